What follows belongs to an exercise in optimizing a design on an open flow for small area, a short achievable clock period and few clock cycles per item; a production flow would make more cautious choices.
Only simulation tests tie the RTL to the original design; equivalence was not proved.
Runs are listed by start time; runs that overlapped did not see each other's results, and the first one shown may already differ from the original design.
Not every run is shown, and edits may drop behaviour that the tests do not exercise.
No driver is modelled on the clock port, so clock power and skew are understated where the tree is cut down; a real chip needs a root buffer or a tree.
Power figures rest on the tool's default switching activity, not on a simulated workload.

==> flow/design.v <==
`timescale 1ns / 1ps
module mult;
endmodule
`timescale 1ns / 1ps
module cbrt (
	input [7 : 0] a_bi,
	output [2 : 0] y_bo
);
    assign y_bo = (a_bi >= 8'd217) ? 3'd7 :
                  (a_bi >= 8'd216) ? 3'd6 :
                  (a_bi >= 8'd125) ? 3'd5 :
                  (a_bi >= 8'd64)  ? 3'd4 :
                  (a_bi >= 8'd27)  ? 3'd3 :
                  (a_bi >= 8'd8)   ? 3'd2 :
                  (a_bi != 8'd0)   ? 3'd1 : 3'd0;
endmodule
`timescale 1ns / 1ps
module main(
	input rst_i,
	input clk_i,
	input [7 : 0] a_in,
	input [7 : 0] b_in,
	output busy_out,
	output [15 : 0] y_out
);
    wire [2:0] g;
    wire [9:0] y_next;
    reg  [9:0] y;
    cbrt cbrt1(.a_bi(b_in), .y_bo(g));
    assign y_next = {2'b00, a_in} + {1'b0, a_in, 1'b0} + {6'd0, g, 1'b0};
    always @(posedge clk_i)
        if (rst_i)
            y <= y_next;
    assign busy_out = 1'b0;
    assign y_out = {6'd0, y};
endmodule
==> flow/flow/run.sh <==
#!/bin/bash
# Own flow: the standard layout, but the port buffers are the smallest
# buffer (buf_1) instead of the resizer's default pick.
set -euo pipefail
bash standard.sh "BUFFER_PORTS_ARGS=-buffer_cell sky130_fd_sc_hd__buf_1" finish > standard.log 2>&1
==> flow/standard.sh <==
#!/bin/bash
# synth_recipe.tcl (not shown) runs the flow's synth.tcl, then flattens the netlist and writes it again
# the make line also repeats each setting of config.mk as NAME=value (left out here)
make -C /OpenROAD-flow-scripts/flow DESIGN_CONFIG=/design/flow/config.mk WORK_HOME=/design/flow/orfs CLKGATE_MAP_FILE= SYNTH_SCRIPT=/design/flow/synth_recipe.tcl "${@:-finish}"
==> flow/config.mk <==
export PLATFORM = sky130hd
export DESIGN_NAME = main
export DESIGN_NICKNAME = main
export VERILOG_FILES = /design/flow/design.v
export SDC_FILE = /design/flow/constraint.sdc
export NUM_CORES = 4
export LEC_CHECK = 0
export CAP_MARGIN = 20
export CORE_AREA = 2.5 2.5 59.5 59.5
export DIE_AREA = 0 0 62 62
export SLEW_MARGIN = 20
==> flow/constraint.sdc <==
create_clock -name core_clock -period 5.0 [get_ports {clk_i}]
set_input_delay 1.0000 -clock core_clock [delete_from_list [all_inputs] [get_ports {clk_i}]]
set_output_delay 1.0000 -clock core_clock [all_outputs]
set_load 0.01 [all_outputs]
==> metrics list, run 1 <==
- Prevailing post-synth register cell: sky130_fd_sc_hd__edfxtp_1
- The clock drives 10 sinks.
* ANT cells: 0
* Flip-flop and latch count after synthesis: 10
* RSZ-0062 raised after global routing: false
* Clock tree from TritonCTS: done
- The synthesized netlist occupies a cell area of approximately 900 µm².
- Mean instance size in the synthesized netlist: approximately 10 µm²
* Most flop-heavy register: y
* Number of antenna violations at the first check in global routing: 0
- Post-DP HPWL: roughly 1200 µm
* Largest register FFs: 10
- With fillers left out, the area of the finished cells amounts to roughly 1000 µm².
* Status: no timing/DRC/antenna violations
* Part of the cycle the worst path needs: between 60% and 70%
* Crit path DAT: around 3.3 ns
* Per-cell routed wire length: about 8.7 µm
* I/O pin cnt: 35
- Commonest non-fill, non-tap cell in the layout: sky130_fd_sc_hd__buf_1
- After clock tree synthesis, the clock-pin slew on the worst setup and hold paths is about 0.05 ns.
- In this run, distinct cell masters in the synthesized netlist total 29.
- Min setup slack post-route: 1.659 ns
- The initialized floorplan defines 20 standard-cell rows.
- Summed over all layers, the global routing overflow is 0.
- Summing over every cut layer, the via total after detailed routing is a little under 700.
- In this run the biggest area consumer among cell types represents 33.85% of the synthesized area.
- Along the worst path, the maximum fanout reaches 4.
- After floorplanning, the core was sized to cover 3078 µm².
* Final worst path period need: 3.341 ns
* TritonCTS Buffers: 3
- Die height: between 60 and 70 µm
- Of the cells placed in the final design, the portion with a size suffix greater than 1 is approximately 4.3%.
* Peak VDD IR: 61.86 µV
* Count of synthesis-stage warnings from yosys: 1
* CP endpoint kind: flip-flop
- Pwr Density: roughly 260 nW/µm²
- After clock tree synthesis, the flow added hold-fix buffers numbering 0.
* Static leakage: about 0.42 nW
- Total number of H-tree levels: 1
* Required time at the endpoint of the critical path: 5.00 ns
- The final layout contains around 150 nets.
- Start point of the worst min-delay path: a_in[0]
* First-pass GRT wire length: 2187 µm
* Number of endpoints with negative hold slack in the final report: 0
- Measured along the x axis, the die boundary spans around 62 µm.
- Critical path launch point: b_in[3]
- Entering global routing, the biggest net connects 11 pins.
- Router iterations before antenna repair: 4
- Detail-routed via count per cell: 4.344
- DRC Markers: 0
- Final-layout fill cell count: approximately 330
- Starting Density: between 20% and 30%
- Total Negative Setup Slacks: 0 ns
* Post-synth EDFFs: 10
* Top cells by area, synth: sky130_fd_sc_hd__edfxtp_1, sky130_fd_sc_hd__ha_1, sky130_fd_sc_hd__fa_1
- In this run, post-CTS repair resized a total of 0 instances.
- Top library cells by usage in the layout, fill and taps aside: sky130_fd_sc_hd__buf_1, sky130_fd_sc_hd__ha_1, sky130_fd_sc_hd__inv_1, sky130_fd_sc_hd__edfxtp_1
- Maximum clock rate: 0.2993 GHz
- The via count of the first global-routing pass came to around 600.
- Critical Path Source Type: input port
* Max Transition Viols Final: 0
- Global routing used ~7.6% of the available tracks.
- Summed over all instances, the cell type with the most area after synthesis is sky130_fd_sc_hd__edfxtp_1.
- Setup violations remaining at the end of the flow were counted as 0.
- Drt first-iter violations: 5
- Die Outline Area: 3844 µm²
- After detailed placement, the total cell area comes to 1013 µm².
- Counting along the longest clock path gives a buffer depth of 2.
* Detailed Route WL: between 1000 and 1500 µm
- Instance count of the mapped netlist: 87
- Worst hold path class: in -> reg
- GP Congestion: approximately 0.80
- Timing analysis after detailed placement gives a worst setup slack of ~1.4 ns.
- Relative to the synthesized area, the layout overhead comes to 16.78%.
- The critical path is of the in -> reg type.
* Synth async-reset ratio: 0%
- Antenna Nets Post-Route: 0
- Once the clock tree was built, the setup fixing pass inserted 0 buffers.
* Root Buffer: sky130_fd_sc_hd__clkbuf_4
- The share of the Yosys chip area taken by registers is 33.85%.
- Count of max-cap constraint violations: 0
- Largest registers in the final layout: y: 10 flops
- The count of buffers added on input and output ports is 27.
[area by class of cell]
type | count | area [µm²] | area share (%)
clock buffers | 3 | 22.52 | 2.174
inverters | 10 | 37.54 | 3.623
multi-input cells | 66 | 519.2 | 50.12
flip-flops and latches | 10 | 300.3 | 28.99
well taps | 44 | 55.05 | 5.314
repair buffers | 27 | 101.3 | 9.783
[path summary, 6_finish.rpt]
path	slack, ns	cells after the start	endpoint
hold / removal	0.95	1	y[0]
setup / recovery	1.66	11	y[8]
[cells in the mapped netlist, drive strengths merged (3+ instances only)]
cell type,n
a21oi,3
buf,7
edfxtp,10
fa,4
ha,11
inv,10
nand2,7
nor2,3
nor3,5
o21ai,3
xor2,4
[worst max-delay path, cell delays in order]
cell and delay (ns):
sky130_fd_sc_hd__buf_1 0.17, sky130_fd_sc_hd__nand2_1 0.12, sky130_fd_sc_hd__o31a_1 0.25, sky130_fd_sc_hd__o32ai_1 0.40, sky130_fd_sc_hd__fa_1 0.24, sky130_fd_sc_hd__inv_1 0.04
sky130_fd_sc_hd__ha_1 0.19, sky130_fd_sc_hd__fa_1 0.42, sky130_fd_sc_hd__a211oi_1 0.26, sky130_fd_sc_hd__or4b_1 0.16, sky130_fd_sc_hd__nand4_1 0.08
[metrics by stage]
step | total power, mW | utilization, % | instances | hold slack, ns
final | 0.2658 | 33.66 | 160 | 0.9496
after global routing | 0.2861 | 33.66 | 160 | 0.9768
after CTS | 0.2694 | 33.66 | 160 | 0.9466
after detailed placement | 0.2185 | 32.93 | 157 | 1.214
after global placement | 0.2168 | 32.93 | 157 | 1.211
after floorplan | 0.1922 | - | 93 | 1.099
[per-layer routing]
metal,wire [µm],global-route usage [%],vias up
met4,23,4.559,0
met3,98,0.6211,2
met1,555,7.234,310
met2,711,15.48,24
met5,0,0,-
li1,-,-,359
[cell families (layout without fill, tap and decap cells)]
group / after synthesis / after routing / synth area share, %
simple gates: 23 / 23 / 13.12
other cells: 1 / 7 / 0.4227
xor+xnor: 5 / 5 / 4.936
buf+inv: 17 / 40 / 10.16
flops: 10 / 10 / 33.85
compound gates: 16 / 16 / 12.98
fa+ha+maj: 15 / 15 / 24.54
[where the power goes]
| group | switching [mW] | leakage [nW] | total [mW] | internal, mW |
|---|---|---|---|---|
| combinational | 0.0576 | 0.309 | 0.0981 | 0.0405 |
| clock | 0.0228 | 0.0138 | 0.0503 | 0.0275 |
| sequential | 0.00301 | 0.0976 | 0.117 | 0.114 |
Testbench counts, summed over its fixed seeds: cycles 2,400, items 2,400.
==> run 2: changes to the inputs <==
==> flow/flow/run.sh (replaced) <==
#!/bin/bash
# Own flow: the standard layout (standard.sh) with two changes:
#  - synthesis runs flow/synth.tcl: ORFS's synthesis with the same passes and
#    register names, but without full-adder extraction and with ABC mapping by
#    flow/abc.script;
#  - the port buffers are the smallest buffer (buf_1).
# Each step's full log is in orfs/logs/; make's output is in standard.log.
set -euo pipefail
here=$(pwd)
export MY_ABC_SCRIPT=$here/flow/abc.script
bash standard.sh "SYNTH_SCRIPT=$here/flow/synth.tcl" \
  "BUFFER_PORTS_ARGS=-buffer_cell sky130_fd_sc_hd__buf_1" finish > standard.log 2>&1
==> flow/flow/abc.script (new file) <==
strash; dch; map -D 1200; topo; buffer -c; upsize -D 1200 -c; dnsize -D 1200 -c
==> flow/flow/synth.tcl (new file) <==
# ORFS synthesis as synth_recipe.tcl runs it, but with extract_fa skipped and
# abc given the script named by MY_ABC_SCRIPT.
proc synth {args} { yosys synth -nofsm -noshare {*}$args }
proc extract_fa {args} { puts "extract_fa: skipped by my_synth.tcl" }
proc abc {args} {
  set i [lsearch -exact $args -script]
  if {$i >= 0} { lset args [expr {$i + 1}] $::env(MY_ABC_SCRIPT) }
  puts "abc (my_synth.tcl): $args"
  yosys abc {*}$args
}
source $::env(SCRIPTS_DIR)/synth.tcl
# left out here: clear keep_hierarchy, flatten, clean up, hide names made inside functions, write 1_2_yosys.v
==> metrics list, run 2 <==
- The worst IR drop on VDD came to 55.72 µV (-9.9%).
* Delay contributed by the slowest stage of the critical path: 0.29 ns (-0.13 ns)
* Critical Path Source Type: input port
* Critical path's slowest cell: sky130_fd_sc_hd__or2_4
- Number of global-route vias before repair: 756 (+25%)
- Horiz. Die Dim: 62 µm (unchanged)
- Maximum fanout count along the critical path: 4 (unchanged)
- Crit path DAT: 2.55 ns (-0.79 ns)
- The number of hold-repair buffers added at the cts stage came to 0 (unchanged).
- The total of max-cap violations was 0 (unchanged).
* Number of endpoints with negative hold slack in the final report: 0 (unchanged)
- The depth of the CTS H-tree was 1 (unchanged).
* Post-DP HPWL: 1512 µm (+23%)
- Clock tree from TritonCTS: done
- Most frequent cells after synthesis: sky130_fd_sc_hd__nor2_1, sky130_fd_sc_hd__nand2_1, sky130_fd_sc_hd__inv_1
* Register area share after synthesis: 30.77% (-3.1 points)
- For this run, the leading register cell type out of synthesis is sky130_fd_sc_hd__edfxtp_1.
- By instance count, the leading cell after synthesis is sky130_fd_sc_hd__nor2_1.
- Top cells by area, synth: sky130_fd_sc_hd__edfxtp_1, sky130_fd_sc_hd__nor2_1, sky130_fd_sc_hd__nand2_1
- Drt first-iter violations: 29 (+24)
* Post-synth EDFFs: 10 (unchanged)
* Sink count of the clock tree: 10 (unchanged)
- Setup repair after global routing left no endpoint under its margin.
* Port Buf Inserts: 27 (unchanged)
- The synthesized area came to 975.9 µm² (+10%).
- The area enclosed by the die boundary is 3844 µm² (unchanged).
- Most flop-heavy register: y
- Row Count: 20 (unchanged)
* Post-CTS Setup Bufs: 0 (unchanged)
* First-pass GRT wire length: 2946 µm (+35%)
- Top cell type by total area after synthesis: sky130_fd_sc_hd__edfxtp_1
- Die height: 62 µm (unchanged)
- The remaining routing DRC violations is 0 (unchanged).
- The leakage dissipation is 0.4849 nW (+15%).
- The global-route usage over all layers was 10.18% (+2.5 points).
* Fraction of final layout cells sized beyond drive strength 1: 10.56% (+6.2 points)
* CTS clock-pin slew for the worst setup and hold paths: 0.06 ns (about the same)
* Starting Density: 31.71% (+2.9 points)
- In this run the tightest slew margin relative to its limit is 66.59%.
- The ratio of total power to cell area is 233.9 nW/µm² (-8.8%).
- Top library cells by usage in the layout, fill and taps aside: sky130_fd_sc_hd__nor2_1, sky130_fd_sc_hd__buf_1, sky130_fd_sc_hd__nand2_1
- The detailed-router iteration count before antenna repair was 4 (unchanged).
- The average routed wire per standard cell came to 8.332 µm (-3.9%).
- I/O pin cnt: 35 (unchanged)
* Crit Path Class: in -> reg
* Required time at the endpoint of the critical path: 5.01 ns (about the same)
* Total Negative Setup Slacks: 0 ns (unchanged)
- The final setup violation count is 0 (unchanged).
- Largest register FFs: 10 (unchanged)
- Part of the cycle the worst path needs: 50.72% (-16 points)
- The proportion of synthesized flip-flops having asynchronous set or reset came to 0% (unchanged).
- Post-route insts no fill: 205 (+28%)
- The largest registers in the layout are y: 10 flops.
- The max-slew violation count is 0 (unchanged).
- Critical path launch point: b_in[3]
* Hold EP: y[0]
- Gates resized, CTS repair: 0 (unchanged)
- Maximum clock rate: 0.3943 GHz (+32%)
- The average via count per standard cell was 4.298 (-1.1%).
* Buffers from clock root to sink, at most: 2 (unchanged)
* Total core area: 3078 µm² (unchanged)
* Detailed Route WL: 1708 µm (+23%)
- Count of placed standard cells including taps: 201 (+28%)
- Walking the worst path, the cells encountered are buf_1, inv_1, nor2_1, nand4_1, nand3_2, a21oi_4, or2_4, o21ai_1, nand2_1, o211ai_1, nor2_1, nand3_1, nand2_1.
- Root Buffer: sky130_fd_sc_hd__clkbuf_4
- The post-route core utilization was 36.67% (+3.0 points).
- Mean instance size in the synthesized netlist: 7.450 µm² (-27%)
- Distinct cells, synth: 30 (+3.4%)
* GP Congestion: 0.9473 (+18%)
* ANT cells: 0 (unchanged)
- CP endpoint kind: flip-flop
- The proportion of netlist area held by the largest area contributor came to 30.77% (-3.1 points).
* Instance count of the mapped netlist: 131 (+51%)
* Flip-flop and latch count after synthesis: 10 (unchanged)
- The startpoint identified for the worst hold timing path is a_in[0].
- Antenna Nets Post-Route: 0 (unchanged)
* Maximum number of pins on one net before global-route repair: 11 (unchanged)
- The number of warnings reported in the yosys synthesis log came to 1 (unchanged).
- Layout Nets: 180 (+19%)
- Number of antenna violations at the first check in global routing: 0 (unchanged)
- The aggregate global routing overflow is 0 (unchanged).
- Routed via count: 881 (+27%)
- Status: no timing/DRC/antenna violations
- Worst hold path class: in -> reg
- Worst Hold Depth: 1 (unchanged)
* TritonCTS Buffers: 3 (unchanged)
- For the pin with the worst max-slew slack, the measured transition is 0.5011 ns.
- From synthesis to final layout, the design area changed by 15.64%.
- The post-layout minimum cycle time is 2.536 ns (-0.8054 ns).
run 2: cell types whose count changed after synthesis, moves of 3 or more:
cell / change
sky130_fd_sc_hd__fa_1: -4
sky130_fd_sc_hd__ha_1: -11
sky130_fd_sc_hd__inv_1: +9
sky130_fd_sc_hd__nand2_1: +16
sky130_fd_sc_hd__nand3_1: +3
sky130_fd_sc_hd__nand3_2: +3
sky130_fd_sc_hd__nor2_1: +24
sky130_fd_sc_hd__nor3_1: -4
sky130_fd_sc_hd__o21ai_0: +3
run 2: critical path, delay by kind of cell:
| kind | cells | cell delay [ns] |
|---|---|---|
| buf+inv | 2 | 0.17 |
| simple gates | 8 | 1.02 |
| compound gates | 3 | 0.34 |
run 2: worst max path at each step:
stage | end | slack [ns]
floorplan | y[7] | 2.54
global placement | y[7] | 2.24
detailed placement | y[7] | 2.18
CTS | y[7] | 2.45
global route | y[7] | 2.17
finish | y[7] | 2.46
run 2: per-layer routing:
metal,vias to the layer above,share of wire (%),global-route usage [%]
met2,29,46,18.75
met3,4,6.8,0.8282
met1,373,46,11.46
met4,0,1.5,5.471
li1,475,-,-
met5,-,0,0
run 2: cell families (layout without fill, tap and decap cells):
family                 after synthesis  count (layout)  synth area share (%)
XOR/XNOR                             8               8                 7.949
AND/OR/NAND/NOR                     63              63                 28.72
buffers and inverters               27              51                 13.08
other                                1               7                0.3842
flip-flops                          10              10                 30.77
AO/OA/AOI/OAI                       22              22                 19.10
run 2: power breakdown:
group | switching (mW) | internal, mW | total [mW]
clock network | 0.0240 | 0.0286 | 0.0526
registers | 0.00262 | 0.110 | 0.112
logic | 0.0641 | 0.0349 | 0.0990
run 2: final cells by class:
type,instances,area [µm²]
fillers,334,1949
repair buffers,27,101.3
multi-input cells,100,570.5
inverters,20,75.07
well taps,44,55.05
clock buffers,3,22.52
flip-flops and latches,10,300.3
clock inverters,1,3.754
run 2: metrics by stage:
step           worst slack (ns)  hold WS [ns]  cell area (µm²)  power [mW]
3_5_place_dp              2.181         1.274             1102      0.2140
3_3_place_gp              2.240         1.276             1102      0.2124
2_1_floorplan             2.540         1.099            998.5      0.1908
6_report                  2.464         1.017             1129      0.2639
4_1_cts                   2.450         1.011             1129      0.2675
5_1_grt                   2.165         1.044             1129      0.2869
==> run 3: changes to the inputs <==
==> flow/design.v (replaced) <==
`timescale 1ns / 1ps
module mult;
endmodule
`timescale 1ns / 1ps
module cbrt (
	input [7 : 0] b,
	output [2 : 0] g
);
    assign g = (b >= 8'd217) ? 3'd7 :
               (b >= 8'd216) ? 3'd6 :
               (b >= 8'd125) ? 3'd5 :
               (b >= 8'd64)  ? 3'd4 :
               (b >= 8'd27)  ? 3'd3 :
               (b >= 8'd8)   ? 3'd2 :
               (b != 8'd0)   ? 3'd1 : 3'd0;
endmodule
`timescale 1ns / 1ps
module main(
	input rst_i,
	input clk_i,
	input [7 : 0] a_in,
	input [7 : 0] b_in,
	output busy_out,
	output [15 : 0] y_out
);
    wire [2:0] g;
    cbrt cbrt1(.b(b_in), .g(g));
    wire [9:0] t = {2'b00, a_in} + {1'b0, a_in, 1'b0};     
    wire [4:0] s = {1'b0, t[3:0]} + {1'b0, g, 1'b0};        
    reg [5:0] q;
    reg e;
    reg [3:0] lo;
    always @(posedge clk_i)
        if (rst_i) begin
            q <= t[9:4];
            e <= s[4];
            lo <= s[3:0];
        end
    assign busy_out = 1'b0;
    assign y_out = {6'd0, q + {5'd0, e}, lo};
endmodule
==> metrics list, run 3 <==
- Sw power: 83.14 µW (-8.3%)
- The via count of the first global-routing pass came to 657 (-13%).
- Max Transition Viols Final: 0 (unchanged)
- Part of the power in the clock network: 21.3% (+1.4 points)
- In the synthesized netlist the dominant register cell turns out to be sky130_fd_sc_hd__edfxtp_1.
- The pre-CTS setup slack was 2.506 ns (+0.3255 ns).
- The final setup violation count came to 0 (unchanged).
- The number of buffers inserted by post-CTS setup repair is 0 (unchanged).
- The data arrival at the endpoint of the critical path was 1.36 ns (-1.19 ns).
- The largest net degree at the start of global routing came to 12 (+1).
- The switching share of power came to 31.62% (-2.7 points).
* Number of buffers inserted by hold repair at cts: 0 (unchanged)
- Finished Cell Area: 1037 µm² (-8.1%)
- Required time at the endpoint of the critical path: 4.00 ns (-1.01 ns)
- Largest register FFs: 6 (-4)
* Clock tree from TritonCTS: done
* Crit Path Class: reg -> out
* DRC Markers: 0 (unchanged)
* Buffers from clock root to sink, at most: 2 (unchanged)
* RSZ-0062 raised after global routing: false
- The number of register bits inferred by synthesis came to 11 (+1).
* Root Buffer: sky130_fd_sc_hd__clkbuf_4
- Horiz. Die Dim: 62 µm (unchanged)
- The number of enable flip-flop cells after synthesis was 11 (+1).
- Number of antenna violations at the first check in global routing: 0 (unchanged)
* Number of endpoints with negative hold slack in the final report: 0 (unchanged)
* Antenna Nets Post-Route: 0 (unchanged)
* Pwr Density: 253.5 nW/µm² (+8.4%)
- Worst-margin pin slew: 0.5559 ns (+0.05474 ns)
* Router iterations before antenna repair: 4 (unchanged)
- Most common cell in the netlist: sky130_fd_sc_hd__nor2_1
- Comb power frac: 31.2% (-6.3 points)
* Count of max-cap constraint violations: 0 (unchanged)
* Gates resized, CTS repair: 0 (unchanged)
- The total negative slack for setup checks came to 0 ns (unchanged).
* Peak VDD IR: 60.66 µV (+8.9%)
* Global-route usage over all layers: 9.367% (-0.81 points)
* GP Congestion: 0.7610 (-20%)
- The largest registers in the layout are q: 6 flops, lo: 4 flops, e: 1 flops.
- The mean cell area of the mapped netlist was 7.561 µm² (+1.5%).
* Register share of total power: 47.5% (+4.9 points)
* Final worst hold slack: 1.031 ns (+0.01399 ns)
* Post-synthesis instance area: 884.6 µm² (-9.4%)
- Total number of H-tree levels: 1 (unchanged)
* Critical Path Source Type: flip-flop
- The worst setup path is captured at a primary output.
- The number of different library cells in the post-synthesis netlist came to 20 (-33%).
- Total core area: 3078 µm² (unchanged)
* Fraction of final layout cells sized beyond drive strength 1: 2.721% (-7.8 points)
* Layout Nets: 166 (-7.8%)
* Port Buf Inserts: 27 (unchanged)
* Instance count of the mapped netlist: 117 (-11%)
* Final Total Pwr: 262.9 µW (-0.38%)
* Most frequent cells after synthesis: sky130_fd_sc_hd__nor2_1, sky130_fd_sc_hd__inv_1, sky130_fd_sc_hd__nand2_1
- Routed via count: 806 (-8.5%)
- The clock buffer count from CTS is 3 (unchanged).
- CTS clock-pin slew for the worst setup and hold paths: 0.06 ns (about the same)
- The run finished with no timing, DRC or antenna violations.
* Most flop-heavy register: q
* Internal power: 179.8 µW (+3.8%)
* Die Outline Area: 3844 µm² (unchanged)
* Part of the cycle the worst path needs: 47.16% (-3.6 points)
- The wire length of the first global-routing pass is 2691 µm (-8.7%).
* Starting Density: 28.74% (-3.0 points)
* Area fraction of the dominant cell type after synthesis: 37.34% (+6.6 points)
- The antenna diode count came to 0 (unchanged).
* Die height: 62 µm (unchanged)
* Sink count of the clock tree: 11 (+1)
* Count of synthesis-stage warnings from yosys: 1 (unchanged)
- The detailed placement HPWL was 1464 µm (-3.1%).
- The upper clock frequency limit is 0.4241 GHz (+7.6%).
- The smallest setup slack after layout came to 2.642 ns (+0.1781 ns).
- The number of rows in the core area was 20 (unchanged).
* Final worst path period need: 2.358 ns (-0.1781 ns)
* I/O pin cnt: 35 (unchanged)
- Area of placed instances: 1011 µm² (-8.3%)
* Top cells by area, synth: sky130_fd_sc_hd__edfxtp_1, sky130_fd_sc_hd__nor2_1, sky130_fd_sc_hd__xor2_1
- Relative area change from synthesis to final layout: 17.26%
- The first-iteration detailed-routing DRC count is 16 (-45%).
* Detailed Route WL: 1724 µm (+0.94%)
- The worst slew margin relative to its limit is 62.94% (-3.6 points).
- Worst hold path class: in -> reg
- The largest total area in the synthesized netlist belongs to sky130_fd_sc_hd__edfxtp_1.
- Register area share after synthesis: 37.34% (+6.6 points)
- The average routed wire per standard cell came to 9.026 µm (+8.3%).
* Maximum fanout count along the critical path: 3 (-1)
- GRT overflow: 0 (unchanged)
- The proportion of synthesized flip-flops having asynchronous set or reset is 0% (unchanged).
- The average via count per standard cell was 4.220 (-1.8%).
* Static leakage: 0.4319 nW (-11%)
- The top cell types in the final layout, fill and taps aside, are sky130_fd_sc_hd__nor2_1, sky130_fd_sc_hd__buf_1, sky130_fd_sc_hd__nand2_1, sky130_fd_sc_hd__inv_1, sky130_fd_sc_hd__edfxtp_1.
## run 3: cell types whose count changed in the layout (fill, tap and decap cells not counted), sizes merged, moves of 2 or more
cell | previous run | this run
nand2 | 23 | 13
inv | 20 | 13
nand3 | 8 | 5
xor2 | 7 | 10
a21boi | 0 | 2
nor2 | 29 | 27
nor3 | 1 | 3
xnor2 | 1 | 3
## run 3: cell families (layout without fill, tap and decap cells)
group	Yosys count	after routing	synth area share (%)
xor gates and xnor gates	13	13	12.87
AOI/OAI and AO/OA	21	21	14.29
and+or+nand+nor	51	51	23.62
other	1	7	0.4239
DFF	11	11	37.34
buffers and inverters	20	44	11.46
## run 3: cell type report
cell class | count | area [µm²]
fill | 341 | 2041
multi-input combinational | 92 | 475.5
sequential | 11 | 330.3
timing repair buffer | 27 | 101.3
tap | 44 | 55.05
inverter | 13 | 48.80
clock buffer | 4 | 26.28
## run 3: final timing paths
kind	slack, ns	to	cells after the start	start
worst max-delay path	2.64	y_out[9]	5	e
worst min-delay path	1.03	lo[0]	1	a_in[0]
## run 3: power by group through the flow
stage / clock (mW) / combinational [mW] / sequential [mW]
floorplan: 0 / 0.0559 / 0.129
global placement: 0 / 0.0801 / 0.127
detailed placement: 0 / 0.0822 / 0.127
CTS: 0.0588 / 0.0825 / 0.125
global route: 0.0638 / 0.0937 / 0.126
finish: 0.0560 / 0.0820 / 0.125
## run 3: worst max-delay path, stage by stage, from the launching register on
cell and delay, ns:
sky130_fd_sc_hd__edfxtp_1 0.38, sky130_fd_sc_hd__nand3_1 0.13, sky130_fd_sc_hd__nor2_1 0.20, sky130_fd_sc_hd__nand2_1 0.09, sky130_fd_sc_hd__xnor2_1 0.13, sky130_fd_sc_hd__buf_1 0.16
## run 3: through the flow
step | utilization (%) | std cells
2_1_floorplan | - | 123
3_3_place_gp | 32.85 | 187
3_5_place_dp | 32.85 | 187
4_1_cts | 33.70 | 191
5_1_grt | 33.70 | 191
6_report | 33.70 | 191
## run 3: layer usage
metal	track usage [%]	share of wire [%]
met2	14.14	45
met4	6.383	1.8
met1	12.76	47
met5	0	0
met3	0.6211	5.6
Testbench counts for the RTL of run 3, summed over its fixed seeds: cycles 2,400, items 2,400.
==> run 4: changes to the inputs <==
--- a/flow/config.mk
+++ b/flow/config.mk
@@ -8,4 +8,5 @@
 export CAP_MARGIN = 20
 export CORE_AREA = 2.5 2.5 59.5 59.5
 export DIE_AREA = 0 0 62 62
+export SETUP_SLACK_MARGIN = 2.5
 export SLEW_MARGIN = 20
==> metrics list, run 4 <==
- The library cell used most frequently in the layout, excluding fill and tap cells, is sky130_fd_sc_hd__buf_1.
- Count of max-cap constraint violations: 0 (unchanged)
* Worst Hold Depth: 1 (unchanged)
- The startpoint identified for the worst hold timing path is a_in[0].
- Part of the power in the clock network: 21.2% (about the same)
* Maximum fanout count along the critical path: 3 (unchanged)
- The transition time at the pin with the least slew margin is 0.5559 ns (unchanged).
* Number of antenna violations at the first check in global routing: 0 (unchanged)
* ANT cells: 0 (unchanged)
* Maximum clock rate: 0.4329 GHz (+2.1%)
- The register share of total power was 47.4% (about the same).
- Area of placed instances: 1011 µm² (unchanged)
- Critical Path Source Type: flip-flop
* Die height: 62 µm (unchanged)
* GRT overflow: 0 (unchanged)
- Internal power: 179.9 µW (about the same)
- Flip-flop and latch count after synthesis: 11 (unchanged)
* Instance count of the mapped netlist: 117 (unchanged)
- Starting Density: 28.74% (unchanged)
- Total Negative Setup Slacks: 0 ns (unchanged)
- The total wire length after detailed routing was 1727 µm (+0.17%).
- The clock buffer count from CTS was 3 (unchanged).
* Fraction of final layout cells sized beyond drive strength 1: 3.401% (+0.68 points)
* Clock tree from TritonCTS: done
- The ratio of total power to cell area was 253.4 nW/µm² (about the same).
- The area taken by multi-input logic gates came to 478.0 µm² (+0.53%).
- Prevailing post-synth register cell: sky130_fd_sc_hd__edfxtp_1
* Footprint of the flip-flops and latches: 330.3 µm² (unchanged)
- Static leakage: 0.4317 nW (about the same)
* Maximum number of pins on one net before global-route repair: 12 (unchanged)
* Area fraction of the dominant cell type after synthesis: 37.34% (unchanged)
- The first-iteration detailed-routing DRC count came to 16 (unchanged).
* Count of synthesis-stage warnings from yosys: 1 (unchanged)
- CP endpoint kind: primary output
* Most frequent cells after synthesis: sky130_fd_sc_hd__nor2_1, sky130_fd_sc_hd__inv_1, sky130_fd_sc_hd__nand2_1
- I/O pin cnt: 35 (unchanged)
- Global-route usage over all layers: 9.367% (unchanged)
* Detail-routed via count per cell: 4.236 (+0.37%)
* Final-layout fill cell count: 342 (+0.29%)
- Port Buf Inserts: 27 (unchanged)
- Worst Setup Slack post-DPL: 2.506 ns (unchanged)
- The die extent in x was 62 µm (unchanged).
- The TritonCTS sink count was 11 (unchanged).
- For hold timing, the worst endpoint is lo[0].
- The number of nets still failing antenna checks after routing came to 0 (unchanged).
* Finished Cell Area: 1040 µm² (+0.24%)
* Crit Path Class: reg -> out
* Top library cells by usage in the layout, fill and taps aside: sky130_fd_sc_hd__buf_1, sky130_fd_sc_hd__nor2_1, sky130_fd_sc_hd__nand2_1, sky130_fd_sc_hd__inv_1, sky130_fd_sc_hd__edfxtp_1
* Sw power: 83.57 µW (+0.52%)
* Buffers from clock root to sink, at most: 2 (unchanged)
- Largest registers in the final layout: q: 6 flops, lo: 4 flops, e: 1 flops
- Top cell type by total area after synthesis: sky130_fd_sc_hd__edfxtp_1
- Top delay family on crit path: simple AND/OR/NAND/NOR gates
- The slowest stage of the critical path belongs to the cell sky130_fd_sc_hd__edfxtp_1.
- The worst slew margin relative to its limit came to 62.94% (unchanged).
* Required time at the endpoint of the critical path: 4.00 ns (about the same)
* Number of endpoints with negative hold slack in the final report: 0 (unchanged)
- The mean cell area of the mapped netlist was 7.561 µm² (unchanged).
- Root Buffer: sky130_fd_sc_hd__clkbuf_4
- The post-layout minimum cycle time came to 2.310 ns (-0.04797 ns).
- Distinct cells, synth: 20 (unchanged)
* Gates resized, CTS repair: 0 (unchanged)
* Post-synth EDFFs: 11 (unchanged)
- Worst hold path class: in -> reg
* Number of global-route vias before repair: 657 (unchanged)
- After synthesis, the cell types taking the most area are sky130_fd_sc_hd__edfxtp_1, sky130_fd_sc_hd__nor2_1, sky130_fd_sc_hd__xor2_1.
- The remaining routing DRC violations came to 0 (unchanged).
* GP Congestion: 0.7610 (unchanged)
* Max Transition Viols Final: 0 (unchanged)
* Part of the cycle the worst path needs: 46.20% (-0.96 points)
* Total core area: 3078 µm² (unchanged)
- List of cells traversed by the critical path: nand3_1, nor2_2, nand2_1, xnor2_1, buf_1
- RSZ-0062 raised after global routing: false
- CTS clock-pin slew for the worst setup and hold paths: 0.06 ns (about the same)
- Post-synthesis instance area: 884.6 µm² (unchanged)
* Final Total Pwr: 263.4 µW (+0.20%)
* Most flop-heavy register: q
* Comb power frac: 31.3% (about the same)
- First-pass GRT wire length: 2691 µm (unchanged)
- The area enclosed by the die boundary was 3844 µm² (unchanged).
- The net count of the finished layout was 166 (unchanged).
- Most common cell in the netlist: sky130_fd_sc_hd__nor2_1
- Min setup slack post-route: 2.690 ns (+0.04797 ns)
* Register area share after synthesis: 37.34% (unchanged)
- Post-CTS Setup Bufs: 0 (unchanged)
- The maximum cell stage delay along the critical path is 0.38 ns (about the same).
- The worst IR drop on VDD was 60.66 µV (about the same).
* Crit path DAT: 1.31 ns (-0.05 ns)
* Relative area change from synthesis to final layout: 17.54%
* # setup viols final: 0 (unchanged)
- Largest register FFs: 6 (unchanged)
- The number of hold-repair buffers added at the cts stage came to 0 (unchanged).
* Per-cell routed wire length: 9.042 µm (+0.17%)
* Synth async-reset ratio: 0% (unchanged)
* Total number of H-tree levels: 1 (unchanged)
- Router iterations before antenna repair: 4 (unchanged)
* Buffer and inverter count on the worst path: 1 (unchanged)
* Routed via count: 809 (+0.37%)
* Status: no timing/DRC/antenna violations
* Post-DP HPWL: 1464 µm (unchanged)
- The number of rows in the core area is 20 (unchanged).
- The switching share of power was 31.72% (+0.10 points).
-- run 4: cell counts after synthesis --
Identical to the previous run, type by type.
-- run 4: cell type report --
type | count | share of cell area [%]
clock buffer | 4 | 2.527
timing repair buffer | 27 | 9.747
tap | 44 | 5.295
multi-input combinational | 92 | 45.97
sequential | 11 | 31.77
inverter | 13 | 4.693
-- run 4: worst max-delay path by stage --
stage	start	to	slack, ns	depth (start not counted)
floorplan	b_in[1]	lo[3]	2.72	8
global placement	a_in[5]	q[4]	2.54	10
detailed placement	b_in[1]	lo[3]	2.51	9
CTS	e	y_out[9]	2.60	5
global route	e	y_out[9]	2.55	5
finish	e	y_out[9]	2.69	5
-- run 4: power by group through the flow --
stage | Sequential, mW | Combinational, mW | Clock, mW
after floorplan | 0.129 | 0.0559 | 0
after global placement | 0.127 | 0.0801 | 0
after detailed placement | 0.127 | 0.0822 | 0
after CTS | 0.125 | 0.0825 | 0.0588
after global routing | 0.126 | 0.0942 | 0.0638
final | 0.125 | 0.0825 | 0.0560
-- run 4: through the flow --
| step | hold WS, ns | cells | util [%] |
|---|---|---|---|
| after floorplan | 1.099 | 123 | - |
| after global placement | 1.306 | 187 | 32.85 |
| after detailed placement | 1.289 | 187 | 32.85 |
| after CTS | 1.014 | 191 | 33.70 |
| after global routing | 1.030 | 191 | 33.78 |
| final | 1.031 | 191 | 33.78 |
-- run 4: cells by family after synthesis --
kind of cell | count (synthesis) | synth area share (%)
AOI/OAI and AO/OA | 21 | 14.29
buffers and inverters | 20 | 11.46
xor gates and xnor gates | 13 | 12.87
other | 1 | 0.4239
and+or+nand+nor | 51 | 23.62
DFF | 11 | 37.34
-- run 4: per-layer routing --
metal  wire (µm)  global-route usage, %  part of all wire, %  vias up
li1            -                      -                    -      435
met1         816                  12.76                   47      350
met2         781                  14.14                   45       22
met3          97                 0.6211                  5.6        2
met4          31                  6.383                  1.8        0
met5           0                      0                    0        -
==> run 5: changes to the inputs <==
--- a/flow/config.mk
+++ b/flow/config.mk
@@ -8,5 +8,5 @@
 export CAP_MARGIN = 20
 export CORE_AREA = 2.5 2.5 59.5 59.5
 export DIE_AREA = 0 0 62 62
-export SETUP_SLACK_MARGIN = 2.5
+export SETUP_SLACK_MARGIN = 2.8
 export SLEW_MARGIN = 20
==> metrics list, run 5 <==
* Status: no timing/DRC/antenna violations
- The die extent in x came to 62 µm (unchanged).
- The synthesized area came to 884.6 µm² (unchanged).
- The post-synthesis share of cell area spent on xor and xnor gates is 12.87% (unchanged).
- Root Buffer: sky130_fd_sc_hd__clkbuf_4
- The initial antenna violation count is 0 (unchanged).
- Count of max-cap constraint violations: 0 (unchanged)
- Register area share after synthesis: 37.34% (unchanged)
- In the layout the commonest cells are sky130_fd_sc_hd__nor2_1, sky130_fd_sc_hd__buf_1, sky130_fd_sc_hd__inv_1.
* Most frequent cells after synthesis: sky130_fd_sc_hd__nor2_1, sky130_fd_sc_hd__inv_1, sky130_fd_sc_hd__nand2_1
* Worst Setup Slack post-DPL: 2.491 ns (-0.01494 ns)
- Ranked by flip-flop count, first place goes to q.
* Min setup slack post-route: 2.776 ns (+0.08563 ns)
* Critical Path Source Type: flip-flop
* Fraction of the mapped netlist area in adder cells: 0% (unchanged)
- The area enclosed by the die boundary came to 3844 µm² (unchanged).
- Number of buffers inserted by hold repair at cts: 0 (unchanged)
- Fraction of final layout cells sized beyond drive strength 1: 21.05% (+18 points)
- Total number of H-tree levels: 1 (unchanged)
- Port Buf Inserts: 27 (unchanged)
- The initial cell density of the core is 28.74% (unchanged).
* Global-route usage over all layers: 10.38% (+1.0 points)
- The data arrival at the endpoint of the critical path came to 1.22 ns (-0.09 ns).
- The number of register bits inferred by synthesis is 11 (unchanged).
- TritonCTS Buffers: 3 (unchanged)
- The last weighted congestion value of the routability-driven placer is 0.8124 (+6.8%).
- Area fraction of the dominant cell type after synthesis: 37.34% (unchanged)
* Most common cell in the netlist: sky130_fd_sc_hd__nor2_1
- Peak VDD IR: 63.21 µV (+4.2%)
- The average routed wire per standard cell is 9.571 µm (+5.9%).
- Count of synthesis-stage warnings from yosys: 1 (unchanged)
- Delay contributed by the slowest stage of the critical path: 0.37 ns (about the same)
* List of cells traversed by the critical path: nand3_2, nor2_4, nand2_2, xnor2_1, buf_2
- The post-layout minimum cycle time was 2.224 ns (-0.08563 ns).
- Worst hold path class: in -> reg
* Router iterations before antenna repair: 4 (unchanged)
- Start point of the worst min-delay path: a_in[0]
* Die height: 62 µm (unchanged)
- ANT cells: 0 (unchanged)
* Prevailing post-synth register cell: sky130_fd_sc_hd__edfxtp_1
* Distinct cells, synth: 20 (unchanged)
- Critical path's slowest cell: sky130_fd_sc_hd__edfxtp_1
* Crit Path Class: reg -> out
- The aggregate global routing overflow came to 0 (unchanged).
- The placeable core area was 3078 µm² (unchanged).
- Compound-Gate Fraction of Synth Area: 14.29% (unchanged)
* Critical path launch point: q[1]
- Required time at the endpoint of the critical path: 4.00 ns (about the same)
- Clock tree from TritonCTS: done
* Synthesized-area fraction occupied by and/or/nand/nor cells: 23.62% (unchanged)
- The final hold violation count was 0 (unchanged).
* First-pass GRT wire length: 2939 µm (+9.2%)
- The post-route core utilization was 37.52% (+3.7 points).
- Antenna Nets Post-Route: 0 (unchanged)
- Detail-routed via count per cell: 4.393 (+3.7%)
- The number of instances in the synthesized netlist came to 117 (unchanged).
- The remaining routing DRC violations is 0 (unchanged).
- The total negative slack for setup checks came to 0 ns (unchanged).
- Top cell type by total area after synthesis: sky130_fd_sc_hd__edfxtp_1
- The post-synthesis mux area share was 0% (unchanged).
* Multi-input logic area: 531.8 µm² (+11%)
* Routed via count: 861 (+6.4%)
* Final-layout fill cell count: 339 (-0.88%)
- Number of global-route vias before repair: 730 (+11%)
* CTS clock-pin slew for the worst setup and hold paths: 0.06 ns (about the same)
* Largest register FFs: 6 (unchanged)
- The transition time at the pin with the least slew margin is 0.5659 ns (+0.01001 ns).
* Footprint of the flip-flops and latches: 330.3 µm² (unchanged)
* Maximum number of pins on one net before global-route repair: 12 (unchanged)
- The worst slew margin relative to its limit was 62.27% (-0.67 points).
- The TritonCTS sink count was 11 (unchanged).
* CP endpoint kind: primary output
* RSZ-0062 raised after global routing: true
- Post-synth EDFFs: 11 (unchanged)
- Mean instance size in the synthesized netlist: 7.561 µm² (unchanged)
- Relative area change from synthesis to final layout: 30.55%
- The share of the cycle needed by the critical path after routing is 44.49% (-1.7 points).
* Drt first-iter violations: 23 (+7)
- The final setup violation count is 0 (unchanged).
* Row Count: 20 (unchanged)
- Maximum fanout count along the critical path: 3 (unchanged)
* Buffers from clock root to sink, at most: 2 (unchanged)
* Largest registers in the final layout: q: 6 flops, lo: 4 flops, e: 1 flops
- Max Transition Viols Final: 0 (unchanged)
- The net count of the finished layout came to 171 (+3.0%).
- The upper clock frequency limit is 0.4496 GHz (+3.8%).
* Post-DP HPWL: 1450 µm (-0.99%)
- Leaving out fill and tap cells, the most frequent cell in the layout is sky130_fd_sc_hd__nor2_1.
* I/O pin cnt: 35 (unchanged)
- The leakage dissipation came to 0.4947 nW (+15%).
- The ratio of total power to cell area came to 244.1 nW/µm² (-3.6%).
- Combinational family with the most area after synthesis: simple AND/OR/NAND/NOR gates
* Detailed Route WL: 1876 µm (+8.6%)
- Top cells by area, synth: sky130_fd_sc_hd__edfxtp_1, sky130_fd_sc_hd__nor2_1, sky130_fd_sc_hd__xor2_1
* Synth async-reset ratio: 0% (unchanged)
run 5: cells by family (layout without fill, tap and decap cells):
family,count (synthesis),count (layout)
buffers and inverters,20,49
AOI/OAI and AO/OA,21,21
other,1,7
xor gates and xnor gates,13,13
DFF,11,11
and+or+nand+nor,51,51
run 5: cell type report:
type | count | area share [%]
clock buffers | 4 | 2.275
multi-input cells | 92 | 46.05
flip-flops and latches | 11 | 28.60
inverters | 13 | 4.225
well taps | 44 | 4.767
repair buffers | 32 | 14.08
run 5: critical path, delay by kind of cell, from the launching register on:
family	cells	cell delay, ns
DFF	1	0.37
buffers and inverters	1	0.15
xor gates and xnor gates	1	0.12
and+or+nand+nor	3	0.33
run 5: through the flow:
step,instances,power [mW],hold WS (ns),area (µm²)
CTS,193,0.2744,1.030,1071
floorplan,123,0.1853,1.099,909.6
global route,196,0.3070,1.029,1155
global placement,187,0.2070,1.313,1013
finish,196,0.2819,1.046,1155
detailed placement,187,0.2099,1.303,1013
run 5: path summary, 6_finish.rpt:
kind / cells after the start / end
setup / recovery: 5 / y_out[9]
hold / removal: 1 / lo[0]
run 5: per-layer routing:
| layer | wire [µm] | global-route usage (%) |
|---|---|---|
| met2 | 901 | 16.67 |
| met1 | 833 | 12.09 |
| met3 | 89 | 1.656 |
| met4 | 51 | 8.511 |
| met5 | 0 | 0 |
run 5: power breakdown:
group / switching, mW / internal (mW)
Clock: 0.0260 / 0.0308
Combinational: 0.0590 / 0.0409
Sequential: 0.00618 / 0.119
Total: 0.0912 / 0.191
run 5: repair_timing:
action,CTS,global route
cloned,0,0
resized for setup,7,25
setup endpoints to repair,4,11
pin swaps,2,10
setup buffers,2,3
==> run 6: changes to the inputs <==
--- a/flow/config.mk
+++ b/flow/config.mk
@@ -7,6 +7,8 @@
 export LEC_CHECK = 0
 export CAP_MARGIN = 20
 export CORE_AREA = 2.5 2.5 59.5 59.5
+export CTS_BUF_LIST = sky130_fd_sc_hd__clkbuf_2
+export CTS_CLUSTER_DIAMETER = 100
+export CTS_CLUSTER_SIZE = 30
 export DIE_AREA = 0 0 62 62
-export SETUP_SLACK_MARGIN = 2.8
 export SLEW_MARGIN = 20
==> metrics list, run 6 <==
* Buffers from clock root to sink, at most: 2 (unchanged)
* Distinct cells, synth: 20 (unchanged)
- Top cell type by total area after synthesis: sky130_fd_sc_hd__edfxtp_1
- Sink count of the clock tree: 11 (unchanged)
- The critical path is of the reg -> out type.
* Maximum fanout count along the critical path: 3 (unchanged)
- Detailed Route WL: 1722 µm (-8.2%)
- Top cells by area, synth: sky130_fd_sc_hd__edfxtp_1, sky130_fd_sc_hd__nor2_1, sky130_fd_sc_hd__xor2_1
- The mean cell area of the mapped netlist was 7.561 µm² (unchanged).
* Router iterations before antenna repair: 4 (unchanged)
- The upper clock frequency limit was 0.4247 GHz (-5.5%).
- The transition time at the pin with the least slew margin was 0.5541 ns (-0.01181 ns).
* Max Transition Viols Final: 0 (unchanged)
* Number of endpoints with negative hold slack in the final report: 0 (unchanged)
- # setup viols final: 0 (unchanged)
* Synth async-reset ratio: 0% (unchanged)
- Post-CTS Setup Bufs: 0 (-2)
- The register share of total power came to 49.2% (+4.8 points).
- Part of the cycle the worst path needs: 47.10% (+2.6 points)
- Die Outline Area: 3844 µm² (unchanged)
- The die height was 62 µm (unchanged).
- Routed via count: 809 (-6.0%)
- Critical path's slowest cell: sky130_fd_sc_hd__edfxtp_1
- ANT cells: 0 (unchanged)
- Port Buf Inserts: 27 (unchanged)
- Global-route usage over all layers: 9.367% (-1.0 points)
* Static leakage: 0.4335 nW (-12%)
- DRC Markers: 0 (unchanged)
- Finished Cell Area: 1031 µm² (-11%)
- The clock share of power was 18.5% (-1.7 points).
* Register area share after synthesis: 37.34% (unchanged)
* Largest registers in the final layout: q: 6 flops, lo: 4 flops, e: 1 flops
* Count of max-cap constraint violations: 0 (unchanged)
* Pwr Density: 246.1 nW/µm² (+0.81%)
- The number of warnings reported in the yosys synthesis log came to 1 (unchanged).
- Crit path DAT: 1.35 ns (+0.13 ns)
- Clock tree from TritonCTS: done
* Start point of the worst min-delay path: a_in[0]
* Status: no timing/DRC/antenna violations
- The fraction of layout cells with a size suffix above 1 came to 3.401% (-18 points).
- Yosys instantiated no cell more often than sky130_fd_sc_hd__nor2_1.
* Prevailing post-synth register cell: sky130_fd_sc_hd__edfxtp_1
- Sw power: 83.62 µW (-8.3%)
* Delay contributed by the slowest stage of the critical path: 0.39 ns (+0.02 ns)
- The aggregate global routing overflow is 0 (unchanged).
- Row Count: 20 (unchanged)
* Switching power share of the total: 32.96% (+0.61 points)
* GP Congestion: 0.7610 (-6.3%)
- The number of instances in the synthesized netlist is 117 (unchanged).
* Post-synth EDFFs: 11 (unchanged)
* Hold EP: lo[0]
- Most flop-heavy register: q
* Worst Setup Slack post-DPL: 2.506 ns (+0.01494 ns)
- Post-synthesis instance area: 884.6 µm² (unchanged)
* Final worst path period need: 2.355 ns (+0.1305 ns)
- The placement-stage cell area was 1011 µm² (-0.25%).
* Final-layout fill cell count: 342 (+0.88%)
* Comb power frac: 32.3% (-3.1 points)
- The average via count per standard cell came to 4.236 (-3.6%).
* Total core area: 3078 µm² (unchanged)
- Setup repair after global routing left no endpoint under its margin.
* Layout Nets: 166 (-2.9%)
* Total Negative Setup Slacks: 0 ns (unchanged)
- The number of buffers and inverters on the critical path is 1 (unchanged).
- The cell family contributing the most delay on the critical path is simple AND/OR/NAND/NOR gates.
* Starting Density: 28.74% (unchanged)
* Horiz. Die Dim: 62 µm (unchanged)
* Relative area change from synthesis to final layout: 16.55%
* First-pass GRT wire length: 2684 µm (-8.7%)
- Drt first-iter violations: 16 (-30%)
- Largest register FFs: 6 (unchanged)
- The average routed wire per standard cell came to 9.016 µm (-5.8%).
* CP endpoint kind: primary output
- The detailed placement HPWL was 1464 µm (+1.0%).
- Top library cells by usage in the layout, fill and taps aside: sky130_fd_sc_hd__nor2_1, sky130_fd_sc_hd__buf_1, sky130_fd_sc_hd__nand2_1, sky130_fd_sc_hd__inv_1, sky130_fd_sc_hd__edfxtp_1
- Worst hold path class: in -> reg
* I/O pin cnt: 35 (unchanged)
- Required time at the endpoint of the critical path: 4.00 ns (about the same)
* Most frequent cells after synthesis: sky130_fd_sc_hd__nor2_1, sky130_fd_sc_hd__inv_1, sky130_fd_sc_hd__nand2_1
* List of cells traversed by the critical path: nand3_1, nor2_1, nand2_1, xnor2_1, buf_1
- Number of antenna violations at the first check in global routing: 0 (unchanged)
- The clock buffer count from CTS was 3 (unchanged).
* Gates resized, CTS repair: 0 (-7)
- Critical path depth: 5 (unchanged)
- Min setup slack post-route: 2.645 ns (-0.1305 ns)
* Final Total Pwr: 253.7 µW (-10%)
* Flip-flop and latch count after synthesis: 11 (unchanged)
- Number of global-route vias before repair: 656 (-10%)
- The largest net degree at the start of global routing came to 12 (unchanged).
- Headroom to the max-slew limit: 63.06% (+0.79 points)
- Root Buffer: sky130_fd_sc_hd__clkbuf_2
- Number of buffers inserted by hold repair at cts: 0 (unchanged)
- CTS clock-pin slew for the worst setup and hold paths: 0.10 ns (+0.04 ns)
- The number of nets still failing antenna checks after routing is 0 (unchanged).
* Peak VDD IR: 50.79 µV (-20%)
- The depth of the CTS H-tree came to 1 (unchanged).
* Critical Path Source Type: flip-flop
* Internal power: 170.1 µW (-11%)
- Area fraction of the dominant cell type after synthesis: 37.34% (unchanged)
- Worst Hold Depth: 1 (unchanged)
==> run 6: cell types whose count changed in the layout (fill, tap and decap cells not counted), moves of 3 or more <==
cell                       change
sky130_fd_sc_hd__nand2_2       -4
sky130_fd_sc_hd__nor2_1        +5
sky130_fd_sc_hd__buf_4         -5
sky130_fd_sc_hd__nand2_1       +4
sky130_fd_sc_hd__nor2_2        -3
sky130_fd_sc_hd__buf_1         +9
sky130_fd_sc_hd__buf_2         -3
sky130_fd_sc_hd__clkbuf_4      -3
==> run 6: how the worst max path moves through the flow <==
stage / from / endpoint / slack (ns)
finish: e / y_out[9] / 2.65
global route: e / y_out[9] / 2.47
CTS: e / y_out[9] / 2.60
detailed placement: b_in[1] / lo[3] / 2.51
global placement: a_in[5] / q[4] / 2.54
floorplan: b_in[1] / lo[3] / 2.72
==> run 6: power by group through the flow <==
stage,sequential (mW),combinational [mW],clock (mW)
after detailed placement,0.127,0.0822,0
after CTS,0.125,0.0824,0.0487
after global placement,0.127,0.0801,0
after floorplan,0.129,0.0559,0
final,0.125,0.0821,0.0469
after global routing,0.126,0.0934,0.0540
==> run 6: final cells by class <==
cell class	count	area (µm²)	share of cell area (%)
Clock buffer	4	20.02	1.942
Inverter	13	48.80	4.733
Multi-Input combinational cell	92	475.5	46.12
Sequential cell	11	330.3	32.04
Tap cell	44	55.05	5.340
Timing Repair Buffer	27	101.3	9.830
==> run 6: layer usage <==
layer / vias to the layer above / global-route usage [%] / wire [µm]
li1: 436 / - / -
met4: 0 / 6.383 / 31
met2: 22 / 14.29 / 777
met3: 2 / 0.6211 / 97
met5: - / 0 / 0
met1: 349 / 12.63 / 816
==> run 6: stage by stage <==
step,std cells,hold WS [ns],util (%)
after detailed placement,187,1.289,32.85
after CTS,191,1.021,33.50
final,191,1.043,33.50
after global routing,191,1.027,33.50
after global placement,187,1.306,32.85
after floorplan,123,1.099,-
==> run 6: kinds of logic after synthesis <==
kind of cell,count (synthesis),synth area share (%)
AO/OA/AOI/OAI,21,14.29
XOR/XNOR,13,12.87
buffers and inverters,20,11.46
flip-flops,11,37.34
other,1,0.4239
AND/OR/NAND/NOR,51,23.62
==> run 7: changes to the inputs <==
--- a/flow/config.mk
+++ b/flow/config.mk
@@ -7,7 +7,6 @@
 export LEC_CHECK = 0
 export CAP_MARGIN = 20
 export CORE_AREA = 2.5 2.5 59.5 59.5
-export CTS_BUF_LIST = sky130_fd_sc_hd__clkbuf_2
 export CTS_CLUSTER_DIAMETER = 100
 export CTS_CLUSTER_SIZE = 30
 export DIE_AREA = 0 0 62 62
==> metrics list, run 7 <==
* Most common cell in the netlist: sky130_fd_sc_hd__nor2_1
* Post-synth EDFFs: 11 (unchanged)
* Port Buf Inserts: 27 (unchanged)
- The post-layout minimum cycle time was 2.358 ns (+0.003070 ns).
* Critical path launch point: e
* Max Transition Viols Final: 0 (unchanged)
* Instance count of the mapped netlist: 117 (unchanged)
- Antenna Nets Post-Route: 0 (unchanged)
- GR Util met2: 14.14% (-0.15 points)
- The worst IR drop on VDD is 60.66 µV (+19%).
- Worst hold path class: in -> reg
- The data arrival at the endpoint of the critical path is 1.36 ns (about the same).
* Layout Nets: 166 (unchanged)
- Number of antenna violations at the first check in global routing: 0 (unchanged)
* Row Count: 20 (unchanged)
- The worst slew margin relative to its limit came to 62.94% (-0.12 points).
- GP Congestion: 0.7610 (unchanged)
- Detail-routed via count per cell: 4.220 (-0.37%)
* Count of synthesis-stage warnings from yosys: 1 (unchanged)
- In this run the most used layer during global routing was met2.
* Met1 routing resource usage after global routing: 12.76% (+0.13 points)
- The first-iteration detailed-routing DRC count is 16 (unchanged).
- Clock tree from TritonCTS: done
- Finished Cell Area: 1037 µm² (+0.61%)
- Total core area: 3078 µm² (unchanged)
- The depth of the CTS H-tree was 1 (unchanged).
- Register area share after synthesis: 37.34% (unchanged)
- By startpoint and endpoint, the worst setup path is classified as reg -> out.
- The clock buffer count from CTS was 3 (unchanged).
* Fraction of final layout cells sized beyond drive strength 1: 2.721% (-0.68 points)
- The leakage dissipation came to 0.4319 nW (-0.38%).
- Horiz. Die Dim: 62 µm (unchanged)
- The synthesized area was 884.6 µm² (unchanged).
* Routed via count: 806 (-0.37%)
- Die height: 62 µm (unchanged)
- Sink count of the clock tree: 11 (unchanged)
- Start point of the worst min-delay path: a_in[0]
- The biggest area contributor in the post-synthesis netlist is sky130_fd_sc_hd__edfxtp_1.
- Hold EP: lo[0]
* Root Buffer: sky130_fd_sc_hd__clkbuf_4
- Critical path's slowest cell: sky130_fd_sc_hd__edfxtp_1
* Buffers from clock root to sink, at most: 2 (unchanged)
- The total negative slack for setup checks was 0 ns (unchanged).
* List of cells traversed by the critical path: nand3_1, nor2_1, nand2_1, xnor2_1, buf_1
* Utilization after layout: 33.70% (+0.20 points)
- CTS clock-pin slew for the worst setup and hold paths: 0.06 ns (-0.04 ns)
- The share of the cycle needed by the critical path after routing is 47.16% (+0.061 points).
- Starting Density: 28.74% (unchanged)
- Detailed Route WL: 1724 µm (+0.12%)
* Status: no timing/DRC/antenna violations
- The number of stages on the worst hold path is 1 (unchanged).
- CP endpoint kind: primary output
- Largest register FFs: 6 (unchanged)
- Critical Path Source Type: flip-flop
- Top library cells by usage in the layout, fill and taps aside: sky130_fd_sc_hd__nor2_1, sky130_fd_sc_hd__buf_1, sky130_fd_sc_hd__nand2_1, sky130_fd_sc_hd__inv_1, sky130_fd_sc_hd__edfxtp_1
- ANT cells: 0 (unchanged)
- Die Outline Area: 3844 µm² (unchanged)
* Area fraction of the dominant cell type after synthesis: 37.34% (unchanged)
- The data required time of the worst path is 4.00 ns (about the same).
* Number of buffers inserted by hold repair at cts: 0 (unchanged)
- Met3 routing resource usage after global routing: 0.6211% (unchanged)
* Area of placed instances: 1011 µm² (unchanged)
- Ranked by flip-flop count, first place goes to q.
- I/O pin cnt: 35 (unchanged)
- Number of global-route vias before repair: 657 (+0.15%)
* Pwr Density: 253.5 nW/µm² (+3.0%)
- Setup repair after global routing left no endpoint under its margin.
- Largest registers in the final layout: q: 6 flops, lo: 4 flops, e: 1 flops
* Number of endpoints with negative hold slack in the final report: 0 (unchanged)
- The count of cells resized by post-cts repair was 0 (unchanged).
- The global-route usage over all layers was 9.367% (unchanged).
- After synthesis, the cell types taking the most area are sky130_fd_sc_hd__edfxtp_1, sky130_fd_sc_hd__nor2_1, sky130_fd_sc_hd__xor2_1.
* Post-CTS Setup Bufs: 0 (unchanged)
- The average routed wire per standard cell is 9.026 µm (+0.12%).
* # setup viols final: 0 (unchanged)
* DRC Markers: 0 (unchanged)
* Maximum clock rate: 0.4241 GHz (-0.13%)
- Post-DP HPWL: 1464 µm (unchanged)
- Delay contributed by the slowest stage of the critical path: 0.38 ns (about the same)
* Synth async-reset ratio: 0% (unchanged)
- The number of register bits inferred by synthesis came to 11 (unchanged).
* Prevailing post-synth register cell: sky130_fd_sc_hd__edfxtp_1
- Maximum number of pins on one net before global-route repair: 12 (unchanged)
* Maximum fanout count along the critical path: 3 (unchanged)
- The number of different library cells in the post-synthesis netlist came to 20 (unchanged).
* Router iterations before antenna repair: 4 (unchanged)
- Relative area change from synthesis to final layout: 17.26%
- By count the netlist is led by sky130_fd_sc_hd__nor2_1, sky130_fd_sc_hd__inv_1, sky130_fd_sc_hd__nand2_1.
* Final-layout fill cell count: 341 (-0.29%)
- First-pass GRT wire length: 2691 µm (+0.26%)
- Mean instance size in the synthesized netlist: 7.561 µm² (unchanged)
- The aggregate global routing overflow was 0 (unchanged).
- The transition time at the pin with the least slew margin is 0.5559 ns (+0.001809 ns).
- The total of max-cap violations came to 0 (unchanged).
## run 7: area by class of cell
class                   count  area (µm²)  share of cell area, %
multi-input cells          92       475.5                  45.84
flip-flops and latches     11       330.3                  31.85
repair buffers             27       101.3                  9.771
well taps                  44       55.05                  5.308
inverters                  13       48.80                  4.704
clock buffers               4       26.28                  2.533
## run 7: worst max path at each step
stage | to | slack (ns) | depth (start not counted)
finish | y_out[9] | 2.64 | 5
detailed placement | lo[3] | 2.51 | 9
floorplan | lo[3] | 2.72 | 8
global placement | q[4] | 2.54 | 10
global route | y_out[9] | 2.48 | 5
CTS | y_out[9] | 2.60 | 5
## run 7: logic make-up (layout without fill, tap and decap cells)
kind of cell	count (synthesis)	after routing	share of synthesized area [%]
AO/OA/AOI/OAI	21	21	14.29
XOR/XNOR	13	13	12.87
buffers and inverters	20	44	11.46
flip-flops	11	11	37.34
other	1	7	0.4239
AND/OR/NAND/NOR	51	51	23.62
## run 7: where the power goes
group,internal (mW),switching (mW)
sequential,0.119,0.00595
clock,0.0307,0.0252
combinational,0.0300,0.0520
total,0.180,0.0831
## run 7: critical path: cells and delay by family (launching register included)
family | cells | cell delay, ns
DFF | 1 | 0.38
and+or+nand+nor | 3 | 0.42
buffers and inverters | 1 | 0.16
xor gates and xnor gates | 1 | 0.13
## run 7: metal layers
metal | routed length (µm) | up-vias
li1 | - | 435
met1 | 816 | 347
met2 | 779 | 22
met3 | 97 | 2
met4 | 31 | 0
met5 | 0 | -
## run 7: per-stage QoR
stage	hold WS (ns)	power, mW	setup slack [ns]	cells
after floorplan	1.099	0.1850	2.719	123
after global placement	1.306	0.2068	2.541	187
after detailed placement	1.289	0.2094	2.506	187
after CTS	1.014	0.2664	2.600	191
after global routing	1.030	0.2835	2.479	191
final	1.031	0.2629	2.642	191
==> run 8: changes to the inputs <==
==> flow/design.v (replaced) <==
`timescale 1ns / 1ps
module add_lo (
	input [3 : 0] a,
	input [7 : 0] b,
	output [3 : 0] lo,
	output e
);
    wire [2 : 0] g;
    cbrt cbrt1(.b(b), .g(g));
    wire [5 : 0] t = {2'b00, a} + {1'b0, a, 1'b0};
    assign {e, lo} = {1'b0, t[3 : 0]} + {1'b0, g, 1'b0};
endmodule
module times3_hi (
	input [7 : 0] a,
	output [5 : 0] q
);
    wire [9 : 0] t = {2'b00, a} + {1'b0, a, 1'b0};
    assign q = t[9 : 4];
endmodule
module inc6 (
	input [5 : 0] q,
	input e,
	output [5 : 0] y
);
    assign y = q + {5'd0, e};
endmodule
`timescale 1ns / 1ps
module cbrt (
	input [7 : 0] b,
	output [2 : 0] g
);
    assign g = (b >= 8'd217) ? 3'd7 :
               (b >= 8'd216) ? 3'd6 :
               (b >= 8'd125) ? 3'd5 :
               (b >= 8'd64)  ? 3'd4 :
               (b >= 8'd27)  ? 3'd3 :
               (b >= 8'd8)   ? 3'd2 :
               (b != 8'd0)   ? 3'd1 : 3'd0;
endmodule
`timescale 1ns / 1ps
module main(
	input rst_i,
	input clk_i,
	input [7 : 0] a_in,
	input [7 : 0] b_in,
	output busy_out,
	output [15 : 0] y_out
);
    wire [3:0] lo_d;
    wire e_d;
    add_lo addl(.a(a_in[3:0]), .b(b_in), .lo(lo_d), .e(e_d));
    wire [5:0] q_d;
    times3_hi hi(.a(a_in), .q(q_d));
    reg [5:0] q;
    reg e;
    reg [3:0] lo;
    always @(posedge clk_i)
        if (rst_i) begin
            q <= q_d;
            e <= e_d;
            lo <= lo_d;
        end
    wire [5:0] y_hi;
    inc6 inc(.q(q), .e(e), .y(y_hi));
    assign busy_out = 1'b0;
    assign y_out = {6'd0, y_hi, lo};
endmodule
==> flow/flow/run.sh (replaced) <==
#!/bin/bash
# Own flow: the standard layout (standard.sh) with these changes:
#  - synthesis is replaced by flow/netlist.v, the netlist that gen/ makes from
#    rtl/ (ORFS synthesis module by module, without full-adder extraction, with
#    the ABC scripts in gen/abc/); its registers are the standard synthesis's;
#  - the port buffers are the smallest buffer (buf_1);
#  - the one tie cell of the netlist drives all constant outputs
#    (SKIP_REPAIR_TIE_FANOUT).
# make's output goes to standard.log, each ORFS step's log to orfs/logs/.
set -euo pipefail
here=$(pwd)
bash standard.sh "SYNTH_NETLIST_FILES=$here/flow/netlist.v" \
  "BUFFER_PORTS_ARGS=-buffer_cell sky130_fd_sc_hd__buf_1" \
  SKIP_REPAIR_TIE_FANOUT=1 finish > standard.log 2>&1
==> flow/flow/netlist.v (new file) <==
/* Generated by Yosys 0.63+post (git sha1 UNKNOWN-dirty, g++ 11.4.0-1ubuntu1~22.04.3 -fPIC -O3) */

module main(rst_i, clk_i, a_in, b_in, busy_out, y_out);
  input rst_i;
  wire rst_i;
  input clk_i;
  wire clk_i;
  input [7:0] a_in;
  wire [7:0] a_in;
  input [7:0] b_in;
  wire [7:0] b_in;
  output busy_out;
  wire busy_out;
  output [15:0] y_out;
  wire [15:0] y_out;
  wire _000_;
  wire _001_;
  wire _002_;
  wire _003_;
  wire _004_;
  wire _005_;
  wire _006_;
  wire _007_;
  wire _008_;
  wire _009_;
  wire _010_;
  wire _011_;
  wire _012_;
  wire _013_;
  wire _014_;
  wire _015_;
  wire _016_;
  wire _017_;
  wire _018_;
  wire _019_;
  wire _020_;
  wire _021_;
  wire _022_;
  wire _023_;
  wire _024_;
  wire _025_;
  wire _026_;
  wire _027_;
  wire _028_;
  wire _029_;
  wire _030_;
  wire _031_;
  wire _032_;
  wire _033_;
  wire _034_;
  wire _035_;
  wire _036_;
  wire _037_;
  wire _038_;
  wire _039_;
  wire _040_;
  wire _041_;
  wire _042_;
  wire _043_;
  wire _044_;
  wire _045_;
  wire _046_;
  wire _047_;
  wire _048_;
  wire _049_;
  wire _050_;
  wire _051_;
  wire _052_;
  wire _053_;
  wire _054_;
  wire _055_;
  wire _056_;
  wire _057_;
  wire _058_;
  wire _059_;
  wire _060_;
  wire _061_;
  wire _062_;
  wire _063_;
  wire _064_;
  wire \addl.e ;
  wire \addl.g[0] ;
  wire \addl.g[1] ;
  wire \addl.g[2] ;
  wire e;
  wire \lo_d[0] ;
  wire \lo_d[1] ;
  wire \lo_d[2] ;
  wire \lo_d[3] ;
  wire \q[0] ;
  wire \q[1] ;
  wire \q[2] ;
  wire \q[3] ;
  wire \q[4] ;
  wire \q[5] ;
  wire \q_d[0] ;
  wire \q_d[1] ;
  wire \q_d[2] ;
  wire \q_d[3] ;
  wire \q_d[4] ;
  wire \q_d[5] ;
  sky130_fd_sc_hd__conb_1 _065_ (
    .LO(_000_)
  );
  sky130_fd_sc_hd__buf_4 _066_ (
    .A(_000_),
    .X(busy_out)
  );
  sky130_fd_sc_hd__buf_4 _067_ (
    .A(_000_),
    .X(y_out[10])
  );
  sky130_fd_sc_hd__buf_4 _068_ (
    .A(_000_),
    .X(y_out[11])
  );
  sky130_fd_sc_hd__buf_4 _069_ (
    .A(_000_),
    .X(y_out[12])
  );
  sky130_fd_sc_hd__buf_4 _070_ (
    .A(_000_),
    .X(y_out[13])
  );
  sky130_fd_sc_hd__buf_4 _071_ (
    .A(_000_),
    .X(y_out[14])
  );
  sky130_fd_sc_hd__buf_4 _072_ (
    .A(_000_),
    .X(y_out[15])
  );
  sky130_fd_sc_hd__nor2_1 _073_ (
    .A(a_in[1]),
    .B(a_in[0]),
    .Y(_001_)
  );
  sky130_fd_sc_hd__nand2_1 _074_ (
    .A(a_in[1]),
    .B(a_in[0]),
    .Y(_002_)
  );
  sky130_fd_sc_hd__inv_1 _075_ (
    .A(_002_),
    .Y(_003_)
  );
  sky130_fd_sc_hd__nor2_1 _076_ (
    .A(_001_),
    .B(_003_),
    .Y(_004_)
  );
  sky130_fd_sc_hd__nand2_1 _077_ (
    .A(_004_),
    .B(\addl.g[0] ),
    .Y(_005_)
  );
  sky130_fd_sc_hd__xnor2_1 _078_ (
    .A(a_in[2]),
    .B(a_in[1]),
    .Y(_006_)
  );
  sky130_fd_sc_hd__nand2_1 _079_ (
    .A(_006_),
    .B(_002_),
    .Y(_007_)
  );
  sky130_fd_sc_hd__inv_1 _080_ (
    .A(a_in[2]),
    .Y(_008_)
  );
  sky130_fd_sc_hd__nand2_1 _081_ (
    .A(_003_),
    .B(_008_),
    .Y(_009_)
  );
  sky130_fd_sc_hd__a21oi_1 _082_ (
    .A1(_007_),
    .A2(_009_),
    .B1(\addl.g[1] ),
    .Y(_010_)
  );
  sky130_fd_sc_hd__nand3_1 _083_ (
    .A(_007_),
    .B(\addl.g[1] ),
    .C(_009_),
    .Y(_011_)
  );
  sky130_fd_sc_hd__nor2b_1 _084_ (
    .A(_010_),
    .B_N(_011_),
    .Y(_012_)
  );
  sky130_fd_sc_hd__xnor2_1 _085_ (
    .A(_005_),
    .B(_012_),
    .Y(\lo_d[2] )
  );
  sky130_fd_sc_hd__o21ai_0 _086_ (
    .A1(_005_),
    .A2(_010_),
    .B1(_011_),
    .Y(_013_)
  );
  sky130_fd_sc_hd__inv_1 _087_ (
    .A(\addl.g[2] ),
    .Y(_014_)
  );
  sky130_fd_sc_hd__o21ai_0 _088_ (
    .A1(_008_),
    .A2(a_in[1]),
    .B1(_009_),
    .Y(_015_)
  );
  sky130_fd_sc_hd__xnor2_1 _089_ (
    .A(a_in[3]),
    .B(_015_),
    .Y(_016_)
  );
  sky130_fd_sc_hd__or2_2 _090_ (
    .A(_014_),
    .B(_016_),
    .X(_017_)
  );
  sky130_fd_sc_hd__nand2_1 _091_ (
    .A(_016_),
    .B(_014_),
    .Y(_018_)
  );
  sky130_fd_sc_hd__nand2_1 _092_ (
    .A(_017_),
    .B(_018_),
    .Y(_019_)
  );
  sky130_fd_sc_hd__xnor2_1 _093_ (
    .A(_013_),
    .B(_019_),
    .Y(\lo_d[3] )
  );
  sky130_fd_sc_hd__xor2_1 _094_ (
    .A(\addl.g[0] ),
    .B(_004_),
    .X(\lo_d[1] )
  );
  sky130_fd_sc_hd__nand3_1 _095_ (
    .A(_017_),
    .B(_013_),
    .C(_018_),
    .Y(_020_)
  );
  sky130_fd_sc_hd__nand2_1 _096_ (
    .A(_020_),
    .B(_017_),
    .Y(\addl.e )
  );
  sky130_fd_sc_hd__buf_4 _097_ (
    .A(a_in[0]),
    .X(\lo_d[0] )
  );
  sky130_fd_sc_hd__nor2_1 _098_ (
    .A(b_in[0]),
    .B(b_in[1]),
    .Y(_021_)
  );
  sky130_fd_sc_hd__nor2_1 _099_ (
    .A(b_in[2]),
    .B(b_in[5]),
    .Y(_022_)
  );
  sky130_fd_sc_hd__nand4_1 _100_ (
    .A(b_in[2]),
    .B(b_in[3]),
    .C(b_in[5]),
    .D(b_in[4]),
    .Y(_023_)
  );
  sky130_fd_sc_hd__o21ai_0 _101_ (
    .A1(_021_),
    .A2(_023_),
    .B1(b_in[6]),
    .Y(_024_)
  );
  sky130_fd_sc_hd__nand2_1 _102_ (
    .A(b_in[0]),
    .B(b_in[1]),
    .Y(_025_)
  );
  sky130_fd_sc_hd__o211ai_1 _103_ (
    .A1(b_in[4]),
    .A2(_021_),
    .B1(_025_),
    .C1(_022_),
    .Y(_026_)
  );
  sky130_fd_sc_hd__a21oi_1 _104_ (
    .A1(b_in[3]),
    .A2(b_in[4]),
    .B1(b_in[5]),
    .Y(_027_)
  );
  sky130_fd_sc_hd__o21ai_0 _105_ (
    .A1(b_in[3]),
    .A2(b_in[4]),
    .B1(_027_),
    .Y(_028_)
  );
  sky130_fd_sc_hd__a31oi_1 _106_ (
    .A1(_026_),
    .A2(_024_),
    .A3(_028_),
    .B1(b_in[7]),
    .Y(_029_)
  );
  sky130_fd_sc_hd__or2_2 _107_ (
    .A(b_in[6]),
    .B(b_in[7]),
    .X(\addl.g[2] )
  );
  sky130_fd_sc_hd__nand2_1 _108_ (
    .A(b_in[6]),
    .B(b_in[7]),
    .Y(_030_)
  );
  sky130_fd_sc_hd__o21bai_1 _109_ (
    .A1(b_in[3]),
    .A2(b_in[4]),
    .B1_N(b_in[6]),
    .Y(_031_)
  );
  sky130_fd_sc_hd__a22oi_1 _110_ (
    .A1(_031_),
    .A2(_027_),
    .B1(\addl.g[2] ),
    .B2(_030_),
    .Y(\addl.g[1] )
  );
  sky130_fd_sc_hd__a31oi_1 _111_ (
    .A1(_021_),
    .A2(_022_),
    .A3(\addl.g[1] ),
    .B1(_029_),
    .Y(\addl.g[0] )
  );
  sky130_fd_sc_hd__clkinv_1 _112_ (
    .A(a_in[7]),
    .Y(_032_)
  );
  sky130_fd_sc_hd__clkinv_1 _113_ (
    .A(a_in[6]),
    .Y(_033_)
  );
  sky130_fd_sc_hd__clkinv_1 _114_ (
    .A(a_in[4]),
    .Y(_034_)
  );
  sky130_fd_sc_hd__clkinv_1 _115_ (
    .A(a_in[3]),
    .Y(_035_)
  );
  sky130_fd_sc_hd__a21oi_1 _116_ (
    .A1(a_in[1]),
    .A2(a_in[0]),
    .B1(a_in[2]),
    .Y(_036_)
  );
  sky130_fd_sc_hd__o21ai_0 _117_ (
    .A1(_035_),
    .A2(_036_),
    .B1(_034_),
    .Y(_037_)
  );
  sky130_fd_sc_hd__nand2_1 _118_ (
    .A(_037_),
    .B(a_in[5]),
    .Y(_038_)
  );
  sky130_fd_sc_hd__nand2_1 _119_ (
    .A(_038_),
    .B(_033_),
    .Y(_039_)
  );
  sky130_fd_sc_hd__clkinv_1 _120_ (
    .A(_039_),
    .Y(_040_)
  );
  sky130_fd_sc_hd__nor2_1 _121_ (
    .A(_032_),
    .B(_040_),
    .Y(\q_d[5] )
  );
  sky130_fd_sc_hd__clkinv_1 _122_ (
    .A(a_in[5]),
    .Y(_041_)
  );
  sky130_fd_sc_hd__nand2_1 _123_ (
    .A(a_in[2]),
    .B(a_in[1]),
    .Y(_042_)
  );
  sky130_fd_sc_hd__nand2_1 _124_ (
    .A(_035_),
    .B(_042_),
    .Y(_043_)
  );
  sky130_fd_sc_hd__nand2_1 _125_ (
    .A(_043_),
    .B(a_in[4]),
    .Y(_044_)
  );
  sky130_fd_sc_hd__nand2_1 _126_ (
    .A(_044_),
    .B(_041_),
    .Y(_045_)
  );
  sky130_fd_sc_hd__a21oi_1 _127_ (
    .A1(_045_),
    .A2(a_in[6]),
    .B1(a_in[7]),
    .Y(_046_)
  );
  sky130_fd_sc_hd__nor2_1 _128_ (
    .A(_046_),
    .B(\q_d[5] ),
    .Y(\q_d[4] )
  );
  sky130_fd_sc_hd__a21oi_1 _129_ (
    .A1(_045_),
    .A2(a_in[6]),
    .B1(_040_),
    .Y(_047_)
  );
  sky130_fd_sc_hd__xor2_1 _130_ (
    .A(a_in[7]),
    .B(_047_),
    .X(\q_d[3] )
  );
  sky130_fd_sc_hd__nand2_1 _131_ (
    .A(_038_),
    .B(_045_),
    .Y(_048_)
  );
  sky130_fd_sc_hd__xor2_1 _132_ (
    .A(_033_),
    .B(_048_),
    .X(\q_d[2] )
  );
  sky130_fd_sc_hd__nand2_1 _133_ (
    .A(_037_),
    .B(_044_),
    .Y(_049_)
  );
  sky130_fd_sc_hd__xor2_1 _134_ (
    .A(_041_),
    .B(_049_),
    .X(\q_d[1] )
  );
  sky130_fd_sc_hd__o21ai_0 _135_ (
    .A1(_035_),
    .A2(_036_),
    .B1(_043_),
    .Y(_050_)
  );
  sky130_fd_sc_hd__xor2_1 _136_ (
    .A(_034_),
    .B(_050_),
    .X(\q_d[0] )
  );
  sky130_fd_sc_hd__clkinv_1 _137_ (
    .A(\q[5] ),
    .Y(_051_)
  );
  sky130_fd_sc_hd__and2_2 _138_ (
    .A(\q[4] ),
    .B(\q[3] ),
    .X(_052_)
  );
  sky130_fd_sc_hd__nand4_1 _139_ (
    .A(\q[0] ),
    .B(e),
    .C(\q[2] ),
    .D(\q[1] ),
    .Y(_053_)
  );
  sky130_fd_sc_hd__nand3b_1 _140_ (
    .A_N(_053_),
    .B(_051_),
    .C(_052_),
    .Y(_054_)
  );
  sky130_fd_sc_hd__nand2_1 _141_ (
    .A(\q[4] ),
    .B(\q[3] ),
    .Y(_055_)
  );
  sky130_fd_sc_hd__o21ai_0 _142_ (
    .A1(_055_),
    .A2(_053_),
    .B1(\q[5] ),
    .Y(_056_)
  );
  sky130_fd_sc_hd__nand2_1 _143_ (
    .A(_054_),
    .B(_056_),
    .Y(y_out[9])
  );
  sky130_fd_sc_hd__clkinv_1 _144_ (
    .A(\q[4] ),
    .Y(_057_)
  );
  sky130_fd_sc_hd__nand3b_1 _145_ (
    .A_N(_053_),
    .B(_057_),
    .C(\q[3] ),
    .Y(_058_)
  );
  sky130_fd_sc_hd__nand3_1 _146_ (
    .A(\q[0] ),
    .B(e),
    .C(\q[1] ),
    .Y(_059_)
  );
  sky130_fd_sc_hd__nand2_1 _147_ (
    .A(\q[3] ),
    .B(\q[2] ),
    .Y(_060_)
  );
  sky130_fd_sc_hd__o21ai_0 _148_ (
    .A1(_060_),
    .A2(_059_),
    .B1(\q[4] ),
    .Y(_061_)
  );
  sky130_fd_sc_hd__nand2_1 _149_ (
    .A(_058_),
    .B(_061_),
    .Y(y_out[8])
  );
  sky130_fd_sc_hd__clkinv_1 _150_ (
    .A(\q[3] ),
    .Y(_062_)
  );
  sky130_fd_sc_hd__nand2_1 _151_ (
    .A(_053_),
    .B(_062_),
    .Y(_063_)
  );
  sky130_fd_sc_hd__o21a_1 _152_ (
    .A1(_059_),
    .A2(_060_),
    .B1(_063_),
    .X(y_out[7])
  );
  sky130_fd_sc_hd__xnor2_1 _153_ (
    .A(\q[2] ),
    .B(_059_),
    .Y(y_out[6])
  );
  sky130_fd_sc_hd__nand2_1 _154_ (
    .A(\q[0] ),
    .B(e),
    .Y(_064_)
  );
  sky130_fd_sc_hd__xnor2_1 _155_ (
    .A(\q[1] ),
    .B(_064_),
    .Y(y_out[5])
  );
  sky130_fd_sc_hd__xor2_1 _156_ (
    .A(\q[0] ),
    .B(e),
    .X(y_out[4])
  );
  sky130_fd_sc_hd__edfxtp_1 \e$_DFFE_PP_  (
    .CLK(clk_i),
    .D(\addl.e ),
    .DE(rst_i),
    .Q(e)
  );
  sky130_fd_sc_hd__edfxtp_1 \lo[0]$_DFFE_PP_  (
    .CLK(clk_i),
    .D(\lo_d[0] ),
    .DE(rst_i),
    .Q(y_out[0])
  );
  sky130_fd_sc_hd__edfxtp_1 \lo[1]$_DFFE_PP_  (
    .CLK(clk_i),
    .D(\lo_d[1] ),
    .DE(rst_i),
    .Q(y_out[1])
  );
  sky130_fd_sc_hd__edfxtp_1 \lo[2]$_DFFE_PP_  (
    .CLK(clk_i),
    .D(\lo_d[2] ),
    .DE(rst_i),
    .Q(y_out[2])
  );
  sky130_fd_sc_hd__edfxtp_1 \lo[3]$_DFFE_PP_  (
    .CLK(clk_i),
    .D(\lo_d[3] ),
    .DE(rst_i),
    .Q(y_out[3])
  );
  sky130_fd_sc_hd__edfxtp_1 \q[0]$_DFFE_PP_  (
    .CLK(clk_i),
    .D(\q_d[0] ),
    .DE(rst_i),
    .Q(\q[0] )
  );
  sky130_fd_sc_hd__edfxtp_1 \q[1]$_DFFE_PP_  (
    .CLK(clk_i),
    .D(\q_d[1] ),
    .DE(rst_i),
    .Q(\q[1] )
  );
  sky130_fd_sc_hd__edfxtp_1 \q[2]$_DFFE_PP_  (
    .CLK(clk_i),
    .D(\q_d[2] ),
    .DE(rst_i),
    .Q(\q[2] )
  );
  sky130_fd_sc_hd__edfxtp_1 \q[3]$_DFFE_PP_  (
    .CLK(clk_i),
    .D(\q_d[3] ),
    .DE(rst_i),
    .Q(\q[3] )
  );
  sky130_fd_sc_hd__edfxtp_1 \q[4]$_DFFE_PP_  (
    .CLK(clk_i),
    .D(\q_d[4] ),
    .DE(rst_i),
    .Q(\q[4] )
  );
  sky130_fd_sc_hd__edfxtp_1 \q[5]$_DFFE_PP_  (
    .CLK(clk_i),
    .D(\q_d[5] ),
    .DE(rst_i),
    .Q(\q[5] )
  );
endmodule
--- a/flow/config.mk
+++ b/flow/config.mk
@@ -7,7 +7,5 @@
 export LEC_CHECK = 0
 export CAP_MARGIN = 20
 export CORE_AREA = 2.5 2.5 59.5 59.5
-export CTS_CLUSTER_DIAMETER = 100
-export CTS_CLUSTER_SIZE = 30
 export DIE_AREA = 0 0 62 62
 export SLEW_MARGIN = 20
removed: flow/flow/abc.script
removed: flow/flow/synth.tcl
==> metrics list, run 8 <==
- Setup repair after global routing left no endpoint under its margin.
* Largest register FFs: 6 (unchanged)
- Router iterations before antenna repair: 4 (unchanged)
- Comb power frac: 28.8% (-2.4 points)
* Largest registers in the final layout: q: 6 flops, lo: 4 flops, e: 1 flops
* Die height: 62 µm (unchanged)
- CP endpoint kind: flip-flop
- The maximum fanout along the worst path is 5 (+2).
- The register share of total power is 48.8% (+1.3 points).
- The total of max-cap violations came to 0 (unchanged).
- The met2 layer wire length in the routed design is 642 µm (-18%).
- Number of global-route vias before repair: 590 (-10%)
* Gates resized, CTS repair: 0 (unchanged)
- The number of hold-repair buffers added at the cts stage is 0 (unchanged).
- The clock buffer count from CTS was 3 (unchanged).
* Mean instance size in the synthesized netlist: 8.054 µm² (+6.5%)
- Clock tree synthesis selected as its root buffer the cell sky130_fd_sc_hd__clkbuf_4.
* Crit Path Class: in -> reg
- Per-cell routed wire length: 8.453 µm (-6.4%)
- The transition time at the pin with the least slew margin is 0.5161 ns (-0.03976 ns).
- The placement-stage cell area was 925.9 µm² (-8.4%).
- Buffers from clock root to sink, at most: 2 (unchanged)
* Status: no timing/DRC/antenna violations
* Antenna Nets Post-Route: 0 (unchanged)
* Crit path DAT: 2.33 ns (+0.97 ns)
* Detailed Route WL: 1437 µm (-17%)
- DRC Markers: 0 (unchanged)
- Horiz. Die Dim: 62 µm (unchanged)
* Critical Path Source Type: input port
* Static leakage: 0.3555 nW (-18%)
* Relative area change from synthesis to final layout: 14.78%
* Die Outline Area: 3844 µm² (unchanged)
- The placeable core area came to 3078 µm² (unchanged).
- The worst slew margin relative to its limit was 65.59% (+2.7 points).
- Most flop-heavy register: q
- The switching share of power came to 30.78% (-0.84 points).
- Post-CTS Setup Bufs: 0 (unchanged)
* Amount of wire on met3 after detailed routing: 107 µm (+10%)
* Post-DP HPWL: 1253 µm (-14%)
- Detail-routed via count per cell: 4.100 (-2.8%)
* First-pass GRT wire length: 2304 µm (-14%)
- GP Congestion: 0.7911 (+4.0%)
- The total vias in the final route is 697 (-14%).
- Clock tree from TritonCTS: done
- The quantity of I/O buffers inserted on ports was 27 (unchanged).
* Total Negative Setup Slacks: 0 ns (unchanged)
* Total number of H-tree levels: 1 (unchanged)
- Number of endpoints with negative hold slack in the final report: 0 (unchanged)
* Row Count: 20 (unchanged)
- Leaving out fill and tap cells, the most frequent cell in the layout is sky130_fd_sc_hd__buf_1.
- The global-route usage over all layers came to 8.230% (-1.1 points).
- The ratio of total power to cell area came to 270.1 nW/µm² (+6.6%).
- The number of warnings reported in the yosys synthesis log is 0 (-1).
- The min-delay analysis places its worst path in the category in -> reg.
* Final-layout fill cell count: 350 (+2.6%)
* Fraction of final layout cells sized beyond drive strength 1: 4.762% (+2.0 points)
* Final worst path period need: 2.319 ns (-0.03908 ns)
- The internal power was 178.0 µW (-0.98%).
- Sink count of the clock tree: 11 (unchanged)
* Max Transition Viols Final: 0 (unchanged)
- The share of the cycle needed by the critical path after routing came to 46.38% (-0.78 points).
- GRT overflow: 0 (unchanged)
- Maximum clock rate: 0.4313 GHz (+1.7%)
* Drt first-iter violations: 21 (+5)
* Uppermost signal routing layer after detailed routing: met4
- The initial cell density of the core was 26.95% (-1.8 points).
* ANT cells: 0 (unchanged)
- In the layout the commonest cells are sky130_fd_sc_hd__buf_1, sky130_fd_sc_hd__nand2_1, sky130_fd_sc_hd__edfxtp_1.
- The initial antenna violation count is 0 (unchanged).
- The number of instances in the synthesized netlist came to 103 (-12%).
* Met1 routed wirelength after detailed routing: 655 µm (-20%)
- Maximum number of pins on one net before global-route repair: 12 (unchanged)
- Finished Cell Area: 952.2 µm² (-8.2%)
- Final worst hold slack: 1.047 ns (+0.01537 ns)
- The total net switching power was 79.16 µW (-4.8%).
* Required time at the endpoint of the critical path: 5.01 ns (+1.01 ns)
- The top-level port count came to 35 (unchanged).
* Part of the power in the clock network: 22.4% (+1.1 points)
- # setup viols final: 0 (unchanged)
- The clock-pin slew of the registers on the worst-case setup and hold paths came to 0.06 ns (about the same).
* Layout Nets: 145 (-13%)
* Post-synthesis instance area: 829.5 µm² (-6.2%)
- The worst IR drop on VDD is 53.49 µV (-12%).
==> run 8: critical path, stage by stage <==
cell and delay, ns:
sky130_fd_sc_hd__buf_1 0.17, sky130_fd_sc_hd__nand4_1 0.12, sky130_fd_sc_hd__o21ai_0 0.17, sky130_fd_sc_hd__a31oi_1 0.10, sky130_fd_sc_hd__a31oi_1 0.23, sky130_fd_sc_hd__nand2_1 0.12, sky130_fd_sc_hd__o21ai_0 0.28, sky130_fd_sc_hd__xnor2_1 0.12
==> run 8: metal layers <==
metal / vias to the layer above / GRT usage, %
met3: 3 / 2.070
met5: - / 0
met1: 285 / 10.01
met4: 0 / 5.471
met2: 30 / 12.80
li1: 379 / -
==> run 8: power groups by stage <==
| stage | registers, mW | logic, mW | clock network (mW) |
|---|---|---|---|
| CTS | 0.126 | 0.0750 | 0.0604 |
| global route | 0.127 | 0.0846 | 0.0649 |
| floorplan | 0.129 | 0.0520 | 0 |
| finish | 0.125 | 0.0741 | 0.0576 |
| global placement | 0.127 | 0.0726 | 0 |
| detailed placement | 0.128 | 0.0747 | 0 |
==> run 8: final timing paths <==
check             startpoint    end  slack, ns  cells after the start
setup / recovery     b_in[4]  lo[3]       2.68                      8
hold / removal       a_in[0]  lo[0]       1.05                      1
==> run 8: area by class of cell <==
cell class	instances	area, µm²	area share (%)
clock buffers	4	26.28	2.760
inverters	12	45.04	4.731
multi-input cells	72	394.1	41.39
flip-flops and latches	11	330.3	34.69
well taps	44	55.05	5.782
repair buffers	27	101.3	10.64
==> run 8: metrics by stage <==
step | setup WS, ns | instances | util (%) | power, mW
5_1_grt | 2.526 | 170 | 30.94 | 0.2767
6_report | 2.681 | 170 | 30.94 | 0.2572
3_3_place_gp | 2.538 | 166 | 30.08 | 0.1999
4_1_cts | 2.683 | 170 | 30.94 | 0.2611
2_1_floorplan | 2.730 | 103 | - | 0.1807
3_5_place_dp | 2.393 | 166 | 30.08 | 0.2024
Testbench counts for the RTL of run 8, summed over its fixed seeds: cycles 2,400, items 2,400.
==> run 9: changes to the inputs <==
--- a/flow/config.mk
+++ b/flow/config.mk
@@ -8,4 +8,5 @@
 export CAP_MARGIN = 20
 export CORE_AREA = 2.5 2.5 59.5 59.5
 export DIE_AREA = 0 0 62 62
+export SETUP_SLACK_MARGIN = 2.75
 export SLEW_MARGIN = 20
==> metrics list, run 9 <==
- Status: no timing/DRC/antenna violations
* Post-synthesis instance area: 829.5 µm² (unchanged)
* Mean instance size in the synthesized netlist: 8.054 µm² (unchanged)
- The number of warnings reported in the yosys synthesis log was 0 (unchanged).
- The placeable core area came to 3078 µm² (unchanged).
- The area enclosed by the die boundary is 3844 µm² (unchanged).
* Total Negative Setup Slacks: 0 ns (unchanged)
- The final setup violation count came to 0 (unchanged).
* Total number of H-tree levels: 1 (unchanged)
* TritonCTS Buffers: 3 (unchanged)
- ANT cells: 0 (unchanged)
* Worst hold path class: in -> reg
- The worst slew margin relative to its limit is 63.89% (-1.7 points).
- Static leakage: 0.3826 nW (+7.6%)
- Drt first-iter violations: 18 (-14%)
- Sink count of the clock tree: 11 (unchanged)
- The library cells used most frequently in the layout, excluding fill and tap cells, are sky130_fd_sc_hd__nand2_1, sky130_fd_sc_hd__buf_1, sky130_fd_sc_hd__edfxtp_1.
- The maximum cell stage delay along the critical path was 0.38 ns (+0.10 ns).
* Port Buf Inserts: 27 (unchanged)
- Maximum clock rate: 0.4547 GHz (+5.4%)
- Router iterations before antenna repair: 5 (+1)
- Relative area change from synthesis to final layout: 19.61%
- Ranked by flip-flop count, first place goes to q.
* List of cells traversed by the critical path: nand4_1, nand3b_1, nand2_1, buf_2
- The last weighted congestion value of the routability-driven placer was 0.7507 (-5.1%).
- Final worst path period need: 2.199 ns (-0.1198 ns)
* Global-route usage over all layers: 8.305% (+0.075 points)
- Start point of the worst min-delay path: a_in[0]
- The detailed placement HPWL came to 1235 µm (-1.5%).
- Row Count: 20 (unchanged)
- Layout Nets: 148 (+2.1%)
- The initial antenna violation count came to 0 (unchanged).
* Worst Hold Depth: 1 (unchanged)
- The worst IR drop on VDD came to 56.56 µV (+5.7%).
- CP endpoint kind: primary output
- The worst setup path is launched from a flip-flop.
- The data arrival at the endpoint of the critical path was 1.20 ns (-1.13 ns).
- Horiz. Die Dim: 62 µm (unchanged)
- Setup repair after global routing could not meet its margin everywhere.
- Max Transition Viols Final: 0 (unchanged)
- Final worst hold slack: 1.057 ns (+0.01009 ns)
* Routed via count: 724 (+3.9%)
- Per-cell routed wire length: 8.272 µm (-2.1%)
- The aggregate global routing overflow is 0 (unchanged).
- The clock-pin slew of the registers on the worst-case setup and hold paths is 0.06 ns (about the same).
- The number of nets still failing antenna checks after routing came to 0 (unchanged).
* Crit Path Class: reg -> out
- The average via count per standard cell came to 4.185 (+2.1%).
- Number of endpoints with negative hold slack in the final report: 0 (unchanged)
- Die height: 62 µm (unchanged)
- The post-route core utilization was 32.24% (+1.3 points).
* Maximum fanout count along the critical path: 4 (-1)
- On the critical path, the stage with the largest delay is an instance of sky130_fd_sc_hd__edfxtp_1.
* Pwr Density: 264.0 nW/µm² (-2.2%)
* Required time at the endpoint of the critical path: 4.00 ns (-1.01 ns)
- Part of the cycle the worst path needs: 43.98% (-2.4 points)
- Min setup slack post-route: 2.801 ns (+0.1198 ns)
- TritonCTS built the clock tree.
* Number of global-route vias before repair: 637 (+8.0%)
* Root Buffer: sky130_fd_sc_hd__clkbuf_4
- The total wire length after detailed routing was 1431 µm (-0.42%).
* Largest registers in the final layout: q: 6 flops, lo: 4 flops, e: 1 flops
* Starting Density: 26.95% (unchanged)
* Instance count of the mapped netlist: 103 (unchanged)
- Maximum number of pins on one net before global-route repair: 12 (unchanged)
* Largest register FFs: 6 (unchanged)
- The total of max-cap violations came to 0 (unchanged).
- The pre-CTS setup slack came to 2.463 ns (+0.07025 ns).
- Fraction of final layout cells sized beyond drive strength 1: 12.40% (+7.6 points)
* DRC Markers: 0 (unchanged)
- The maximum buffer depth of the clock tree is 2 (unchanged).
- Worst-margin pin slew: 0.5417 ns (+0.02556 ns)
- Hold EP: lo[0]
* First-pass GRT wire length: 2380 µm (+3.3%)
- I/O pin cnt: 35 (unchanged)
[run 9: cell count changes in the layout (fill, tap and decap cells not counted), moves of 2 or more]
cell,delta
sky130_fd_sc_hd__buf_2,+3
sky130_fd_sc_hd__buf_1,-4
sky130_fd_sc_hd__buf_4,+3
sky130_fd_sc_hd__o21ai_0,-2
[run 9: worst max path at each step]
stage	start	endpoint
5_1_grt	q[0]	y_out[8]
2_1_floorplan	b_in[4]	lo[3]
3_5_place_dp	b_in[4]	lo[3]
4_1_cts	q[1]	y_out[8]
3_3_place_gp	b_in[4]	lo[3]
6_report	e	y_out[8]
[run 9: cell type report]
cell class	count	area, µm²
clock buffer	4	26.28
fill	349	2086
inverter	12	45.04
multi-input combinational	72	406.6
sequential	11	330.3
tap	44	55.05
timing repair buffer	30	128.9
[run 9: repair_timing]
| item | CTS | global route |
|---|---|---|
| endpoints found under the setup margin | 3 | 5 |
| pin swaps | 1 | 2 |
| cloned | 0 | 0 |
| hold buffers | 0 | 0 |
| buffers inserted | 2 | 1 |
| resized for setup | 1 | 10 |
[run 9: per-stage QoR]
step / std cells / power, mW / instance area [µm²]
after floorplan: 103 / 0.1813 / 834.6
after global placement: 166 / 0.2004 / 930.9
after detailed placement: 166 / 0.2030 / 930.9
after CTS: 172 / 0.2617 / 972.2
after global routing: 173 / 0.2835 / 992.2
final: 173 / 0.2620 / 992.2
[run 9: power by group]
part,switching [mW],total [mW],internal [mW]
clock,0.0243,0.0550,0.0307
sequential,0.00656,0.124,0.118
combinational,0.0479,0.0829,0.0350
[run 9: critical path, delay by kind of cell (launching register included)]
| family | cells | cell delay [ns] |
|---|---|---|
| buffers and inverters | 1 | 0.12 |
| DFF | 1 | 0.38 |
| and+or+nand+nor | 3 | 0.45 |
[run 9: metal layers]
metal  GRT usage [%]  vias to the layer above  share of wire, %
li1                -                      385                 -
met1           10.23                      312                44
met2           13.39                       27                47
met3           1.242                        0               8.5
met4           5.471                        0                 0
met5               0                        -                 0
==> run 10: changes to the inputs <==
--- a/flow/config.mk
+++ b/flow/config.mk
@@ -8,5 +8,5 @@
 export CAP_MARGIN = 20
 export CORE_AREA = 2.5 2.5 59.5 59.5
 export DIE_AREA = 0 0 62 62
-export SETUP_SLACK_MARGIN = 2.75
+export SETUP_SLACK_MARGIN = 2.9
 export SLEW_MARGIN = 20
==> metrics list, run 10 <==
- The count of placed standard cells including taps came to 166 (unchanged).
- The average via count per standard cell was 4.277 (+2.2%).
- Drt first-iter violations: 20 (+2)
- Final-layout fill cell count: 321 (-8.0%)
- The total wire length after detailed routing was 1530 µm (+6.9%).
* Top library cells by usage in the layout, fill and taps aside: sky130_fd_sc_hd__nand2_1, sky130_fd_sc_hd__buf_1, sky130_fd_sc_hd__edfxtp_1
* Post-synthesis instance area: 829.5 µm² (unchanged)
- Number of global-route vias before repair: 665 (+4.4%)
- The tree is rooted in a sky130_fd_sc_hd__clkbuf_4.
- The maximum cell stage delay along the critical path is 0.42 ns (+0.04 ns).
- Total number of H-tree levels: 1 (unchanged)
- Largest registers in the final layout: q: 6 flops, lo: 4 flops, e: 1 flops
- Maximum fanout count along the critical path: 4 (unchanged)
- The average routed wire per standard cell was 8.644 µm (+4.5%).
* Worst Hold Depth: 1 (unchanged)
- Worst Setup Slack post-DPL: 2.601 ns (+0.1380 ns)
- The share of the cycle needed by the critical path after routing was 44.35% (+0.37 points).
- Row Count: 20 (unchanged)
- The total vias in the final route came to 757 (+4.6%).
- Area of placed instances: 940.9 µm² (+1.1%)
- The ratio of total power to cell area is 259.3 nW/µm² (-1.8%).
- The filler-free cell count of the finished design is 177 (+2.3%).
- Setup repair after global routing could not meet its margin everywhere.
- The area enclosed by the die boundary is 3844 µm² (unchanged).
- ANT cells: 0 (unchanged)
- The placeable core area was 3078 µm² (unchanged).
- The number of hold-repair buffers added at the cts stage came to 0 (unchanged).
- The transition time at the pin with the least slew margin was 0.5136 ns (-0.02808 ns).
- Horiz. Die Dim: 62 µm (unchanged)
* Post-DP HPWL: 1234 µm (about the same)
- Required time at the endpoint of the critical path: 4.00 ns (about the same)
* Count of max-cap constraint violations: 0 (unchanged)
* Relative area change from synthesis to final layout: 28.66%
- The internal power is 193.4 µW (+5.6%).
* Buffers from clock root to sink, at most: 2 (unchanged)
- Layout Nets: 152 (+2.7%)
- The data arrival at the endpoint of the critical path came to 1.22 ns (+0.02 ns).
- Sink count of the clock tree: 11 (unchanged)
- Peak VDD IR: 61.60 µV (+8.9%)
* Worst hold path class: in -> reg
* CP endpoint kind: primary output
* Switching power share of the total: 30.10% (+0.048 points)
* Count of synthesis-stage warnings from yosys: 0 (unchanged)
- The post-layout minimum cycle time came to 2.218 ns (+0.01870 ns).
* Finished Cell Area: 1067 µm² (+7.6%)
- The max-slew violation count was 0 (unchanged).
- Commonest non-fill, non-tap cell in the layout: sky130_fd_sc_hd__nand2_1
- The aggregate global routing overflow was 0 (unchanged).
- Comb power frac: 34.8% (+3.1 points)
- The final setup violation count is 0 (unchanged).
- Multi-input logic area: 425.4 µm² (+4.6%)
* Maximum number of pins on one net before global-route repair: 12 (unchanged)
* CTS clock-pin slew for the worst setup and hold paths: 0.06 ns (about the same)
- Largest register FFs: 6 (unchanged)
- Register share of total power: 44.8% (-2.6 points)
- The number of nets still failing antenna checks after routing was 0 (unchanged).
* Headroom to the max-slew limit: 65.76% (+1.9 points)
* Utilization after layout: 34.67% (+2.4 points)
- Instance count of the mapped netlist: 103 (unchanged)
- The upper clock frequency limit was 0.4509 GHz (-0.84%).
* Min setup slack post-route: 2.782 ns (-0.01870 ns)
- The mean cell area of the mapped netlist came to 8.054 µm² (unchanged).
- List of cells traversed by the critical path: buf_4, buf_6, xor2_1, buf_2
* Most flop-heavy register: q
- The quantity of I/O buffers inserted on ports was 27 (unchanged).
* Global-route usage over all layers: 8.939% (+0.63 points)
* Footprint of the flip-flops and latches: 330.3 µm² (unchanged)
* Critical path's slowest cell: sky130_fd_sc_hd__edfxtp_1
* Fraction of final layout cells sized beyond drive strength 1: 23.31% (+11 points)
- TritonCTS Buffers: 3 (unchanged)
- The total negative slack for setup checks is 0 ns (unchanged).
* Crit Path Class: reg -> out
- Sw power: 83.29 µW (+5.8%)
* Number of antenna violations at the first check in global routing: 0 (unchanged)
- The final hold violation count is 0 (unchanged).
- Status: no timing/DRC/antenna violations
- The worst setup path is launched from a flip-flop.
- DRC Markers: 0 (unchanged)
- I/O pin cnt: 35 (unchanged)
* Starting Density: 26.95% (unchanged)
* First-pass GRT wire length: 2490 µm (+4.6%)
- Router iterations before antenna repair: 4 (-1)
- GP Congestion: 0.6949 (-7.4%)
- Clock tree from TritonCTS: done
- Part of the power in the clock network: 20.4% (-0.6 points)
* Die height: 62 µm (unchanged)
- The leakage dissipation was 0.4356 nW (+14%).
-- run 10: cell count changes in the layout (fill, tap and decap cells not counted), moves of 2 or more --
cell / change
sky130_fd_sc_hd__buf_2: +3
sky130_fd_sc_hd__or2_2: -2
sky130_fd_sc_hd__buf_4: +3
sky130_fd_sc_hd__clkbuf_2: +3
sky130_fd_sc_hd__or2_4: +2
sky130_fd_sc_hd__clkbuf_4: +2
sky130_fd_sc_hd__o21ai_1: +2
sky130_fd_sc_hd__buf_6: +2
sky130_fd_sc_hd__buf_1: -9
sky130_fd_sc_hd__o21ai_0: -2
-- run 10: worst paths after layout --
check	slack, ns	start	endpoint
min	0.98	a_in[0]	lo[0]
max	2.78	e	y_out[4]
-- run 10: cell type report --
class / count / area share (%)
clock buffer: 4 / 2.462
inverter: 12 / 4.220
multi-input combinational: 72 / 39.86
sequential: 11 / 30.95
tap: 44 / 5.158
timing repair buffer: 34 / 17.35
-- run 10: power groups by stage --
| stage | registers, mW | clock network [mW] | logic [mW] |
|---|---|---|---|
| after global routing | 0.126 | 0.0646 | 0.109 |
| after global placement | 0.127 | 0 | 0.0749 |
| after CTS | 0.124 | 0.0574 | 0.0880 |
| after detailed placement | 0.127 | 0 | 0.0776 |
| final | 0.124 | 0.0563 | 0.0963 |
| after floorplan | 0.129 | 0 | 0.0540 |
-- run 10: per-stage QoR --
step                hold WS, ns  total power [mW]
finish                   0.9802            0.2767
global route             0.9759            0.2987
detailed placement        1.305            0.2047
floorplan                 1.113            0.1827
CTS                       1.034            0.2694
global placement          1.319            0.2023
-- run 10: layer usage --
metal,share of wire [%],vias to the layer above,GRT usage (%)
li1,-,393,-
met1,39,337,9.566
met2,50,25,14.73
met3,9.2,2,2.070
met4,0.85,0,7.599
met5,0,-,0
-- run 10: what timing repair did --
item | CTS | global route
endpoints found under the setup margin | 6 | 8
cloned | 0 | 0
pin swaps | 2 | 8
resized for setup | 8 | 19
hold endpoints to repair | 0 | 0
buffers inserted | 5 | 2
-- run 10: critical path: cells and delay by family (launching register included) --
family | cells | cell delay [ns]
DFF | 1 | 0.42
buffers and inverters | 3 | 0.39
xor gates and xnor gates | 1 | 0.14
==> run 11: changes to the inputs <==
==> flow/design.v (replaced) <==
`timescale 1ns / 1ps
module mult;
endmodule
`timescale 1ns / 1ps
module cbrt (
	input [7 : 0] b,
	output [2 : 0] g
);
    assign g = (b >= 8'd217) ? 3'd7 :
               (b >= 8'd216) ? 3'd6 :
               (b >= 8'd125) ? 3'd5 :
               (b >= 8'd64)  ? 3'd4 :
               (b >= 8'd27)  ? 3'd3 :
               (b >= 8'd8)   ? 3'd2 :
               (b != 8'd0)   ? 3'd1 : 3'd0;
endmodule
`timescale 1ns / 1ps
module main(
	input rst_i,
	input clk_i,
	input [7 : 0] a_in,
	input [7 : 0] b_in,
	output busy_out,
	output [15 : 0] y_out
);
    wire [2:0] g;
    cbrt cbrt1(.b(b_in), .g(g));
    wire [9:0] t = {2'b00, a_in} + {1'b0, a_in, 1'b0};     
    wire [4:0] s = {1'b0, t[3:0]} + {1'b0, g, 1'b0};        
    reg [5:0] q;
    reg e;
    reg [3:0] lo;
    always @(posedge clk_i)
        if (rst_i) begin
            q <= t[9:4];
            e <= s[4];
            lo <= s[3:0];
        end
    assign busy_out = 1'b0;
    assign y_out = {6'd0, q + {5'd0, e}, lo};
endmodule
==> flow/flow/run.sh (replaced) <==
#!/bin/bash
# Own flow: the standard layout (standard.sh) with these changes:
#  - the port buffers are the smallest buffer (buf_1);
#  - the one tie cell of the netlist drives all constant outputs
#    (SKIP_REPAIR_TIE_FANOUT).
# make's output goes to standard.log, each ORFS step's log to orfs/logs/.
set -euo pipefail
here=$(pwd)
bash standard.sh "SYNTH_NETLIST_FILES=$here/flow/netlist.v" \
  "BUFFER_PORTS_ARGS=-buffer_cell sky130_fd_sc_hd__buf_1" \
  SKIP_REPAIR_TIE_FANOUT=1 finish > standard.log 2>&1
==> flow/flow/netlist.v (replaced) <==
module main(rst_i, clk_i, a_in, b_in, busy_out, y_out);
  input rst_i;
  wire rst_i;
  input clk_i;
  wire clk_i;
  input [7:0] a_in;
  wire [7:0] a_in;
  input [7:0] b_in;
  wire [7:0] b_in;
  output busy_out;
  wire busy_out;
  output [15:0] y_out;
  wire [15:0] y_out;
  wire cb__00_;
  wire cb__01_;
  wire cb__02_;
  wire cb__03_;
  wire cb__04_;
  wire cb__05_;
  wire cb__06_;
  wire cb__07_;
  wire cb__08_;
  wire cb__09_;
  wire cb__10_;
  wire cb__11_;
  wire cb__12_;
  wire cb__13_;
  wire cb__14_;
  wire cb__15_;
  wire e;
  wire g0;
  wire g1;
  wire g2;
  wire n10_xor2;
  wire n11_nand2;
  wire n12_nor2;
  wire n13_inv;
  wire n14_o21ai;
  wire n1_xor2;
  wire n2_xor2;
  wire n3_nand2;
  wire n4_xnor2;
  wire n5_nand2;
  wire n6_nand2;
  wire n7_inv;
  wire n8_o21ai;
  wire n9_xor2;
  wire o10_nor2;
  wire o12_nand2;
  wire o2_nand2;
  wire o4_nand3;
  wire o6_nand4;
  wire o8_nand4;
  wire o9_inv;
  wire q0;
  wire q1;
  wire q2;
  wire q3;
  wire q4;
  wire q5;
  wire qd0;
  wire qd1;
  wire qd2;
  wire qd3;
  wire qd4;
  wire qd5;
  wire t3__00_;
  wire t3__01_;
  wire t3__02_;
  wire t3__03_;
  wire t3__04_;
  wire t3__05_;
  wire t3__06_;
  wire t3__07_;
  wire t3__08_;
  wire t3__09_;
  wire t3__10_;
  wire t3__11_;
  wire t3__12_;
  wire t3__13_;
  wire t3__14_;
  wire t3__15_;
  wire t3__16_;
  wire t3__17_;
  wire t3__18_;
  wire t3__19_;
  wire t3__20_;
  wire t3__21_;
  wire t3__22_;
  wire t3__23_;
  wire t3__24_;
  wire t3__25_;
  wire tr1;
  wire tr2;
  wire tr3;
  wire const0;
  sky130_fd_sc_hd__and2_2 u0 (.A(b_in[3]), .B(b_in[4]), .X(cb__00_));
  sky130_fd_sc_hd__clkinv_1 u1 (.A(b_in[2]), .Y(cb__01_));
  sky130_fd_sc_hd__nand2_1 u2 (.A(b_in[1]), .B(b_in[0]), .Y(cb__02_));
  sky130_fd_sc_hd__nand2_1 u3 (.A(cb__02_), .B(cb__01_), .Y(cb__03_));
  sky130_fd_sc_hd__a21oi_1 u4 (.A1(cb__03_), .A2(cb__00_), .B1(b_in[7]), .Y(cb__04_));
  sky130_fd_sc_hd__a21o_2 u5 (.A1(b_in[3]), .A2(b_in[4]), .B1(b_in[5]), .X(cb__05_));
  sky130_fd_sc_hd__nor2_1 u6 (.A(b_in[1]), .B(b_in[0]), .Y(cb__06_));
  sky130_fd_sc_hd__nand2_1 u7 (.A(b_in[2]), .B(b_in[5]), .Y(cb__07_));
  sky130_fd_sc_hd__o211a_1 u8 (.A1(cb__07_), .A2(cb__06_), .B1(b_in[6]), .C1(cb__05_), .X(cb__08_));
  sky130_fd_sc_hd__nand2_1 u9 (.A(cb__06_), .B(cb__01_), .Y(cb__09_));
  sky130_fd_sc_hd__nor2_1 u10 (.A(b_in[6]), .B(b_in[7]), .Y(cb__10_));
  sky130_fd_sc_hd__o31ai_1 u11 (.A1(b_in[3]), .A2(b_in[5]), .A3(b_in[4]), .B1(cb__10_), .Y(cb__11_));
  sky130_fd_sc_hd__a21oi_1 u12 (.A1(cb__11_), .A2(cb__09_), .B1(b_in[5]), .Y(cb__12_));
  sky130_fd_sc_hd__clkinv_1 u13 (.A(b_in[6]), .Y(cb__13_));
  sky130_fd_sc_hd__nor2_1 u14 (.A(b_in[7]), .B(cb__13_), .Y(cb__14_));
  sky130_fd_sc_hd__o22ai_1 u15 (.A1(cb__04_), .A2(cb__08_), .B1(cb__14_), .B2(cb__12_), .Y(g0));
  sky130_fd_sc_hd__nand3_1 u16 (.A(cb__05_), .B(b_in[6]), .C(b_in[7]), .Y(cb__15_));
  sky130_fd_sc_hd__nand2_1 u17 (.A(cb__15_), .B(cb__11_), .Y(g1));
  sky130_fd_sc_hd__clkinv_1 u18 (.A(cb__10_), .Y(g2));
  sky130_fd_sc_hd__clkinv_1 u19 (.A(a_in[7]), .Y(t3__00_));
  sky130_fd_sc_hd__clkinv_1 u20 (.A(a_in[3]), .Y(t3__01_));
  sky130_fd_sc_hd__a21oi_1 u21 (.A1(a_in[1]), .A2(a_in[0]), .B1(a_in[2]), .Y(t3__02_));
  sky130_fd_sc_hd__o21bai_1 u22 (.A1(t3__01_), .A2(t3__02_), .B1_N(a_in[4]), .Y(t3__03_));
  sky130_fd_sc_hd__a21oi_1 u23 (.A1(t3__03_), .A2(a_in[5]), .B1(a_in[6]), .Y(t3__04_));
  sky130_fd_sc_hd__nor2_1 u24 (.A(t3__00_), .B(t3__04_), .Y(qd5));
  sky130_fd_sc_hd__xor2_1 u25 (.A(a_in[1]), .B(a_in[0]), .X(tr1));
  sky130_fd_sc_hd__clkinv_1 u26 (.A(a_in[6]), .Y(t3__05_));
  sky130_fd_sc_hd__clkinv_1 u27 (.A(a_in[5]), .Y(t3__06_));
  sky130_fd_sc_hd__nand2_1 u28 (.A(a_in[2]), .B(a_in[1]), .Y(t3__07_));
  sky130_fd_sc_hd__nand2_1 u29 (.A(t3__07_), .B(t3__01_), .Y(t3__08_));
  sky130_fd_sc_hd__nand2_1 u30 (.A(t3__08_), .B(a_in[4]), .Y(t3__09_));
  sky130_fd_sc_hd__a21oi_1 u31 (.A1(t3__09_), .A2(t3__06_), .B1(t3__05_), .Y(t3__10_));
  sky130_fd_sc_hd__nor2_1 u32 (.A(a_in[7]), .B(t3__10_), .Y(t3__11_));
  sky130_fd_sc_hd__nor2_1 u33 (.A(t3__11_), .B(qd5), .Y(qd4));
  sky130_fd_sc_hd__o21bai_1 u34 (.A1(t3__10_), .A2(t3__04_), .B1_N(t3__00_), .Y(t3__12_));
  sky130_fd_sc_hd__nand2_1 u35 (.A(t3__03_), .B(a_in[5]), .Y(t3__13_));
  sky130_fd_sc_hd__nand2_1 u36 (.A(t3__13_), .B(t3__05_), .Y(t3__14_));
  sky130_fd_sc_hd__nand2_1 u37 (.A(t3__09_), .B(t3__06_), .Y(t3__15_));
  sky130_fd_sc_hd__nand2_1 u38 (.A(t3__15_), .B(a_in[6]), .Y(t3__16_));
  sky130_fd_sc_hd__nand3_1 u39 (.A(t3__14_), .B(t3__00_), .C(t3__16_), .Y(t3__17_));
  sky130_fd_sc_hd__nand2_1 u40 (.A(t3__12_), .B(t3__17_), .Y(qd3));
  sky130_fd_sc_hd__nand2_1 u41 (.A(t3__13_), .B(t3__15_), .Y(t3__18_));
  sky130_fd_sc_hd__nand2_1 u42 (.A(t3__18_), .B(a_in[6]), .Y(t3__19_));
  sky130_fd_sc_hd__nand3_1 u43 (.A(t3__13_), .B(t3__05_), .C(t3__15_), .Y(t3__20_));
  sky130_fd_sc_hd__nand2_1 u44 (.A(t3__19_), .B(t3__20_), .Y(qd2));
  sky130_fd_sc_hd__nand2_1 u45 (.A(t3__03_), .B(t3__09_), .Y(t3__21_));
  sky130_fd_sc_hd__xor2_1 u46 (.A(t3__06_), .B(t3__21_), .X(qd1));
  sky130_fd_sc_hd__o21ai_0 u47 (.A1(t3__01_), .A2(t3__02_), .B1(t3__08_), .Y(t3__22_));
  sky130_fd_sc_hd__xnor2_1 u48 (.A(a_in[4]), .B(t3__22_), .Y(qd0));
  sky130_fd_sc_hd__a21oi_1 u49 (.A1(a_in[2]), .A2(a_in[1]), .B1(t3__02_), .Y(t3__23_));
  sky130_fd_sc_hd__xor2_1 u50 (.A(a_in[3]), .B(t3__23_), .X(tr3));
  sky130_fd_sc_hd__clkinv_1 u51 (.A(a_in[0]), .Y(t3__24_));
  sky130_fd_sc_hd__nand2_1 u52 (.A(t3__24_), .B(a_in[1]), .Y(t3__25_));
  sky130_fd_sc_hd__xnor2_1 u53 (.A(a_in[2]), .B(t3__25_), .Y(tr2));
  sky130_fd_sc_hd__xor2_1 u54 (.A(tr1), .B(g0), .X(n1_xor2));
  sky130_fd_sc_hd__xor2_1 u55 (.A(tr2), .B(g1), .X(n2_xor2));
  sky130_fd_sc_hd__nand2_1 u56 (.A(tr1), .B(g0), .Y(n3_nand2));
  sky130_fd_sc_hd__xnor2_1 u57 (.A(n2_xor2), .B(n3_nand2), .Y(n4_xnor2));
  sky130_fd_sc_hd__nand2_1 u58 (.A(tr2), .B(g1), .Y(n5_nand2));
  sky130_fd_sc_hd__nand2_1 u59 (.A(n2_xor2), .B(tr1), .Y(n6_nand2));
  sky130_fd_sc_hd__inv_1 u60 (.A(g0), .Y(n7_inv));
  sky130_fd_sc_hd__o21ai_1 u61 (.A1(n6_nand2), .A2(n7_inv), .B1(n5_nand2), .Y(n8_o21ai));
  sky130_fd_sc_hd__xor2_1 u62 (.A(tr3), .B(g2), .X(n9_xor2));
  sky130_fd_sc_hd__xor2_1 u63 (.A(n9_xor2), .B(n8_o21ai), .X(n10_xor2));
  sky130_fd_sc_hd__nand2_1 u64 (.A(tr3), .B(g2), .Y(n11_nand2));
  sky130_fd_sc_hd__nor2_1 u65 (.A(tr3), .B(g2), .Y(n12_nor2));
  sky130_fd_sc_hd__inv_1 u66 (.A(n8_o21ai), .Y(n13_inv));
  sky130_fd_sc_hd__o21ai_1 u67 (.A1(n12_nor2), .A2(n13_inv), .B1(n11_nand2), .Y(n14_o21ai));
  sky130_fd_sc_hd__xor2_1 u68 (.A(q0), .B(e), .X(y_out[4]));
  sky130_fd_sc_hd__nand2_1 u69 (.A(q0), .B(e), .Y(o2_nand2));
  sky130_fd_sc_hd__xnor2_1 u70 (.A(q1), .B(o2_nand2), .Y(y_out[5]));
  sky130_fd_sc_hd__nand3_1 u71 (.A(q0), .B(q1), .C(e), .Y(o4_nand3));
  sky130_fd_sc_hd__xnor2_1 u72 (.A(q2), .B(o4_nand3), .Y(y_out[6]));
  sky130_fd_sc_hd__nand4_1 u73 (.A(q0), .B(q1), .C(q2), .D(e), .Y(o6_nand4));
  sky130_fd_sc_hd__xnor2_1 u74 (.A(q3), .B(o6_nand4), .Y(y_out[7]));
  sky130_fd_sc_hd__nand4_1 u75 (.A(q0), .B(q1), .C(q2), .D(q3), .Y(o8_nand4));
  sky130_fd_sc_hd__inv_1 u76 (.A(e), .Y(o9_inv));
  sky130_fd_sc_hd__nor2_1 u77 (.A(o8_nand4), .B(o9_inv), .Y(o10_nor2));
  sky130_fd_sc_hd__xor2_1 u78 (.A(q4), .B(o10_nor2), .X(y_out[8]));
  sky130_fd_sc_hd__nand2_1 u79 (.A(o10_nor2), .B(q4), .Y(o12_nand2));
  sky130_fd_sc_hd__nand2b_1 u80 (.A_N(q5), .B(o12_nand2), .Y(y_out[9]));
  sky130_fd_sc_hd__edfxtp_1 \lo[0]$_DFFE_PP_  (.CLK(clk_i), .D(a_in[0]), .DE(rst_i), .Q(y_out[0]));
  sky130_fd_sc_hd__edfxtp_1 \lo[1]$_DFFE_PP_  (.CLK(clk_i), .D(n1_xor2), .DE(rst_i), .Q(y_out[1]));
  sky130_fd_sc_hd__edfxtp_1 \lo[2]$_DFFE_PP_  (.CLK(clk_i), .D(n4_xnor2), .DE(rst_i), .Q(y_out[2]));
  sky130_fd_sc_hd__edfxtp_1 \lo[3]$_DFFE_PP_  (.CLK(clk_i), .D(n10_xor2), .DE(rst_i), .Q(y_out[3]));
  sky130_fd_sc_hd__edfxtp_1 \e$_DFFE_PP_  (.CLK(clk_i), .D(n14_o21ai), .DE(rst_i), .Q(e));
  sky130_fd_sc_hd__edfxtp_1 \q[0]$_DFFE_PP_  (.CLK(clk_i), .D(qd0), .DE(rst_i), .Q(q0));
  sky130_fd_sc_hd__edfxtp_1 \q[1]$_DFFE_PP_  (.CLK(clk_i), .D(qd1), .DE(rst_i), .Q(q1));
  sky130_fd_sc_hd__edfxtp_1 \q[2]$_DFFE_PP_  (.CLK(clk_i), .D(qd2), .DE(rst_i), .Q(q2));
  sky130_fd_sc_hd__edfxtp_1 \q[3]$_DFFE_PP_  (.CLK(clk_i), .D(qd3), .DE(rst_i), .Q(q3));
  sky130_fd_sc_hd__edfxtp_1 \q[4]$_DFFE_PP_  (.CLK(clk_i), .D(qd4), .DE(rst_i), .Q(q4));
  sky130_fd_sc_hd__edfxtp_1 \q[5]$_DFFE_PP_  (.CLK(clk_i), .D(qd5), .DE(rst_i), .Q(q5));
  sky130_fd_sc_hd__conb_1 tie0 (.LO(const0));
  sky130_fd_sc_hd__buf_4 cbuf10 (.A(const0), .X(y_out[10]));
  sky130_fd_sc_hd__buf_4 cbuf11 (.A(const0), .X(y_out[11]));
  sky130_fd_sc_hd__buf_4 cbuf12 (.A(const0), .X(y_out[12]));
  sky130_fd_sc_hd__buf_4 cbuf13 (.A(const0), .X(y_out[13]));
  sky130_fd_sc_hd__buf_4 cbuf14 (.A(const0), .X(y_out[14]));
  sky130_fd_sc_hd__buf_4 cbuf15 (.A(const0), .X(y_out[15]));
  sky130_fd_sc_hd__buf_4 cbufb (.A(const0), .X(busy_out));
endmodule
--- a/flow/config.mk
+++ b/flow/config.mk
@@ -8,5 +8,5 @@
 export CAP_MARGIN = 20
 export CORE_AREA = 2.5 2.5 59.5 59.5
 export DIE_AREA = 0 0 62 62
-export SETUP_SLACK_MARGIN = 2.9
+export SETUP_SLACK_MARGIN = 2.75
 export SLEW_MARGIN = 20
==> metrics list, run 11 <==
- The run finished with no timing, DRC or antenna violations.
- The critical path is of the reg -> out type.
- Comb power frac: 32.3% (-2.5 points)
* Buffer and inverter count on the worst path: 2 (-1)
- The smallest setup slack after layout is 2.801 ns (+0.01880 ns).
* Worst setup path endpoint: y_out[6]
- The library cells used most frequently in the layout, excluding fill and tap cells, are sky130_fd_sc_hd__nand2_1, sky130_fd_sc_hd__buf_1, sky130_fd_sc_hd__edfxtp_1.
- Antenna Nets Post-Route: 0 (unchanged)
- Router iterations before antenna repair: 2 (-2)
* Buffers from clock root to sink, at most: 2 (unchanged)
* Crit path DAT: 1.20 ns (-0.02 ns)
* Pwr Density: 268.3 nW/µm² (+3.5%)
* Required time at the endpoint of the critical path: 4.00 ns (about the same)
- The initial cell density of the core was 26.59% (-0.37 points).
* Number of endpoints with negative hold slack in the final report: 0 (unchanged)
- The total vias in the final route came to 709 (-6.3%).
- The total wire length after detailed routing was 1510 µm (-1.3%).
* Drt first-iter violations: 6 (-70%)
- The average routed wire per standard cell came to 8.779 µm (+1.6%).
- ANT cells: 0 (unchanged)
- Register share of total power: 46.5% (+1.7 points)
- First-pass GRT wire length: 2415 µm (-3.0%)
* Internal power: 185.3 µW (-4.2%)
- The die height came to 62 µm (unchanged).
- Sw power: 81.90 µW (-1.7%)
- Headroom to the max-slew limit: 63.37% (-2.4 points)
- The detailed placement HPWL was 1266 µm (+2.6%).
* Relative area change from synthesis to final layout: 21.71%
- TritonCTS built the clock tree.
- Number of global-route vias before repair: 657 (-1.2%)
- Utilization after layout: 32.36% (-2.3 points)
* Top delay family on crit path: flip-flops
* CTS clock-pin slew for the worst setup and hold paths: 0.06 ns (about the same)
- Final worst path period need: 2.199 ns (-0.01880 ns)
* Total core area: 3078 µm² (unchanged)
- Final-layout fill cell count: 349 (+8.7%)
* Total number of H-tree levels: 1 (unchanged)
- The design area came to 996.0 µm² (-6.7%).
- The mean cell area of the mapped netlist was 8.183 µm² (+1.6%).
- Sink count of the clock tree: 11 (unchanged)
* List of cells traversed by the critical path: buf_4, nand3_1, xnor2_1, buf_2
- Commonest non-fill, non-tap cell in the layout: sky130_fd_sc_hd__nand2_1
* Post-route insts no fill: 172 (-2.8%)
- The global-route usage over all layers was 8.387% (-0.55 points).
* TritonCTS Buffers: 3 (unchanged)
* Footprint of the flip-flops and latches: 330.3 µm² (unchanged)
- The number of warnings reported in the yosys synthesis log is 0 (unchanged).
* RSZ-0062 raised after global routing: true
- The share of the cycle needed by the critical path after routing was 43.98% (-0.38 points).
- The worst hold path belongs to the class in -> reg.
* Count of placed standard cells including taps: 164 (-1.2%)
- The remaining routing DRC violations was 0 (unchanged).
- The total negative slack for setup checks is 0 ns (unchanged).
- Maximum fanout count along the critical path: 3 (-1)
- The pre-CTS setup slack came to 2.564 ns (-0.03712 ns).
* I/O pin cnt: 35 (unchanged)
* Worst-margin pin slew: 0.5494 ns (+0.03582 ns)
- Max Transition Viols Final: 0 (unchanged)
* Port Buf Inserts: 27 (unchanged)
* Critical path depth: 4 (unchanged)
- The total of max-cap violations was 0 (unchanged).
- STA classifies the critical path startpoint as a flip-flop.
- Peak VDD IR: 50.96 µV (-17%)
- Maximum number of pins on one net before global-route repair: 12 (unchanged)
- CP endpoint kind: primary output
* # setup viols final: 0 (unchanged)
* Multi-input logic area: 405.4 µm² (-4.7%)
- The leakage dissipation came to 0.4094 nW (-6.0%).
- The flip-flop count of the largest register after layout came to 6 (unchanged).
- The last weighted congestion value of the routability-driven placer came to 0.7999 (+15%).
- The placement-stage cell area is 922.1 µm² (-2.0%).
* Final worst hold slack: 1.060 ns (+0.08016 ns)
- The fraction of layout cells with a size suffix above 1 was 13.28% (-10 points).
- The switching share of power came to 30.65% (+0.55 points).
* Delay contributed by the slowest stage of the critical path: 0.42 ns (about the same)
* Horiz. Die Dim: 62 µm (unchanged)
- Most flop-heavy register: q
* Final Total Pwr: 267.2 µW (-3.4%)
* Root Buffer: sky130_fd_sc_hd__clkbuf_4
* Maximum clock rate: 0.4548 GHz (+0.85%)
* Instance count of the mapped netlist: 100 (-2.9%)
- Part of the power in the clock network: 21.2% (+0.8 points)
- The net count of the finished layout is 147 (-3.3%).
- In this run the worst setup path begins at q[1].
- The synthesized area is 818.3 µm² (-1.4%).
- The aggregate global routing overflow came to 0 (unchanged).
* Critical path's slowest cell: sky130_fd_sc_hd__edfxtp_1
- Largest registers in the final layout: q: 6 flops, lo: 4 flops, e: 1 flops
* Detail-routed via count per cell: 4.122 (-3.6%)
* Row Count: 20 (unchanged)
* Die Outline Area: 3844 µm² (unchanged)
* Number of antenna violations at the first check in global routing: 0 (unchanged)
==> run 11: changes by cell type in the layout (fill, tap and decap cells not counted), moves of 3 or more <==
cell,delta
sky130_fd_sc_hd__buf_1,+8
sky130_fd_sc_hd__buf_2,-4
sky130_fd_sc_hd__o21ai_0,-3
sky130_fd_sc_hd__xor2_1,+3
==> run 11: worst min-delay path by stage <==
stage	to	startpoint	depth (start not counted)	slack, ns
after floorplan	lo[0]	a_in[0]	0	1.10
after CTS	lo[0]	a_in[0]	1	1.05
after global placement	lo[0]	a_in[0]	1	1.33
after detailed placement	lo[0]	a_in[0]	1	1.33
after global routing	lo[0]	a_in[0]	1	1.06
final	lo[0]	a_in[0]	1	1.06
==> run 11: timing repair <==
item,CTS,global route
pin swaps,0,3
hold buffers,0,0
gates resized for setup,0,10
buffers inserted,2,2
endpoints found under the setup margin,1,7
==> run 11: power by group through the flow <==
| stage | clock network (mW) | registers, mW | logic (mW) |
|---|---|---|---|
| floorplan | 0 | 0.129 | 0.0515 |
| global placement | 0 | 0.127 | 0.0731 |
| detailed placement | 0 | 0.128 | 0.0765 |
| CTS | 0.0594 | 0.125 | 0.0804 |
| global route | 0.0641 | 0.126 | 0.0978 |
| finish | 0.0567 | 0.124 | 0.0864 |
==> run 11: area by class of cell <==
class | count | area share (%)
multi-input combinational | 71 | 40.70
sequential | 11 | 33.17
clock buffer | 4 | 2.638
inverter | 11 | 4.146
tap | 44 | 5.528
timing repair buffer | 31 | 13.82
==> run 11: routing by layer <==
layer / vias up / share of wire [%] / GRT usage (%)
li1: 375 / - / -
met3: 2 / 5.4 / 0.6211
met4: 0 / 0.93 / 6.079
met1: 318 / 35 / 7.407
met2: 14 / 59 / 17.11
met5: - / 0 / 0
Testbench counts for the RTL of run 11, summed over its fixed seeds: cycles 2,400, items 2,400.
==> run 12: changes to the inputs <==
--- a/flow/flow/netlist.v
+++ b/flow/flow/netlist.v
@@ -47,6 +47,7 @@
   wire n9_xor2;
   wire o10_nor2;
   wire o12_nand2;
+  wire o13_nor2;
   wire o2_nand2;
   wire o4_nand3;
   wire o6_nand4;
@@ -173,8 +174,9 @@
   sky130_fd_sc_hd__inv_1 u76 (.A(e), .Y(o9_inv));
   sky130_fd_sc_hd__nor2_1 u77 (.A(o8_nand4), .B(o9_inv), .Y(o10_nor2));
   sky130_fd_sc_hd__xor2_1 u78 (.A(q4), .B(o10_nor2), .X(y_out[8]));
-  sky130_fd_sc_hd__nand2_1 u79 (.A(o10_nor2), .B(q4), .Y(o12_nand2));
-  sky130_fd_sc_hd__nand2b_1 u80 (.A_N(q5), .B(o12_nand2), .Y(y_out[9]));
+  sky130_fd_sc_hd__nand2_1 u79 (.A(q4), .B(e), .Y(o12_nand2));
+  sky130_fd_sc_hd__nor2_1 u80 (.A(o8_nand4), .B(o12_nand2), .Y(o13_nor2));
+  sky130_fd_sc_hd__xor2_1 u81 (.A(q5), .B(o13_nor2), .X(y_out[9]));
   sky130_fd_sc_hd__edfxtp_1 \lo[0]$_DFFE_PP_  (.CLK(clk_i), .D(a_in[0]), .DE(rst_i), .Q(y_out[0]));
   sky130_fd_sc_hd__edfxtp_1 \lo[1]$_DFFE_PP_  (.CLK(clk_i), .D(n1_xor2), .DE(rst_i), .Q(y_out[1]));
   sky130_fd_sc_hd__edfxtp_1 \lo[2]$_DFFE_PP_  (.CLK(clk_i), .D(n4_xnor2), .DE(rst_i), .Q(y_out[2]));
--- a/flow/config.mk
+++ b/flow/config.mk
@@ -8,5 +8,4 @@
 export CAP_MARGIN = 20
 export CORE_AREA = 2.5 2.5 59.5 59.5
 export DIE_AREA = 0 0 62 62
-export SETUP_SLACK_MARGIN = 2.75
 export SLEW_MARGIN = 20
==> metrics list, run 12 <==
* Part of the cycle the worst path needs: 45.45% (+1.5 points)
- Post-route insts no fill: 169 (-1.7%)
- The detailed placement HPWL came to 1325 µm (+4.7%).
- The maximum fanout along the worst path was 5 (+2).
* Relative area change from synthesis to final layout: 15.78%
* Status: no timing/DRC/antenna violations
- The number of buffers and inverters on the critical path came to 1 (-1).
- The total wire length after detailed routing was 1547 µm (+2.5%).
- Total number of H-tree levels: 1 (unchanged)
- Headroom to the max-slew limit: 62.16% (-1.2 points)
- Horiz. Die Dim: 62 µm (unchanged)
- Layout Nets: 144 (-2.0%)
* DRC Markers: 0 (unchanged)
- Post-synthesis instance area: 824.5 µm² (+0.76%)
* Worst hold path class: in -> reg
* Router iterations before antenna repair: 4 (+2)
* # setup viols final: 0 (unchanged)
- The largest registers in the layout are q: 6 flops, lo: 4 flops, e: 1 flops.
- Per-cell routed wire length: 9.154 µm (+4.3%)
- Min setup slack post-route: 2.728 ns (-0.07341 ns)
- Number of global-route vias before repair: 691 (+5.2%)
- The TritonCTS sink count was 11 (unchanged).
- Routed via count: 696 (-1.8%)
- Delay contributed by the slowest stage of the critical path: 0.43 ns (about the same)
- Crit Path Class: reg -> out
- The total negative slack for setup checks came to 0 ns (unchanged).
* Pwr Density: 271.8 nW/µm² (+1.3%)
- Number of endpoints with negative hold slack in the final report: 0 (unchanged)
* Port Buf Inserts: 27 (unchanged)
- The pre-CTS setup slack came to 2.563 ns (-0.0009900 ns).
- The flip-flop count of the largest register after layout was 6 (unchanged).
* Crit path DAT: 1.27 ns (+0.07 ns)
- The last weighted congestion value of the routability-driven placer was 0.7975 (-0.30%).
- Count of max-cap constraint violations: 0 (unchanged)
* Final worst path period need: 2.272 ns (+0.07341 ns)
* Critical Path Source Type: flip-flop
- Root Buffer: sky130_fd_sc_hd__clkbuf_4
- The number of warnings reported in the yosys synthesis log was 0 (unchanged).
* Global-route usage over all layers: 9.149% (+0.76 points)
- The number of instances in the synthesized netlist was 101 (+1.0%).
- The transition time at the pin with the least slew margin was 0.5676 ns (+0.01813 ns).
* Die height: 62 µm (unchanged)
- The count of placed standard cells including taps was 165 (+0.61%).
- GRT overflow: 0 (unchanged)
- Clock tree from TritonCTS: done
* Maximum clock rate: 0.4401 GHz (-3.2%)
* Post-CTS Setup Bufs: 0 (-2)
- Critical path's slowest cell: sky130_fd_sc_hd__edfxtp_1
- The clock buffer count from CTS came to 3 (unchanged).
- The area enclosed by the die boundary was 3844 µm² (unchanged).
- The count of cells resized by post-cts repair came to 0 (unchanged).
- The wire length of the first global-routing pass is 2553 µm (+5.7%).
- Peak VDD IR: 63.61 µV (+25%)
- Static leakage: 0.3782 nW (-7.6%)
- The number of rows in the core area is 20 (unchanged).
* Starting Density: 26.79% (+0.20 points)
* Number of antenna violations at the first check in global routing: 0 (unchanged)
- The maximum buffer depth of the clock tree is 2 (unchanged).
* I/O pin cnt: 35 (unchanged)
- Detail-routed via count per cell: 4.118 (about the same)
- The data required time of the worst path was 4.00 ns (about the same).
* Maximum number of pins on one net before global-route repair: 12 (unchanged)
- The worst setup path is captured at a primary output.
- Total core area: 3078 µm² (unchanged)
- RSZ-0062 raised after global routing: false
* Antenna Nets Post-Route: 0 (unchanged)
* Final-layout fill cell count: 334 (-4.3%)
* Drt first-iter violations: 20 (+14)
* Top library cells by usage in the layout, fill and taps aside: sky130_fd_sc_hd__buf_1, sky130_fd_sc_hd__nand2_1, sky130_fd_sc_hd__edfxtp_1
- The antenna diode count was 0 (unchanged).
- List of cells traversed by the critical path: nand4_1, nor2_1, xor2_1, buf_1
- The number of hold-repair buffers added at the cts stage is 0 (unchanged).
- Top delay family on crit path: flip-flops
- Fraction of final layout cells sized beyond drive strength 1: 4.000% (-9.3 points)
- Mean instance size in the synthesized netlist: 8.164 µm² (-0.23%)
* CTS clock-pin slew for the worst setup and hold paths: 0.07 ns (about the same)
- The max-slew violation count was 0 (unchanged).
* Commonest non-fill, non-tap cell in the layout: sky130_fd_sc_hd__buf_1
- Most flop-heavy register: q
-- run 12: worst paths after layout --
kind	start	end	slack, ns	depth (start not counted)
setup / recovery	q[0]	y_out[8]	2.73	4
hold / removal	a_in[0]	lo[0]	1.06	1
-- run 12: routing by layer --
metal	vias up	share of wire, %	global-route usage, %	wire (µm)
met1	305	38	7.389	590
met5	-	0	0	0
met3	2	5.0	1.656	78
met4	0	1.7	7.903	27
met2	17	55	18.15	851
li1	372	-	-	-
-- run 12: final cells by class --
type                            instances  area (µm²)  area share (%)
Clock buffer                            4       26.28           2.752
Multi-Input combinational cell         72       400.4           41.94
Inverter                               11       41.29           4.325
Sequential cell                        11       330.3           34.60
Timing Repair Buffer                   27       101.3           10.62
Tap cell                               44       55.05           5.767
-- run 12: where the power goes --
| group | switching [mW] | internal (mW) | leakage (nW) |
|---|---|---|---|
| registers | 0.00794 | 0.118 | 0.107 |
| clock network | 0.0260 | 0.0308 | 0.0150 |
| logic | 0.0469 | 0.0297 | 0.256 |
| total | 0.0809 | 0.179 | 0.378 |
-- run 12: stage by stage --
stage | total power [mW] | cell area, µm² | hold slack (ns) | utilization [%]
4_1_cts | 0.2628 | 954.7 | 1.054 | 31.02
5_1_grt | 0.2816 | 954.7 | 1.047 | 31.02
6_report | 0.2595 | 954.7 | 1.059 | 31.02
3_5_place_dp | 0.2052 | 928.4 | 1.336 | 30.16
3_3_place_gp | 0.2011 | 928.4 | 1.333 | 30.16
2_1_floorplan | 0.1820 | 824.5 | 1.099 | -
==> run 13: changes to the inputs <==
==> flow/flow/netlist.v (replaced) <==
module main(rst_i, clk_i, a_in, b_in, busy_out, y_out);
  input rst_i;
  wire rst_i;
  input clk_i;
  wire clk_i;
  input [7:0] a_in;
  wire [7:0] a_in;
  input [7:0] b_in;
  wire [7:0] b_in;
  output busy_out;
  wire busy_out;
  output [15:0] y_out;
  wire [15:0] y_out;
  wire cb__00_;
  wire cb__01_;
  wire cb__02_;
  wire cb__03_;
  wire cb__04_;
  wire cb__05_;
  wire cb__06_;
  wire cb__07_;
  wire cb__08_;
  wire cb__09_;
  wire cb__10_;
  wire cb__11_;
  wire cb__12_;
  wire cb__13_;
  wire cb__14_;
  wire cb__15_;
  wire e;
  wire g0;
  wire g1;
  wire g2;
  wire n10_nand2;
  wire n11_nor2;
  wire n12_o21ai;
  wire n1_xor2;
  wire n2_xor2;
  wire n3_nand2;
  wire n4_xnor2;
  wire n5_and2;
  wire n6_o21a;
  wire n7_a21oi;
  wire n8_xor2;
  wire n9_xnor2;
  wire o10_nor2;
  wire o12_nand2;
  wire o13_nor2;
  wire o2_nand2;
  wire o4_nand3;
  wire o6_nand4;
  wire o8_nand4;
  wire o9_inv;
  wire q0;
  wire q1;
  wire q2;
  wire q3;
  wire q4;
  wire q5;
  wire qd0;
  wire qd1;
  wire qd2;
  wire qd3;
  wire qd4;
  wire qd5;
  wire t3__00_;
  wire t3__01_;
  wire t3__02_;
  wire t3__03_;
  wire t3__04_;
  wire t3__05_;
  wire t3__06_;
  wire t3__07_;
  wire t3__08_;
  wire t3__09_;
  wire t3__10_;
  wire t3__11_;
  wire t3__12_;
  wire t3__13_;
  wire t3__14_;
  wire t3__15_;
  wire t3__16_;
  wire t3__17_;
  wire t3__18_;
  wire t3__19_;
  wire tr1;
  wire tr2;
  wire tr3;
  wire const0;
  sky130_fd_sc_hd__and2_2 u0 (.A(b_in[3]), .B(b_in[4]), .X(cb__00_));
  sky130_fd_sc_hd__clkinv_1 u1 (.A(b_in[2]), .Y(cb__01_));
  sky130_fd_sc_hd__nand2_1 u2 (.A(b_in[1]), .B(b_in[0]), .Y(cb__02_));
  sky130_fd_sc_hd__nand2_1 u3 (.A(cb__02_), .B(cb__01_), .Y(cb__03_));
  sky130_fd_sc_hd__a21oi_1 u4 (.A1(cb__03_), .A2(cb__00_), .B1(b_in[7]), .Y(cb__04_));
  sky130_fd_sc_hd__a21o_2 u5 (.A1(b_in[3]), .A2(b_in[4]), .B1(b_in[5]), .X(cb__05_));
  sky130_fd_sc_hd__nor2_1 u6 (.A(b_in[1]), .B(b_in[0]), .Y(cb__06_));
  sky130_fd_sc_hd__nand2_1 u7 (.A(b_in[2]), .B(b_in[5]), .Y(cb__07_));
  sky130_fd_sc_hd__o211a_1 u8 (.A1(cb__07_), .A2(cb__06_), .B1(b_in[6]), .C1(cb__05_), .X(cb__08_));
  sky130_fd_sc_hd__nand2_1 u9 (.A(cb__06_), .B(cb__01_), .Y(cb__09_));
  sky130_fd_sc_hd__nor2_1 u10 (.A(b_in[6]), .B(b_in[7]), .Y(cb__10_));
  sky130_fd_sc_hd__o31ai_1 u11 (.A1(b_in[3]), .A2(b_in[5]), .A3(b_in[4]), .B1(cb__10_), .Y(cb__11_));
  sky130_fd_sc_hd__a21oi_1 u12 (.A1(cb__11_), .A2(cb__09_), .B1(b_in[5]), .Y(cb__12_));
  sky130_fd_sc_hd__clkinv_1 u13 (.A(b_in[6]), .Y(cb__13_));
  sky130_fd_sc_hd__nor2_1 u14 (.A(b_in[7]), .B(cb__13_), .Y(cb__14_));
  sky130_fd_sc_hd__o22ai_1 u15 (.A1(cb__04_), .A2(cb__08_), .B1(cb__14_), .B2(cb__12_), .Y(g0));
  sky130_fd_sc_hd__nand3_1 u16 (.A(cb__05_), .B(b_in[6]), .C(b_in[7]), .Y(cb__15_));
  sky130_fd_sc_hd__nand2_1 u17 (.A(cb__15_), .B(cb__11_), .Y(g1));
  sky130_fd_sc_hd__clkinv_1 u18 (.A(cb__10_), .Y(g2));
  sky130_fd_sc_hd__clkinv_1 u19 (.A(a_in[7]), .Y(t3__00_));
  sky130_fd_sc_hd__clkinv_1 u20 (.A(a_in[5]), .Y(t3__01_));
  sky130_fd_sc_hd__clkinv_1 u21 (.A(a_in[3]), .Y(t3__02_));
  sky130_fd_sc_hd__a21oi_1 u22 (.A1(a_in[1]), .A2(a_in[0]), .B1(a_in[2]), .Y(t3__03_));
  sky130_fd_sc_hd__nor2_1 u23 (.A(t3__02_), .B(t3__03_), .Y(t3__04_));
  sky130_fd_sc_hd__nor2_1 u24 (.A(a_in[4]), .B(t3__04_), .Y(t3__05_));
  sky130_fd_sc_hd__nor2_1 u25 (.A(t3__01_), .B(t3__05_), .Y(t3__06_));
  sky130_fd_sc_hd__nor2_1 u26 (.A(a_in[6]), .B(t3__06_), .Y(t3__07_));
  sky130_fd_sc_hd__nor2_1 u27 (.A(t3__00_), .B(t3__07_), .Y(qd5));
  sky130_fd_sc_hd__xor2_1 u28 (.A(a_in[1]), .B(a_in[0]), .X(tr1));
  sky130_fd_sc_hd__nand2_1 u29 (.A(a_in[2]), .B(a_in[1]), .Y(t3__08_));
  sky130_fd_sc_hd__nand2_1 u30 (.A(t3__08_), .B(t3__02_), .Y(t3__09_));
  sky130_fd_sc_hd__nand2_1 u31 (.A(t3__09_), .B(a_in[4]), .Y(t3__10_));
  sky130_fd_sc_hd__nand2_1 u32 (.A(t3__10_), .B(t3__01_), .Y(t3__11_));
  sky130_fd_sc_hd__a21oi_1 u33 (.A1(t3__11_), .A2(a_in[6]), .B1(a_in[7]), .Y(t3__12_));
  sky130_fd_sc_hd__nor2_1 u34 (.A(t3__12_), .B(qd5), .Y(qd4));
  sky130_fd_sc_hd__a21oi_1 u35 (.A1(a_in[6]), .A2(t3__11_), .B1(t3__07_), .Y(t3__13_));
  sky130_fd_sc_hd__xor2_1 u36 (.A(a_in[7]), .B(t3__13_), .X(qd3));
  sky130_fd_sc_hd__o21ai_0 u37 (.A1(t3__01_), .A2(t3__05_), .B1(t3__11_), .Y(t3__14_));
  sky130_fd_sc_hd__xnor2_1 u38 (.A(a_in[6]), .B(t3__14_), .Y(qd2));
  sky130_fd_sc_hd__o21ai_0 u39 (.A1(a_in[4]), .A2(t3__04_), .B1(t3__10_), .Y(t3__15_));
  sky130_fd_sc_hd__xor2_1 u40 (.A(t3__01_), .B(t3__15_), .X(qd1));
  sky130_fd_sc_hd__o21ai_0 u41 (.A1(t3__02_), .A2(t3__03_), .B1(t3__09_), .Y(t3__16_));
  sky130_fd_sc_hd__xnor2_1 u42 (.A(a_in[4]), .B(t3__16_), .Y(qd0));
  sky130_fd_sc_hd__a21oi_1 u43 (.A1(a_in[2]), .A2(a_in[1]), .B1(t3__03_), .Y(t3__17_));
  sky130_fd_sc_hd__xor2_1 u44 (.A(a_in[3]), .B(t3__17_), .X(tr3));
  sky130_fd_sc_hd__clkinv_1 u45 (.A(a_in[1]), .Y(t3__18_));
  sky130_fd_sc_hd__nor2_1 u46 (.A(a_in[0]), .B(t3__18_), .Y(t3__19_));
  sky130_fd_sc_hd__xor2_1 u47 (.A(a_in[2]), .B(t3__19_), .X(tr2));
  sky130_fd_sc_hd__xor2_1 u48 (.A(tr1), .B(g0), .X(n1_xor2));
  sky130_fd_sc_hd__xor2_1 u49 (.A(tr2), .B(g1), .X(n2_xor2));
  sky130_fd_sc_hd__nand2_1 u50 (.A(tr1), .B(g0), .Y(n3_nand2));
  sky130_fd_sc_hd__xnor2_1 u51 (.A(n2_xor2), .B(n3_nand2), .Y(n4_xnor2));
  sky130_fd_sc_hd__and2_0 u52 (.A(tr2), .B(g1), .X(n5_and2));
  sky130_fd_sc_hd__o21a_1 u53 (.A1(tr2), .A2(g1), .B1(tr1), .X(n6_o21a));
  sky130_fd_sc_hd__a21oi_1 u54 (.A1(n6_o21a), .A2(g0), .B1(n5_and2), .Y(n7_a21oi));
  sky130_fd_sc_hd__xor2_1 u55 (.A(tr3), .B(g2), .X(n8_xor2));
  sky130_fd_sc_hd__xnor2_1 u56 (.A(n8_xor2), .B(n7_a21oi), .Y(n9_xnor2));
  sky130_fd_sc_hd__nand2_1 u57 (.A(tr3), .B(g2), .Y(n10_nand2));
  sky130_fd_sc_hd__nor2_1 u58 (.A(tr3), .B(g2), .Y(n11_nor2));
  sky130_fd_sc_hd__o21ai_1 u59 (.A1(n11_nor2), .A2(n7_a21oi), .B1(n10_nand2), .Y(n12_o21ai));
  sky130_fd_sc_hd__xor2_1 u60 (.A(q0), .B(e), .X(y_out[4]));
  sky130_fd_sc_hd__nand2_1 u61 (.A(q0), .B(e), .Y(o2_nand2));
  sky130_fd_sc_hd__xnor2_1 u62 (.A(q1), .B(o2_nand2), .Y(y_out[5]));
  sky130_fd_sc_hd__nand3_1 u63 (.A(q0), .B(q1), .C(e), .Y(o4_nand3));
  sky130_fd_sc_hd__xnor2_1 u64 (.A(q2), .B(o4_nand3), .Y(y_out[6]));
  sky130_fd_sc_hd__nand4_1 u65 (.A(q0), .B(q1), .C(q2), .D(e), .Y(o6_nand4));
  sky130_fd_sc_hd__xnor2_1 u66 (.A(q3), .B(o6_nand4), .Y(y_out[7]));
  sky130_fd_sc_hd__nand4_1 u67 (.A(q0), .B(q1), .C(q2), .D(q3), .Y(o8_nand4));
  sky130_fd_sc_hd__inv_1 u68 (.A(e), .Y(o9_inv));
  sky130_fd_sc_hd__nor2_1 u69 (.A(o8_nand4), .B(o9_inv), .Y(o10_nor2));
  sky130_fd_sc_hd__xor2_1 u70 (.A(q4), .B(o10_nor2), .X(y_out[8]));
  sky130_fd_sc_hd__nand2_1 u71 (.A(q4), .B(e), .Y(o12_nand2));
  sky130_fd_sc_hd__nor2_1 u72 (.A(o8_nand4), .B(o12_nand2), .Y(o13_nor2));
  sky130_fd_sc_hd__xor2_1 u73 (.A(q5), .B(o13_nor2), .X(y_out[9]));
  sky130_fd_sc_hd__edfxtp_1 \lo[0]$_DFFE_PP_  (.CLK(clk_i), .D(a_in[0]), .DE(rst_i), .Q(y_out[0]));
  sky130_fd_sc_hd__edfxtp_1 \lo[1]$_DFFE_PP_  (.CLK(clk_i), .D(n1_xor2), .DE(rst_i), .Q(y_out[1]));
  sky130_fd_sc_hd__edfxtp_1 \lo[2]$_DFFE_PP_  (.CLK(clk_i), .D(n4_xnor2), .DE(rst_i), .Q(y_out[2]));
  sky130_fd_sc_hd__edfxtp_1 \lo[3]$_DFFE_PP_  (.CLK(clk_i), .D(n9_xnor2), .DE(rst_i), .Q(y_out[3]));
  sky130_fd_sc_hd__edfxtp_1 \e$_DFFE_PP_  (.CLK(clk_i), .D(n12_o21ai), .DE(rst_i), .Q(e));
  sky130_fd_sc_hd__edfxtp_1 \q[0]$_DFFE_PP_  (.CLK(clk_i), .D(qd0), .DE(rst_i), .Q(q0));
  sky130_fd_sc_hd__edfxtp_1 \q[1]$_DFFE_PP_  (.CLK(clk_i), .D(qd1), .DE(rst_i), .Q(q1));
  sky130_fd_sc_hd__edfxtp_1 \q[2]$_DFFE_PP_  (.CLK(clk_i), .D(qd2), .DE(rst_i), .Q(q2));
  sky130_fd_sc_hd__edfxtp_1 \q[3]$_DFFE_PP_  (.CLK(clk_i), .D(qd3), .DE(rst_i), .Q(q3));
  sky130_fd_sc_hd__edfxtp_1 \q[4]$_DFFE_PP_  (.CLK(clk_i), .D(qd4), .DE(rst_i), .Q(q4));
  sky130_fd_sc_hd__edfxtp_1 \q[5]$_DFFE_PP_  (.CLK(clk_i), .D(qd5), .DE(rst_i), .Q(q5));
  sky130_fd_sc_hd__conb_1 tie0 (.LO(const0));
  sky130_fd_sc_hd__buf_4 cbuf10 (.A(const0), .X(y_out[10]));
  sky130_fd_sc_hd__buf_4 cbuf11 (.A(const0), .X(y_out[11]));
  sky130_fd_sc_hd__buf_4 cbuf12 (.A(const0), .X(y_out[12]));
  sky130_fd_sc_hd__buf_4 cbuf13 (.A(const0), .X(y_out[13]));
  sky130_fd_sc_hd__buf_4 cbuf14 (.A(const0), .X(y_out[14]));
  sky130_fd_sc_hd__buf_4 cbuf15 (.A(const0), .X(y_out[15]));
  sky130_fd_sc_hd__buf_4 cbufb (.A(const0), .X(busy_out));
endmodule
==> metrics list, run 13 <==
* Status: no timing/DRC/antenna violations
- Count of synthesis-stage warnings from yosys: 0 (unchanged)
- Leaving out fill and tap cells, the most frequent cell in the layout is sky130_fd_sc_hd__buf_1.
* Min setup slack post-route: 2.732 ns (+0.004230 ns)
- The worst setup path is captured at a primary output.
- Count of max-cap constraint violations: 0 (unchanged)
- The count of cells resized by post-cts repair was 0 (unchanged).
- The detailed placement HPWL came to 1174 µm (-11%).
- Horiz. Die Dim: 62 µm (unchanged)
* Crit path DAT: 1.27 ns (about the same)
- The remaining routing DRC violations was 0 (unchanged).
- The maximum fanout along the worst path came to 5 (unchanged).
- The transition time at the pin with the least slew margin is 0.5391 ns (-0.02847 ns).
- Worst hold path class: in -> reg
* Router iterations before antenna repair: 4 (unchanged)
- Buffer and inverter count on the worst path: 1 (unchanged)
- The critical path goes through nand4_1, nor2_1, xor2_1, buf_1.
* Delay contributed by the slowest stage of the critical path: 0.42 ns (about the same)
* Required time at the endpoint of the critical path: 4.00 ns (about the same)
* Most flop-heavy register: q
- Detailed Route WL: 1349 µm (-13%)
- The largest net degree at the start of global routing was 12 (unchanged).
- Peak VDD IR: 63.42 µV (-0.29%)
- Sink count of the clock tree: 11 (unchanged)
- STA classifies the critical path startpoint as a flip-flop.
* Total Negative Setup Slacks: 0 ns (unchanged)
- Final worst path period need: 2.268 ns (-0.004230 ns)
* Drt first-iter violations: 20 (unchanged)
- Post-synthesis instance area: 803.3 µm² (-2.6%)
- Starting Density: 26.10% (-0.69 points)
* Headroom to the max-slew limit: 64.06% (+1.9 points)
* First-pass GRT wire length: 2263 µm (-11%)
* Top delay family on crit path: flip-flops
- The number of stages on the worst hold path came to 1 (unchanged).
- The top-level port count is 35 (unchanged).
* Detail-routed via count per cell: 3.975 (-3.5%)
* Port Buf Inserts: 27 (unchanged)
* Final worst hold slack: 1.052 ns (-0.007080 ns)
* Relative area change from synthesis to final layout: 16.20%
- Clock tree from TritonCTS: done
* Static leakage: 0.3420 nW (-9.6%)
- The final hold violation count was 0 (unchanged).
* Buffers from clock root to sink, at most: 2 (unchanged)
- The die height was 62 µm (unchanged).
- The number of hold-repair buffers added at the cts stage came to 0 (unchanged).
* TritonCTS Buffers: 3 (unchanged)
- Setup repair after global routing left no endpoint under its margin.
- The worst hold path terminates at lo[0].
- The number of instances in the synthesized netlist is 93 (-7.9%).
- Layout Nets: 136 (-5.6%)
- Routed via count: 640 (-8.0%)
- The root buffer cell chosen for the clock tree is sky130_fd_sc_hd__clkbuf_4.
* Critical path launch point: q[0]
* Area of placed instances: 907.1 µm² (-2.3%)
* Maximum clock rate: 0.4409 GHz (+0.19%)
- Fraction of final layout cells sized beyond drive strength 1: 4.274% (+0.27 points)
- In the final layout, the registers with the most flip-flops are q: 6 flops, lo: 4 flops, e: 1 flops.
* Largest register FFs: 6 (unchanged)
* Number of antenna violations at the first check in global routing: 0 (unchanged)
* Max Transition Viols Final: 0 (unchanged)
- CTS clock-pin slew for the worst setup and hold paths: 0.06 ns (about the same)
* Global-route usage over all layers: 8.130% (-1.0 points)
- The pre-CTS setup slack was 2.624 ns (+0.06145 ns).
- The depth of the CTS H-tree is 1 (unchanged).
* Post-CTS Setup Bufs: 0 (unchanged)
* Final-layout fill cell count: 334 (unchanged)
- The final setup violation count came to 0 (unchanged).
- Mean instance size in the synthesized netlist: 8.637 µm² (+5.8%)
- Per-cell routed wire length: 8.379 µm (-8.5%)
- Crit Path Class: reg -> out
* Number of global-route vias before repair: 598 (-13%)
* Row Count: 20 (unchanged)
- GP Congestion: 0.7005 (-12%)
- Start point of the worst min-delay path: a_in[0]
* Total core area: 3078 µm² (unchanged)
- Pwr Density: 274.7 nW/µm² (+1.1%)
- The number of nets still failing antenna checks after routing is 0 (unchanged).
- ANT cells: 0 (unchanged)
- The aggregate global routing overflow came to 0 (unchanged).
- Critical path's slowest cell: sky130_fd_sc_hd__edfxtp_1
* Finished Cell Area: 933.4 µm² (-2.2%)
- The top cell types in the final layout, fill and taps aside, are sky130_fd_sc_hd__buf_1, sky130_fd_sc_hd__nor2_1, sky130_fd_sc_hd__nand2_1.
* Die Outline Area: 3844 µm² (unchanged)
* Part of the cycle the worst path needs: 45.36% (-0.085 points)
[run 13: cell count changes in the layout (fill, tap and decap cells not counted), moves of 2 or more]
| cell | previous run | this run |
|---|---|---|
| sky130_fd_sc_hd__nor2_1 | 9 | 13 |
| sky130_fd_sc_hd__o21bai_1 | 2 | 0 |
| sky130_fd_sc_hd__inv_1 | 3 | 1 |
| sky130_fd_sc_hd__nand3_1 | 4 | 2 |
| sky130_fd_sc_hd__nand2_1 | 24 | 13 |
| sky130_fd_sc_hd__o21ai_0 | 1 | 3 |
[run 13: worst max path at each step]
stage	cells after the start	end	slack (ns)
6_report	4	y_out[9]	2.73
5_1_grt	4	y_out[8]	2.60
4_1_cts	4	y_out[9]	2.72
3_5_place_dp	6	lo[3]	2.62
3_3_place_gp	6	lo[3]	2.70
2_1_floorplan	5	lo[3]	2.92
[run 13: metal layers]
metal / wire, µm / GRT usage [%] / vias up
li1: - / - / 347
met1: 576 / 8.174 / 273
met2: 668 / 13.99 / 20
met3: 104 / 2.692 / 0
met4: 0 / 5.775 / 0
met5: 0 / 0 / -
[run 13: power breakdown]
group	leakage, nW	internal (mW)	switching [mW]
logic	0.219	0.0304	0.0447
clock network	0.0150	0.0307	0.0242
registers	0.108	0.118	0.00803
total	0.342	0.179	0.0769
[run 13: per-stage QoR]
stage	utilization (%)	power, mW	instances
final	30.33	0.2564	161
after global routing	30.33	0.2761	161
after CTS	30.33	0.2594	161
after detailed placement	29.47	0.2044	157
after global placement	29.47	0.2017	157
after floorplan	-	0.1816	93
[run 13: layout make-up]
type / instances / area [µm²] / area share, %
Multi-Input combinational cell: 67 / 390.4 / 41.82
Timing Repair Buffer: 27 / 101.3 / 10.86
Clock buffer: 4 / 26.28 / 2.815
Inverter: 8 / 30.03 / 3.217
Tap cell: 44 / 55.05 / 5.898
Sequential cell: 11 / 330.3 / 35.39
==> run 14: changes to the inputs <==
==> flow/flow/netlist.v (replaced) <==
module main(rst_i, clk_i, a_in, b_in, busy_out, y_out);
  input rst_i;
  wire rst_i;
  input clk_i;
  wire clk_i;
  input [7:0] a_in;
  wire [7:0] a_in;
  input [7:0] b_in;
  wire [7:0] b_in;
  output busy_out;
  wire busy_out;
  output [15:0] y_out;
  wire [15:0] y_out;
  wire cb__00_;
  wire cb__01_;
  wire cb__02_;
  wire cb__03_;
  wire cb__04_;
  wire cb__05_;
  wire cb__06_;
  wire cb__07_;
  wire cb__08_;
  wire cb__09_;
  wire cb__10_;
  wire cb__11_;
  wire cb__12_;
  wire cb__13_;
  wire cb__14_;
  wire e;
  wire g0;
  wire g1;
  wire g2;
  wire n10_nand2;
  wire n11_nor2;
  wire n12_o21ai;
  wire n1_xor2;
  wire n2_xor2;
  wire n3_nand2;
  wire n4_xnor2;
  wire n5_and2;
  wire n6_o21a;
  wire n7_a21oi;
  wire n8_xor2;
  wire n9_xnor2;
  wire o10_nor2;
  wire o12_nand2;
  wire o13_nor2;
  wire o2_nand2;
  wire o4_nand3;
  wire o6_nand4;
  wire o8_nand4;
  wire o9_inv;
  wire q0;
  wire q1;
  wire q2;
  wire q3;
  wire q4;
  wire q5;
  wire qd0;
  wire qd1;
  wire qd2;
  wire qd3;
  wire qd4;
  wire qd5;
  wire t3__00_;
  wire t3__01_;
  wire t3__02_;
  wire t3__03_;
  wire t3__04_;
  wire t3__05_;
  wire t3__06_;
  wire t3__07_;
  wire t3__08_;
  wire t3__09_;
  wire t3__10_;
  wire t3__11_;
  wire t3__12_;
  wire t3__13_;
  wire t3__14_;
  wire t3__15_;
  wire t3__16_;
  wire t3__17_;
  wire t3__18_;
  wire t3__19_;
  wire tr1;
  wire tr2;
  wire tr3;
  wire const0;
  sky130_fd_sc_hd__nand2_1 u0 (.A(b_in[3]), .B(b_in[4]), .Y(cb__00_));
  sky130_fd_sc_hd__nor2_1 u1 (.A(b_in[1]), .B(b_in[0]), .Y(cb__01_));
  sky130_fd_sc_hd__clkinv_1 u2 (.A(cb__01_), .Y(cb__02_));
  sky130_fd_sc_hd__nand3_1 u3 (.A(cb__02_), .B(b_in[2]), .C(b_in[5]), .Y(cb__03_));
  sky130_fd_sc_hd__nor2_1 u4 (.A(cb__00_), .B(cb__03_), .Y(cb__04_));
  sky130_fd_sc_hd__nor2_1 u5 (.A(b_in[7]), .B(cb__04_), .Y(cb__05_));
  sky130_fd_sc_hd__clkinv_1 u6 (.A(b_in[5]), .Y(cb__06_));
  sky130_fd_sc_hd__nand2_1 u7 (.A(cb__00_), .B(cb__06_), .Y(cb__07_));
  sky130_fd_sc_hd__nand3_1 u8 (.A(cb__07_), .B(b_in[6]), .C(b_in[7]), .Y(cb__08_));
  sky130_fd_sc_hd__nor4_1 u9 (.A(b_in[2]), .B(b_in[5]), .C(cb__02_), .D(cb__08_), .Y(cb__09_));
  sky130_fd_sc_hd__clkinv_1 u10 (.A(b_in[3]), .Y(cb__10_));
  sky130_fd_sc_hd__clkinv_1 u11 (.A(b_in[4]), .Y(cb__11_));
  sky130_fd_sc_hd__a21oi_1 u12 (.A1(cb__10_), .A2(cb__11_), .B1(cb__07_), .Y(cb__12_));
  sky130_fd_sc_hd__nor2_1 u13 (.A(b_in[3]), .B(cb__01_), .Y(cb__13_));
  sky130_fd_sc_hd__a2111oi_0 u14 (.A1(b_in[1]), .A2(b_in[0]), .B1(b_in[2]), .C1(b_in[5]), .D1(cb__13_), .Y(cb__14_));
  sky130_fd_sc_hd__o32ai_1 u15 (.A1(b_in[6]), .A2(cb__12_), .A3(cb__14_), .B1(cb__05_), .B2(cb__09_), .Y(g0));
  sky130_fd_sc_hd__or2_2 u16 (.A(b_in[6]), .B(b_in[7]), .X(g2));
  sky130_fd_sc_hd__a32oi_1 u17 (.A1(cb__10_), .A2(cb__06_), .A3(cb__11_), .B1(cb__08_), .B2(g2), .Y(g1));
  sky130_fd_sc_hd__clkinv_1 u18 (.A(a_in[7]), .Y(t3__00_));
  sky130_fd_sc_hd__clkinv_1 u19 (.A(a_in[5]), .Y(t3__01_));
  sky130_fd_sc_hd__clkinv_1 u20 (.A(a_in[3]), .Y(t3__02_));
  sky130_fd_sc_hd__a21oi_1 u21 (.A1(a_in[1]), .A2(a_in[0]), .B1(a_in[2]), .Y(t3__03_));
  sky130_fd_sc_hd__nor2_1 u22 (.A(t3__02_), .B(t3__03_), .Y(t3__04_));
  sky130_fd_sc_hd__nor2_1 u23 (.A(a_in[4]), .B(t3__04_), .Y(t3__05_));
  sky130_fd_sc_hd__nor2_1 u24 (.A(t3__01_), .B(t3__05_), .Y(t3__06_));
  sky130_fd_sc_hd__nor2_1 u25 (.A(a_in[6]), .B(t3__06_), .Y(t3__07_));
  sky130_fd_sc_hd__nor2_1 u26 (.A(t3__00_), .B(t3__07_), .Y(qd5));
  sky130_fd_sc_hd__xor2_1 u27 (.A(a_in[1]), .B(a_in[0]), .X(tr1));
  sky130_fd_sc_hd__nand2_1 u28 (.A(a_in[2]), .B(a_in[1]), .Y(t3__08_));
  sky130_fd_sc_hd__nand2_1 u29 (.A(t3__08_), .B(t3__02_), .Y(t3__09_));
  sky130_fd_sc_hd__nand2_1 u30 (.A(t3__09_), .B(a_in[4]), .Y(t3__10_));
  sky130_fd_sc_hd__nand2_1 u31 (.A(t3__10_), .B(t3__01_), .Y(t3__11_));
  sky130_fd_sc_hd__a21oi_1 u32 (.A1(t3__11_), .A2(a_in[6]), .B1(a_in[7]), .Y(t3__12_));
  sky130_fd_sc_hd__nor2_1 u33 (.A(t3__12_), .B(qd5), .Y(qd4));
  sky130_fd_sc_hd__a21oi_1 u34 (.A1(a_in[6]), .A2(t3__11_), .B1(t3__07_), .Y(t3__13_));
  sky130_fd_sc_hd__xor2_1 u35 (.A(a_in[7]), .B(t3__13_), .X(qd3));
  sky130_fd_sc_hd__o21ai_0 u36 (.A1(t3__01_), .A2(t3__05_), .B1(t3__11_), .Y(t3__14_));
  sky130_fd_sc_hd__xnor2_1 u37 (.A(a_in[6]), .B(t3__14_), .Y(qd2));
  sky130_fd_sc_hd__o21ai_0 u38 (.A1(a_in[4]), .A2(t3__04_), .B1(t3__10_), .Y(t3__15_));
  sky130_fd_sc_hd__xor2_1 u39 (.A(t3__01_), .B(t3__15_), .X(qd1));
  sky130_fd_sc_hd__o21ai_0 u40 (.A1(t3__02_), .A2(t3__03_), .B1(t3__09_), .Y(t3__16_));
  sky130_fd_sc_hd__xnor2_1 u41 (.A(a_in[4]), .B(t3__16_), .Y(qd0));
  sky130_fd_sc_hd__a21oi_1 u42 (.A1(a_in[2]), .A2(a_in[1]), .B1(t3__03_), .Y(t3__17_));
  sky130_fd_sc_hd__xor2_1 u43 (.A(a_in[3]), .B(t3__17_), .X(tr3));
  sky130_fd_sc_hd__clkinv_1 u44 (.A(a_in[1]), .Y(t3__18_));
  sky130_fd_sc_hd__nor2_1 u45 (.A(a_in[0]), .B(t3__18_), .Y(t3__19_));
  sky130_fd_sc_hd__xor2_1 u46 (.A(a_in[2]), .B(t3__19_), .X(tr2));
  sky130_fd_sc_hd__xor2_1 u47 (.A(tr1), .B(g0), .X(n1_xor2));
  sky130_fd_sc_hd__xor2_1 u48 (.A(tr2), .B(g1), .X(n2_xor2));
  sky130_fd_sc_hd__nand2_1 u49 (.A(tr1), .B(g0), .Y(n3_nand2));
  sky130_fd_sc_hd__xnor2_1 u50 (.A(n2_xor2), .B(n3_nand2), .Y(n4_xnor2));
  sky130_fd_sc_hd__and2_0 u51 (.A(tr2), .B(g1), .X(n5_and2));
  sky130_fd_sc_hd__o21a_1 u52 (.A1(tr2), .A2(g1), .B1(tr1), .X(n6_o21a));
  sky130_fd_sc_hd__a21oi_1 u53 (.A1(n6_o21a), .A2(g0), .B1(n5_and2), .Y(n7_a21oi));
  sky130_fd_sc_hd__xor2_1 u54 (.A(tr3), .B(g2), .X(n8_xor2));
  sky130_fd_sc_hd__xnor2_1 u55 (.A(n8_xor2), .B(n7_a21oi), .Y(n9_xnor2));
  sky130_fd_sc_hd__nand2_1 u56 (.A(tr3), .B(g2), .Y(n10_nand2));
  sky130_fd_sc_hd__nor2_1 u57 (.A(tr3), .B(g2), .Y(n11_nor2));
  sky130_fd_sc_hd__o21ai_1 u58 (.A1(n11_nor2), .A2(n7_a21oi), .B1(n10_nand2), .Y(n12_o21ai));
  sky130_fd_sc_hd__xor2_1 u59 (.A(q0), .B(e), .X(y_out[4]));
  sky130_fd_sc_hd__nand2_1 u60 (.A(q0), .B(e), .Y(o2_nand2));
  sky130_fd_sc_hd__xnor2_1 u61 (.A(q1), .B(o2_nand2), .Y(y_out[5]));
  sky130_fd_sc_hd__nand3_1 u62 (.A(q0), .B(q1), .C(e), .Y(o4_nand3));
  sky130_fd_sc_hd__xnor2_1 u63 (.A(q2), .B(o4_nand3), .Y(y_out[6]));
  sky130_fd_sc_hd__nand4_1 u64 (.A(q0), .B(q1), .C(q2), .D(e), .Y(o6_nand4));
  sky130_fd_sc_hd__xnor2_1 u65 (.A(q3), .B(o6_nand4), .Y(y_out[7]));
  sky130_fd_sc_hd__nand4_1 u66 (.A(q0), .B(q1), .C(q2), .D(q3), .Y(o8_nand4));
  sky130_fd_sc_hd__inv_1 u67 (.A(e), .Y(o9_inv));
  sky130_fd_sc_hd__nor2_1 u68 (.A(o8_nand4), .B(o9_inv), .Y(o10_nor2));
  sky130_fd_sc_hd__xor2_1 u69 (.A(q4), .B(o10_nor2), .X(y_out[8]));
  sky130_fd_sc_hd__nand2_1 u70 (.A(q4), .B(e), .Y(o12_nand2));
  sky130_fd_sc_hd__nor2_1 u71 (.A(o8_nand4), .B(o12_nand2), .Y(o13_nor2));
  sky130_fd_sc_hd__xor2_1 u72 (.A(q5), .B(o13_nor2), .X(y_out[9]));
  sky130_fd_sc_hd__edfxtp_1 \lo[0]$_DFFE_PP_  (.CLK(clk_i), .D(a_in[0]), .DE(rst_i), .Q(y_out[0]));
  sky130_fd_sc_hd__edfxtp_1 \lo[1]$_DFFE_PP_  (.CLK(clk_i), .D(n1_xor2), .DE(rst_i), .Q(y_out[1]));
  sky130_fd_sc_hd__edfxtp_1 \lo[2]$_DFFE_PP_  (.CLK(clk_i), .D(n4_xnor2), .DE(rst_i), .Q(y_out[2]));
  sky130_fd_sc_hd__edfxtp_1 \lo[3]$_DFFE_PP_  (.CLK(clk_i), .D(n9_xnor2), .DE(rst_i), .Q(y_out[3]));
  sky130_fd_sc_hd__edfxtp_1 \e$_DFFE_PP_  (.CLK(clk_i), .D(n12_o21ai), .DE(rst_i), .Q(e));
  sky130_fd_sc_hd__edfxtp_1 \q[0]$_DFFE_PP_  (.CLK(clk_i), .D(qd0), .DE(rst_i), .Q(q0));
  sky130_fd_sc_hd__edfxtp_1 \q[1]$_DFFE_PP_  (.CLK(clk_i), .D(qd1), .DE(rst_i), .Q(q1));
  sky130_fd_sc_hd__edfxtp_1 \q[2]$_DFFE_PP_  (.CLK(clk_i), .D(qd2), .DE(rst_i), .Q(q2));
  sky130_fd_sc_hd__edfxtp_1 \q[3]$_DFFE_PP_  (.CLK(clk_i), .D(qd3), .DE(rst_i), .Q(q3));
  sky130_fd_sc_hd__edfxtp_1 \q[4]$_DFFE_PP_  (.CLK(clk_i), .D(qd4), .DE(rst_i), .Q(q4));
  sky130_fd_sc_hd__edfxtp_1 \q[5]$_DFFE_PP_  (.CLK(clk_i), .D(qd5), .DE(rst_i), .Q(q5));
  sky130_fd_sc_hd__conb_1 tie0 (.LO(const0));
  sky130_fd_sc_hd__buf_4 cbuf10 (.A(const0), .X(y_out[10]));
  sky130_fd_sc_hd__buf_4 cbuf11 (.A(const0), .X(y_out[11]));
  sky130_fd_sc_hd__buf_4 cbuf12 (.A(const0), .X(y_out[12]));
  sky130_fd_sc_hd__buf_4 cbuf13 (.A(const0), .X(y_out[13]));
  sky130_fd_sc_hd__buf_4 cbuf14 (.A(const0), .X(y_out[14]));
  sky130_fd_sc_hd__buf_4 cbuf15 (.A(const0), .X(y_out[15]));
  sky130_fd_sc_hd__buf_4 cbufb (.A(const0), .X(busy_out));
endmodule
==> metrics list, run 14 <==
- Status: no timing/DRC/antenna violations
- The count of cells resized by post-cts repair is 0 (unchanged).
* Maximum clock rate: 0.4272 GHz (-3.1%)
- Commonest non-fill, non-tap cell in the layout: sky130_fd_sc_hd__buf_1
- The area taken by multi-input logic gates came to 381.6 µm² (-2.2%).
- RSZ-0062 raised after global routing: false
* Most flop-heavy register: q
* Delay contributed by the slowest stage of the critical path: 0.47 ns (+0.05 ns)
- Largest register FFs: 6 (unchanged)
* Count of placed standard cells including taps: 156 (-0.64%)
- Crit Path Class: in -> reg
- Most used cell, CP: sky130_fd_sc_hd__nor2_1
- TritonCTS built the clock tree.
* Detail-routed via count per cell: 4.031 (+1.4%)
- CP endpoint kind: flip-flop
* Root Buffer: sky130_fd_sc_hd__clkbuf_4
- The maximum buffer depth of the clock tree was 2 (unchanged).
- Starting Density: 25.93% (-0.16 points)
* Post-DP HPWL: 1217 µm (+3.7%)
- Number of endpoints with negative hold slack in the final report: 0 (unchanged)
- DRC Markers: 0 (unchanged)
- Per-cell routed wire length: 8.519 µm (+1.7%)
- Number of antenna violations at the first check in global routing: 0 (unchanged)
* Mean instance size in the synthesized netlist: 8.677 µm² (+0.46%)
- The max-slew violation count was 0 (unchanged).
* Final worst hold slack: 1.052 ns (-0.0008700 ns)
- Peak VDD IR: 53.31 µV (-16%)
* Post-CTS Setup Bufs: 0 (unchanged)
* Top library cells by usage in the layout, fill and taps aside: sky130_fd_sc_hd__buf_1, sky130_fd_sc_hd__nor2_1, sky130_fd_sc_hd__edfxtp_1, sky130_fd_sc_hd__xor2_1, sky130_fd_sc_hd__nand2_1
* Post-synthesis instance area: 798.3 µm² (-0.62%)
- The sequential standard cell area was 330.3 µm² (unchanged).
- The wire length of the first global-routing pass came to 2235 µm (-1.2%).
- The first-iteration detailed-routing DRC count is 22 (+10%).
- Die Outline Area: 3844 µm² (unchanged)
- TritonCTS Buffers: 3 (unchanged)
* Global-route usage over all layers: 8.012% (-0.12 points)
- The ratio of total power to cell area is 273.6 nW/µm² (-0.40%).
- Sink count of the clock tree: 11 (unchanged)
* Final-layout fill cell count: 351 (+5.1%)
- The die height was 62 µm (unchanged).
* Headroom to the max-slew limit: 60.57% (-3.5 points)
- Critical path's slowest cell: sky130_fd_sc_hd__a2111oi_0
* # setup viols final: 0 (unchanged)
- The total power came to 254.0 µW (-0.93%).
* Worst-margin pin slew: 0.5765 ns (+0.03744 ns)
- Post-route insts no fill: 160 (-0.62%)
* Fraction of final layout cells sized beyond drive strength 1: 3.448% (-0.83 points)
- The share of the cycle needed by the critical path after routing came to 46.82% (+1.5 points).
* Crit path DAT: 2.35 ns (+1.08 ns)
* Router iterations before antenna repair: 4 (unchanged)
- Relative area change from synthesis to final layout: 16.30% (about the same)
* Static leakage: 0.3219 nW (-5.9%)
- The aggregate global routing overflow is 0 (unchanged).
* Required time at the endpoint of the critical path: 5.00 ns (+1.00 ns)
* Count of max-cap constraint violations: 0 (unchanged)
- The clock-pin slew of the registers on the worst-case setup and hold paths is 0.06 ns (about the same).
- The placeable core area is 3078 µm² (unchanged).
* Instance count of the mapped netlist: 92 (-1.1%)
* Routed via count: 645 (+0.78%)
- The via count of the first global-routing pass is 609 (+1.8%).
- Total number of H-tree levels: 1 (unchanged)
- Horiz. Die Dim: 62 µm (unchanged)
- The worst setup path is launched from an input port.
- GP Congestion: 0.7458 (+6.5%)
* Count of synthesis-stage warnings from yosys: 0 (unchanged)
* Worst hold path class: in -> reg
- Maximum number of pins on one net before global-route repair: 12 (unchanged)
* List of cells traversed by the critical path: buf_1, nor2_1, nor2_1, a2111oi_0, o32ai_1, a21oi_1, o21ai_1
- The number of hold-repair buffers added at the cts stage was 0 (unchanged).
- Final worst path period need: 2.341 ns (+0.07283 ns)
- The total wire length after detailed routing came to 1363 µm (+1.0%).
- The top-level port count came to 35 (unchanged).
- The total negative slack for setup checks came to 0 ns (unchanged).
- Largest registers in the final layout: q: 6 flops, lo: 4 flops, e: 1 flops
- Row Count: 20 (unchanged)
- The maximum fanout along the worst path came to 3 (-2).
- Port Buf Inserts: 27 (unchanged)
* Antenna Nets Post-Route: 0 (unchanged)
- Layout Nets: 135 (-0.74%)
* ANT cells: 0 (unchanged)
## run 14: layout make-up
cell class | count | share of cell area (%)
clock buffer | 4 | 2.830
multi-input combinational | 65 | 41.11
inverter | 9 | 3.639
sequential | 11 | 35.58
timing repair buffer | 27 | 10.92
tap | 44 | 5.930
## run 14: layer usage
| metal | track usage (%) | share of wire (%) | vias to the layer above |
|---|---|---|---|
| li1 | - | - | 347 |
| met1 | 8.333 | 42 | 272 |
| met2 | 12.95 | 50 | 22 |
| met3 | 1.863 | 5.7 | 4 |
| met4 | 7.903 | 3.1 | 0 |
| met5 | 0 | 0 | - |
## run 14: path summary, 6_finish.rpt
path     from     to  cells past startpoint
min   a_in[0]  lo[0]                      1
max   b_in[1]      e                      7
## run 14: worst max-delay path, delay by kind of cell
| family | cells | cell delay (ns) |
|---|---|---|
| buf+inv | 1 | 0.09 |
| simple gates | 2 | 0.21 |
| compound gates | 4 | 1.04 |
## run 14: metrics by stage
step | utilization, % | area, µm² | setup slack [ns]
3_3_place_gp | 29.31 | 902.1 | 2.625
5_1_grt | 30.16 | 928.4 | 2.612
4_1_cts | 30.16 | 928.4 | 2.706
3_5_place_dp | 29.31 | 902.1 | 2.428
6_report | 30.16 | 928.4 | 2.659
2_1_floorplan | - | 798.3 | 2.829
## run 14: where the power goes
| group | leakage, nW | total [mW] | internal, mW | switching, mW |
|---|---|---|---|---|
| clock network | 0.0150 | 0.0542 | 0.0306 | 0.0236 |
| registers | 0.108 | 0.126 | 0.118 | 0.00793 |
| logic | 0.199 | 0.0735 | 0.0295 | 0.0440 |
==> run 15: changes to the inputs <==
--- a/flow/flow/run.sh
+++ b/flow/flow/run.sh
@@ -8,4 +8,5 @@
 here=$(pwd)
 bash standard.sh "SYNTH_NETLIST_FILES=$here/flow/netlist.v" \
   "BUFFER_PORTS_ARGS=-buffer_cell sky130_fd_sc_hd__buf_1" \
-  SKIP_REPAIR_TIE_FANOUT=1 finish > standard.log 2>&1
+  SKIP_REPAIR_TIE_FANOUT=1 \
+  "CTS_ARGS=-sink_clustering_enable -sink_clustering_size 50 -sink_clustering_max_diameter 500 -repair_clock_nets -dont_use_dummy_load -root_buf sky130_fd_sc_hd__clkbuf_4 -buf_list sky130_fd_sc_hd__clkbuf_4" finish > standard.log 2>&1
==> flow/flow/netlist.v: back to that of run 13 <==
==> metrics list, run 15 <==
- The run finished with no timing, DRC or antenna violations.
- The upper clock frequency limit was 0.4426 GHz (+3.6%).
- Critical Path Source Type: flip-flop
* RSZ-0062 raised after global routing: false
- Area of placed instances: 907.1 µm² (+0.55%)
* Row Count: 20 (unchanged)
* Worst hold path class: in -> reg
- The final setup violation count was 0 (unchanged).
* TritonCTS Buffers: 3 (unchanged)
- The number of warnings reported in the yosys synthesis log was 0 (unchanged).
- Total number of H-tree levels: 1 (unchanged)
- Global-route usage over all layers: 8.130% (+0.12 points)
- Die height: 62 µm (unchanged)
- Post-CTS Setup Bufs: 0 (unchanged)
- The area taken by multi-input logic gates came to 390.4 µm² (+2.3%).
- Mean instance size in the synthesized netlist: 8.637 µm² (-0.46%)
- The worst slew margin relative to its limit was 64.37% (+3.8 points).
- CTS clock-pin slew for the worst setup and hold paths: 0.06 ns (about the same)
- Clock tree from TritonCTS: done
* Number of global-route vias before repair: 598 (-1.8%)
- Routed via count: 641 (-0.62%)
- Router iterations before antenna repair: 4 (unchanged)
* Final Total Pwr: 251.6 µW (-0.95%)
* ANT cells: 0 (unchanged)
* Finished Cell Area: 929.6 µm² (+0.13%)
- GR Util met2: 13.99% (+1.0 points)
- The post-route core utilization was 30.20% (+0.041 points).
- The leakage dissipation is 0.3408 nW (+5.9%).
* Sink count of the clock tree: 11 (unchanged)
- In this run the worst setup path begins at q[0].
- The largest registers in the layout are q: 6 flops, lo: 4 flops, e: 1 flops.
- Root Buffer: sky130_fd_sc_hd__clkbuf_4
- The area enclosed by the die boundary was 3844 µm² (unchanged).
- The total negative slack for setup checks is 0 ns (unchanged).
- Gates resized, CTS repair: 0 (unchanged)
- Pwr Density: 270.6 nW/µm² (-1.1%)
- The share of the cycle needed by the critical path after routing is 45.19% (-1.6 points).
- Maximum number of pins on one net before global-route repair: 12 (unchanged)
- The detailed placement HPWL came to 1174 µm (-3.6%).
* Total core area: 3078 µm² (unchanged)
- The number of hold-repair buffers added at the cts stage came to 0 (unchanged).
- The number of nets still failing antenna checks after routing was 0 (unchanged).
- The synthesized area was 803.3 µm² (+0.63%).
- Worst-margin pin slew: 0.5344 ns (-0.04211 ns)
* First-pass GRT wire length: 2263 µm (+1.3%)
- Top library cells by usage in the layout, fill and taps aside: sky130_fd_sc_hd__buf_1, sky130_fd_sc_hd__nor2_1, sky130_fd_sc_hd__nand2_1
* Detail-routed via count per cell: 4.006 (-0.62%)
- Horiz. Die Dim: 62 µm (unchanged)
- The worst setup path is captured at a primary output.
- Buffers from clock root to sink, at most: 2 (unchanged)
- The global routing stage identified its most utilized layer as met2.
- Most flop-heavy register: q
- The sequential standard cell area came to 330.3 µm² (unchanged).
- The critical path is of the reg -> out type.
* Port Buf Inserts: 27 (unchanged)
- GP Congestion: 0.7005 (-6.1%)
- The total of max-cap violations came to 0 (unchanged).
- The slowest stage of the critical path is the sky130_fd_sc_hd__edfxtp_1 cell.
- The path with the worst hold slack has its endpoint at lo[0].
* Number of endpoints with negative hold slack in the final report: 0 (unchanged)
* Number of antenna violations at the first check in global routing: 0 (unchanged)
* Layout Nets: 136 (+0.74%)
- The data required time of the worst path was 4.00 ns (-1.00 ns).
* Detailed Route WL: 1347 µm (-1.2%)
- The maximum cell stage delay along the critical path is 0.42 ns (-0.05 ns).
- Fraction of final layout cells sized beyond drive strength 1: 4.310% (+0.86 points)
* Final worst hold slack: 1.060 ns (+0.008740 ns)
- The first-iteration detailed-routing DRC count was 22 (unchanged).
* Worst Hold Depth: 1 (unchanged)
* Commonest non-fill, non-tap cell in the layout: sky130_fd_sc_hd__buf_1
- Instance count of the mapped netlist: 93 (+1.1%)
- The number of fill cells in the layout came to 335 (-4.6%).
- The average routed wire per standard cell is 8.419 µm (-1.2%).
- The startpoint identified for the worst hold timing path is a_in[0].
- Relative area change from synthesis to final layout: 15.73%
- The global-route met3 utilization is 2.692% (+0.83 points).
- Final worst path period need: 2.259 ns (-0.08164 ns)
- Maximum fanout count along the critical path: 5 (+2)
* Peak VDD IR: 63.42 µV (+19%)
- The top-level port count was 35 (unchanged).
* GRT overflow: 0 (unchanged)
- Crit path DAT: 1.26 ns (-1.09 ns)
* Met1 routing resource usage after global routing: 8.174% (-0.16 points)
- The remaining routing DRC violations came to 0 (unchanged).
* Largest register FFs: 6 (unchanged)
* List of cells traversed by the critical path: nand4_1, nor2_1, xor2_1, buf_1
- Max Transition Viols Final: 0 (unchanged)
* Starting Density: 26.10% (+0.16 points)
-- run 15: worst max-delay path by stage --
stage | end | slack, ns | cells past startpoint
finish | y_out[9] | 2.74 | 4
detailed placement | lo[3] | 2.62 | 6
floorplan | lo[3] | 2.92 | 5
CTS | y_out[9] | 2.72 | 4
global route | y_out[8] | 2.61 | 4
global placement | lo[3] | 2.70 | 6
-- run 15: worst max-delay path, delay by kind of cell (launching register included) --
kind          cells  cell delay [ns]
xor+xnor          1             0.15
buf+inv           1             0.16
flops             1             0.42
simple gates      2             0.28
-- run 15: layout make-up --
cell class	instances	share of cell area (%)
multi-input combinational	67	41.99
sequential	11	35.53
timing repair buffer	27	10.90
tap	44	5.922
inverter	8	3.230
clock buffer	3	2.423
-- run 15: stage by stage --
stage	instances	setup slack, ns
finish	160	2.741
detailed placement	157	2.624
floorplan	93	2.917
global placement	157	2.697
CTS	160	2.725
global route	160	2.608
-- run 15: power breakdown --
group,internal [mW],total (mW),leakage (nW),switching (mW)
clock network,0.0275,0.0501,0.0138,0.0226
registers,0.118,0.127,0.108,0.00803
logic,0.0304,0.0750,0.219,0.0446
total,0.176,0.252,0.341,0.0752
-- run 15: metal layers --
layer	routed length [µm]	share of wire, %	up-vias
met5	0	0	-
met4	0	0	0
met3	104	7.7	0
met2	663	49	20
met1	580	43	275
li1	-	-	346
==> run 16: changes to the inputs <==
--- a/flow/flow/run.sh
+++ b/flow/flow/run.sh
@@ -9,4 +9,4 @@
 bash standard.sh "SYNTH_NETLIST_FILES=$here/flow/netlist.v" \
   "BUFFER_PORTS_ARGS=-buffer_cell sky130_fd_sc_hd__buf_1" \
   SKIP_REPAIR_TIE_FANOUT=1 \
-  "CTS_ARGS=-sink_clustering_enable -sink_clustering_size 50 -sink_clustering_max_diameter 500 -repair_clock_nets -dont_use_dummy_load -root_buf sky130_fd_sc_hd__clkbuf_4 -buf_list sky130_fd_sc_hd__clkbuf_4" finish > standard.log 2>&1
+  "CTS_ARGS=-repair_clock_nets -dont_use_dummy_load -root_buf sky130_fd_sc_hd__clkbuf_4 -buf_list sky130_fd_sc_hd__clkbuf_4" finish > standard.log 2>&1
==> metrics list, run 16 <==
- Status: no timing/DRC/antenna violations
- The count of placed standard cells including taps was 157 (unchanged).
- # setup viols final: 0 (unchanged)
- Start point of the worst min-delay path: a_in[0]
- The fraction of layout cells with a size suffix above 1 was 4.310% (unchanged).
- The TritonCTS sink count came to 11 (unchanged).
- Setup repair after global routing left no endpoint under its margin.
- Critical path launch point: q[0]
- TritonCTS built the clock tree.
* Total core area: 3078 µm² (unchanged)
- The detailed placement HPWL came to 1174 µm (unchanged).
- Per-cell routed wire length: 8.419 µm (unchanged)
- The leakage dissipation came to 0.3408 nW (unchanged).
* Worst-margin pin slew: 0.5344 ns (unchanged)
- The worst IR drop on VDD came to 63.42 µV (unchanged).
- STA classifies the critical path endpoint as a primary output.
- Total Negative Setup Slacks: 0 ns (unchanged)
- The data required time of the worst path was 4.00 ns (about the same).
* Detail-routed via count per cell: 4.006 (unchanged)
- The maximum buffer depth of the clock tree was 2 (unchanged).
* Part of the cycle the worst path needs: 45.19% (unchanged)
- DRC Markers: 0 (unchanged)
- Number of global-route vias before repair: 598 (unchanged)
- The filler-free cell count of the finished design was 160 (unchanged).
- The mean cell area of the mapped netlist came to 8.637 µm² (unchanged).
- Global-route usage over all layers: 8.130% (unchanged)
- The number of buffers inserted by post-CTS setup repair is 0 (unchanged).
- Die height: 62 µm (unchanged)
- Router iterations before antenna repair: 4 (unchanged)
- The largest net degree at the start of global routing is 12 (unchanged).
- The maximum fanout along the worst path was 5 (unchanged).
* Gates resized, CTS repair: 0 (unchanged)
- The total of max-cap violations is 0 (unchanged).
* Die Outline Area: 3844 µm² (unchanged)
* Top library cells by usage in the layout, fill and taps aside: sky130_fd_sc_hd__buf_1, sky130_fd_sc_hd__nor2_1, sky130_fd_sc_hd__nand2_1
* Row Count: 20 (unchanged)
- Critical Path Source Type: flip-flop
- Routed via count: 641 (unchanged)
- The max-slew violation count came to 0 (unchanged).
- The data arrival at the endpoint of the critical path was 1.26 ns (about the same).
- Most flop-heavy register: q
* Starting Density: 26.10% (unchanged)
* Count of synthesis-stage warnings from yosys: 0 (unchanged)
- The die extent in x was 62 µm (unchanged).
- The synthesized area is 803.3 µm² (unchanged).
- Number of buffers inserted by hold repair at cts: 0 (unchanged)
- The number of nets still failing antenna checks after routing is 0 (unchanged).
* Drt first-iter violations: 22 (unchanged)
- Instance count of the mapped netlist: 93 (unchanged)
* Root Buffer: sky130_fd_sc_hd__clkbuf_4
- Largest register FFs: 6 (unchanged)
- The area growth from synthesis to layout came to 15.73% (unchanged).
* Crit Path Class: reg -> out
- The quantity of I/O buffers inserted on ports is 27 (unchanged).
- The antenna diode count was 0 (unchanged).
* Maximum clock rate: 0.4426 GHz (unchanged)
* Layout Nets: 136 (unchanged)
* Total number of H-tree levels: 1 (unchanged)
* Headroom to the max-slew limit: 64.37% (unchanged)
- The largest registers in the layout are q: 6 flops, lo: 4 flops, e: 1 flops.
- The top-level port count came to 35 (unchanged).
- The total wire length after detailed routing was 1347 µm (unchanged).
- Pwr Density: 270.6 nW/µm² (unchanged)
- TritonCTS Buffers: 3 (unchanged)
- First-pass GRT wire length: 2263 µm (unchanged)
* Final worst path period need: 2.259 ns (unchanged)
- Worst hold path class: in -> reg
- Number of endpoints with negative hold slack in the final report: 0 (unchanged)
- Commonest non-fill, non-tap cell in the layout: sky130_fd_sc_hd__buf_1
- GRT overflow: 0 (unchanged)
- The last weighted congestion value of the routability-driven placer came to 0.7005 (unchanged).
- Final-layout fill cell count: 335 (unchanged)
- The initial antenna violation count came to 0 (unchanged).
* CTS clock-pin slew for the worst setup and hold paths: 0.06 ns (about the same)
==> run 16: cell counts in the layout (fill, tap and decap cells not counted) <==
Identical to the previous run, type by type.
==> run 16: per-layer routing <==
| metal | GRT usage (%) | vias up | wire length [µm] |
|---|---|---|---|
| met4 | 5.775 | 0 | 0 |
| met3 | 2.692 | 0 | 104 |
| met1 | 8.174 | 275 | 580 |
| li1 | - | 346 | - |
| met2 | 13.99 | 20 | 663 |
| met5 | 0 | - | 0 |
==> run 16: layout make-up <==
cell class                      instances  area (µm²)  share of cell area, %
Multi-Input combinational cell         67       390.4                  41.99
Tap cell                               44       55.05                  5.922
Inverter                                8       30.03                  3.230
Clock buffer                            3       22.52                  2.423
Timing Repair Buffer                   27       101.3                  10.90
Sequential cell                        11       330.3                  35.53
==> run 16: through the flow <==
stage | util, % | hold slack, ns | power, mW | cell area (µm²) | setup slack [ns]
after floorplan | - | 1.099 | 0.1816 | 803.3 | 2.917
after global placement | 29.47 | 1.301 | 0.2017 | 907.1 | 2.697
after detailed placement | 29.47 | 1.322 | 0.2044 | 907.1 | 2.624
after CTS | 30.20 | 1.054 | 0.2549 | 929.6 | 2.725
after global routing | 30.20 | 1.063 | 0.2712 | 929.6 | 2.608
final | 30.20 | 1.060 | 0.2516 | 929.6 | 2.741
==> run 16: path summary, 6_finish.rpt <==
kind	slack (ns)	cells after the start	endpoint
setup / recovery	2.74	4	y_out[9]
hold / removal	1.06	1	lo[0]
==> run 16: worst max-delay path, stage by stage (launching register included) <==
cell                       delay [ns]
sky130_fd_sc_hd__edfxtp_1        0.42
sky130_fd_sc_hd__nand4_1         0.13
sky130_fd_sc_hd__nor2_1          0.15
sky130_fd_sc_hd__xor2_1          0.15
sky130_fd_sc_hd__buf_1           0.16
==> run 16: report_power, final <==
part	internal (mW)	switching, mW
clock network	0.0275	0.0226
logic	0.0304	0.0446
registers	0.118	0.00803
total	0.176	0.0752
==> run 17: changes to the inputs <==
==> flow/flow/run.sh (replaced) <==
#!/bin/bash
# Own flow: the standard layout (standard.sh) with these changes:
#  - the port buffers are the smallest buffer (buf_1);
#  - the one tie cell of the netlist drives all constant outputs
#    (SKIP_REPAIR_TIE_FANOUT);
#  - CTS's root buffer drives all flip-flops (flow/one_clkbuf.tcl).
# make's output goes to standard.log, each ORFS step's log to orfs/logs/.
set -euo pipefail
here=$(pwd)
bash standard.sh "SYNTH_NETLIST_FILES=$here/flow/netlist.v" \
  "BUFFER_PORTS_ARGS=-buffer_cell sky130_fd_sc_hd__buf_1" \
  SKIP_REPAIR_TIE_FANOUT=1 "POST_CTS_TCL=$here/flow/one_clkbuf.tcl" \
  "CTS_ARGS=-sink_clustering_enable -sink_clustering_size 50 -sink_clustering_max_diameter 500 -repair_clock_nets -dont_use_dummy_load -root_buf sky130_fd_sc_hd__clkbuf_4 -buf_list sky130_fd_sc_hd__clkbuf_4" finish > standard.log 2>&1
==> flow/flow/one_clkbuf.tcl (new file) <==
# POST_CTS_TCL: drive every flip-flop from the root clock buffer that CTS made,
# and remove the leaf buffers below it (a two-level tree for 11 sinks). All
# registers stay on one buffer, so their clock arrival stays the same.
set block [ord::get_db_block]
set root ""
set leaves {}
foreach inst [$block getInsts] {
  set m [[$inst getMaster] getName]
  if {![string match "sky130_fd_sc_hd__clkbuf_*" $m]} { continue }
  set a [$inst findITerm A]
  set anet [$a getNet]
  if {$anet ne "NULL" && [$anet getName] eq "clk_i"} { set root $inst } else { lappend leaves $inst }
}
if {$root eq ""} { error "one_clkbuf.tcl: no root clock buffer on clk_i" }
set rootnet [[$root findITerm X] getNet]
foreach leaf $leaves {
  set a [$leaf findITerm A]
  if {[$a getNet] ne $rootnet} { continue }
  set onet [[$leaf findITerm X] getNet]
  foreach it [$onet getITerms] {
    if {[$it getInst] eq $leaf} { continue }
    $it disconnect
    $it connect $rootnet
  }
  puts "one_clkbuf.tcl: removed [$leaf getName], its sinks now on [$rootnet getName]"
  $a disconnect
  odb::dbInst_destroy $leaf
  odb::dbNet_destroy $onet
}
estimate_parasitics -placement
report_checks -path_delay min_max -format end -group_path_count 3
==> metrics list, run 17 <==
- Relative area change from synthesis to final layout: 13.86%
* Number of antenna violations at the first check in global routing: 0 (unchanged)
* Static leakage: 0.3316 nW (-2.7%)
* Finished Cell Area: 914.6 µm² (-1.6%)
- Die Outline Area: 3844 µm² (unchanged)
- The flip-flop count of the largest register after layout is 6 (unchanged).
* Switching power share of the total: 30.89% (+0.98 points)
- The total net switching power came to 70.68 µW (-6.1%).
* Post-synthesis instance area: 803.3 µm² (unchanged)
- GRT overflow: 0 (unchanged)
- The worst setup path is launched from an input port.
- Per-cell routed wire length: 8.411 µm (about the same)
- Detail-routed via count per cell: 3.975 (-0.79%)
- The upper clock frequency limit came to 0.4553 GHz (+2.9%).
- The detailed placement HPWL was 1174 µm (unchanged).
- The data required time of the worst path was 4.91 ns (+0.91 ns).
* Internal power: 158.2 µW (-10%)
* Router iterations before antenna repair: 4 (unchanged)
* Pwr Density: 250.2 nW/µm² (-7.5%)
* Most flop-heavy register: q
* Number of global-route vias before repair: 584 (-2.3%)
- Max Transition Viols Final: 0 (unchanged)
- The share of the cycle needed by the critical path after routing was 43.93% (-1.3 points).
* Fraction of final layout cells sized beyond drive strength 1: 2.632% (-1.7 points)
- Top library cells by usage in the layout, fill and taps aside: sky130_fd_sc_hd__buf_1, sky130_fd_sc_hd__nor2_1, sky130_fd_sc_hd__nand2_1
- I/O pin cnt: 35 (unchanged)
- The global-route met3 utilization was 1.035% (-1.7 points).
- Largest registers in the final layout: q: 6 flops, lo: 4 flops, e: 1 flops
- Maximum fanout count along the critical path: 4 (-1)
- Starting Density: 26.10% (unchanged)
- The share of total power in combinational logic was 32.8% (+3.0 points).
- The global-route track usage on met1 came to 8.174% (unchanged).
* Number of endpoints with negative hold slack in the final report: 0 (unchanged)
* Global-route usage over all layers: 8.045% (-0.086 points)
* Total core area: 3078 µm² (unchanged)
- ANT cells: 0 (unchanged)
- Worst hold path class: in -> reg
* GP Congestion: 0.7005 (unchanged)
- Detailed Route WL: 1329 µm (-1.3%)
* Final Total Pwr: 228.8 µW (-9.0%)
- The placement-stage cell area was 907.1 µm² (unchanged).
- The transition time at the pin with the least slew margin is 0.5224 ns (-0.01196 ns).
* Peak VDD IR: 70.46 µV (+11%)
- Sink count of the clock tree: 11 (unchanged)
- Crit path DAT: 2.11 ns (+0.85 ns)
* DRC Markers: 0 (unchanged)
- Horiz. Die Dim: 62 µm (unchanged)
* Port Buf Inserts: 27 (unchanged)
- Commonest non-fill, non-tap cell in the layout: sky130_fd_sc_hd__buf_1
- Routed via count: 628 (-2.0%)
* Final worst path period need: 2.196 ns (-0.06289 ns)
- The register share of total power came to 55.2% (+4.9 points).
* Final-layout fill cell count: 336 (+0.30%)
- First-pass GRT wire length: 2152 µm (-4.9%)
- Top Usage Layer GRT: met2
- Crit Path Class: in -> reg
- Part of the power in the clock network: 12.0% (-7.9 points)
- GR Util met2: 15.63% (+1.6 points)
- The net count of the finished layout was 134 (-1.5%).
* Count of synthesis-stage warnings from yosys: 0 (unchanged)
* Status: no timing/DRC/antenna violations
- # setup viols final: 0 (unchanged)
- The mean cell area of the mapped netlist was 8.637 µm² (unchanged).
- Drt first-iter violations: 30 (+36%)
- Antenna Nets Post-Route: 0 (unchanged)
- The number of instances in the synthesized netlist was 93 (unchanged).
- The die height came to 62 µm (unchanged).
- Count of max-cap constraint violations: 0 (unchanged)
* RSZ-0062 raised after global routing: false
- Total Negative Setup Slacks: 0 ns (unchanged)
- The clock-pin slew of the registers on the worst-case setup and hold paths is 0.09 ns (+0.03 ns).
- The worst slew margin relative to its limit is 65.17% (+0.80 points).
- Maximum number of pins on one net before global-route repair: 12 (unchanged)
- The worst hold margin is 1.145 ns (+0.08456 ns).
- Row Count: 20 (unchanged)
- STA classifies the critical path endpoint as a flip-flop.
[run 17: layer usage]
metal	part of all wire [%]	vias to the layer above	routed length [µm]
met1	42	264	564
li1	-	342	-
met3	7.9	2	105
met2	47	20	631
met4	2.0	0	27
met5	0	-	0
[run 17: final timing paths]
| kind | from | to | slack (ns) | cells after the start |
|---|---|---|---|---|
| max | b_in[5] | lo[3] | 2.80 | 6 |
| min | a_in[0] | lo[0] | 1.14 | 1 |
[run 17: power by group through the flow]
stage | Clock [mW] | Sequential, mW | Combinational, mW
detailed placement | 0 | 0.129 | 0.0759
global route | 0.0319 | 0.128 | 0.0849
finish | 0.0275 | 0.126 | 0.0751
global placement | 0 | 0.129 | 0.0732
floorplan | 0 | 0.130 | 0.0513
[run 17: final cells by class]
cell class	count	area, µm²	area share, %
flip-flops and latches	11	330.3	36.11
well taps	44	55.05	6.019
multi-input cells	67	390.4	42.68
repair buffers	27	101.3	11.08
clock buffers	1	7.507	0.8208
inverters	8	30.03	3.283
[run 17: worst max-delay path, stage by stage]
cell and delay, ns:
sky130_fd_sc_hd__buf_1 0.11, sky130_fd_sc_hd__o31ai_1 0.31, sky130_fd_sc_hd__a21oi_1 0.12, sky130_fd_sc_hd__o22ai_1 0.26
sky130_fd_sc_hd__a21oi_1 0.16, sky130_fd_sc_hd__xnor2_1 0.15
[run 17: stage by stage]
| stage | util, % | instances | setup slack [ns] |
|---|---|---|---|
| after floorplan | - | 93 | 2.917 |
| final | 29.72 | 158 | 2.804 |
| after global routing | 29.72 | 158 | 2.687 |
| after detailed placement | 29.47 | 157 | 2.624 |
| after global placement | 29.47 | 157 | 2.697 |
==> run 18: changes to the inputs <==
--- a/flow/flow/run.sh
+++ b/flow/flow/run.sh
@@ -3,7 +3,9 @@
 #  - the port buffers are the smallest buffer (buf_1);
 #  - the one tie cell of the netlist drives all constant outputs
 #    (SKIP_REPAIR_TIE_FANOUT);
-#  - CTS's root buffer drives all flip-flops (flow/one_clkbuf.tcl).
+#  - CTS (CTS_ARGS) adds no dummy load, and after it the root clock buffer
+#    drives all flip-flops, with the leaf buffers under it removed
+#    (flow/one_clkbuf.tcl), so every register's clock arrives alike.
 # make's output goes to standard.log, each ORFS step's log to orfs/logs/.
 set -euo pipefail
 here=$(pwd)
==> metrics list, run 18 <==
- The data required time of the worst path is 4.91 ns (about the same).
* Met3 routing resource usage after global routing: 1.035% (unchanged)
- Maximum clock rate: 0.4553 GHz (unchanged)
* # setup viols final: 0 (unchanged)
- The number of nets still failing antenna checks after routing was 0 (unchanged).
- The total vias in the final route is 628 (unchanged).
* Part of the cycle the worst path needs: 43.93% (unchanged)
- Worst Setup Slack post-DPL: 2.624 ns (unchanged)
- The top-level port count came to 35 (unchanged).
- Delay contributed by the slowest stage of the critical path: 0.31 ns (about the same)
- STA classifies the critical path startpoint as an input port.
- Crit path DAT: 2.11 ns (about the same)
- Global-route usage over all layers: 8.045% (unchanged)
- Layout Nets: 134 (unchanged)
- CP endpoint kind: flip-flop
- Starting Density: 26.10% (unchanged)
* GP Congestion: 0.7005 (unchanged)
* RSZ-0062 raised after global routing: false
- The die extent in x was 62 µm (unchanged).
* Critical path's slowest cell: sky130_fd_sc_hd__o31ai_1
- Number of endpoints with negative hold slack in the final report: 0 (unchanged)
- The largest net degree at the start of global routing was 12 (unchanged).
- By instance count, the cell type seen most on the critical path is sky130_fd_sc_hd__a21oi_1.
* Final worst path period need: 2.196 ns (unchanged)
* Total Negative Setup Slacks: 0 ns (unchanged)
* Critical path depth: 6 (unchanged)
- The path class of the tightest hold or removal check is in -> reg.
* DRC Markers: 0 (unchanged)
- In the layout the commonest cells are sky130_fd_sc_hd__buf_1, sky130_fd_sc_hd__nor2_1, sky130_fd_sc_hd__nand2_1.
- The average routed wire per standard cell is 8.411 µm (unchanged).
* Detailed Route WL: 1329 µm (unchanged)
- The synthesized area came to 803.3 µm² (unchanged).
* Top Usage Layer GRT: met2
- Total core area: 3078 µm² (unchanged)
* GR Util met2: 15.63% (unchanged)
* Status: no timing/DRC/antenna violations
- First-pass GRT wire length: 2152 µm (unchanged)
* Count of synthesis-stage warnings from yosys: 0 (unchanged)
* Commonest non-fill, non-tap cell in the layout: sky130_fd_sc_hd__buf_1
- The smallest setup slack after layout came to 2.804 ns (unchanged).
- Largest register FFs: 6 (unchanged)
- The design area was 914.6 µm² (unchanged).
- Met1 routing resource usage after global routing: 8.174% (unchanged)
* Critical path launch point: b_in[5]
- The die height is 62 µm (unchanged).
- The number of rows in the core area was 20 (unchanged).
- The worst slew margin relative to its limit was 65.17% (unchanged).
- Instance count of the mapped netlist: 93 (unchanged)
- Peak VDD IR: 70.46 µV (unchanged)
* Largest registers in the final layout: q: 6 flops, lo: 4 flops, e: 1 flops
* Top delay family on crit path: compound AO/OA/AOI/OAI gates
- Number of global-route vias before repair: 584 (unchanged)
- The number of buffers and inverters on the critical path is 1 (unchanged).
* Final-layout fill cell count: 336 (unchanged)
* Pwr Density: 250.2 nW/µm² (unchanged)
- The post-route core utilization was 29.72% (unchanged).
* Worst-margin pin slew: 0.5224 ns (unchanged)
- Walking the worst path, the cells encountered are buf_1, o31ai_1, a21oi_1, o22ai_1, a21oi_1, xnor2_1.
* Mean instance size in the synthesized netlist: 8.637 µm² (unchanged)
* Number of antenna violations at the first check in global routing: 0 (unchanged)
- Most flop-heavy register: q
* Maximum fanout count along the critical path: 4 (unchanged)
- Max Transition Viols Final: 0 (unchanged)
- Port Buf Inserts: 27 (unchanged)
- The TritonCTS sink count is 11 (unchanged).
- The detailed-router iteration count before antenna repair came to 4 (unchanged).
- The area enclosed by the die boundary is 3844 µm² (unchanged).
- Post-DP HPWL: 1174 µm (unchanged)
- Static leakage: 0.3316 nW (unchanged)
- Drt first-iter violations: 30 (unchanged)
- Area of placed instances: 907.1 µm² (unchanged)
- Count of max-cap constraint violations: 0 (unchanged)
- The antenna diode count came to 0 (unchanged).
- In this run the worst setup path terminates at lo[3].
- Crit Path Class: in -> reg
* Fraction of final layout cells sized beyond drive strength 1: 2.632% (unchanged)
* Relative area change from synthesis to final layout: 13.86% (unchanged)
- The clock-pin slew of the registers on the worst-case setup and hold paths came to 0.09 ns (about the same).
* Detail-routed via count per cell: 3.975 (unchanged)
- The aggregate global routing overflow is 0 (unchanged).
==> run 18: cell counts in the layout (fill, tap and decap cells not counted) <==
No cell type changed its count.
==> run 18: layout make-up <==
cell class,count,area (µm²),share of cell area [%]
Multi-Input combinational cell,67,390.4,42.68
Sequential cell,11,330.3,36.11
Clock buffer,1,7.507,0.8208
Timing Repair Buffer,27,101.3,11.08
Inverter,8,30.03,3.283
Tap cell,44,55.05,6.019
==> run 18: worst min path at each step <==
stage | start | end | slack, ns | cells after the start
final | a_in[0] | lo[0] | 1.14 | 1
after global routing | a_in[0] | lo[0] | 1.15 | 1
after detailed placement | a_in[0] | lo[0] | 1.32 | 1
after global placement | a_in[0] | lo[0] | 1.30 | 1
after floorplan | a_in[0] | lo[0] | 1.10 | 0
==> run 18: per-stage QoR <==
stage	total power, mW	instances	hold WS (ns)
floorplan	0.1816	93	1.099
global placement	0.2017	157	1.301
detailed placement	0.2044	157	1.322
global route	0.2448	158	1.149
finish	0.2288	158	1.145
==> run 18: metal layers <==
metal / vias up / share of wire, %
met5: - / 0
met4: 0 / 2.0
met3: 2 / 7.9
met2: 20 / 47
met1: 264 / 42
li1: 342 / -
==> run 18: report_power, final <==
group          switching (mW)  internal (mW)
registers             0.00803          0.118
logic                  0.0447         0.0304
clock network          0.0180        0.00959
==> run 19: changes to the inputs <==
--- a/flow/config.mk
+++ b/flow/config.mk
@@ -8,4 +8,5 @@
 export CAP_MARGIN = 20
 export CORE_AREA = 2.5 2.5 59.5 59.5
 export DIE_AREA = 0 0 62 62
+export SETUP_SLACK_MARGIN = 2.85
 export SLEW_MARGIN = 20
==> metrics list, run 19 <==
- Crit path DAT: 1.12 ns (-0.99 ns)
- Maximum clock rate: 0.4724 GHz (+3.8%)
- The final hold violation count is 0 (unchanged).
- First-pass GRT wire length: 2221 µm (+3.2%)
* Instance count of the mapped netlist: 93 (unchanged)
- The total wire length after detailed routing was 1449 µm (+9.0%).
- Largest registers in the final layout: q: 6 flops, lo: 4 flops, e: 1 flops
- Finished Cell Area: 979.7 µm² (+7.1%)
- Top library cells by usage in the layout, fill and taps aside: sky130_fd_sc_hd__buf_1, sky130_fd_sc_hd__nand2_1, sky130_fd_sc_hd__nor2_1
* Part of the cycle the worst path needs: 42.33% (-1.6 points)
- GR Util met2: 16.82% (+1.2 points)
* GP Congestion: 0.7005 (unchanged)
- CP endpoint kind: primary output
- Number of global-route vias before repair: 610 (+4.5%)
- The number of warnings reported in the yosys synthesis log is 0 (unchanged).
- The library cell used most frequently in the layout, excluding fill and tap cells, is sky130_fd_sc_hd__buf_1.
* Row Count: 20 (unchanged)
- The detailed-router iteration count before antenna repair came to 4 (unchanged).
- Comb power frac: 36.8% (+4.0 points)
* Post-route insts no fill: 163 (+3.2%)
- Most flop-heavy register: q
- The fraction of layout cells with a size suffix above 1 is 16.81% (+14 points).
* GRT overflow: 0 (unchanged)
- Critical Path Source Type: flip-flop
* Internal power: 167.6 µW (+6.0%)
- The synthesized area was 803.3 µm² (unchanged).
- The mean cell area of the mapped netlist came to 8.637 µm² (unchanged).
- Min setup slack post-route: 2.883 ns (+0.07971 ns)
* Area of placed instances: 907.1 µm² (unchanged)
* Total Negative Setup Slacks: 0 ns (unchanged)
* I/O pin cnt: 35 (unchanged)
- The remaining routing DRC violations came to 0 (unchanged).
- CTS clock-pin slew for the worst setup and hold paths: 0.09 ns (about the same)
- The register share of total power came to 51.8% (-3.4 points).
- The pre-CTS setup slack came to 2.624 ns (unchanged).
* Starting Density: 26.10% (unchanged)
- The placeable core area came to 3078 µm² (unchanged).
- The net count of the finished layout was 139 (+3.7%).
- Part of the power in the clock network: 11.4% (-0.6 points)
- From synthesis to final layout, the design area changed by 21.96%.
* Max Transition Viols Final: 0 (unchanged)
- The total power was 240.9 µW (+5.3%).
- The global-route track usage on met1 came to 7.918% (-0.26 points).
- Crit Path Class: reg -> out
- Die height: 62 µm (unchanged)
* Sw power: 73.35 µW (+3.8%)
- Port Buf Inserts: 27 (unchanged)
- The global routing stage identified its most utilized layer as met2.
- The antenna diode count was 0 (unchanged).
* Switching power share of the total: 30.44% (-0.45 points)
* Worst setup path endpoint: y_out[9]
- Required time at the endpoint of the critical path: 4.00 ns (-0.91 ns)
- Routed via count: 651 (+3.7%)
- Die Outline Area: 3844 µm² (unchanged)
- The global-route usage over all layers was 8.301% (+0.26 points).
* Worst-margin pin slew: 0.5225 ns (+0.00004041 ns)
- The die extent in x is 62 µm (unchanged).
* Maximum fanout count along the critical path: 3 (-1)
- Status: no timing/DRC/antenna violations
- Critical path launch point: q[2]
* Final-layout fill cell count: 335 (-0.30%)
* Pwr Density: 245.9 nW/µm² (-1.7%)
- The post-layout minimum cycle time is 2.117 ns (-0.07971 ns).
- The detailed placement HPWL came to 1174 µm (unchanged).
- # setup viols final: 0 (unchanged)
- Antenna Nets Post-Route: 0 (unchanged)
- Sink count of the clock tree: 11 (unchanged)
* Peak VDD IR: 71.11 µV (+0.93%)
- Drt first-iter violations: 22 (-27%)
* Count of placed standard cells including taps: 157 (unchanged)
- The worst slew margin relative to its limit is 65.17% (about the same).
- Detail-routed via count per cell: 3.994 (+0.48%)
- The total of max-cap violations is 0 (unchanged).
- Largest register FFs: 6 (unchanged)
- Per-cell routed wire length: 8.890 µm (+5.7%)
- The global-route met3 utilization was 1.035% (unchanged).
- RSZ-0062 raised after global routing: true
* Maximum number of pins on one net before global-route repair: 12 (unchanged)
- The leakage dissipation is 0.3856 nW (+16%).
- The initial antenna violation count is 0 (unchanged).
- In this run the worst hold path is classified as in -> reg.
* Start point of the worst min-delay path: a_in[0]
## run 19: cell type report
cell class	instances	area [µm²]	area share, %
clock buffers	1	7.507	0.7663
inverters	8	30.03	3.065
multi-input cells	67	407.9	41.63
flip-flops and latches	11	330.3	33.72
well taps	44	55.05	5.619
repair buffers	32	148.9	15.20
## run 19: through the flow
step           utilization [%]  hold slack (ns)
5_1_grt                  31.83            1.084
2_1_floorplan                -            1.099
3_3_place_gp             29.47            1.301
3_5_place_dp             29.47            1.322
6_report                 31.83            1.082
## run 19: metal layers
| layer | up-vias | share of wire (%) |
|---|---|---|
| li1 | 352 | - |
| met1 | 279 | 38 |
| met2 | 18 | 53 |
| met3 | 2 | 6.9 |
| met4 | 0 | 1.9 |
| met5 | - | 0 |
## run 19: critical path, cell delays in order (launching register included)
cell and delay [ns]:
sky130_fd_sc_hd__edfxtp_1 0.39, sky130_fd_sc_hd__nand4_1 0.14, sky130_fd_sc_hd__nor2_1 0.15, sky130_fd_sc_hd__xor2_1 0.14, sky130_fd_sc_hd__buf_2 0.14
## run 19: worst min-delay path by stage
stage / to / slack [ns] / depth (start not counted)
floorplan: lo[0] / 1.10 / 0
global placement: lo[0] / 1.30 / 1
detailed placement: lo[0] / 1.32 / 1
global route: lo[0] / 1.08 / 1
finish: lo[0] / 1.08 / 1
## run 19: power by group through the flow
stage / sequential [mW] / combinational [mW] / clock [mW]
after floorplan: 0.130 / 0.0513 / 0
after global placement: 0.129 / 0.0732 / 0
after detailed placement: 0.129 / 0.0759 / 0
after global routing: 0.126 / 0.0991 / 0.0319
final: 0.125 / 0.0886 / 0.0275
==> run 20: changes to the inputs <==
--- a/flow/config.mk
+++ b/flow/config.mk
@@ -8,5 +8,5 @@
 export CAP_MARGIN = 20
 export CORE_AREA = 2.5 2.5 59.5 59.5
 export DIE_AREA = 0 0 62 62
-export SETUP_SLACK_MARGIN = 2.85
+export SETUP_SLACK_MARGIN = 2.95
 export SLEW_MARGIN = 20
==> metrics list, run 20 <==
- The number of nets still failing antenna checks after routing came to 0 (unchanged).
- Status: no timing/DRC/antenna violations
* Starting Density: 26.10% (unchanged)
* Largest register FFs: 6 (unchanged)
- Router iterations before antenna repair: 4 (unchanged)
- The maximum fanout along the worst path came to 6 (+3).
* Max Transition Viols Final: 0 (unchanged)
- Detail-routed via count per cell: 4.184 (+4.8%)
- The ratio of total power to cell area was 242.0 nW/µm² (-1.6%).
* Final worst hold slack: 1.089 ns (+0.007330 ns)
* Maximum number of pins on one net before global-route repair: 12 (unchanged)
* Number of endpoints with negative hold slack in the final report: 0 (unchanged)
- Post-route insts no fill: 163 (unchanged)
* Worst hold path class: in -> reg
- Start point of the worst min-delay path: a_in[0]
* Commonest non-fill, non-tap cell in the layout: sky130_fd_sc_hd__buf_1
* GRT overflow: 0 (unchanged)
- Count of max-cap constraint violations: 0 (unchanged)
* Row Count: 20 (unchanged)
* Finished Cell Area: 1035 µm² (+5.6%)
- More flip-flops sit in one register than any other, and that register is q.
* Post-synthesis instance area: 803.3 µm² (unchanged)
* Port Buf Inserts: 27 (unchanged)
- The fraction of layout cells with a size suffix above 1 was 25.21% (+8.4 points).
- The number of stages on the worst hold path was 1 (unchanged).
* Worst setup path endpoint: y_out[9]
- Final Total Pwr: 250.4 µW (+3.9%)
- Layout Nets: 139 (unchanged)
- The mean cell area of the mapped netlist came to 8.637 µm² (unchanged).
* Number of global-route vias before repair: 637 (+4.4%)
- DRC Markers: 0 (unchanged)
- The worst setup path is of the reg -> out kind.
- The initial antenna violation count is 0 (unchanged).
* # setup viols final: 0 (unchanged)
- The largest registers in the layout are q: 6 flops, lo: 4 flops, e: 1 flops.
* First-pass GRT wire length: 2359 µm (+6.2%)
* Worst-margin pin slew: 0.6048 ns (+0.08229 ns)
* Crit path DAT: 1.12 ns (about the same)
* Critical Path Source Type: flip-flop
- Part of the cycle the worst path needs: 42.47% (+0.13 points)
* Instance count of the mapped netlist: 93 (unchanged)
* Detailed Route WL: 1544 µm (+6.6%)
- Critical path launch point: e
* Total core area: 3078 µm² (unchanged)
* Die Outline Area: 3844 µm² (unchanged)
* Sink count of the clock tree: 11 (unchanged)
- The leakage dissipation is 0.4103 nW (+6.4%).
- The antenna diode count is 0 (unchanged).
- The upper clock frequency limit was 0.4710 GHz (-0.31%).
- Count of synthesis-stage warnings from yosys: 0 (unchanged)
- Count of placed standard cells including taps: 157 (unchanged)
* Headroom to the max-slew limit: 59.68% (-5.5 points)
- GP Congestion: 0.6790 (-3.1%)
- The average routed wire per standard cell was 9.472 µm (+6.6%).
- STA classifies the critical path endpoint as a primary output.
- Total Negative Setup Slacks: 0 ns (unchanged)
- Final worst path period need: 2.123 ns (+0.006590 ns)
- I/O pin cnt: 35 (unchanged)
* CTS clock-pin slew for the worst setup and hold paths: 0.11 ns (+0.02 ns)
- RSZ-0062 raised after global routing: true
* Die height: 62 µm (unchanged)
- The die extent in x came to 62 µm (unchanged).
* Routed via count: 682 (+4.8%)
- The top cell types in the final layout, fill and taps aside, are sky130_fd_sc_hd__buf_1, sky130_fd_sc_hd__edfxtp_1, sky130_fd_sc_hd__nor2_1, sky130_fd_sc_hd__nand2_1, sky130_fd_sc_hd__xor2_1.
- Global-route usage over all layers: 9.180% (+0.88 points)
- Relative area change from synthesis to final layout: 28.82%
- The placement-stage cell area came to 917.1 µm² (+1.1%).
- Drt first-iter violations: 15 (-32%)
- Final-layout fill cell count: 331 (-1.2%)
- Required time at the endpoint of the critical path: 4.00 ns (about the same)
- The worst IR drop on VDD came to 78.72 µV (+11%).
- Post-DP HPWL: 1234 µm (+5.2%)
[run 20: cell types whose count changed in the layout (fill, tap and decap cells not counted), sizes merged]
cell and delta:
clkbuf +3, buf -3
[run 20: where the power goes]
group	switching (mW)	total (mW)	internal (mW)
registers	0.00730	0.125	0.118
clock network	0.0209	0.0305	0.00962
logic	0.0510	0.0944	0.0435
total	0.0791	0.250	0.171
[run 20: worst max-delay path, cell delays in order (launching register included)]
cell,delay (ns)
sky130_fd_sc_hd__edfxtp_1,0.47
sky130_fd_sc_hd__nand2_1,0.08
sky130_fd_sc_hd__nor2_1,0.13
sky130_fd_sc_hd__xor2_1,0.14
sky130_fd_sc_hd__buf_2,0.14
[run 20: layout make-up]
cell class                      count  area (µm²)  share of cell area [%]
Multi-Input combinational cell     67       436.7                   42.20
Timing Repair Buffer               32       175.2                   16.93
Inverter                            8       30.03                   2.902
Clock buffer                        1       7.507                  0.7255
Tap cell                           44       55.05                   5.320
Sequential cell                    11       330.3                   31.92
[run 20: metal layers]
metal,global-route usage (%),routed length (µm)
met4,3.647,27
met2,19.05,846
met3,0.4141,81
met1,9.264,587
met5,0,0
[run 20: how the worst min path moves through the flow]
stage	end	slack [ns]
3_5_place_dp	lo[0]	1.31
3_3_place_gp	lo[0]	1.29
2_1_floorplan	lo[0]	1.10
5_1_grt	lo[0]	1.08
6_report	lo[0]	1.09
[run 20: through the flow]
step / setup WS (ns) / utilization (%)
finish: 2.877 / 33.62
global route: 2.747 / 33.62
detailed placement: 2.710 / 29.80
global placement: 2.743 / 29.80
floorplan: 2.957 / -
==> run 21: changes to the inputs <==
--- a/flow/config.mk
+++ b/flow/config.mk
@@ -8,5 +8,5 @@
 export CAP_MARGIN = 20
 export CORE_AREA = 2.5 2.5 59.5 59.5
 export DIE_AREA = 0 0 62 62
-export SETUP_SLACK_MARGIN = 2.95
+export PLACE_DENSITY = 0.9
 export SLEW_MARGIN = 20
==> metrics list, run 21 <==
* Status: no timing/DRC/antenna violations
- Global-route usage over all layers: 7.525% (-1.7 points)
- The worst IR drop on VDD is 57.90 µV (-26%).
* DRC Markers: 0 (unchanged)
* CTS clock-pin slew for the worst setup and hold paths: 0.10 ns (about the same)
- I/O pin cnt: 35 (unchanged)
- Switching power share of the total: 31.00% (-0.61 points)
- GP Congestion: 0.7254 (+6.8%)
- The synthesized area came to 803.3 µm² (unchanged).
- The aggregate global routing overflow came to 0 (unchanged).
- # setup viols final: 0 (unchanged)
* Per-cell routed wire length: 8.120 µm (-14%)
* ANT cells: 0 (unchanged)
- The data required time of the worst path came to 4.00 ns (about the same).
* Relative area change from synthesis to final layout: 13.86%
- Most flop-heavy register: q
- The placeable core area came to 3078 µm² (unchanged).
* List of cells traversed by the critical path: nand4_1, nor2_1, xor2_1, buf_1
* Routed via count: 619 (-9.2%)
* Comb power frac: 32.7% (-5.0 points)
- Worst Setup Slack post-DPL: 2.673 ns (-0.03718 ns)
- Final worst hold slack: 1.144 ns (+0.05437 ns)
- The number of fill cells in the layout was 338 (+2.1%).
- The upper clock frequency limit was 0.4618 GHz (-1.9%).
* Internal power: 158.2 µW (-7.6%)
- The quantity of I/O buffers inserted on ports came to 27 (unchanged).
- The number of nets still failing antenna checks after routing came to 0 (unchanged).
* Instance count of the mapped netlist: 93 (unchanged)
* Part of the cycle the worst path needs: 43.31% (+0.84 points)
- The sequential standard cell area is 330.3 µm² (unchanged).
* Fraction of final layout cells sized beyond drive strength 1: 2.632% (-23 points)
* First-pass GRT wire length: 2028 µm (-14%)
- The number of warnings reported in the yosys synthesis log came to 0 (unchanged).
- The flip-flop count of the largest register after layout is 6 (unchanged).
- Row Count: 20 (unchanged)
- Sw power: 71.05 µW (-10%)
- Number of global-route vias before repair: 554 (-13%)
- The total of max-cap violations was 0 (unchanged).
- The total power is 229.2 µW (-8.5%).
* Drt first-iter violations: 22 (+7)
- The mean cell area of the mapped netlist is 8.637 µm² (unchanged).
* Die height: 62 µm (unchanged)
* Part of the power in the clock network: 12.2% (about the same)
- Number of endpoints with negative hold slack in the final report: 0 (unchanged)
- The register share of total power was 55.0% (+4.9 points).
- On the critical path, the stage with the largest delay is an instance of sky130_fd_sc_hd__edfxtp_1.
* Largest registers in the final layout: q: 6 flops, lo: 4 flops, e: 1 flops
- Horiz. Die Dim: 62 µm (unchanged)
* Commonest non-fill, non-tap cell in the layout: sky130_fd_sc_hd__buf_1
- The filler-free cell count of the finished design came to 158 (-3.1%).
- Static leakage: 0.3316 nW (-19%)
* Worst hold path class: in -> reg
- The transition time at the pin with the least slew margin came to 0.5407 ns (-0.06408 ns).
- STA classifies the critical path startpoint as a flip-flop.
- STA classifies the critical path endpoint as a primary output.
- The total negative slack for setup checks is 0 ns (unchanged).
- Sink count of the clock tree: 11 (unchanged)
* Detailed Route WL: 1283 µm (-17%)
* Delay contributed by the slowest stage of the critical path: 0.43 ns (-0.04 ns)
* Max Transition Viols Final: 0 (unchanged)
- Headroom to the max-slew limit: 63.95% (+4.3 points)
* Final worst path period need: 2.165 ns (+0.04198 ns)
- The area taken by multi-input logic gates came to 390.4 µm² (-11%).
* Count of placed standard cells including taps: 157 (unchanged)
- The data arrival at the endpoint of the critical path was 1.17 ns (+0.05 ns).
- The initial antenna violation count was 0 (unchanged).
- The largest net degree at the start of global routing came to 12 (unchanged).
- By startpoint and endpoint, the worst setup path is classified as reg -> out.
* Detail-routed via count per cell: 3.918 (-6.4%)
* Post-DP HPWL: 1170 µm (-5.2%)
* Min setup slack post-route: 2.835 ns (-0.04198 ns)
- The ratio of total power to cell area was 250.6 nW/µm² (+3.6%).
- Setup repair after global routing left no endpoint under its margin.
- Layout Nets: 134 (-3.6%)
* Router iterations before antenna repair: 5 (+1)
- Starting Density: 26.10% (unchanged)
* Die Outline Area: 3844 µm² (unchanged)
- Maximum fanout count along the critical path: 5 (-1)
- In the layout the commonest cells are sky130_fd_sc_hd__buf_1, sky130_fd_sc_hd__nor2_1, sky130_fd_sc_hd__nand2_1.
## run 21: changes by cell type in the layout (fill, tap and decap cells not counted), sizes merged
cell	change
clkbuf	-5
## run 21: layer usage
layer	up-vias	global-route usage (%)	part of all wire, %
met4	0	2.128	0
met3	0	1.035	9.7
li1	344	-	-
met1	261	8.153	38
met5	-	0	0
met2	14	14.88	52
## run 21: worst paths after layout
| kind | start | endpoint | slack (ns) | depth (start not counted) |
|---|---|---|---|---|
| worst max-delay path | q[0] | y_out[9] | 2.83 | 4 |
| worst min-delay path | a_in[0] | lo[0] | 1.14 | 1 |
## run 21: worst max-delay path: cells and delay by family, from the launching register on
family / cells / cell delay, ns
xor gates and xnor gates: 1 / 0.15
buffers and inverters: 1 / 0.16
DFF: 1 / 0.43
and+or+nand+nor: 2 / 0.26
## run 21: area by class of cell
| type | count | area share, % |
|---|---|---|
| multi-input combinational | 67 | 42.68 |
| sequential | 11 | 36.11 |
| timing repair buffer | 27 | 11.08 |
| tap | 44 | 6.019 |
| inverter | 8 | 3.283 |
| clock buffer | 1 | 0.8208 |
## run 21: power groups by stage
stage / Sequential, mW / Combinational, mW / Clock (mW)
6_report: 0.126 / 0.0751 / 0.0280
5_1_grt: 0.128 / 0.0856 / 0.0349
3_5_place_dp: 0.129 / 0.0760 / 0
3_3_place_gp: 0.129 / 0.0735 / 0
2_1_floorplan: 0.130 / 0.0513 / 0
## run 21: stage by stage
step | utilization, % | area, µm²
after floorplan | - | 803.3
after global placement | 29.47 | 907.1
after detailed placement | 29.47 | 907.1
after global routing | 29.72 | 914.6
final | 29.72 | 914.6
==> run 22: changes to the inputs <==
--- a/flow/config.mk
+++ b/flow/config.mk
@@ -8,5 +8,5 @@
 export CAP_MARGIN = 20
 export CORE_AREA = 2.5 2.5 59.5 59.5
 export DIE_AREA = 0 0 62 62
-export PLACE_DENSITY = 0.9
+export PLACE_DENSITY = 0.8
 export SLEW_MARGIN = 20
==> metrics list, run 22 <==
* Post-route insts no fill: 158 (unchanged)
* Horiz. Die Dim: 62 µm (unchanged)
- CTS clock-pin slew for the worst setup and hold paths: 0.10 ns (about the same)
- The count of placed standard cells including taps was 157 (unchanged).
- Relative area change from synthesis to final layout: 13.86% (unchanged)
- The worst hold margin came to 1.148 ns (+0.004320 ns).
- In the layout the commonest cells are sky130_fd_sc_hd__buf_1, sky130_fd_sc_hd__nor2_1, sky130_fd_sc_hd__nand2_1.
- The total wire length after detailed routing was 1214 µm (-5.4%).
- The transition time at the pin with the least slew margin was 0.5188 ns (-0.02186 ns).
- Headroom to the max-slew limit: 65.41% (+1.5 points)
- Worst hold path class: in -> reg
- The last weighted congestion value of the routability-driven placer was 0.7328 (+1.0%).
* Peak VDD IR: 56.65 µV (-2.2%)
- Finished Cell Area: 914.6 µm² (unchanged)
- The area enclosed by the die boundary came to 3844 µm² (unchanged).
- Leaving out fill and tap cells, the most frequent cell in the layout is sky130_fd_sc_hd__buf_1.
- The average via count per standard cell is 3.937 (+0.48%).
- Starting Density: 26.10% (unchanged)
- List of cells traversed by the critical path: nand4_1, nor2_1, xor2_1, buf_1
- Total core area: 3078 µm² (unchanged)
- The remaining routing DRC violations is 0 (unchanged).
- The number of fill cells in the layout is 326 (-3.6%).
- The initial antenna violation count is 0 (unchanged).
- Total Negative Setup Slacks: 0 ns (unchanged)
- Global-route usage over all layers: 7.774% (+0.25 points)
- The fraction of layout cells with a size suffix above 1 is 2.632% (unchanged).
- Die height: 62 µm (unchanged)
* Port Buf Inserts: 27 (unchanged)
- Post-DP HPWL: 1094 µm (-6.5%)
- Mean instance size in the synthesized netlist: 8.637 µm² (unchanged)
- Maximum fanout count along the critical path: 5 (unchanged)
- The antenna diode count was 0 (unchanged).
* Maximum clock rate: 0.4563 GHz (-1.2%)
- Row Count: 20 (unchanged)
- Sink count of the clock tree: 11 (unchanged)
* Area of placed instances: 907.1 µm² (unchanged)
- Instance count of the mapped netlist: 93 (unchanged)
* RSZ-0062 raised after global routing: false
* Largest registers in the final layout: q: 6 flops, lo: 4 flops, e: 1 flops
- The aggregate global routing overflow came to 0 (unchanged).
- Count of synthesis-stage warnings from yosys: 0 (unchanged)
- Final worst path period need: 2.192 ns (+0.02644 ns)
- Maximum number of pins on one net before global-route repair: 12 (unchanged)
- The flow ran to the end and the layout has no timing, DRC or antenna violations.
* Delay contributed by the slowest stage of the critical path: 0.42 ns (about the same)
- # setup viols final: 0 (unchanged)
- The total of max-cap violations was 0 (unchanged).
* Max Transition Viols Final: 0 (unchanged)
- The ratio of total power to cell area came to 250.1 nW/µm² (-0.20%).
- The setup path with the least slack is of type reg -> out.
* Part of the cycle the worst path needs: 43.83% (+0.53 points)
- First-pass GRT wire length: 2214 µm (+9.2%)
- Layout Nets: 134 (unchanged)
* Critical Path Source Type: flip-flop
- The sequential standard cell area was 330.3 µm² (unchanged).
- Most flop-heavy register: q
- Routed via count: 622 (+0.48%)
* CP endpoint kind: primary output
- Router iterations before antenna repair: 4 (-1)
- Per-cell routed wire length: 7.684 µm (-5.4%)
- The leakage dissipation was 0.3316 nW (unchanged).
- The first-iteration detailed-routing DRC count is 24 (+9.1%).
- Number of global-route vias before repair: 604 (+9.0%)
- The synthesized area is 803.3 µm² (unchanged).
- Number of endpoints with negative hold slack in the final report: 0 (unchanged)
- Multi-input logic area: 390.4 µm² (unchanged)
* I/O pin cnt: 35 (unchanged)
- The number of nets still failing antenna checks after routing is 0 (unchanged).
- Crit path DAT: 1.19 ns (+0.02 ns)
- Required time at the endpoint of the critical path: 4.00 ns (about the same)
- Largest register FFs: 6 (unchanged)
- Critical path's slowest cell: sky130_fd_sc_hd__edfxtp_1
==> run 22: cell counts in the layout (fill, tap and decap cells not counted) <==
Identical to the previous run, type by type.
==> run 22: per-layer routing <==
layer	share of wire (%)	track usage [%]	wire, µm	up-vias
li1	-	-	-	345
met1	45	10.29	551	263
met2	45	13.99	552	14
met3	9.0	0.8282	109	0
met4	0	0.9119	0	0
met5	0	0	0	-
==> run 22: path summary, 6_finish.rpt <==
kind	from	endpoint	slack (ns)	cells after the start
worst min-delay path	a_in[0]	lo[0]	1.15	1
worst max-delay path	q[0]	y_out[9]	2.81	4
==> run 22: cell type report <==
cell class,instances,area share [%]
Timing Repair Buffer,27,11.08
Clock buffer,1,0.8208
Tap cell,44,6.019
Sequential cell,11,36.11
Multi-Input combinational cell,67,42.68
Inverter,8,3.283
==> run 22: power breakdown <==
| part | switching (mW) | total, mW | internal (mW) |
|---|---|---|---|
| registers | 0.00809 | 0.126 | 0.118 |
| clock network | 0.0183 | 0.0279 | 0.00959 |
| logic | 0.0442 | 0.0745 | 0.0304 |
| total | 0.0706 | 0.229 | 0.158 |
==> run 22: critical path, delay by kind of cell, from the launching register on <==
| kind | cells | cell delay (ns) |
|---|---|---|
| XOR/XNOR | 1 | 0.16 |
| buffers and inverters | 1 | 0.18 |
| flip-flops | 1 | 0.42 |
| AND/OR/NAND/NOR | 2 | 0.28 |
==> run 22: per-stage QoR <==
step	power (mW)	util, %	worst slack (ns)
2_1_floorplan	0.1816	-	2.917
3_5_place_dp	0.2045	29.47	2.691
3_3_place_gp	0.2029	29.47	2.681
5_1_grt	0.2474	29.72	2.615
6_report	0.2288	29.72	2.808
==> run 23: changes to the inputs <==
==> flow/flow/netlist.v (replaced) <==
module main(rst_i, clk_i, a_in, b_in, busy_out, y_out);
  input rst_i;
  wire rst_i;
  input clk_i;
  wire clk_i;
  input [7:0] a_in;
  wire [7:0] a_in;
  input [7:0] b_in;
  wire [7:0] b_in;
  output busy_out;
  wire busy_out;
  output [15:0] y_out;
  wire [15:0] y_out;
  wire cb__00_;
  wire cb__01_;
  wire cb__02_;
  wire cb__03_;
  wire cb__04_;
  wire cb__05_;
  wire cb__06_;
  wire cb__07_;
  wire cb__08_;
  wire cb__09_;
  wire cb__10_;
  wire cb__11_;
  wire cb__12_;
  wire cb__13_;
  wire cb__14_;
  wire e;
  wire g0;
  wire g1;
  wire g2;
  wire n10_nand2;
  wire n11_nor2;
  wire n12_o21ai;
  wire n1_xor2;
  wire n2_xor2;
  wire n3_nand2;
  wire n4_xnor2;
  wire n5_and2;
  wire n6_o21a;
  wire n7_a21oi;
  wire n8_xor2;
  wire n9_xnor2;
  wire o10_nor2;
  wire o12_nand2;
  wire o13_nor2;
  wire o2_nand2;
  wire o4_nand3;
  wire o6_nand4;
  wire o8_nand4;
  wire o9_inv;
  wire q0;
  wire q1;
  wire q2;
  wire q3;
  wire q4;
  wire q5;
  wire qd0;
  wire qd1;
  wire qd2;
  wire qd3;
  wire qd4;
  wire qd5;
  wire t3__00_;
  wire t3__01_;
  wire t3__02_;
  wire t3__03_;
  wire t3__04_;
  wire t3__05_;
  wire t3__06_;
  wire t3__07_;
  wire t3__08_;
  wire t3__09_;
  wire t3__10_;
  wire t3__11_;
  wire t3__12_;
  wire t3__13_;
  wire t3__14_;
  wire t3__15_;
  wire t3__16_;
  wire t3__17_;
  wire t3__18_;
  wire t3__19_;
  wire tr1;
  wire tr2;
  wire tr3;
  wire const0;
  sky130_fd_sc_hd__clkinv_1 u0 (.A(b_in[7]), .Y(cb__00_));
  sky130_fd_sc_hd__o21ai_0 u1 (.A1(b_in[3]), .A2(b_in[4]), .B1(cb__00_), .Y(cb__01_));
  sky130_fd_sc_hd__clkinv_1 u2 (.A(b_in[2]), .Y(cb__02_));
  sky130_fd_sc_hd__clkinv_1 u3 (.A(b_in[1]), .Y(cb__03_));
  sky130_fd_sc_hd__clkinv_1 u4 (.A(b_in[0]), .Y(cb__04_));
  sky130_fd_sc_hd__nand3_1 u5 (.A(cb__02_), .B(cb__03_), .C(cb__04_), .Y(cb__05_));
  sky130_fd_sc_hd__a21oi_1 u6 (.A1(cb__05_), .A2(cb__01_), .B1(b_in[5]), .Y(cb__06_));
  sky130_fd_sc_hd__xor2_1 u7 (.A(b_in[6]), .B(b_in[7]), .X(cb__07_));
  sky130_fd_sc_hd__nand2_1 u8 (.A(b_in[3]), .B(b_in[4]), .Y(cb__08_));
  sky130_fd_sc_hd__a21oi_1 u9 (.A1(b_in[1]), .A2(b_in[0]), .B1(b_in[2]), .Y(cb__09_));
  sky130_fd_sc_hd__o21ai_0 u10 (.A1(cb__08_), .A2(cb__09_), .B1(cb__00_), .Y(cb__10_));
  sky130_fd_sc_hd__nor2_1 u11 (.A(b_in[1]), .B(b_in[0]), .Y(cb__11_));
  sky130_fd_sc_hd__nand2_1 u12 (.A(b_in[2]), .B(b_in[5]), .Y(cb__12_));
  sky130_fd_sc_hd__o2111ai_1 u13 (.A1(cb__12_), .A2(cb__11_), .B1(b_in[3]), .C1(b_in[6]), .D1(b_in[4]), .Y(cb__13_));
  sky130_fd_sc_hd__o2bb2ai_1 u14 (.A1_N(cb__10_), .A2_N(cb__13_), .B1(cb__07_), .B2(cb__06_), .Y(g0));
  sky130_fd_sc_hd__a21oi_1 u15 (.A1(b_in[3]), .A2(b_in[4]), .B1(b_in[5]), .Y(cb__14_));
  sky130_fd_sc_hd__a21oi_1 u16 (.A1(cb__01_), .A2(cb__14_), .B1(cb__07_), .Y(g1));
  sky130_fd_sc_hd__or2_2 u17 (.A(b_in[6]), .B(b_in[7]), .X(g2));
  sky130_fd_sc_hd__clkinv_1 u18 (.A(a_in[7]), .Y(t3__00_));
  sky130_fd_sc_hd__clkinv_1 u19 (.A(a_in[5]), .Y(t3__01_));
  sky130_fd_sc_hd__clkinv_1 u20 (.A(a_in[3]), .Y(t3__02_));
  sky130_fd_sc_hd__a21oi_1 u21 (.A1(a_in[1]), .A2(a_in[0]), .B1(a_in[2]), .Y(t3__03_));
  sky130_fd_sc_hd__nor2_1 u22 (.A(t3__02_), .B(t3__03_), .Y(t3__04_));
  sky130_fd_sc_hd__nor2_1 u23 (.A(a_in[4]), .B(t3__04_), .Y(t3__05_));
  sky130_fd_sc_hd__nor2_1 u24 (.A(t3__01_), .B(t3__05_), .Y(t3__06_));
  sky130_fd_sc_hd__nor2_1 u25 (.A(a_in[6]), .B(t3__06_), .Y(t3__07_));
  sky130_fd_sc_hd__nor2_1 u26 (.A(t3__00_), .B(t3__07_), .Y(qd5));
  sky130_fd_sc_hd__xor2_1 u27 (.A(a_in[1]), .B(a_in[0]), .X(tr1));
  sky130_fd_sc_hd__nand2_1 u28 (.A(a_in[2]), .B(a_in[1]), .Y(t3__08_));
  sky130_fd_sc_hd__nand2_1 u29 (.A(t3__08_), .B(t3__02_), .Y(t3__09_));
  sky130_fd_sc_hd__nand2_1 u30 (.A(t3__09_), .B(a_in[4]), .Y(t3__10_));
  sky130_fd_sc_hd__nand2_1 u31 (.A(t3__10_), .B(t3__01_), .Y(t3__11_));
  sky130_fd_sc_hd__a21oi_1 u32 (.A1(t3__11_), .A2(a_in[6]), .B1(a_in[7]), .Y(t3__12_));
  sky130_fd_sc_hd__nor2_1 u33 (.A(t3__12_), .B(qd5), .Y(qd4));
  sky130_fd_sc_hd__a21oi_1 u34 (.A1(a_in[6]), .A2(t3__11_), .B1(t3__07_), .Y(t3__13_));
  sky130_fd_sc_hd__xor2_1 u35 (.A(a_in[7]), .B(t3__13_), .X(qd3));
  sky130_fd_sc_hd__o21ai_0 u36 (.A1(t3__01_), .A2(t3__05_), .B1(t3__11_), .Y(t3__14_));
  sky130_fd_sc_hd__xnor2_1 u37 (.A(a_in[6]), .B(t3__14_), .Y(qd2));
  sky130_fd_sc_hd__o21ai_0 u38 (.A1(a_in[4]), .A2(t3__04_), .B1(t3__10_), .Y(t3__15_));
  sky130_fd_sc_hd__xor2_1 u39 (.A(t3__01_), .B(t3__15_), .X(qd1));
  sky130_fd_sc_hd__o21ai_0 u40 (.A1(t3__02_), .A2(t3__03_), .B1(t3__09_), .Y(t3__16_));
  sky130_fd_sc_hd__xnor2_1 u41 (.A(a_in[4]), .B(t3__16_), .Y(qd0));
  sky130_fd_sc_hd__a21oi_1 u42 (.A1(a_in[2]), .A2(a_in[1]), .B1(t3__03_), .Y(t3__17_));
  sky130_fd_sc_hd__xor2_1 u43 (.A(a_in[3]), .B(t3__17_), .X(tr3));
  sky130_fd_sc_hd__clkinv_1 u44 (.A(a_in[1]), .Y(t3__18_));
  sky130_fd_sc_hd__nor2_1 u45 (.A(a_in[0]), .B(t3__18_), .Y(t3__19_));
  sky130_fd_sc_hd__xor2_1 u46 (.A(a_in[2]), .B(t3__19_), .X(tr2));
  sky130_fd_sc_hd__xor2_1 u47 (.A(tr1), .B(g0), .X(n1_xor2));
  sky130_fd_sc_hd__xor2_1 u48 (.A(tr2), .B(g1), .X(n2_xor2));
  sky130_fd_sc_hd__nand2_1 u49 (.A(tr1), .B(g0), .Y(n3_nand2));
  sky130_fd_sc_hd__xnor2_1 u50 (.A(n2_xor2), .B(n3_nand2), .Y(n4_xnor2));
  sky130_fd_sc_hd__and2_0 u51 (.A(tr2), .B(g1), .X(n5_and2));
  sky130_fd_sc_hd__o21a_1 u52 (.A1(tr2), .A2(g1), .B1(tr1), .X(n6_o21a));
  sky130_fd_sc_hd__a21oi_1 u53 (.A1(n6_o21a), .A2(g0), .B1(n5_and2), .Y(n7_a21oi));
  sky130_fd_sc_hd__xor2_1 u54 (.A(tr3), .B(g2), .X(n8_xor2));
  sky130_fd_sc_hd__xnor2_1 u55 (.A(n8_xor2), .B(n7_a21oi), .Y(n9_xnor2));
  sky130_fd_sc_hd__nand2_1 u56 (.A(tr3), .B(g2), .Y(n10_nand2));
  sky130_fd_sc_hd__nor2_1 u57 (.A(tr3), .B(g2), .Y(n11_nor2));
  sky130_fd_sc_hd__o21ai_1 u58 (.A1(n11_nor2), .A2(n7_a21oi), .B1(n10_nand2), .Y(n12_o21ai));
  sky130_fd_sc_hd__xor2_1 u59 (.A(q0), .B(e), .X(y_out[4]));
  sky130_fd_sc_hd__nand2_1 u60 (.A(q0), .B(e), .Y(o2_nand2));
  sky130_fd_sc_hd__xnor2_1 u61 (.A(q1), .B(o2_nand2), .Y(y_out[5]));
  sky130_fd_sc_hd__nand3_1 u62 (.A(q0), .B(q1), .C(e), .Y(o4_nand3));
  sky130_fd_sc_hd__xnor2_1 u63 (.A(q2), .B(o4_nand3), .Y(y_out[6]));
  sky130_fd_sc_hd__nand4_1 u64 (.A(q0), .B(q1), .C(q2), .D(e), .Y(o6_nand4));
  sky130_fd_sc_hd__xnor2_1 u65 (.A(q3), .B(o6_nand4), .Y(y_out[7]));
  sky130_fd_sc_hd__nand4_1 u66 (.A(q0), .B(q1), .C(q2), .D(q3), .Y(o8_nand4));
  sky130_fd_sc_hd__inv_1 u67 (.A(e), .Y(o9_inv));
  sky130_fd_sc_hd__nor2_1 u68 (.A(o8_nand4), .B(o9_inv), .Y(o10_nor2));
  sky130_fd_sc_hd__xor2_1 u69 (.A(q4), .B(o10_nor2), .X(y_out[8]));
  sky130_fd_sc_hd__nand2_1 u70 (.A(q4), .B(e), .Y(o12_nand2));
  sky130_fd_sc_hd__nor2_1 u71 (.A(o8_nand4), .B(o12_nand2), .Y(o13_nor2));
  sky130_fd_sc_hd__xor2_1 u72 (.A(q5), .B(o13_nor2), .X(y_out[9]));
  sky130_fd_sc_hd__edfxtp_1 \lo[0]$_DFFE_PP_  (.CLK(clk_i), .D(a_in[0]), .DE(rst_i), .Q(y_out[0]));
  sky130_fd_sc_hd__edfxtp_1 \lo[1]$_DFFE_PP_  (.CLK(clk_i), .D(n1_xor2), .DE(rst_i), .Q(y_out[1]));
  sky130_fd_sc_hd__edfxtp_1 \lo[2]$_DFFE_PP_  (.CLK(clk_i), .D(n4_xnor2), .DE(rst_i), .Q(y_out[2]));
  sky130_fd_sc_hd__edfxtp_1 \lo[3]$_DFFE_PP_  (.CLK(clk_i), .D(n9_xnor2), .DE(rst_i), .Q(y_out[3]));
  sky130_fd_sc_hd__edfxtp_1 \e$_DFFE_PP_  (.CLK(clk_i), .D(n12_o21ai), .DE(rst_i), .Q(e));
  sky130_fd_sc_hd__edfxtp_1 \q[0]$_DFFE_PP_  (.CLK(clk_i), .D(qd0), .DE(rst_i), .Q(q0));
  sky130_fd_sc_hd__edfxtp_1 \q[1]$_DFFE_PP_  (.CLK(clk_i), .D(qd1), .DE(rst_i), .Q(q1));
  sky130_fd_sc_hd__edfxtp_1 \q[2]$_DFFE_PP_  (.CLK(clk_i), .D(qd2), .DE(rst_i), .Q(q2));
  sky130_fd_sc_hd__edfxtp_1 \q[3]$_DFFE_PP_  (.CLK(clk_i), .D(qd3), .DE(rst_i), .Q(q3));
  sky130_fd_sc_hd__edfxtp_1 \q[4]$_DFFE_PP_  (.CLK(clk_i), .D(qd4), .DE(rst_i), .Q(q4));
  sky130_fd_sc_hd__edfxtp_1 \q[5]$_DFFE_PP_  (.CLK(clk_i), .D(qd5), .DE(rst_i), .Q(q5));
  sky130_fd_sc_hd__conb_1 tie0 (.LO(const0));
  sky130_fd_sc_hd__buf_4 cbuf10 (.A(const0), .X(y_out[10]));
  sky130_fd_sc_hd__buf_4 cbuf11 (.A(const0), .X(y_out[11]));
  sky130_fd_sc_hd__buf_4 cbuf12 (.A(const0), .X(y_out[12]));
  sky130_fd_sc_hd__buf_4 cbuf13 (.A(const0), .X(y_out[13]));
  sky130_fd_sc_hd__buf_4 cbuf14 (.A(const0), .X(y_out[14]));
  sky130_fd_sc_hd__buf_4 cbuf15 (.A(const0), .X(y_out[15]));
  sky130_fd_sc_hd__buf_4 cbufb (.A(const0), .X(busy_out));
endmodule
--- a/flow/config.mk
+++ b/flow/config.mk
@@ -8,5 +8,5 @@
 export CAP_MARGIN = 20
 export CORE_AREA = 2.5 2.5 59.5 59.5
 export DIE_AREA = 0 0 62 62
-export PLACE_DENSITY = 0.8
+export PLACE_DENSITY = 0.9
 export SLEW_MARGIN = 20
==> metrics list, run 23 <==
- Status: no timing/DRC/antenna violations
- Amount of wire on met3 after detailed routing: 115 µm (+5.5%)
* Max Transition Viols Final: 0 (unchanged)
- Worst Hold Depth: 1 (unchanged)
- RSZ-0062 raised after global routing: false
- The smallest setup slack after layout was 2.799 ns (-0.009630 ns).
- The average routed wire per standard cell was 7.949 µm (+3.5%).
- The worst hold path begins at a_in[0].
- The mean cell area of the mapped netlist was 8.704 µm² (+0.77%).
* Final-layout fill cell count: 345 (+5.8%)
- Worst Setup Slack post-DPL: 2.695 ns (+0.003860 ns)
- Delay contributed by the slowest stage of the critical path: 0.43 ns (about the same)
- Post-DP HPWL: 1087 µm (-0.69%)
* Crit Path Class: reg -> out
- ANT cells: 0 (unchanged)
- The met2 layer wire length in the routed design is 584 µm (+5.8%).
* GP Congestion: 0.6739 (-8.0%)
* Required time at the endpoint of the critical path: 4.00 ns (about the same)
- Maximum fanout count along the critical path: 5 (unchanged)
- The ratio of total power to cell area came to 252.9 nW/µm² (+1.1%).
* Antenna Nets Post-Route: 0 (unchanged)
- # setup viols final: 0 (unchanged)
- Router iterations before antenna repair: 4 (unchanged)
* Routed via count: 623 (+0.16%)
- The area taken by multi-input logic gates came to 384.1 µm² (-1.6%).
* Global-route usage over all layers: 6.981% (-0.79 points)
* Total core area: 3078 µm² (unchanged)
* Instance count of the mapped netlist: 92 (-1.1%)
- The sequential standard cell area was 330.3 µm² (unchanged).
- The total of max-cap violations came to 0 (unchanged).
- The highest layer touched by signal routing is met4.
* Hold EP: lo[0]
- Static leakage: 0.3145 nW (-5.2%)
* Number of endpoints with negative hold slack in the final report: 0 (unchanged)
- The average via count per standard cell was 3.968 (+0.80%).
- Maximum number of pins on one net before global-route repair: 12 (unchanged)
- The first-iteration detailed-routing DRC count was 33 (+38%).
- The TritonCTS sink count came to 11 (unchanged).
* Crit path DAT: 1.20 ns (about the same)
- Critical path's slowest cell: sky130_fd_sc_hd__edfxtp_1
* Number of antenna violations at the first check in global routing: 0 (unchanged)
* Row Count: 20 (unchanged)
* Maximum clock rate: 0.4543 GHz (-0.44%)
- The count of placed standard cells including taps came to 156 (-0.64%).
- The total wire length after detailed routing came to 1248 µm (+2.8%).
- Layout Nets: 133 (-0.75%)
- Top library cells by usage in the layout, fill and taps aside: sky130_fd_sc_hd__buf_1, sky130_fd_sc_hd__xor2_1, sky130_fd_sc_hd__edfxtp_1, sky130_fd_sc_hd__nor2_1, sky130_fd_sc_hd__nand2_1
- Port Buf Inserts: 27 (unchanged)
- STA classifies the critical path startpoint as a flip-flop.
* Worst hold path class: in -> reg
- I/O pin cnt: 35 (unchanged)
- Largest registers in the final layout: q: 6 flops, lo: 4 flops, e: 1 flops
- Total Negative Setup Slacks: 0 ns (unchanged)
- The synthesized area came to 800.8 µm² (-0.31%).
* Post-route insts no fill: 157 (-0.63%)
- Die Outline Area: 3844 µm² (unchanged)
* DRC Markers: 0 (unchanged)
- Met1 routed wirelength after detailed routing: 518 µm (-6.0%)
* Horiz. Die Dim: 62 µm (unchanged)
* Most flop-heavy register: q
- Commonest non-fill, non-tap cell in the layout: sky130_fd_sc_hd__buf_1
- The die height was 62 µm (unchanged).
- Worst-margin pin slew: 0.5412 ns (+0.02240 ns)
* Peak VDD IR: 90.43 µV (+60%)
- Headroom to the max-slew limit: 63.92% (-1.5 points)
- CTS clock-pin slew for the worst setup and hold paths: 0.09 ns (about the same)
- The fraction of layout cells with a size suffix above 1 is 1.770% (-0.86 points).
* Starting Density: 26.02% (-0.081 points)
- The flip-flop count of the largest register after layout was 6 (unchanged).
* CP endpoint kind: primary output
- The wire length of the first global-routing pass came to 1856 µm (-16%).
* GRT overflow: 0 (unchanged)
- The number of warnings reported in the yosys synthesis log came to 0 (unchanged).
* Part of the cycle the worst path needs: 44.03% (+0.19 points)
- The via count of the first global-routing pass is 479 (-21%).
* Final worst path period need: 2.201 ns (+0.009630 ns)
* Utilization after layout: 29.63% (-0.081 points)
* List of cells traversed by the critical path: nand4_1, nor2_1, xor2_1, buf_1
- Top delay family on crit path: flip-flops
- The number of buffers and inverters on the critical path is 1 (unchanged).
- Relative area change from synthesis to final layout: 13.91% (about the same)
[run 23: changes by cell type in the layout (fill, tap and decap cells not counted), sizes merged, moves of 2 or more]
| cell | before | now |
|---|---|---|
| nor2 | 13 | 11 |
| a21oi | 7 | 9 |
| nand2 | 13 | 10 |
| o21ai | 4 | 6 |
[run 23: how the worst max path moves through the flow]
stage	from	slack (ns)	cells after the start	endpoint
2_1_floorplan	b_in[3]	3.00	5	lo[3]
3_3_place_gp	a_in[1]	2.76	7	lo[3]
3_5_place_dp	a_in[1]	2.70	7	lo[3]
5_1_grt	q[0]	2.67	4	y_out[8]
6_report	q[0]	2.80	4	y_out[8]
[run 23: routing by layer]
layer / up-vias / global-route usage (%)
li1: 341 / -
met1: 264 / 7.939
met2: 16 / 12.20
met3: 2 / 1.242
met4: 0 / 3.951
met5: - / 0
[run 23: where the power goes]
group	total [mW]	leakage [nW]	internal, mW	switching (mW)
combinational	0.0763	0.202	0.0308	0.0455
sequential	0.127	0.108	0.119	0.00792
clock	0.0277	0.00460	0.00959	0.0181
[run 23: layout make-up]
| class | count | share of cell area (%) |
|---|---|---|
| Clock buffer | 1 | 0.8230 |
| Timing Repair Buffer | 27 | 11.11 |
| Multi-Input combinational cell | 65 | 42.11 |
| Sequential cell | 11 | 36.21 |
| Inverter | 9 | 3.704 |
| Tap cell | 44 | 6.036 |
[run 23: metrics by stage]
step / hold slack (ns) / total power [mW] / instance area (µm²)
finish: 1.152 / 0.2307 / 912.1
global route: 1.146 / 0.2472 / 912.1
detailed placement: 1.324 / 0.2067 / 904.6
global placement: 1.325 / 0.2048 / 904.6
floorplan: 1.099 / 0.1832 / 800.8
==> run 24: changes to the inputs <==
--- a/flow/config.mk
+++ b/flow/config.mk
@@ -8,5 +8,5 @@
 export CAP_MARGIN = 20
 export CORE_AREA = 2.5 2.5 59.5 59.5
 export DIE_AREA = 0 0 62 62
-export PLACE_DENSITY = 0.9
+export PLACE_DENSITY = 0.95
 export SLEW_MARGIN = 20
==> metrics list, run 24 <==
- Maximum clock rate: 0.4545 GHz (about the same)
* Crit path DAT: 1.20 ns (about the same)
- Status: no timing/DRC/antenna violations
- STA classifies the critical path endpoint as a primary output.
* Final worst path period need: 2.200 ns (-0.0009600 ns)
- RSZ-0062 raised after global routing: false
* Maximum number of pins on one net before global-route repair: 12 (unchanged)
- DRC Markers: 0 (unchanged)
- The synthesized area came to 800.8 µm² (unchanged).
- The final setup violation count came to 0 (unchanged).
- Total Negative Setup Slacks: 0 ns (unchanged)
- The total vias in the final route came to 629 (+0.96%).
- The register with the most flip-flops in the final layout is q.
- Sink count of the clock tree: 11 (unchanged)
- Per-cell routed wire length: 8.561 µm (+7.7%)
* Part of the power in the clock network: 12.7% (+0.7 points)
- Maximum fanout count along the critical path: 5 (unchanged)
- The quantity of I/O buffers inserted on ports was 27 (unchanged).
* Register share of total power: 54.2% (-0.7 points)
- Comb power frac: 33.1% (about the same)
- The global-route usage over all layers is 7.738% (+0.76 points).
- The total wire length after detailed routing is 1344 µm (+7.7%).
- Sw power: 74.72 µW (+4.4%)
- The number of rows in the core area came to 20 (unchanged).
- The library cell used most frequently in the layout, excluding fill and tap cells, is sky130_fd_sc_hd__buf_1.
- Footprint of the flip-flops and latches: 330.3 µm² (unchanged)
- Number of endpoints with negative hold slack in the final report: 0 (unchanged)
- The placeable core area came to 3078 µm² (unchanged).
- The max-slew violation count was 0 (unchanged).
- The leakage dissipation is 0.3145 nW (unchanged).
- Largest register FFs: 6 (unchanged)
- The aggregate global routing overflow is 0 (unchanged).
* Post-DP HPWL: 1204 µm (+11%)
- The last weighted congestion value of the routability-driven placer is 0.6726 (-0.19%).
- The area growth from synthesis to layout is 13.91% (unchanged).
- The top-level port count is 35 (unchanged).
- The mean cell area of the mapped netlist was 8.704 µm² (unchanged).
- Worst hold path class: in -> reg
- The first-iteration detailed-routing DRC count was 22 (-33%).
- The antenna diode count came to 0 (unchanged).
- Top library cells by usage in the layout, fill and taps aside: sky130_fd_sc_hd__buf_1, sky130_fd_sc_hd__xor2_1, sky130_fd_sc_hd__edfxtp_1, sky130_fd_sc_hd__nor2_1, sky130_fd_sc_hd__nand2_1
- The fraction of layout cells with a size suffix above 1 is 1.770% (unchanged).
* CTS clock-pin slew for the worst setup and hold paths: 0.10 ns (about the same)
- The die height came to 62 µm (unchanged).
- The total of max-cap violations was 0 (unchanged).
* Number of antenna violations at the first check in global routing: 0 (unchanged)
* Headroom to the max-slew limit: 62.16% (-1.8 points)
- Router iterations before antenna repair: 6 (+2)
- Critical Path Source Type: flip-flop
* Horiz. Die Dim: 62 µm (unchanged)
- Part of the cycle the worst path needs: 44.01% (about the same)
* Largest registers in the final layout: q: 6 flops, lo: 4 flops, e: 1 flops
- The average via count per standard cell came to 4.006 (+0.96%).
* Die Outline Area: 3844 µm² (unchanged)
- The worst IR drop on VDD came to 76.02 µV (-16%).
- The via count of the first global-routing pass is 548 (+14%).
- The worst setup path is of the reg -> out kind.
- Pwr Density: 256.4 nW/µm² (+1.4%)
- Final Total Pwr: 233.9 µW (+1.4%)
* Antenna Nets Post-Route: 0 (unchanged)
- First-pass GRT wire length: 2083 µm (+12%)
- The transition time at the pin with the least slew margin is 0.5676 ns (+0.02639 ns).
- Instance count of the mapped netlist: 92 (unchanged)
- The data required time of the worst path is 4.00 ns (about the same).
- The net count of the finished layout was 133 (unchanged).
- Count of synthesis-stage warnings from yosys: 0 (unchanged)
- Starting Density: 26.02% (unchanged)
- Multi-input logic area: 384.1 µm² (unchanged)
- Final-layout fill cell count: 350 (+1.4%)
- The switching share of power is 31.95% (+0.93 points).
- The internal power came to 159.2 µW (about the same).
==> run 24: per-layer routing <==
layer | wire length [µm] | GRT usage, % | vias to the layer above
met5 | 0 | 0 | -
met4 | 0 | 2.128 | 0
met3 | 106 | 1.242 | 0
met2 | 712 | 14.73 | 21
met1 | 525 | 8.790 | 266
li1 | - | - | 342
==> run 24: final timing paths <==
path	start	endpoint	depth (start not counted)
setup / recovery	q[0]	y_out[9]	4
hold / removal	a_in[0]	lo[0]	1
==> run 24: per-stage QoR <==
stage | cell area [µm²] | hold slack (ns) | setup slack, ns | utilization [%] | std cells
after floorplan | 800.8 | 1.099 | 3.002 | - | 92
after global placement | 904.6 | 1.326 | 2.758 | 29.39 | 156
after global routing | 912.1 | 1.149 | 2.653 | 29.63 | 157
final | 912.1 | 1.150 | 2.800 | 29.63 | 157
after detailed placement | 904.6 | 1.335 | 2.684 | 29.39 | 156
==> run 24: worst max-delay path: stages, from the launching register on <==
cell	delay (ns)
sky130_fd_sc_hd__edfxtp_1	0.43
sky130_fd_sc_hd__nand4_1	0.14
sky130_fd_sc_hd__nor2_1	0.15
sky130_fd_sc_hd__xor2_1	0.15
sky130_fd_sc_hd__buf_1	0.16
==> run 24: layout make-up <==
| class | count | area share [%] |
|---|---|---|
| Clock buffer | 1 | 0.8230 |
| Timing Repair Buffer | 27 | 11.11 |
| Tap cell | 44 | 6.036 |
| Inverter | 9 | 3.704 |
| Sequential cell | 11 | 36.21 |
| Multi-Input combinational cell | 65 | 42.11 |
==> run 24: power groups by stage <==
stage	clock network, mW	registers, mW	logic [mW]
3_3_place_gp	0	0.129	0.0757
3_5_place_dp	0	0.129	0.0791
5_1_grt	0.0327	0.129	0.0881
2_1_floorplan	0	0.131	0.0521
6_report	0.0296	0.127	0.0775
==> run 25: changes to the inputs <==
--- a/flow/config.mk
+++ b/flow/config.mk
@@ -8,5 +8,4 @@
 export CAP_MARGIN = 20
 export CORE_AREA = 2.5 2.5 59.5 59.5
 export DIE_AREA = 0 0 62 62
-export PLACE_DENSITY = 0.95
 export SLEW_MARGIN = 20
==> metrics list, run 25 <==
- The flow ran to the end and the layout has no timing, DRC or antenna violations.
* Crit Path Class: reg -> out
- The area growth from synthesis to layout was 13.91% (unchanged).
- Detailed Route WL: 1258 µm (-6.4%)
- Total core area: 3078 µm² (unchanged)
* Detail-routed via count per cell: 3.885 (-3.0%)
* Worst Setup Slack post-DPL: 2.674 ns (-0.01039 ns)
- The initial cell density of the core was 26.02% (unchanged).
* Horiz. Die Dim: 62 µm (unchanged)
- Per-cell routed wire length: 8.013 µm (-6.4%)
* Row Count: 20 (unchanged)
* Part of the cycle the worst path needs: 43.34% (-0.66 points)
- The smallest setup slack after layout was 2.833 ns (+0.03315 ns).
- The post-layout minimum cycle time was 2.167 ns (-0.03315 ns).
* CP endpoint kind: primary output
- The remaining routing DRC violations is 0 (unchanged).
- Multi-input logic area: 384.1 µm² (unchanged)
* CTS clock-pin slew for the worst setup and hold paths: 0.09 ns (about the same)
* Die height: 62 µm (unchanged)
- GRT overflow: 0 (unchanged)
- Top library cells by usage in the layout, fill and taps aside: sky130_fd_sc_hd__buf_1, sky130_fd_sc_hd__xor2_1, sky130_fd_sc_hd__edfxtp_1, sky130_fd_sc_hd__nor2_1, sky130_fd_sc_hd__nand2_1
- Post-DP HPWL: 1144 µm (-4.9%)
* Port Buf Inserts: 27 (unchanged)
- Peak VDD IR: 48.22 µV (-37%)
* Antenna Nets Post-Route: 0 (unchanged)
- Count of max-cap constraint violations: 0 (unchanged)
* First-pass GRT wire length: 2235 µm (+7.3%)
- Maximum fanout count along the critical path: 5 (unchanged)
* Crit path DAT: 1.17 ns (-0.03 ns)
- The worst slew margin relative to its limit was 66.45% (+4.3 points).
- Number of global-route vias before repair: 579 (+5.7%)
* Fraction of final layout cells sized beyond drive strength 1: 1.770% (unchanged)
- The worst hold margin is 1.153 ns (+0.002690 ns).
* Router iterations before antenna repair: 6 (unchanged)
- The flip-flop count of the largest register after layout was 6 (unchanged).
- Utilization after layout: 29.63% (unchanged)
- List of cells traversed by the critical path: nand4_1, nor2_1, xor2_1, buf_1
* Layout Nets: 133 (unchanged)
* Max Transition Viols Final: 0 (unchanged)
- The number of instances in the synthesized netlist is 92 (unchanged).
- Number of endpoints with negative hold slack in the final report: 0 (unchanged)
- I/O pin cnt: 35 (unchanged)
- The sequential standard cell area is 330.3 µm² (unchanged).
* Critical path's slowest cell: sky130_fd_sc_hd__edfxtp_1
* Required time at the endpoint of the critical path: 4.00 ns (about the same)
- # setup viols final: 0 (unchanged)
- The largest net degree at the start of global routing came to 12 (unchanged).
- Static leakage: 0.3145 nW (unchanged)
- Most flop-heavy register: q
* Maximum clock rate: 0.4614 GHz (+1.5%)
- Pwr Density: 251.9 nW/µm² (-1.8%)
* Post-route insts no fill: 157 (unchanged)
- Mean instance size in the synthesized netlist: 8.704 µm² (unchanged)
- The total vias in the final route was 610 (-3.0%).
* Critical Path Source Type: flip-flop
- The largest registers in the layout are q: 6 flops, lo: 4 flops, e: 1 flops.
- Number of antenna violations at the first check in global routing: 0 (unchanged)
- GP Congestion: 0.7386 (+9.8%)
- The count of placed standard cells including taps came to 156 (unchanged).
- Die Outline Area: 3844 µm² (unchanged)
- The synthesized area was 800.8 µm² (unchanged).
- Global-route usage over all layers: 7.537% (-0.20 points)
- ANT cells: 0 (unchanged)
- The TritonCTS sink count is 11 (unchanged).
- Commonest non-fill, non-tap cell in the layout: sky130_fd_sc_hd__buf_1
- The first-iteration detailed-routing DRC count came to 36 (+64%).
- Final-layout fill cell count: 346 (-1.1%)
- RSZ-0062 raised after global routing: false
- Count of synthesis-stage warnings from yosys: 0 (unchanged)
* Total Negative Setup Slacks: 0 ns (unchanged)
* Delay contributed by the slowest stage of the critical path: 0.42 ns (about the same)
* Worst-margin pin slew: 0.5033 ns (-0.06436 ns)
* Worst hold path class: in -> reg
[run 25: cell counts in the layout (fill, tap and decap cells not counted)]
No cell type changed its count.
[run 25: final timing paths]
| check | from | end | slack (ns) | cells past startpoint |
|---|---|---|---|---|
| max | q[0] | y_out[8] | 2.83 | 4 |
| min | a_in[0] | lo[0] | 1.15 | 1 |
[run 25: layer usage]
layer / vias to the layer above / wire (µm) / track usage, %
met4: 0 / 0 / 1.520
met1: 255 / 558 / 9.731
met2: 15 / 615 / 13.54
met3: 0 / 84 / 0.8282
li1: 340 / - / -
met5: - / 0 / 0
[run 25: critical path, delay by kind of cell, from the launching register on]
family                 cells  cell delay (ns)
flip-flops                 1             0.42
XOR/XNOR                   1             0.15
AND/OR/NAND/NOR            2             0.28
buffers and inverters      1             0.16
[run 25: power breakdown]
part / leakage, nW / total (mW) / switching, mW / internal (mW)
clock network: 0.00460 / 0.0265 / 0.0170 / 0.00958
logic: 0.202 / 0.0763 / 0.0455 / 0.0308
registers: 0.108 / 0.127 / 0.00816 / 0.119
[run 25: layout make-up]
type / count / area share [%]
Clock buffer: 1 / 0.8230
Multi-Input combinational cell: 65 / 42.11
Timing Repair Buffer: 27 / 11.11
Tap cell: 44 / 6.036
Inverter: 9 / 3.704
Sequential cell: 11 / 36.21
[run 25: stage by stage]
stage | power, mW | instance area, µm²
floorplan | 0.1832 | 800.8
global placement | 0.2046 | 904.6
detailed placement | 0.2065 | 904.6
global route | 0.2458 | 912.1
finish | 0.2297 | 912.1
==> run 26: changes to the inputs <==
==> flow/flow/netlist.v (replaced) <==
module main(rst_i, clk_i, a_in, b_in, busy_out, y_out);
  input rst_i;
  wire rst_i;
  input clk_i;
  wire clk_i;
  input [7:0] a_in;
  wire [7:0] a_in;
  input [7:0] b_in;
  wire [7:0] b_in;
  output busy_out;
  wire busy_out;
  output [15:0] y_out;
  wire [15:0] y_out;
  wire cb__00_;
  wire cb__01_;
  wire cb__02_;
  wire cb__03_;
  wire cb__04_;
  wire cb__05_;
  wire cb__06_;
  wire cb__07_;
  wire cb__08_;
  wire e;
  wire g0;
  wire g1;
  wire g2;
  wire n10_nand2;
  wire n11_nor2;
  wire n12_o21ai;
  wire n1_xor2;
  wire n2_xor2;
  wire n3_nand2;
  wire n4_xnor2;
  wire n5_and2;
  wire n6_o21a;
  wire n7_a21oi;
  wire n8_xor2;
  wire n9_xnor2;
  wire o10_nor2;
  wire o12_nand2;
  wire o13_nor2;
  wire o2_nand2;
  wire o4_nand3;
  wire o6_nand4;
  wire o8_nand4;
  wire o9_inv;
  wire q0;
  wire q1;
  wire q2;
  wire q3;
  wire q4;
  wire q5;
  wire qd0;
  wire qd1;
  wire qd2;
  wire qd3;
  wire qd4;
  wire qd5;
  wire t3__00_;
  wire t3__01_;
  wire t3__02_;
  wire t3__03_;
  wire t3__04_;
  wire t3__05_;
  wire t3__06_;
  wire t3__07_;
  wire t3__08_;
  wire t3__09_;
  wire t3__10_;
  wire t3__11_;
  wire t3__12_;
  wire t3__13_;
  wire t3__14_;
  wire t3__15_;
  wire t3__16_;
  wire t3__17_;
  wire t3__18_;
  wire t3__19_;
  wire tr1;
  wire tr2;
  wire tr3;
  wire const0;
  sky130_fd_sc_hd__a21o_1 u0 (.A1(b_in[1]), .A2(b_in[0]), .B1(b_in[2]), .X(cb__00_));
  sky130_fd_sc_hd__a31oi_1 u1 (.A1(b_in[3]), .A2(b_in[4]), .A3(cb__00_), .B1(b_in[7]), .Y(cb__01_));
  sky130_fd_sc_hd__o211ai_1 u2 (.A1(b_in[1]), .A2(b_in[0]), .B1(b_in[5]), .C1(b_in[2]), .Y(cb__02_));
  sky130_fd_sc_hd__and4_1 u3 (.A(b_in[3]), .B(b_in[6]), .C(b_in[4]), .D(cb__02_), .X(cb__03_));
  sky130_fd_sc_hd__o21bai_1 u4 (.A1(b_in[3]), .A2(b_in[4]), .B1_N(b_in[7]), .Y(cb__04_));
  sky130_fd_sc_hd__or3_1 u5 (.A(b_in[2]), .B(b_in[1]), .C(b_in[0]), .X(cb__05_));
  sky130_fd_sc_hd__a21oi_1 u6 (.A1(cb__04_), .A2(cb__05_), .B1(b_in[5]), .Y(cb__06_));
  sky130_fd_sc_hd__or2_0 u7 (.A(b_in[6]), .B(b_in[7]), .X(g2));
  sky130_fd_sc_hd__xor2_1 u8 (.A(b_in[6]), .B(b_in[7]), .X(cb__07_));
  sky130_fd_sc_hd__o22ai_1 u9 (.A1(cb__01_), .A2(cb__03_), .B1(cb__06_), .B2(cb__07_), .Y(g0));
  sky130_fd_sc_hd__a21oi_1 u10 (.A1(b_in[3]), .A2(b_in[4]), .B1(b_in[5]), .Y(cb__08_));
  sky130_fd_sc_hd__a21oi_1 u11 (.A1(cb__04_), .A2(cb__08_), .B1(cb__07_), .Y(g1));
  sky130_fd_sc_hd__clkinv_1 u12 (.A(a_in[7]), .Y(t3__00_));
  sky130_fd_sc_hd__clkinv_1 u13 (.A(a_in[5]), .Y(t3__01_));
  sky130_fd_sc_hd__clkinv_1 u14 (.A(a_in[3]), .Y(t3__02_));
  sky130_fd_sc_hd__a21oi_1 u15 (.A1(a_in[1]), .A2(a_in[0]), .B1(a_in[2]), .Y(t3__03_));
  sky130_fd_sc_hd__nor2_1 u16 (.A(t3__02_), .B(t3__03_), .Y(t3__04_));
  sky130_fd_sc_hd__nor2_1 u17 (.A(a_in[4]), .B(t3__04_), .Y(t3__05_));
  sky130_fd_sc_hd__nor2_1 u18 (.A(t3__01_), .B(t3__05_), .Y(t3__06_));
  sky130_fd_sc_hd__nor2_1 u19 (.A(a_in[6]), .B(t3__06_), .Y(t3__07_));
  sky130_fd_sc_hd__nor2_1 u20 (.A(t3__00_), .B(t3__07_), .Y(qd5));
  sky130_fd_sc_hd__xor2_1 u21 (.A(a_in[1]), .B(a_in[0]), .X(tr1));
  sky130_fd_sc_hd__nand2_1 u22 (.A(a_in[2]), .B(a_in[1]), .Y(t3__08_));
  sky130_fd_sc_hd__nand2_1 u23 (.A(t3__08_), .B(t3__02_), .Y(t3__09_));
  sky130_fd_sc_hd__nand2_1 u24 (.A(t3__09_), .B(a_in[4]), .Y(t3__10_));
  sky130_fd_sc_hd__nand2_1 u25 (.A(t3__10_), .B(t3__01_), .Y(t3__11_));
  sky130_fd_sc_hd__a21oi_1 u26 (.A1(t3__11_), .A2(a_in[6]), .B1(a_in[7]), .Y(t3__12_));
  sky130_fd_sc_hd__nor2_1 u27 (.A(t3__12_), .B(qd5), .Y(qd4));
  sky130_fd_sc_hd__a21oi_1 u28 (.A1(a_in[6]), .A2(t3__11_), .B1(t3__07_), .Y(t3__13_));
  sky130_fd_sc_hd__xor2_1 u29 (.A(a_in[7]), .B(t3__13_), .X(qd3));
  sky130_fd_sc_hd__o21ai_0 u30 (.A1(t3__01_), .A2(t3__05_), .B1(t3__11_), .Y(t3__14_));
  sky130_fd_sc_hd__xnor2_1 u31 (.A(a_in[6]), .B(t3__14_), .Y(qd2));
  sky130_fd_sc_hd__o21ai_0 u32 (.A1(a_in[4]), .A2(t3__04_), .B1(t3__10_), .Y(t3__15_));
  sky130_fd_sc_hd__xor2_1 u33 (.A(t3__01_), .B(t3__15_), .X(qd1));
  sky130_fd_sc_hd__o21ai_0 u34 (.A1(t3__02_), .A2(t3__03_), .B1(t3__09_), .Y(t3__16_));
  sky130_fd_sc_hd__xnor2_1 u35 (.A(a_in[4]), .B(t3__16_), .Y(qd0));
  sky130_fd_sc_hd__a21oi_1 u36 (.A1(a_in[2]), .A2(a_in[1]), .B1(t3__03_), .Y(t3__17_));
  sky130_fd_sc_hd__xor2_1 u37 (.A(a_in[3]), .B(t3__17_), .X(tr3));
  sky130_fd_sc_hd__clkinv_1 u38 (.A(a_in[1]), .Y(t3__18_));
  sky130_fd_sc_hd__nor2_1 u39 (.A(a_in[0]), .B(t3__18_), .Y(t3__19_));
  sky130_fd_sc_hd__xor2_1 u40 (.A(a_in[2]), .B(t3__19_), .X(tr2));
  sky130_fd_sc_hd__xor2_1 u41 (.A(tr1), .B(g0), .X(n1_xor2));
  sky130_fd_sc_hd__xor2_1 u42 (.A(tr2), .B(g1), .X(n2_xor2));
  sky130_fd_sc_hd__nand2_1 u43 (.A(tr1), .B(g0), .Y(n3_nand2));
  sky130_fd_sc_hd__xnor2_1 u44 (.A(n2_xor2), .B(n3_nand2), .Y(n4_xnor2));
  sky130_fd_sc_hd__and2_0 u45 (.A(tr2), .B(g1), .X(n5_and2));
  sky130_fd_sc_hd__o21a_1 u46 (.A1(tr2), .A2(g1), .B1(tr1), .X(n6_o21a));
  sky130_fd_sc_hd__a21oi_1 u47 (.A1(n6_o21a), .A2(g0), .B1(n5_and2), .Y(n7_a21oi));
  sky130_fd_sc_hd__xor2_1 u48 (.A(tr3), .B(g2), .X(n8_xor2));
  sky130_fd_sc_hd__xnor2_1 u49 (.A(n8_xor2), .B(n7_a21oi), .Y(n9_xnor2));
  sky130_fd_sc_hd__nand2_1 u50 (.A(tr3), .B(g2), .Y(n10_nand2));
  sky130_fd_sc_hd__nor2_1 u51 (.A(tr3), .B(g2), .Y(n11_nor2));
  sky130_fd_sc_hd__o21ai_1 u52 (.A1(n11_nor2), .A2(n7_a21oi), .B1(n10_nand2), .Y(n12_o21ai));
  sky130_fd_sc_hd__xor2_1 u53 (.A(q0), .B(e), .X(y_out[4]));
  sky130_fd_sc_hd__nand2_1 u54 (.A(q0), .B(e), .Y(o2_nand2));
  sky130_fd_sc_hd__xnor2_1 u55 (.A(q1), .B(o2_nand2), .Y(y_out[5]));
  sky130_fd_sc_hd__nand3_1 u56 (.A(q0), .B(q1), .C(e), .Y(o4_nand3));
  sky130_fd_sc_hd__xnor2_1 u57 (.A(q2), .B(o4_nand3), .Y(y_out[6]));
  sky130_fd_sc_hd__nand4_1 u58 (.A(q0), .B(q1), .C(q2), .D(e), .Y(o6_nand4));
  sky130_fd_sc_hd__xnor2_1 u59 (.A(q3), .B(o6_nand4), .Y(y_out[7]));
  sky130_fd_sc_hd__nand4_1 u60 (.A(q0), .B(q1), .C(q2), .D(q3), .Y(o8_nand4));
  sky130_fd_sc_hd__inv_1 u61 (.A(e), .Y(o9_inv));
  sky130_fd_sc_hd__nor2_1 u62 (.A(o8_nand4), .B(o9_inv), .Y(o10_nor2));
  sky130_fd_sc_hd__xor2_1 u63 (.A(q4), .B(o10_nor2), .X(y_out[8]));
  sky130_fd_sc_hd__nand2_1 u64 (.A(q4), .B(e), .Y(o12_nand2));
  sky130_fd_sc_hd__nor2_1 u65 (.A(o8_nand4), .B(o12_nand2), .Y(o13_nor2));
  sky130_fd_sc_hd__xor2_1 u66 (.A(q5), .B(o13_nor2), .X(y_out[9]));
  sky130_fd_sc_hd__edfxtp_1 \lo[0]$_DFFE_PP_  (.CLK(clk_i), .D(a_in[0]), .DE(rst_i), .Q(y_out[0]));
  sky130_fd_sc_hd__edfxtp_1 \lo[1]$_DFFE_PP_  (.CLK(clk_i), .D(n1_xor2), .DE(rst_i), .Q(y_out[1]));
  sky130_fd_sc_hd__edfxtp_1 \lo[2]$_DFFE_PP_  (.CLK(clk_i), .D(n4_xnor2), .DE(rst_i), .Q(y_out[2]));
  sky130_fd_sc_hd__edfxtp_1 \lo[3]$_DFFE_PP_  (.CLK(clk_i), .D(n9_xnor2), .DE(rst_i), .Q(y_out[3]));
  sky130_fd_sc_hd__edfxtp_1 \e$_DFFE_PP_  (.CLK(clk_i), .D(n12_o21ai), .DE(rst_i), .Q(e));
  sky130_fd_sc_hd__edfxtp_1 \q[0]$_DFFE_PP_  (.CLK(clk_i), .D(qd0), .DE(rst_i), .Q(q0));
  sky130_fd_sc_hd__edfxtp_1 \q[1]$_DFFE_PP_  (.CLK(clk_i), .D(qd1), .DE(rst_i), .Q(q1));
  sky130_fd_sc_hd__edfxtp_1 \q[2]$_DFFE_PP_  (.CLK(clk_i), .D(qd2), .DE(rst_i), .Q(q2));
  sky130_fd_sc_hd__edfxtp_1 \q[3]$_DFFE_PP_  (.CLK(clk_i), .D(qd3), .DE(rst_i), .Q(q3));
  sky130_fd_sc_hd__edfxtp_1 \q[4]$_DFFE_PP_  (.CLK(clk_i), .D(qd4), .DE(rst_i), .Q(q4));
  sky130_fd_sc_hd__edfxtp_1 \q[5]$_DFFE_PP_  (.CLK(clk_i), .D(qd5), .DE(rst_i), .Q(q5));
  sky130_fd_sc_hd__conb_1 tie0 (.LO(const0));
  sky130_fd_sc_hd__buf_4 cbuf10 (.A(const0), .X(y_out[10]));
  sky130_fd_sc_hd__buf_4 cbuf11 (.A(const0), .X(y_out[11]));
  sky130_fd_sc_hd__buf_4 cbuf12 (.A(const0), .X(y_out[12]));
  sky130_fd_sc_hd__buf_4 cbuf13 (.A(const0), .X(y_out[13]));
  sky130_fd_sc_hd__buf_4 cbuf14 (.A(const0), .X(y_out[14]));
  sky130_fd_sc_hd__buf_4 cbuf15 (.A(const0), .X(y_out[15]));
  sky130_fd_sc_hd__buf_4 cbufb (.A(const0), .X(busy_out));
endmodule
==> metrics list, run 26 <==
* Pwr Density: 254.6 nW/µm² (+1.1%)
* Horiz. Die Dim: 62 µm (unchanged)
* Total Negative Setup Slacks: 0 ns (unchanged)
* Critical Path Source Type: input port
* Min setup slack post-route: 2.822 ns (-0.01101 ns)
- Final Total Pwr: 228.7 µW (-0.46%)
* Worst hold path class: in -> reg
* Delay contributed by the slowest stage of the critical path: 0.29 ns (-0.13 ns)
* Final worst path period need: 2.178 ns (+0.01101 ns)
* Post-DP HPWL: 1113 µm (-2.7%)
- The TritonCTS sink count came to 11 (unchanged).
* Crit path DAT: 2.09 ns (+0.92 ns)
- Layout Nets: 127 (-4.5%)
* Commonest non-fill, non-tap cell in the layout: sky130_fd_sc_hd__buf_1
* GP Congestion: 0.7753 (+5.0%)
- Mean instance size in the synthesized netlist: 9.151 µm² (+5.1%)
- In the layout the commonest cells are sky130_fd_sc_hd__buf_1, sky130_fd_sc_hd__xor2_1, sky130_fd_sc_hd__edfxtp_1.
- GRT overflow: 0 (unchanged)
- RSZ-0062 raised after global routing: false
- Total core area: 3078 µm² (unchanged)
- Number of global-route vias before repair: 523 (-9.7%)
* Instance count of the mapped netlist: 86 (-6.5%)
- STA classifies the critical path endpoint as a flip-flop.
- Per-cell routed wire length: 8.066 µm (+0.67%)
- The pre-CTS setup slack is 2.621 ns (-0.05285 ns).
- The first-iteration detailed-routing DRC count was 17 (-53%).
* Largest register FFs: 6 (unchanged)
- ANT cells: 0 (unchanged)
- The largest net degree at the start of global routing came to 12 (unchanged).
* Post-synthesis instance area: 787.0 µm² (-1.7%)
- The max-slew violation count is 0 (unchanged).
- The total of max-cap violations was 0 (unchanged).
- The transition time at the pin with the least slew margin was 0.5291 ns (+0.02579 ns).
* Routed via count: 603 (-1.1%)
- List of cells traversed by the critical path: buf_1, a21oi_1, a21oi_1, xor2_1, xor2_1, xnor2_1
- I/O pin cnt: 35 (unchanged)
- The number of fill cells in the layout is 343 (-0.87%).
- The critical path is of the in -> reg type.
- The number of warnings reported in the yosys synthesis log came to 0 (unchanged).
- The detailed-router iteration count before antenna repair came to 4 (-2).
- Finished Cell Area: 898.4 µm² (-1.5%)
- The die height was 62 µm (unchanged).
- Fraction of final layout cells sized beyond drive strength 1: 0.9346% (-0.84 points)
- Maximum clock rate: 0.4591 GHz (-0.51%)
- The total wire length after detailed routing is 1218 µm (-3.2%).
* Critical path's slowest cell: sky130_fd_sc_hd__xor2_1
- Row Count: 20 (unchanged)
- The share of the cycle needed by the critical path after routing is 43.56% (+0.22 points).
- The post-route core utilization was 29.19% (-0.45 points).
* Number of antenna violations at the first check in global routing: 0 (unchanged)
- The number of nets still failing antenna checks after routing was 0 (unchanged).
* Detail-routed via count per cell: 3.993 (+2.8%)
* Static leakage: 0.3097 nW (-1.5%)
- Maximum fanout count along the critical path: 5 (unchanged)
* Global-route usage over all layers: 7.495% (-0.043 points)
- CTS clock-pin slew for the worst setup and hold paths: 0.09 ns (about the same)
- Starting Density: 25.57% (-0.45 points)
* Status: no timing/DRC/antenna violations
- Count of placed standard cells including taps: 150 (-3.8%)
* DRC Markers: 0 (unchanged)
- The worst IR drop on VDD came to 56.25 µV (+17%).
- The placement-stage cell area came to 890.9 µm² (-1.5%).
* Required time at the endpoint of the critical path: 4.92 ns (+0.92 ns)
- The area enclosed by the die boundary is 3844 µm² (unchanged).
* Most flop-heavy register: q
- Largest registers in the final layout: q: 6 flops, lo: 4 flops, e: 1 flops
- The worst hold margin is 1.150 ns (-0.002970 ns).
* First-pass GRT wire length: 1952 µm (-13%)
- The worst slew margin relative to its limit was 64.73% (-1.7 points).
- The final hold violation count was 0 (unchanged).
- Relative area change from synthesis to final layout: 14.15%
- # setup viols final: 0 (unchanged)
* Port Buf Inserts: 27 (unchanged)
- The filler-free cell count of the finished design is 151 (-3.8%).
-- run 26: final cells by class --
| type | instances | area, µm² | share of cell area, % |
|---|---|---|---|
| multi-input cells | 63 | 385.4 | 42.90 |
| flip-flops and latches | 11 | 330.3 | 36.77 |
| repair buffers | 27 | 101.3 | 11.28 |
| well taps | 44 | 55.05 | 6.128 |
| inverters | 5 | 18.77 | 2.089 |
| clock buffers | 1 | 7.507 | 0.8357 |
-- run 26: path summary, 6_finish.rpt --
| kind | startpoint | end | slack [ns] | cells after the start |
|---|---|---|---|---|
| worst max-delay path | a_in[1] | lo[3] | 2.82 | 6 |
| worst min-delay path | a_in[0] | lo[0] | 1.15 | 1 |
-- run 26: report_power, final --
group	internal, mW	switching (mW)	leakage, nW
clock network	0.00958	0.0174	0.00460
logic	0.0308	0.0443	0.198
registers	0.119	0.00788	0.108
total	0.159	0.0696	0.310
-- run 26: routing by layer --
metal,track usage [%],wire [µm]
met5,0,0
met4,3.951,27
met3,1.863,112
met2,13.99,589
met1,7.554,489
-- run 26: worst max-delay path: cells and delay by family --
kind                   cells  cell delay, ns
XOR/XNOR                   3            0.59
AO/OA/AOI/OAI              2            0.31
buffers and inverters      1            0.20
==> run 27: changes to the inputs <==
--- a/flow/flow/netlist.v
+++ b/flow/flow/netlist.v
@@ -37,13 +37,13 @@
   wire n8_xor2;
   wire n9_xnor2;
   wire o10_nor2;
-  wire o12_nand2;
+  wire o12_nand4;
   wire o13_nor2;
   wire o2_nand2;
-  wire o4_nand3;
-  wire o6_nand4;
-  wire o8_nand4;
-  wire o9_inv;
+  wire o4_nor2b;
+  wire o6_nand2;
+  wire o7_nor2;
+  wire o9_nand3;
   wire q0;
   wire q1;
   wire q2;
@@ -134,18 +134,18 @@
   sky130_fd_sc_hd__nor2_1 u51 (.A(tr3), .B(g2), .Y(n11_nor2));
   sky130_fd_sc_hd__o21ai_1 u52 (.A1(n11_nor2), .A2(n7_a21oi), .B1(n10_nand2), .Y(n12_o21ai));
   sky130_fd_sc_hd__xor2_1 u53 (.A(q0), .B(e), .X(y_out[4]));
-  sky130_fd_sc_hd__nand2_1 u54 (.A(q0), .B(e), .Y(o2_nand2));
+  sky130_fd_sc_hd__nand2_2 u54 (.A(q0), .B(e), .Y(o2_nand2));
   sky130_fd_sc_hd__xnor2_1 u55 (.A(q1), .B(o2_nand2), .Y(y_out[5]));
-  sky130_fd_sc_hd__nand3_1 u56 (.A(q0), .B(q1), .C(e), .Y(o4_nand3));
-  sky130_fd_sc_hd__xnor2_1 u57 (.A(q2), .B(o4_nand3), .Y(y_out[6]));
-  sky130_fd_sc_hd__nand4_1 u58 (.A(q0), .B(q1), .C(q2), .D(e), .Y(o6_nand4));
-  sky130_fd_sc_hd__xnor2_1 u59 (.A(q3), .B(o6_nand4), .Y(y_out[7]));
-  sky130_fd_sc_hd__nand4_1 u60 (.A(q0), .B(q1), .C(q2), .D(q3), .Y(o8_nand4));
-  sky130_fd_sc_hd__inv_1 u61 (.A(e), .Y(o9_inv));
-  sky130_fd_sc_hd__nor2_1 u62 (.A(o8_nand4), .B(o9_inv), .Y(o10_nor2));
+  sky130_fd_sc_hd__nor2b_1 u56 (.A(o2_nand2), .B_N(q1), .Y(o4_nor2b));
+  sky130_fd_sc_hd__xor2_1 u57 (.A(q2), .B(o4_nor2b), .X(y_out[6]));
+  sky130_fd_sc_hd__nand2_1 u58 (.A(q1), .B(q2), .Y(o6_nand2));
+  sky130_fd_sc_hd__nor2_1 u59 (.A(o2_nand2), .B(o6_nand2), .Y(o7_nor2));
+  sky130_fd_sc_hd__xor2_1 u60 (.A(q3), .B(o7_nor2), .X(y_out[7]));
+  sky130_fd_sc_hd__nand3_1 u61 (.A(q1), .B(q2), .C(q3), .Y(o9_nand3));
+  sky130_fd_sc_hd__nor2_1 u62 (.A(o2_nand2), .B(o9_nand3), .Y(o10_nor2));
   sky130_fd_sc_hd__xor2_1 u63 (.A(q4), .B(o10_nor2), .X(y_out[8]));
-  sky130_fd_sc_hd__nand2_1 u64 (.A(q4), .B(e), .Y(o12_nand2));
-  sky130_fd_sc_hd__nor2_1 u65 (.A(o8_nand4), .B(o12_nand2), .Y(o13_nor2));
+  sky130_fd_sc_hd__nand4_1 u64 (.A(q1), .B(q2), .C(q3), .D(q4), .Y(o12_nand4));
+  sky130_fd_sc_hd__nor2_1 u65 (.A(o2_nand2), .B(o12_nand4), .Y(o13_nor2));
   sky130_fd_sc_hd__xor2_1 u66 (.A(q5), .B(o13_nor2), .X(y_out[9]));
   sky130_fd_sc_hd__edfxtp_1 \lo[0]$_DFFE_PP_  (.CLK(clk_i), .D(a_in[0]), .DE(rst_i), .Q(y_out[0]));
   sky130_fd_sc_hd__edfxtp_1 \lo[1]$_DFFE_PP_  (.CLK(clk_i), .D(n1_xor2), .DE(rst_i), .Q(y_out[1]));
==> metrics list, run 27 <==
* Final-layout fill cell count: 328 (-4.4%)
* Buffer and inverter count on the worst path: 1 (unchanged)
- Maximum number of pins on one net before global-route repair: 12 (unchanged)
- Headroom to the max-slew limit: 65.79% (+1.1 points)
- The initial antenna violation count was 0 (unchanged).
- The final hold violation count came to 0 (unchanged).
* Crit Path Class: in -> reg
* Port Buf Inserts: 27 (unchanged)
* Worst hold path class: in -> reg
* GRT overflow: 0 (unchanged)
* ANT cells: 0 (unchanged)
- The mean cell area of the mapped netlist is 9.180 µm² (+0.32%).
- Final Total Pwr: 227.2 µW (-0.63%)
- List of cells traversed by the critical path: buf_1, or3_1, a21oi_1, o22ai_1, a21oi_1, o21ai_1
- Part of the cycle the worst path needs: 43.75% (+0.18 points)
- RSZ-0062 raised after global routing: false
- Most used cell, CP: sky130_fd_sc_hd__a21oi_1
- Start point of the worst min-delay path: a_in[0]
- I/O pin cnt: 35 (unchanged)
- Detailed Route WL: 1151 µm (-5.5%)
- The maximum cell stage delay along the critical path was 0.37 ns (+0.08 ns).
- The post-layout minimum cycle time came to 2.187 ns (+0.009070 ns).
* GP Congestion: 0.6957 (-10%)
- The average routed wire per standard cell was 7.623 µm (-5.5%).
- The detailed placement HPWL is 1042 µm (-6.4%).
- The number of stages on the worst hold path was 1 (unchanged).
- STA classifies the critical path startpoint as an input port.
- The area enclosed by the die boundary is 3844 µm² (unchanged).
- Global-route usage over all layers: 7.406% (-0.089 points)
- The design area came to 900.9 µm² (+0.28%).
- Sink count of the clock tree: 11 (unchanged)
- The fraction of layout cells with a size suffix above 1 is 1.869% (+0.93 points).
- Top library cells by usage in the layout, fill and taps aside: sky130_fd_sc_hd__buf_1, sky130_fd_sc_hd__xor2_1, sky130_fd_sc_hd__edfxtp_1, sky130_fd_sc_hd__nor2_1, sky130_fd_sc_hd__a21oi_1
* CTS clock-pin slew for the worst setup and hold paths: 0.09 ns (about the same)
- Count of max-cap constraint violations: 0 (unchanged)
* Horiz. Die Dim: 62 µm (unchanged)
- CP endpoint kind: flip-flop
* Row Count: 20 (unchanged)
- # setup viols final: 0 (unchanged)
* Area of placed instances: 893.4 µm² (+0.28%)
- q holds more flip-flops than any other register.
* Critical path's slowest cell: sky130_fd_sc_hd__or3_1
- The ratio of total power to cell area is 252.3 nW/µm² (-0.90%).
- Routed via count: 600 (-0.50%)
- The flow ran to the end and the layout has no timing, DRC or antenna violations.
- The worst IR drop on VDD is 56.99 µV (+1.3%).
* Largest register FFs: 6 (unchanged)
* Commonest non-fill, non-tap cell in the layout: sky130_fd_sc_hd__buf_1
* Relative area change from synthesis to final layout: 14.10% (about the same)
* First-pass GRT wire length: 2035 µm (+4.3%)
- Total core area: 3078 µm² (unchanged)
* Drt first-iter violations: 27 (+10)
- Post-synthesis instance area: 789.5 µm² (+0.32%)
- Max Transition Viols Final: 0 (unchanged)
- The number of warnings reported in the yosys synthesis log came to 0 (unchanged).
* Total Negative Setup Slacks: 0 ns (unchanged)
* Worst-margin pin slew: 0.5132 ns (-0.01588 ns)
- The die height is 62 µm (unchanged).
* Detail-routed via count per cell: 3.974 (-0.50%)
- The number of nets still failing antenna checks after routing came to 0 (unchanged).
* DRC Markers: 0 (unchanged)
* Count of placed standard cells including taps: 150 (unchanged)
* Maximum fanout count along the critical path: 3 (-2)
- The path with the worst hold slack has its endpoint at lo[0].
- The leakage dissipation was 0.3131 nW (+1.1%).
- Router iterations before antenna repair: 4 (unchanged)
- Post-route insts no fill: 151 (unchanged)
* Maximum clock rate: 0.4572 GHz (-0.41%)
- The data arrival at the endpoint of the critical path was 2.10 ns (about the same).
- The data required time of the worst path came to 4.91 ns (about the same).
- The initial cell density of the core was 25.65% (+0.081 points).
* Number of global-route vias before repair: 526 (+0.57%)
- Utilization after layout: 29.27% (+0.081 points)
- Layout Nets: 127 (unchanged)
- Largest registers in the final layout: q: 6 flops, lo: 4 flops, e: 1 flops
- The number of instances in the synthesized netlist was 86 (unchanged).
- Top delay family on crit path: compound AO/OA/AOI/OAI gates
-- run 27: stage by stage --
stage          setup slack [ns]  hold slack (ns)
5_1_grt                   2.712            1.154
6_report                  2.813            1.154
3_3_place_gp              2.686            1.329
3_5_place_dp              2.646            1.333
2_1_floorplan             2.839            1.099
-- run 27: area by class of cell --
cell class,count,area [µm²],area share (%)
clock buffer,1,7.507,0.8333
inverter,4,15.01,1.667
multi-input combinational,64,391.6,43.47
sequential,11,330.3,36.67
tap,44,55.05,6.111
timing repair buffer,27,101.3,11.25
-- run 27: worst max-delay path by stage --
stage,to,slack (ns),startpoint,depth (start not counted)
finish,e,2.81,b_in[2],6
global route,e,2.71,b_in[2],6
detailed placement,lo[3],2.65,b_in[2],6
global placement,lo[3],2.69,b_in[2],6
floorplan,lo[3],2.84,b_in[2],5
-- run 27: power breakdown --
group	switching, mW	leakage, nW	internal (mW)
logic	0.0447	0.201	0.0304
clock network	0.0170	0.00460	0.00958
registers	0.00692	0.108	0.119
-- run 27: metal layers --
layer,global-route usage (%),share of wire (%),up-vias
li1,-,-,326
met1,8.824,44,260
met2,13.99,49,14
met3,0.6211,7.1,0
met4,2.128,0,0
met5,0,0,-
==> run 28: changes to the inputs <==
==> flow/flow/run.sh (replaced) <==
#!/bin/bash
# Own flow: the standard layout (standard.sh) with these changes:
#  - the port buffers are the smallest buffer (buf_1);
#  - the one tie cell of the netlist drives all constant outputs
#    (SKIP_REPAIR_TIE_FANOUT);
#  - CTS (CTS_ARGS) adds no dummy load.
# make's output goes to standard.log, each ORFS step's log to orfs/logs/.
set -euo pipefail
here=$(pwd)
bash standard.sh "SYNTH_NETLIST_FILES=$here/flow/netlist.v" \
  "BUFFER_PORTS_ARGS=-buffer_cell sky130_fd_sc_hd__buf_1" \
  SKIP_REPAIR_TIE_FANOUT=1 \
  "CTS_ARGS=-sink_clustering_enable -sink_clustering_size 50 -sink_clustering_max_diameter 500 -repair_clock_nets -dont_use_dummy_load -root_buf sky130_fd_sc_hd__clkbuf_4 -buf_list sky130_fd_sc_hd__clkbuf_4" finish > standard.log 2>&1
removed: flow/flow/one_clkbuf.tcl
==> metrics list, run 28 <==
- Worst-margin pin slew: 0.5107 ns (-0.002505 ns)
- In the layout the commonest cells are sky130_fd_sc_hd__buf_1, sky130_fd_sc_hd__xor2_1, sky130_fd_sc_hd__edfxtp_1, sky130_fd_sc_hd__nor2_1, sky130_fd_sc_hd__a21oi_1.
- The worst IR drop on VDD is 54.00 µV (-5.2%).
- List of cells traversed by the critical path: nand4_1, nor2_1, xor2_1, buf_1
* Buffers from clock root to sink, at most: 2
* # setup viols final: 0 (unchanged)
- Number of buffers inserted by hold repair at cts: 0
- The via count of the first global-routing pass is 532 (+1.1%).
- The largest net degree at the start of global routing came to 12 (unchanged).
* Global-route usage over all layers: 7.363% (-0.043 points)
* Maximum fanout count along the critical path: 5 (+2)
- Static leakage: 0.3223 nW (+2.9%)
* Part of the cycle the worst path needs: 44.06% (+0.31 points)
- Largest register FFs: 6 (unchanged)
- The average via count per standard cell was 3.941 (-0.81%).
- GP Congestion: 0.6957 (unchanged)
- STA classifies the critical path endpoint as a primary output.
* Instance count of the mapped netlist: 86 (unchanged)
* Number of antenna violations at the first check in global routing: 0 (unchanged)
* Router iterations before antenna repair: 2 (-2)
- The total wire length after detailed routing came to 1197 µm (+4.0%).
- The initial cell density of the core is 25.65% (unchanged).
- Delay contributed by the slowest stage of the critical path: 0.42 ns (+0.05 ns)
- Row Count: 20 (unchanged)
- Die height: 62 µm (unchanged)
- Once the clock tree was built, the resizer swapped 0 gates to a different size.
- The total vias in the final route is 603 (+0.50%).
* Final worst path period need: 2.203 ns (+0.01568 ns)
* Post-DP HPWL: 1042 µm (unchanged)
- Antenna Nets Post-Route: 0 (unchanged)
* Crit path DAT: 1.20 ns (-0.90 ns)
- The final hold violation count came to 0 (unchanged).
* Drt first-iter violations: 26 (-3.7%)
- The root buffer cell chosen for the clock tree is sky130_fd_sc_hd__clkbuf_4.
* Final worst hold slack: 1.052 ns (-0.1024 ns)
- After clock tree synthesis, the setup repair step added 0 buffers.
- In this run, CTS created clock tree buffers numbering 3.
- Worst hold path class: in -> reg
* GRT overflow: 0 (unchanged)
- Port Buf Inserts: 27 (unchanged)
* Status: no timing/DRC/antenna violations
* Count of max-cap constraint violations: 0 (unchanged)
* Maximum clock rate: 0.4539 GHz (-0.71%)
* Pwr Density: 276.3 nW/µm² (+9.5%)
- The post-route core utilization is 29.76% (+0.49 points).
- In this run the number of H-tree levels came out at 1.
- The data required time of the worst path came to 4.00 ns (-0.91 ns).
- In the final layout, the registers with the most flip-flops are q: 6 flops, lo: 4 flops, e: 1 flops.
- Horiz. Die Dim: 62 µm (unchanged)
* Top delay family on crit path: flip-flops
- CTS clock-pin slew for the worst setup and hold paths: 0.06 ns (-0.03 ns)
- The fraction of layout cells with a size suffix above 1 was 3.670% (+1.8 points).
* Per-cell routed wire length: 7.824 µm (+2.6%)
- Buffer and inverter count on the worst path: 1 (unchanged)
- Clock tree from TritonCTS: done
* Total core area: 3078 µm² (unchanged)
- Final-layout fill cell count: 329 (+0.30%)
* Relative area change from synthesis to final layout: 16.01%
- The mean cell area of the mapped netlist is 9.180 µm² (unchanged).
* Headroom to the max-slew limit: 65.95% (+0.17 points)
* Crit Path Class: reg -> out
- The max-slew violation count is 0 (unchanged).
- Count of synthesis-stage warnings from yosys: 0 (unchanged)
- Post-synthesis instance area: 789.5 µm² (unchanged)
- Sink count of the clock tree: 11 (unchanged)
- Most flop-heavy register: q
- Commonest non-fill, non-tap cell in the layout: sky130_fd_sc_hd__buf_1
* ANT cells: 0 (unchanged)
- Critical Path Source Type: flip-flop
- Setup repair after global routing left no endpoint under its margin.
* Critical path's slowest cell: sky130_fd_sc_hd__edfxtp_1
- The remaining routing DRC violations is 0 (unchanged).
- The total negative slack for setup checks was 0 ns (unchanged).
- Die Outline Area: 3844 µm² (unchanged)
- The wire length of the first global-routing pass was 2083 µm (+2.4%).
- I/O pin cnt: 35 (unchanged)
- Layout Nets: 129 (+1.6%)
[run 28: final cells by class]
type / instances / area, µm² / area share (%)
Inverter: 4 / 15.01 / 1.639
Tap cell: 44 / 55.05 / 6.011
Timing Repair Buffer: 27 / 101.3 / 11.07
Sequential cell: 11 / 330.3 / 36.07
Multi-Input combinational cell: 64 / 391.6 / 42.76
Clock buffer: 3 / 22.52 / 2.459
[run 28: per-layer routing]
layer  part of all wire [%]  track usage [%]
met1                     43            8.440
met2                     48            12.05
met3                    7.4            1.242
met4                    1.8            5.775
met5                      0                0
[run 28: where the power goes]
group          switching [mW]  internal, mW
combinational          0.0444        0.0304
clock                  0.0246        0.0276
sequential            0.00699         0.119
[run 28: final timing paths]
kind,startpoint,endpoint,slack [ns],cells after the start
min,a_in[0],lo[0],1.05,1
max,q[1],y_out[9],2.80,4
[run 28: metrics by stage]
stage / total power [mW] / setup WS [ns] / cell area [µm²] / cells
finish: 0.2530 / 2.797 / 915.9 / 153
global route: 0.2722 / 2.678 / 915.9 / 153
CTS: 0.2563 / 2.780 / 915.9 / 153
detailed placement: 0.2040 / 2.646 / 893.4 / 150
global placement: 0.2020 / 2.686 / 893.4 / 150
floorplan: 0.1823 / 2.839 / 789.5 / 86
==> run 29: changes to the inputs <==
==> flow/flow/run.sh (replaced) <==
#!/bin/bash
# Own flow: the standard layout (standard.sh) with these changes:
#  - the port buffers are the smallest buffer (buf_1), except that an input
#    buffer with 4 or more loads becomes a buf_2 (flow/upsize_inbuf.tcl);
#  - the one tie cell of the netlist drives all constant outputs
#    (SKIP_REPAIR_TIE_FANOUT);
#  - CTS (CTS_ARGS) adds no dummy load, and after it the root clock buffer
#    drives all flip-flops, with the leaf buffers under it removed
#    (flow/one_clkbuf.tcl), so every register's clock arrives alike.
# make's output goes to standard.log, each ORFS step's log to orfs/logs/.
set -euo pipefail
here=$(pwd)
bash standard.sh "SYNTH_NETLIST_FILES=$here/flow/netlist.v" \
  "BUFFER_PORTS_ARGS=-buffer_cell sky130_fd_sc_hd__buf_1" \
  SKIP_REPAIR_TIE_FANOUT=1 "POST_CTS_TCL=$here/flow/one_clkbuf.tcl" \
  "POST_GLOBAL_PLACE_TCL=$here/flow/upsize_inbuf.tcl" \
  "CTS_ARGS=-sink_clustering_enable -sink_clustering_size 50 -sink_clustering_max_diameter 500 -repair_clock_nets -dont_use_dummy_load -root_buf sky130_fd_sc_hd__clkbuf_4 -buf_list sky130_fd_sc_hd__clkbuf_4" finish > standard.log 2>&1
==> flow/flow/one_clkbuf.tcl (new file) <==
# POST_CTS_TCL: drive every flip-flop from the root clock buffer that CTS made,
# and remove the leaf buffers below it (a two-level tree for 11 sinks). All
# registers stay on one buffer, so their clock arrival stays the same.
set block [ord::get_db_block]
set root ""
set leaves {}
foreach inst [$block getInsts] {
  set m [[$inst getMaster] getName]
  if {![string match "sky130_fd_sc_hd__clkbuf_*" $m]} { continue }
  set a [$inst findITerm A]
  set anet [$a getNet]
  if {$anet ne "NULL" && [$anet getName] eq "clk_i"} { set root $inst } else { lappend leaves $inst }
}
if {$root eq ""} { error "one_clkbuf.tcl: no root clock buffer on clk_i" }
set rootnet [[$root findITerm X] getNet]
foreach leaf $leaves {
  set a [$leaf findITerm A]
  if {[$a getNet] ne $rootnet} { continue }
  set onet [[$leaf findITerm X] getNet]
  foreach it [$onet getITerms] {
    if {[$it getInst] eq $leaf} { continue }
    $it disconnect
    $it connect $rootnet
  }
  puts "one_clkbuf.tcl: removed [$leaf getName], its sinks now on [$rootnet getName]"
  $a disconnect
  odb::dbInst_destroy $leaf
  odb::dbNet_destroy $onet
}
estimate_parasitics -placement
report_checks -path_delay min_max -format end -group_path_count 3
==> flow/flow/upsize_inbuf.tcl (new file) <==
# POST_GLOBAL_PLACE_TCL: an input port's buf_1 that drives 4 or more pins
# becomes a buf_2.
set block [ord::get_db_block]
foreach inst [$block getInsts] {
  if {[[$inst getMaster] getName] ne "sky130_fd_sc_hd__buf_1"} { continue }
  set n [[$inst findITerm A] getNet]
  if {$n eq "NULL" || [llength [$n getBTerms]] == 0} { continue }
  set x [[$inst findITerm X] getNet]
  if {$x eq "NULL"} { continue }
  set loads [expr {[llength [$x getITerms]] - 1}]
  if {$loads >= 4} {
    puts "upsize_inbuf.tcl: [$inst getName] ([$n getName], $loads loads) -> buf_2"
    replace_cell [$inst getName] sky130_fd_sc_hd__buf_2
  }
}
==> metrics list, run 29 <==
- The total power came to 228.7 µW (-9.6%).
* Global-route usage over all layers: 7.363% (unchanged)
* GRT overflow: 0 (unchanged)
- The total vias in the final route was 603 (unchanged).
* Final worst hold slack: 1.076 ns (+0.02447 ns)
- Instance count of the mapped netlist: 86 (unchanged)
* Largest register FFs: 6 (unchanged)
- The total of max-cap violations came to 0 (unchanged).
* Detail-routed via count per cell: 3.993 (+1.3%)
* Most flop-heavy register: q
- The detailed-router iteration count before antenna repair is 5 (+3).
- The worst hold path begins at a_in[0].
- The area enclosed by the die boundary was 3844 µm² (unchanged).
* I/O pin cnt: 35 (unchanged)
- The die extent in x was 62 µm (unchanged).
* Min setup slack post-route: 2.832 ns (+0.03465 ns)
- Largest registers in the final layout: q: 6 flops, lo: 4 flops, e: 1 flops
* Commonest non-fill, non-tap cell in the layout: sky130_fd_sc_hd__buf_1
- The wire length of the first global-routing pass was 2021 µm (-3.0%).
- Drt first-iter violations: 26 (unchanged)
- From synthesis to final layout, the design area changed by 15.53%.
- STA classifies the critical path startpoint as an input port.
- CTS clock-pin slew for the worst setup and hold paths: 0.09 ns (+0.03 ns)
- The data arrival at the endpoint of the critical path was 2.09 ns (+0.89 ns).
- The leakage dissipation came to 0.3379 nW (+4.8%).
- Total core area: 3078 µm² (unchanged)
- The mean cell area of the mapped netlist is 9.180 µm² (unchanged).
- Maximum clock rate: 0.4612 GHz (+1.6%)
* List of cells traversed by the critical path: buf_1, or3_1, a21oi_1, o22ai_1, a21oi_1, xnor2_1
* Post-synthesis instance area: 789.5 µm² (unchanged)
- Die height: 62 µm (unchanged)
* Fraction of final layout cells sized beyond drive strength 1: 10.28% (+6.6 points)
* Final-layout fill cell count: 335 (+1.8%)
* DRC Markers: 0 (unchanged)
- Post-DP HPWL: 1055 µm (+1.2%)
* Worst hold path class: in -> reg
* Per-cell routed wire length: 7.662 µm (-2.1%)
- The antenna diode count was 0 (unchanged).
* Layout Nets: 127 (-1.6%)
* Count of synthesis-stage warnings from yosys: 0 (unchanged)
- Sink count of the clock tree: 11 (unchanged)
* Critical path's slowest cell: sky130_fd_sc_hd__or3_1
* Peak VDD IR: 70.35 µV (+30%)
* Required time at the endpoint of the critical path: 4.92 ns (+0.92 ns)
- Port Buf Inserts: 27 (unchanged)
- The total negative slack for setup checks was 0 ns (unchanged).
- The path with the worst hold slack has its endpoint at lo[0].
- Detailed Route WL: 1157 µm (-3.3%)
* Antenna Nets Post-Route: 0 (unchanged)
- STA classifies the critical path endpoint as a flip-flop.
- The post-layout minimum cycle time came to 2.168 ns (-0.03465 ns).
* Maximum number of pins on one net before global-route repair: 12 (unchanged)
- Number of endpoints with negative hold slack in the final report: 0 (unchanged)
- Multi-input logic area: 391.6 µm² (unchanged)
* Part of the cycle the worst path needs: 43.37% (-0.69 points)
* Most used cell, CP: sky130_fd_sc_hd__a21oi_1
* RSZ-0062 raised after global routing: false
- Crit Path Class: in -> reg
- The number of rows in the core area came to 20 (unchanged).
- Number of antenna violations at the first check in global routing: 0 (unchanged)
- The maximum fanout along the worst path was 3 (-2).
- Pwr Density: 250.8 nW/µm² (-9.2%)
- The initial cell density of the core is 25.65% (unchanged).
- The via count of the first global-routing pass came to 527 (-0.94%).
- The number of stages on the worst hold path came to 1 (unchanged).
* Delay contributed by the slowest stage of the critical path: 0.37 ns (-0.05 ns)
* Footprint of the flip-flops and latches: 330.3 µm² (unchanged)
- The run finished with no timing, DRC or antenna violations.
- The final setup violation count was 0 (unchanged).
* Max Transition Viols Final: 0 (unchanged)
- Worst Setup Slack post-DPL: 2.647 ns (+0.001550 ns)
- The top cell types in the final layout, fill and taps aside, are sky130_fd_sc_hd__buf_1, sky130_fd_sc_hd__xor2_1, sky130_fd_sc_hd__edfxtp_1, sky130_fd_sc_hd__nor2_1, sky130_fd_sc_hd__buf_2.
run 29: cell types whose count changed in the layout (fill, tap and decap cells not counted):
cell                       before  now
sky130_fd_sc_hd__buf_1         27   18
sky130_fd_sc_hd__buf_2          0    9
sky130_fd_sc_hd__clkbuf_4       3    1
run 29: critical path: cells and delay by family:
family | cells | cell delay [ns]
AOI/OAI and AO/OA | 3 | 0.53
and+or+nand+nor | 1 | 0.37
buffers and inverters | 1 | 0.09
xor gates and xnor gates | 1 | 0.08
run 29: metal layers:
metal,wire length [µm],track usage (%),vias to the layer above,part of all wire [%]
met5,0,0,-,0
met3,77,0.6211,0,6.7
li1,-,-,328,-
met1,494,8.568,261,43
met2,585,14.29,14,51
met4,0,1.824,0,0
run 29: per-stage QoR:
step | cells | utilization (%) | instance area [µm²]
after floorplan | 86 | - | 789.5
after global routing | 151 | 29.63 | 912.1
final | 151 | 29.63 | 912.1
after detailed placement | 150 | 29.39 | 904.6
after global placement | 150 | 29.02 | 893.4
run 29: layout make-up:
cell class,instances,area share (%)
flip-flops and latches,11,36.21
clock buffers,1,0.8230
multi-input cells,64,42.94
inverters,4,1.646
repair buffers,27,12.35
well taps,44,6.036
run 29: power breakdown:
group / total, mW / switching, mW / internal [mW]
clock network: 0.0272 / 0.0176 / 0.00958
registers: 0.126 / 0.00690 / 0.119
logic: 0.0760 / 0.0445 / 0.0315
run 29: worst max path at each step:
stage / start / end / slack (ns) / depth (start not counted)
global route: b_in[2] / e / 2.72 / 6
finish: b_in[2] / lo[3] / 2.83 / 6
floorplan: b_in[2] / lo[3] / 2.84 / 5
global placement: b_in[2] / lo[3] / 2.69 / 6
detailed placement: b_in[2] / lo[3] / 2.65 / 6

-- port drivers added, routing unchanged --
In the flow no input, the clock included, has a driving cell. The finished layouts below were timed again as built, in two steps. Step 1 sets driving cells, clkbuf_16 on the clock port and buf_2 on the other inputs (assumed; they add their load-dependent delay and slew). Step 2, shift: input delay + t, output delay - t, t = (earliest + latest rising clock arrival at the registers) / 2. This alone moves slack from input paths to output paths. Slacks: ideal ports / drivers / drivers and shift; pairs: ideal ports / drivers.
run	t, ns	slack for setup (ns)	hold WS [ns]	slew at the worst register clock pin (ns)	worst slew at a driven data input, ns
run 1	0.270	1.659 / 1.653 / 1.383	0.950 / 0.958 / 1.227	0.05 / 0.05	0.04
run 2	0.271	2.464 / 2.458 / 2.187	1.017 / 1.032 / 1.303	0.06 / 0.06	0.03
run 3	0.277	2.642 / 2.620 / 2.493	1.031 / 1.031 / 1.307	0.06 / 0.06	0.04
run 4	0.277	2.690 / 2.668 / 2.493	1.031 / 1.031 / 1.307	0.06 / 0.06	0.04
run 5	0.278	2.776 / 2.755 / 2.525	1.046 / 1.050 / 1.328	0.06 / 0.06	0.05
run 6	0.260	2.645 / 2.623 / 2.500	1.043 / 1.042 / 1.302	0.10 / 0.10	0.04
run 7	0.277	2.642 / 2.620 / 2.493	1.031 / 1.031 / 1.307	0.06 / 0.06	0.04
run 8	0.281	2.681 / 2.672 / 2.391	1.047 / 1.052 / 1.333	0.06 / 0.06	0.03
run 9	0.273	2.801 / 2.782 / 2.609	1.057 / 1.060 / 1.333	0.06 / 0.06	0.03
run 10	0.277	2.782 / 2.765 / 2.686	0.980 / 0.996 / 1.272	0.06 / 0.06	0.04
run 11	0.275	2.801 / 2.785 / 2.609	1.060 / 1.063 / 1.338	0.06 / 0.06	0.04
run 12	0.276	2.728 / 2.707 / 2.543	1.059 / 1.059 / 1.335	0.07 / 0.07	0.04
run 13	0.269	2.732 / 2.714 / 2.626	1.052 / 1.063 / 1.332	0.06 / 0.06	0.03
run 14	0.272	2.659 / 2.646 / 2.374	1.052 / 1.064 / 1.336	0.06 / 0.06	0.04
run 15	0.266	2.741 / 2.723 / 2.622	1.060 / 1.071 / 1.337	0.06 / 0.06	0.03
run 16	0.266	2.741 / 2.723 / 2.622	1.060 / 1.071 / 1.337	0.06 / 0.06	0.03
run 17	0.174	2.804 / 2.799 / 2.628	1.145 / 1.154 / 1.329	0.09 / 0.09	0.03
run 18	0.174	2.804 / 2.799 / 2.628	1.145 / 1.154 / 1.329	0.09 / 0.09	0.03
run 19	0.174	2.883 / 2.864 / 2.735	1.082 / 1.096 / 1.271	0.09 / 0.09	0.04
run 20	0.185	2.877 / 2.857 / 2.794	1.089 / 1.091 / 1.276	0.11 / 0.11	0.04
run 21	0.173	2.835 / 2.819 / 2.681	1.144 / 1.156 / 1.329	0.10 / 0.10	0.03
run 22	0.171	2.808 / 2.793 / 2.688	1.148 / 1.154 / 1.326	0.10 / 0.10	0.03
run 23	0.179	2.799 / 2.776 / 2.686	1.152 / 1.149 / 1.328	0.09 / 0.09	0.03
run 24	0.178	2.800 / 2.783 / 2.693	1.150 / 1.153 / 1.332	0.10 / 0.10	0.03
run 25	0.168	2.833 / 2.817 / 2.663	1.153 / 1.166 / 1.334	0.09 / 0.09	0.04
run 26	0.173	2.822 / 2.809 / 2.644	1.150 / 1.150 / 1.323	0.09 / 0.09	0.03
run 27	0.170	2.813 / 2.808 / 2.639	1.154 / 1.157 / 1.326	0.09 / 0.09	0.03
run 28	0.278	2.797 / 2.780 / 2.634	1.052 / 1.054 / 1.332	0.06 / 0.06	0.03
run 29	0.170	2.832 / 2.824 / 2.654	1.076 / 1.081 / 1.251	0.09 / 0.09	0.03
After both steps every run listed still meets setup and hold. The setup slack of run 8, which loses most, moves by -0.009 ns with the drivers and by -0.290 ns with both steps.
